This is an optimization exercise on Yosys and OpenROAD, whose aim is small area, a short achievable clock period and few clock cycles, not a production implementation.
RTL that was checked went through simulation tests only; none was proved equivalent to the original.
Order is by start time. A run may have started before the one above it ended, and the first run may already hold edits.
Some runs may be left out. An edit can pass the tests and still lose a function that they never use.
No functional check of the RTL was part of runs 8, 11, 13, 16 to 19, 25, 29, 36, 37, 42, 44, 48, 49 and 51.

===== config.mk =====
export PLATFORM = sky130hd
export DESIGN_NAME = circle
export DESIGN_NICKNAME = circle
export VERILOG_FILES = /design/flow/design.v
export SDC_FILE = /design/flow/constraint.sdc
export NUM_CORES = 4
export LEC_CHECK = 0
export CAP_MARGIN = 20
export CORE_MARGIN = 2
export CORE_UTILIZATION = 40
export SLEW_MARGIN = 20

===== run.sh =====
#!/bin/bash
# synth_recipe.tcl (not shown) runs the flow's synth.tcl, then flattens the netlist and writes it again
# the make line also repeats each setting of config.mk as NAME=value (left out here)
make -C /OpenROAD-flow-scripts/flow DESIGN_CONFIG=/design/flow/config.mk WORK_HOME=/design/flow/orfs CLKGATE_MAP_FILE= SYNTH_SCRIPT=/design/flow/synth_recipe.tcl finish

===== design.v =====
module circle(
     input  logic       clk, 
     input  logic       rst_n, 
     input  logic [2:0] colour,
     input  logic [7:0] centre_x, 
     input  logic [6:0] centre_y, 
     input  logic [7:0] radius,
     input  logic       start, 
     output logic      done,
     output logic [7:0] vga_x, 
     output logic [6:0] vga_y,
     output logic [2:0] vga_colour, 
     output logic       vga_plot
     );
     logic signed [9:0]  offset_y;
     logic signed [9:0]  offset_x;
     logic signed [11:0] crit;
     logic signed [9:0]  signed_radius;
     logic signed [10:0] signed_vga_y;
     logic signed [10:0] signed_vga_x;
     logic signed [10:0] signed_centre_x;
     logic signed [10:0] signed_centre_y;
     enum { READY, PREP, OCT_1, OCT_2, OCT_3, OCT_4, OCT_5, OCT_6, OCT_7, OCT_8, CALC, DONE, ERROR } state;
     assign vga_colour    = colour;
     assign signed_radius = {2'b00, radius};
     assign signed_centre_x = {3'b000, centre_x};
     assign signed_centre_y = {4'b0000, centre_y};
     always_ff @(posedge clk) begin
          if(~rst_n) begin
               state    <= READY;
               done     <= 1'b0;
               vga_x     = 8'd0;
               vga_y     = 7'd0;
               vga_plot <= 1'b0;
          end
          else begin
               case (state)
                    READY: begin
                         if(start)
                              state = PREP;
                         else
                              state = READY;
                    end
                    PREP: begin
                         if(offset_y <= offset_x)
                              state = OCT_1;
                         else
                              state = DONE;
                    end
                    OCT_1: state = OCT_2;
                    OCT_2: state = OCT_3;
                    OCT_3: state = OCT_4;
                    OCT_4: state = OCT_5;
                    OCT_5: state = OCT_6;
                    OCT_6: state = OCT_7;
                    OCT_7: state = OCT_8;
                    OCT_8: state = CALC;
                    CALC: begin
                         if(offset_y <= offset_x)
                              state = OCT_1;
                         else
                              state = DONE;
                    end
                    DONE: begin     
                         if(~start)
                              state = READY;
                         else
                              state = DONE;
                    end
                    default: state = ERROR;
               endcase
               case (state)
                    READY: begin
                         done     <= 1'b0;
                         vga_x    <= 7'd0;
                         vga_y    <= 7'd0;
                         vga_plot <= 1'b0;
                    end 
                    PREP: begin
                         offset_y <= 6'd0;
                         offset_x <= signed_radius;
                         crit     <= 12'sd1 - signed_radius;
                         vga_plot  = 1'b0;
                    end
                    OCT_1: begin
                         signed_vga_x = signed_centre_x + offset_x;
                         signed_vga_y = signed_centre_y + offset_y;
                         if((signed_vga_x < 0) || (signed_vga_y < 0) || (signed_vga_x > 11'sd159) || (signed_vga_y > 11'sd119)) begin
                              vga_plot = 1'b0;
                              vga_x    = 8'd0;
                              vga_y    = 7'd0;
                         end
                         else begin
                              vga_plot = 1'b1;
                              vga_x    = signed_vga_x [7:0];
                              vga_y    = signed_vga_y [6:0];
                         end
                    end
                    OCT_2: begin
                         signed_vga_x = signed_centre_x + offset_y;
                         signed_vga_y = signed_centre_y + offset_x;
                         if((signed_vga_x < 0) || (signed_vga_y < 0) || (signed_vga_x > 11'sd159) || (signed_vga_y > 11'sd119)) begin
                              vga_plot = 1'b0;
                              vga_x    = 8'd0;
                              vga_y    = 7'd0;
                         end
                         else begin
                              vga_plot = 1'b1;
                              vga_x    = signed_vga_x [7:0];
                              vga_y    = signed_vga_y [6:0];
                         end
                    end
                    OCT_3: begin
                         signed_vga_x = signed_centre_x - offset_x;
                         signed_vga_y = signed_centre_y + offset_y;
                         if((signed_vga_x < 0) || (signed_vga_y < 0) || (signed_vga_x > 11'sd159) || (signed_vga_y > 11'sd119)) begin
                              vga_plot = 1'b0;
                              vga_x    = 8'd0;
                              vga_y    = 7'd0;
                         end
                         else begin
                              vga_plot = 1'b1;
                              vga_x    = signed_vga_x [7:0];
                              vga_y    = signed_vga_y [6:0];
                         end
                    end
                    OCT_4: begin
                         signed_vga_x = signed_centre_x - offset_y;
                         signed_vga_y = signed_centre_y + offset_x;
                         if((signed_vga_x < 0) || (signed_vga_y < 0) || (signed_vga_x > 11'sd159) || (signed_vga_y > 11'sd119)) begin
                              vga_plot = 1'b0;
                              vga_x    = 8'd0;
                              vga_y    = 7'd0;
                         end
                         else begin
                              vga_plot = 1'b1;
                              vga_x    = signed_vga_x [7:0];
                              vga_y    = signed_vga_y [6:0];
                         end
                    end
                    OCT_5: begin
                         signed_vga_x = signed_centre_x - offset_x;
                         signed_vga_y = signed_centre_y - offset_y;
                         if((signed_vga_x < 0) || (signed_vga_y < 0) || (signed_vga_x > 11'sd159) || (signed_vga_y > 11'sd119)) begin
                              vga_plot = 1'b0;
                              vga_x    = 8'd0;
                              vga_y    = 7'd0;
                         end
                         else begin
                              vga_plot = 1'b1;
                              vga_x    = signed_vga_x [7:0];
                              vga_y    = signed_vga_y [6:0];
                         end
                    end
                    OCT_6: begin
                         signed_vga_x = signed_centre_x - offset_y;
                         signed_vga_y = signed_centre_y - offset_x;
                         if((signed_vga_x < 0) || (signed_vga_y < 0) || (signed_vga_x > 11'sd159) || (signed_vga_y > 11'sd119)) begin
                              vga_plot = 1'b0;
                              vga_x    = 8'd0;
                              vga_y    = 7'd0;
                         end
                         else begin
                              vga_plot = 1'b1;
                              vga_x    = signed_vga_x [7:0];
                              vga_y    = signed_vga_y [6:0];
                         end
                    end
                    OCT_7: begin 
                         signed_vga_x = signed_centre_x + offset_x;
                         signed_vga_y = signed_centre_y - offset_y;
                         if((signed_vga_x < 0) || (signed_vga_y < 0) || (signed_vga_x > 11'sd159) || (signed_vga_y > 11'sd119)) begin
                              vga_plot = 1'b0;
                              vga_x    = 8'd0;
                              vga_y    = 7'd0;
                         end
                         else begin
                              vga_plot = 1'b1;
                              vga_x    = signed_vga_x [7:0];
                              vga_y    = signed_vga_y [6:0];
                         end
                    end
                    OCT_8: begin
                         signed_vga_x = signed_centre_x + offset_y;
                         signed_vga_y = signed_centre_y - offset_x;
                         if((signed_vga_x < 0) || (signed_vga_y < 0) || (signed_vga_x > 11'sd159) || (signed_vga_y > 11'sd119)) begin
                              vga_plot = 1'b0;
                              vga_x    = 8'd0;
                              vga_y    = 7'd0;
                         end
                         else begin
                              vga_plot = 1'b1;
                              vga_x    = signed_vga_x [7:0];
                              vga_y    = signed_vga_y [6:0];
                         end
                    end
                    CALC: begin
                         offset_y = offset_y + 1;
                         if(crit <= 0)
                              crit = crit + 12'sd2 * offset_y + 12'sd1;
                         else begin
                              offset_x = offset_x - 1;
                              crit = crit + 12'sd2 * (offset_y - offset_x) + 12'sd1;
                         end
                    end
                    DONE: begin
                         vga_plot <= 1'b0;
                         done     <= 1'b1;
                    end
                    default: begin
                         vga_x    <= 8'dx;
                         vga_y    <= 7'dx;
                         vga_plot <= 1'bx;
                         done     <= 1'bx;
                    end
               endcase
          end
     end
endmodule

===== constraint.sdc =====
create_clock -name core_clock -period 5.0 [get_ports {clk}]
set_input_delay 1.0000 -clock core_clock [delete_from_list [all_inputs] [get_ports {clk}]]
set_output_delay 1.0000 -clock core_clock [all_outputs]
set_load 0.01 [all_outputs]

==> results of run 1 <==
==> how the worst min path moves through the flow <==
stage	slack, ns	from	endpoint	cells after the start
CTS	0.52	vga_x[1]$_SDFFE_PN0N_	vga_x[1]$_SDFFE_PN0N_	2
global route	0.55	vga_x[1]$_SDFFE_PN0N_	vga_x[1]$_SDFFE_PN0N_	2
global placement	0.50	done$_SDFFE_PN0N_	done$_SDFFE_PN0N_	2
floorplan	0.50	vga_x[1]$_SDFFE_PN0N_	vga_x[1]$_SDFFE_PN0N_	2
finish	0.50	vga_x[1]$_SDFFE_PN0N_	vga_x[1]$_SDFFE_PN0N_	2
detailed placement	0.50	done$_SDFFE_PN0N_	done$_SDFFE_PN0N_	2
==> layout by cell type (no fill, tap or decap), drive strengths merged, types with 7 or more instances in the layout <==
cell,instances
a2111oi,8
nor3,31
a211oi,17
a21oi,60
o21ai,60
clkdlybuf4s50,42
ha,103
xor2,19
or3,13
a22oi,9
or2,9
fa,11
nand4,7
and2,12
o21bai,7
buf,12
nand3,26
o211ai,10
a221oi,7
o31a,11
nand2,62
nor3b,7
a21o,20
nor2,84
nand2b,28
edfxtp,32
a31oi,17
xnor2,54
inv,65
nand3b,7
dfxtp,21
nor2b,29
==> routing by layer <==
| layer | vias to the layer above | GRT usage | part of all wire |
|---|---|---|---|
| li1 | 3673 | - | - |
| met4 | 0 | 0.114 | 0.051 |
| met1 | 3472 | 0.296 | 0.43 |
| met5 | - | 0 | 0 |
| met2 | 208 | 0.379 | 0.45 |
| met3 | 47 | 0.0467 | 0.064 |
==> cell type report <==
type / count / area, um2
Multi-Input combinational cell: 828 / 6100
Fill cell: 1938 / 10700
Timing Repair Buffer: 54 / 510
Sequential cell: 53 / 1380
Clock buffer: 6 / 129
Inverter: 65 / 246
Clock inverter: 2 / 33.8
Tap cell: 265 / 332
==> Yosys cell counts (10+ instances only) <==
| cell | number |
|---|---|
| sky130_fd_sc_hd__a21oi_1 | 60 |
| sky130_fd_sc_hd__xor2_1 | 19 |
| sky130_fd_sc_hd__dfxtp_1 | 21 |
| sky130_fd_sc_hd__nand2_1 | 62 |
| sky130_fd_sc_hd__nor2b_1 | 29 |
| sky130_fd_sc_hd__a211oi_1 | 16 |
| sky130_fd_sc_hd__or3_1 | 13 |
| sky130_fd_sc_hd__nor2_1 | 84 |
| sky130_fd_sc_hd__o31a_1 | 11 |
| sky130_fd_sc_hd__o21ai_0 | 55 |
| sky130_fd_sc_hd__buf_4 | 10 |
| sky130_fd_sc_hd__inv_1 | 64 |
| sky130_fd_sc_hd__nor3_1 | 31 |
| sky130_fd_sc_hd__fa_1 | 11 |
| sky130_fd_sc_hd__clkbuf_1 | 19 |
| sky130_fd_sc_hd__ha_1 | 103 |
| sky130_fd_sc_hd__edfxtp_1 | 32 |
| sky130_fd_sc_hd__and2_1 | 12 |
| sky130_fd_sc_hd__nand3_1 | 26 |
| sky130_fd_sc_hd__a21o_1 | 20 |
| sky130_fd_sc_hd__a31oi_1 | 17 |
| sky130_fd_sc_hd__xnor2_1 | 54 |
| sky130_fd_sc_hd__nand2b_1 | 27 |
==> kinds of logic after synthesis <==
kind of cell	after synthesis
AOI/OAI and AO/OA	297
DFF	53
xor gates and xnor gates	73
buffers and inverters	106
adders and majority gates	114
and+or+nand+nor	337
muxes	7
==> through the flow <==
stage / utilization / instances / worst slack (ns) / hold WS, ns / instance area, um2
2_1_floorplan: - / 987 / 1.24 / 0.499 / 7930
3_3_place_gp: 0.440 / 1265 / 0.500 / 0.495 / 8570
3_5_place_dp: 0.440 / 1265 / 0.377 / 0.501 / 8570
4_1_cts: 0.449 / 1273 / 0.677 / 0.516 / 8730
5_1_grt: 0.449 / 1273 / 0.469 / 0.545 / 8730
6_report: 0.449 / 1273 / 0.678 / 0.500 / 8730
==> state kept, by name, indices dropped and copies added, names as in the netlist <==
name	flops
vga_x	8
vga_y	7
crit	12
offset_x	10
offset_y	10
vga_plot	1
done	1
state	4
==> worst min-delay path, delay by kind of cell (launching register included) <==
family           cells  cell delay (ns)
AO/OA/AOI/OAI        1             0.07
flip-flops           1             0.32
AND/OR/NAND/NOR      1             0.06
==> key figures, run 1 <==
CTS
  • CTS tree: done
  • H-tree lvl count: 2
  • Latest clock arrival within the worst-skew pair: between 0.3 and 0.4 ns
  • Count of hold-fix buffers inserted at cts: 0
  • Number of sinks driven by the clock tree: 53
  • CTS root buf: sky130_fd_sc_hd__clkbuf_16
  • CTS buffer count: 5
  • Max Root-Sink Buffers: 2
  • Resized cells post-CTS: 0
  • Post-CTS Setup Inserts: 0
  • Clock transition at the registers of the reported paths: roughly 0.07 ns

Worst setup path
  • Max stage delay cell, worst path: sky130_fd_sc_hd__ha_1
  • Family of cells with the greatest summed delay on the critical path: compound AO/OA/AOI/OAI gates
  • WP data arrival: roughly 4.5 ns
  • Worst setup path startpoint: centre_y[4]
  • Source of the worst register-to-register timing path: offset_y[0]$_SDFFCE_PP0P_
  • Crit path kind: in2reg
  • Required time of the worst setup path: a little over 5 ns
  • Setup slack on the worst flop-to-flop path: slightly above 0.9 ns
  • Critical-path cell list: clkdlybuf4s50_1 -> ha_1 -> nor2_1 -> a211o_1 -> o31a_1 -> a221oi_1 -> a221oi_1 -> o211ai_2 -> a21oi_1 -> a2111oi_0 -> a31oi_1
  • Worst Path Buf+Inv: 1
  • Worst Reg-to-Reg Cells: 16
  • Endpoint kind of the worst setup timing path: register
  • Crit path to: vga_x[3]$_SDFFE_PN0N_
  • Startpoint types: input pin
  • Number of stages on the worst setup path: 11
  • Most prevalent standard cell on the critical path: sky130_fd_sc_hd__a221oi_1
  • Reg-to-reg endpoint: crit[11]$_DFFE_PP_
  • Delay of the slowest critical-path stage: approximately 0.66 ns
  • Critical-path maximum fanout: 14

Yosys
  • Syn Nets: ~1100
  • Count of mapped cells out of synthesis: ~990
  • Share of the yosys chip area belonging to registers: 0.174
  • Post-synthesis xor/xnor area fraction: 0.0807
  • Netlist Area Pre-Place: 7930 um2
  • Number of enable flip-flop cells after synthesis: 32
  • Synth async-reset ratio: 0
  • Post-Synth Simple-Gate Area: 0.218
  • Average cell area after synthesis: between 8 and 9 um2
  • Largest family of logic cells by synthesized area: compound AO/OA/AOI/OAI gates
  • Main synth FF type: sky130_fd_sc_hd__edfxtp_1
  • Arithmetic-cell share of the synthesized area counting full adders, half adders and majority gates: 0.190
  • Library cell with the largest summed area after synthesis: sky130_fd_sc_hd__ha_1
  • Number of warnings reported in the yosys synthesis log: 1
  • Synth area leaders: sky130_fd_sc_hd__ha_1 16%, sky130_fd_sc_hd__edfxtp_1 12%, sky130_fd_sc_hd__xnor2_1 6.0%
  • Synth unique cells: slightly above 90
  • Share of Yosys cell area claimed by the top area cell type: 0.163
  • Compound-cell area share of the yosys netlist: 0.270
  • Mux contribution to synthesized area: 0.00900
  • Flip-flop and latch count after synthesis: 53

Finish
  • Area growth from synthesis to layout: 10.2%
  • NumNets Final: approximately 1200
  • Antenna cells: 0
  • Fraction of layout cells with a size suffix above 1: 0.0526

Min path
  • Kind of path behind the tightest hold check: reg2reg

Routing
  • Total vias in the final route: 7400
  • Final routed wirelength across all metal layers: ~24 mm
  • Number of iterations in the first detailed-routing pass: 5
  • Routed vias/inst: between 5 and 6
  • Final routed wire length divided by cell count: ~19 um
  • Starting DRC count in detailed routing: 436
  • Number of nets with antenna violations after routing: 0
  • Remaining design rule violation count: 0

Timing
  • Transition time at the pin with the least slew margin: around 0.84 ns
  • Final count of pins violating max slew: 0
  • Worst Clk Skew: around 0.014 ns
  • Total negative slack for setup checks: 0 ns
  • Maximum achievable frequency: approximately 230 MHz
  • RSZ-0062 raised after global routing: no
  • Final Setup Violations: 0
  • Final Cycle Share: 0.864
  • Number of hold-slack violations in the final timing report: 0
  • Final critical path time including I/O delays and setup: 4.32 ns
  • Worst slew slack as a fraction of its limit: 0.438

Floorplanning
  • Chip height: 145 um
  • Core ar.: just under 20000 um2
  • Starting Density: 0.407
  • Total Die Area: about 21000 um2
  • Width of the die: about 140 um
  • Number of I/O pins: 49
  • Site Rows: 51

GRT
  • Global-route wire length before repair: about 38 mm
  • Vias in the first global route: 7138
  • Initial antenna violation count: 0
  • Remaining Overflow, GRT: 0
  • GR Util All Layers: 0.234
  • Maximum number of pins on one net before global-route repair: 54

Outcome
  • Result of the run: finished clean

Place
  • Final GP Congestion: between 0.9 and 1
  • Quantity of I/O buffers inserted on ports: 42
  • Placed wire-length estimate: around 19 mm

Run
  • Max capacitance violation total: 0
Testbench counts, summed over its fixed seeds: cycles 380,700.
Power of run 1 is not shown: the default activity estimate is doubtful for this run.
==> inputs of run 2 (changes only) <==
==> design.v (replaced) <==
module circle(
     input  logic       clk,
     input  logic       rst_n,
     input  logic [2:0] colour,
     input  logic [7:0] centre_x,
     input  logic [6:0] centre_y,
     input  logic [7:0] radius,
     input  logic       start,
     output logic       done,
     output logic [7:0] vga_x,
     output logic [6:0] vga_y,
     output logic [2:0] vga_colour,
     output logic       vga_plot
     );
     logic              busy;
     logic [7:0]        ox, oy;
     logic signed [9:0] c;       
     logic signed [8:0] e;       
     logic [7:0]        em;      
     assign vga_colour = colour;
     wire signed [9:0] cx = {2'b00, centre_x};
     wire signed [9:0] cy = {3'b000, centre_y};
     wire signed [9:0] sx = {2'b00, ox};
     wire signed [9:0] sy = {2'b00, oy};
     wire signed [9:0] xa = cx + sx;    
     wire signed [9:0] xb = cx - sx;    
     wire signed [9:0] xc = cx + sy;    
     wire signed [9:0] xd = cx - sy;    
     wire signed [9:0] ya = cy + sy;    
     wire signed [9:0] yb = cy - sy;    
     wire signed [9:0] yc = cy + sx;    
     wire signed [9:0] yd = cy - sx;    
     wire vxa = xa <= 10'sd159;
     wire vxb = !xb[9] && xb <= 10'sd159;
     wire vxc = xc <= 10'sd159;
     wire vxd = !xd[9] && xd <= 10'sd159;
     wire vya = ya <= 10'sd119;
     wire vyb = !yb[9] && yb <= 10'sd119;
     wire vyc = yc <= 10'sd119;
     wire vyd = !yd[9] && yd <= 10'sd119;
     wire y0 = (oy == 8'd0);
     wire dg = (e == 9'sd0);    
     wire [7:0] vis = { vxc & vyd, vxa & vyb, vxd & vyd, vxb & vyb,
                        vxd & vyc, vxb & vya, vxc & vyc, vxa & vya };
     wire [7:0] dup = ({8{y0}} & 8'b1101_1000) | ({8{dg}} & 8'b1010_1010);
     wire [7:0] rem = vis & ~dup & ~em;
     wire [7:0] sel = rem & (~rem + 8'd1);
     wire       last = (rem & ~sel) == 8'd0;
     logic [7:0] px;
     logic [6:0] py;
     always_comb begin
          px = 8'd0;
          py = 7'd0;
          if (sel[0] | sel[6]) px = px | xa[7:0];
          if (sel[2] | sel[4]) px = px | xb[7:0];
          if (sel[1] | sel[7]) px = px | xc[7:0];
          if (sel[3] | sel[5]) px = px | xd[7:0];
          if (sel[0] | sel[2]) py = py | ya[6:0];
          if (sel[4] | sel[6]) py = py | yb[6:0];
          if (sel[1] | sel[3]) py = py | yc[6:0];
          if (sel[5] | sel[7]) py = py | yd[6:0];
     end
     wire       dec = !c[9];                   
     wire [9:0] cinc = dec ? ({e, 1'b0} + 10'sd5) : ({1'b0, oy, 1'b0} + 10'sd3);
     wire signed [8:0] e_n = e + (dec ? 9'sd2 : 9'sd1);
     wire       fin = !e_n[8] && (e_n != 9'sd0) ;    
     always_ff @(posedge clk) begin
          if (!rst_n) begin
               busy     <= 1'b0;
               done     <= 1'b0;
               vga_plot <= 1'b0;
          end else begin
               vga_plot <= 1'b0;
               if (busy) begin
                    vga_plot <= |rem;
                    vga_x    <= px;
                    vga_y    <= py;
                    if (last) begin
                         em <= 8'd0;
                         oy <= oy + 8'd1;
                         if (dec) ox <= ox - 8'd1;
                         c  <= c + cinc;
                         e  <= e_n;
                         if (fin) begin
                              busy <= 1'b0;
                              done <= 1'b1;
                         end
                    end else
                         em <= em | sel;
               end else if (done) begin
                    if (!start) done <= 1'b0;
               end else if (start) begin
                    busy <= 1'b1;
                    ox   <= radius;
                    oy   <= 8'd0;
                    c    <= 10'd0 - {2'b00, radius};
                    e    <= 9'd0 - {1'b0, radius};
                    em   <= 8'd0;
               end
          end
     end
endmodule
==> key figures, run 2 <==
Routing
  • Remaining design rule violation count: 0 (unchanged)
  • Final routed wire length divided by cell count: 18.0 um (was 18.7 um)
  • Number of nets with antenna violations after routing: 0 (unchanged)
  • Number of iterations in the first detailed-routing pass: 5 (unchanged)

Floorplanning
  • Total Die Area: 19100 um2 (was 21000 um2)
  • Number of I/O pins: 49 (unchanged)
  • Starting Density: 0.405 (was 0.407)
  • Chip height: 138 um (was 145 um)
  • Core ar.: 17800 um2 (was 19500 um2)

Worst setup path
  • Family of cells with the greatest summed delay on the critical path: compound AO/OA/AOI/OAI gates (unchanged)
  • Setup slack on the worst flop-to-flop path: 0.71 ns (was 0.92 ns)
  • Endpoint kind of the worst setup timing path: register (unchanged)
  • Required time of the worst setup path: 5.04 ns (was 5.17 ns)
  • Reg-to-reg endpoint: e[2]$_DFFE_PP_ (was crit[11]$_DFFE_PP_)
  • Max stage delay cell, worst path: sky130_fd_sc_hd__or4_4 (was sky130_fd_sc_hd__ha_1)
  • WP data arrival: 4.83 ns (was 4.49 ns)

Finish
  • Fraction of layout cells with a size suffix above 1: 0.168 (was 0.0526)
  • Most used cells in the layout excluding fill and tap cells: 88 x sky130_fd_sc_hd__nor2_1, 81 x sky130_fd_sc_hd__buf_4, 79 x sky130_fd_sc_hd__ha_1, 62 x sky130_fd_sc_hd__inv_1, 58 x sky130_fd_sc_hd__edfxtp_1 (was 103 x sky130_fd_sc_hd__ha_1, 84 x sky130_fd_sc_hd__nor2_1, 64 x sky130_fd_sc_hd__inv_1, 62 x sky130_fd_sc_hd__nand2_1, 59 x sky130_fd_sc_hd__a21oi_1)
  • Most flop-heavy register: c (was crit)
  • Largest register FFs: 10 (was 12)

Timing
  • Maximum achievable frequency: 209 MHz (was 231 MHz)
  • Transition time at the pin with the least slew margin: 0.767 ns (was 0.841 ns)
  • Total negative slack for setup checks: 0 ns (unchanged)
  • Worst slew slack as a fraction of its limit: 0.488 (was 0.438)
  • Worst Clk Skew: 0.00745 ns (was 0.0140 ns)
  • Setup slack of the critical path after layout: 0.207 ns (was 0.678 ns)
  • Final Setup Violations: 0 (unchanged)
  • Final Cycle Share: 0.959 (was 0.864)
  • RSZ-0062 raised after global routing: no (unchanged)
  • Final count of pins violating max slew: 0 (unchanged)

Place
  • Area of placed instances: 8370 um2 (was 8570 um2)
  • Inst Count DP: 1134 (was 1265)
  • Placed wire-length estimate: 16.8 mm (was 19.3 mm)
  • Final GP Congestion: 0.961 (was 0.971)
  • Quantity of I/O buffers inserted on ports: 42 (unchanged)

CTS
  • Latest clock arrival within the worst-skew pair: 0.34 ns (was 0.32 ns)
  • Clock transition at the registers of the reported paths: 0.06 ns (was 0.07 ns)
  • Max Root-Sink Buffers: 2 (unchanged)
  • CTS buffer count: 9 (was 5)
  • CTS tree: done (unchanged)
  • H-tree lvl count: 3 (was 2)

GRT
  • Vias in the first global route: 6232 (was 7138)

Yosys
  • Netlist Area Pre-Place: 7190 um2 (was 7930 um2)
  • Count of mapped cells out of synthesis: 815 (was 987)
  • Main synth FF type: sky130_fd_sc_hd__edfxtp_1 (unchanged)
  • Share of Yosys cell area claimed by the top area cell type: 0.242 (was 0.163)

Outcome
  • Result of the run: finished clean (unchanged)

Min path
  • Hold depth: 2 (unchanged)
  • Source of the worst hold timing path: done$_SDFFE_PN0P_ (was vga_x[1]$_SDFFE_PN0N_)
-- run 2: cell count changes after synthesis, moves of 11 or more --
cell and delta:
sky130_fd_sc_hd__dfxtp_1 -18, sky130_fd_sc_hd__ha_1 -24, sky130_fd_sc_hd__nor3_2 +11, sky130_fd_sc_hd__a31oi_1 -11, sky130_fd_sc_hd__nand2_1 -27, sky130_fd_sc_hd__nand2b_1 -11, sky130_fd_sc_hd__o21ai_0 -21, sky130_fd_sc_hd__a21oi_1 -16
sky130_fd_sc_hd__edfxtp_1 +26
-- run 2: area by class of cell --
| cell class | instances | area [um2] |
|---|---|---|
| Tap cell | 229 | 287 |
| Sequential cell | 61 | 1800 |
| Multi-Input combinational cell | 655 | 4960 |
| Clock buffer | 10 | 229 |
| Fill cell | 1741 | 9110 |
| Clock inverter | 6 | 63.8 |
| Timing Repair Buffer | 126 | 1090 |
| Inverter | 63 | 236 |
-- run 2: worst min-delay path, cell delays in order, from the launching register on --
cell and delay (ns):
sky130_fd_sc_hd__dfxtp_1 0.32, sky130_fd_sc_hd__o211ai_1 0.08, sky130_fd_sc_hd__o31ai_1 0.07
-- run 2: metal layers --
metal / up-vias / share of wire / GRT usage
met2: 145 / 0.48 / 0.367
li1: 3176 / - / -
met5: - / 0 / 0
met1: 3016 / 0.46 / 0.290
met4: 0 / 0.021 / 0.0607
met3: 28 / 0.040 / 0.0378
-- run 2: how the worst max path moves through the flow --
stage	start	endpoint	slack, ns	cells past startpoint
finish	centre_y[0]	e[2]$_DFFE_PP_	0.21	16
global route	centre_y[0]	e[5]$_DFFE_PP_	0.02	16
CTS	centre_y[0]	e[8]$_DFFE_PP_	0.24	16
detailed placement	centre_y[0]	c[1]$_DFFE_PP_	-0.09	16
global placement	centre_y[0]	c[2]$_DFFE_PP_	-0.06	16
floorplan	centre_y[0]	c[0]$_DFFE_PP_	0.02	14
-- run 2: kinds of logic (layout without fill, tap and decap cells) --
family,count (synthesis),after routing,share of synthesized area
AND/OR/NAND/NOR,267,267,0.199
AO/OA/AOI/OAI,224,224,0.231
buffers and inverters,99,205,0.0605
adder cells (fa/ha/maj),90,90,0.167
XOR/XNOR,68,68,0.0828
flip-flops,61,61,0.250
multiplexers,6,6,0.00956
Testbench counts for the RTL of run 2, summed over its fixed seeds: cycles 120,983.
Power of run 2 is not shown: the default activity estimate is doubtful for this run.
==> inputs of run 3 (changes only) <==
==> design.v (replaced) <==
module circle(
     input  logic       clk,
     input  logic       rst_n,
     input  logic [2:0] colour,
     input  logic [7:0] centre_x,
     input  logic [6:0] centre_y,
     input  logic [7:0] radius,
     input  logic       start,
     output logic       done,
     output logic [7:0] vga_x,
     output logic [6:0] vga_y,
     output logic [2:0] vga_colour,
     output logic       vga_plot
     );
     logic              busy;
     logic              prime;    
     logic [7:0]        ox, oy;
     logic signed [9:0] c;        
     logic signed [8:0] e;        
     logic [7:0]        rem;      
     logic [7:0]        cxr;      
     logic [6:0]        cyr;
     wire signed [9:0] cx = {2'b00, cxr};
     wire signed [9:0] cy = {3'b000, cyr};
     wire signed [9:0] sx = {2'b00, ox};
     wire signed [9:0] sy = {2'b00, oy};
     wire signed [9:0] xa = cx + sx;    
     wire signed [9:0] xb = cx - sx;    
     wire signed [9:0] xc = cx + sy;    
     wire signed [9:0] xd = cx - sy;    
     wire signed [9:0] ya = cy + sy;    
     wire signed [9:0] yb = cy - sy;    
     wire signed [9:0] yc = cy + sx;    
     wire signed [9:0] yd = cy - sx;    
     wire       dec = !c[9];             
     wire       dx  = dec & !prime;
     wire       dy  = !prime;
     wire vxa = dx ? (xa <= 10'sd160) : (xa <= 10'sd159);
     wire vxb = dx ? (xb >= -10'sd1 && xb <= 10'sd158) : (xb >= 10'sd0 && xb <= 10'sd159);
     wire vxc = dy ? (xc <= 10'sd158) : (xc <= 10'sd159);
     wire vxd = dy ? (xd >= 10'sd1 && xd <= 10'sd160) : (xd >= 10'sd0 && xd <= 10'sd159);
     wire vya = dy ? (ya <= 10'sd118) : (ya <= 10'sd119);
     wire vyb = dy ? (yb >= 10'sd1 && yb <= 10'sd120) : (yb >= 10'sd0 && yb <= 10'sd119);
     wire vyc = dx ? (yc <= 10'sd120) : (yc <= 10'sd119);
     wire vyd = dx ? (yd >= -10'sd1 && yd <= 10'sd118) : (yd >= 10'sd0 && yd <= 10'sd119);
     wire signed [8:0] e_n = prime ? e : e + (dec ? 9'sd2 : 9'sd1);
     wire       dg  = (e_n == 9'sd0);       
     wire       fin = !e_n[8] && !dg;       
     wire [7:0] vis = { vxc & vyd, vxa & vyb, vxd & vyd, vxb & vyb,
                        vxd & vyc, vxb & vya, vxc & vyc, vxa & vya };
     wire [7:0] dup = ({8{prime}} & 8'b1101_1000) | ({8{dg}} & 8'b1010_1010);
     wire [7:0] vis_n = vis & ~dup;
     wire [7:0] sel = rem & (~rem + 8'd1);
     wire       adv = (rem & (rem - 8'd1)) == 8'd0;
     logic [7:0] px;
     logic [6:0] py;
     always_comb begin
          px = 8'd0;
          py = 7'd0;
          if (sel[0] | sel[6]) px = px | xa[7:0];
          if (sel[2] | sel[4]) px = px | xb[7:0];
          if (sel[1] | sel[7]) px = px | xc[7:0];
          if (sel[3] | sel[5]) px = px | xd[7:0];
          if (sel[0] | sel[2]) py = py | ya[6:0];
          if (sel[4] | sel[6]) py = py | yb[6:0];
          if (sel[1] | sel[3]) py = py | yc[6:0];
          if (sel[5] | sel[7]) py = py | yd[6:0];
     end
     wire [9:0] cinc = dec ? ({e, 1'b0} + 10'sd5) : ({1'b0, oy, 1'b0} + 10'sd3);
     always_ff @(posedge clk) begin
          cxr        <= centre_x;
          cyr        <= centre_y;
          vga_colour <= colour;
          vga_x      <= px;
          vga_y      <= py;
          if (!rst_n) begin
               busy     <= 1'b0;
               done     <= 1'b0;
               vga_plot <= 1'b0;
          end else begin
               vga_plot <= busy & (|rem);
               if (busy) begin
                    if (adv) begin
                         rem   <= vis_n;
                         prime <= 1'b0;
                         if (!prime) begin
                              oy <= oy + 8'd1;
                              if (dec) ox <= ox - 8'd1;
                              c  <= c + cinc;
                              e  <= e_n;
                         end
                         if (fin) begin
                              busy <= 1'b0;
                              done <= 1'b1;
                         end
                    end else
                         rem <= rem & ~sel;
               end else if (done) begin
                    if (!start) done <= 1'b0;
               end else if (start) begin
                    busy  <= 1'b1;
                    prime <= 1'b1;
                    rem   <= 8'd0;
                    ox    <= radius;
                    oy    <= 8'd0;
                    c     <= 10'd0 - {2'b00, radius};
                    e     <= 9'd0 - {1'b0, radius};
               end
          end
     end
endmodule
==> key figures, run 3 <==
Finish
  • Antenna cells: 0 (unchanged)
  • Most used cells in the layout excluding fill and tap cells: 91 x sky130_fd_sc_hd__nor2_1, 76 x sky130_fd_sc_hd__ha_1, 59 x sky130_fd_sc_hd__inv_1, 53 x sky130_fd_sc_hd__a21oi_1, 48 x sky130_fd_sc_hd__clkdlybuf4s50_1 (was 88 x sky130_fd_sc_hd__nor2_1, 81 x sky130_fd_sc_hd__buf_4, 79 x sky130_fd_sc_hd__ha_1, 62 x sky130_fd_sc_hd__inv_1, 58 x sky130_fd_sc_hd__edfxtp_1)
  • Most common cell after layout, fill and taps aside: sky130_fd_sc_hd__nor2_1 (unchanged)
  • Most flop-heavy register: c (unchanged)
  • FILL cells: 1707 (was 1741)
  • Largest register FFs: 10 (unchanged)
  • Registers with the most flip-flops: c (10), e (9) (unchanged)
  • Layout Cell Area excl Fill: 8070 um2 (was 8670 um2)

Routing
  • Amount of wire on met2 after detailed routing: 9.49 mm (was 9.82 mm)
  • Uppermost routed layer: met4 (unchanged)
  • Wire length on met3: 1.12 mm (was 824 um)
  • Routed length on met1: 9.49 mm (was 9.59 mm)
  • Starting DRC count in detailed routing: 467 (was 374)
  • Number of nets with antenna violations after routing: 0 (unchanged)
  • Number of iterations in the first detailed-routing pass: 5 (unchanged)
  • Remaining design rule violation count: 0 (unchanged)

CTS
  • Max Root-Sink Buffers: 2 (unchanged)
  • CTS tree: done (unchanged)
  • Resized cells post-CTS: 0 (unchanged)
  • H-tree lvl count: 3 (unchanged)
  • Number of sinks driven by the clock tree: 80 (was 61)
  • Latest clock arrival within the worst-skew pair: 0.36 ns (was 0.34 ns)
  • Count of hold-fix buffers inserted at cts: 0 (unchanged)
  • Post-CTS Setup Inserts: 0 (unchanged)
  • Clock transition at the registers of the reported paths: 0.07 ns (was 0.06 ns)
  • CTS root buf: sky130_fd_sc_hd__clkbuf_16 (unchanged)

Yosys
  • Post-Synth Simple-Gate Area: 0.167 (was 0.199)
  • Library cell with the largest summed area after synthesis: sky130_fd_sc_hd__edfxtp_1 (unchanged)
  • Synth area leaders: sky130_fd_sc_hd__edfxtp_1 19%, sky130_fd_sc_hd__ha_1 13%, sky130_fd_sc_hd__dfxtp_1 10% (was sky130_fd_sc_hd__edfxtp_1 24%, sky130_fd_sc_hd__ha_1 14%, sky130_fd_sc_hd__xnor2_1 6.7%)
  • Synth async-reset ratio: 0 (unchanged)
  • Average cell area after synthesis: 8.73 um2 (was 8.83 um2)
  • Arithmetic-cell share of the synthesized area counting full adders, half adders and majority gates: 0.163 (was 0.167)
  • Share of the yosys chip area belonging to registers: 0.287 (was 0.250)
  • Largest family of logic cells by synthesized area: compound AO/OA/AOI/OAI gates (unchanged)
  • Synth unique cells: 73 (was 96)
  • Flip-flop and latch count after synthesis: 80 (was 61)
  • Mux contribution to synthesized area: 0.0162 (was 0.00957)
  • Syn Nets: 929 (was 933)
  • Library cell with the highest instance count after synthesis: sky130_fd_sc_hd__nor2_1 (unchanged)
  • Main synth FF type: sky130_fd_sc_hd__edfxtp_1 (unchanged)

GRT
  • GR Util All Layers: 0.230 (was 0.218)
  • Maximum number of pins on one net before global-route repair: 53 (was 45)
  • Initial antenna violation count: 0 (unchanged)
  • Vias in the first global route: 5730 (was 6232)

Timing
  • Final critical path time including I/O delays and setup: 3.59 ns (was 4.79 ns)
  • Transition time at the pin with the least slew margin: 0.948 ns (was 0.767 ns)
  • Final hold slack: 0.532 ns (was 0.519 ns)
  • Number of hold-slack violations in the final timing report: 0 (unchanged)
  • Final Cycle Share: 0.719 (was 0.959)
  • Maximum achievable frequency: 278 MHz (was 209 MHz)
  • RSZ-0062 raised after global routing: no (unchanged)
  • Worst slew slack as a fraction of its limit: 0.360 (was 0.488)
  • Final count of pins violating max slew: 0 (unchanged)

Worst setup path
  • Most prevalent standard cell on the critical path: sky130_fd_sc_hd__o21ai_0
  • WP data arrival: 3.67 ns (was 4.83 ns)
  • Max stage delay cell, worst path: sky130_fd_sc_hd__edfxtp_1 (was sky130_fd_sc_hd__or4_4)
  • Required time of the worst setup path: 5.08 ns (was 5.04 ns)
  • Delay of the slowest critical-path stage: 0.59 ns (was 0.55 ns)
  • Critical-path cell list: ha_1 -> inv_1 -> fa_1 -> a211oi_1 -> o21ai_0 -> a2111oi_0 -> a21oi_1 -> a31oi_1 -> o21ai_0 (was clkdlybuf4s50_1 -> inv_1 -> ha_1 -> inv_1 -> fa_1 -> a211oi_2 -> o21a_2 -> o211ai_2 -> or4_4 -> o211ai_2 -> nor4b_2 -> buf_4 -> or3_2 -> a31o_1 -> a21oi_2 -> buf_12)
  • Crit path kind: reg2reg (was in2reg)
  • Critical-path maximum fanout: 7 (was 27)

Floorplanning
  • Total Die Area: 18900 um2 (was 19100 um2)
  • Core ar.: 17400 um2 (was 17800 um2)
  • Width of the die: 137 um (was 138 um)
  • Starting Density: 0.410 (was 0.405)
  • Site Rows: 48 (was 49)
  • Chip height: 137 um (was 138 um)
  • Number of I/O pins: 49 (unchanged)

Place
  • Quantity of I/O buffers inserted on ports: 48 (was 42)

Outcome
  • Result of the run: finished clean (unchanged)

Run
  • Max capacitance violation total: 0 (unchanged)
==> run 3: routing by layer <==
metal | up-vias | GRT usage
met1 | 2910 | 0.304
met4 | 0 | 0.0928
li1 | 3049 | -
met3 | 33 | 0.0423
met5 | - | 0
met2 | 211 | 0.370
==> run 3: final timing paths <==
path	from	end	slack (ns)	depth (start not counted)
setup / recovery	ox[0]$_DFFE_PP_	rem[5]$_SDFFCE_PN0P_	1.41	9
hold / removal	done$_SDFFE_PN0P_	done$_SDFFE_PN0P_	0.53	2
setup reg to reg	ox[0]$_DFFE_PP_	rem[5]$_SDFFCE_PN0P_	1.41	9
hold reg to reg	done$_SDFFE_PN0P_	done$_SDFFE_PN0P_	0.53	2
==> run 3: kinds of logic after synthesis <==
group | after synthesis
and+or+nand+nor | 240
AOI/OAI and AO/OA | 239
buffers and inverters | 92
adders and majority gates | 87
DFF | 80
xor gates and xnor gates | 65
muxes | 11
==> run 3: final cells by class <==
type                            instances  area, um2  area share
Clock inverter                          7       77.6     0.00961
Clock buffer                            9        225      0.0279
Multi-Input combinational cell        642       4710       0.583
Inverter                               60        225      0.0279
Timing Repair Buffer                   52        510      0.0632
Tap cell                              225        282      0.0349
Sequential cell                        80       2040       0.253
==> run 3: stage by stage <==
stage / setup WS [ns] / utilization / cells
after CTS: 1.47 / 0.465 / 1075
after global routing: 1.13 / 0.465 / 1075
final: 1.41 / 0.465 / 1075
after global placement: 1.49 / 0.448 / 1059
after detailed placement: 1.49 / 0.448 / 1059
after floorplan: 0.882 / - / 814
==> run 3: worst max-delay path, delay by kind of cell, from the launching register on <==
family                     cells  cell delay (ns)
adders and majority gates      2             0.72
buffers and inverters          1             0.06
DFF                            1             0.59
AOI/OAI and AO/OA              6             1.95
Testbench counts for the RTL of run 3, summed over its fixed seeds: cycles 121,943.
Power of run 3 is not shown: the default activity estimate is doubtful for this run.
==> inputs of run 4 (changes only) <==
--- a/config.mk
+++ b/config.mk
@@ -10,2 +10,3 @@
 export CORE_UTILIZATION = 40
+export SETUP_SLACK_MARGIN = 2.0
 export SLEW_MARGIN = 20
==> key figures, run 4 <==
Routing
  • Number of nets with antenna violations after routing: 0 (unchanged)
  • Number of iterations in the first detailed-routing pass: 5 (unchanged)
  • Routed vias/inst: 5.76 (was 5.77)
  • Starting DRC count in detailed routing: 518 (was 467)
  • Final routed wire length divided by cell count: 19.7 um (was 19.3 um)
  • Total vias in the final route: 6428 (was 6203)
  • Remaining design rule violation count: 0 (unchanged)

Worst setup path
  • Required time of the worst setup path: 5.09 ns (was 5.08 ns)
  • Max stage delay cell, worst path: sky130_fd_sc_hd__edfxtp_1 (unchanged)
  • Critical-path maximum fanout: 4 (was 7)
  • Delay of the slowest critical-path stage: 0.53 ns (was 0.59 ns)
  • WP data arrival: 3.16 ns (was 3.67 ns)
  • Critical-path cell list: ha_2 -> fa_2 -> nor2b_1 -> o31a_1 -> or4b_1 -> o311a_1 -> or4_4 -> o2111ai_4 -> o32ai_1 (was ha_1 -> inv_1 -> fa_1 -> a211oi_1 -> o21ai_0 -> a2111oi_0 -> a21oi_1 -> a31oi_1 -> o21ai_0)
  • Startpoint types: register (unchanged)

Yosys
  • Syn Nets: 929 (unchanged)
  • Main synth FF type: sky130_fd_sc_hd__edfxtp_1 (unchanged)
  • Library cell with the highest instance count after synthesis: sky130_fd_sc_hd__nor2_1 (unchanged)
  • Count of mapped cells out of synthesis: 814 (unchanged)
  • Netlist Area Pre-Place: 7110 um2 (unchanged)
  • Flip-flop and latch count after synthesis: 80 (unchanged)
  • Share of Yosys cell area claimed by the top area cell type: 0.186 (unchanged)
  • Most common library cells after synthesis: 91 x sky130_fd_sc_hd__nor2_1, 76 x sky130_fd_sc_hd__ha_1, 59 x sky130_fd_sc_hd__inv_1, 53 x sky130_fd_sc_hd__a21oi_1, 47 x sky130_fd_sc_hd__xnor2_1 (unchanged)
  • Synth area leaders: sky130_fd_sc_hd__edfxtp_1 19%, sky130_fd_sc_hd__ha_1 13%, sky130_fd_sc_hd__dfxtp_1 10% (unchanged)
  • Number of warnings reported in the yosys synthesis log: 1 (unchanged)
  • Average cell area after synthesis: 8.73 um2 (unchanged)
  • Synth async-reset ratio: 0 (unchanged)
  • Number of enable flip-flop cells after synthesis: 44 (unchanged)
  • Synth unique cells: 73 (unchanged)
  • Library cell with the largest summed area after synthesis: sky130_fd_sc_hd__edfxtp_1 (unchanged)

Finish
  • Area growth from synthesis to layout: 22.1% (was 13.6%)
  • Most flop-heavy register: c (unchanged)
  • FILL cells: 1639 (was 1707)
  • Most used cells in the layout excluding fill and tap cells: 91 x sky130_fd_sc_hd__nor2_1, 67 x sky130_fd_sc_hd__ha_1, 52 x sky130_fd_sc_hd__inv_1, 48 x sky130_fd_sc_hd__clkdlybuf4s50_1, 47 x sky130_fd_sc_hd__a21oi_1 (was 91 x sky130_fd_sc_hd__nor2_1, 76 x sky130_fd_sc_hd__ha_1, 59 x sky130_fd_sc_hd__inv_1, 53 x sky130_fd_sc_hd__a21oi_1, 48 x sky130_fd_sc_hd__clkdlybuf4s50_1)
  • Registers with the most flip-flops: c (10), e (9) (unchanged)
  • NumNets Final: 1001 (was 960)
  • Most common cell after layout, fill and taps aside: sky130_fd_sc_hd__nor2_1 (unchanged)
  • Fraction of layout cells with a size suffix above 1: 0.160 (was 0.0482)

CTS
  • Latest clock arrival within the worst-skew pair: 0.36 ns (about the same)
  • CTS root buf: sky130_fd_sc_hd__clkbuf_16 (unchanged)
  • Number of sinks driven by the clock tree: 80 (unchanged)
  • CTS tree: done (unchanged)
  • Count of hold-fix buffers inserted at cts: 0 (unchanged)
  • CTS buffer count: 9 (unchanged)
  • H-tree lvl count: 3 (unchanged)
  • Max Root-Sink Buffers: 2 (unchanged)

Timing
  • Maximum achievable frequency: 327 MHz (was 278 MHz)
  • Final Setup Violations: 0 (unchanged)
  • Transition time at the pin with the least slew margin: 1.01 ns (was 0.948 ns)
  • Total negative slack for setup checks: 0 ns (unchanged)
  • Number of hold-slack violations in the final timing report: 0 (unchanged)
  • Final Cycle Share: 0.612 (was 0.719)
  • Final critical path time including I/O delays and setup: 3.06 ns (was 3.59 ns)
  • Worst slew slack as a fraction of its limit: 0.322 (was 0.360)
  • Worst Clk Skew: 0.0146 ns (was 0.00906 ns)
  • Final hold slack: 0.501 ns (was 0.532 ns)

GRT
  • Initial antenna violation count: 0 (unchanged)
  • GR Util All Layers: 0.239 (was 0.230)
  • Maximum number of pins on one net before global-route repair: 54 (was 53)
  • Remaining Overflow, GRT: 0 (unchanged)

Floorplanning
  • Number of I/O pins: 49 (unchanged)
  • Chip height: 137 um (unchanged)
  • Total Die Area: 18900 um2 (unchanged)
  • Core ar.: 17400 um2 (unchanged)
  • Starting Density: 0.410 (unchanged)
  • Site Rows: 48 (unchanged)
  • Width of the die: 137 um (unchanged)

Place
  • Placed wire-length estimate: 16.5 mm (was 16.3 mm)
  • Final GP Congestion: 0.948 (was 0.921)

Outcome
  • Result of the run: finished clean (unchanged)

Min path
  • Kind of path behind the tightest hold check: reg2reg (unchanged)

Run
  • Max capacitance violation total: 0 (unchanged)
## run 4: metal layers
metal,share of wire,GRT usage,vias up
met4,0.039,0.108,0
li1,-,-,3128
met2,0.46,0.383,217
met1,0.44,0.316,3046
met5,0,0,-
met3,0.058,0.0375,37
## run 4: logic make-up (layout without fill, tap and decap cells)
logic type               Yosys count  after routing  share of synthesized area
adder cells (fa/ha/maj)           87             87                      0.163
flip-flops                        80             80                      0.287
AO/OA/AOI/OAI                    239            239                      0.236
multiplexers                      11             11                     0.0162
buffers and inverters             92            169                     0.0509
XOR/XNOR                          65             65                     0.0801
AND/OR/NAND/NOR                  240            240                      0.167
## run 4: final cells by class
class                      instances  area, um2  share of cell area
multi-input combinational        642       5020               0.578
inverter                          60        230              0.0265
timing repair buffer              93        830              0.0955
clock buffer                      11        243              0.0280
clock inverter                     5       33.8             0.00389
tap                              225        282              0.0324
sequential                        80       2040               0.235
## run 4: worst paths after layout
check	start	slack, ns	end	cells past startpoint
setup / recovery	oy[0]$_SDFFCE_PN0P_	1.94	rem[6]$_SDFFCE_PN0P_	9
hold / removal	done$_SDFFE_PN0P_	0.50	done$_SDFFE_PN0P_	2
setup reg to reg	oy[0]$_SDFFCE_PN0P_	1.94	rem[6]$_SDFFCE_PN0P_	9
hold reg to reg	done$_SDFFE_PN0P_	0.50	done$_SDFFE_PN0P_	2
## run 4: metrics by stage
stage                     utilization  worst slack [ns]  cell area, um2  cells
after global placement          0.449              1.54            7780   1061
after CTS                       0.482              1.96            8370   1099
final                           0.500              1.94            8680   1116
after floorplan                     -              2.01            7110    814
after global routing            0.500              1.85            8680   1116
after detailed placement        0.449              1.51            7780   1061
## run 4: worst max-delay path: cells and delay by family, from the launching register on
kind	cells	cell delay, ns
AND/OR/NAND/NOR	3	1.05
adder cells (fa/ha/maj)	2	0.51
flip-flops	1	0.53
AO/OA/AOI/OAI	4	0.70
## run 4: timing repair
item	4_1_cts	5_1_grt
buffers inserted	22	17
hold endpoints to repair	0	0
setup endpoints to repair	11	11
pin swaps	3	17
resized for setup	40	42
Power of run 4 is not shown: the default activity estimate is doubtful for this run.
==> inputs of run 5 (changes only) <==
--- a/config.mk
+++ b/config.mk
@@ -7,2 +7,3 @@
 export LEC_CHECK = 0
+export ABC_CLOCK_PERIOD_IN_PS = 2500
 export CAP_MARGIN = 20
==> key figures, run 5 <==
Outcome
  • Result of the run: finished clean (unchanged)

Finish
  • Antenna cells: 0 (unchanged)
  • Area growth from synthesis to layout: 22.1% (unchanged)
  • Layout Cell Area excl Fill: 8680 um2 (unchanged)
  • Most flop-heavy register: c (unchanged)
  • Fin util: 0.500 (unchanged)
  • NumNets Final: 1001 (unchanged)
  • Most common cell after layout, fill and taps aside: sky130_fd_sc_hd__nor2_1 (unchanged)
  • Most used cells in the layout excluding fill and tap cells: 91 x sky130_fd_sc_hd__nor2_1, 67 x sky130_fd_sc_hd__ha_1, 52 x sky130_fd_sc_hd__inv_1, 48 x sky130_fd_sc_hd__clkdlybuf4s50_1, 47 x sky130_fd_sc_hd__a21oi_1 (unchanged)
  • Post-Layout Cell Count: 1116 (unchanged)

Routing
  • Total vias in the final route: 6428 (unchanged)
  • Wire length on met3: 1.27 mm (unchanged)
  • Starting DRC count in detailed routing: 518 (unchanged)
  • Number of iterations in the first detailed-routing pass: 5 (unchanged)
  • Final routed wirelength across all metal layers: 21.9 mm (unchanged)
  • Final routed wire length divided by cell count: 19.7 um (unchanged)
  • Routed vias/inst: 5.76 (unchanged)
  • Number of nets with antenna violations after routing: 0 (unchanged)
  • Routed length on met1: 9.64 mm (unchanged)

GRT
  • Initial antenna violation count: 0 (unchanged)
  • Vias in the first global route: 6058 (unchanged)
  • Remaining Overflow, GRT: 0 (unchanged)
  • GR Util All Layers: 0.239 (unchanged)
  • Global-route wire length before repair: 33.8 mm (unchanged)

Place
  • Placed wire-length estimate: 16.5 mm (unchanged)
  • Inst Count DP: 1061 (unchanged)
  • Area of placed instances: 7780 um2 (unchanged)
  • Post-place setup slack: 1.51 ns (unchanged)

CTS
  • Latest clock arrival within the worst-skew pair: 0.36 ns (about the same)
  • Max Root-Sink Buffers: 2 (unchanged)
  • Number of sinks driven by the clock tree: 80 (unchanged)
  • H-tree lvl count: 3 (unchanged)
  • Clock transition at the registers of the reported paths: 0.07 ns (about the same)

Yosys
  • Syn Nets: 929 (unchanged)
  • Share of the yosys chip area belonging to registers: 0.287 (unchanged)
  • Synth area leaders: sky130_fd_sc_hd__edfxtp_1 19%, sky130_fd_sc_hd__ha_1 13%, sky130_fd_sc_hd__dfxtp_1 10% (unchanged)
  • Flip-flop and latch count after synthesis: 80 (unchanged)
  • Synth async-reset ratio: 0 (unchanged)
  • Synth unique cells: 73 (unchanged)
  • Library cell with the largest summed area after synthesis: sky130_fd_sc_hd__edfxtp_1 (unchanged)
  • Average cell area after synthesis: 8.73 um2 (unchanged)
  • Number of enable flip-flop cells after synthesis: 44 (unchanged)
  • Most common library cells after synthesis: 91 x sky130_fd_sc_hd__nor2_1, 76 x sky130_fd_sc_hd__ha_1, 59 x sky130_fd_sc_hd__inv_1, 53 x sky130_fd_sc_hd__a21oi_1, 47 x sky130_fd_sc_hd__xnor2_1 (unchanged)
  • Netlist Area Pre-Place: 7110 um2 (unchanged)
  • Library cell with the highest instance count after synthesis: sky130_fd_sc_hd__nor2_1 (unchanged)
  • Number of warnings reported in the yosys synthesis log: 1 (unchanged)

Timing
  • Worst Clk Skew: 0.0146 ns (unchanged)
  • Worst slew slack as a fraction of its limit: 0.322 (unchanged)
  • Final count of pins violating max slew: 0 (unchanged)
  • Maximum achievable frequency: 327 MHz (unchanged)
  • Final critical path time including I/O delays and setup: 3.06 ns (unchanged)
  • Final Setup Violations: 0 (unchanged)
  • Final Cycle Share: 0.612 (unchanged)
  • Setup slack of the critical path after layout: 1.94 ns (unchanged)
  • Total negative slack for setup checks: 0 ns (unchanged)
  • Number of hold-slack violations in the final timing report: 0 (unchanged)
  • Final hold slack: 0.501 ns (unchanged)

Worst setup path
  • Required time of the worst setup path: 5.09 ns (about the same)
  • Startpoint types: register (unchanged)
  • Crit path kind: reg2reg (unchanged)
  • Endpoint kind of the worst setup timing path: register (unchanged)
  • Critical-path cell list: ha_2 -> fa_2 -> nor2b_1 -> o31a_1 -> or4b_1 -> o311a_1 -> or4_4 -> o2111ai_4 -> o32ai_1 (unchanged)
  • Worst Path Buf+Inv: 0 (unchanged)
  • Family of cells with the greatest summed delay on the critical path: simple AND/OR/NAND/NOR gates (unchanged)
  • Delay of the slowest critical-path stage: 0.53 ns (about the same)
  • WP data arrival: 3.16 ns (about the same)

Floorplanning
  • Chip height: 137 um (unchanged)
  • Core ar.: 17400 um2 (unchanged)
  • Starting Density: 0.410 (unchanged)
  • Total Die Area: 18900 um2 (unchanged)
  • Number of I/O pins: 49 (unchanged)
run 5: cell counts in the layout (fill, tap and decap cells not counted):
Identical to the previous run, type by type.
run 5: worst register-to-register path: stages (launching register included):
cell and delay (ns):
sky130_fd_sc_hd__edfxtp_1 0.53, sky130_fd_sc_hd__ha_2 0.28, sky130_fd_sc_hd__fa_2 0.24, sky130_fd_sc_hd__nor2b_1 0.07, sky130_fd_sc_hd__o31a_1 0.26, sky130_fd_sc_hd__or4b_1 0.47
sky130_fd_sc_hd__o311a_1 0.17, sky130_fd_sc_hd__or4_4 0.51, sky130_fd_sc_hd__o2111ai_4 0.15, sky130_fd_sc_hd__o32ai_1 0.12
run 5: layer usage:
| layer | global-route usage | up-vias |
|---|---|---|
| met1 | 0.316 | 3046 |
| met5 | 0 | - |
| li1 | - | 3128 |
| met2 | 0.383 | 217 |
| met3 | 0.0375 | 37 |
| met4 | 0.108 | 0 |
run 5: worst paths after layout:
| path | to | cells after the start | start |
|---|---|---|---|
| setup reg to reg | rem[6]$_SDFFCE_PN0P_ | 9 | oy[0]$_SDFFCE_PN0P_ |
| hold / removal | done$_SDFFE_PN0P_ | 2 | done$_SDFFE_PN0P_ |
| setup / recovery | rem[6]$_SDFFCE_PN0P_ | 9 | oy[0]$_SDFFCE_PN0P_ |
| hold reg to reg | done$_SDFFE_PN0P_ | 2 | done$_SDFFE_PN0P_ |
run 5: cell type report:
cell class | count | area [um2] | share of cell area
clock buffers | 11 | 243 | 0.0280
inverters | 60 | 230 | 0.0265
well taps | 225 | 282 | 0.0324
multi-input cells | 642 | 5020 | 0.578
repair buffers | 93 | 830 | 0.0955
clock inverters | 5 | 33.8 | 0.00389
flip-flops and latches | 80 | 2040 | 0.235
run 5: what timing repair did:
item,4_1_cts,5_1_grt
endpoints found under the setup margin,11,11
setup buffers,22,17
pin swaps,3,17
gates resized for setup,40,42
run 5: cells by family after synthesis:
| group | synth area share |
|---|---|
| and+or+nand+nor | 0.167 |
| muxes | 0.0162 |
| xor gates and xnor gates | 0.0801 |
| adders and majority gates | 0.163 |
| AOI/OAI and AO/OA | 0.236 |
| buffers and inverters | 0.0509 |
| DFF | 0.287 |
Power of run 5 is not shown: the default activity estimate is doubtful for this run.
==> inputs of run 6 (changes only) <==
--- a/design.v
+++ b/design.v
@@ -37,10 +37,18 @@
      wire       dy  = !prime;
-     wire vxa = dx ? (xa <= 10'sd160) : (xa <= 10'sd159);
-     wire vxb = dx ? (xb >= -10'sd1 && xb <= 10'sd158) : (xb >= 10'sd0 && xb <= 10'sd159);
-     wire vxc = dy ? (xc <= 10'sd158) : (xc <= 10'sd159);
-     wire vxd = dy ? (xd >= 10'sd1 && xd <= 10'sd160) : (xd >= 10'sd0 && xd <= 10'sd159);
-     wire vya = dy ? (ya <= 10'sd118) : (ya <= 10'sd119);
-     wire vyb = dy ? (yb >= 10'sd1 && yb <= 10'sd120) : (yb >= 10'sd0 && yb <= 10'sd119);
-     wire vyc = dx ? (yc <= 10'sd120) : (yc <= 10'sd119);
-     wire vyd = dx ? (yd >= -10'sd1 && yd <= 10'sd118) : (yd >= 10'sd0 && yd <= 10'sd119);
+     function automatic le(input logic [9:0] a, input logic [9:0] b);
+          logic r;
+          r = 1'b1;
+          for (int i = 0; i < 10; i++)
+               if (i == 9) r = (a[i] & !b[i]) | (r & !(!a[i] & b[i]));
+               else        r = (!a[i] & b[i]) | (r & !(a[i] & !b[i]));
+          le = r;
+     endfunction
+     wire vxa = dx ? le(xa, 10'd160) : le(xa, 10'd159);
+     wire vxb = dx ? (le(-10'd1, xb) && le(xb, 10'd158)) : (!xb[9] && le(xb, 10'd159));
+     wire vxc = dy ? le(xc, 10'd158) : le(xc, 10'd159);
+     wire vxd = dy ? (le(10'd1, xd) && le(xd, 10'd160)) : (!xd[9] && le(xd, 10'd159));
+     wire vya = dy ? le(ya, 10'd118) : le(ya, 10'd119);
+     wire vyb = dy ? (le(10'd1, yb) && le(yb, 10'd120)) : (!yb[9] && le(yb, 10'd119));
+     wire vyc = dx ? le(yc, 10'd120) : le(yc, 10'd119);
+     wire vyd = dx ? (le(-10'd1, yd) && le(yd, 10'd118)) : (!yd[9] && le(yd, 10'd119));
      wire signed [8:0] e_n = prime ? e : e + (dec ? 9'sd2 : 9'sd1);
@@ -75,2 +83,3 @@
           vga_y      <= py;
+          rem        <= !busy ? 8'd0 : adv ? vis_n : rem & ~sel;
           if (!rst_n) begin
@@ -83,3 +92,2 @@
                     if (adv) begin
-                         rem   <= vis_n;
                          prime <= 1'b0;
@@ -95,4 +103,3 @@
                          end
-                    end else
-                         rem <= rem & ~sel;
+                    end
                end else if (done) begin
@@ -102,3 +109,2 @@
                     prime <= 1'b1;
-                    rem   <= 8'd0;
                     ox    <= radius;
--- a/config.mk
+++ b/config.mk
@@ -7,3 +7,2 @@
 export LEC_CHECK = 0
-export ABC_CLOCK_PERIOD_IN_PS = 2500
 export CAP_MARGIN = 20
@@ -11,3 +10,3 @@
 export CORE_UTILIZATION = 40
-export SETUP_SLACK_MARGIN = 2.0
+export SETUP_SLACK_MARGIN = 2.5
 export SLEW_MARGIN = 20
==> key figures, run 6 <==
Worst setup path
  • Startpoint types: register (unchanged)
  • Critical-path maximum fanout: 6 (was 4)
  • Family of cells with the greatest summed delay on the critical path: compound AO/OA/AOI/OAI gates (was simple AND/OR/NAND/NOR gates)
  • Reg-to-reg endpoint: rem[7]$_SDFF_PN0_ (was rem[6]$_SDFFCE_PN0P_)
  • Required time of the worst setup path: 5.28 ns (was 5.09 ns)
  • Number of stages on the worst setup path: 11 (was 9)
  • Crit path kind: reg2reg (unchanged)
  • Crit path to: rem[7]$_SDFF_PN0_ (was rem[6]$_SDFFCE_PN0P_)
  • Critical-path cell list: buf_6 -> ha_4 -> fa_2 -> nor2b_4 -> or3_4 -> a21oi_2 -> o21bai_2 -> xnor2_2 -> o311ai_2 -> a211o_1 -> o31ai_2 (was ha_2 -> fa_2 -> nor2b_1 -> o31a_1 -> or4b_1 -> o311a_1 -> or4_4 -> o2111ai_4 -> o32ai_1)
  • Endpoint kind of the worst setup timing path: register (unchanged)
  • Worst setup path startpoint: oy[0]$_SDFFCE_PN0P_ (unchanged)
  • Delay of the slowest critical-path stage: 0.38 ns (was 0.53 ns)

Finish
  • Fin util: 0.553 (was 0.500)
  • Most flop-heavy register: c (unchanged)
  • Most common cell after layout, fill and taps aside: sky130_fd_sc_hd__nor2_1 (unchanged)
  • Largest register FFs: 10 (unchanged)
  • Fraction of layout cells with a size suffix above 1: 0.263 (was 0.160)
  • Area growth from synthesis to layout: 34.6% (was 22.1%)
  • Post-Layout Cell Count: 1117 (was 1116)
  • Registers with the most flip-flops: c (10), e (9) (unchanged)

CTS
  • CTS buffer count: 9 (unchanged)
  • Max Root-Sink Buffers: 2 (unchanged)
  • Number of sinks driven by the clock tree: 80 (unchanged)
  • CTS root buf: sky130_fd_sc_hd__clkbuf_16 (unchanged)
  • H-tree lvl count: 3 (unchanged)
  • CTS tree: done (unchanged)
  • Latest clock arrival within the worst-skew pair: 0.36 ns (about the same)
  • Clock transition at the registers of the reported paths: 0.06 ns (was 0.07 ns)

Routing
  • Number of iterations in the first detailed-routing pass: 5 (unchanged)
  • Remaining design rule violation count: 0 (unchanged)
  • Number of nets with antenna violations after routing: 0 (unchanged)
  • Total vias in the final route: 6375 (was 6428)
  • Starting DRC count in detailed routing: 370 (was 518)
  • Final routed wire length divided by cell count: 19.2 um (was 19.7 um)
  • Routed vias/inst: 5.71 (was 5.76)

GRT
  • Maximum number of pins on one net before global-route repair: 52 (was 54)
  • Global-route wire length before repair: 33.0 mm (was 33.8 mm)
  • Remaining Overflow, GRT: 0 (unchanged)
  • Initial antenna violation count: 0 (unchanged)
  • GR Util All Layers: 0.234 (was 0.239)
  • Vias in the first global route: 6219 (was 6058)

Timing
  • Worst slew slack as a fraction of its limit: 0.449 (was 0.322)
  • Final Cycle Share: 0.555 (was 0.612)
  • Final critical path time including I/O delays and setup: 2.77 ns (was 3.06 ns)
  • Number of hold-slack violations in the final timing report: 0 (unchanged)
  • Final count of pins violating max slew: 0 (unchanged)

Yosys
  • Share of the yosys chip area belonging to registers: 0.287 (about the same)
  • Number of enable flip-flop cells after synthesis: 36 (was 44)
  • Library cell with the highest instance count after synthesis: sky130_fd_sc_hd__nor2_1 (unchanged)
  • Average cell area after synthesis: 8.70 um2 (was 8.73 um2)
  • Share of Yosys cell area claimed by the top area cell type: 0.158 (was 0.186)
  • Synth unique cells: 75 (was 73)
  • Number of warnings reported in the yosys synthesis log: 1 (unchanged)
  • Library cell with the largest summed area after synthesis: sky130_fd_sc_hd__edfxtp_1 (unchanged)
  • Count of mapped cells out of synthesis: 785 (was 814)
  • Flip-flop and latch count after synthesis: 80 (unchanged)
  • Synth async-reset ratio: 0 (unchanged)
  • Synth area leaders: sky130_fd_sc_hd__edfxtp_1 16%, sky130_fd_sc_hd__ha_1 14%, sky130_fd_sc_hd__dfxtp_1 13% (was sky130_fd_sc_hd__edfxtp_1 19%, sky130_fd_sc_hd__ha_1 13%, sky130_fd_sc_hd__dfxtp_1 10%)
  • Netlist Area Pre-Place: 6830 um2 (was 7110 um2)

Place
  • Placed wire-length estimate: 15.1 mm (was 16.5 mm)
  • Quantity of I/O buffers inserted on ports: 48 (unchanged)
  • Inst Count DP: 1028 (was 1061)

Floorplanning
  • Site Rows: 47 (was 48)
  • Starting Density: 0.411 (was 0.410)
  • Width of the die: 135 um (was 137 um)
  • Chip height: 135 um (was 137 um)
  • Number of I/O pins: 49 (unchanged)
  • Core ar.: 16600 um2 (was 17400 um2)

Min path
  • Kind of path behind the tightest hold check: reg2reg (unchanged)
  • Source of the worst hold timing path: done$_SDFFE_PN0P_ (unchanged)

Outcome
  • Result of the run: finished clean (unchanged)
-- run 6: cell count changes in the layout (fill, tap and decap cells not counted), sizes merged, moves of 7 or more --
cell,delta
a21oi,+9
buf,+27
dfxtp,+8
edfxtp,-8
nor2,-10
o21ai,+7
xnor2,+7
-- run 6: cells by family after synthesis --
kind of cell	count (synthesis)	share of synthesized area
AO/OA/AOI/OAI	229	0.226
XOR/XNOR	77	0.0987
adder cells (fa/ha/maj)	85	0.167
buffers and inverters	90	0.0531
flip-flops	80	0.287
multiplexers	8	0.0119
AND/OR/NAND/NOR	216	0.157
-- run 6: final cells by class --
type                            instances  area (um2)  area share
Multi-Input combinational cell        616        5310       0.577
Tap cell                              220         275      0.0299
Inverter                               64         248      0.0269
Timing Repair inverter                  1        5.00    0.000544
Clock inverter                          5        81.3     0.00884
Timing Repair Buffer                  120        1080       0.117
Sequential cell                        80        1970       0.214
Clock buffer                           11         233      0.0253
-- run 6: worst min-delay path by stage --
stage	endpoint	cells past startpoint	slack, ns
2_1_floorplan	rem[5]$_SDFF_PN0_	2	0.51
3_3_place_gp	done$_SDFFE_PN0P_	2	0.51
3_5_place_dp	done$_SDFFE_PN0P_	2	0.50
4_1_cts	done$_SDFFE_PN0P_	2	0.52
5_1_grt	done$_SDFFE_PN0P_	2	0.55
6_report	done$_SDFFE_PN0P_	2	0.52
-- run 6: what timing repair did --
item,4_1_cts,5_1_grt
hold endpoints to repair,0,0
pin swaps,33,43
hold buffers,0,0
setup endpoints to repair,55,29
gates resized for setup,85,90
gates cloned,2,0
buffers inserted,55,16
-- run 6: stage by stage --
step           hold slack (ns)  instance area (um2)
5_1_grt                  0.549                 9200
3_5_place_dp             0.504                 7540
2_1_floorplan            0.512                 6900
6_report                 0.519                 9200
3_3_place_gp             0.507                 7540
4_1_cts                  0.516                 8640
-- run 6: per-layer routing --
metal  up-vias  wire length (um)  track usage
met3        62              1210       0.0394
met4         0               842       0.0959
li1       3024                 -            -
met5         -                 0            0
met2       240             10500        0.401
met1      3049              8910        0.291
-- run 6: tightest hold or removal path, delay by kind of cell (launching register included) --
| family | cells | cell delay, ns |
|---|---|---|
| DFF | 1 | 0.33 |
| AOI/OAI and AO/OA | 2 | 0.14 |
Testbench counts for the RTL of run 6, summed over its fixed seeds: cycles 121,943.
Power of run 6 is not shown: the default activity estimate is doubtful for this run.
==> inputs of run 7 (changes only) <==
--- a/config.mk
+++ b/config.mk
@@ -10,3 +10,3 @@
 export CORE_UTILIZATION = 40
-export SETUP_SLACK_MARGIN = 2.5
+export SETUP_SLACK_MARGIN = 3.0
 export SLEW_MARGIN = 20
==> key figures, run 7 <==
Routing
  • Uppermost routed layer: met4 (unchanged)
  • Starting DRC count in detailed routing: 373 (was 370)
  • Amount of wire on met2 after detailed routing: 11.6 mm (was 10.5 mm)
  • Final routed wire length divided by cell count: 20.3 um (was 19.2 um)
  • Number of nets with antenna violations after routing: 0 (unchanged)
  • Wire length on met3: 1.18 mm (was 1.21 mm)
  • Routed vias/inst: 5.62 (was 5.71)

Timing
  • Final count of pins violating max slew: 0 (unchanged)
  • Worst slew slack as a fraction of its limit: 0.389 (was 0.449)
  • RSZ-0062 raised after global routing: yes (unchanged)

Min path
  • Hold depth: 2 (unchanged)
  • Kind of path behind the tightest hold check: reg2reg (unchanged)
  • End point of the worst hold path: done$_SDFFE_PN0P_ (unchanged)
  • Source of the worst hold timing path: done$_SDFFE_PN0P_ (unchanged)

Worst setup path
  • Worst Reg-to-Reg Cells: 10 (was 11)
  • Delay of the slowest critical-path stage: 0.48 ns (was 0.38 ns)
  • Critical-path maximum fanout: 4 (was 6)
  • Critical-path cell list: ha_2 -> fa_2 -> nor2b_4 -> or3_4 -> a21oi_2 -> o21bai_1 -> xnor2_2 -> o311ai_2 -> a211o_1 -> o31ai_2 (was buf_6 -> ha_4 -> fa_2 -> nor2b_4 -> or3_4 -> a21oi_2 -> o21bai_2 -> xnor2_2 -> o311ai_2 -> a211o_1 -> o31ai_2)
  • Startpoint types: register (unchanged)
  • Family of cells with the greatest summed delay on the critical path: compound AO/OA/AOI/OAI gates (unchanged)
  • Setup slack on the worst flop-to-flop path: 2.12 ns (was 2.23 ns)

Finish
  • Registers with the most flip-flops: c (10), e (9) (unchanged)
  • Most flop-heavy register: c (unchanged)
  • Area growth from synthesis to layout: 38.0% (was 34.6%)

Yosys
  • Post-synthesis xor/xnor area fraction: 0.0987 (unchanged)
  • Share of Yosys cell area claimed by the top area cell type: 0.158 (unchanged)
  • Synth area leaders: sky130_fd_sc_hd__edfxtp_1 16%, sky130_fd_sc_hd__ha_1 14%, sky130_fd_sc_hd__dfxtp_1 13% (unchanged)
  • Number of enable flip-flop cells after synthesis: 36 (unchanged)
  • Arithmetic-cell share of the synthesized area counting full adders, half adders and majority gates: 0.167 (unchanged)
  • Number of warnings reported in the yosys synthesis log: 1 (unchanged)
  • Flip-flop and latch count after synthesis: 80 (unchanged)
  • Library cell with the highest instance count after synthesis: sky130_fd_sc_hd__nor2_1 (unchanged)
  • Largest family of logic cells by synthesized area: compound AO/OA/AOI/OAI gates (unchanged)
  • Average cell area after synthesis: 8.70 um2 (unchanged)

Floorplanning
  • Chip height: 135 um (unchanged)
  • Core ar.: 16600 um2 (unchanged)

Outcome
  • Result of the run: finished clean (unchanged)

GRT
  • Remaining Overflow, GRT: 0 (unchanged)
  • Grt met2 use: 0.455 (was 0.401)
  • Met1 usage in global routing: 0.305 (was 0.291)
  • GR Util All Layers: 0.257 (was 0.234)
  • Maximum number of pins on one net before global-route repair: 51 (was 52)

Place
  • Placed wire-length estimate: 16.7 mm (was 15.1 mm)
  • Final GP Congestion: 0.983 (was 0.941)

CTS
  • CTS tree: done (unchanged)
  • Clock transition at the registers of the reported paths: 0.07 ns (was 0.06 ns)
  • H-tree lvl count: 3 (unchanged)
  • CTS root buf: sky130_fd_sc_hd__clkbuf_16 (unchanged)
  • Max Root-Sink Buffers: 2 (unchanged)
==> run 7: cell counts after synthesis <==
Identical to the previous run, type by type.
==> run 7: what timing repair did <==
| action | CTS | global route |
|---|---|---|
| pin swaps | 40 | 50 |
| setup endpoints to repair | 98 | 74 |
| cloned | 2 | 0 |
| buffers inserted | 69 | 16 |
| resized for setup | 165 | 64 |
==> run 7: cells by family after synthesis <==
family                   count (synthesis)
adder cells (fa/ha/maj)                 85
multiplexers                             8
flip-flops                              80
AO/OA/AOI/OAI                          229
AND/OR/NAND/NOR                        216
buffers and inverters                   90
XOR/XNOR                                77
==> run 7: how the worst max path moves through the flow <==
stage | from | to | slack (ns) | cells past startpoint
3_5_place_dp | oy[0]$_SDFFCE_PN0P_ | rem[7]$_SDFF_PN0_ | 1.92 | 10
3_3_place_gp | oy[0]$_SDFFCE_PN0P_ | rem[7]$_SDFF_PN0_ | 1.88 | 10
4_1_cts | oy[0]$_SDFFCE_PN0P_ | rem[7]$_SDFF_PN0_ | 2.18 | 10
6_report | oy[0]$_SDFFCE_PN0P_ | rem[7]$_SDFF_PN0_ | 2.12 | 10
5_1_grt | oy[0]$_SDFFCE_PN0P_ | rem[7]$_SDFF_PN0_ | 1.99 | 10
2_1_floorplan | oy[0]$_SDFFCE_PN0P_ | rem[7]$_SDFF_PN0_ | 2.39 | 10
==> run 7: worst register-to-register path, delay by kind of cell, from the launching register on <==
family	cells	cell delay (ns)
AOI/OAI and AO/OA	5	0.98
xor gates and xnor gates	1	0.25
adders and majority gates	2	0.61
DFF	1	0.48
and+or+nand+nor	2	0.48
==> run 7: layout make-up <==
type,count,share of cell area
clock buffer,10,0.0265
clock inverter,6,0.0102
inverter,64,0.0279
multi-input combinational,616,0.567
sequential,80,0.209
tap,220,0.0292
timing repair buffer,136,0.130
==> run 7: stage by stage <==
step / instances / hold WS [ns] / cell area, um2 / setup WS, ns / util
2_1_floorplan: 785 / 0.509 / 7030 / 2.39 / -
3_3_place_gp: 1029 / 0.508 / 7660 / 1.88 / 0.461
3_5_place_dp: 1029 / 0.527 / 7660 / 1.92 / 0.461
4_1_cts: 1116 / 0.550 / 9060 / 2.18 / 0.544
5_1_grt: 1132 / 0.591 / 9430 / 1.99 / 0.567
6_report: 1132 / 0.549 / 9430 / 2.12 / 0.567
Power of run 7 is not shown: the default activity estimate is doubtful for this run.
==> inputs of run 8 (changes only) <==
==> design.v (replaced) <==
module circle(
     input  logic       clk,
     input  logic       rst_n,
     input  logic [2:0] colour,
     input  logic [7:0] centre_x,
     input  logic [6:0] centre_y,
     input  logic [7:0] radius,
     input  logic       start,
     output logic       done,
     output logic [7:0] vga_x,
     output logic [6:0] vga_y,
     output logic [2:0] vga_colour,
     output logic       vga_plot
     );
     logic              busy;
     logic              prime;    
     logic              pass;
     logic [7:0]        ox, oy;
     logic signed [9:0] c;        
     logic signed [8:0] e;        
     logic [3:0]        rem;      
     logic [7:0]        cxr;      
     logic [6:0]        cyr;
     function automatic le(input logic [9:0] a, input logic [9:0] b);
          logic r;
          r = 1'b1;
          for (int i = 0; i < 10; i++)
               if (i == 9) r = (a[i] & !b[i]) | (r & !(!a[i] & b[i]));
               else        r = (!a[i] & b[i]) | (r & !(a[i] & !b[i]));
          le = r;
     endfunction
     wire [7:0] a = pass ? oy : ox;
     wire [7:0] b = pass ? ox : oy;
     wire signed [9:0] cx = {2'b00, cxr};
     wire signed [9:0] cy = {3'b000, cyr};
     wire signed [9:0] xp = cx + {2'b00, a};
     wire signed [9:0] xm = cx - {2'b00, a};
     wire signed [9:0] yp = cy + {2'b00, b};
     wire signed [9:0] ym = cy - {2'b00, b};
     wire       dec = !c[9];             
     wire       dx  = dec & !prime;
     wire       dy  = !prime;
     wire       ainc = pass & dy;        
     wire       adec = !pass & dx;       
     wire       binc = !pass & dy;
     wire       bdec = pass & dx;
     wire vxp = ainc ? le(xp, 10'd158) : adec ? le(xp, 10'd160) : le(xp, 10'd159);
     wire vxm = ainc ? (le(10'd1, xm) && le(xm, 10'd160)) :
                adec ? (le(-10'd1, xm) && le(xm, 10'd158)) : (!xm[9] && le(xm, 10'd159));
     wire vyp = binc ? le(yp, 10'd118) : bdec ? le(yp, 10'd120) : le(yp, 10'd119);
     wire vym = binc ? (le(10'd1, ym) && le(ym, 10'd120)) :
                bdec ? (le(-10'd1, ym) && le(ym, 10'd118)) : (!ym[9] && le(ym, 10'd119));
     wire signed [8:0] e_n = prime ? e : e + (dec ? 9'sd2 : 9'sd1);
     wire       dg  = (e_n == 9'sd0);       
     wire       gone = pass ? (!vxp && (ainc ? le(xm, 10'd0) : xm[9]))
                            : (!vyp && (binc ? le(ym, 10'd0) : ym[9]));
     wire       last = (!e_n[8] && !dg) || gone;    
     wire [3:0] vis = { vxp & vym, vxm & vym, vxm & vyp, vxp & vyp };
     wire [3:0] dup = ({4{prime & !pass}} & 4'b1100) | ({4{prime & pass}} & 4'b0110) |
                      ({4{dg & pass}} & 4'b1111);
     wire [3:0] vis_n = vis & ~dup;
     wire [3:0] sel = rem & (~rem + 4'd1);
     wire       adv = (rem & (rem - 4'd1)) == 4'd0;
     wire [7:0] px = (sel[0] | sel[3]) ? xp[7:0] : xm[7:0];
     wire [6:0] py = (sel[0] | sel[1]) ? yp[6:0] : ym[6:0];
     wire [9:0] cinc = dec ? ({e, 1'b0} + 10'sd5) : ({1'b0, oy, 1'b0} + 10'sd3);
     always_ff @(posedge clk) begin
          cxr        <= centre_x;
          cyr        <= centre_y;
          vga_colour <= colour;
          vga_x      <= px;
          vga_y      <= py;
          rem        <= (!busy || (adv && last)) ? 4'd0 : adv ? vis_n : rem & ~sel;
          if (!rst_n) begin
               busy     <= 1'b0;
               done     <= 1'b0;
               vga_plot <= 1'b0;
          end else begin
               vga_plot <= busy & (|rem);
               if (busy) begin
                    if (adv) begin
                         prime <= 1'b0;
                         if (last) begin
                              if (pass) begin
                                   busy <= 1'b0;
                                   done <= 1'b1;
                              end else begin
                                   pass  <= 1'b1;
                                   prime <= 1'b1;
                                   ox    <= radius;
                                   oy    <= 8'd0;
                                   c     <= 10'd0 - {2'b00, radius};
                                   e     <= 9'd0 - {1'b0, radius};
                              end
                         end else if (!prime) begin
                              oy <= oy + 8'd1;
                              if (dec) ox <= ox - 8'd1;
                              c  <= c + cinc;
                              e  <= e_n;
                         end
                    end
               end else if (done) begin
                    if (!start) done <= 1'b0;
               end else if (start) begin
                    busy  <= 1'b1;
                    prime <= 1'b1;
                    pass  <= 1'b0;
                    ox    <= radius;
                    oy    <= 8'd0;
                    c     <= 10'd0 - {2'b00, radius};
                    e     <= 9'd0 - {1'b0, radius};
               end
          end
     end
endmodule
--- a/config.mk
+++ b/config.mk
@@ -10,3 +10,3 @@
 export CORE_UTILIZATION = 40
-export SETUP_SLACK_MARGIN = 3.0
+export SETUP_SLACK_MARGIN = 2.0
 export SLEW_MARGIN = 20
==> key figures, run 8 <==
Timing
  • Total negative slack for setup checks: 0 ns (unchanged)
  • Setup slack of the critical path after layout: 1.21 ns (was 2.12 ns)
  • Final hold slack: 0.492 ns (was 0.549 ns)
  • Number of hold-slack violations in the final timing report: 0 (unchanged)
  • Final count of pins violating max slew: 0 (unchanged)
  • Worst slew slack as a fraction of its limit: 0.315 (was 0.389)
  • Final Setup Violations: 0 (unchanged)
  • RSZ-0062 raised after global routing: yes (unchanged)
  • Maximum achievable frequency: 264 MHz (was 348 MHz)
  • Final critical path time including I/O delays and setup: 3.79 ns (was 2.88 ns)

Yosys
  • Share of the yosys chip area belonging to registers: 0.333 (was 0.287)
  • Library cell with the largest summed area after synthesis: sky130_fd_sc_hd__edfxtp_1 (unchanged)
  • Synth async-reset ratio: 0 (unchanged)
  • Number of warnings reported in the yosys synthesis log: 1 (unchanged)
  • Netlist Area Pre-Place: 5740 um2 (was 6830 um2)
  • Share of Yosys cell area claimed by the top area cell type: 0.194 (was 0.158)
  • Flip-flop and latch count after synthesis: 77 (was 80)
  • Syn Nets: 711 (was 899)
  • Count of mapped cells out of synthesis: 632 (was 785)
  • Average cell area after synthesis: 9.08 um2 (was 8.70 um2)

GRT
  • Maximum number of pins on one net before global-route repair: 16 (was 51)
  • Remaining Overflow, GRT: 0 (unchanged)
  • GR Util All Layers: 0.217 (was 0.257)

Routing
  • Number of iterations in the first detailed-routing pass: 5 (unchanged)
  • Routed vias/inst: 5.73 (was 5.62)
  • Final routed wirelength across all metal layers: 16.1 mm (was 23.0 mm)
  • Remaining design rule violation count: 0 (unchanged)
  • Starting DRC count in detailed routing: 433 (was 373)
  • Number of nets with antenna violations after routing: 0 (unchanged)

Floorplanning
  • Number of I/O pins: 49 (unchanged)
  • Site Rows: 43 (was 47)
  • Width of the die: 124 um (was 135 um)
  • Chip height: 124 um (was 135 um)
  • Starting Density: 0.412 (was 0.411)

Finish
  • FILL cells: 1156 (was 1451)
  • Storage element area: 1910 um2 (was 1970 um2)
  • Fraction of layout cells with a size suffix above 1: 0.249 (was 0.307)
  • Most common cell after layout, fill and taps aside: sky130_fd_sc_hd__clkdlybuf4s50_1 (was sky130_fd_sc_hd__nor2_1)
  • Post-Layout Cell Count: 895 (was 1132)
  • Area used by multi-input combinational logic: 4240 um2 (was 5350 um2)
  • Largest register FFs: 10 (unchanged)
  • Most used cells in the layout excluding fill and tap cells: 48 x sky130_fd_sc_hd__clkdlybuf4s50_1, 42 x sky130_fd_sc_hd__inv_1, 42 x sky130_fd_sc_hd__nor2_1, 40 x sky130_fd_sc_hd__dfxtp_1 (was 71 x sky130_fd_sc_hd__nor2_1, 67 x sky130_fd_sc_hd__buf_4, 56 x sky130_fd_sc_hd__ha_1, 52 x sky130_fd_sc_hd__inv_1, 44 x sky130_fd_sc_hd__xnor2_1)
  • Area growth from synthesis to layout: 35.7% (was 38.0%)
  • Most flop-heavy register: c (unchanged)
  • NumNets Final: 790 (was 1021)

CTS
  • CTS tree: done (unchanged)
  • CTS buffer count: 9 (unchanged)
  • Latest clock arrival within the worst-skew pair: 0.35 ns (was 0.36 ns)
  • Count of hold-fix buffers inserted at cts: 0 (unchanged)
  • Clock transition at the registers of the reported paths: 0.06 ns (was 0.07 ns)
  • Number of sinks driven by the clock tree: 77 (was 80)

Place
  • Final GP Congestion: 0.883 (was 0.983)
  • Post-place setup slack: 0.609 ns (was 1.92 ns)
  • Inst Count DP: 838 (was 1029)
  • Quantity of I/O buffers inserted on ports: 48 (unchanged)
  • Placed wire-length estimate: 10.8 mm (was 16.7 mm)

Worst setup path
  • WP data arrival: 3.88 ns (was 3.16 ns)
  • Startpoint types: register (unchanged)
  • Setup slack on the worst flop-to-flop path: 1.21 ns (was 2.12 ns)
  • Crit path kind: reg2reg (unchanged)
  • Worst Path Buf+Inv: 5 (was 0)
  • Max stage delay cell, worst path: sky130_fd_sc_hd__edfxtp_1 (unchanged)
  • Reg-to-reg endpoint: c[9]$_DFFE_PP_ (was rem[7]$_SDFF_PN0_)
  • Critical-path cell list: buf_6 -> mux2_4 -> ha_4 -> inv_2 -> fa_2 -> nor2_4 -> o311ai_4 -> buf_4 -> mux2_4 -> nor4_4 -> a311o_1 -> a211oi_2 -> a21bo_4 -> buf_12 -> buf_16 -> nor2_4 -> a21oi_2 (was ha_2 -> fa_2 -> nor2b_4 -> or3_4 -> a21oi_2 -> o21bai_1 -> xnor2_2 -> o311ai_2 -> a211o_1 -> o31ai_2)
  • Source of the worst register-to-register timing path: pass$_DFFE_PP_ (was oy[0]$_SDFFCE_PN0P_)

Min path
  • End point of the worst hold path: done$_SDFFE_PN0P_ (unchanged)
  • Hold depth: 2 (unchanged)
  • Kind of path behind the tightest hold check: reg2reg (unchanged)
  • Source of the worst hold timing path: done$_SDFFE_PN0P_ (unchanged)

Run
  • Max capacitance violation total: 0 (unchanged)

Outcome
  • Result of the run: finished clean (unchanged)
run 8: cell types whose count changed after synthesis, moves of 11 or more:
cell	delta
sky130_fd_sc_hd__inv_1	-18
sky130_fd_sc_hd__a21o_1	-16
sky130_fd_sc_hd__mux2i_1	+14
sky130_fd_sc_hd__nand2_1	+17
sky130_fd_sc_hd__nor2_1	-29
sky130_fd_sc_hd__a21oi_1	-27
sky130_fd_sc_hd__o21ai_1	+19
sky130_fd_sc_hd__ha_1	-31
sky130_fd_sc_hd__xnor2_1	-22
sky130_fd_sc_hd__o21ai_0	-11
run 8: cell type report:
cell class / count / area share
inverter: 44 / 0.0212
clock inverter: 5 / 0.00466
tap: 180 / 0.0289
multi-input combinational: 490 / 0.544
timing repair buffer: 89 / 0.125
sequential: 77 / 0.246
clock buffer: 10 / 0.0307
run 8: per-stage QoR:
stage,instance area (um2),utilization
after global placement,6400,0.460
final,7790,0.559
after floorplan,5870,-
after global routing,7790,0.559
after detailed placement,6400,0.460
after CTS,7440,0.534
run 8: cells by family (layout without fill, tap and decap cells):
family	Yosys count	after routing	synth area share
multiplexers	24	24	0.0425
XOR/XNOR	60	60	0.0916
buffers and inverters	68	148	0.0562
adder cells (fa/ha/maj)	51	51	0.119
flip-flops	77	77	0.333
AND/OR/NAND/NOR	199	199	0.174
AO/OA/AOI/OAI	153	156	0.184
run 8: metal layers:
layer	global-route usage	share of wire
met1	0.288	0.46
met2	0.347	0.47
met3	0.0540	0.053
met4	0.0717	0.022
met5	0	0
run 8: what timing repair did:
| item | 4_1_cts | 5_1_grt |
|---|---|---|
| cloned | 9 | 0 |
| resized for setup | 92 | 62 |
| setup buffers | 27 | 6 |
| endpoints found under the setup margin | 80 | 78 |
| pin swaps | 33 | 21 |
run 8: how the worst max path moves through the flow:
stage,slack (ns),from,endpoint
final,1.21,pass$_DFFE_PP_,c[9]$_DFFE_PP_
after global routing,1.12,pass$_DFFE_PP_,c[9]$_DFFE_PP_
after CTS,1.27,pass$_DFFE_PP_,e[1]$_DFFE_PP_
after detailed placement,0.61,pass$_DFFE_PP_,e[2]$_DFFE_PP_
after global placement,0.67,pass$_DFFE_PP_,e[3]$_DFFE_PP_
after floorplan,1.41,pass$_DFFE_PP_,c[0]$_DFFE_PP_
Power of run 8 is not shown: the default activity estimate is doubtful for this run.
==> inputs of run 9 (changes only) <==
==> design.v: back to that of run 6 <==
--- a/config.mk
+++ b/config.mk
@@ -10,3 +10,3 @@
 export CORE_UTILIZATION = 40
-export SETUP_SLACK_MARGIN = 2.0
+export SETUP_SLACK_MARGIN = 1.5
 export SLEW_MARGIN = 20
==> key figures, run 9 <==
Outcome
  • Result of the run: finished clean (unchanged)

CTS
  • CTS buffer count: 9 (unchanged)
  • Clock transition at the registers of the reported paths: 0.08 ns (was 0.06 ns)
  • CTS root buf: sky130_fd_sc_hd__clkbuf_16 (unchanged)
  • Number of sinks driven by the clock tree: 80 (was 77)
  • H-tree lvl count: 3 (unchanged)
  • Latest clock arrival within the worst-skew pair: 0.37 ns (was 0.35 ns)
  • CTS tree: done (unchanged)

Yosys
  • Library cell with the largest summed area after synthesis: sky130_fd_sc_hd__edfxtp_1 (unchanged)
  • Most common library cells after synthesis: 80 x sky130_fd_sc_hd__nor2_1, 75 x sky130_fd_sc_hd__ha_1, 62 x sky130_fd_sc_hd__inv_1, 60 x sky130_fd_sc_hd__a21oi_1, 54 x sky130_fd_sc_hd__xnor2_1 (was 51 x sky130_fd_sc_hd__nand2_1, 51 x sky130_fd_sc_hd__nor2_1, 44 x sky130_fd_sc_hd__ha_1, 44 x sky130_fd_sc_hd__inv_1, 40 x sky130_fd_sc_hd__dfxtp_1)
  • Flip-flop and latch count after synthesis: 80 (was 77)
  • Number of warnings reported in the yosys synthesis log: 1 (unchanged)
  • Share of the yosys chip area belonging to registers: 0.287 (was 0.333)
  • Count of mapped cells out of synthesis: 785 (was 632)
  • Synth unique cells: 75 (was 72)
  • Library cell with the highest instance count after synthesis: sky130_fd_sc_hd__nor2_1
  • Number of enable flip-flop cells after synthesis: 36 (was 37)
  • Synth async-reset ratio: 0 (unchanged)
  • Syn Nets: 899 (was 711)
  • Main synth FF type: sky130_fd_sc_hd__dfxtp_1 (unchanged)
  • Average cell area after synthesis: 8.70 um2 (was 9.08 um2)

Finish
  • Post-Layout Cell Count: 1046 (was 895)
  • Registers with the most flip-flops: c (10), e (9) (unchanged)
  • Storage element area: 1960 um2 (was 1910 um2)
  • FILL cells: 1644 (was 1156)
  • Largest register FFs: 10 (unchanged)
  • Fin util: 0.469 (was 0.559)
  • Antenna cells: 0 (unchanged)
  • Most common cell after layout, fill and taps aside: sky130_fd_sc_hd__nor2_1 (was sky130_fd_sc_hd__clkdlybuf4s50_1)
  • NumNets Final: 935 (was 790)
  • Fraction of layout cells with a size suffix above 1: 0.0472 (was 0.249)
  • Most flop-heavy register: c (unchanged)

GRT
  • Met3 capacity usage during global routing: 0.0443 (was 0.0540)
  • Global-route wire length before repair: 29.6 mm (was 25.2 mm)
  • Initial antenna violation count: 0 (unchanged)
  • Most utilized layer in the global route result: met2 (unchanged)
  • GR Util All Layers: 0.213 (was 0.217)
  • Maximum number of pins on one net before global-route repair: 50 (was 16)
  • Grt met2 use: 0.370 (was 0.347)

Place
  • Final GP Congestion: 0.940 (was 0.883)
  • Area of placed instances: 7490 um2 (was 6400 um2)
  • Placed wire-length estimate: 15.1 mm (was 10.8 mm)
  • Quantity of I/O buffers inserted on ports: 48 (unchanged)
  • Post-place setup slack: 1.81 ns (was 0.609 ns)

Floorplanning
  • Core ar.: 16600 um2 (was 13900 um2)
  • Width of the die: 135 um (was 124 um)
  • Starting Density: 0.411 (was 0.412)
  • Site Rows: 47 (was 43)

Min path
  • Kind of path behind the tightest hold check: reg2reg (unchanged)

Routing
  • Total vias in the final route: 5842 (was 5132)
  • Number of nets with antenna violations after routing: 0 (unchanged)
  • Final routed wirelength across all metal layers: 18.8 mm (was 16.1 mm)
  • Final routed wire length divided by cell count: 18.0 um (about the same)
  • Starting DRC count in detailed routing: 348 (was 433)
  • Remaining design rule violation count: 0 (unchanged)
  • Routed vias/inst: 5.59 (was 5.73)

Worst setup path
  • WP data arrival: 3.36 ns (was 3.88 ns)
  • Startpoint types: register (unchanged)
  • Endpoint kind of the worst setup timing path: register (unchanged)
  • Crit path kind: reg2reg (unchanged)
  • Critical-path maximum fanout: 11 (was 7)

Timing
  • Maximum achievable frequency: 318 MHz (was 264 MHz)
  • Final Cycle Share: 0.630 (was 0.759)
  • Final count of pins violating max slew: 0 (unchanged)
  • Final critical path time including I/O delays and setup: 3.15 ns (was 3.79 ns)
  • Worst Clk Skew: 0.0120 ns (was 0.0110 ns)
  • Total negative slack for setup checks: 0 ns (unchanged)
  • Final hold slack: 0.512 ns (was 0.492 ns)
  • Final Setup Violations: 0 (unchanged)
  • Worst slew slack as a fraction of its limit: 0.408 (was 0.315)

Run
  • Max capacitance violation total: 0 (unchanged)
[run 9: cell types whose count changed after synthesis, sizes merged, moves of 10 or more]
cell / change
ha: +31
mux2i: -14
clkbuf: +10
a21oi: +28
a21o: +16
nand2: -17
xnor2: +22
nor2: +29
inv: +18
[run 9: worst paths after layout]
| path | from | to | depth (start not counted) | slack (ns) |
|---|---|---|---|---|
| worst max-delay path | c[9]$_DFFE_PP_ | rem[3]$_SDFF_PN0_ | 9 | 1.85 |
| worst min-delay path | done$_SDFFE_PN0P_ | done$_SDFFE_PN0P_ | 2 | 0.51 |
| worst max register to register | c[9]$_DFFE_PP_ | rem[3]$_SDFF_PN0_ | 9 | 1.85 |
| worst min register to register | done$_SDFFE_PN0P_ | done$_SDFFE_PN0P_ | 2 | 0.51 |
[run 9: cell families after synthesis]
logic type	count (synthesis)	synth area share
AOI/OAI and AO/OA	229	0.226
DFF	80	0.287
muxes	8	0.0119
and+or+nand+nor	216	0.157
buffers and inverters	90	0.0531
adders and majority gates	85	0.167
xor gates and xnor gates	77	0.0987
[run 9: routing by layer]
metal | part of all wire | wire length, um
met1 | 0.43 | 8150
met2 | 0.49 | 9230
met3 | 0.052 | 973
met4 | 0.026 | 488
met5 | 0 | 0
[run 9: worst max-delay path: stages, from the launching register on]
cell and delay, ns:
sky130_fd_sc_hd__edfxtp_1 0.59, sky130_fd_sc_hd__clkinvlp_4 0.33, sky130_fd_sc_hd__fa_1 0.60, sky130_fd_sc_hd__nor4_1 0.34
sky130_fd_sc_hd__a21oi_1 0.07, sky130_fd_sc_hd__o21ai_0 0.32, sky130_fd_sc_hd__o211ai_1 0.21, sky130_fd_sc_hd__o21ai_2 0.24
sky130_fd_sc_hd__a2111o_1 0.23, sky130_fd_sc_hd__o31ai_2 0.07
[run 9: layout make-up]
class                   instances  share of cell area
clock inverters                 7              0.0111
clock buffers                   9              0.0288
multi-input cells             615               0.578
inverters                      64              0.0312
flip-flops and latches         80               0.251
repair buffers                 51              0.0644
well taps                     220              0.0353
[run 9: what timing repair did]
| action | CTS | global route |
|---|---|---|
| setup endpoints to repair | 0 | 1 |
| hold buffers | 0 | 0 |
| buffers inserted | 0 | 0 |
| endpoints found under the hold margin | 0 | 0 |
| resized for setup | 0 | 1 |
Testbench counts for the RTL of run 9, summed over its fixed seeds: cycles 121,943.
Power of run 9 is not shown: the default activity estimate is doubtful for this run.
==> inputs of run 10 (changes only) <==
--- a/config.mk
+++ b/config.mk
@@ -10,3 +10,3 @@
 export CORE_UTILIZATION = 40
-export SETUP_SLACK_MARGIN = 1.5
+export SETUP_SLACK_MARGIN = 1.0
 export SLEW_MARGIN = 20
==> key figures, run 10 <==
Outcome
  • Result of the run: finished clean (unchanged)

Finish
  • Most common cell after layout, fill and taps aside: sky130_fd_sc_hd__nor2_1 (unchanged)
  • Most used cells in the layout excluding fill and tap cells: 80 x sky130_fd_sc_hd__nor2_1, 75 x sky130_fd_sc_hd__ha_1, 62 x sky130_fd_sc_hd__inv_1, 59 x sky130_fd_sc_hd__a21oi_1, 54 x sky130_fd_sc_hd__xnor2_1 (unchanged)
  • Area used by multi-input combinational logic: 4510 um2 (unchanged)
  • Most flop-heavy register: c (unchanged)
  • Post-Layout Cell Count: 1046 (unchanged)
  • Registers with the most flip-flops: c (10), e (9) (unchanged)
  • Antenna cells: 0 (unchanged)
  • Storage element area: 1960 um2 (unchanged)
  • NumNets Final: 935 (unchanged)
  • Area growth from synthesis to layout: 14.2% (was 14.3%)

Yosys
  • Synth area leaders: sky130_fd_sc_hd__edfxtp_1 16%, sky130_fd_sc_hd__ha_1 14%, sky130_fd_sc_hd__dfxtp_1 13% (unchanged)
  • Syn Nets: 899 (unchanged)
  • Share of the yosys chip area belonging to registers: 0.287 (unchanged)
  • Count of mapped cells out of synthesis: 785 (unchanged)
  • Number of warnings reported in the yosys synthesis log: 1 (unchanged)
  • Post-Synth Simple-Gate Area: 0.157 (unchanged)
  • Main synth FF type: sky130_fd_sc_hd__dfxtp_1 (unchanged)
  • Number of enable flip-flop cells after synthesis: 36 (unchanged)
  • Most common library cells after synthesis: 80 x sky130_fd_sc_hd__nor2_1, 75 x sky130_fd_sc_hd__ha_1, 62 x sky130_fd_sc_hd__inv_1, 60 x sky130_fd_sc_hd__a21oi_1, 54 x sky130_fd_sc_hd__xnor2_1 (unchanged)
  • Compound-cell area share of the yosys netlist: 0.226 (unchanged)
  • Synth async-reset ratio: 0 (unchanged)
  • Library cell with the highest instance count after synthesis: sky130_fd_sc_hd__nor2_1 (unchanged)

CTS
  • CTS tree: done (unchanged)
  • Max Root-Sink Buffers: 2 (unchanged)
  • Post-CTS Setup Inserts: 0 (unchanged)
  • CTS buffer count: 9 (unchanged)
  • Latest clock arrival within the worst-skew pair: 0.36 ns (was 0.37 ns)
  • Clock transition at the registers of the reported paths: 0.07 ns (was 0.08 ns)
  • Count of hold-fix buffers inserted at cts: 0 (unchanged)
  • H-tree lvl count: 3 (unchanged)
  • CTS root buf: sky130_fd_sc_hd__clkbuf_16 (unchanged)

Worst setup path
  • Startpoint types: register (unchanged)
  • Required time of the worst setup path: 5.27 ns (was 5.22 ns)
  • Critical-path cell list: clkinv_1 -> ha_1 -> a21oi_1 -> nand2b_1 -> nor2_1 -> a22o_1 -> o211ai_1 -> o21ai_2 -> a2111o_1 -> o31ai_2 (was clkinvlp_4 -> fa_1 -> nor4_1 -> a21oi_1 -> o21ai_0 -> o211ai_1 -> o21ai_2 -> a2111o_1 -> o31ai_2)
  • Max stage delay cell, worst path: sky130_fd_sc_hd__edfxtp_1 (was sky130_fd_sc_hd__fa_1)
  • Delay of the slowest critical-path stage: 0.55 ns (was 0.60 ns)
  • Endpoint kind of the worst setup timing path: register (unchanged)
  • Crit path kind: reg2reg (unchanged)
  • Critical-path maximum fanout: 11 (unchanged)

Routing
  • Final routed wirelength across all metal layers: 18.8 mm (about the same)
  • Number of nets with antenna violations after routing: 0 (unchanged)
  • Total vias in the final route: 5839 (was 5842)
  • Final routed wire length divided by cell count: 18.0 um (about the same)
  • Routed vias/inst: 5.58 (was 5.59)
  • Remaining design rule violation count: 0 (unchanged)
  • Number of iterations in the first detailed-routing pass: 5 (unchanged)
  • Starting DRC count in detailed routing: 329 (was 348)

Timing
  • Final Setup Violations: 0 (unchanged)
  • Final Cycle Share: 0.643 (was 0.630)
  • Total negative slack for setup checks: 0 ns (unchanged)
  • Final count of pins violating max slew: 0 (unchanged)
  • Worst Clk Skew: 0.0122 ns (was 0.0120 ns)
  • RSZ-0062 raised after global routing: no (unchanged)
  • Final critical path time including I/O delays and setup: 3.21 ns (was 3.15 ns)
  • Worst slew slack as a fraction of its limit: 0.408 (about the same)

Run
  • Max capacitance violation total: 0 (unchanged)

Place
  • Inst Count DP: 1030 (unchanged)
  • Quantity of I/O buffers inserted on ports: 48 (unchanged)
  • Final GP Congestion: 0.940 (unchanged)
  • Placed wire-length estimate: 15.1 mm (unchanged)

GRT
  • Remaining Overflow, GRT: 0 (unchanged)
  • Global-route wire length before repair: 29.6 mm (unchanged)
  • Vias in the first global route: 5681 (unchanged)
  • Initial antenna violation count: 0 (unchanged)

Floorplanning
  • Chip height: 135 um (unchanged)
  • Total Die Area: 18100 um2 (unchanged)
  • Starting Density: 0.411 (unchanged)
  • Number of I/O pins: 49 (unchanged)
  • Core ar.: 16600 um2 (unchanged)

Min path
  • Kind of path behind the tightest hold check: reg2reg (unchanged)
-- run 10: cell counts after synthesis --
No cell type changed its count.
-- run 10: final cells by class --
type / count / share of cell area
repair buffers: 51 / 0.0644
flip-flops and latches: 80 / 0.252
clock inverters: 7 / 0.0111
multi-input cells: 615 / 0.578
inverters: 64 / 0.0308
clock buffers: 9 / 0.0289
well taps: 220 / 0.0353
-- run 10: worst max-delay path: cells and delay by family, from the launching register on --
family	cells	cell delay, ns
AO/OA/AOI/OAI	6	1.43
flip-flops	1	0.55
adder cells (fa/ha/maj)	1	0.39
AND/OR/NAND/NOR	2	0.38
buffers and inverters	1	0.37
-- run 10: worst paths after layout --
path	from	slack [ns]	end	cells after the start
hold / removal	done$_SDFFE_PN0P_	0.51	done$_SDFFE_PN0P_	2
hold reg to reg	done$_SDFFE_PN0P_	0.51	done$_SDFFE_PN0P_	2
setup / recovery	c[9]$_DFFE_PP_	1.79	rem[3]$_SDFF_PN0_	10
setup reg to reg	c[9]$_DFFE_PP_	1.79	rem[3]$_SDFF_PN0_	10
-- run 10: layer usage --
metal / GRT usage / share of wire / wire length, um
met2: 0.370 / 0.49 / 9240
met3: 0.0443 / 0.050 / 945
met1: 0.261 / 0.43 / 8120
met4: 0.0749 / 0.026 / 480
met5: 0 / 0 / 0
-- run 10: cell families after synthesis --
family	Yosys count
AOI/OAI and AO/OA	229
xor gates and xnor gates	77
adders and majority gates	85
buffers and inverters	90
DFF	80
muxes	8
and+or+nand+nor	216
-- run 10: through the flow --
| stage | utilization | setup slack, ns | hold slack (ns) | instance area, um2 |
|---|---|---|---|---|
| final | 0.469 | 1.79 | 0.512 | 7800 |
| after global routing | 0.469 | 1.49 | 0.534 | 7800 |
| after CTS | 0.469 | 1.78 | 0.518 | 7800 |
| after detailed placement | 0.450 | 1.81 | 0.507 | 7490 |
| after global placement | 0.450 | 1.84 | 0.498 | 7490 |
| after floorplan | - | 1.86 | 0.513 | 6830 |
Power of run 10 is not shown: the default activity estimate is doubtful for this run.
==> inputs of run 11 (changes only) <==
--- a/design.v
+++ b/design.v
@@ -53,5 +53,7 @@
      wire vyd = dx ? (le(-10'd1, yd) && le(yd, 10'd118)) : (!yd[9] && le(yd, 10'd119));
-     wire signed [8:0] e_n = prime ? e : e + (dec ? 9'sd2 : 9'sd1);
-     wire       dg  = (e_n == 9'sd0);       
-     wire       fin = !e_n[8] && !dg;       
+     wire signed [8:0] e_n = e + {7'd0, dec, !dec};
+     wire       em1 = (e == 9'h1ff);        
+     wire       em2 = (e == 9'h1fe);        
+     wire       dg  = prime ? (e == 9'd0) : dec ? em2 : em1;
+     wire       fin = !prime && (dec ? (!e[8] || em1) : !e[8]);
      wire [7:0] vis = { vxc & vyd, vxa & vyb, vxd & vyd, vxb & vyb,
@@ -60,4 +62,7 @@
      wire [7:0] vis_n = vis & ~dup;
-     wire [7:0] sel = rem & (~rem + 8'd1);
-     wire       adv = (rem & (rem - 8'd1)) == 8'd0;
+     logic [7:0] sel;
+     always_comb
+          for (int i = 0; i < 8; i++)
+               sel[i] = rem[i] && (i == 0 || (rem & ((8'd1 << i) - 8'd1)) == 8'd0);
+     wire       adv = (rem & ~sel) == 8'd0;
      logic [7:0] px;
@@ -76,3 +81,9 @@
      end
+     wire       stp  = busy & adv & !prime;         
+     wire       load = !busy & !done & start;
      wire [9:0] cinc = dec ? ({e, 1'b0} + 10'sd5) : ({1'b0, oy, 1'b0} + 10'sd3);
+     wire [7:0] ox_n = ox - {7'd0, stp & dec};
+     wire [7:0] oy_n = oy + {7'd0, stp};
+     wire [9:0] c_n  = c + (stp ? cinc : 10'd0);
+     wire [8:0] e_s  = e + {7'd0, stp & dec, stp & !dec};
      always_ff @(posedge clk) begin
@@ -84,2 +95,6 @@
           rem        <= !busy ? 8'd0 : adv ? vis_n : rem & ~sel;
+          ox         <= load ? radius : ox_n;
+          oy         <= load ? 8'd0 : oy_n;
+          c          <= load ? 10'd0 - {2'b00, radius} : c_n;
+          e          <= load ? 9'd0 - {1'b0, radius} : e_s;
           if (!rst_n) begin
@@ -93,8 +108,2 @@
                          prime <= 1'b0;
-                         if (!prime) begin
-                              oy <= oy + 8'd1;
-                              if (dec) ox <= ox - 8'd1;
-                              c  <= c + cinc;
-                              e  <= e_n;
-                         end
                          if (fin) begin
@@ -109,6 +118,2 @@
                     prime <= 1'b1;
-                    ox    <= radius;
-                    oy    <= 8'd0;
-                    c     <= 10'd0 - {2'b00, radius};
-                    e     <= 9'd0 - {1'b0, radius};
                end
--- a/config.mk
+++ b/config.mk
@@ -10,3 +10,3 @@
 export CORE_UTILIZATION = 40
-export SETUP_SLACK_MARGIN = 1.0
+export SETUP_SLACK_MARGIN = 2.0
 export SLEW_MARGIN = 20
==> key figures, run 11 <==
Routing
  • Remaining design rule violation count: 0 (unchanged)
  • Wire length on met3: 1.23 mm (was 945 um)
  • Total vias in the final route: 6211 (was 5839)
  • Number of nets with antenna violations after routing: 0 (unchanged)
  • Final routed wire length divided by cell count: 18.7 um (was 18.0 um)
  • Routed length on met1: 9.08 mm (was 8.12 mm)
  • Number of iterations in the first detailed-routing pass: 4 (was 5)
  • Starting DRC count in detailed routing: 474 (was 329)

CTS
  • H-tree lvl count: 3 (unchanged)
  • CTS root buf: sky130_fd_sc_hd__clkbuf_16 (unchanged)
  • Clock transition at the registers of the reported paths: 0.07 ns (about the same)
  • Count of hold-fix buffers inserted at cts: 0 (unchanged)
  • Number of sinks driven by the clock tree: 80 (unchanged)
  • Latest clock arrival within the worst-skew pair: 0.36 ns (about the same)
  • CTS tree: done (unchanged)

Yosys
  • Flip-flop and latch count after synthesis: 80 (unchanged)
  • Share of Yosys cell area claimed by the top area cell type: 0.242 (was 0.158)
  • Syn Nets: 926 (was 899)
  • Synth area leaders: sky130_fd_sc_hd__dfxtp_1 24%, sky130_fd_sc_hd__ha_1 15%, sky130_fd_sc_hd__xnor2_1 6.8% (was sky130_fd_sc_hd__edfxtp_1 16%, sky130_fd_sc_hd__ha_1 14%, sky130_fd_sc_hd__dfxtp_1 13%)
  • Share of the yosys chip area belonging to registers: 0.246 (was 0.287)
  • Number of enable flip-flop cells after synthesis: 1 (was 36)
  • Most common library cells after synthesis: 79 x sky130_fd_sc_hd__dfxtp_1, 78 x sky130_fd_sc_hd__ha_1, 76 x sky130_fd_sc_hd__nor2_1, 66 x sky130_fd_sc_hd__o21ai_0, 56 x sky130_fd_sc_hd__nand2_1 (was 80 x sky130_fd_sc_hd__nor2_1, 75 x sky130_fd_sc_hd__ha_1, 62 x sky130_fd_sc_hd__inv_1, 60 x sky130_fd_sc_hd__a21oi_1, 54 x sky130_fd_sc_hd__xnor2_1)
  • Library cell with the largest summed area after synthesis: sky130_fd_sc_hd__dfxtp_1 (was sky130_fd_sc_hd__edfxtp_1)
  • Number of warnings reported in the yosys synthesis log: 1 (unchanged)

Min path
  • End point of the worst hold path: done$_SDFFE_PN0P_ (unchanged)
  • Source of the worst hold timing path: done$_SDFFE_PN0P_ (unchanged)
  • Hold depth: 2 (unchanged)

GRT
  • Remaining Overflow, GRT: 0 (unchanged)
  • Initial antenna violation count: 0 (unchanged)
  • Global-route wire length before repair: 31.7 mm (was 29.6 mm)
  • GR Util All Layers: 0.233 (was 0.213)
  • Maximum number of pins on one net before global-route repair: 25 (was 50)

Timing
  • Total negative slack for setup checks: 0 ns (unchanged)
  • Number of hold-slack violations in the final timing report: 0 (unchanged)
  • RSZ-0062 raised after global routing: yes (was no)
  • Final Setup Violations: 0 (unchanged)
  • Worst Clk Skew: 0.00995 ns (was 0.0122 ns)
  • Setup slack of the critical path after layout: 2.01 ns (was 1.79 ns)
  • Worst slew slack as a fraction of its limit: 0.362 (was 0.408)
  • Maximum achievable frequency: 334 MHz (was 311 MHz)
  • Final count of pins violating max slew: 0 (unchanged)

Floorplanning
  • Number of I/O pins: 49 (unchanged)
  • Total Die Area: 17400 um2 (was 18100 um2)
  • Site Rows: 46 (was 47)
  • Starting Density: 0.410 (was 0.411)

Worst setup path
  • WP data arrival: 3.27 ns (was 3.48 ns)
  • Endpoint kind of the worst setup timing path: register (unchanged)
  • Source of the worst register-to-register timing path: oy[0]$_SDFF_PP0_ (was c[9]$_DFFE_PP_)
  • Max stage delay cell, worst path: sky130_fd_sc_hd__dfxtp_4 (was sky130_fd_sc_hd__edfxtp_1)
  • Critical-path maximum fanout: 5 (was 11)
  • Setup slack on the worst flop-to-flop path: 2.01 ns (was 1.79 ns)
  • Most prevalent standard cell on the critical path: sky130_fd_sc_hd__or3_4
  • Startpoint types: register (unchanged)
  • Reg-to-reg endpoint: rem[2]$_SDFF_PN0_ (was rem[3]$_SDFF_PN0_)
  • Crit path kind: reg2reg (unchanged)
  • Required time of the worst setup path: 5.28 ns (was 5.27 ns)
  • Delay of the slowest critical-path stage: 0.39 ns (was 0.55 ns)

Finish
  • Largest register FFs: 10 (unchanged)
  • Layout Cell Area excl Fill: 7990 um2 (was 7800 um2)
  • Area growth from synthesis to layout: 22.2% (was 14.2%)
  • Most common cell after layout, fill and taps aside: sky130_fd_sc_hd__nor2_1 (unchanged)
  • Fin util: 0.501 (was 0.469)
  • NumNets Final: 988 (was 935)
  • Antenna cells: 0 (unchanged)

Place
  • Post-place setup slack: 1.37 ns (was 1.81 ns)
  • Placed wire-length estimate: 15.5 mm (was 15.1 mm)
  • Area of placed instances: 7220 um2 (was 7490 um2)
  • Quantity of I/O buffers inserted on ports: 48 (unchanged)
  • Final GP Congestion: 0.922 (was 0.940)

Run
  • Max capacitance violation total: 0 (unchanged)

Outcome
  • Result of the run: finished clean (unchanged)
-- run 11: cell types whose count changed after synthesis, moves of 9 or more --
cell	delta
sky130_fd_sc_hd__dfxtp_1	+35
sky130_fd_sc_hd__edfxtp_1	-35
sky130_fd_sc_hd__o21ai_0	+24
sky130_fd_sc_hd__nand2_1	+22
sky130_fd_sc_hd__a21o_1	-20
sky130_fd_sc_hd__inv_1	-10
sky130_fd_sc_hd__clkbuf_1	+9
-- run 11: worst max path at each step --
stage / cells after the start / end / start / slack (ns)
finish: 9 / rem[2]$_SDFF_PN0_ / oy[0]$_SDFF_PP0_ / 2.01
global route: 15 / c[8]$_DFF_P_ / rem[7]$_SDFF_PN0_ / 1.85
CTS: 15 / c[8]$_DFF_P_ / rem[6]$_SDFF_PN0_ / 1.99
detailed placement: 15 / c[8]$_DFF_P_ / rem[0]$_SDFF_PP0_ / 1.37
global placement: 15 / c[8]$_DFF_P_ / rem[0]$_SDFF_PP0_ / 1.43
floorplan: 17 / c[8]$_DFF_P_ / rem[1]$_SDFF_PN0_ / 1.95
-- run 11: final cells by class --
cell class	instances	area [um2]
repair buffers	81	728
multi-input cells	647	4840
flip-flops and latches	80	1660
clock inverters	6	52.6
fillers	1580	7950
clock buffers	10	239
inverters	52	205
well taps	216	270
-- run 11: what timing repair did --
action                                  CTS  global route
endpoints found under the setup margin   15            12
cloned                                    0             0
gates resized for setup                  47            35
setup buffers                            15            15
pin swaps                                 7            19
-- run 11: routing by layer --
layer / GRT usage / vias up
met5: 0 / -
met4: 0.132 / 0
met3: 0.0450 / 62
met2: 0.361 / 254
met1: 0.303 / 2880
li1: - / 3015
-- run 11: worst max-delay path: cells and delay by family, from the launching register on --
kind / cells / cell delay [ns]
AO/OA/AOI/OAI: 3 / 0.87
adder cells (fa/ha/maj): 2 / 0.50
flip-flops: 1 / 0.39
multiplexers: 1 / 0.26
AND/OR/NAND/NOR: 3 / 0.86
-- run 11: cells by family (layout without fill, tap and decap cells) --
family,Yosys count,count (layout),synth area share
XOR/XNOR,76,76,0.102
adder cells (fa/ha/maj),88,88,0.180
buffers and inverters,82,149,0.0488
flip-flops,80,80,0.246
multiplexers,1,1,0.00172
AO/OA/AOI/OAI,239,239,0.239
AND/OR/NAND/NOR,243,243,0.183
Power of run 11 is not shown: the default activity estimate is doubtful for this run.
==> inputs of run 12 (changes only) <==
--- a/design.v
+++ b/design.v
@@ -53,7 +53,5 @@
      wire vyd = dx ? (le(-10'd1, yd) && le(yd, 10'd118)) : (!yd[9] && le(yd, 10'd119));
-     wire signed [8:0] e_n = e + {7'd0, dec, !dec};
-     wire       em1 = (e == 9'h1ff);        
-     wire       em2 = (e == 9'h1fe);        
-     wire       dg  = prime ? (e == 9'd0) : dec ? em2 : em1;
-     wire       fin = !prime && (dec ? (!e[8] || em1) : !e[8]);
+     wire signed [8:0] e_n = prime ? e : e + (dec ? 9'sd2 : 9'sd1);
+     wire       dg  = (e_n == 9'sd0);       
+     wire       fin = !e_n[8] && !dg;       
      wire [7:0] vis = { vxc & vyd, vxa & vyb, vxd & vyd, vxb & vyb,
@@ -62,7 +60,4 @@
      wire [7:0] vis_n = vis & ~dup;
-     logic [7:0] sel;
-     always_comb
-          for (int i = 0; i < 8; i++)
-               sel[i] = rem[i] && (i == 0 || (rem & ((8'd1 << i) - 8'd1)) == 8'd0);
-     wire       adv = (rem & ~sel) == 8'd0;
+     wire [7:0] sel = rem & (~rem + 8'd1);
+     wire       adv = (rem & (rem - 8'd1)) == 8'd0;
      logic [7:0] px;
@@ -81,9 +76,3 @@
      end
-     wire       stp  = busy & adv & !prime;         
-     wire       load = !busy & !done & start;
      wire [9:0] cinc = dec ? ({e, 1'b0} + 10'sd5) : ({1'b0, oy, 1'b0} + 10'sd3);
-     wire [7:0] ox_n = ox - {7'd0, stp & dec};
-     wire [7:0] oy_n = oy + {7'd0, stp};
-     wire [9:0] c_n  = c + (stp ? cinc : 10'd0);
-     wire [8:0] e_s  = e + {7'd0, stp & dec, stp & !dec};
      always_ff @(posedge clk) begin
@@ -95,6 +84,2 @@
           rem        <= !busy ? 8'd0 : adv ? vis_n : rem & ~sel;
-          ox         <= load ? radius : ox_n;
-          oy         <= load ? 8'd0 : oy_n;
-          c          <= load ? 10'd0 - {2'b00, radius} : c_n;
-          e          <= load ? 9'd0 - {1'b0, radius} : e_s;
           if (!rst_n) begin
@@ -108,2 +93,8 @@
                          prime <= 1'b0;
+                         if (!prime) begin
+                              oy <= oy + 8'd1;
+                              if (dec) ox <= ox - 8'd1;
+                              c  <= c + cinc;
+                              e  <= e_n;
+                         end
                          if (fin) begin
@@ -118,2 +109,6 @@
                     prime <= 1'b1;
+                    ox    <= radius;
+                    oy    <= 8'd0;
+                    c     <= 10'd0 - {2'b00, radius};
+                    e     <= 9'd0 - {1'b0, radius};
                end
==> key figures, run 12 <==
GRT
  • Global-route wire length before repair: 29.8 mm (was 31.7 mm)
  • Maximum number of pins on one net before global-route repair: 50 (was 25)
  • Vias in the first global route: 5764 (was 5890)
  • Met3 capacity usage during global routing: 0.0424 (was 0.0450)
  • Remaining Overflow, GRT: 0 (unchanged)
  • GR Util All Layers: 0.214 (was 0.233)

Outcome
  • Result of the run: finished clean (unchanged)

CTS
  • Clock transition at the registers of the reported paths: 0.07 ns (about the same)
  • Latest clock arrival within the worst-skew pair: 0.36 ns (about the same)
  • Max Root-Sink Buffers: 2 (unchanged)
  • H-tree lvl count: 3 (unchanged)

Timing
  • Final critical path time including I/O delays and setup: 2.89 ns (was 2.99 ns)
  • Final Cycle Share: 0.578 (was 0.598)
  • Final count of pins violating max slew: 0 (unchanged)
  • Maximum achievable frequency: 346 MHz (was 334 MHz)
  • RSZ-0062 raised after global routing: yes (unchanged)
  • Final Setup Violations: 0 (unchanged)
  • Transition time at the pin with the least slew margin: 0.934 ns (was 0.958 ns)

Worst setup path
  • Crit path to: rem[4]$_SDFF_PN0_ (was rem[2]$_SDFF_PN0_)
  • Crit path kind: reg2reg (unchanged)
  • Worst Reg-to-Reg Cells: 11 (was 9)
  • Reg-to-reg endpoint: rem[4]$_SDFF_PN0_ (was rem[2]$_SDFF_PN0_)
  • Most prevalent standard cell on the critical path: sky130_fd_sc_hd__buf_4 (was sky130_fd_sc_hd__or3_4)
  • Critical-path maximum fanout: 4 (was 5)
  • Endpoint kind of the worst setup timing path: register (unchanged)
  • Critical-path cell list: buf_4 -> buf_4 -> ha_1 -> fa_1 -> nor2b_2 -> o31a_1 -> a21oi_1 -> or3_1 -> o311ai_1 -> nor3_2 -> a32o_1 (was ha_4 -> fa_2 -> nor2b_4 -> or3_4 -> a2111o_1 -> mux2_2 -> o32a_1 -> or3_4 -> o32ai_2)

Finish
  • Fraction of layout cells with a size suffix above 1: 0.0909 (was 0.144)
  • Largest register FFs: 10 (unchanged)
  • Most used cells in the layout excluding fill and tap cells: 79 x sky130_fd_sc_hd__nor2_1, 74 x sky130_fd_sc_hd__ha_1, 60 x sky130_fd_sc_hd__inv_1, 56 x sky130_fd_sc_hd__a21oi_1, 53 x sky130_fd_sc_hd__xnor2_1 (was 76 x sky130_fd_sc_hd__nor2_1, 68 x sky130_fd_sc_hd__ha_1, 60 x sky130_fd_sc_hd__dfxtp_1, 58 x sky130_fd_sc_hd__o21ai_0, 55 x sky130_fd_sc_hd__nand2_1)
  • Antenna cells: 0 (unchanged)

Run
  • Max capacitance violation total: 0 (unchanged)

Yosys
  • Post-synthesis xor/xnor area fraction: 0.0987 (was 0.102)
  • Synth area leaders: sky130_fd_sc_hd__edfxtp_1 16%, sky130_fd_sc_hd__ha_1 14%, sky130_fd_sc_hd__dfxtp_1 13% (was sky130_fd_sc_hd__dfxtp_1 24%, sky130_fd_sc_hd__ha_1 15%, sky130_fd_sc_hd__xnor2_1 6.8%)
  • Library cell with the highest instance count after synthesis: sky130_fd_sc_hd__nor2_1 (was sky130_fd_sc_hd__dfxtp_1)
  • Post-Synth Simple-Gate Area: 0.157 (was 0.183)
  • Synth unique cells: 75 (was 69)
  • Mux contribution to synthesized area: 0.0119 (was 0.00172)
  • Share of the yosys chip area belonging to registers: 0.287 (was 0.246)
  • Average cell area after synthesis: 8.70 um2 (was 8.09 um2)
  • Library cell with the largest summed area after synthesis: sky130_fd_sc_hd__edfxtp_1 (was sky130_fd_sc_hd__dfxtp_1)
  • Number of enable flip-flop cells after synthesis: 36 (was 1)
  • Share of Yosys cell area claimed by the top area cell type: 0.158 (was 0.242)

Routing
  • Remaining design rule violation count: 0 (unchanged)
  • Routed length on met1: 8.07 mm (was 9.08 mm)
  • Starting DRC count in detailed routing: 301 (was 474)

Floorplanning
  • Number of I/O pins: 49 (unchanged)
  • Width of the die: 135 um (was 132 um)
  • Chip height: 135 um (was 132 um)

Place
  • Final GP Congestion: 0.958 (was 0.922)
==> run 12: cell count changes in the layout (fill, tap and decap cells not counted), sizes merged, moves of 9 or more <==
cell    change
buf         -9
inv        +12
a21o       +20
nand2      -22
edfxtp     +35
dfxtp      -35
o21ai      -18
==> run 12: worst min path at each step <==
stage | from | endpoint | slack [ns] | cells after the start
finish | done$_SDFFE_PN0P_ | done$_SDFFE_PN0P_ | 0.51 | 2
global route | done$_SDFFE_PN0P_ | done$_SDFFE_PN0P_ | 0.58 | 2
CTS | done$_SDFFE_PN0P_ | done$_SDFFE_PN0P_ | 0.52 | 2
detailed placement | done$_SDFFE_PN0P_ | done$_SDFFE_PN0P_ | 0.50 | 2
global placement | done$_SDFFE_PN0P_ | done$_SDFFE_PN0P_ | 0.52 | 2
floorplan | rem[5]$_SDFF_PN0_ | rem[5]$_SDFF_PN0_ | 0.51 | 2
==> run 12: worst max-delay path, delay by kind of cell (launching register included) <==
kind | cells | cell delay (ns)
AOI/OAI and AO/OA | 4 | 0.73
and+or+nand+nor | 3 | 0.71
adders and majority gates | 2 | 0.66
DFF | 1 | 0.38
buffers and inverters | 2 | 0.30
==> run 12: cell families (layout without fill, tap and decap cells) <==
group / after synthesis / count (layout)
AO/OA/AOI/OAI: 229 / 229
AND/OR/NAND/NOR: 216 / 216
buffers and inverters: 90 / 152
adder cells (fa/ha/maj): 85 / 85
flip-flops: 80 / 80
XOR/XNOR: 77 / 77
multiplexers: 8 / 8
==> run 12: stage by stage <==
stage / instances / hold WS, ns / area (um2) / setup slack (ns)
after detailed placement: 1029 / 0.502 / 7490 / 1.73
after floorplan: 785 / 0.513 / 6840 / 2.11
after CTS: 1052 / 0.517 / 7850 / 2.02
after global routing: 1067 / 0.581 / 8030 / 1.97
final: 1067 / 0.509 / 8030 / 2.11
after global placement: 1029 / 0.522 / 7490 / 1.74
==> run 12: area by class of cell <==
type / instances / area (um2)
Timing Repair Buffer: 72 / 661
Fill cell: 1609 / 8610
Sequential cell: 80 / 1960
Multi-Input combinational cell: 615 / 4590
Inverter: 64 / 244
Tap cell: 220 / 275
Clock buffer: 10 / 229
Clock inverter: 6 / 67.6
==> run 12: what timing repair did <==
item / in CTS / in global routing
endpoints found under the setup margin: 21 / 23
hold buffers: 0 / 0
pin swaps: 0 / 6
gates resized for setup: 5 / 20
endpoints found under the hold margin: 0 / 0
buffers inserted: 7 / 15
Testbench counts for the RTL of run 12, summed over its fixed seeds: cycles 121,943.
Power of run 12 is not shown: the default activity estimate is doubtful for this run.
==> inputs of run 13 (changes only) <==
==> design.v (replaced) <==
module circle(
     input  logic       clk,
     input  logic       rst_n,
     input  logic [2:0] colour,
     input  logic [7:0] centre_x,
     input  logic [6:0] centre_y,
     input  logic [7:0] radius,
     input  logic       start,
     output logic       done,
     output logic [7:0] vga_x,
     output logic [6:0] vga_y,
     output logic [2:0] vga_colour,
     output logic       vga_plot
     );
     logic              busy;
     logic              prime;    
     logic              pass;
     logic              sw;       
     logic [7:0]        ox, oy;
     logic signed [9:0] c;        
     logic signed [8:0] e;        
     logic [3:0]        rem;      
     logic [7:0]        cxr;      
     logic [6:0]        cyr;
     function automatic le(input logic [9:0] a, input logic [9:0] b);
          logic r;
          r = 1'b1;
          for (int i = 0; i < 10; i++)
               if (i == 9) r = (a[i] & !b[i]) | (r & !(!a[i] & b[i]));
               else        r = (!a[i] & b[i]) | (r & !(a[i] & !b[i]));
          le = r;
     endfunction
     wire [7:0] a = pass ? oy : ox;
     wire [7:0] b = pass ? ox : oy;
     wire signed [9:0] cx = {2'b00, cxr};
     wire signed [9:0] cy = {3'b000, cyr};
     wire signed [9:0] xp = cx + {2'b00, a};
     wire signed [9:0] xm = cx - {2'b00, a};
     wire signed [9:0] yp = cy + {2'b00, b};
     wire signed [9:0] ym = cy - {2'b00, b};
     wire       dec = !c[9];             
     wire       dx  = dec & !prime;
     wire       dy  = !prime;
     wire       ainc = pass & dy;        
     wire       adec = !pass & dx;       
     wire       binc = !pass & dy;
     wire       bdec = pass & dx;
     wire vxp = ainc ? le(xp, 10'd158) : adec ? le(xp, 10'd160) : le(xp, 10'd159);
     wire vxm = ainc ? (le(10'd1, xm) && le(xm, 10'd160)) :
                adec ? (le(-10'd1, xm) && le(xm, 10'd158)) : (!xm[9] && le(xm, 10'd159));
     wire vyp = binc ? le(yp, 10'd118) : bdec ? le(yp, 10'd120) : le(yp, 10'd119);
     wire vym = binc ? (le(10'd1, ym) && le(ym, 10'd120)) :
                bdec ? (le(-10'd1, ym) && le(ym, 10'd118)) : (!ym[9] && le(ym, 10'd119));
     wire signed [8:0] e_n = prime ? e : e + (dec ? 9'sd2 : 9'sd1);
     wire       dg  = (e_n == 9'sd0);       
     wire       gone = pass ? (!vxp && (ainc ? le(xm, 10'd0) : xm[9]))
                            : (!vyp && (binc ? le(ym, 10'd0) : ym[9]));
     wire       last = (!e_n[8] && !dg) || gone;    
     wire [3:0] vis = { vxp & vym, vxm & vym, vxm & vyp, vxp & vyp };
     wire [3:0] dup = ({4{prime & !pass}} & 4'b1100) | ({4{prime & pass}} & 4'b0110) |
                      ({4{dg & pass}} & 4'b1111);
     wire [3:0] vis_n = vis & ~dup;
     wire [3:0] sel = {rem[3] & ~|rem[2:0], rem[2] & ~|rem[1:0], rem[1] & ~rem[0], rem[0]};
     wire       adv = (rem & ~sel) == 4'd0;
     wire [7:0] px = (sel[0] | sel[3]) ? xp[7:0] : xm[7:0];
     wire [6:0] py = (sel[0] | sel[1]) ? yp[6:0] : ym[6:0];
     wire       stp  = busy & adv & !prime;         
     wire       load = (!busy & !done & start) | sw;
     wire [9:0] cinc = dec ? ({e, 1'b0} + 10'sd5) : ({1'b0, oy, 1'b0} + 10'sd3);
     wire [7:0] ox_n = ox - {7'd0, stp & dec};
     wire [7:0] oy_n = oy + {7'd0, stp};
     wire [9:0] c_n  = c + (stp ? cinc : 10'd0);
     wire [8:0] e_s  = e + {7'd0, stp & dec, stp & !dec};
     always_ff @(posedge clk) begin
          cxr        <= centre_x;
          cyr        <= centre_y;
          vga_colour <= colour;
          vga_x      <= px;
          vga_y      <= py;
          rem        <= (!busy || sw || (adv && last)) ? 4'd0 : adv ? vis_n : rem & ~sel;
          ox         <= load ? radius : ox_n;
          oy         <= load ? 8'd0 : oy_n;
          c          <= load ? 10'd0 - {2'b00, radius} : c_n;
          e          <= load ? 9'd0 - {1'b0, radius} : e_s;
          if (!rst_n) begin
               busy     <= 1'b0;
               done     <= 1'b0;
               vga_plot <= 1'b0;
               sw       <= 1'b0;
          end else begin
               vga_plot <= busy & (|rem);
               if (busy) begin
                    if (sw) begin
                         sw    <= 1'b0;
                         pass  <= 1'b1;
                         prime <= 1'b1;
                    end else if (adv) begin
                         prime <= 1'b0;
                         if (last) begin
                              if (pass) begin
                                   busy <= 1'b0;
                                   done <= 1'b1;
                              end else
                                   sw <= 1'b1;
                         end
                    end
               end else if (done) begin
                    if (!start) done <= 1'b0;
               end else if (start) begin
                    busy  <= 1'b1;
                    prime <= 1'b1;
                    pass  <= 1'b0;
               end
          end
     end
endmodule
==> key figures, run 13 <==
Outcome
  • Result of the run: finished clean (unchanged)

Worst setup path
  • Critical-path cell list: buf_4 -> mux2i_4 -> inv_1 -> fa_2 -> buf_4 -> xnor2_1 -> nor3b_2 -> o2111ai_2 -> nor4_1 -> nor3_1 -> o31ai_2 -> buf_4 -> o2111a_1 -> o21a_1 (was buf_4 -> buf_4 -> ha_1 -> fa_1 -> nor2b_2 -> o31a_1 -> a21oi_1 -> or3_1 -> o311ai_1 -> nor3_2 -> a32o_1)
  • Critical-path maximum fanout: 8 (was 4)
  • Required time of the worst setup path: 5.30 ns (was 5.25 ns)
  • Endpoint kind of the worst setup timing path: register (unchanged)
  • Crit path kind: reg2reg (unchanged)

Timing
  • Worst slew slack as a fraction of its limit: 0.285 (was 0.378)
  • Worst Clk Skew: 0.00896 ns (was 0.0111 ns)
  • Total negative slack for setup checks: 0 ns (unchanged)
  • Final Setup Violations: 0 (unchanged)
  • Final count of pins violating max slew: 0 (unchanged)
  • Final critical path time including I/O delays and setup: 3.35 ns (was 2.89 ns)

Yosys
  • Library cell with the highest instance count after synthesis: sky130_fd_sc_hd__dfxtp_1 (was sky130_fd_sc_hd__nor2_1)
  • Most common library cells after synthesis: 76 x sky130_fd_sc_hd__dfxtp_1, 65 x sky130_fd_sc_hd__nor2_1, 50 x sky130_fd_sc_hd__ha_1, 48 x sky130_fd_sc_hd__nand2_1, 42 x sky130_fd_sc_hd__o21ai_0 (was 80 x sky130_fd_sc_hd__nor2_1, 75 x sky130_fd_sc_hd__ha_1, 62 x sky130_fd_sc_hd__inv_1, 60 x sky130_fd_sc_hd__a21oi_1, 54 x sky130_fd_sc_hd__xnor2_1)
  • Number of enable flip-flop cells after synthesis: 2 (was 36)
  • Synth async-reset ratio: 0 (unchanged)
  • Number of warnings reported in the yosys synthesis log: 1 (unchanged)
  • Share of the yosys chip area belonging to registers: 0.290 (was 0.287)
  • Synth unique cells: 64 (was 75)
  • Count of mapped cells out of synthesis: 652 (was 785)
  • Average cell area after synthesis: 8.38 um2 (was 8.70 um2)
  • Share of Yosys cell area claimed by the top area cell type: 0.279 (was 0.158)
  • Library cell with the largest summed area after synthesis: sky130_fd_sc_hd__dfxtp_1 (was sky130_fd_sc_hd__edfxtp_1)
  • Flip-flop and latch count after synthesis: 78 (was 80)

GRT
  • Remaining Overflow, GRT: 0 (unchanged)
  • Initial antenna violation count: 0 (unchanged)
  • GR Util All Layers: 0.202 (was 0.214)
  • Most utilized layer in the global route result: met2 (unchanged)
  • Maximum number of pins on one net before global-route repair: 48 (was 50)

Routing
  • Wire length on met3: 557 um (was 814 um)
  • Total vias in the final route: 4776 (was 5902)
  • Routed vias/inst: 5.36 (was 5.53)
  • Number of iterations in the first detailed-routing pass: 4 (was 5)
  • Number of nets with antenna violations after routing: 0 (unchanged)
  • Final routed wire length divided by cell count: 16.1 um (was 17.6 um)

Place
  • Placed wire-length estimate: 10.7 mm (was 14.9 mm)

Finish
  • NumNets Final: 796 (was 956)
  • Most common cell after layout, fill and taps aside: sky130_fd_sc_hd__dfxtp_1 (was sky130_fd_sc_hd__nor2_1)
  • Most used cells in the layout excluding fill and tap cells: 72 x sky130_fd_sc_hd__dfxtp_1, 63 x sky130_fd_sc_hd__nor2_1, 48 x sky130_fd_sc_hd__clkdlybuf4s50_1, 47 x sky130_fd_sc_hd__nand2_1, 40 x sky130_fd_sc_hd__xnor2_1 (was 79 x sky130_fd_sc_hd__nor2_1, 74 x sky130_fd_sc_hd__ha_1, 60 x sky130_fd_sc_hd__inv_1, 56 x sky130_fd_sc_hd__a21oi_1, 53 x sky130_fd_sc_hd__xnor2_1)
  • Largest register FFs: 10 (unchanged)
  • Fraction of layout cells with a size suffix above 1: 0.180 (was 0.0909)
  • Registers with the most flip-flops: c (10), e (9) (unchanged)

CTS
  • Clock transition at the registers of the reported paths: 0.06 ns (was 0.07 ns)
  • Latest clock arrival within the worst-skew pair: 0.35 ns (was 0.36 ns)
  • CTS root buf: sky130_fd_sc_hd__clkbuf_16 (unchanged)

Min path
  • Kind of path behind the tightest hold check: reg2reg (unchanged)

Floorplanning
  • Chip height: 121 um (was 135 um)
  • Total Die Area: 14600 um2 (was 18100 um2)
  • Core ar.: 13300 um2 (was 16600 um2)
-- run 13: changes by cell type after synthesis, sizes merged, moves of 11 or more --
| cell | delta |
|---|---|
| edfxtp | -34 |
| dfxtp | +32 |
| ha | -25 |
| a21oi | -24 |
| inv | -20 |
| a21o | -17 |
| nor2 | -16 |
| nand2 | +14 |
| nor3 | -13 |
| xnor2 | -13 |
| mux2i | +11 |
-- run 13: cell type report --
class / instances / area [um2]
Clock buffer: 9 / 225
Clock inverter: 7 / 97.6
Fill cell: 1261 / 6280
Inverter: 42 / 160
Multi-Input combinational cell: 502 / 4010
Sequential cell: 78 / 1590
Tap cell: 176 / 220
Timing Repair Buffer: 77 / 718
-- run 13: kinds of logic (layout without fill, tap and decap cells) --
logic type | after synthesis | count (layout) | share of synthesized area
AND/OR/NAND/NOR | 208 | 208 | 0.189
flip-flops | 78 | 78 | 0.290
XOR/XNOR | 67 | 67 | 0.107
AO/OA/AOI/OAI | 149 | 149 | 0.183
adder cells (fa/ha/maj) | 57 | 57 | 0.140
buffers and inverters | 72 | 135 | 0.0518
multiplexers | 21 | 21 | 0.0392
-- run 13: path summary, 6_finish.rpt --
path / start / depth (start not counted) / end / slack [ns]
hold / removal: cxr[0]$_DFF_P_ / 3 / vga_x[0]$_DFF_P_ / 0.57
hold reg to reg: cxr[0]$_DFF_P_ / 3 / vga_x[0]$_DFF_P_ / 0.57
setup reg to reg: pass$_DFFE_PP_ / 14 / done$_SDFFE_PN0P_ / 1.65
setup / recovery: pass$_DFFE_PP_ / 14 / done$_SDFFE_PN0P_ / 1.65
-- run 13: worst max-delay path: cells and delay by family, from the launching register on --
kind	cells	cell delay, ns
AOI/OAI and AO/OA	4	0.69
xor gates and xnor gates	1	0.14
adders and majority gates	1	0.41
buffers and inverters	4	0.66
DFF	1	0.46
muxes	1	0.31
and+or+nand+nor	3	0.60
-- run 13: per-stage QoR --
| stage | area, um2 | worst slack, ns |
|---|---|---|
| 6_report | 7020 | 1.65 |
| 2_1_floorplan | 5540 | 1.78 |
| 3_5_place_dp | 6080 | 1.16 |
| 4_1_cts | 6800 | 1.70 |
| 5_1_grt | 7020 | 1.51 |
| 3_3_place_gp | 6080 | 1.27 |
-- run 13: timing repair --
item / 4_1_cts / 5_1_grt
setup endpoints to repair: 16 / 10
pin swaps: 27 / 21
endpoints found under the hold margin: 0 / 0
resized for setup: 53 / 36
setup buffers: 21 / 7
hold buffers: 0 / 0
Power of run 13 is not shown: the default activity estimate is doubtful for this run.
==> inputs of run 14 (changes only) <==
==> design.v: back to that of run 6 <==
--- a/config.mk
+++ b/config.mk
@@ -9,3 +9,3 @@
 export CORE_MARGIN = 2
-export CORE_UTILIZATION = 40
+export CORE_UTILIZATION = 60
 export SETUP_SLACK_MARGIN = 2.0
==> key figures, run 14 <==
Routing
  • Remaining design rule violation count: 0 (unchanged)
  • Number of iterations in the first detailed-routing pass: 5 (was 4)
  • Total vias in the final route: 6144 (was 4776)

Finish
  • Most common cell after layout, fill and taps aside: sky130_fd_sc_hd__nor2_1 (was sky130_fd_sc_hd__dfxtp_1)
  • Fin util: 0.719 (was 0.528)
  • Antenna cells: 0 (unchanged)
  • Layout Cell Area excl Fill: 7900 um2 (was 7020 um2)
  • Fraction of layout cells with a size suffix above 1: 0.0842 (was 0.180)
  • Largest register FFs: 10 (unchanged)
  • Area growth from synthesis to layout: 15.5% (was 28.5%)
  • NumNets Final: 952 (was 796)
  • Registers with the most flip-flops: c (10), e (9) (unchanged)

Place
  • Final GP Congestion: 1.05 (was 0.881)
  • Placed wire-length estimate: 14.9 mm (was 10.7 mm)
  • Area of placed instances: 7380 um2 (was 6080 um2)

GRT
  • Maximum number of pins on one net before global-route repair: 50 (was 48)
  • Most utilized layer in the global route result: met2 (unchanged)
  • Remaining Overflow, GRT: 0 (unchanged)
  • Vias in the first global route: 5971 (was 4652)
  • Initial antenna violation count: 0 (unchanged)
  • Met1 usage in global routing: 0.382 (was 0.257)
  • GR Util All Layers: 0.312 (was 0.202)

Yosys
  • Synth async-reset ratio: 0 (unchanged)
  • Netlist Area Pre-Place: 6830 um2 (was 5460 um2)
  • Library cell with the largest summed area after synthesis: sky130_fd_sc_hd__edfxtp_1 (was sky130_fd_sc_hd__dfxtp_1)
  • Number of warnings reported in the yosys synthesis log: 1 (unchanged)
  • Compound-cell area share of the yosys netlist: 0.226 (was 0.183)
  • Number of enable flip-flop cells after synthesis: 36 (was 2)
  • Average cell area after synthesis: 8.70 um2 (was 8.38 um2)
  • Largest family of logic cells by synthesized area: compound AO/OA/AOI/OAI gates (was simple AND/OR/NAND/NOR gates)
  • Share of Yosys cell area claimed by the top area cell type: 0.158 (was 0.279)
  • Mux contribution to synthesized area: 0.0119 (was 0.0392)
  • Main synth FF type: sky130_fd_sc_hd__dfxtp_1 (unchanged)
  • Synth area leaders: sky130_fd_sc_hd__edfxtp_1 16%, sky130_fd_sc_hd__ha_1 14%, sky130_fd_sc_hd__dfxtp_1 13% (was sky130_fd_sc_hd__dfxtp_1 28%, sky130_fd_sc_hd__ha_1 11%, sky130_fd_sc_hd__xnor2_1 6.6%)

Min path
  • End point of the worst hold path: done$_SDFFE_PN0P_ (was vga_x[0]$_DFF_P_)
  • Source of the worst hold timing path: done$_SDFFE_PN0P_ (was cxr[0]$_DFF_P_)

Worst setup path
  • WP data arrival: 3.27 ns (was 3.65 ns)
  • Reg-to-reg endpoint: rem[2]$_SDFF_PN0_ (was done$_SDFFE_PN0P_)
  • Required time of the worst setup path: 5.30 ns (about the same)
  • Crit path kind: reg2reg (unchanged)
  • Worst Reg-to-Reg Cells: 10 (was 14)

Timing
  • Worst slew slack as a fraction of its limit: 0.422 (was 0.285)
  • Transition time at the pin with the least slew margin: 0.858 ns (was 1.07 ns)
  • Final hold slack: 0.508 ns (was 0.567 ns)
  • RSZ-0062 raised after global routing: yes (unchanged)

CTS
  • Latest clock arrival within the worst-skew pair: 0.35 ns (about the same)
  • Max Root-Sink Buffers: 2 (unchanged)
  • Count of hold-fix buffers inserted at cts: 0 (unchanged)

Outcome
  • Result of the run: finished clean (unchanged)
run 14: changes by cell type after synthesis, moves of 13 or more:
cell                       delta
sky130_fd_sc_hd__edfxtp_1    +34
sky130_fd_sc_hd__dfxtp_1     -32
sky130_fd_sc_hd__ha_1        +25
sky130_fd_sc_hd__a21oi_1     +24
sky130_fd_sc_hd__inv_1       +21
sky130_fd_sc_hd__a21o_1      +17
sky130_fd_sc_hd__nor2_1      +15
sky130_fd_sc_hd__nand2_1     -14
sky130_fd_sc_hd__xnor2_1     +13
run 14: repair_timing:
item / in CTS / in global routing
gates resized for setup: 1 / 21
setup endpoints to repair: 7 / 11
setup buffers: 5 / 13
pin swaps: 0 / 1
run 14: critical path, stage by stage, from the launching register on:
cell	delay, ns
sky130_fd_sc_hd__edfxtp_1	0.59
sky130_fd_sc_hd__ha_2	0.30
sky130_fd_sc_hd__fa_1	0.42
sky130_fd_sc_hd__nand2b_1	0.22
sky130_fd_sc_hd__a21oi_2	0.22
sky130_fd_sc_hd__o21ai_0	0.11
sky130_fd_sc_hd__nand2b_1	0.15
sky130_fd_sc_hd__xnor2_1	0.16
sky130_fd_sc_hd__o31a_1	0.34
sky130_fd_sc_hd__mux2i_2	0.23
sky130_fd_sc_hd__a2bb2o_1	0.18
run 14: area by class of cell:
cell class	instances	area [um2]	area share
tap	140	175	0.0222
timing repair buffer	68	631	0.0799
clock buffer	10	229	0.0290
multi-input combinational	615	4590	0.581
sequential	80	1960	0.248
clock inverter	6	68.8	0.00872
inverter	64	241	0.0306
run 14: worst max-delay path by stage:
| stage | start | endpoint |
|---|---|---|
| after global placement | oy[0]$_SDFFCE_PN0P_ | rem[7]$_SDFF_PN0_ |
| after CTS | oy[0]$_SDFFCE_PN0P_ | rem[7]$_SDFF_PN0_ |
| after detailed placement | oy[0]$_SDFFCE_PN0P_ | rem[7]$_SDFF_PN0_ |
| final | ox[0]$_DFFE_PP_ | rem[2]$_SDFF_PN0_ |
| after global routing | oy[0]$_SDFFCE_PN0P_ | c[8]$_DFFE_PP_ |
| after floorplan | c[9]$_DFFE_PP_ | c[9]$_DFFE_PP_ |
run 14: layer usage:
metal,up-vias,routed length (um)
li1,2912,-
met3,69,1430
met2,304,9080
met5,-,0
met1,2859,7850
met4,0,1080
Testbench counts for the RTL of run 14, summed over its fixed seeds: cycles 121,943.
Power of run 14 is not shown: the default activity estimate is doubtful for this run.
==> inputs of run 15 (changes only) <==
--- a/design.v
+++ b/design.v
@@ -18,3 +18,3 @@
      logic signed [9:0] c;        
-     logic signed [8:0] e;        
+     logic [9:0]        e5;       
      logic [7:0]        rem;      
@@ -53,5 +53,7 @@
      wire vyd = dx ? (le(-10'd1, yd) && le(yd, 10'd118)) : (!yd[9] && le(yd, 10'd119));
-     wire signed [8:0] e_n = prime ? e : e + (dec ? 9'sd2 : 9'sd1);
-     wire       dg  = (e_n == 9'sd0);       
-     wire       fin = !e_n[8] && !dg;       
+     wire       em1 = (e5 == 10'd3);        
+     wire       em2 = (e5 == 10'd1);        
+     wire       eneg = e5[9] || e5 < 10'd5;   
+     wire       dg  = prime ? (e5 == 10'd5) : dec ? em2 : em1;
+     wire       fin = !prime && (dec ? (!eneg || em1) : !eneg);
      wire [7:0] vis = { vxc & vyd, vxa & vyb, vxd & vyd, vxb & vyb,
@@ -60,4 +62,7 @@
      wire [7:0] vis_n = vis & ~dup;
-     wire [7:0] sel = rem & (~rem + 8'd1);
-     wire       adv = (rem & (rem - 8'd1)) == 8'd0;
+     logic [7:0] sel;
+     always_comb
+          for (int i = 0; i < 8; i++)
+               sel[i] = rem[i] && (i == 0 || (rem & ((8'd1 << i) - 8'd1)) == 8'd0);
+     wire       adv = (rem & ~sel) == 8'd0;
      logic [7:0] px;
@@ -76,3 +81,11 @@
      end
-     wire [9:0] cinc = dec ? ({e, 1'b0} + 10'sd5) : ({1'b0, oy, 1'b0} + 10'sd3);
+     wire       stp  = busy & adv & !prime;         
+     wire       load = !busy & !done & start;
+     wire [7:0] oy1 = oy + 8'd1;
+     wire [9:0] c_d = c + e5;                   
+     wire [9:0] c_s = c + {1'b0, oy1, 1'b1};    
+     wire [7:0] ox_n = ox - {7'd0, stp & dec};
+     wire [7:0] oy_n = oy + {7'd0, stp};
+     wire [9:0] c_n  = !stp ? c : dec ? c_d : c_s;
+     wire [9:0] e_s  = e5 + {7'd0, stp & dec, stp & !dec, 1'b0};
      always_ff @(posedge clk) begin
@@ -84,2 +97,6 @@
           rem        <= !busy ? 8'd0 : adv ? vis_n : rem & ~sel;
+          ox         <= load ? radius : ox_n;
+          oy         <= load ? 8'd0 : oy_n;
+          c          <= load ? 10'd0 - {2'b00, radius} : c_n;
+          e5         <= load ? 10'd5 - {2'b00, radius, 1'b0} : e_s;
           if (!rst_n) begin
@@ -93,8 +110,2 @@
                          prime <= 1'b0;
-                         if (!prime) begin
-                              oy <= oy + 8'd1;
-                              if (dec) ox <= ox - 8'd1;
-                              c  <= c + cinc;
-                              e  <= e_n;
-                         end
                          if (fin) begin
@@ -109,6 +120,2 @@
                     prime <= 1'b1;
-                    ox    <= radius;
-                    oy    <= 8'd0;
-                    c     <= 10'd0 - {2'b00, radius};
-                    e     <= 9'd0 - {1'b0, radius};
                end
--- a/config.mk
+++ b/config.mk
@@ -9,3 +9,3 @@
 export CORE_MARGIN = 2
-export CORE_UTILIZATION = 60
+export CORE_UTILIZATION = 40
 export SETUP_SLACK_MARGIN = 2.0
==> key figures, run 15 <==
Yosys
  • Number of warnings reported in the yosys synthesis log: 1 (unchanged)
  • Netlist Area Pre-Place: 6890 um2 (was 6830 um2)
  • Syn Nets: 966 (was 899)
  • Average cell area after synthesis: 8.10 um2 (was 8.70 um2)
  • Share of Yosys cell area claimed by the top area cell type: 0.200 (was 0.158)
  • Number of enable flip-flop cells after synthesis: 11 (was 36)
  • Synth async-reset ratio: 0 (unchanged)
  • Synth unique cells: 72 (was 75)

Worst setup path
  • Source of the worst register-to-register timing path: oy[3]$_SDFF_PP0_ (was ox[0]$_DFFE_PP_)
  • Number of stages on the worst setup path: 9 (was 10)
  • Worst Path Buf+Inv: 1 (was 0)
  • Endpoint kind of the worst setup timing path: register (unchanged)
  • Startpoint types: register (unchanged)
  • Reg-to-reg endpoint: rem[5]$_SDFF_PN0_ (was rem[2]$_SDFF_PN0_)
  • WP data arrival: 3.15 ns (was 3.27 ns)
  • Setup slack on the worst flop-to-flop path: 2.13 ns (was 2.03 ns)
  • Delay of the slowest critical-path stage: 0.51 ns (was 0.59 ns)
  • Family of cells with the greatest summed delay on the critical path: compound AO/OA/AOI/OAI gates (unchanged)
  • Max stage delay cell, worst path: sky130_fd_sc_hd__dfxtp_1 (was sky130_fd_sc_hd__edfxtp_1)

Min path
  • Kind of path behind the tightest hold check: reg2reg (unchanged)
  • Hold depth: 2 (unchanged)

Floorplanning
  • Total Die Area: 18300 um2 (was 12300 um2)
  • Chip height: 135 um (was 111 um)

Timing
  • Final Cycle Share: 0.574 (was 0.594)
  • Number of hold-slack violations in the final timing report: 0 (unchanged)
  • Transition time at the pin with the least slew margin: 0.671 ns (was 0.858 ns)
  • Final critical path time including I/O delays and setup: 2.87 ns (was 2.97 ns)
  • RSZ-0062 raised after global routing: yes (unchanged)

Finish
  • Most flop-heavy register: c (unchanged)
  • Most used cells in the layout excluding fill and tap cells: 82 x sky130_fd_sc_hd__nor2_1, 76 x sky130_fd_sc_hd__ha_1, 62 x sky130_fd_sc_hd__dfxtp_1, 57 x sky130_fd_sc_hd__nand2_1, 57 x sky130_fd_sc_hd__a21oi_1 (was 80 x sky130_fd_sc_hd__nor2_1, 72 x sky130_fd_sc_hd__ha_1, 61 x sky130_fd_sc_hd__inv_1, 55 x sky130_fd_sc_hd__a21oi_1, 53 x sky130_fd_sc_hd__xnor2_1)
  • NumNets Final: 994 (was 952)
  • Area growth from synthesis to layout: 14.1% (was 15.5%)
  • Largest register FFs: 10 (unchanged)

GRT
  • Maximum number of pins on one net before global-route repair: 48 (was 50)
  • Global-route wire length before repair: 31.7 mm (was 30.2 mm)
  • GR Util All Layers: 0.225 (was 0.312)
  • Initial antenna violation count: 0 (unchanged)

Place
  • Quantity of I/O buffers inserted on ports: 48 (unchanged)

CTS
  • CTS buffer count: 9 (unchanged)
  • H-tree lvl count: 3 (unchanged)
  • Number of sinks driven by the clock tree: 80 (unchanged)
  • CTS root buf: sky130_fd_sc_hd__clkbuf_16 (unchanged)
  • Max Root-Sink Buffers: 2 (unchanged)

Routing
  • Number of iterations in the first detailed-routing pass: 5 (unchanged)
  • Final routed wire length divided by cell count: 18.2 um (was 19.8 um)
  • Remaining design rule violation count: 0 (unchanged)
  • Final routed wirelength across all metal layers: 20.2 mm (was 19.5 mm)

Run
  • Max capacitance violation total: 0 (unchanged)

Outcome
  • Result of the run: finished clean (unchanged)
run 15: routing by layer:
metal  global-route usage  part of all wire
met4               0.0700             0.024
met1                0.303              0.46
met3               0.0441             0.050
met5                    0                 0
met2                0.365              0.46
run 15: area by class of cell:
class,count,share of cell area
clock inverters,7,0.00906
repair buffers,51,0.0639
clock buffers,9,0.0286
inverters,50,0.0243
well taps,225,0.0358
multi-input cells,687,0.619
flip-flops and latches,80,0.219
run 15: cell families (layout without fill, tap and decap cells):
| logic type | Yosys count | count (layout) | synth area share |
|---|---|---|---|
| flip-flops | 80 | 80 | 0.248 |
| AND/OR/NAND/NOR | 291 | 291 | 0.213 |
| adder cells (fa/ha/maj) | 87 | 87 | 0.167 |
| buffers and inverters | 84 | 117 | 0.0483 |
| multiplexers | 4 | 4 | 0.00581 |
| XOR/XNOR | 80 | 80 | 0.102 |
| AO/OA/AOI/OAI | 225 | 225 | 0.216 |
run 15: what timing repair did:
item / in CTS / in global routing
pin swaps: 0 / 0
endpoints found under the setup margin: 2 / 9
setup buffers: 1 / 1
hold endpoints to repair: 0 / 0
resized for setup: 1 / 15
run 15: tightest hold or removal path: cells and delay by family, from the launching register on:
kind | cells | cell delay (ns)
flops | 1 | 0.34
compound gates | 2 | 0.14
run 15: worst max-delay path by stage:
| stage | end | slack (ns) |
|---|---|---|
| 6_report | rem[5]$_SDFF_PN0_ | 2.13 |
| 5_1_grt | rem[7]$_SDFF_PN0_ | 1.92 |
| 4_1_cts | rem[5]$_SDFF_PN0_ | 2.04 |
| 3_5_place_dp | c[8]$_DFFE_PP_ | 1.91 |
| 3_3_place_gp | c[8]$_DFFE_PP_ | 1.95 |
| 2_1_floorplan | c[8]$_DFFE_PP_ | 2.23 |
run 15: stage by stage:
stage / setup slack [ns] / utilization / instances / area (um2)
final: 2.13 / 0.461 / 1109 / 7870
after global routing: 1.92 / 0.461 / 1109 / 7870
after CTS: 2.04 / 0.459 / 1108 / 7830
after detailed placement: 1.91 / 0.441 / 1091 / 7520
after global placement: 1.95 / 0.441 / 1091 / 7520
after floorplan: 2.23 / - / 851 / 6890
Testbench counts for the RTL of run 15, summed over its fixed seeds: cycles 121,943.
Power of run 15 is not shown: the default activity estimate is doubtful for this run.
==> inputs of run 16 (changes only) <==
--- a/design.v
+++ b/design.v
@@ -18,3 +18,3 @@
      logic signed [9:0] c;        
-     logic [9:0]        e5;       
+     logic signed [8:0] e;        
      logic [7:0]        rem;      
@@ -53,7 +53,7 @@
      wire vyd = dx ? (le(-10'd1, yd) && le(yd, 10'd118)) : (!yd[9] && le(yd, 10'd119));
-     wire       em1 = (e5 == 10'd3);        
-     wire       em2 = (e5 == 10'd1);        
-     wire       eneg = e5[9] || e5 < 10'd5;   
-     wire       dg  = prime ? (e5 == 10'd5) : dec ? em2 : em1;
-     wire       fin = !prime && (dec ? (!eneg || em1) : !eneg);
+     wire signed [8:0] e_n = e + {7'd0, dec, !dec};
+     wire       em1 = (e == 9'h1ff);        
+     wire       em2 = (e == 9'h1fe);        
+     wire       dg  = prime ? (e == 9'd0) : dec ? em2 : em1;
+     wire       fin = !prime && (dec ? (!e[8] || em1) : !e[8]);
      wire [7:0] vis = { vxc & vyd, vxa & vyb, vxd & vyd, vxb & vyb,
@@ -83,5 +83,4 @@
      wire       load = !busy & !done & start;
-     wire [7:0] oy1 = oy + 8'd1;
-     wire [9:0] c_d = c + e5;                   
-     wire [9:0] c_s = c + {1'b0, oy1, 1'b1};    
+     wire [9:0] c_d = c + {e, 1'b1} + 10'd4;           
+     wire [9:0] c_s = c + {1'b0, oy, 1'b1} + 10'd2;    
      wire [7:0] ox_n = ox - {7'd0, stp & dec};
@@ -89,3 +88,3 @@
      wire [9:0] c_n  = !stp ? c : dec ? c_d : c_s;
-     wire [9:0] e_s  = e5 + {7'd0, stp & dec, stp & !dec, 1'b0};
+     wire [8:0] e_s  = e + {7'd0, stp & dec, stp & !dec};
      always_ff @(posedge clk) begin
@@ -100,3 +99,3 @@
           c          <= load ? 10'd0 - {2'b00, radius} : c_n;
-          e5         <= load ? 10'd5 - {2'b00, radius, 1'b0} : e_s;
+          e          <= load ? 9'd0 - {1'b0, radius} : e_s;
           if (!rst_n) begin
==> key figures, run 16 <==
Yosys
  • Share of the yosys chip area belonging to registers: 0.237 (was 0.248)
  • Number of warnings reported in the yosys synthesis log: 1 (unchanged)
  • Most common library cells after synthesis: 99 x sky130_fd_sc_hd__ha_1, 82 x sky130_fd_sc_hd__nor2_1, 69 x sky130_fd_sc_hd__dfxtp_1, 66 x sky130_fd_sc_hd__inv_1, 58 x sky130_fd_sc_hd__a21oi_1 (was 82 x sky130_fd_sc_hd__nor2_1, 77 x sky130_fd_sc_hd__ha_1, 69 x sky130_fd_sc_hd__dfxtp_1, 57 x sky130_fd_sc_hd__a21oi_1, 57 x sky130_fd_sc_hd__nand2_1)
  • Syn Nets: 1021 (was 966)
  • Synth area leaders: sky130_fd_sc_hd__dfxtp_1 19%, sky130_fd_sc_hd__ha_1 17%, sky130_fd_sc_hd__xnor2_1 4.9% (was sky130_fd_sc_hd__dfxtp_1 20%, sky130_fd_sc_hd__ha_1 14%, sky130_fd_sc_hd__xnor2_1 6.1%)
  • Number of enable flip-flop cells after synthesis: 11 (unchanged)
  • Flip-flop and latch count after synthesis: 80 (unchanged)
  • Library cell with the largest summed area after synthesis: sky130_fd_sc_hd__dfxtp_1 (unchanged)
  • Count of mapped cells out of synthesis: 883 (was 851)

Timing
  • Total negative slack for setup checks: 0 ns (unchanged)
  • Final Cycle Share: 0.597 (was 0.574)
  • RSZ-0062 raised after global routing: yes (unchanged)
  • Final count of pins violating max slew: 0 (unchanged)
  • Number of hold-slack violations in the final timing report: 0 (unchanged)
  • Final Setup Violations: 0 (unchanged)
  • Final hold slack: 0.557 ns (was 0.523 ns)

Place
  • Inst Count DP: 1134 (was 1091)
  • Quantity of I/O buffers inserted on ports: 48 (unchanged)
  • Placed wire-length estimate: 17.0 mm (was 15.9 mm)
  • Final GP Congestion: 0.964 (was 0.907)

Routing
  • Total vias in the final route: 6587 (was 6341)
  • Starting DRC count in detailed routing: 602 (was 491)
  • Remaining design rule violation count: 0 (unchanged)

GRT
  • GR Util All Layers: 0.221 (was 0.225)
  • Initial antenna violation count: 0 (unchanged)

Worst setup path
  • Most prevalent standard cell on the critical path: sky130_fd_sc_hd__o31a_1
  • Worst Path Buf+Inv: 1 (unchanged)
  • WP data arrival: 3.20 ns (was 3.15 ns)
  • Crit path kind: reg2reg (unchanged)
  • Family of cells with the greatest summed delay on the critical path: compound AO/OA/AOI/OAI gates (unchanged)
  • Critical-path cell list: inv_1 -> ha_1 -> o21a_1 -> o31a_1 -> o31a_1 -> or4_1 -> and2_1 -> a222oi_1 -> nand2_1 (was inv_1 -> ha_1 -> o21ai_1 -> a21oi_1 -> o311a_1 -> nor3_1 -> or3_1 -> mux2i_2 -> o31ai_1)
  • Delay of the slowest critical-path stage: 0.46 ns (was 0.51 ns)

Floorplanning
  • Chip height: 138 um (was 135 um)
  • Core ar.: 17800 um2 (was 17100 um2)
  • Width of the die: 138 um (was 135 um)
  • Site Rows: 49 (was 48)

CTS
  • Latest clock arrival within the worst-skew pair: 0.36 ns (about the same)
  • H-tree lvl count: 3 (unchanged)
  • Max Root-Sink Buffers: 2 (unchanged)
  • Count of hold-fix buffers inserted at cts: 0 (unchanged)

Finish
  • Largest register FFs: 10 (unchanged)
  • Fraction of layout cells with a size suffix above 1: 0.0703 (was 0.0486)
  • FILL cells: 1750 (was 1709)
  • Fin util: 0.467 (was 0.461)
  • Most used cells in the layout excluding fill and tap cells: 92 x sky130_fd_sc_hd__ha_1, 82 x sky130_fd_sc_hd__nor2_1, 65 x sky130_fd_sc_hd__inv_1, 57 x sky130_fd_sc_hd__dfxtp_1, 56 x sky130_fd_sc_hd__a21oi_1 (was 82 x sky130_fd_sc_hd__nor2_1, 76 x sky130_fd_sc_hd__ha_1, 62 x sky130_fd_sc_hd__dfxtp_1, 57 x sky130_fd_sc_hd__nand2_1, 57 x sky130_fd_sc_hd__a21oi_1)
  • Area growth from synthesis to layout: 15.5% (was 14.1%)
  • Most common cell after layout, fill and taps aside: sky130_fd_sc_hd__ha_1 (was sky130_fd_sc_hd__nor2_1)

Run
  • Max capacitance violation total: 0 (unchanged)

Outcome
  • Result of the run: finished clean (unchanged)
## run 16: cell count changes after synthesis, sizes merged, moves of 7 or more
| cell | before | now |
|---|---|---|
| nand2 | 58 | 49 |
| inv | 50 | 66 |
| a221oi | 11 | 1 |
| xor2 | 32 | 25 |
| ha | 77 | 99 |
| or2 | 11 | 1 |
| o21ai | 54 | 62 |
| xnor2 | 48 | 40 |
| o31a | 1 | 8 |
## run 16: cell families (layout without fill, tap and decap cells)
| logic type | after synthesis | after routing | synth area share |
|---|---|---|---|
| buf+inv | 94 | 136 | 0.0510 |
| flops | 80 | 80 | 0.237 |
| simple gates | 285 | 285 | 0.199 |
| xor+xnor | 65 | 65 | 0.0789 |
| mux | 3 | 3 | 0.00433 |
| compound gates | 246 | 246 | 0.229 |
| fa+ha+maj | 110 | 110 | 0.201 |
## run 16: timing repair
item | 4_1_cts | 5_1_grt
endpoints found under the setup margin | 11 | 15
buffers inserted | 2 | 2
pin swaps | 0 | 3
resized for setup | 13 | 28
## run 16: layout make-up
| class | instances | area [um2] | share of cell area |
|---|---|---|---|
| Clock buffer | 10 | 250 | 0.0300 |
| Clock inverter | 6 | 42.5 | 0.00510 |
| Inverter | 66 | 251 | 0.0302 |
| Multi-Input combinational cell | 709 | 5250 | 0.630 |
| Sequential cell | 80 | 1730 | 0.208 |
| Tap cell | 229 | 287 | 0.0344 |
| Timing Repair Buffer | 54 | 526 | 0.0630 |
## run 16: worst paths after layout
path	startpoint	depth (start not counted)	slack, ns	end
worst min register to register	done$_SDFFE_PN0P_	2	0.56	done$_SDFFE_PN0P_
worst max register to register	ox[2]$_DFF_P_	9	2.01	vga_x[7]$_DFF_P_
worst min-delay path	done$_SDFFE_PN0P_	2	0.56	done$_SDFFE_PN0P_
worst max-delay path	ox[2]$_DFF_P_	9	2.01	vga_x[7]$_DFF_P_
## run 16: stage by stage
step           setup slack [ns]  cell area (um2)
2_1_floorplan              2.19             7220
3_3_place_gp               1.85             7890
3_5_place_dp               1.85             7890
4_1_cts                    2.00             8230
5_1_grt                    1.95             8340
6_report                   2.01             8340
## run 16: metal layers
metal / vias up / GRT usage
met2: 191 / 0.343
met4: 0 / 0.0859
met5: - / 0
li1: 3286 / -
met3: 34 / 0.0326
met1: 3076 / 0.310
Power of run 16 is not shown: the default activity estimate is doubtful for this run.
==> inputs of run 17 (changes only) <==
==> design.v (replaced) <==
module circle(
     input  logic       clk,
     input  logic       rst_n,
     input  logic [2:0] colour,
     input  logic [7:0] centre_x,
     input  logic [6:0] centre_y,
     input  logic [7:0] radius,
     input  logic       start,
     output logic       done,
     output logic [7:0] vga_x,
     output logic [6:0] vga_y,
     output logic [2:0] vga_colour,
     output logic       vga_plot
     );
     logic              busy;
     logic [1:0]        ph;       
     logic [7:0]        oy;
     logic signed [9:0] c;        
     logic signed [8:0] e;        
     logic [7:0]        rem;      
     logic [8:0]        xa, xb, xc, xd;    
     logic [8:0]        ya, yb, yc, yd;    
     wire prime = (ph == 2'd3);
     function automatic le(input logic [8:0] a, input logic [8:0] b);
          logic r;
          r = 1'b1;
          for (int i = 0; i < 9; i++)
               r = (!a[i] & b[i]) | (r & !(a[i] & !b[i]));
          le = r;
     endfunction
     wire       dec = !c[9];             
     wire       dx  = dec & !prime;
     wire       dy  = !prime;
     wire vxa = dx ? le(xa, 9'd160) : le(xa, 9'd159);
     wire vxb = dx ? (le(xb, 9'd158) || xb == 9'h1ff) : le(xb, 9'd159);
     wire vxc = dy ? le(xc, 9'd158) : le(xc, 9'd159);
     wire vxd = dy ? (le(xd, 9'd160) && xd != 9'd0) : le(xd, 9'd159);
     wire vya = dy ? le(ya, 9'd118) : le(ya, 9'd119);
     wire vyb = dy ? (le(yb, 9'd120) && yb != 9'd0) : le(yb, 9'd119);
     wire vyc = dx ? le(yc, 9'd120) : le(yc, 9'd119);
     wire vyd = dx ? (le(yd, 9'd118) || yd == 9'h1ff) : le(yd, 9'd119);
     wire       em1 = (e == 9'h1ff);        
     wire       em2 = (e == 9'h1fe);        
     wire       dg  = prime ? (e == 9'd0) : dec ? em2 : em1;
     wire       fin = !prime && (dec ? (!e[8] || em1) : !e[8]);
     wire [7:0] vis = { vxc & vyd, vxa & vyb, vxd & vyd, vxb & vyb,
                        vxd & vyc, vxb & vya, vxc & vyc, vxa & vya };
     wire [7:0] dup = ({8{prime}} & 8'b1101_1000) | ({8{dg}} & 8'b1010_1010);
     wire [7:0] vis_n = vis & ~dup;
     logic [7:0] sel;
     always_comb
          for (int i = 0; i < 8; i++)
               sel[i] = rem[i] && (i == 0 || (rem & ((8'd1 << i) - 8'd1)) == 8'd0);
     wire       adv = (rem & ~sel) == 8'd0;
     logic [7:0] px;
     logic [6:0] py;
     always_comb begin
          px = 8'd0;
          py = 7'd0;
          if (sel[0] | sel[6]) px = px | xa[7:0];
          if (sel[2] | sel[4]) px = px | xb[7:0];
          if (sel[1] | sel[7]) px = px | xc[7:0];
          if (sel[3] | sel[5]) px = px | xd[7:0];
          if (sel[0] | sel[2]) py = py | ya[6:0];
          if (sel[4] | sel[6]) py = py | yb[6:0];
          if (sel[1] | sel[3]) py = py | yc[6:0];
          if (sel[5] | sel[7]) py = py | yd[6:0];
     end
     wire [8:0] xi = ph[1] ? xc + e : xc - e;
     wire [8:0] yi = ph[1] ? ya + e : ya - e;
     wire       walk = busy & (ph == 2'd0);
     wire       stp  = walk & adv;                  
     wire       sx   = stp & dec;                   
     wire       load = !busy & !done & start;
     wire [9:0] cinc = dec ? ({e, 1'b0} + 10'sd5) : ({1'b0, oy, 1'b0} + 10'sd3);
     always_ff @(posedge clk) begin
          vga_colour <= colour;
          vga_x      <= px;
          vga_y      <= py;
          rem        <= !busy ? 8'd0 : (prime || (walk && adv)) ? vis_n : rem & ~sel;
          if (load) begin
               xc <= {1'b0, centre_x};
               xd <= {1'b0, centre_x};
               ya <= {2'b00, centre_y};
               yb <= {2'b00, centre_y};
               oy <= 8'd0;
               c  <= 10'd0 - {2'b00, radius};
               e  <= 9'd0 - {1'b0, radius};
          end else if (stp) begin
               xc <= xc + 9'd1;
               xd <= xd - 9'd1;
               ya <= ya + 9'd1;
               yb <= yb - 9'd1;
               oy <= oy + 8'd1;
               c  <= c + cinc;
               e  <= e + (dec ? 9'sd2 : 9'sd1);
          end
          if (busy && ph == 2'd1) begin
               xa <= xi;
               yc <= yi;
          end else if (busy && ph == 2'd2) begin
               xb <= xi;
               yd <= yi;
          end else if (sx) begin
               xa <= xa - 9'd1;
               xb <= xb + 9'd1;
               yc <= yc - 9'd1;
               yd <= yd + 9'd1;
          end
          if (!rst_n) begin
               busy     <= 1'b0;
               done     <= 1'b0;
               vga_plot <= 1'b0;
               ph       <= 2'd0;
          end else begin
               vga_plot <= walk & (|rem);
               if (busy) begin
                    if (ph != 2'd0)
                         ph <= ph + 2'd1;
                    else if (adv && fin) begin
                         busy <= 1'b0;
                         done <= 1'b1;
                    end
               end else if (done) begin
                    if (!start) done <= 1'b0;
               end else if (start) begin
                    busy <= 1'b1;
                    ph   <= 2'd1;
               end
          end
     end
endmodule
==> key figures, run 17 <==
Outcome
  • Result of the run: finished clean (unchanged)

Yosys
  • Main synth FF type: sky130_fd_sc_hd__edfxtp_1 (was sky130_fd_sc_hd__dfxtp_1)
  • Average cell area after synthesis: 9.28 um2 (was 8.17 um2)
  • Flip-flop and latch count after synthesis: 130 (was 80)
  • Number of enable flip-flop cells after synthesis: 85 (was 11)
  • Share of Yosys cell area claimed by the top area cell type: 0.309 (was 0.191)
  • Post-Synth Simple-Gate Area: 0.181 (was 0.199)
  • Post-synthesis xor/xnor area fraction: 0.112 (was 0.0789)
  • Netlist Area Pre-Place: 8250 um2 (was 7220 um2)
  • Count of mapped cells out of synthesis: 889 (was 883)
  • Synth area leaders: sky130_fd_sc_hd__edfxtp_1 31%, sky130_fd_sc_hd__dfxtp_1 11%, sky130_fd_sc_hd__ha_1 8.2% (was sky130_fd_sc_hd__dfxtp_1 19%, sky130_fd_sc_hd__ha_1 17%, sky130_fd_sc_hd__xnor2_1 4.9%)
  • Share of the yosys chip area belonging to registers: 0.418 (was 0.237)
  • Arithmetic-cell share of the synthesized area counting full adders, half adders and majority gates: 0.0916 (was 0.201)

Floorplanning
  • Core ar.: 20200 um2 (was 17800 um2)
  • Total Die Area: 21800 um2 (was 19100 um2)
  • Chip height: 148 um (was 138 um)
  • Width of the die: 148 um (was 138 um)
  • Starting Density: 0.408 (was 0.405)

CTS
  • Count of hold-fix buffers inserted at cts: 0 (unchanged)
  • Number of sinks driven by the clock tree: 130 (was 80)
  • Resized cells post-CTS: 3 (was 13)
  • CTS tree: done (unchanged)
  • Max Root-Sink Buffers: 2 (unchanged)
  • Latest clock arrival within the worst-skew pair: 0.43 ns (was 0.36 ns)
  • H-tree lvl count: 4 (was 3)
  • CTS buffer count: 17 (was 9)

Worst setup path
  • Worst Reg-to-Reg Cells: 7 (was 9)
  • Critical-path maximum fanout: 11 (was 9)

Timing
  • Final Cycle Share: 0.577 (was 0.597)
  • Final count of pins violating max slew: 0 (unchanged)
  • Worst slew slack as a fraction of its limit: 0.487 (was 0.492)
  • Final critical path time including I/O delays and setup: 2.89 ns (was 2.99 ns)
  • Worst Clk Skew: 0.00880 ns (was 0.0102 ns)

GRT
  • Vias in the first global route: 6359 (was 6134)
  • Global-route wire length before repair: 33.8 mm (was 33.6 mm)
  • Maximum number of pins on one net before global-route repair: 52 (was 32)
  • Initial antenna violation count: 0 (unchanged)
  • GR Util All Layers: 0.200 (was 0.221)

Finish
  • Most common cell after layout, fill and taps aside: sky130_fd_sc_hd__nand2_1 (was sky130_fd_sc_hd__ha_1)
  • FILL cells: 1923 (was 1750)
  • Fraction of layout cells with a size suffix above 1: 0.0751 (was 0.0703)
  • NumNets Final: 1020 (was 1058)

Place
  • Final GP Congestion: 0.888 (was 0.964)
  • Placed wire-length estimate: 15.5 mm (was 17.0 mm)

Routing
  • Starting DRC count in detailed routing: 548 (was 602)
  • Remaining design rule violation count: 0 (unchanged)
  • Number of iterations in the first detailed-routing pass: 5 (unchanged)

Min path
  • Kind of path behind the tightest hold check: reg2reg (unchanged)
  • Hold depth: 2 (unchanged)
## run 17: cell count changes in the layout (fill, tap and decap cells not counted), sizes merged, moves of 15 or more
cell and change:
dfxtp -24, edfxtp +74, ha -45, inv -29, nand2 +60, nand2b -15, nor2b -15, xnor2 +17
xor2 +24
## run 17: area by class of cell
cell class                      instances  area, um2  area share
Clock buffer                           19        464      0.0479
Timing Repair Buffer                   61        591      0.0610
Tap cell                              270        338      0.0349
Clock inverter                         13        125      0.0129
Inverter                               34        128      0.0132
Multi-Input combinational cell        689       4590       0.474
Sequential cell                       130       3450       0.356
## run 17: final timing paths
check	startpoint	endpoint	slack, ns
worst max-delay path	ph[1]$_SDFFE_PN0P_	rem[7]$_SDFF_PN0_	2.11
worst min-delay path	yd[1]$_DFFE_PP_	vga_y[1]$_DFF_P_	0.51
worst max register to register	ph[1]$_SDFFE_PN0P_	rem[7]$_SDFF_PN0_	2.11
worst min register to register	yd[1]$_DFFE_PP_	vga_y[1]$_DFF_P_	0.51
## run 17: critical path, cell delays in order, from the launching register on
cell and delay, ns:
sky130_fd_sc_hd__dfxtp_1 0.62, sky130_fd_sc_hd__ha_1 0.64, sky130_fd_sc_hd__nor2_1 0.34, sky130_fd_sc_hd__a21o_1 0.26
sky130_fd_sc_hd__a211oi_1 0.22, sky130_fd_sc_hd__a31o_2 0.18, sky130_fd_sc_hd__nor4bb_1 0.40, sky130_fd_sc_hd__o21a_1 0.16
## run 17: cell families (layout without fill, tap and decap cells)
logic type                 Yosys count  after routing
and+or+nand+nor                    316            316
buffers and inverters               70            127
DFF                                130            130
adders and majority gates           58             58
AOI/OAI and AO/OA                  201            201
xor gates and xnor gates           106            106
muxes                                8              8
## run 17: metrics by stage
step | setup WS [ns] | instance area (um2) | std cells | util | hold WS [ns]
2_1_floorplan | 2.23 | 8260 | 889 | - | 0.462
3_3_place_gp | 1.68 | 8980 | 1176 | 0.444 | 0.490
6_report | 2.11 | 9690 | 1216 | 0.479 | 0.509
5_1_grt | 2.00 | 9690 | 1216 | 0.479 | 0.526
4_1_cts | 2.07 | 9610 | 1211 | 0.475 | 0.511
3_5_place_dp | 1.66 | 8980 | 1176 | 0.444 | 0.497
## run 17: layer usage
metal,wire (um),vias to the layer above,global-route usage
met4,312,0,0.0524
met5,0,-,0
met2,9830,181,0.314
met3,1220,22,0.0423
met1,9760,3125,0.282
li1,-,3303,-
Power of run 17 is not shown: the default activity estimate is doubtful for this run.
==> inputs of run 18 (changes only) <==
--- a/config.mk
+++ b/config.mk
@@ -10,3 +10,3 @@
 export CORE_UTILIZATION = 40
-export SETUP_SLACK_MARGIN = 2.0
+export SETUP_SLACK_MARGIN = 2.6
 export SLEW_MARGIN = 20
==> key figures, run 18 <==
Outcome
  • Result of the run: finished clean (unchanged)

Place
  • Inst Count DP: 1176 (unchanged)
  • Quantity of I/O buffers inserted on ports: 48 (unchanged)
  • Placed wire-length estimate: 15.6 mm (was 15.5 mm)
  • Final GP Congestion: 0.897 (was 0.888)
  • Post-place setup slack: 1.76 ns (was 1.66 ns)

CTS
  • Latest clock arrival within the worst-skew pair: 0.43 ns (about the same)
  • Clock transition at the registers of the reported paths: 0.06 ns (about the same)
  • Max Root-Sink Buffers: 2 (unchanged)
  • CTS tree: done (unchanged)
  • H-tree lvl count: 4 (unchanged)

Worst setup path
  • WP data arrival: 2.84 ns (was 3.26 ns)
  • Crit path kind: reg2reg (unchanged)
  • Critical-path maximum fanout: 4 (was 11)
  • Critical-path cell list: inv_2 -> ha_4 -> mux2_4 -> fa_2 -> a21o_1 -> a21oi_2 -> buf_4 -> o21ai_1 -> a31oi_1 -> xnor2_1 -> o21ai_0 (was ha_1 -> nor2_1 -> a21o_1 -> a211oi_1 -> a31o_2 -> nor4bb_1 -> o21a_1)
  • Endpoint kind of the worst setup timing path: register (unchanged)
  • Worst Reg-to-Reg Cells: 11 (was 7)
  • Required time of the worst setup path: 5.17 ns (was 5.37 ns)
  • Startpoint types: register (unchanged)

Routing
  • Wire length on met3: 1.39 mm (was 1.22 mm)
  • Starting DRC count in detailed routing: 641 (was 548)
  • Routed length on met1: 10.1 mm (was 9.76 mm)
  • Total vias in the final route: 6924 (was 6631)
  • Final routed wirelength across all metal layers: 22.8 mm (was 21.1 mm)
  • Routed vias/inst: 5.52 (was 5.45)
  • Amount of wire on met2 after detailed routing: 10.8 mm (was 9.83 mm)
  • Number of nets with antenna violations after routing: 0 (unchanged)
  • Final routed wire length divided by cell count: 18.2 um (was 17.4 um)

Run
  • Max capacitance violation total: 0 (unchanged)

Yosys
  • Count of mapped cells out of synthesis: 889 (unchanged)
  • Syn Nets: 976 (unchanged)
  • Average cell area after synthesis: 9.28 um2 (unchanged)
  • Flip-flop and latch count after synthesis: 130 (unchanged)
  • Synth unique cells: 63 (unchanged)
  • Mux contribution to synthesized area: 0.0103 (unchanged)
  • Post-Synth Simple-Gate Area: 0.181 (unchanged)
  • Library cell with the largest summed area after synthesis: sky130_fd_sc_hd__edfxtp_1 (unchanged)
  • Netlist Area Pre-Place: 8250 um2 (unchanged)
  • Synth area leaders: sky130_fd_sc_hd__edfxtp_1 31%, sky130_fd_sc_hd__dfxtp_1 11%, sky130_fd_sc_hd__ha_1 8.2% (unchanged)
  • Post-synthesis xor/xnor area fraction: 0.112 (unchanged)
  • Synth async-reset ratio: 0 (unchanged)
  • Largest family of logic cells by synthesized area: simple AND/OR/NAND/NOR gates (unchanged)
  • Number of enable flip-flop cells after synthesis: 85 (unchanged)
  • Share of Yosys cell area claimed by the top area cell type: 0.309 (unchanged)

Floorplanning
  • Starting Density: 0.408 (unchanged)
  • Number of I/O pins: 49 (unchanged)
  • Total Die Area: 21800 um2 (unchanged)
  • Width of the die: 148 um (unchanged)
  • Site Rows: 52 (unchanged)

Finish
  • Fraction of layout cells with a size suffix above 1: 0.187 (was 0.0751)
  • Most flop-heavy register: c (unchanged)
  • Antenna cells: 0 (unchanged)
  • NumNets Final: 1058 (was 1020)
  • Most used cells in the layout excluding fill and tap cells: 107 x sky130_fd_sc_hd__nand2_1, 85 x sky130_fd_sc_hd__edfxtp_1, 75 x sky130_fd_sc_hd__nor2_1, 57 x sky130_fd_sc_hd__a21oi_1, 54 x sky130_fd_sc_hd__xnor2_1 (was 108 x sky130_fd_sc_hd__nand2_1, 85 x sky130_fd_sc_hd__edfxtp_1, 82 x sky130_fd_sc_hd__nor2_1, 66 x sky130_fd_sc_hd__a21oi_1, 59 x sky130_fd_sc_hd__o21ai_0)
  • Area growth from synthesis to layout: 27.3% (was 17.4%)
  • Post-Layout Cell Count: 1254 (was 1216)

GRT
  • GR Util All Layers: 0.206 (was 0.200)
  • Global-route wire length before repair: 34.7 mm (was 33.8 mm)
  • Maximum number of pins on one net before global-route repair: 52 (unchanged)
  • Vias in the first global route: 6603 (was 6359)
  • Initial antenna violation count: 0 (unchanged)
  • Remaining Overflow, GRT: 0 (unchanged)

Timing
  • Total negative slack for setup checks: 0 ns (unchanged)
  • Final hold slack: 0.505 ns (was 0.509 ns)
  • Worst slew slack as a fraction of its limit: 0.484 (was 0.487)
  • Maximum achievable frequency: 374 MHz (was 346 MHz)
  • Final Cycle Share: 0.535 (was 0.577)
  • Transition time at the pin with the least slew margin: 0.771 ns (was 0.766 ns)
  • Final Setup Violations: 0 (unchanged)
  • Worst Clk Skew: 0.00906 ns (was 0.00880 ns)

Min path
  • Kind of path behind the tightest hold check: reg2reg (unchanged)
-- run 18: area by class of cell --
| type | instances | area, um2 | share of cell area |
|---|---|---|---|
| Multi-Input combinational cell | 690 | 5110 | 0.486 |
| Timing Repair Buffer | 98 | 910 | 0.0865 |
| Tap cell | 270 | 338 | 0.0321 |
| Clock buffer | 17 | 425 | 0.0405 |
| Clock inverter | 15 | 131 | 0.0125 |
| Inverter | 34 | 133 | 0.0126 |
| Sequential cell | 130 | 3460 | 0.329 |
-- run 18: final timing paths --
| path | start | end | slack, ns |
|---|---|---|---|
| worst max-delay path | e[0]$_DFFE_PP_ | yd[8]$_DFFE_PP_ | 2.32 |
| worst min-delay path | yd[1]$_DFFE_PP_ | vga_y[1]$_DFF_P_ | 0.51 |
| worst max register to register | e[0]$_DFFE_PP_ | yd[8]$_DFFE_PP_ | 2.32 |
| worst min register to register | yd[1]$_DFFE_PP_ | vga_y[1]$_DFF_P_ | 0.51 |
-- run 18: repair_timing --
item | CTS | global route
cloned | 1 | 0
gates resized for setup | 42 | 73
pin swaps | 25 | 44
endpoints found under the setup margin | 155 | 75
setup buffers | 23 | 22
hold buffers | 0 | 0
-- run 18: layer usage --
| metal | track usage | vias up |
|---|---|---|
| li1 | - | 3375 |
| met1 | 0.276 | 3321 |
| met2 | 0.329 | 200 |
| met3 | 0.0444 | 28 |
| met4 | 0.0760 | 0 |
| met5 | 0 | - |
-- run 18: worst max-delay path, delay by kind of cell, from the launching register on --
family	cells	cell delay, ns
muxes	1	0.32
buffers and inverters	2	0.25
adders and majority gates	2	0.57
AOI/OAI and AO/OA	5	0.67
xor gates and xnor gates	1	0.16
DFF	1	0.44
-- run 18: through the flow --
step | area (um2) | util
finish | 10500 | 0.519
global route | 10500 | 0.519
CTS | 9960 | 0.492
detailed placement | 9010 | 0.446
global placement | 9010 | 0.446
floorplan | 8310 | -
-- run 18: logic make-up after synthesis --
family / count (synthesis)
AND/OR/NAND/NOR: 316
AO/OA/AOI/OAI: 201
flip-flops: 130
XOR/XNOR: 106
buffers and inverters: 70
adder cells (fa/ha/maj): 58
multiplexers: 8
Power of run 18 is not shown: the default activity estimate is doubtful for this run.
==> inputs of run 19 (changes only) <==
--- a/config.mk
+++ b/config.mk
@@ -10,3 +10,3 @@
 export CORE_UTILIZATION = 40
-export SETUP_SLACK_MARGIN = 2.6
+export SETUP_SLACK_MARGIN = 3.0
 export SLEW_MARGIN = 20
==> key figures, run 19 <==
Outcome
  • Result of the run: finished clean (unchanged)

Floorplanning
  • Chip height: 148 um (unchanged)
  • Core ar.: 20200 um2 (unchanged)
  • Site Rows: 52 (unchanged)
  • Number of I/O pins: 49 (unchanged)

Timing
  • Total negative slack for setup checks: 0 ns (unchanged)
  • Worst slew slack as a fraction of its limit: 0.519 (was 0.484)
  • Final count of pins violating max slew: 0 (unchanged)
  • Setup slack of the critical path after layout: 2.31 ns (was 2.32 ns)
  • Maximum achievable frequency: 371 MHz (was 374 MHz)
  • Final Setup Violations: 0 (unchanged)
  • Transition time at the pin with the least slew margin: 0.717 ns (was 0.771 ns)
  • Final hold slack: 0.499 ns (was 0.505 ns)

Yosys
  • Post-synthesis xor/xnor area fraction: 0.112 (unchanged)
  • Most common library cells after synthesis: 109 x sky130_fd_sc_hd__nand2_1, 85 x sky130_fd_sc_hd__edfxtp_1, 82 x sky130_fd_sc_hd__nor2_1, 68 x sky130_fd_sc_hd__a21oi_1, 60 x sky130_fd_sc_hd__o21ai_0 (unchanged)
  • Synth area leaders: sky130_fd_sc_hd__edfxtp_1 31%, sky130_fd_sc_hd__dfxtp_1 11%, sky130_fd_sc_hd__ha_1 8.2% (unchanged)
  • Count of mapped cells out of synthesis: 889 (unchanged)
  • Share of Yosys cell area claimed by the top area cell type: 0.309 (unchanged)
  • Number of enable flip-flop cells after synthesis: 85 (unchanged)
  • Netlist Area Pre-Place: 8250 um2 (unchanged)
  • Post-Synth Simple-Gate Area: 0.181 (unchanged)
  • Main synth FF type: sky130_fd_sc_hd__edfxtp_1 (unchanged)
  • Share of the yosys chip area belonging to registers: 0.418 (unchanged)
  • Synth unique cells: 63 (unchanged)

Worst setup path
  • Startpoint types: register (unchanged)
  • Delay of the slowest critical-path stage: 0.51 ns (was 0.44 ns)
  • Family of cells with the greatest summed delay on the critical path: compound AO/OA/AOI/OAI gates (unchanged)
  • Crit path kind: reg2reg (unchanged)
  • Required time of the worst setup path: 5.18 ns (was 5.17 ns)
  • Max stage delay cell, worst path: sky130_fd_sc_hd__edfxtp_1 (unchanged)
  • Source of the worst register-to-register timing path: e[2]$_DFFE_PP_ (was e[0]$_DFFE_PP_)
  • Worst Reg-to-Reg Cells: 12 (was 11)
  • Worst Path Buf+Inv: 1 (was 2)

Run
  • Max capacitance violation total: 0 (unchanged)

Finish
  • Post-Layout Cell Count: 1330 (was 1254)
  • Largest register FFs: 10 (unchanged)
  • Area growth from synthesis to layout: 44.6% (was 27.3%)
  • Most common cell after layout, fill and taps aside: sky130_fd_sc_hd__nand2_1 (unchanged)

Place
  • Placed wire-length estimate: 15.7 mm (was 15.6 mm)
  • Area of placed instances: 9230 um2 (was 9010 um2)
  • Inst Count DP: 1174 (was 1176)
  • Quantity of I/O buffers inserted on ports: 48 (unchanged)

Routing
  • Starting DRC count in detailed routing: 740 (was 641)
  • Number of nets with antenna violations after routing: 0 (unchanged)

Min path
  • Hold depth: 2 (unchanged)
  • Source of the worst hold timing path: yd[1]$_DFFE_PP_ (unchanged)
  • Kind of path behind the tightest hold check: reg2reg (unchanged)

CTS
  • CTS tree: done (unchanged)
  • H-tree lvl count: 4 (unchanged)
[run 19: cell types whose count changed in the layout (fill, tap and decap cells not counted), moves of 6 or more]
cell,change
sky130_fd_sc_hd__clkdlybuf4s50_1,-20
sky130_fd_sc_hd__o21ai_0,-12
sky130_fd_sc_hd__nor2_1,-14
sky130_fd_sc_hd__nand2_8,+6
sky130_fd_sc_hd__buf_4,+33
sky130_fd_sc_hd__dfxtp_1,-6
sky130_fd_sc_hd__a21oi_2,+8
sky130_fd_sc_hd__clkdlybuf4s15_1,+15
sky130_fd_sc_hd__dfxtp_4,+7
sky130_fd_sc_hd__nor2_4,+14
sky130_fd_sc_hd__o21ai_1,+10
sky130_fd_sc_hd__buf_6,+21
sky130_fd_sc_hd__buf_12,+8
[run 19: final timing paths]
kind	to	slack (ns)
worst max register to register	c[9]$_DFFE_PP_	2.31
worst min register to register	vga_y[1]$_DFF_P_	0.50
worst max-delay path	c[9]$_DFFE_PP_	2.31
worst min-delay path	vga_y[1]$_DFF_P_	0.50
[run 19: worst reg2reg max path, delay by kind of cell, from the launching register on]
kind | cells | cell delay [ns]
adders and majority gates | 2 | 0.45
buffers and inverters | 1 | 0.18
DFF | 1 | 0.51
AOI/OAI and AO/OA | 4 | 0.54
xor gates and xnor gates | 2 | 0.27
and+or+nand+nor | 3 | 0.50
[run 19: timing repair]
item	in CTS	in global routing
gates resized for setup	153	112
cloned	8	7
setup endpoints to repair	227	194
buffers inserted	61	48
hold buffers	0	0
pin swaps	40	59
[run 19: cells by family (layout without fill, tap and decap cells)]
family | after synthesis | in the layout
xor gates and xnor gates | 106 | 106
AOI/OAI and AO/OA | 201 | 201
adders and majority gates | 58 | 58
and+or+nand+nor | 316 | 328
DFF | 130 | 130
buffers and inverters | 70 | 229
muxes | 8 | 8
[run 19: area by class of cell]
cell class	instances	area, um2
clock buffers	21	503
inverters	34	150
flip-flops and latches	130	3490
repair buffers	163	1610
clock inverters	11	169
well taps	270	338
multi-input cells	701	5680
fillers	1658	8300
[run 19: layer usage]
layer	global-route usage	share of wire	up-vias	routed length, um
met5	0	0	-	0
met4	0.0986	0.040	0	1060
met3	0.0410	0.061	78	1610
met2	0.370	0.48	344	12800
met1	0.300	0.42	3704	11100
li1	-	-	3559	-
Power of run 19 is not shown: the default activity estimate is doubtful for this run.
==> inputs of run 20 (changes only) <==
==> design.v: back to that of run 15 <==
--- a/config.mk
+++ b/config.mk
@@ -7,6 +7,6 @@
 export LEC_CHECK = 0
-export CAP_MARGIN = 20
+export CAP_MARGIN = 0
 export CORE_MARGIN = 2
 export CORE_UTILIZATION = 40
-export SETUP_SLACK_MARGIN = 3.0
-export SLEW_MARGIN = 20
+export SETUP_SLACK_MARGIN = 2.0
+export SLEW_MARGIN = 0
==> key figures, run 20 <==
Outcome
  • Result of the run: finished clean (unchanged)

Routing
  • Remaining design rule violation count: 0 (unchanged)
  • Final routed wirelength across all metal layers: 20.2 mm (was 26.6 mm)
  • Routed vias/inst: 5.72 (was 5.78)
  • Number of nets with antenna violations after routing: 0 (unchanged)
  • Final routed wire length divided by cell count: 18.2 um (was 20.0 um)
  • Total vias in the final route: 6341 (was 7685)
  • Number of iterations in the first detailed-routing pass: 5 (was 7)
  • Starting DRC count in detailed routing: 491 (was 740)

Yosys
  • Share of Yosys cell area claimed by the top area cell type: 0.200 (was 0.309)
  • Synth unique cells: 72 (was 63)
  • Most common library cells after synthesis: 82 x sky130_fd_sc_hd__nor2_1, 77 x sky130_fd_sc_hd__ha_1, 69 x sky130_fd_sc_hd__dfxtp_1, 57 x sky130_fd_sc_hd__a21oi_1, 57 x sky130_fd_sc_hd__nand2_1 (was 109 x sky130_fd_sc_hd__nand2_1, 85 x sky130_fd_sc_hd__edfxtp_1, 82 x sky130_fd_sc_hd__nor2_1, 68 x sky130_fd_sc_hd__a21oi_1, 60 x sky130_fd_sc_hd__o21ai_0)
  • Netlist Area Pre-Place: 6890 um2 (was 8250 um2)
  • Number of enable flip-flop cells after synthesis: 11 (was 85)
  • Syn Nets: 966 (was 976)
  • Library cell with the largest summed area after synthesis: sky130_fd_sc_hd__dfxtp_1 (was sky130_fd_sc_hd__edfxtp_1)
  • Synth async-reset ratio: 0 (unchanged)
  • Main synth FF type: sky130_fd_sc_hd__dfxtp_1 (was sky130_fd_sc_hd__edfxtp_1)

Place
  • Quantity of I/O buffers inserted on ports: 48 (unchanged)
  • Placed wire-length estimate: 15.9 mm (was 15.7 mm)

Finish
  • FILL cells: 1709 (was 1658)
  • Most used cells in the layout excluding fill and tap cells: 82 x sky130_fd_sc_hd__nor2_1, 76 x sky130_fd_sc_hd__ha_1, 62 x sky130_fd_sc_hd__dfxtp_1, 57 x sky130_fd_sc_hd__nand2_1, 57 x sky130_fd_sc_hd__a21oi_1 (was 105 x sky130_fd_sc_hd__nand2_1, 85 x sky130_fd_sc_hd__edfxtp_1, 77 x sky130_fd_sc_hd__buf_4, 61 x sky130_fd_sc_hd__nor2_1, 52 x sky130_fd_sc_hd__a21oi_1)
  • Fraction of layout cells with a size suffix above 1: 0.0486 (was 0.302)
  • Storage element area: 1720 um2 (was 3490 um2)
  • Largest register FFs: 10 (unchanged)
  • NumNets Final: 994 (was 1134)

Worst setup path
  • Worst Reg-to-Reg Cells: 9 (was 12)
  • Critical-path cell list: inv_1 -> ha_1 -> o21ai_1 -> a21oi_1 -> o311a_1 -> nor3_1 -> or3_1 -> mux2i_2 -> o31ai_1 (was buf_6 -> ha_4 -> nand3_2 -> xnor2_1 -> nand2_1 -> o21ai_1 -> ha_1 -> a21o_1 -> or3_1 -> a31oi_1 -> xnor2_1 -> o21ai_1)
  • Source of the worst register-to-register timing path: oy[3]$_SDFF_PP0_ (was e[2]$_DFFE_PP_)
  • Endpoint kind of the worst setup timing path: register (unchanged)
  • WP data arrival: 3.15 ns (was 2.87 ns)
  • Reg-to-reg endpoint: rem[5]$_SDFF_PN0_ (was c[9]$_DFFE_PP_)
  • Delay of the slowest critical-path stage: 0.51 ns (about the same)
  • Required time of the worst setup path: 5.27 ns (was 5.18 ns)

Floorplanning
  • Width of the die: 135 um (was 148 um)
  • Chip height: 135 um (was 148 um)
  • Total Die Area: 18300 um2 (was 21800 um2)

Timing
  • Worst slew slack as a fraction of its limit: 0.551 (was 0.519)
  • Worst Clk Skew: 0.00810 ns (was 0.0106 ns)
  • RSZ-0062 raised after global routing: yes (unchanged)
  • Number of hold-slack violations in the final timing report: 0 (unchanged)
  • Final hold slack: 0.523 ns (was 0.499 ns)
  • Final count of pins violating max slew: 0 (unchanged)

GRT
  • Remaining Overflow, GRT: 0 (unchanged)
  • Vias in the first global route: 5824 (was 7159)
  • Initial antenna violation count: 0 (unchanged)

CTS
  • Count of hold-fix buffers inserted at cts: 0 (unchanged)
  • CTS buffer count: 9 (was 17)
  • H-tree lvl count: 3 (was 4)
## run 20: kinds of logic after synthesis
kind of cell,Yosys count,share of synthesized area
simple gates,291,0.213
compound gates,225,0.216
fa+ha+maj,87,0.167
buf+inv,84,0.0483
xor+xnor,80,0.102
flops,80,0.248
mux,4,0.00581
## run 20: what timing repair did
item                                    in CTS  in global routing
resized for setup                            1                 15
pin swaps                                    0                  0
buffers inserted                             1                  1
endpoints found under the setup margin       2                  9
## run 20: metal layers
metal | GRT usage | routed length (um) | share of wire | vias to the layer above
met5 | 0 | 0 | 0 | -
li1 | - | - | - | 3122
met4 | 0.0700 | 490 | 0.024 | 0
met1 | 0.303 | 9310 | 0.46 | 3000
met3 | 0.0441 | 1000 | 0.050 | 33
met2 | 0.365 | 9370 | 0.46 | 186
## run 20: layout make-up
| class | instances | area share |
|---|---|---|
| multi-input combinational | 687 | 0.619 |
| sequential | 80 | 0.219 |
| timing repair buffer | 51 | 0.0639 |
| tap | 225 | 0.0358 |
| clock buffer | 9 | 0.0286 |
| inverter | 50 | 0.0243 |
| clock inverter | 7 | 0.00906 |
## run 20: worst max-delay path by stage
stage          slack [ns]  cells past startpoint             start           endpoint
2_1_floorplan        2.23                     10  oy[1]$_SDFF_PP0_     c[8]$_DFFE_PP_
3_3_place_gp         1.95                     10  oy[1]$_SDFF_PP0_     c[8]$_DFFE_PP_
3_5_place_dp         1.91                     10  oy[1]$_SDFF_PP0_     c[8]$_DFFE_PP_
4_1_cts              2.04                      9  oy[2]$_SDFF_PP0_  rem[5]$_SDFF_PN0_
5_1_grt              1.92                      9     ox[1]$_DFF_P_  rem[7]$_SDFF_PN0_
6_report             2.13                      9  oy[3]$_SDFF_PP0_  rem[5]$_SDFF_PN0_
## run 20: stage by stage
step / cells / setup slack (ns)
global placement: 1091 / 1.95
floorplan: 851 / 2.23
finish: 1109 / 2.13
detailed placement: 1091 / 1.91
CTS: 1108 / 2.04
global route: 1109 / 1.92
Testbench counts for the RTL of run 20, summed over its fixed seeds: cycles 121,943.
Power of run 20 is not shown: the default activity estimate is doubtful for this run.
==> inputs of run 21 (changes only) <==
--- a/config.mk
+++ b/config.mk
@@ -7,6 +7,6 @@
 export LEC_CHECK = 0
-export CAP_MARGIN = 0
+export CAP_MARGIN = 20
 export CORE_MARGIN = 2
 export CORE_UTILIZATION = 40
-export SETUP_SLACK_MARGIN = 2.0
-export SLEW_MARGIN = 0
+export SETUP_SLACK_MARGIN = 2.2
+export SLEW_MARGIN = 20
==> key figures, run 21 <==
Outcome
  • Result of the run: finished clean (unchanged)

Worst setup path
  • Family of cells with the greatest summed delay on the critical path: simple AND/OR/NAND/NOR gates (was compound AO/OA/AOI/OAI gates)
  • Worst Reg-to-Reg Cells: 8 (was 9)
  • Critical-path cell list: inv_1 -> ha_1 -> and3_1 -> nor4_1 -> xnor2_1 -> or3_1 -> nand3_1 -> o22ai_1 (was inv_1 -> ha_1 -> o21ai_1 -> a21oi_1 -> o311a_1 -> nor3_1 -> or3_1 -> mux2i_2 -> o31ai_1)
  • Startpoint types: register (unchanged)
  • Endpoint kind of the worst setup timing path: register (unchanged)
  • Delay of the slowest critical-path stage: 0.47 ns (was 0.51 ns)
  • Worst Path Buf+Inv: 1 (unchanged)
  • Setup slack on the worst flop-to-flop path: 2.30 ns (was 2.13 ns)
  • Required time of the worst setup path: 5.22 ns (was 5.27 ns)

Floorplanning
  • Starting Density: 0.404 (unchanged)
  • Chip height: 135 um (unchanged)
  • Total Die Area: 18300 um2 (unchanged)
  • Site Rows: 48 (unchanged)

GRT
  • Maximum number of pins on one net before global-route repair: 48 (unchanged)
  • Global-route wire length before repair: 31.8 mm (was 31.7 mm)

Yosys
  • Count of mapped cells out of synthesis: 851 (unchanged)
  • Syn Nets: 966 (unchanged)
  • Synth async-reset ratio: 0 (unchanged)
  • Netlist Area Pre-Place: 6890 um2 (unchanged)

Routing
  • Remaining design rule violation count: 0 (unchanged)
  • Starting DRC count in detailed routing: 505 (was 491)
  • Total vias in the final route: 6309 (was 6341)
  • Final routed wire length divided by cell count: 18.3 um (was 18.2 um)
  • Routed vias/inst: 5.66 (was 5.72)
  • Number of nets with antenna violations after routing: 0 (unchanged)
  • Final routed wirelength across all metal layers: 20.4 mm (was 20.2 mm)

Timing
  • Final critical path time including I/O delays and setup: 2.70 ns (was 2.87 ns)
  • Maximum achievable frequency: 370 MHz (was 348 MHz)
  • Final count of pins violating max slew: 0 (unchanged)
  • Setup slack of the critical path after layout: 2.30 ns (was 2.13 ns)
  • Worst slew slack as a fraction of its limit: 0.553 (was 0.551)
  • RSZ-0062 raised after global routing: yes (unchanged)
  • Transition time at the pin with the least slew margin: 0.669 ns (was 0.671 ns)
  • Number of hold-slack violations in the final timing report: 0 (unchanged)

Finish
  • Fin util: 0.470 (was 0.461)
  • Registers with the most flip-flops: c (10), e5 (9) (unchanged)
  • Area growth from synthesis to layout: 16.2% (was 14.1%)
  • FILL cells: 1700 (was 1709)
  • Most used cells in the layout excluding fill and tap cells: 82 x sky130_fd_sc_hd__nor2_1, 71 x sky130_fd_sc_hd__ha_1, 57 x sky130_fd_sc_hd__nand2_1, 56 x sky130_fd_sc_hd__dfxtp_1, 53 x sky130_fd_sc_hd__a21oi_1 (was 82 x sky130_fd_sc_hd__nor2_1, 76 x sky130_fd_sc_hd__ha_1, 62 x sky130_fd_sc_hd__dfxtp_1, 57 x sky130_fd_sc_hd__nand2_1, 57 x sky130_fd_sc_hd__a21oi_1)
  • Storage element area: 1740 um2 (was 1720 um2)
  • Antenna cells: 0 (unchanged)

CTS
  • Latest clock arrival within the worst-skew pair: 0.36 ns (about the same)
  • CTS buffer count: 9 (unchanged)
  • Clock transition at the registers of the reported paths: 0.07 ns (about the same)
  • Count of hold-fix buffers inserted at cts: 0 (unchanged)
  • Max Root-Sink Buffers: 2 (unchanged)

Place
  • Quantity of I/O buffers inserted on ports: 48 (unchanged)
  • Post-place setup slack: 1.91 ns (unchanged)
[run 21: changes by cell type in the layout (fill, tap and decap cells not counted), sizes merged]
cell,delta
inv,+1
clkinvlp,-1
buf,+5
[run 21: metal layers]
| metal | vias up | part of all wire | GRT usage |
|---|---|---|---|
| met2 | 182 | 0.46 | 0.367 |
| met3 | 35 | 0.054 | 0.0453 |
| met5 | - | 0 | 0 |
| met4 | 0 | 0.026 | 0.0741 |
| li1 | 3127 | - | - |
| met1 | 2965 | 0.46 | 0.302 |
[run 21: area by class of cell]
| type | instances | share of cell area |
|---|---|---|
| Tap cell | 225 | 0.0352 |
| Timing Repair Buffer | 56 | 0.0675 |
| Inverter | 50 | 0.0234 |
| Multi-Input combinational cell | 687 | 0.620 |
| Sequential cell | 80 | 0.217 |
| Clock inverter | 7 | 0.00890 |
| Clock buffer | 9 | 0.0281 |
[run 21: logic make-up (layout without fill, tap and decap cells)]
family	after synthesis	in the layout	share of synthesized area
mux	4	4	0.00581
compound gates	225	225	0.216
buf+inv	84	122	0.0483
fa+ha+maj	87	87	0.167
xor+xnor	80	80	0.102
simple gates	291	291	0.213
flops	80	80	0.248
[run 21: stage by stage]
step	std cells	area, um2	hold WS [ns]
floorplan	851	6890	0.491
global placement	1091	7520	0.507
detailed placement	1091	7520	0.524
CTS	1111	7880	0.533
global route	1114	8010	0.559
finish	1114	8010	0.525
[run 21: tightest hold or removal path: cells and delay by family, from the launching register on]
kind / cells / cell delay (ns)
flip-flops: 1 / 0.34
AO/OA/AOI/OAI: 2 / 0.14
[run 21: what timing repair did]
action / CTS / global route
pin swaps: 0 / 1
gates resized for setup: 13 / 33
setup buffers: 4 / 3
endpoints found under the setup margin: 11 / 16
[run 21: worst max-delay path by stage]
stage                           from                end  slack, ns  cells past startpoint
floorplan           oy[1]$_SDFF_PP0_     c[8]$_DFFE_PP_       2.23                     10
global placement    oy[1]$_SDFF_PP0_     c[8]$_DFFE_PP_       1.95                     10
detailed placement  oy[1]$_SDFF_PP0_     c[8]$_DFFE_PP_       1.91                     10
CTS                 oy[1]$_SDFF_PP0_     c[8]$_DFFE_PP_       2.16                     10
global route          c[9]$_DFFE_PP_     c[8]$_DFFE_PP_       2.15                     11
finish              oy[4]$_SDFF_PP0_  rem[6]$_SDFF_PN0_       2.30                      8
Power of run 21 is not shown: the default activity estimate is doubtful for this run.
==> inputs of run 22 (changes only) <==
--- a/config.mk
+++ b/config.mk
@@ -10,3 +10,5 @@
 export CORE_UTILIZATION = 40
-export SETUP_SLACK_MARGIN = 2.2
+export CTS_CLUSTER_DIAMETER = 100
+export CTS_CLUSTER_SIZE = 50
+export SETUP_SLACK_MARGIN = 2.0
 export SLEW_MARGIN = 20
==> key figures, run 22 <==
Finish
  • Antenna cells: 0 (unchanged)
  • FILL cells: 1709 (was 1700)
  • Registers with the most flip-flops: c (10), e5 (9) (unchanged)
  • Area growth from synthesis to layout: 14.1% (was 16.2%)
  • Most flop-heavy register: c (unchanged)
  • Most used cells in the layout excluding fill and tap cells: 82 x sky130_fd_sc_hd__nor2_1, 76 x sky130_fd_sc_hd__ha_1, 62 x sky130_fd_sc_hd__dfxtp_1, 57 x sky130_fd_sc_hd__nand2_1, 57 x sky130_fd_sc_hd__a21oi_1 (was 82 x sky130_fd_sc_hd__nor2_1, 71 x sky130_fd_sc_hd__ha_1, 57 x sky130_fd_sc_hd__nand2_1, 56 x sky130_fd_sc_hd__dfxtp_1, 53 x sky130_fd_sc_hd__a21oi_1)
  • Fraction of layout cells with a size suffix above 1: 0.0486 (was 0.0821)
  • NumNets Final: 994 (was 999)
  • Largest register FFs: 10 (unchanged)

Routing
  • Number of nets with antenna violations after routing: 0 (unchanged)
  • Total vias in the final route: 6341 (was 6309)
  • Number of iterations in the first detailed-routing pass: 5 (was 7)
  • Uppermost routed layer: met4 (unchanged)
  • Routed vias/inst: 5.72 (was 5.66)
  • Routed length on met1: 9.31 mm (was 9.29 mm)
  • Amount of wire on met2 after detailed routing: 9.37 mm (was 9.48 mm)

Timing
  • Number of hold-slack violations in the final timing report: 0 (unchanged)
  • Final Setup Violations: 0 (unchanged)
  • Worst Clk Skew: 0.00810 ns (was 0.00848 ns)
  • Final Cycle Share: 0.574 (was 0.541)
  • Worst slew slack as a fraction of its limit: 0.551 (was 0.553)
  • Transition time at the pin with the least slew margin: 0.671 ns (was 0.669 ns)
  • Total negative slack for setup checks: 0 ns (unchanged)
  • Final count of pins violating max slew: 0 (unchanged)

CTS
  • CTS buffer count: 9 (unchanged)
  • Clock transition at the registers of the reported paths: 0.07 ns (about the same)
  • CTS root buf: sky130_fd_sc_hd__clkbuf_16 (unchanged)
  • Latest clock arrival within the worst-skew pair: 0.36 ns (about the same)
  • Max Root-Sink Buffers: 2 (unchanged)
  • H-tree lvl count: 3 (unchanged)
  • Count of hold-fix buffers inserted at cts: 0 (unchanged)
  • Number of sinks driven by the clock tree: 80 (unchanged)

Min path
  • Source of the worst hold timing path: done$_SDFFE_PN0P_ (unchanged)

Yosys
  • Most common library cells after synthesis: 82 x sky130_fd_sc_hd__nor2_1, 77 x sky130_fd_sc_hd__ha_1, 69 x sky130_fd_sc_hd__dfxtp_1, 57 x sky130_fd_sc_hd__a21oi_1, 57 x sky130_fd_sc_hd__nand2_1 (unchanged)
  • Syn Nets: 966 (unchanged)
  • Library cell with the highest instance count after synthesis: sky130_fd_sc_hd__nor2_1 (unchanged)
  • Share of Yosys cell area claimed by the top area cell type: 0.200 (unchanged)
  • Share of the yosys chip area belonging to registers: 0.248 (unchanged)
  • Number of warnings reported in the yosys synthesis log: 1 (unchanged)
  • Number of enable flip-flop cells after synthesis: 11 (unchanged)
  • Main synth FF type: sky130_fd_sc_hd__dfxtp_1 (unchanged)
  • Flip-flop and latch count after synthesis: 80 (unchanged)
  • Synth area leaders: sky130_fd_sc_hd__dfxtp_1 20%, sky130_fd_sc_hd__ha_1 14%, sky130_fd_sc_hd__xnor2_1 6.1% (unchanged)
  • Count of mapped cells out of synthesis: 851 (unchanged)
  • Netlist Area Pre-Place: 6890 um2 (unchanged)

Worst setup path
  • Worst Path Buf+Inv: 1 (unchanged)
  • Crit path kind: reg2reg (unchanged)
  • Startpoint types: register (unchanged)
  • Max stage delay cell, worst path: sky130_fd_sc_hd__dfxtp_1 (unchanged)
  • Required time of the worst setup path: 5.27 ns (was 5.22 ns)
  • Critical-path maximum fanout: 10 (was 8)
  • Endpoint kind of the worst setup timing path: register (unchanged)
  • WP data arrival: 3.15 ns (was 2.93 ns)
  • Delay of the slowest critical-path stage: 0.51 ns (was 0.47 ns)
  • Family of cells with the greatest summed delay on the critical path: compound AO/OA/AOI/OAI gates (was simple AND/OR/NAND/NOR gates)

GRT
  • Grt met2 use: 0.365 (was 0.367)
  • Vias in the first global route: 5824 (was 5875)
  • Remaining Overflow, GRT: 0 (unchanged)
  • Met1 usage in global routing: 0.303 (was 0.302)
  • Maximum number of pins on one net before global-route repair: 48 (unchanged)
  • GR Util All Layers: 0.225 (was 0.226)
  • Met3 capacity usage during global routing: 0.0441 (was 0.0453)
  • Initial antenna violation count: 0 (unchanged)
  • Global-route wire length before repair: 31.7 mm (was 31.8 mm)

Outcome
  • Result of the run: finished clean (unchanged)

Place
  • Quantity of I/O buffers inserted on ports: 48 (unchanged)
  • Final GP Congestion: 0.907 (unchanged)

Floorplanning
  • Site Rows: 48 (unchanged)
  • Width of the die: 135 um (unchanged)
  • Core ar.: 17100 um2 (unchanged)
  • Chip height: 135 um (unchanged)
[run 22: logic make-up (layout without fill, tap and decap cells)]
logic type	Yosys count	count (layout)	synth area share
mux	4	4	0.00581
buf+inv	84	117	0.0483
fa+ha+maj	87	87	0.167
xor+xnor	80	80	0.102
flops	80	80	0.248
simple gates	291	291	0.213
compound gates	225	225	0.216
[run 22: layout make-up]
cell class / instances / area [um2] / area share
Sequential cell: 80 / 1720 / 0.219
Clock inverter: 7 / 71.3 / 0.00906
Inverter: 50 / 191 / 0.0243
Multi-Input combinational cell: 687 / 4870 / 0.619
Clock buffer: 9 / 225 / 0.0286
Tap cell: 225 / 282 / 0.0358
Timing Repair Buffer: 51 / 503 / 0.0639
[run 22: what timing repair did]
item,4_1_cts,5_1_grt
setup buffers,1,1
resized for setup,1,15
cloned,0,0
setup endpoints to repair,2,9
pin swaps,0,0
[run 22: final timing paths]
check | end | slack, ns | cells after the start
setup / recovery | rem[5]$_SDFF_PN0_ | 2.13 | 9
hold reg to reg | done$_SDFFE_PN0P_ | 0.52 | 2
setup reg to reg | rem[5]$_SDFF_PN0_ | 2.13 | 9
hold / removal | done$_SDFFE_PN0P_ | 0.52 | 2
[run 22: worst register-to-register path, cell delays in order (launching register included)]
cell and delay [ns]:
sky130_fd_sc_hd__dfxtp_1 0.51, sky130_fd_sc_hd__inv_1 0.24, sky130_fd_sc_hd__ha_1 0.49, sky130_fd_sc_hd__o21ai_1 0.18, sky130_fd_sc_hd__a21oi_1 0.07, sky130_fd_sc_hd__o311a_1 0.32
sky130_fd_sc_hd__nor3_1 0.44, sky130_fd_sc_hd__or3_1 0.21, sky130_fd_sc_hd__mux2i_2 0.10, sky130_fd_sc_hd__o31ai_1 0.24
[run 22: through the flow]
| stage | hold slack, ns | utilization | worst slack (ns) | area, um2 | std cells |
|---|---|---|---|---|---|
| CTS | 0.533 | 0.459 | 2.04 | 7830 | 1108 |
| global route | 0.559 | 0.461 | 1.92 | 7870 | 1109 |
| finish | 0.523 | 0.461 | 2.13 | 7870 | 1109 |
| global placement | 0.507 | 0.441 | 1.95 | 7520 | 1091 |
| floorplan | 0.491 | - | 2.23 | 6890 | 851 |
| detailed placement | 0.524 | 0.441 | 1.91 | 7520 | 1091 |
Power of run 22 is not shown: the default activity estimate is doubtful for this run.
==> inputs of run 23 (changes only) <==
--- a/config.mk
+++ b/config.mk
@@ -10,5 +10,3 @@
 export CORE_UTILIZATION = 40
-export CTS_CLUSTER_DIAMETER = 100
-export CTS_CLUSTER_SIZE = 50
-export SETUP_SLACK_MARGIN = 2.0
+export SETUP_SLACK_MARGIN = 1.8
 export SLEW_MARGIN = 20
==> key figures, run 23 <==
Routing
  • Routed vias/inst: 5.66 (was 5.72)
  • Wire length on met3: 1.20 mm (was 1.00 mm)
  • Amount of wire on met2 after detailed routing: 9.26 mm (was 9.37 mm)
  • Number of nets with antenna violations after routing: 0 (unchanged)
  • Routed length on met1: 9.07 mm (was 9.31 mm)
  • Total vias in the final route: 6268 (was 6341)
  • Final routed wirelength across all metal layers: 20.0 mm (was 20.2 mm)
  • Remaining design rule violation count: 0 (unchanged)
  • Starting DRC count in detailed routing: 489 (was 491)

Place
  • Quantity of I/O buffers inserted on ports: 48 (unchanged)
  • Final GP Congestion: 0.907 (unchanged)
  • Post-place setup slack: 1.91 ns (unchanged)
  • Placed wire-length estimate: 15.9 mm (unchanged)

Yosys
  • Netlist Area Pre-Place: 6890 um2 (unchanged)
  • Library cell with the largest summed area after synthesis: sky130_fd_sc_hd__dfxtp_1 (unchanged)
  • Count of mapped cells out of synthesis: 851 (unchanged)
  • Syn Nets: 966 (unchanged)
  • Library cell with the highest instance count after synthesis: sky130_fd_sc_hd__nor2_1 (unchanged)
  • Main synth FF type: sky130_fd_sc_hd__dfxtp_1 (unchanged)
  • Flip-flop and latch count after synthesis: 80 (unchanged)
  • Average cell area after synthesis: 8.10 um2 (unchanged)
  • Most common library cells after synthesis: 82 x sky130_fd_sc_hd__nor2_1, 77 x sky130_fd_sc_hd__ha_1, 69 x sky130_fd_sc_hd__dfxtp_1, 57 x sky130_fd_sc_hd__a21oi_1, 57 x sky130_fd_sc_hd__nand2_1 (unchanged)
  • Synth async-reset ratio: 0 (unchanged)

GRT
  • Met3 capacity usage during global routing: 0.0441 (unchanged)
  • Met1 usage in global routing: 0.303 (about the same)
  • Remaining Overflow, GRT: 0 (unchanged)
  • Initial antenna violation count: 0 (unchanged)
  • Most utilized layer in the global route result: met2 (unchanged)
  • Maximum number of pins on one net before global-route repair: 48 (unchanged)

CTS
  • Clock transition at the registers of the reported paths: 0.06 ns (was 0.07 ns)
  • CTS root buf: sky130_fd_sc_hd__clkbuf_16 (unchanged)
  • CTS tree: done (unchanged)
  • Number of sinks driven by the clock tree: 80 (unchanged)

Floorplanning
  • Width of the die: 135 um (unchanged)
  • Site Rows: 48 (unchanged)
  • Starting Density: 0.404 (unchanged)
  • Number of I/O pins: 49 (unchanged)
  • Core ar.: 17100 um2 (unchanged)
  • Total Die Area: 18300 um2 (unchanged)
  • Chip height: 135 um (unchanged)

Worst setup path
  • Most prevalent standard cell on the critical path: sky130_fd_sc_hd__o311a_1
  • Required time of the worst setup path: 5.23 ns (was 5.27 ns)
  • Max stage delay cell, worst path: sky130_fd_sc_hd__ha_1 (was sky130_fd_sc_hd__dfxtp_1)
  • Crit path kind: reg2reg (unchanged)
  • Delay of the slowest critical-path stage: 0.53 ns (was 0.51 ns)
  • Worst Path Buf+Inv: 1 (unchanged)
  • Critical-path cell list: inv_1 -> ha_1 -> or2_1 -> o311a_1 -> o21ai_1 -> o2bb2ai_1 -> o311a_1 -> a21oi_1 -> o32ai_1 (was inv_1 -> ha_1 -> o21ai_1 -> a21oi_1 -> o311a_1 -> nor3_1 -> or3_1 -> mux2i_2 -> o31ai_1)

Timing
  • Worst slew slack as a fraction of its limit: 0.552 (was 0.551)
  • Final count of pins violating max slew: 0 (unchanged)
  • RSZ-0062 raised after global routing: no (was yes)
  • Maximum achievable frequency: 338 MHz (was 348 MHz)
  • Final Cycle Share: 0.591 (was 0.574)
  • Transition time at the pin with the least slew margin: 0.670 ns (was 0.671 ns)
  • Total negative slack for setup checks: 0 ns (unchanged)
  • Number of hold-slack violations in the final timing report: 0 (unchanged)
  • Final Setup Violations: 0 (unchanged)
  • Worst Clk Skew: 0.00798 ns (was 0.00810 ns)
  • Final critical path time including I/O delays and setup: 2.96 ns (was 2.87 ns)

Finish
  • Fin util: 0.459 (was 0.461)
  • Most used cells in the layout excluding fill and tap cells: 82 x sky130_fd_sc_hd__nor2_1, 77 x sky130_fd_sc_hd__ha_1, 67 x sky130_fd_sc_hd__dfxtp_1, 57 x sky130_fd_sc_hd__nand2_1, 57 x sky130_fd_sc_hd__a21oi_1 (was 82 x sky130_fd_sc_hd__nor2_1, 76 x sky130_fd_sc_hd__ha_1, 62 x sky130_fd_sc_hd__dfxtp_1, 57 x sky130_fd_sc_hd__nand2_1, 57 x sky130_fd_sc_hd__a21oi_1)
  • FILL cells: 1705 (was 1709)
  • Largest register FFs: 10 (unchanged)
  • Storage element area: 1710 um2 (was 1720 um2)
  • Most common cell after layout, fill and taps aside: sky130_fd_sc_hd__nor2_1 (unchanged)
  • Most flop-heavy register: c (unchanged)
  • Antenna cells: 0 (unchanged)
  • Registers with the most flip-flops: c (10), e5 (9) (unchanged)
  • Fraction of layout cells with a size suffix above 1: 0.0362 (was 0.0486)

Outcome
  • Result of the run: finished clean (unchanged)

Run
  • Max capacitance violation total: 0 (unchanged)

Min path
  • Kind of path behind the tightest hold check: reg2reg (unchanged)
==> run 23: cell counts after synthesis <==
Identical to the previous run, type by type.
==> run 23: timing repair <==
| action | CTS | global route |
|---|---|---|
| setup endpoints to repair | 0 | 4 |
| resized for setup | 0 | 2 |
| buffers inserted | 0 | 1 |
==> run 23: path summary, 6_finish.rpt <==
| path | startpoint | end | slack (ns) | cells past startpoint |
|---|---|---|---|---|
| hold / removal | done$_SDFFE_PN0P_ | done$_SDFFE_PN0P_ | 0.52 | 2 |
| hold reg to reg | done$_SDFFE_PN0P_ | done$_SDFFE_PN0P_ | 0.52 | 2 |
| setup / recovery | ox[2]$_DFF_P_ | rem[7]$_SDFF_PN0_ | 2.04 | 9 |
| setup reg to reg | ox[2]$_DFF_P_ | rem[7]$_SDFF_PN0_ | 2.04 | 9 |
==> run 23: logic make-up (layout without fill, tap and decap cells) <==
logic type / count (synthesis) / after routing / share of synthesized area
compound gates: 225 / 225 / 0.216
xor+xnor: 80 / 80 / 0.102
fa+ha+maj: 87 / 87 / 0.167
buf+inv: 84 / 116 / 0.0483
flops: 80 / 80 / 0.248
mux: 4 / 4 / 0.00581
simple gates: 291 / 291 / 0.213
==> run 23: cell type report <==
| class | instances | share of cell area |
|---|---|---|
| multi-input combinational | 687 | 0.620 |
| clock inverter | 7 | 0.00911 |
| timing repair buffer | 50 | 0.0633 |
| sequential | 80 | 0.219 |
| tap | 225 | 0.0360 |
| clock buffer | 9 | 0.0288 |
| inverter | 50 | 0.0240 |
==> run 23: metrics by stage <==
stage	hold slack, ns	cells	area (um2)
6_report	0.523	1108	7830
5_1_grt	0.559	1108	7830
3_3_place_gp	0.507	1091	7520
3_5_place_dp	0.524	1091	7520
2_1_floorplan	0.491	851	6890
4_1_cts	0.533	1107	7820
==> run 23: worst reg2reg max path, cell delays in order, from the launching register on <==
cell and delay, ns:
sky130_fd_sc_hd__dfxtp_1 0.51, sky130_fd_sc_hd__inv_1 0.18, sky130_fd_sc_hd__ha_1 0.53, sky130_fd_sc_hd__or2_1 0.18, sky130_fd_sc_hd__o311a_1 0.19, sky130_fd_sc_hd__o21ai_1 0.11
sky130_fd_sc_hd__o2bb2ai_1 0.22, sky130_fd_sc_hd__o311a_1 0.38, sky130_fd_sc_hd__a21oi_1 0.37, sky130_fd_sc_hd__o32ai_1 0.16
Power of run 23 is not shown: the default activity estimate is doubtful for this run.
==> inputs of run 24 (changes only) <==
--- a/config.mk
+++ b/config.mk
@@ -10,3 +10,3 @@
 export CORE_UTILIZATION = 40
-export SETUP_SLACK_MARGIN = 1.8
+export SETUP_SLACK_MARGIN = 2.6
 export SLEW_MARGIN = 20
==> key figures, run 24 <==
Outcome
  • Result of the run: finished clean (unchanged)

Floorplanning
  • Chip height: 135 um (unchanged)
  • Total Die Area: 18300 um2 (unchanged)
  • Site Rows: 48 (unchanged)
  • Width of the die: 135 um (unchanged)

Yosys
  • Netlist Area Pre-Place: 6890 um2 (unchanged)
  • Number of warnings reported in the yosys synthesis log: 1 (unchanged)
  • Syn Nets: 966 (unchanged)
  • Share of the yosys chip area belonging to registers: 0.248 (unchanged)
  • Library cell with the largest summed area after synthesis: sky130_fd_sc_hd__dfxtp_1 (unchanged)
  • Count of mapped cells out of synthesis: 851 (unchanged)
  • Share of Yosys cell area claimed by the top area cell type: 0.200 (unchanged)
  • Synth async-reset ratio: 0 (unchanged)
  • Synth unique cells: 72 (unchanged)
  • Main synth FF type: sky130_fd_sc_hd__dfxtp_1 (unchanged)
  • Synth area leaders: sky130_fd_sc_hd__dfxtp_1 20%, sky130_fd_sc_hd__ha_1 14%, sky130_fd_sc_hd__xnor2_1 6.1% (unchanged)
  • Library cell with the highest instance count after synthesis: sky130_fd_sc_hd__nor2_1 (unchanged)
  • Most common library cells after synthesis: 82 x sky130_fd_sc_hd__nor2_1, 77 x sky130_fd_sc_hd__ha_1, 69 x sky130_fd_sc_hd__dfxtp_1, 57 x sky130_fd_sc_hd__a21oi_1, 57 x sky130_fd_sc_hd__nand2_1 (unchanged)

Routing
  • Remaining design rule violation count: 0 (unchanged)
  • Number of nets with antenna violations after routing: 0 (unchanged)
  • Amount of wire on met2 after detailed routing: 9.93 mm (was 9.26 mm)
  • Routed vias/inst: 5.68 (was 5.66)
  • Wire length on met3: 1.17 mm (was 1.20 mm)
  • Total vias in the final route: 6610 (was 6268)
  • Routed length on met1: 9.80 mm (was 9.07 mm)
  • Number of iterations in the first detailed-routing pass: 6 (was 5)
  • Starting DRC count in detailed routing: 510 (was 489)

Worst setup path
  • Delay of the slowest critical-path stage: 0.40 ns (was 0.53 ns)
  • Max stage delay cell, worst path: sky130_fd_sc_hd__fa_2 (was sky130_fd_sc_hd__ha_1)
  • Required time of the worst setup path: 5.24 ns (was 5.23 ns)
  • Worst Path Buf+Inv: 1 (unchanged)
  • WP data arrival: 2.80 ns (was 3.19 ns)
  • Worst setup path startpoint: cxr[0]$_DFF_P_ (was ox[2]$_DFF_P_)
  • Family of cells with the greatest summed delay on the critical path: simple AND/OR/NAND/NOR gates (was compound AO/OA/AOI/OAI gates)
  • Critical-path maximum fanout: 3 (was 9)
  • Endpoint kind of the worst setup timing path: register (unchanged)
  • Crit path kind: reg2reg (unchanged)

Finish
  • Largest register FFs: 10 (unchanged)
  • Area growth from synthesis to layout: 31.2% (was 13.6%)
  • FILL cells: 1579 (was 1705)
  • NumNets Final: 1048 (was 993)
  • Most used cells in the layout excluding fill and tap cells: 81 x sky130_fd_sc_hd__nor2_1, 56 x sky130_fd_sc_hd__nand2_1, 53 x sky130_fd_sc_hd__ha_1, 52 x sky130_fd_sc_hd__buf_4, 46 x sky130_fd_sc_hd__clkdlybuf4s50_1 (was 82 x sky130_fd_sc_hd__nor2_1, 77 x sky130_fd_sc_hd__ha_1, 67 x sky130_fd_sc_hd__dfxtp_1, 57 x sky130_fd_sc_hd__nand2_1, 57 x sky130_fd_sc_hd__a21oi_1)
  • Most common cell after layout, fill and taps aside: sky130_fd_sc_hd__nor2_1 (unchanged)

Timing
  • Maximum achievable frequency: 389 MHz (was 338 MHz)
  • Final critical path time including I/O delays and setup: 2.57 ns (was 2.96 ns)
  • RSZ-0062 raised after global routing: yes (was no)
  • Number of hold-slack violations in the final timing report: 0 (unchanged)
  • Total negative slack for setup checks: 0 ns (unchanged)
  • Worst slew slack as a fraction of its limit: 0.535 (was 0.552)
  • Final Setup Violations: 0 (unchanged)
  • Transition time at the pin with the least slew margin: 0.690 ns (was 0.670 ns)
  • Worst Clk Skew: 0.0113 ns (was 0.00798 ns)
  • Final count of pins violating max slew: 0 (unchanged)

Min path
  • Source of the worst hold timing path: done$_SDFFE_PN0P_ (unchanged)
  • Kind of path behind the tightest hold check: reg2reg (unchanged)

GRT
  • Vias in the first global route: 6005 (was 5812)
  • Maximum number of pins on one net before global-route repair: 48 (unchanged)
  • Initial antenna violation count: 0 (unchanged)
  • GR Util All Layers: 0.229 (was 0.225)

CTS
  • Clock transition at the registers of the reported paths: 0.07 ns (was 0.06 ns)
  • Max Root-Sink Buffers: 2 (unchanged)
  • H-tree lvl count: 3 (unchanged)
  • CTS tree: done (unchanged)
  • Latest clock arrival within the worst-skew pair: 0.35 ns (was 0.36 ns)
  • CTS buffer count: 9 (unchanged)
  • CTS root buf: sky130_fd_sc_hd__clkbuf_16 (unchanged)

Run
  • Max capacitance violation total: 0 (unchanged)

Place
  • Quantity of I/O buffers inserted on ports: 48 (unchanged)
  • Final GP Congestion: 0.917 (was 0.907)
  • Post-place setup slack: 2.06 ns (was 1.91 ns)
  • Placed wire-length estimate: 15.8 mm (was 15.9 mm)
## run 24: cell counts after synthesis
No cell type changed its count.
## run 24: logic make-up (layout without fill, tap and decap cells)
group / after synthesis / after routing / synth area share
mux: 4 / 4 / 0.00581
xor+xnor: 80 / 80 / 0.102
simple gates: 291 / 291 / 0.213
fa+ha+maj: 87 / 87 / 0.167
compound gates: 225 / 225 / 0.216
buf+inv: 84 / 171 / 0.0483
flops: 80 / 80 / 0.248
## run 24: per-stage QoR
stage	instance area (um2)	instances	hold WS, ns	util
6_report	9040	1163	0.513	0.530
5_1_grt	9040	1163	0.539	0.530
4_1_cts	8370	1128	0.518	0.491
3_5_place_dp	7560	1091	0.512	0.443
3_3_place_gp	7560	1091	0.508	0.443
2_1_floorplan	6960	851	0.491	-
## run 24: path summary, 6_finish.rpt
| path | slack [ns] | endpoint | cells past startpoint |
|---|---|---|---|
| worst max-delay path | 2.43 | rem[5]$_SDFF_PN0_ | 10 |
| worst min-delay path | 0.51 | done$_SDFFE_PN0P_ | 2 |
| worst max register to register | 2.43 | rem[5]$_SDFF_PN0_ | 10 |
| worst min register to register | 0.51 | done$_SDFFE_PN0P_ | 2 |
## run 24: timing repair
item,4_1_cts,5_1_grt
endpoints found under the setup margin,43,44
buffers inserted,21,35
pin swaps,42,44
gates resized for setup,85,78
hold buffers,0,0
endpoints found under the hold margin,0,0
## run 24: area by class of cell
| cell class | count | area [um2] | share of cell area |
|---|---|---|---|
| inverters | 50 | 204 | 0.0226 |
| clock buffers | 13 | 287 | 0.0317 |
| repair buffers | 105 | 958 | 0.106 |
| multi-input cells | 687 | 5500 | 0.608 |
| flip-flops and latches | 80 | 1770 | 0.195 |
| well taps | 225 | 282 | 0.0311 |
| clock inverters | 3 | 45.0 | 0.00498 |
## run 24: metal layers
layer  vias up  GRT usage
li1       3231          -
met1      3126      0.321
met5         -          0
met2       224      0.367
met4         0     0.0584
met3        29     0.0374
Power of run 24 is not shown: the default activity estimate is doubtful for this run.
==> inputs of run 25 (changes only) <==
--- a/design.v
+++ b/design.v
@@ -57,3 +57,4 @@
      wire       dg  = prime ? (e5 == 10'd5) : dec ? em2 : em1;
-     wire       fin = !prime && (dec ? (!eneg || em1) : !eneg);
+     wire       gone = !vya && yb[9] && !vxc && xd[9];
+     wire       fin = !prime && ((dec ? (!eneg || em1) : !eneg) || gone);
      wire [7:0] vis = { vxc & vyd, vxa & vyb, vxd & vyd, vxb & vyb,
--- a/config.mk
+++ b/config.mk
@@ -10,3 +10,3 @@
 export CORE_UTILIZATION = 40
-export SETUP_SLACK_MARGIN = 2.6
+export SETUP_SLACK_MARGIN = 2.2
 export SLEW_MARGIN = 20
==> key figures, run 25 <==
Min path
  • End point of the worst hold path: done$_SDFFE_PN0P_ (unchanged)

Yosys
  • Post-Synth Simple-Gate Area: 0.200 (was 0.213)
  • Synth async-reset ratio: 0 (unchanged)
  • Number of warnings reported in the yosys synthesis log: 1 (unchanged)
  • Post-synthesis xor/xnor area fraction: 0.0754 (was 0.102)
  • Synth area leaders: sky130_fd_sc_hd__dfxtp_1 19%, sky130_fd_sc_hd__ha_1 14%, sky130_fd_sc_hd__xnor2_1 6.1% (was sky130_fd_sc_hd__dfxtp_1 20%, sky130_fd_sc_hd__ha_1 14%, sky130_fd_sc_hd__xnor2_1 6.1%)
  • Synth unique cells: 84 (was 72)
  • Count of mapped cells out of synthesis: 889 (was 851)
  • Mux contribution to synthesized area: 0.00695 (was 0.00581)
  • Average cell area after synthesis: 8.10 um2 (about the same)
  • Main synth FF type: sky130_fd_sc_hd__dfxtp_1 (unchanged)
  • Most common library cells after synthesis: 97 x sky130_fd_sc_hd__nor2_1, 78 x sky130_fd_sc_hd__ha_1, 69 x sky130_fd_sc_hd__dfxtp_1, 64 x sky130_fd_sc_hd__inv_1, 59 x sky130_fd_sc_hd__a21oi_1 (was 82 x sky130_fd_sc_hd__nor2_1, 77 x sky130_fd_sc_hd__ha_1, 69 x sky130_fd_sc_hd__dfxtp_1, 57 x sky130_fd_sc_hd__a21oi_1, 57 x sky130_fd_sc_hd__nand2_1)
  • Compound-cell area share of the yosys netlist: 0.256 (was 0.216)
  • Netlist Area Pre-Place: 7200 um2 (was 6890 um2)
  • Library cell with the largest summed area after synthesis: sky130_fd_sc_hd__dfxtp_1 (unchanged)

Floorplanning
  • Total Die Area: 19100 um2 (was 18300 um2)
  • Core ar.: 17800 um2 (was 17100 um2)
  • Starting Density: 0.404 (about the same)

Worst setup path
  • Source of the worst register-to-register timing path: oy[0]$_SDFF_PP0_ (was cxr[0]$_DFF_P_)
  • Critical-path maximum fanout: 8 (was 3)
  • Endpoint kind of the worst setup timing path: register (unchanged)
  • Startpoint types: register (unchanged)
  • Delay of the slowest critical-path stage: 0.41 ns (was 0.40 ns)

Timing
  • Setup slack of the critical path after layout: 2.24 ns (was 2.43 ns)
  • Final Cycle Share: 0.553 (was 0.514)
  • Worst Clk Skew: 0.0130 ns (was 0.0113 ns)
  • Maximum achievable frequency: 362 MHz (was 389 MHz)
  • Final critical path time including I/O delays and setup: 2.76 ns (was 2.57 ns)

CTS
  • Clock transition at the registers of the reported paths: 0.07 ns (about the same)
  • Max Root-Sink Buffers: 2 (unchanged)
  • Post-CTS Setup Inserts: 9 (was 21)
  • CTS tree: done (unchanged)
  • CTS root buf: sky130_fd_sc_hd__clkbuf_16 (unchanged)
  • H-tree lvl count: 3 (unchanged)

Place
  • Placed wire-length estimate: 16.8 mm (was 15.8 mm)
  • Area of placed instances: 7790 um2 (was 7560 um2)
  • Quantity of I/O buffers inserted on ports: 48 (unchanged)

Finish
  • Largest register FFs: 10 (unchanged)
  • NumNets Final: 1056 (was 1048)
  • Antenna cells: 0 (unchanged)
  • Fraction of layout cells with a size suffix above 1: 0.158 (was 0.231)
  • Area growth from synthesis to layout: 21.7% (was 31.2%)
  • Most used cells in the layout excluding fill and tap cells: 95 x sky130_fd_sc_hd__nor2_1, 61 x sky130_fd_sc_hd__inv_1, 59 x sky130_fd_sc_hd__ha_1, 55 x sky130_fd_sc_hd__a21oi_1, 55 x sky130_fd_sc_hd__o21ai_0 (was 81 x sky130_fd_sc_hd__nor2_1, 56 x sky130_fd_sc_hd__nand2_1, 53 x sky130_fd_sc_hd__ha_1, 52 x sky130_fd_sc_hd__buf_4, 46 x sky130_fd_sc_hd__clkdlybuf4s50_1)
  • Most common cell after layout, fill and taps aside: sky130_fd_sc_hd__nor2_1 (unchanged)

GRT
  • Remaining Overflow, GRT: 0 (unchanged)
  • GR Util All Layers: 0.225 (was 0.229)
  • Initial antenna violation count: 0 (unchanged)

Outcome
  • Result of the run: finished clean (unchanged)

Routing
  • Routed vias/inst: 5.82 (was 5.68)
[run 25: changes by cell type after synthesis, moves of 9 or more]
cell and delta:
sky130_fd_sc_hd__xor2_1 -20, sky130_fd_sc_hd__o21ai_0 +33, sky130_fd_sc_hd__nor2_1 +15, sky130_fd_sc_hd__o31a_1 +9, sky130_fd_sc_hd__inv_1 +19, sky130_fd_sc_hd__o21ai_1 -28
[run 25: cell families after synthesis]
group	after synthesis
muxes	5
xor gates and xnor gates	62
and+or+nand+nor	286
DFF	80
AOI/OAI and AO/OA	267
buffers and inverters	101
adders and majority gates	88
[run 25: cell type report]
cell class / count / area [um2]
Timing Repair Buffer: 76 / 691
Clock inverter: 5 / 43.8
Multi-Input combinational cell: 708 / 5470
Inverter: 64 / 244
Clock buffer: 11 / 264
Sequential cell: 80 / 1760
Fill cell: 1711 / 9080
Tap cell: 229 / 287
[run 25: how the worst max path moves through the flow]
stage | start | endpoint | slack (ns) | cells past startpoint
2_1_floorplan | rem[0]$_SDFF_PP0_ | e5[9]$_DFF_P_ | 2.25 | 14
3_3_place_gp | rem[0]$_SDFF_PP0_ | e5[9]$_DFF_P_ | 1.53 | 13
3_5_place_dp | rem[0]$_SDFF_PP0_ | e5[7]$_DFF_P_ | 1.59 | 13
4_1_cts | rem[3]$_SDFF_PN0_ | e5[9]$_DFF_P_ | 2.14 | 13
5_1_grt | rem[6]$_SDFF_PN0_ | e5[8]$_DFF_P_ | 2.16 | 12
6_report | oy[0]$_SDFF_PP0_ | rem[7]$_SDFF_PN0_ | 2.24 | 9
[run 25: critical path, delay by kind of cell (launching register included)]
family / cells / cell delay (ns)
fa+ha+maj: 2 / 0.63
compound gates: 5 / 1.29
buf+inv: 1 / 0.17
simple gates: 1 / 0.18
flops: 1 / 0.40
[run 25: metrics by stage]
step           cells  hold WS [ns]
2_1_floorplan    889         0.516
3_3_place_gp    1131         0.540
3_5_place_dp    1131         0.522
4_1_cts         1156         0.542
5_1_grt         1173         0.581
6_report        1173         0.556
[run 25: layer usage]
| metal | routed length, um | GRT usage | part of all wire |
|---|---|---|---|
| met1 | 9970 | 0.308 | 0.45 |
| met2 | 10300 | 0.362 | 0.46 |
| met3 | 1340 | 0.0360 | 0.060 |
| met4 | 602 | 0.0795 | 0.027 |
| met5 | 0 | 0 | 0 |
Power of run 25 is not shown: the default activity estimate is doubtful for this run.
==> inputs of run 26 (changes only) <==
--- a/design.v
+++ b/design.v
@@ -57,4 +57,3 @@
      wire       dg  = prime ? (e5 == 10'd5) : dec ? em2 : em1;
-     wire       gone = !vya && yb[9] && !vxc && xd[9];
-     wire       fin = !prime && ((dec ? (!eneg || em1) : !eneg) || gone);
+     wire       fin = !prime && (dec ? (!eneg || em1) : !eneg);
      wire [7:0] vis = { vxc & vyd, vxa & vyb, vxd & vyd, vxb & vyb,
--- a/config.mk
+++ b/config.mk
@@ -10,3 +10,3 @@
 export CORE_UTILIZATION = 40
-export SETUP_SLACK_MARGIN = 2.2
+export SETUP_SLACK_MARGIN = 2.3
 export SLEW_MARGIN = 20
==> key figures, run 26 <==
Worst setup path
  • Reg-to-reg endpoint: rem[7]$_SDFF_PN0_ (unchanged)
  • Source of the worst register-to-register timing path: cyr[0]$_DFF_P_ (was oy[0]$_SDFF_PP0_)
  • Crit path kind: reg2reg (unchanged)
  • Required time of the worst setup path: 5.25 ns (was 5.26 ns)
  • Delay of the slowest critical-path stage: 0.37 ns (was 0.41 ns)
  • Worst Reg-to-Reg Cells: 11 (was 9)
  • Startpoint types: register (unchanged)
  • Critical-path cell list: inv_1 -> ha_1 -> inv_1 -> fa_2 -> a21o_1 -> a21oi_1 -> xnor2_1 -> nand2_1 -> a2111oi_4 -> a21oi_2 -> o32ai_1 (was ha_2 -> fa_2 -> nor2b_2 -> o211a_1 -> o311ai_4 -> o311ai_2 -> a211o_1 -> buf_4 -> o32ai_1)
  • Setup slack on the worst flop-to-flop path: 2.33 ns (was 2.24 ns)
  • Endpoint kind of the worst setup timing path: register (unchanged)
  • Most prevalent standard cell on the critical path: sky130_fd_sc_hd__inv_1

Finish
  • NumNets Final: 1004 (was 1056)
  • Fraction of layout cells with a size suffix above 1: 0.113 (was 0.158)
  • FILL cells: 1740 (was 1711)
  • Registers with the most flip-flops: c (10), e5 (9) (unchanged)
  • Most common cell after layout, fill and taps aside: sky130_fd_sc_hd__nor2_1 (unchanged)
  • Antenna cells: 0 (unchanged)
  • Layout Cell Area excl Fill: 8140 um2 (was 8760 um2)

CTS
  • CTS tree: done (unchanged)
  • Latest clock arrival within the worst-skew pair: 0.35 ns (was 0.36 ns)
  • H-tree lvl count: 3 (unchanged)
  • CTS buffer count: 9 (unchanged)
  • Number of sinks driven by the clock tree: 80 (unchanged)
  • Max Root-Sink Buffers: 2 (unchanged)
  • Clock transition at the registers of the reported paths: 0.06 ns (was 0.07 ns)
  • CTS root buf: sky130_fd_sc_hd__clkbuf_16 (unchanged)

Yosys
  • Share of Yosys cell area claimed by the top area cell type: 0.200 (was 0.192)
  • Netlist Area Pre-Place: 6890 um2 (was 7200 um2)
  • Count of mapped cells out of synthesis: 851 (was 889)
  • Number of enable flip-flop cells after synthesis: 11 (unchanged)
  • Syn Nets: 966 (was 1006)
  • Flip-flop and latch count after synthesis: 80 (unchanged)
  • Number of warnings reported in the yosys synthesis log: 1 (unchanged)
  • Main synth FF type: sky130_fd_sc_hd__dfxtp_1 (unchanged)
  • Library cell with the largest summed area after synthesis: sky130_fd_sc_hd__dfxtp_1 (unchanged)
  • Share of the yosys chip area belonging to registers: 0.248 (was 0.238)

Outcome
  • Result of the run: finished clean (unchanged)

Timing
  • RSZ-0062 raised after global routing: yes (unchanged)
  • Worst slew slack as a fraction of its limit: 0.524 (was 0.356)
  • Maximum achievable frequency: 375 MHz (was 362 MHz)
  • Final Cycle Share: 0.534 (was 0.553)
  • Total negative slack for setup checks: 0 ns (unchanged)
  • Final critical path time including I/O delays and setup: 2.67 ns (was 2.76 ns)

Floorplanning
  • Site Rows: 48 (was 49)
  • Starting Density: 0.404 (about the same)
  • Core ar.: 17100 um2 (was 17800 um2)
  • Chip height: 135 um (was 138 um)
  • Total Die Area: 18300 um2 (was 19100 um2)
  • Number of I/O pins: 49 (unchanged)

Place
  • Placed wire-length estimate: 16.1 mm (was 16.8 mm)
  • Area of placed instances: 7520 um2 (was 7790 um2)
  • Quantity of I/O buffers inserted on ports: 48 (unchanged)

Routing
  • Final routed wirelength across all metal layers: 20.8 mm (was 22.2 mm)
  • Number of iterations in the first detailed-routing pass: 5 (unchanged)
  • Starting DRC count in detailed routing: 519 (was 567)
  • Routed vias/inst: 5.74 (was 5.82)
  • Remaining design rule violation count: 0 (unchanged)
  • Final routed wire length divided by cell count: 18.6 um (was 18.9 um)
  • Number of nets with antenna violations after routing: 0 (unchanged)

Min path
  • End point of the worst hold path: done$_SDFFE_PN0P_ (unchanged)
  • Hold depth: 2 (unchanged)
  • Source of the worst hold timing path: done$_SDFFE_PN0P_ (unchanged)
  • Kind of path behind the tightest hold check: reg2reg (unchanged)

GRT
  • Met3 capacity usage during global routing: 0.0340 (was 0.0360)
  • Global-route wire length before repair: 32.2 mm (was 34.2 mm)
  • Met1 usage in global routing: 0.304 (was 0.308)
  • Remaining Overflow, GRT: 0 (unchanged)
  • Vias in the first global route: 5980 (was 6284)
  • Maximum number of pins on one net before global-route repair: 48 (was 30)
  • Grt met2 use: 0.376 (was 0.362)

Run
  • Max capacitance violation total: 0 (unchanged)
run 26: cell types whose count changed in the layout (fill, tap and decap cells not counted), moves of 13 or more:
cell	change
sky130_fd_sc_hd__o21ai_0	-31
sky130_fd_sc_hd__buf_4	-15
sky130_fd_sc_hd__xor2_1	+20
sky130_fd_sc_hd__nor2_1	-13
sky130_fd_sc_hd__o21ai_1	+25
sky130_fd_sc_hd__inv_1	-18
run 26: cell type report:
cell class	instances	area (um2)	area share
Clock buffer	11	233	0.0286
Clock inverter	5	33.8	0.00415
Inverter	50	188	0.0231
Multi-Input combinational cell	687	5080	0.624
Sequential cell	80	1740	0.214
Tap cell	225	282	0.0346
Timing Repair Buffer	61	578	0.0710
run 26: logic make-up after synthesis:
group / share of synthesized area
DFF: 0.248
AOI/OAI and AO/OA: 0.216
and+or+nand+nor: 0.213
adders and majority gates: 0.167
muxes: 0.00581
xor gates and xnor gates: 0.102
buffers and inverters: 0.0483
run 26: worst max path at each step:
stage                              to  slack (ns)  cells after the start
floorplan              c[8]$_DFFE_PP_        2.31                     11
global placement       c[8]$_DFFE_PP_        2.06                     10
detailed placement     c[8]$_DFFE_PP_        1.96                     10
CTS                    c[8]$_DFFE_PP_        2.22                     10
global route        rem[3]$_SDFF_PN0_        2.24                      9
finish              rem[7]$_SDFF_PN0_        2.33                     11
run 26: per-layer routing:
metal / part of all wire / vias up
met2: 0.47 / 225
met3: 0.058 / 39
li1: - / 3140
met4: 0.030 / 0
met1: 0.45 / 3014
met5: 0 / -
run 26: metrics by stage:
stage	instances	setup WS (ns)	hold slack (ns)	utilization
3_3_place_gp	1091	2.06	0.507	0.441
4_1_cts	1111	2.22	0.522	0.461
2_1_floorplan	851	2.31	0.491	-
3_5_place_dp	1091	1.96	0.514	0.441
5_1_grt	1119	2.24	0.547	0.477
6_report	1119	2.33	0.513	0.477
run 26: critical path: cells and delay by family, from the launching register on:
family	cells	cell delay (ns)
buf+inv	2	0.15
compound gates	5	1.19
simple gates	1	0.16
flops	1	0.34
fa+ha+maj	2	0.54
xor+xnor	1	0.18
run 26: timing repair:
action	CTS	global route
hold endpoints to repair	0	0
resized for setup	20	52
endpoints found under the setup margin	14	22
buffers inserted	4	8
pin swaps	1	8
hold buffers	0	0
Testbench counts for the RTL of run 26, summed over its fixed seeds: cycles 121,943.
Power of run 26 is not shown: the default activity estimate is doubtful for this run.
==> inputs of run 27 (changes only) <==
--- a/config.mk
+++ b/config.mk
@@ -10,3 +10,3 @@
 export CORE_UTILIZATION = 40
-export SETUP_SLACK_MARGIN = 2.3
+export SETUP_SLACK_MARGIN = 2.4
 export SLEW_MARGIN = 20
==> key figures, run 27 <==
Worst setup path
  • Worst Reg-to-Reg Cells: 9 (was 11)
  • Startpoint types: register (unchanged)
  • Critical-path maximum fanout: 6 (was 4)
  • Delay of the slowest critical-path stage: 0.41 ns (was 0.37 ns)
  • Max stage delay cell, worst path: sky130_fd_sc_hd__fa_2 (unchanged)
  • Crit path kind: reg2reg (unchanged)
  • WP data arrival: 2.81 ns (was 2.91 ns)
  • Setup slack on the worst flop-to-flop path: 2.43 ns (was 2.33 ns)

Floorplanning
  • Total Die Area: 18300 um2 (unchanged)
  • Number of I/O pins: 49 (unchanged)
  • Site Rows: 48 (unchanged)
  • Chip height: 135 um (unchanged)
  • Starting Density: 0.404 (unchanged)

Finish
  • Fraction of layout cells with a size suffix above 1: 0.152 (was 0.113)
  • Largest register FFs: 10 (unchanged)
  • Most flop-heavy register: c (unchanged)
  • NumNets Final: 1012 (was 1004)
  • Area growth from synthesis to layout: 21.6% (was 18.0%)
  • Most used cells in the layout excluding fill and tap cells: 81 x sky130_fd_sc_hd__nor2_1, 62 x sky130_fd_sc_hd__ha_1, 56 x sky130_fd_sc_hd__nand2_1, 47 x sky130_fd_sc_hd__dfxtp_1, 47 x sky130_fd_sc_hd__clkdlybuf4s50_1 (was 82 x sky130_fd_sc_hd__nor2_1, 66 x sky130_fd_sc_hd__ha_1, 57 x sky130_fd_sc_hd__nand2_1, 53 x sky130_fd_sc_hd__a21oi_1, 51 x sky130_fd_sc_hd__dfxtp_1)

Routing
  • Remaining design rule violation count: 0 (unchanged)
  • Routed vias/inst: 5.75 (was 5.74)
  • Final routed wirelength across all metal layers: 21.1 mm (was 20.8 mm)
  • Number of iterations in the first detailed-routing pass: 6 (was 5)
  • Final routed wire length divided by cell count: 18.7 um (was 18.6 um)
  • Starting DRC count in detailed routing: 567 (was 519)

GRT
  • Global-route wire length before repair: 32.6 mm (was 32.2 mm)
  • Remaining Overflow, GRT: 0 (unchanged)
  • Vias in the first global route: 6041 (was 5980)
  • Initial antenna violation count: 0 (unchanged)
  • GR Util All Layers: 0.232 (was 0.229)

Yosys
  • Count of mapped cells out of synthesis: 851 (unchanged)
  • Most common library cells after synthesis: 82 x sky130_fd_sc_hd__nor2_1, 77 x sky130_fd_sc_hd__ha_1, 69 x sky130_fd_sc_hd__dfxtp_1, 57 x sky130_fd_sc_hd__a21oi_1, 57 x sky130_fd_sc_hd__nand2_1 (unchanged)
  • Synth async-reset ratio: 0 (unchanged)
  • Largest family of logic cells by synthesized area: compound AO/OA/AOI/OAI gates (unchanged)
  • Mux contribution to synthesized area: 0.00581 (unchanged)
  • Arithmetic-cell share of the synthesized area counting full adders, half adders and majority gates: 0.167 (unchanged)
  • Share of Yosys cell area claimed by the top area cell type: 0.200 (unchanged)
  • Post-Synth Simple-Gate Area: 0.213 (unchanged)
  • Syn Nets: 966 (unchanged)
  • Compound-cell area share of the yosys netlist: 0.216 (unchanged)
  • Main synth FF type: sky130_fd_sc_hd__dfxtp_1 (unchanged)
  • Number of enable flip-flop cells after synthesis: 11 (unchanged)
  • Flip-flop and latch count after synthesis: 80 (unchanged)
  • Number of warnings reported in the yosys synthesis log: 1 (unchanged)
  • Netlist Area Pre-Place: 6890 um2 (unchanged)

CTS
  • Latest clock arrival within the worst-skew pair: 0.36 ns (was 0.35 ns)
  • H-tree lvl count: 3 (unchanged)
  • Count of hold-fix buffers inserted at cts: 0 (unchanged)
  • Clock transition at the registers of the reported paths: 0.07 ns (was 0.06 ns)
  • Number of sinks driven by the clock tree: 80 (unchanged)
  • CTS buffer count: 9 (unchanged)
  • Max Root-Sink Buffers: 2 (unchanged)
  • CTS tree: done (unchanged)

Place
  • Post-place setup slack: 1.98 ns (was 1.96 ns)
  • Placed wire-length estimate: 16.2 mm (was 16.1 mm)
  • Final GP Congestion: 0.913 (was 0.924)

Timing
  • Final critical path time including I/O delays and setup: 2.57 ns (was 2.67 ns)
  • Final Setup Violations: 0 (unchanged)
  • Transition time at the pin with the least slew margin: 0.776 ns (was 0.706 ns)
  • Final hold slack: 0.528 ns (was 0.513 ns)
  • Worst Clk Skew: 0.00827 ns (was 0.00847 ns)
  • Maximum achievable frequency: 390 MHz (was 375 MHz)
  • Total negative slack for setup checks: 0 ns (unchanged)
  • RSZ-0062 raised after global routing: yes (unchanged)
  • Setup slack of the critical path after layout: 2.43 ns (was 2.33 ns)
  • Final Cycle Share: 0.513 (was 0.534)
  • Final count of pins violating max slew: 0 (unchanged)
  • Number of hold-slack violations in the final timing report: 0 (unchanged)

Outcome
  • Result of the run: finished clean (unchanged)

Min path
  • Kind of path behind the tightest hold check: reg2reg (unchanged)

Run
  • Max capacitance violation total: 0 (unchanged)
## run 27: cell counts after synthesis
No cell type changed its count.
## run 27: area by class of cell
type                            count  area (um2)
Clock buffer                       10         229
Sequential cell                    80        1750
Clock inverter                      6        58.8
Fill cell                        1681        8670
Tap cell                          225         282
Inverter                           50         188
Multi-Input combinational cell    687        5240
Timing Repair Buffer               69         641
## run 27: critical path, delay by kind of cell (launching register included)
kind,cells,cell delay (ns)
DFF,1,0.38
adders and majority gates,2,0.68
and+or+nand+nor,3,0.51
AOI/OAI and AO/OA,4,0.87
## run 27: per-stage QoR
stage | std cells | utilization | cell area (um2)
6_report | 1127 | 0.492 | 8390
5_1_grt | 1127 | 0.492 | 8390
4_1_cts | 1116 | 0.470 | 8020
3_5_place_dp | 1092 | 0.442 | 7530
3_3_place_gp | 1092 | 0.442 | 7530
2_1_floorplan | 851 | - | 6900
## run 27: what timing repair did
| action | in CTS | in global routing |
|---|---|---|
| setup buffers | 8 | 11 |
| endpoints found under the setup margin | 22 | 22 |
| gates resized for setup | 46 | 63 |
| pin swaps | 3 | 34 |
## run 27: metal layers
metal / track usage / vias up / share of wire
li1: - / 3165 / -
met1: 0.307 / 3050 / 0.44
met2: 0.380 / 228 / 0.46
met3: 0.0397 / 36 / 0.065
met4: 0.0851 / 0 / 0.033
met5: 0 / - / 0
## run 27: cells by family (layout without fill, tap and decap cells)
group,Yosys count,after routing
flip-flops,80,80
multiplexers,4,4
XOR/XNOR,80,80
AO/OA/AOI/OAI,225,225
adder cells (fa/ha/maj),87,87
buffers and inverters,84,135
AND/OR/NAND/NOR,291,291
## run 27: final timing paths
kind,start,endpoint
max,ox[0]$_DFF_P_,rem[3]$_SDFF_PN0_
min,done$_SDFFE_PN0P_,done$_SDFFE_PN0P_
max reg2reg,ox[0]$_DFF_P_,rem[3]$_SDFF_PN0_
min reg2reg,done$_SDFFE_PN0P_,done$_SDFFE_PN0P_
Power of run 27 is not shown: the default activity estimate is doubtful for this run.
==> inputs of run 28 (changes only) <==
==> flow/run.sh (new file) <==
#!/bin/bash
# The standard layout, with the ports buffered by a small plain buffer
# instead of the delay buffer that buffer_ports picks by default.
set -e
cp standard.sh standard_sh.txt
export BUFFER_PORTS_ARGS="-buffer_cell sky130_fd_sc_hd__buf_2"
bash standard.sh > standard.log 2>&1
==> standard.sh (new file) <==
#!/bin/bash
# synth_recipe.tcl (not shown) runs the flow's synth.tcl, then flattens the netlist and writes it again
# the make line also repeats each setting of config.mk as NAME=value (left out here)
make -C /OpenROAD-flow-scripts/flow DESIGN_CONFIG=/design/flow/config.mk WORK_HOME=/design/flow/orfs CLKGATE_MAP_FILE= SYNTH_SCRIPT=/design/flow/synth_recipe.tcl "${@:-finish}"
removed: run.sh
==> key figures, run 28 <==
Yosys
  • Syn Nets: 966 (unchanged)
  • Share of Yosys cell area claimed by the top area cell type: 0.200 (unchanged)
  • Most common library cells after synthesis: 82 x sky130_fd_sc_hd__nor2_1, 77 x sky130_fd_sc_hd__ha_1, 69 x sky130_fd_sc_hd__dfxtp_1, 57 x sky130_fd_sc_hd__a21oi_1, 57 x sky130_fd_sc_hd__nand2_1 (unchanged)
  • Number of warnings reported in the yosys synthesis log: 1 (unchanged)
  • Flip-flop and latch count after synthesis: 80 (unchanged)
  • Synth async-reset ratio: 0 (unchanged)
  • Synth area leaders: sky130_fd_sc_hd__dfxtp_1 20%, sky130_fd_sc_hd__ha_1 14%, sky130_fd_sc_hd__xnor2_1 6.1% (unchanged)
  • Library cell with the highest instance count after synthesis: sky130_fd_sc_hd__nor2_1 (unchanged)
  • Number of enable flip-flop cells after synthesis: 11 (unchanged)
  • Share of the yosys chip area belonging to registers: 0.248 (unchanged)
  • Count of mapped cells out of synthesis: 851 (unchanged)
  • Main synth FF type: sky130_fd_sc_hd__dfxtp_1 (unchanged)
  • Netlist Area Pre-Place: 6890 um2 (unchanged)

Timing
  • Transition time at the pin with the least slew margin: 0.793 ns (was 0.776 ns)
  • Maximum achievable frequency: 392 MHz (was 390 MHz)
  • Total negative slack for setup checks: 0 ns (unchanged)
  • Final Cycle Share: 0.511 (was 0.513)
  • Worst slew slack as a fraction of its limit: 0.466 (was 0.477)
  • RSZ-0062 raised after global routing: no (was yes)
  • Number of hold-slack violations in the final timing report: 0 (unchanged)
  • Worst Clk Skew: 0.0122 ns (was 0.00827 ns)
  • Final Setup Violations: 0 (unchanged)
  • Final count of pins violating max slew: 0 (unchanged)

GRT
  • Maximum number of pins on one net before global-route repair: 48 (unchanged)
  • Vias in the first global route: 5984 (was 6041)
  • Global-route wire length before repair: 32.7 mm (was 32.6 mm)
  • Remaining Overflow, GRT: 0 (unchanged)

Routing
  • Total vias in the final route: 6496 (was 6479)
  • Final routed wire length divided by cell count: 18.9 um (was 18.7 um)
  • Routed vias/inst: 5.76 (was 5.75)
  • Remaining design rule violation count: 0 (unchanged)
  • Final routed wirelength across all metal layers: 21.3 mm (was 21.1 mm)
  • Number of nets with antenna violations after routing: 0 (unchanged)
  • Number of iterations in the first detailed-routing pass: 6 (unchanged)
  • Starting DRC count in detailed routing: 589 (was 567)

Finish
  • Fin util: 0.478 (was 0.492)
  • Most flop-heavy register: c (unchanged)
  • Registers with the most flip-flops: c (10), e5 (9) (unchanged)
  • Most used cells in the layout excluding fill and tap cells: 80 x sky130_fd_sc_hd__nor2_1, 60 x sky130_fd_sc_hd__ha_1, 57 x sky130_fd_sc_hd__nand2_1, 48 x sky130_fd_sc_hd__buf_2, 46 x sky130_fd_sc_hd__dfxtp_1 (was 81 x sky130_fd_sc_hd__nor2_1, 62 x sky130_fd_sc_hd__ha_1, 56 x sky130_fd_sc_hd__nand2_1, 47 x sky130_fd_sc_hd__dfxtp_1, 47 x sky130_fd_sc_hd__clkdlybuf4s50_1)
  • NumNets Final: 1012 (unchanged)
  • Antenna cells: 0 (unchanged)
  • Largest register FFs: 10 (unchanged)
  • Fraction of layout cells with a size suffix above 1: 0.211 (was 0.152)
  • FILL cells: 1691 (was 1681)
  • Area growth from synthesis to layout: 18.3% (was 21.6%)

Place
  • Post-place setup slack: 2.00 ns (was 1.98 ns)
  • Final GP Congestion: 0.961 (was 0.913)
  • Quantity of I/O buffers inserted on ports: 48 (unchanged)

Floorplanning
  • Number of I/O pins: 49 (unchanged)
  • Total Die Area: 18300 um2 (unchanged)
  • Chip height: 135 um (unchanged)
  • Site Rows: 48 (unchanged)
  • Starting Density: 0.404 (unchanged)
  • Width of the die: 135 um (unchanged)
  • Core ar.: 17100 um2 (unchanged)

CTS
  • Count of hold-fix buffers inserted at cts: 0 (unchanged)
  • Clock transition at the registers of the reported paths: 0.06 ns (was 0.07 ns)
  • Latest clock arrival within the worst-skew pair: 0.36 ns (about the same)
  • Max Root-Sink Buffers: 2 (unchanged)
  • CTS buffer count: 9 (unchanged)
  • CTS root buf: sky130_fd_sc_hd__clkbuf_16 (unchanged)
  • H-tree lvl count: 3 (unchanged)
  • Number of sinks driven by the clock tree: 80 (unchanged)
  • CTS tree: done (unchanged)

Worst setup path
  • Endpoint kind of the worst setup timing path: register (unchanged)
  • Critical-path maximum fanout: 8 (was 6)
  • Source of the worst register-to-register timing path: oy[0]$_SDFF_PP0_ (was ox[0]$_DFF_P_)

Min path
  • Kind of path behind the tightest hold check: reg2reg (unchanged)
  • Source of the worst hold timing path: rem[6]$_SDFF_PN0_ (was done$_SDFFE_PN0P_)

Run
  • Max capacitance violation total: 0 (unchanged)

Outcome
  • Result of the run: finished clean (unchanged)
run 28: worst paths after layout:
path / to / slack (ns) / cells after the start
worst min-delay path: rem[6]$_SDFF_PN0_ / 0.53 / 2
worst min register to register: rem[6]$_SDFF_PN0_ / 0.53 / 2
worst max register to register: rem[5]$_SDFF_PN0_ / 2.45 / 9
worst max-delay path: rem[5]$_SDFF_PN0_ / 2.45 / 9
run 28: cells by family after synthesis:
group,Yosys count,synth area share
xor gates and xnor gates,80,0.102
AOI/OAI and AO/OA,225,0.216
muxes,4,0.00581
and+or+nand+nor,291,0.213
buffers and inverters,84,0.0483
adders and majority gates,87,0.167
DFF,80,0.248
run 28: cell type report:
| class | count | area [um2] | share of cell area |
|---|---|---|---|
| Timing Repair Buffer | 69 | 398 | 0.0488 |
| Clock inverter | 7 | 70.1 | 0.00859 |
| Multi-Input combinational cell | 687 | 5240 | 0.642 |
| Inverter | 50 | 188 | 0.0230 |
| Clock buffer | 9 | 225 | 0.0276 |
| Tap cell | 225 | 282 | 0.0345 |
| Sequential cell | 80 | 1760 | 0.215 |
run 28: per-layer routing:
| layer | global-route usage | vias to the layer above | part of all wire |
|---|---|---|---|
| met1 | 0.306 | 3059 | 0.44 |
| met2 | 0.382 | 246 | 0.47 |
| met3 | 0.0430 | 35 | 0.066 |
| met4 | 0.0816 | 0 | 0.029 |
| met5 | 0 | - | 0 |
| li1 | - | 3156 | - |
run 28: critical path: stages (launching register included):
cell and delay, ns:
sky130_fd_sc_hd__dfxtp_4 0.39, sky130_fd_sc_hd__ha_2 0.21, sky130_fd_sc_hd__fa_2 0.35, sky130_fd_sc_hd__buf_4 0.16, sky130_fd_sc_hd__xor2_1 0.12, sky130_fd_sc_hd__nand4b_1 0.13
sky130_fd_sc_hd__or3_4 0.39, sky130_fd_sc_hd__or3_1 0.32, sky130_fd_sc_hd__mux2i_2 0.25, sky130_fd_sc_hd__o31ai_1 0.12
run 28: what timing repair did:
action | in CTS | in global routing
gates resized for setup | 38 | 73
pin swaps | 2 | 25
buffers inserted | 9 | 11
endpoints found under the setup margin | 23 | 22
run 28: stage by stage:
step           cell area (um2)  cells
2_1_floorplan             6900    851
3_3_place_gp              7290   1091
3_5_place_dp              7290   1091
4_1_cts                   7760   1116
5_1_grt                   8160   1127
6_report                  8160   1127
Power of run 28 is not shown: the default activity estimate is doubtful for this run.
==> inputs of run 29 (changes only) <==
--- a/design.v
+++ b/design.v
@@ -57,3 +57,4 @@
      wire       dg  = prime ? (e5 == 10'd5) : dec ? em2 : em1;
-     wire       fin = !prime && (dec ? (!eneg || em1) : !eneg);
+     wire       gone = !vya && yb[9] && !vxc && xd[9];
+     wire       fin = !prime && ((dec ? (!eneg || em1) : !eneg) || gone);
      wire [7:0] vis = { vxc & vyd, vxa & vyb, vxd & vyd, vxb & vyb,
==> run.sh (new file) <==
#!/bin/bash
# synth_recipe.tcl (not shown) runs the flow's synth.tcl, then flattens the netlist and writes it again
# the make line also repeats each setting of config.mk as NAME=value (left out here)
make -C /OpenROAD-flow-scripts/flow DESIGN_CONFIG=/design/flow/config.mk WORK_HOME=/design/flow/orfs CLKGATE_MAP_FILE= SYNTH_SCRIPT=/design/flow/synth_recipe.tcl finish
removed: flow/run.sh
removed: standard.sh
==> key figures, run 29 <==
Worst setup path
  • Delay of the slowest critical-path stage: 0.43 ns (was 0.39 ns)
  • Source of the worst register-to-register timing path: oy[0]$_SDFF_PP0_ (unchanged)
  • Critical-path cell list: buf_4 -> ha_1 -> fa_2 -> nand2b_4 -> a21oi_1 -> xor2_1 -> a21o_1 -> o311ai_4 -> a31oi_4 -> a221o_1 (was ha_2 -> fa_2 -> buf_4 -> xor2_1 -> nand4b_1 -> or3_4 -> or3_1 -> mux2i_2 -> o31ai_1)
  • WP data arrival: 2.96 ns (was 2.79 ns)
  • Worst Path Buf+Inv: 1 (unchanged)
  • Worst Reg-to-Reg Cells: 10 (was 9)
  • Family of cells with the greatest summed delay on the critical path: compound AO/OA/AOI/OAI gates (was simple AND/OR/NAND/NOR gates)
  • Critical-path maximum fanout: 6 (was 8)
  • Crit path kind: reg2reg (unchanged)

Routing
  • Final routed wirelength across all metal layers: 23.1 mm (was 21.3 mm)
  • Remaining design rule violation count: 0 (unchanged)
  • Starting DRC count in detailed routing: 467 (was 589)
  • Number of nets with antenna violations after routing: 0 (unchanged)

Timing
  • Worst slew slack as a fraction of its limit: 0.435 (was 0.466)
  • Final critical path time including I/O delays and setup: 2.72 ns (was 2.55 ns)
  • Final Setup Violations: 0 (unchanged)
  • Transition time at the pin with the least slew margin: 0.841 ns (was 0.793 ns)
  • Setup slack of the critical path after layout: 2.28 ns (was 2.45 ns)

Place
  • Area of placed instances: 7810 um2 (was 7290 um2)
  • Final GP Congestion: 0.956 (was 0.961)
  • Placed wire-length estimate: 16.6 mm (was 16.3 mm)

Yosys
  • Library cell with the largest summed area after synthesis: sky130_fd_sc_hd__dfxtp_1 (unchanged)
  • Main synth FF type: sky130_fd_sc_hd__dfxtp_1 (unchanged)
  • Share of Yosys cell area claimed by the top area cell type: 0.192 (was 0.200)
  • Netlist Area Pre-Place: 7200 um2 (was 6890 um2)
  • Share of the yosys chip area belonging to registers: 0.238 (was 0.248)
  • Most common library cells after synthesis: 97 x sky130_fd_sc_hd__nor2_1, 78 x sky130_fd_sc_hd__ha_1, 69 x sky130_fd_sc_hd__dfxtp_1, 64 x sky130_fd_sc_hd__inv_1, 59 x sky130_fd_sc_hd__a21oi_1 (was 82 x sky130_fd_sc_hd__nor2_1, 77 x sky130_fd_sc_hd__ha_1, 69 x sky130_fd_sc_hd__dfxtp_1, 57 x sky130_fd_sc_hd__a21oi_1, 57 x sky130_fd_sc_hd__nand2_1)
  • Number of enable flip-flop cells after synthesis: 11 (unchanged)

Finish
  • Fraction of layout cells with a size suffix above 1: 0.259 (was 0.211)
  • Area growth from synthesis to layout: 32.5% (was 18.3%)
  • Largest register FFs: 10 (unchanged)
  • Most flop-heavy register: c (unchanged)
  • Registers with the most flip-flops: c (10), e5 (9) (unchanged)
  • Antenna cells: 0 (unchanged)

GRT
  • Grt met2 use: 0.367 (was 0.382)
  • Most utilized layer in the global route result: met2 (unchanged)
  • Met1 usage in global routing: 0.307 (was 0.306)

CTS
  • Number of sinks driven by the clock tree: 80 (unchanged)
  • Latest clock arrival within the worst-skew pair: 0.36 ns (about the same)
  • Count of hold-fix buffers inserted at cts: 0 (unchanged)
  • CTS tree: done (unchanged)
  • CTS buffer count: 9 (unchanged)
  • Max Root-Sink Buffers: 2 (unchanged)
  • H-tree lvl count: 3 (unchanged)
  • Clock transition at the registers of the reported paths: 0.06 ns (about the same)

Outcome
  • Result of the run: finished clean (unchanged)

Floorplanning
  • Core ar.: 17800 um2 (was 17100 um2)
  • Width of the die: 138 um (was 135 um)

Min path
  • Kind of path behind the tightest hold check: reg2reg (unchanged)
run 29: cell types whose count changed after synthesis, moves of 9 or more:
cell	previous run	this run
sky130_fd_sc_hd__nor2_1	82	97
sky130_fd_sc_hd__inv_1	45	64
sky130_fd_sc_hd__o21ai_1	30	2
sky130_fd_sc_hd__o31a_1	1	10
sky130_fd_sc_hd__o21ai_0	24	57
sky130_fd_sc_hd__xor2_1	32	12
run 29: kinds of logic after synthesis:
group	after synthesis	share of synthesized area
adders and majority gates	88	0.163
and+or+nand+nor	286	0.200
AOI/OAI and AO/OA	267	0.256
muxes	5	0.00695
buffers and inverters	101	0.0598
xor gates and xnor gates	62	0.0754
DFF	80	0.238
run 29: repair_timing:
action                     4_1_cts  5_1_grt
resized for setup              107      108
setup endpoints to repair       47       28
hold endpoints to repair         0        0
pin swaps                       33       60
buffers inserted                43       26
gates cloned                     0        0
run 29: worst max-delay path by stage:
| stage | start | endpoint | slack (ns) | depth (start not counted) |
|---|---|---|---|---|
| 6_report | oy[0]$_SDFF_PP0_ | busy$_SDFF_PN0_ | 2.28 | 10 |
| 3_3_place_gp | oy[2]$_SDFF_PP0_ | busy$_SDFF_PN0_ | 1.68 | 9 |
| 3_5_place_dp | oy[2]$_SDFF_PP0_ | busy$_SDFF_PN0_ | 1.69 | 9 |
| 5_1_grt | oy[0]$_SDFF_PP0_ | busy$_SDFF_PN0_ | 2.21 | 10 |
| 4_1_cts | oy[0]$_SDFF_PP0_ | busy$_SDFF_PN0_ | 2.28 | 10 |
| 2_1_floorplan | rem[1]$_SDFF_PN0_ | e5[9]$_DFF_P_ | 2.37 | 14 |
run 29: layout make-up:
| class | instances | area [um2] |
|---|---|---|
| multi-input cells | 708 | 5910 |
| fillers | 1653 | 8300 |
| clock inverters | 7 | 55.1 |
| well taps | 229 | 287 |
| flip-flops and latches | 80 | 1780 |
| inverters | 64 | 258 |
| clock buffers | 9 | 225 |
| repair buffers | 119 | 1030 |
run 29: stage by stage:
stage	hold WS, ns	cells
global route	0.581	1216
global placement	0.575	1131
CTS	0.538	1190
finish	0.562	1216
floorplan	0.516	889
detailed placement	0.553	1131
run 29: per-layer routing:
metal,wire (um),up-vias
met1,10500,3352
met4,1020,0
met5,0,-
met3,1090,62
li1,-,3409
met2,10500,232
Power of run 29 is not shown: the default activity estimate is doubtful for this run.
==> inputs of run 30 (changes only) <==
--- a/design.v
+++ b/design.v
@@ -57,4 +57,3 @@
      wire       dg  = prime ? (e5 == 10'd5) : dec ? em2 : em1;
-     wire       gone = !vya && yb[9] && !vxc && xd[9];
-     wire       fin = !prime && ((dec ? (!eneg || em1) : !eneg) || gone);
+     wire       fin = !prime && (dec ? (!eneg || em1) : !eneg);
      wire [7:0] vis = { vxc & vyd, vxa & vyb, vxd & vyd, vxb & vyb,
--- a/config.mk
+++ b/config.mk
@@ -10,3 +10,3 @@
 export CORE_UTILIZATION = 40
-export SETUP_SLACK_MARGIN = 2.4
+export SETUP_SLACK_MARGIN = 2.5
 export SLEW_MARGIN = 20
==> key figures, run 30 <==
GRT
  • Global-route wire length before repair: 33.7 mm (was 35.4 mm)
  • Initial antenna violation count: 0 (unchanged)
  • Remaining Overflow, GRT: 0 (unchanged)

Routing
  • Starting DRC count in detailed routing: 685 (was 467)
  • Number of nets with antenna violations after routing: 0 (unchanged)
  • Remaining design rule violation count: 0 (unchanged)
  • Routed vias/inst: 5.80 (about the same)

Worst setup path
  • Critical-path cell list: ha_4 -> fa_2 -> buf_4 -> xor2_1 -> nand4b_1 -> or3_1 -> or3_4 -> mux2i_4 -> o31ai_1 (was buf_4 -> ha_1 -> fa_2 -> nand2b_4 -> a21oi_1 -> xor2_1 -> a21o_1 -> o311ai_4 -> a31oi_4 -> a221o_1)
  • Setup slack on the worst flop-to-flop path: 2.50 ns (was 2.28 ns)
  • Max stage delay cell, worst path: sky130_fd_sc_hd__dfxtp_4 (was sky130_fd_sc_hd__fa_2)
  • Startpoint types: register (unchanged)
  • Required time of the worst setup path: 5.23 ns (was 5.24 ns)
  • Delay of the slowest critical-path stage: 0.40 ns (was 0.43 ns)
  • Family of cells with the greatest summed delay on the critical path: simple AND/OR/NAND/NOR gates (was compound AO/OA/AOI/OAI gates)
  • Source of the worst register-to-register timing path: oy[0]$_SDFF_PP0_ (unchanged)
  • Worst Reg-to-Reg Cells: 9 (was 10)
  • Endpoint kind of the worst setup timing path: register (unchanged)

Place
  • Quantity of I/O buffers inserted on ports: 48 (unchanged)
  • Placed wire-length estimate: 16.6 mm (about the same)
  • Final GP Congestion: 0.955 (was 0.956)

Floorplanning
  • Chip height: 135 um (was 138 um)
  • Site Rows: 48 (was 49)
  • Number of I/O pins: 49 (unchanged)

Yosys
  • Most common library cells after synthesis: 82 x sky130_fd_sc_hd__nor2_1, 77 x sky130_fd_sc_hd__ha_1, 69 x sky130_fd_sc_hd__dfxtp_1, 57 x sky130_fd_sc_hd__a21oi_1, 57 x sky130_fd_sc_hd__nand2_1 (was 97 x sky130_fd_sc_hd__nor2_1, 78 x sky130_fd_sc_hd__ha_1, 69 x sky130_fd_sc_hd__dfxtp_1, 64 x sky130_fd_sc_hd__inv_1, 59 x sky130_fd_sc_hd__a21oi_1)
  • Synth unique cells: 72 (was 84)
  • Share of the yosys chip area belonging to registers: 0.248 (was 0.238)
  • Average cell area after synthesis: 8.10 um2 (about the same)
  • Library cell with the highest instance count after synthesis: sky130_fd_sc_hd__nor2_1 (unchanged)
  • Main synth FF type: sky130_fd_sc_hd__dfxtp_1 (unchanged)
  • Library cell with the largest summed area after synthesis: sky130_fd_sc_hd__dfxtp_1 (unchanged)
  • Share of Yosys cell area claimed by the top area cell type: 0.200 (was 0.192)
  • Number of enable flip-flop cells after synthesis: 11 (unchanged)

CTS
  • CTS buffer count: 9 (unchanged)
  • Number of sinks driven by the clock tree: 80 (unchanged)
  • Count of hold-fix buffers inserted at cts: 0 (unchanged)
  • CTS root buf: sky130_fd_sc_hd__clkbuf_16 (unchanged)
  • Max Root-Sink Buffers: 2 (unchanged)

Timing
  • Worst slew slack as a fraction of its limit: 0.490 (was 0.435)
  • Total negative slack for setup checks: 0 ns (unchanged)
  • Worst Clk Skew: 0.0128 ns (was 0.00853 ns)
  • Number of hold-slack violations in the final timing report: 0 (unchanged)
  • Final Setup Violations: 0 (unchanged)

Run
  • Max capacitance violation total: 0 (unchanged)

Finish
  • NumNets Final: 1034 (was 1099)
  • Antenna cells: 0 (unchanged)
  • Registers with the most flip-flops: c (10), e5 (9) (unchanged)

Min path
  • Kind of path behind the tightest hold check: reg2reg (unchanged)
  • Hold depth: 2 (unchanged)

Outcome
  • Result of the run: finished clean (unchanged)
[run 30: cells by family after synthesis]
logic type | Yosys count | synth area share
XOR/XNOR | 80 | 0.102
AO/OA/AOI/OAI | 225 | 0.216
flip-flops | 80 | 0.248
multiplexers | 4 | 0.00581
AND/OR/NAND/NOR | 291 | 0.213
buffers and inverters | 84 | 0.0483
adder cells (fa/ha/maj) | 87 | 0.167
[run 30: layout make-up]
cell class | count | area, um2
clock buffers | 11 | 233
inverters | 50 | 198
multi-input cells | 687 | 5480
well taps | 225 | 282
fillers | 1625 | 8220
flip-flops and latches | 80 | 1780
repair buffers | 91 | 816
clock inverters | 5 | 55.1
[run 30: worst max path at each step]
stage / startpoint / endpoint / depth (start not counted)
after floorplan: c[9]$_DFFE_PP_ / c[9]$_DFFE_PP_ / 11
after CTS: oy[0]$_SDFF_PP0_ / c[8]$_DFFE_PP_ / 10
final: oy[0]$_SDFF_PP0_ / rem[5]$_SDFF_PN0_ / 9
after detailed placement: c[9]$_DFFE_PP_ / c[8]$_DFFE_PP_ / 10
after global routing: cxr[0]$_DFF_P_ / rem[7]$_SDFF_PN0_ / 11
after global placement: c[9]$_DFFE_PP_ / c[8]$_DFFE_PP_ / 10
[run 30: per-layer routing]
metal | global-route usage | wire length [um] | vias up
met5 | 0 | 0 | -
met4 | 0.0868 | 647 | 0
met3 | 0.0486 | 1450 | 51
met2 | 0.377 | 10100 | 274
met1 | 0.329 | 9990 | 3138
li1 | - | - | 3197
[run 30: what timing repair did]
item | CTS | global route
gates resized for setup | 64 | 105
pin swaps | 18 | 54
buffers inserted | 18 | 24
endpoints found under the setup margin | 39 | 37
[run 30: worst min-delay path, delay by kind of cell (launching register included)]
kind / cells / cell delay, ns
DFF: 1 / 0.33
AOI/OAI and AO/OA: 2 / 0.14
[run 30: per-stage QoR]
step | hold slack, ns | worst slack [ns] | util | instances | cell area (um2)
final | 0.518 | 2.50 | 0.518 | 1149 | 8830
after global routing | 0.578 | 2.40 | 0.518 | 1149 | 8830
after floorplan | 0.491 | 2.52 | - | 851 | 6940
after CTS | 0.522 | 2.44 | 0.479 | 1125 | 8170
after detailed placement | 0.512 | 2.04 | 0.443 | 1091 | 7550
after global placement | 0.506 | 2.07 | 0.443 | 1091 | 7550
Testbench counts for the RTL of run 30, summed over its fixed seeds: cycles 121,943.
Power of run 30 is not shown: the default activity estimate is doubtful for this run.
==> inputs of run 31 (changes only) <==
==> flow/run.sh (new file) <==
#!/bin/bash
# The standard layout, with the ports buffered by a small plain buffer
# instead of the delay buffer that buffer_ports picks by default.
set -e
cp standard.sh standard_sh.txt
export BUFFER_PORTS_ARGS="-buffer_cell sky130_fd_sc_hd__buf_1"
bash standard.sh > standard.log 2>&1
==> standard.sh (new file) <==
#!/bin/bash
# synth_recipe.tcl (not shown) runs the flow's synth.tcl, then flattens the netlist and writes it again
# the make line also repeats each setting of config.mk as NAME=value (left out here)
make -C /OpenROAD-flow-scripts/flow DESIGN_CONFIG=/design/flow/config.mk WORK_HOME=/design/flow/orfs CLKGATE_MAP_FILE= SYNTH_SCRIPT=/design/flow/synth_recipe.tcl "${@:-finish}"
--- a/config.mk
+++ b/config.mk
@@ -10,3 +10,3 @@
 export CORE_UTILIZATION = 40
-export SETUP_SLACK_MARGIN = 2.5
+export SETUP_SLACK_MARGIN = 2.4
 export SLEW_MARGIN = 20
removed: run.sh
==> key figures, run 31 <==
Timing
  • Final Cycle Share: 0.514 (was 0.500)
  • Final critical path time including I/O delays and setup: 2.57 ns (was 2.50 ns)
  • Final count of pins violating max slew: 0 (unchanged)
  • RSZ-0062 raised after global routing: yes (unchanged)
  • Setup slack of the critical path after layout: 2.43 ns (was 2.50 ns)
  • Worst slew slack as a fraction of its limit: 0.443 (was 0.490)
  • Final Setup Violations: 0 (unchanged)
  • Worst Clk Skew: 0.0123 ns (was 0.0128 ns)
  • Transition time at the pin with the least slew margin: 0.827 ns (was 0.757 ns)
  • Final hold slack: 0.513 ns (was 0.518 ns)
  • Total negative slack for setup checks: 0 ns (unchanged)
  • Number of hold-slack violations in the final timing report: 0 (unchanged)
  • Maximum achievable frequency: 389 MHz (was 400 MHz)

Yosys
  • Syn Nets: 966 (unchanged)
  • Count of mapped cells out of synthesis: 851 (unchanged)
  • Share of Yosys cell area claimed by the top area cell type: 0.200 (unchanged)
  • Flip-flop and latch count after synthesis: 80 (unchanged)
  • Most common library cells after synthesis: 82 x sky130_fd_sc_hd__nor2_1, 77 x sky130_fd_sc_hd__ha_1, 69 x sky130_fd_sc_hd__dfxtp_1, 57 x sky130_fd_sc_hd__a21oi_1, 57 x sky130_fd_sc_hd__nand2_1 (unchanged)
  • Main synth FF type: sky130_fd_sc_hd__dfxtp_1 (unchanged)
  • Library cell with the highest instance count after synthesis: sky130_fd_sc_hd__nor2_1 (unchanged)
  • Number of enable flip-flop cells after synthesis: 11 (unchanged)
  • Number of warnings reported in the yosys synthesis log: 1 (unchanged)

Run
  • Max capacitance violation total: 0 (unchanged)

Floorplanning
  • Number of I/O pins: 49 (unchanged)
  • Starting Density: 0.404 (unchanged)
  • Chip height: 135 um (unchanged)
  • Width of the die: 135 um (unchanged)
  • Site Rows: 48 (unchanged)
  • Core ar.: 17100 um2 (unchanged)

Worst setup path
  • WP data arrival: 2.84 ns (was 2.73 ns)
  • Endpoint kind of the worst setup timing path: register (unchanged)
  • Crit path kind: reg2reg (unchanged)
  • Startpoint types: register (unchanged)
  • Required time of the worst setup path: 5.27 ns (was 5.23 ns)
  • Critical-path maximum fanout: 6 (was 7)

Place
  • Final GP Congestion: 0.940 (was 0.955)
  • Placed wire-length estimate: 16.2 mm (was 16.6 mm)
  • Inst Count DP: 1091 (unchanged)
  • Area of placed instances: 7230 um2 (was 7550 um2)
  • Quantity of I/O buffers inserted on ports: 48 (unchanged)

GRT
  • Vias in the first global route: 5969 (was 6088)
  • Global-route wire length before repair: 32.6 mm (was 33.7 mm)
  • Initial antenna violation count: 0 (unchanged)
  • Remaining Overflow, GRT: 0 (unchanged)
  • Maximum number of pins on one net before global-route repair: 48 (unchanged)

CTS
  • Latest clock arrival within the worst-skew pair: 0.36 ns (about the same)
  • CTS root buf: sky130_fd_sc_hd__clkbuf_16 (unchanged)
  • H-tree lvl count: 3 (unchanged)
  • Clock transition at the registers of the reported paths: 0.06 ns (was 0.07 ns)
  • CTS buffer count: 9 (unchanged)

Finish
  • Fin util: 0.485 (was 0.518)
  • FILL cells: 1675 (was 1625)
  • Most used cells in the layout excluding fill and tap cells: 79 x sky130_fd_sc_hd__nor2_1, 58 x sky130_fd_sc_hd__ha_1, 56 x sky130_fd_sc_hd__nand2_1, 48 x sky130_fd_sc_hd__a21oi_1, 48 x sky130_fd_sc_hd__buf_1 (was 77 x sky130_fd_sc_hd__nor2_1, 57 x sky130_fd_sc_hd__ha_1, 54 x sky130_fd_sc_hd__nand2_1, 46 x sky130_fd_sc_hd__a21oi_1, 45 x sky130_fd_sc_hd__clkdlybuf4s50_1)
  • Layout Cell Area excl Fill: 8270 um2 (was 8830 um2)
  • Largest register FFs: 10 (unchanged)
  • Antenna cells: 0 (unchanged)
  • Fraction of layout cells with a size suffix above 1: 0.174 (was 0.215)
  • Area growth from synthesis to layout: 19.9% (was 28.1%)
  • NumNets Final: 1017 (was 1034)
  • Most common cell after layout, fill and taps aside: sky130_fd_sc_hd__nor2_1 (unchanged)
  • Post-Layout Cell Count: 1131 (was 1149)
  • Most flop-heavy register: c (unchanged)

Routing
  • Routed vias/inst: 5.74 (was 5.80)
  • Number of nets with antenna violations after routing: 0 (unchanged)
  • Remaining design rule violation count: 0 (unchanged)
  • Number of iterations in the first detailed-routing pass: 7 (was 5)
  • Starting DRC count in detailed routing: 546 (was 685)
  • Final routed wirelength across all metal layers: 21.3 mm (was 22.2 mm)
  • Final routed wire length divided by cell count: 18.9 um (was 19.3 um)

Outcome
  • Result of the run: finished clean (unchanged)

Min path
  • Kind of path behind the tightest hold check: reg2reg (unchanged)
## run 31: kinds of logic (layout without fill, tap and decap cells)
kind of cell | count (synthesis) | count (layout) | synth area share
AOI/OAI and AO/OA | 225 | 225 | 0.216
xor gates and xnor gates | 80 | 80 | 0.102
adders and majority gates | 87 | 87 | 0.167
buffers and inverters | 84 | 139 | 0.0483
DFF | 80 | 80 | 0.248
muxes | 4 | 4 | 0.00581
and+or+nand+nor | 291 | 291 | 0.213
## run 31: worst paths after layout
| path | depth (start not counted) | from | to | slack, ns |
|---|---|---|---|---|
| max | 9 | ox[0]$_DFF_P_ | rem[5]$_SDFF_PN0_ | 2.43 |
| min reg2reg | 2 | done$_SDFFE_PN0P_ | done$_SDFFE_PN0P_ | 0.51 |
| max reg2reg | 9 | ox[0]$_DFF_P_ | rem[5]$_SDFF_PN0_ | 2.43 |
| min | 2 | done$_SDFFE_PN0P_ | done$_SDFFE_PN0P_ | 0.51 |
## run 31: area by class of cell
type | count | area, um2 | area share
Tap cell | 225 | 282 | 0.0340
Clock inverter | 2 | 60.1 | 0.00726
Timing Repair Buffer | 74 | 388 | 0.0469
Inverter | 50 | 188 | 0.0227
Clock buffer | 13 | 282 | 0.0340
Multi-Input combinational cell | 687 | 5320 | 0.643
Sequential cell | 80 | 1760 | 0.212
## run 31: routing by layer
metal,wire [um],track usage,part of all wire,vias up
met5,0,0,0,-
met4,775,0.0972,0.036,0
met3,1300,0.0408,0.061,43
met1,9400,0.311,0.44,3023
li1,-,-,-,3162
met2,9870,0.370,0.46,265
## run 31: worst max-delay path: stages, from the launching register on
cell,delay [ns]
sky130_fd_sc_hd__dfxtp_4,0.39
sky130_fd_sc_hd__ha_2,0.19
sky130_fd_sc_hd__inv_1,0.06
sky130_fd_sc_hd__fa_2,0.44
sky130_fd_sc_hd__xnor2_2,0.17
sky130_fd_sc_hd__nor4b_4,0.34
sky130_fd_sc_hd__nand2_1,0.15
sky130_fd_sc_hd__a2111oi_4,0.38
sky130_fd_sc_hd__a21oi_4,0.14
sky130_fd_sc_hd__o31ai_1,0.22
## run 31: timing repair
| action | in CTS | in global routing |
|---|---|---|
| endpoints found under the hold margin | 0 | 0 |
| resized for setup | 40 | 85 |
| setup endpoints to repair | 22 | 22 |
| pin swaps | 5 | 43 |
| buffers inserted | 9 | 16 |
Power of run 31 is not shown: the default activity estimate is doubtful for this run.
==> inputs of run 32 (changes only) <==
--- a/flow/run.sh
+++ b/flow/run.sh
@@ -5,3 +5,3 @@
 cp standard.sh standard_sh.txt
-export BUFFER_PORTS_ARGS="-buffer_cell sky130_fd_sc_hd__buf_1"
+export BUFFER_PORTS_ARGS="-buffer_cell sky130_fd_sc_hd__buf_2"
 bash standard.sh > standard.log 2>&1
--- a/config.mk
+++ b/config.mk
@@ -10,2 +10,3 @@
 export CORE_UTILIZATION = 40
+export CTS_BUF_LIST = sky130_fd_sc_hd__clkbuf_4 sky130_fd_sc_hd__clkbuf_8
 export SETUP_SLACK_MARGIN = 2.4
==> key figures, run 32 <==
Yosys
  • Share of the yosys chip area belonging to registers: 0.248 (unchanged)
  • Library cell with the largest summed area after synthesis: sky130_fd_sc_hd__dfxtp_1 (unchanged)
  • Share of Yosys cell area claimed by the top area cell type: 0.200 (unchanged)
  • Synth area leaders: sky130_fd_sc_hd__dfxtp_1 20%, sky130_fd_sc_hd__ha_1 14%, sky130_fd_sc_hd__xnor2_1 6.1% (unchanged)
  • Number of enable flip-flop cells after synthesis: 11 (unchanged)
  • Main synth FF type: sky130_fd_sc_hd__dfxtp_1 (unchanged)
  • Number of warnings reported in the yosys synthesis log: 1 (unchanged)
  • Netlist Area Pre-Place: 6890 um2 (unchanged)
  • Syn Nets: 966 (unchanged)
  • Count of mapped cells out of synthesis: 851 (unchanged)
  • Flip-flop and latch count after synthesis: 80 (unchanged)
  • Most common library cells after synthesis: 82 x sky130_fd_sc_hd__nor2_1, 77 x sky130_fd_sc_hd__ha_1, 69 x sky130_fd_sc_hd__dfxtp_1, 57 x sky130_fd_sc_hd__a21oi_1, 57 x sky130_fd_sc_hd__nand2_1 (unchanged)
  • Average cell area after synthesis: 8.10 um2 (unchanged)
  • Synth async-reset ratio: 0 (unchanged)
  • Library cell with the highest instance count after synthesis: sky130_fd_sc_hd__nor2_1 (unchanged)

CTS
  • CTS root buf: sky130_fd_sc_hd__clkbuf_8 (was sky130_fd_sc_hd__clkbuf_16)
  • Clock transition at the registers of the reported paths: 0.08 ns (was 0.06 ns)
  • Latest clock arrival within the worst-skew pair: 0.40 ns (was 0.36 ns)
  • Number of sinks driven by the clock tree: 80 (unchanged)
  • CTS tree: done (unchanged)
  • Max Root-Sink Buffers: 2 (unchanged)

GRT
  • Maximum number of pins on one net before global-route repair: 48 (unchanged)
  • Global-route wire length before repair: 33.0 mm (was 32.6 mm)
  • Initial antenna violation count: 0 (unchanged)
  • GR Util All Layers: 0.233 (was 0.232)
  • Remaining Overflow, GRT: 0 (unchanged)
  • Vias in the first global route: 5987 (was 5969)

Worst setup path
  • WP data arrival: 2.81 ns (was 2.84 ns)
  • Startpoint types: register (unchanged)
  • Critical-path maximum fanout: 3 (was 6)
  • Crit path kind: reg2reg (unchanged)
  • Required time of the worst setup path: 5.27 ns (about the same)
  • Endpoint kind of the worst setup timing path: register (unchanged)
  • Worst Reg-to-Reg Cells: 10 (was 9)

Floorplanning
  • Chip height: 135 um (unchanged)
  • Site Rows: 48 (unchanged)
  • Total Die Area: 18300 um2 (unchanged)
  • Width of the die: 135 um (unchanged)
  • Core ar.: 17100 um2 (unchanged)
  • Number of I/O pins: 49 (unchanged)

Timing
  • Total negative slack for setup checks: 0 ns (unchanged)
  • Number of hold-slack violations in the final timing report: 0 (unchanged)
  • Final Cycle Share: 0.508 (was 0.514)
  • RSZ-0062 raised after global routing: yes (unchanged)
  • Worst Clk Skew: 0.0206 ns (was 0.0123 ns)
  • Final critical path time including I/O delays and setup: 2.54 ns (was 2.57 ns)
  • Worst slew slack as a fraction of its limit: 0.434 (was 0.443)
  • Final Setup Violations: 0 (unchanged)
  • Maximum achievable frequency: 394 MHz (was 389 MHz)

Place
  • Area of placed instances: 7290 um2 (was 7230 um2)
  • Quantity of I/O buffers inserted on ports: 48 (unchanged)
  • Final GP Congestion: 0.961 (was 0.940)

Finish
  • Area growth from synthesis to layout: 17.0% (was 19.9%)
  • Largest register FFs: 10 (unchanged)
  • FILL cells: 1714 (was 1675)
  • Most common cell after layout, fill and taps aside: sky130_fd_sc_hd__nor2_1 (unchanged)
  • Registers with the most flip-flops: c (10), e5 (9) (unchanged)
  • Layout Cell Area excl Fill: 8070 um2 (was 8270 um2)
  • Storage element area: 1760 um2 (about the same)
  • Antenna cells: 0 (unchanged)
  • NumNets Final: 1013 (was 1017)

Min path
  • Kind of path behind the tightest hold check: reg2reg (unchanged)
  • Hold depth: 2 (unchanged)

Routing
  • Routed vias/inst: 5.73 (was 5.74)
  • Number of iterations in the first detailed-routing pass: 5 (was 7)
  • Final routed wirelength across all metal layers: 21.3 mm (about the same)
  • Final routed wire length divided by cell count: 18.9 um (about the same)
  • Total vias in the final route: 6461 (was 6493)
  • Starting DRC count in detailed routing: 521 (was 546)

Outcome
  • Result of the run: finished clean (unchanged)

Run
  • Max capacitance violation total: 0 (unchanged)
[run 32: what timing repair did]
item	in CTS	in global routing
resized for setup	42	70
setup endpoints to repair	23	22
hold buffers	0	0
setup buffers	11	10
hold endpoints to repair	0	0
pin swaps	4	28
[run 32: path summary, 6_finish.rpt]
path,start,to,slack (ns)
setup reg to reg,cxr[0]$_DFF_P_,rem[5]$_SDFF_PN0_,2.46
hold / removal,rem[6]$_SDFF_PN0_,rem[6]$_SDFF_PN0_,0.53
setup / recovery,cxr[0]$_DFF_P_,rem[5]$_SDFF_PN0_,2.46
hold reg to reg,rem[6]$_SDFF_PN0_,rem[6]$_SDFF_PN0_,0.53
[run 32: metrics by stage]
step / worst slack [ns] / hold WS, ns / utilization / std cells
6_report: 2.46 / 0.531 / 0.473 / 1128
5_1_grt: 2.36 / 0.561 / 0.473 / 1128
4_1_cts: 2.37 / 0.537 / 0.451 / 1118
3_5_place_dp: 2.00 / 0.522 / 0.427 / 1091
3_3_place_gp: 2.05 / 0.507 / 0.427 / 1091
2_1_floorplan: 2.41 / 0.491 / - / 851
[run 32: area by class of cell]
class	instances	area share
multi-input cells	687	0.647
flip-flops and latches	80	0.218
repair buffers	70	0.0523
well taps	225	0.0349
inverters	50	0.0237
clock buffers	9	0.0154
clock inverters	7	0.00868
[run 32: cell families after synthesis]
group           synth area share
buf+inv                   0.0483
compound gates             0.216
mux                      0.00581
xor+xnor                   0.102
fa+ha+maj                  0.167
simple gates               0.213
flops                      0.248
[run 32: per-layer routing]
metal	vias to the layer above	GRT usage	share of wire
met2	226	0.388	0.48
met5	-	0	0
li1	3156	-	-
met3	31	0.0453	0.059
met1	3048	0.306	0.44
met4	0	0.0723	0.023
[run 32: worst max-delay path, cell delays in order, from the launching register on]
cell	delay, ns
sky130_fd_sc_hd__dfxtp_2	0.38
sky130_fd_sc_hd__inv_2	0.05
sky130_fd_sc_hd__ha_2	0.18
sky130_fd_sc_hd__fa_2	0.35
sky130_fd_sc_hd__buf_4	0.15
sky130_fd_sc_hd__xor2_1	0.12
sky130_fd_sc_hd__nand4b_1	0.13
sky130_fd_sc_hd__or3_4	0.41
sky130_fd_sc_hd__or3_1	0.32
sky130_fd_sc_hd__mux2i_2	0.25
sky130_fd_sc_hd__o31ai_1	0.09
Power of run 32 is not shown: the default activity estimate is doubtful for this run.
==> inputs of run 33 (changes only) <==
--- a/config.mk
+++ b/config.mk
@@ -10,3 +10,3 @@
 export CORE_UTILIZATION = 40
-export CTS_BUF_LIST = sky130_fd_sc_hd__clkbuf_4 sky130_fd_sc_hd__clkbuf_8
+export CTS_BUF_LIST = sky130_fd_sc_hd__clkbuf_2 sky130_fd_sc_hd__clkbuf_4 sky130_fd_sc_hd__clkbuf_8
 export SETUP_SLACK_MARGIN = 2.4
==> key figures, run 33 <==
Finish
  • Antenna cells: 0 (unchanged)
  • Largest cell class by area: multi-input gates (unchanged)
  • ClkCell Share: 0.0240 (unchanged)
  • Storage element area: 1760 um2 (unchanged)
  • NumNets Final: 1013 (unchanged)
  • Largest register FFs: 10 (unchanged)
  • Area used by multi-input combinational logic: 5220 um2 (unchanged)
  • Share of cell area taken by flip-flops and latches: 0.218 (unchanged)
  • Count of plain and timing-repair buffers in the layout: 70 (unchanged)
  • Most flop-heavy register: c (unchanged)
  • Inverters excl. clock: 50 (unchanged)
  • Fraction of layout cells with a size suffix above 1: 0.212 (unchanged)
  • FILL cells: 1714 (unchanged)
  • Clk_buf instances: 9 (unchanged)
  • Most used cells in the layout excluding fill and tap cells: 80 x sky130_fd_sc_hd__nor2_1, 62 x sky130_fd_sc_hd__ha_1, 57 x sky130_fd_sc_hd__nand2_1, 48 x sky130_fd_sc_hd__buf_2 (unchanged)
  • Proportion of cell area occupied by multi-input gates: 0.647 (unchanged)
  • Fin util: 0.473 (unchanged)

Routing
  • Routed vias/inst: 5.73 (unchanged)
  • Final routed wire length divided by cell count: 18.9 um (unchanged)
  • Final routed wirelength across all metal layers: 21.3 mm (unchanged)
  • Starting DRC count in detailed routing: 521 (unchanged)
  • Total vias in the final route: 6461 (unchanged)
  • Remaining design rule violation count: 0 (unchanged)
  • Number of iterations in the first detailed-routing pass: 5 (unchanged)

Timing
  • Final critical path time including I/O delays and setup: 2.54 ns (unchanged)
  • Total negative slack for setup checks: 0 ns (unchanged)
  • Number of hold-slack violations in the final timing report: 0 (unchanged)
  • Final Setup Violations: 0 (unchanged)
  • Final Cycle Share: 0.508 (unchanged)
  • Transition time at the pin with the least slew margin: 0.840 ns (unchanged)
  • RSZ-0062 raised after global routing: yes (unchanged)
  • Maximum achievable frequency: 394 MHz (unchanged)
  • Final count of pins violating max slew: 0 (unchanged)
  • Worst Clk Skew: 0.0206 ns (unchanged)
  • Worst slew slack as a fraction of its limit: 0.434 (unchanged)

Run
  • Max capacitance violation total: 0 (unchanged)

Worst setup path
  • Reg-to-reg endpoint: rem[5]$_SDFF_PN0_ (unchanged)
  • Critical-path maximum fanout: 3 (unchanged)
  • Required time of the worst setup path: 5.27 ns (about the same)
  • Source of the worst register-to-register timing path: cxr[0]$_DFF_P_ (unchanged)
  • Worst Reg-to-Reg Cells: 10 (unchanged)

Floorplanning
  • Number of I/O pins: 49 (unchanged)
  • Core ar.: 17100 um2 (unchanged)
  • Width of the die: 135 um (unchanged)
  • Well-tap cell count: 225 (unchanged)

GRT
  • Global-route wire length before repair: 33.0 mm (unchanged)
  • Initial antenna violation count: 0 (unchanged)
  • Maximum number of pins on one net before global-route repair: 48 (unchanged)
  • Vias in the first global route: 5987 (unchanged)
  • Remaining Overflow, GRT: 0 (unchanged)

CTS
  • Clock transition at the registers of the reported paths: 0.08 ns (about the same)
  • CTS buffer count: 9 (unchanged)
  • Latest clock arrival within the worst-skew pair: 0.40 ns (about the same)
  • CTS root buf: sky130_fd_sc_hd__clkbuf_8 (unchanged)

Yosys
  • Share of the yosys chip area belonging to registers: 0.248 (unchanged)
  • Count of mapped cells out of synthesis: 851 (unchanged)
  • Average cell area after synthesis: 8.10 um2 (unchanged)
  • Synth unique cells: 72 (unchanged)
  • Netlist Area Pre-Place: 6890 um2 (unchanged)
  • Synth area leaders: sky130_fd_sc_hd__dfxtp_1 20%, sky130_fd_sc_hd__ha_1 14%, sky130_fd_sc_hd__xnor2_1 6.1% (unchanged)
  • Share of Yosys cell area claimed by the top area cell type: 0.200 (unchanged)
  • Number of warnings reported in the yosys synthesis log: 1 (unchanged)
  • Synth async-reset ratio: 0 (unchanged)
  • Library cell with the highest instance count after synthesis: sky130_fd_sc_hd__nor2_1 (unchanged)
  • Number of enable flip-flop cells after synthesis: 11 (unchanged)

Min path
  • Source of the worst hold timing path: rem[6]$_SDFF_PN0_ (unchanged)
  • Hold depth: 2 (unchanged)
  • End point of the worst hold path: rem[6]$_SDFF_PN0_ (unchanged)

Place
  • Final GP Congestion: 0.961 (unchanged)
  • Quantity of I/O buffers inserted on ports: 48 (unchanged)

Outcome
  • Result of the run: finished clean (unchanged)
==> run 33: cell counts in the layout (fill, tap and decap cells not counted) <==
No cell type changed its count.
==> run 33: kinds of logic (layout without fill, tap and decap cells) <==
| logic type | after synthesis | after routing | share of synthesized area |
|---|---|---|---|
| fa+ha+maj | 87 | 87 | 0.167 |
| buf+inv | 84 | 136 | 0.0483 |
| simple gates | 291 | 291 | 0.213 |
| xor+xnor | 80 | 80 | 0.102 |
| mux | 4 | 4 | 0.00581 |
| flops | 80 | 80 | 0.248 |
| compound gates | 225 | 225 | 0.216 |
==> run 33: worst max-delay path, stage by stage (launching register included) <==
cell and delay (ns):
sky130_fd_sc_hd__dfxtp_2 0.38, sky130_fd_sc_hd__inv_2 0.05, sky130_fd_sc_hd__ha_2 0.18, sky130_fd_sc_hd__fa_2 0.35
sky130_fd_sc_hd__buf_4 0.15, sky130_fd_sc_hd__xor2_1 0.12, sky130_fd_sc_hd__nand4b_1 0.13, sky130_fd_sc_hd__or3_4 0.41
sky130_fd_sc_hd__or3_1 0.32, sky130_fd_sc_hd__mux2i_2 0.25, sky130_fd_sc_hd__o31ai_1 0.09
==> run 33: worst max path at each step <==
stage / startpoint / endpoint / cells past startpoint
6_report: cxr[0]$_DFF_P_ / rem[5]$_SDFF_PN0_ / 10
5_1_grt: ox[2]$_DFF_P_ / vga_x[7]$_DFF_P_ / 9
4_1_cts: oy[0]$_SDFF_PP0_ / c[8]$_DFFE_PP_ / 10
3_5_place_dp: c[9]$_DFFE_PP_ / c[8]$_DFFE_PP_ / 10
3_3_place_gp: c[9]$_DFFE_PP_ / c[8]$_DFFE_PP_ / 10
2_1_floorplan: c[9]$_DFFE_PP_ / c[8]$_DFFE_PP_ / 11
==> run 33: through the flow <==
stage	hold slack, ns	setup WS [ns]	area (um2)	cells
final	0.531	2.46	8070	1128
after global routing	0.561	2.36	8070	1128
after CTS	0.537	2.37	7690	1118
after detailed placement	0.522	2.00	7290	1091
after global placement	0.507	2.05	7290	1091
after floorplan	0.491	2.41	6900	851
==> run 33: routing by layer <==
layer	part of all wire	vias to the layer above	global-route usage
met5	0	-	0
met4	0.023	0	0.0723
met3	0.059	31	0.0453
met2	0.48	226	0.388
met1	0.44	3048	0.306
li1	-	3156	-
==> run 33: timing repair <==
item	4_1_cts	5_1_grt
endpoints found under the setup margin	23	22
pin swaps	4	28
resized for setup	42	70
buffers inserted	11	10
hold endpoints to repair	0	0
Power of run 33 is not shown: the default activity estimate is doubtful for this run.
==> inputs of run 34 (changes only) <==
--- a/config.mk
+++ b/config.mk
@@ -10,4 +10,4 @@
 export CORE_UTILIZATION = 40
-export CTS_BUF_LIST = sky130_fd_sc_hd__clkbuf_2 sky130_fd_sc_hd__clkbuf_4 sky130_fd_sc_hd__clkbuf_8
-export SETUP_SLACK_MARGIN = 2.4
+export CTS_BUF_LIST = sky130_fd_sc_hd__clkbuf_4 sky130_fd_sc_hd__clkbuf_8
+export SETUP_SLACK_MARGIN = 2.5
 export SLEW_MARGIN = 20
==> key figures, run 34 <==
Yosys
  • Syn Nets: 966 (unchanged)
  • Main synth FF type: sky130_fd_sc_hd__dfxtp_1 (unchanged)
  • Library cell with the largest summed area after synthesis: sky130_fd_sc_hd__dfxtp_1 (unchanged)
  • Netlist Area Pre-Place: 6890 um2 (unchanged)
  • Count of mapped cells out of synthesis: 851 (unchanged)
  • Synth async-reset ratio: 0 (unchanged)
  • Synth area leaders: sky130_fd_sc_hd__dfxtp_1 20%, sky130_fd_sc_hd__ha_1 14%, sky130_fd_sc_hd__xnor2_1 6.1% (unchanged)
  • Library cell with the highest instance count after synthesis: sky130_fd_sc_hd__nor2_1 (unchanged)
  • Share of the yosys chip area belonging to registers: 0.248 (unchanged)
  • Number of warnings reported in the yosys synthesis log: 1 (unchanged)
  • Synth unique cells: 72 (unchanged)
  • Average cell area after synthesis: 8.10 um2 (unchanged)
  • Most common library cells after synthesis: 82 x sky130_fd_sc_hd__nor2_1, 77 x sky130_fd_sc_hd__ha_1, 69 x sky130_fd_sc_hd__dfxtp_1, 57 x sky130_fd_sc_hd__a21oi_1, 57 x sky130_fd_sc_hd__nand2_1 (unchanged)

Timing
  • Final Setup Violations: 0 (unchanged)
  • RSZ-0062 raised after global routing: yes (unchanged)
  • Transition time at the pin with the least slew margin: 0.730 ns (was 0.840 ns)
  • Final hold slack: 0.546 ns (was 0.531 ns)
  • Worst Clk Skew: 0.0110 ns (was 0.0206 ns)
  • Final count of pins violating max slew: 0 (unchanged)
  • Total negative slack for setup checks: 0 ns (unchanged)
  • Final critical path time including I/O delays and setup: 2.58 ns (was 2.54 ns)
  • Worst slew slack as a fraction of its limit: 0.512 (was 0.434)
  • Final Cycle Share: 0.516 (was 0.508)

CTS
  • Count of hold-fix buffers inserted at cts: 0 (unchanged)
  • CTS buffer count: 9 (unchanged)
  • Latest clock arrival within the worst-skew pair: 0.38 ns (was 0.40 ns)
  • H-tree lvl count: 3 (unchanged)
  • Number of sinks driven by the clock tree: 80 (unchanged)

Worst setup path
  • Required time of the worst setup path: 5.25 ns (was 5.27 ns)
  • Critical-path maximum fanout: 6 (was 3)
  • Crit path kind: reg2reg (unchanged)
  • Endpoint kind of the worst setup timing path: register (unchanged)
  • Critical-path cell list: ha_2 -> inv_1 -> fa_2 -> a21o_1 -> a21oi_2 -> xnor2_2 -> nand2_2 -> o311a_1 -> a21oi_2 -> o32ai_1 (was inv_2 -> ha_2 -> fa_2 -> buf_4 -> xor2_1 -> nand4b_1 -> or3_4 -> or3_1 -> mux2i_2 -> o31ai_1)
  • Number of stages on the worst setup path: 10 (unchanged)
  • Startpoint types: register (unchanged)
  • Worst Reg-to-Reg Cells: 10 (unchanged)
  • Delay of the slowest critical-path stage: 0.44 ns (was 0.41 ns)
  • Most prevalent standard cell on the critical path: sky130_fd_sc_hd__a21oi_2
  • WP data arrival: 2.83 ns (was 2.81 ns)
  • Max stage delay cell, worst path: sky130_fd_sc_hd__fa_2 (was sky130_fd_sc_hd__or3_4)
  • Family of cells with the greatest summed delay on the critical path: compound AO/OA/AOI/OAI gates (was simple AND/OR/NAND/NOR gates)

Place
  • Final GP Congestion: 0.905 (was 0.961)
  • Area of placed instances: 7320 um2 (was 7290 um2)
  • Quantity of I/O buffers inserted on ports: 48 (unchanged)
  • Inst Count DP: 1092 (was 1091)

Finish
  • NumNets Final: 1025 (was 1013)
  • Post-Layout Cell Count: 1140 (was 1128)
  • Most flop-heavy register: c (unchanged)
  • Area growth from synthesis to layout: 21.8% (was 17.0%)
  • Layout Cell Area excl Fill: 8390 um2 (was 8070 um2)
  • Antenna cells: 0 (unchanged)
  • Fraction of layout cells with a size suffix above 1: 0.247 (was 0.212)

Routing
  • Final routed wire length divided by cell count: 18.7 um (was 18.9 um)
  • Final routed wirelength across all metal layers: 21.3 mm (about the same)
  • Starting DRC count in detailed routing: 574 (was 521)
  • Routed vias/inst: 5.71 (was 5.73)
  • Number of nets with antenna violations after routing: 0 (unchanged)
  • Total vias in the final route: 6506 (was 6461)
  • Remaining design rule violation count: 0 (unchanged)

Floorplanning
  • Total Die Area: 18300 um2 (unchanged)
  • Starting Density: 0.404 (unchanged)
  • Chip height: 135 um (unchanged)
  • Core ar.: 17100 um2 (unchanged)

GRT
  • Remaining Overflow, GRT: 0 (unchanged)
  • Initial antenna violation count: 0 (unchanged)
  • Vias in the first global route: 6093 (was 5987)
  • Maximum number of pins on one net before global-route repair: 33 (was 48)
  • GR Util All Layers: 0.231 (was 0.233)
  • Global-route wire length before repair: 32.6 mm (was 33.0 mm)

Outcome
  • Result of the run: finished clean (unchanged)

Min path
  • Hold depth: 2 (unchanged)
## run 34: cell count changes in the layout (fill, tap and decap cells not counted), sizes merged
| cell | before | now |
|---|---|---|
| clkinvlp | 2 | 4 |
| bufinv | 1 | 2 |
| clkbuf | 9 | 11 |
| inv | 50 | 48 |
| clkinv | 4 | 1 |
| buf | 70 | 82 |
## run 34: path summary, 6_finish.rpt
path | from | end | slack, ns
max | ox[0]$_DFF_P_ | rem[7]$_SDFF_PN0_ | 2.42
min | rem[6]$_SDFF_PN0_ | rem[6]$_SDFF_PN0_ | 0.55
max reg2reg | ox[0]$_DFF_P_ | rem[7]$_SDFF_PN0_ | 2.42
min reg2reg | rem[6]$_SDFF_PN0_ | rem[6]$_SDFF_PN0_ | 0.55
## run 34: layout make-up
type,instances,area (um2)
Clock buffer,11,145
Clock inverter,5,80.1
Fill cell,1680,8660
Inverter,50,195
Multi-Input combinational cell,687,5430
Sequential cell,80,1770
Tap cell,225,282
Timing Repair Buffer,82,493
## run 34: cell families (layout without fill, tap and decap cells)
family,Yosys count,count (layout),share of synthesized area
buffers and inverters,84,148,0.0483
adders and majority gates,87,87,0.167
muxes,4,4,0.00581
and+or+nand+nor,291,291,0.213
xor gates and xnor gates,80,80,0.102
DFF,80,80,0.248
AOI/OAI and AO/OA,225,225,0.216
## run 34: what timing repair did
action,4_1_cts,5_1_grt
pin swaps,26,38
resized for setup,76,74
endpoints found under the setup margin,27,30
setup buffers,16,16
## run 34: metrics by stage
| step | util | worst slack (ns) |
|---|---|---|
| 5_1_grt | 0.492 | 2.33 |
| 3_5_place_dp | 0.429 | 2.03 |
| 2_1_floorplan | - | 2.52 |
| 4_1_cts | 0.464 | 2.49 |
| 3_3_place_gp | 0.429 | 2.04 |
| 6_report | 0.492 | 2.42 |
## run 34: layer usage
metal,up-vias,track usage,part of all wire
met1,3068,0.301,0.44
met2,206,0.375,0.47
met5,-,0,0
li1,3185,-,-
met4,0,0.0943,0.039
met3,47,0.0475,0.053
Power of run 34 is not shown: the default activity estimate is doubtful for this run.
==> inputs of run 35 (changes only) <==
--- a/config.mk
+++ b/config.mk
@@ -11,3 +11,3 @@
 export CTS_BUF_LIST = sky130_fd_sc_hd__clkbuf_4 sky130_fd_sc_hd__clkbuf_8
-export SETUP_SLACK_MARGIN = 2.5
+export SETUP_SLACK_MARGIN = 2.3
 export SLEW_MARGIN = 20
==> key figures, run 35 <==
Yosys
  • Most common library cells after synthesis: 82 x sky130_fd_sc_hd__nor2_1, 77 x sky130_fd_sc_hd__ha_1, 69 x sky130_fd_sc_hd__dfxtp_1, 57 x sky130_fd_sc_hd__a21oi_1, 57 x sky130_fd_sc_hd__nand2_1 (unchanged)
  • Netlist Area Pre-Place: 6890 um2 (unchanged)
  • Count of mapped cells out of synthesis: 851 (unchanged)
  • Library cell with the highest instance count after synthesis: sky130_fd_sc_hd__nor2_1 (unchanged)
  • Library cell with the largest summed area after synthesis: sky130_fd_sc_hd__dfxtp_1 (unchanged)
  • Share of the yosys chip area belonging to registers: 0.248 (unchanged)
  • Number of enable flip-flop cells after synthesis: 11 (unchanged)
  • Syn Nets: 966 (unchanged)
  • Average cell area after synthesis: 8.10 um2 (unchanged)
  • Main synth FF type: sky130_fd_sc_hd__dfxtp_1 (unchanged)

Timing
  • Transition time at the pin with the least slew margin: 0.773 ns (was 0.730 ns)
  • Worst Clk Skew: 0.0107 ns (was 0.0110 ns)
  • Total negative slack for setup checks: 0 ns (unchanged)
  • Final count of pins violating max slew: 0 (unchanged)
  • Maximum achievable frequency: 379 MHz (was 388 MHz)
  • Worst slew slack as a fraction of its limit: 0.479 (was 0.512)
  • Final critical path time including I/O delays and setup: 2.64 ns (was 2.58 ns)
  • RSZ-0062 raised after global routing: yes (unchanged)
  • Final Cycle Share: 0.528 (was 0.516)
  • Number of hold-slack violations in the final timing report: 0 (unchanged)

GRT
  • Vias in the first global route: 5954 (was 6093)
  • GR Util All Layers: 0.230 (was 0.231)
  • Initial antenna violation count: 0 (unchanged)
  • Remaining Overflow, GRT: 0 (unchanged)
  • Maximum number of pins on one net before global-route repair: 32 (was 33)
  • Global-route wire length before repair: 32.4 mm (was 32.6 mm)

Place
  • Final GP Congestion: 0.916 (was 0.905)
  • Quantity of I/O buffers inserted on ports: 48 (unchanged)
  • Placed wire-length estimate: 16.4 mm (was 16.0 mm)

Run
  • Max capacitance violation total: 0 (unchanged)

Finish
  • Area growth from synthesis to layout: 13.6% (was 21.8%)
  • Storage element area: 1740 um2 (was 1770 um2)
  • Fin util: 0.459 (was 0.492)
  • Most common cell after layout, fill and taps aside: sky130_fd_sc_hd__nor2_1 (unchanged)
  • Area used by multi-input combinational logic: 5030 um2 (was 5430 um2)
  • Fraction of layout cells with a size suffix above 1: 0.166 (was 0.247)
  • Antenna cells: 0 (unchanged)
  • FILL cells: 1722 (was 1680)
  • Most used cells in the layout excluding fill and tap cells: 81 x sky130_fd_sc_hd__nor2_1, 67 x sky130_fd_sc_hd__ha_1, 57 x sky130_fd_sc_hd__nand2_1, 50 x sky130_fd_sc_hd__a21oi_1, 50 x sky130_fd_sc_hd__dfxtp_1 (was 81 x sky130_fd_sc_hd__nor2_1, 60 x sky130_fd_sc_hd__ha_1, 56 x sky130_fd_sc_hd__nand2_1, 49 x sky130_fd_sc_hd__buf_2, 47 x sky130_fd_sc_hd__a21oi_1)
  • NumNets Final: 1003 (was 1025)

Outcome
  • Result of the run: finished clean (unchanged)

Worst setup path
  • Startpoint types: register (unchanged)
  • Family of cells with the greatest summed delay on the critical path: compound AO/OA/AOI/OAI gates (unchanged)
  • WP data arrival: 2.89 ns (was 2.83 ns)
  • Setup slack on the worst flop-to-flop path: 2.36 ns (was 2.42 ns)
  • Critical-path maximum fanout: 11 (was 6)
  • Endpoint kind of the worst setup timing path: register (unchanged)
  • Worst Path Buf+Inv: 1 (unchanged)
  • Crit path kind: reg2reg (unchanged)
  • Delay of the slowest critical-path stage: 0.49 ns (was 0.44 ns)
  • Critical-path cell list: inv_1 -> ha_2 -> o21bai_1 -> a21oi_1 -> xor2_1 -> nor3_1 -> o21ba_1 -> o221ai_1 -> o22ai_1 (was ha_2 -> inv_1 -> fa_2 -> a21o_1 -> a21oi_2 -> xnor2_2 -> nand2_2 -> o311a_1 -> a21oi_2 -> o32ai_1)

CTS
  • Latest clock arrival within the worst-skew pair: 0.38 ns (about the same)
  • Clock transition at the registers of the reported paths: 0.08 ns (was 0.09 ns)
  • H-tree lvl count: 3 (unchanged)
  • Max Root-Sink Buffers: 2 (unchanged)
  • CTS root buf: sky130_fd_sc_hd__clkbuf_8 (unchanged)
  • Number of sinks driven by the clock tree: 80 (unchanged)

Floorplanning
  • Total Die Area: 18300 um2 (unchanged)
  • Chip height: 135 um (unchanged)
  • Core ar.: 17100 um2 (unchanged)
  • Number of I/O pins: 49 (unchanged)
  • Width of the die: 135 um (unchanged)
  • Starting Density: 0.404 (unchanged)
  • Site Rows: 48 (unchanged)

Routing
  • Total vias in the final route: 6378 (was 6506)
  • Number of iterations in the first detailed-routing pass: 7 (was 6)
  • Routed vias/inst: 5.70 (was 5.71)
  • Final routed wire length divided by cell count: 18.8 um (was 18.7 um)
  • Number of nets with antenna violations after routing: 0 (unchanged)
  • Final routed wirelength across all metal layers: 21.0 mm (was 21.3 mm)

Min path
  • Kind of path behind the tightest hold check: reg2reg (unchanged)
-- run 35: cell families (layout without fill, tap and decap cells) --
group,after synthesis,after routing,synth area share
AND/OR/NAND/NOR,291,291,0.213
AO/OA/AOI/OAI,225,225,0.216
adder cells (fa/ha/maj),87,87,0.167
buffers and inverters,84,126,0.0483
XOR/XNOR,80,80,0.102
flip-flops,80,80,0.248
multiplexers,4,4,0.00581
-- run 35: path summary, 6_finish.rpt --
path                                   startpoint           endpoint  cells after the start
worst max-delay path                ox[2]$_DFF_P_  rem[6]$_SDFF_PN0_                      9
worst max register to register      ox[2]$_DFF_P_  rem[6]$_SDFF_PN0_                      9
worst min-delay path            done$_SDFFE_PN0P_  done$_SDFFE_PN0P_                      2
worst min register to register  done$_SDFFE_PN0P_  done$_SDFFE_PN0P_                      2
-- run 35: timing repair --
| action | 4_1_cts | 5_1_grt |
|---|---|---|
| buffers inserted | 3 | 7 |
| hold buffers | 0 | 0 |
| pin swaps | 1 | 7 |
| resized for setup | 22 | 45 |
| endpoints found under the setup margin | 16 | 22 |
-- run 35: through the flow --
step	hold WS, ns	std cells	cell area, um2	setup WS (ns)
6_report	0.516	1118	7830	2.36
5_1_grt	0.573	1118	7830	2.18
3_5_place_dp	0.511	1092	7290	2.00
3_3_place_gp	0.505	1092	7290	2.07
4_1_cts	0.521	1111	7620	2.27
2_1_floorplan	0.491	851	6900	2.31
-- run 35: worst reg2reg max path: cells and delay by family (launching register included) --
kind            cells  cell delay (ns)
compound gates      5             1.01
xor+xnor            1             0.33
fa+ha+maj           1             0.49
buf+inv             1             0.13
flops               1             0.44
simple gates        1             0.11
-- run 35: cell type report --
cell class | count | share of cell area
flip-flops and latches | 80 | 0.222
inverters | 50 | 0.0240
repair buffers | 60 | 0.0422
clock buffers | 11 | 0.0193
well taps | 225 | 0.0360
clock inverters | 5 | 0.0131
multi-input cells | 687 | 0.643
-- run 35: layer usage --
layer  part of all wire  GRT usage  vias to the layer above
met5                  0          0                        -
met4              0.034      0.104                        0
met3              0.044     0.0333                       41
met2               0.47      0.377                      167
met1               0.45      0.301                     3033
li1                   -          -                     3137
Power of run 35 is not shown: the default activity estimate is doubtful for this run.
==> inputs of run 36 (changes only) <==
==> design.v (replaced) <==
module circle(
     input  logic       clk,
     input  logic       rst_n,
     input  logic [2:0] colour,
     input  logic [7:0] centre_x,
     input  logic [6:0] centre_y,
     input  logic [7:0] radius,
     input  logic       start,
     output logic       done,
     output logic [7:0] vga_x,
     output logic [6:0] vga_y,
     output logic [2:0] vga_colour,
     output logic       vga_plot
     );
     logic              busy;
     logic              prime;    
     logic              pass;
     logic              sw;       
     logic              gone;     
     logic [7:0]        a, b;     
     logic signed [9:0] c;        
     logic [9:0]        e5;       
     logic [3:0]        rem;      
     logic [7:0]        cxr;      
     logic [6:0]        cyr;
     function automatic le(input logic [9:0] a, input logic [9:0] b);
          logic r;
          r = 1'b1;
          for (int i = 0; i < 10; i++)
               if (i == 9) r = (a[i] & !b[i]) | (r & !(!a[i] & b[i]));
               else        r = (!a[i] & b[i]) | (r & !(a[i] & !b[i]));
          le = r;
     endfunction
     wire signed [9:0] cx = {2'b00, cxr};
     wire signed [9:0] cy = {3'b000, cyr};
     wire signed [9:0] xp = cx + {2'b00, a};
     wire signed [9:0] xm = cx - {2'b00, a};
     wire signed [9:0] yp = cy + {2'b00, b};
     wire signed [9:0] ym = cy - {2'b00, b};
     wire       dec  = !c[9];             
     wire       dx   = dec & !prime;
     wire       dy   = !prime;
     wire       ainc = pass & dy;         
     wire       adec = !pass & dx;        
     wire       binc = !pass & dy;
     wire       bdec = pass & dx;
     wire vxp = ainc ? le(xp, 10'd158) : adec ? le(xp, 10'd160) : le(xp, 10'd159);
     wire vxm = ainc ? (le(10'd1, xm) && le(xm, 10'd160)) :
                adec ? (le(-10'd1, xm) && le(xm, 10'd158)) : (!xm[9] && le(xm, 10'd159));
     wire vyp = binc ? le(yp, 10'd118) : bdec ? le(yp, 10'd120) : le(yp, 10'd119);
     wire vym = binc ? (le(10'd1, ym) && le(ym, 10'd120)) :
                bdec ? (le(-10'd1, ym) && le(ym, 10'd118)) : (!ym[9] && le(ym, 10'd119));
     wire       em1 = (e5 == 10'd3);        
     wire       em2 = (e5 == 10'd1);        
     wire       eneg = e5[9] || e5 < 10'd5;   
     wire       dg  = prime ? (e5 == 10'd5) : dec ? em2 : em1;
     wire       last = (!prime && (dec ? (!eneg || em1) : !eneg)) || gone;
     wire [3:0] vis = { vxp & vym, vxm & vym, vxm & vyp, vxp & vyp };
     wire [3:0] dup = ({4{prime & !pass}} & 4'b1100) | ({4{prime & pass}} & 4'b0110) |
                      ({4{dg & pass}} & 4'b1111);
     wire [3:0] vis_n = vis & ~dup;
     wire [3:0] sel = {rem[3] & ~|rem[2:0], rem[2] & ~|rem[1:0], rem[1] & ~rem[0], rem[0]};
     wire       adv = (rem & ~sel) == 4'd0;
     wire [7:0] px = (sel[0] | sel[3]) ? xp[7:0] : xm[7:0];
     wire [6:0] py = (sel[0] | sel[1]) ? yp[6:0] : ym[6:0];
     wire       gone_n = pass ? (!le(xp, 10'd159) && xm[9]) : (!le(yp, 10'd119) && ym[9]);
     wire       stp  = busy & adv & !prime & !sw;   
     wire       sa   = stp & (pass | dec);          
     wire       sb   = stp & (!pass | dec);         
     wire       load = (!busy & !done & start) | sw;
     wire [7:0] oy   = pass ? a : b;
     wire [7:0] oy1  = oy + 8'd1;
     wire [9:0] c_d  = c + e5;                      
     wire [9:0] c_s  = c + {1'b0, oy1, 1'b1};       
     wire [9:0] c_n  = !stp ? c : dec ? c_d : c_s;
     wire [9:0] e_s  = e5 + {7'd0, stp & dec, stp & !dec, 1'b0};
     wire [7:0] a_n  = pass ? a + {7'd0, sa} : a - {7'd0, sa};
     wire [7:0] b_n  = pass ? b - {7'd0, sb} : b + {7'd0, sb};
     always_ff @(posedge clk) begin
          cxr        <= centre_x;
          cyr        <= centre_y;
          vga_colour <= colour;
          vga_x      <= px;
          vga_y      <= py;
          rem        <= (!busy || sw || (adv && last)) ? 4'd0 : adv ? vis_n : rem & ~sel;
          gone       <= busy && !sw && !prime && gone_n;
          a          <= load ? (sw ? 8'd0 : radius) : a_n;
          b          <= load ? (sw ? radius : 8'd0) : b_n;
          c          <= load ? 10'd0 - {2'b00, radius} : c_n;
          e5         <= load ? 10'd5 - {1'b0, radius, 1'b0} : e_s;
          if (!rst_n) begin
               busy     <= 1'b0;
               done     <= 1'b0;
               vga_plot <= 1'b0;
               sw       <= 1'b0;
          end else begin
               vga_plot <= busy & (|rem);
               if (busy) begin
                    if (sw) begin
                         sw    <= 1'b0;
                         pass  <= 1'b1;
                         prime <= 1'b1;
                    end else if (adv) begin
                         prime <= 1'b0;
                         if (last) begin
                              if (pass) begin
                                   busy <= 1'b0;
                                   done <= 1'b1;
                              end else
                                   sw <= 1'b1;
                         end
                    end
               end else if (done) begin
                    if (!start) done <= 1'b0;
               end else if (start) begin
                    busy  <= 1'b1;
                    prime <= 1'b1;
                    pass  <= 1'b0;
               end
          end
     end
endmodule
--- a/config.mk
+++ b/config.mk
@@ -7,2 +7,3 @@
 export LEC_CHECK = 0
+export ABC_AREA = 1
 export CAP_MARGIN = 20
@@ -11,3 +12,3 @@
 export CTS_BUF_LIST = sky130_fd_sc_hd__clkbuf_4 sky130_fd_sc_hd__clkbuf_8
-export SETUP_SLACK_MARGIN = 2.3
+export SETUP_SLACK_MARGIN = 2.4
 export SLEW_MARGIN = 20
==> key figures, run 36 <==
Outcome
  • Result of the run: finished clean (unchanged)

Worst setup path
  • Worst Reg-to-Reg Cells: 18 (was 9)
  • Startpoint types: register (unchanged)
  • Worst setup path startpoint: pass$_DFFE_PP_ (was ox[2]$_DFF_P_)
  • Required time of the worst setup path: 5.14 ns (was 5.25 ns)

Finish
  • Area used by multi-input combinational logic: 4310 um2 (was 5030 um2)
  • Most flop-heavy register: c (unchanged)
  • Area growth from synthesis to layout: 20.6% (was 13.6%)
  • NumNets Final: 1134 (was 1003)
  • Fin util: 0.496 (was 0.459)
  • Most used cells in the layout excluding fill and tap cells: 257 x sky130_fd_sc_hd__nand2_1, 130 x sky130_fd_sc_hd__inv_1, 85 x sky130_fd_sc_hd__nor2_1, 84 x sky130_fd_sc_hd__nand3_1, 59 x sky130_fd_sc_hd__dfxtp_1 (was 81 x sky130_fd_sc_hd__nor2_1, 67 x sky130_fd_sc_hd__ha_1, 57 x sky130_fd_sc_hd__nand2_1, 50 x sky130_fd_sc_hd__a21oi_1, 50 x sky130_fd_sc_hd__dfxtp_1)
  • Post-Layout Cell Count: 1261 (was 1118)
  • Antenna cells: 0 (unchanged)
  • Storage element area: 1710 um2 (was 1740 um2)

Yosys
  • Average cell area after synthesis: 6.50 um2 (was 8.10 um2)
  • Synth unique cells: 45 (was 72)
  • Synth async-reset ratio: 0 (unchanged)
  • Netlist Area Pre-Place: 6300 um2 (was 6890 um2)
  • Library cell with the largest summed area after synthesis: sky130_fd_sc_hd__dfxtp_1 (unchanged)
  • Flip-flop and latch count after synthesis: 79 (was 80)

Floorplanning
  • Core ar.: 15300 um2 (was 17100 um2)
  • Site Rows: 45 (was 48)
  • Chip height: 130 um (was 135 um)
  • Width of the die: 130 um (was 135 um)
  • Number of I/O pins: 49 (unchanged)
  • Starting Density: 0.411 (was 0.404)

CTS
  • Resized cells post-CTS: 44 (was 22)
  • CTS root buf: sky130_fd_sc_hd__clkbuf_8 (unchanged)
  • Post-CTS Setup Inserts: 25 (was 3)
  • H-tree lvl count: 3 (unchanged)
  • CTS buffer count: 9 (unchanged)
  • Clock transition at the registers of the reported paths: 0.09 ns (was 0.08 ns)

Timing
  • Final hold slack: 0.535 ns (was 0.516 ns)
  • Final Setup Violations: 0 (unchanged)
  • Transition time at the pin with the least slew margin: 0.571 ns (was 0.773 ns)
  • Number of hold-slack violations in the final timing report: 0 (unchanged)
  • Final critical path time including I/O delays and setup: 2.70 ns (was 2.64 ns)

GRT
  • Remaining Overflow, GRT: 0 (unchanged)
  • GR Util All Layers: 0.217 (was 0.230)
  • Initial antenna violation count: 0 (unchanged)
  • Global-route wire length before repair: 28.4 mm (was 32.4 mm)

Routing
  • Remaining design rule violation count: 0 (unchanged)
  • Final routed wire length divided by cell count: 14.3 um (was 18.8 um)
  • Routed vias/inst: 5.02 (was 5.70)
  • Final routed wirelength across all metal layers: 18.0 mm (was 21.0 mm)

Place
  • Quantity of I/O buffers inserted on ports: 48 (unchanged)
  • Final GP Congestion: 0.883 (was 0.916)
  • Post-place setup slack: 1.76 ns (was 2.00 ns)

Run
  • Max capacitance violation total: 0 (unchanged)
## run 36: cell type report
class	instances	area share
multi-input combinational	723	0.568
sequential	79	0.225
inverter	148	0.0744
timing repair buffer	84	0.0692
tap	211	0.0347
clock buffer	9	0.0163
clock inverter	7	0.0125
## run 36: cell families (layout without fill, tap and decap cells)
kind of cell / after synthesis / in the layout / share of synthesized area
buffers and inverters: 168 / 248 / 0.104
DFF: 79 / 79 / 0.270
xor gates and xnor gates: 18 / 18 / 0.0250
AOI/OAI and AO/OA: 140 / 140 / 0.123
adders and majority gates: 60 / 60 / 0.127
and+or+nand+nor: 504 / 504 / 0.349
muxes: 1 / 1 / 0.00159
## run 36: worst max-delay path: stages (launching register included)
cell and delay [ns]:
sky130_fd_sc_hd__edfxtp_1 0.41, sky130_fd_sc_hd__buf_6 0.16, sky130_fd_sc_hd__nand2_2 0.07, sky130_fd_sc_hd__o21ai_2 0.05
sky130_fd_sc_hd__inv_2 0.11, sky130_fd_sc_hd__ha_4 0.16, sky130_fd_sc_hd__nand3_2 0.10, sky130_fd_sc_hd__nor2_2 0.15
sky130_fd_sc_hd__nand2_1 0.08, sky130_fd_sc_hd__xor2_1 0.14, sky130_fd_sc_hd__o21ai_1 0.08, sky130_fd_sc_hd__ha_1 0.32
sky130_fd_sc_hd__nand2_2 0.08, sky130_fd_sc_hd__nor3_4 0.14, sky130_fd_sc_hd__nand3_1 0.11, sky130_fd_sc_hd__o2111ai_2 0.10
sky130_fd_sc_hd__xor2_1 0.09, sky130_fd_sc_hd__nand2_1 0.06, sky130_fd_sc_hd__nand2_1 0.04
## run 36: worst min path at each step
stage | from | to | slack, ns | cells after the start
2_1_floorplan | sw$_SDFFE_PN0P_ | sw$_SDFFE_PN0P_ | 0.48 | 2
3_3_place_gp | done$_SDFFE_PN0P_ | done$_SDFFE_PN0P_ | 0.52 | 2
3_5_place_dp | busy$_SDFF_PN0_ | pass$_DFFE_PP_ | 0.52 | 0
4_1_cts | busy$_SDFF_PN0_ | pass$_DFFE_PP_ | 0.53 | 0
5_1_grt | rem[3]$_SDFF_PP0_ | rem[3]$_SDFF_PP0_ | 0.55 | 2
6_report | busy$_SDFF_PN0_ | pass$_DFFE_PP_ | 0.54 | 0
## run 36: per-layer routing
layer	track usage	up-vias	part of all wire
li1	-	3292	-
met1	0.295	2850	0.47
met2	0.351	164	0.47
met3	0.0450	22	0.050
met4	0.0620	0	0.016
met5	0	-	0
Power of run 36 is not shown: the default activity estimate is doubtful for this run.
==> inputs of run 37 (changes only) <==
--- a/config.mk
+++ b/config.mk
@@ -7,3 +7,2 @@
 export LEC_CHECK = 0
-export ABC_AREA = 1
 export CAP_MARGIN = 20
==> key figures, run 37 <==
Outcome
  • Result of the run: finished clean (unchanged)

Finish
  • Area used by multi-input combinational logic: 4280 um2 (was 4310 um2)
  • Most flop-heavy register: c (unchanged)
  • Registers with the most flip-flops: c (10), e5 (9) (unchanged)
  • FILL cells: 1261 (was 1609)
  • Antenna cells: 0 (unchanged)
  • Post-Layout Cell Count: 949 (was 1261)
  • Most used cells in the layout excluding fill and tap cells: 57 x sky130_fd_sc_hd__nor2_1, 54 x sky130_fd_sc_hd__dfxtp_1, 49 x sky130_fd_sc_hd__nand2_1, 48 x sky130_fd_sc_hd__buf_2, 48 x sky130_fd_sc_hd__buf_4 (was 257 x sky130_fd_sc_hd__nand2_1, 130 x sky130_fd_sc_hd__inv_1, 85 x sky130_fd_sc_hd__nor2_1, 84 x sky130_fd_sc_hd__nand3_1, 59 x sky130_fd_sc_hd__dfxtp_1)
  • Storage element area: 1730 um2 (was 1710 um2)
  • Area growth from synthesis to layout: 27.8% (was 20.6%)
  • NumNets Final: 853 (was 1134)

Worst setup path
  • Worst Reg-to-Reg Cells: 14 (was 18)
  • Most prevalent standard cell on the critical path: sky130_fd_sc_hd__a21o_1 (was sky130_fd_sc_hd__nand2_1)
  • Source of the worst register-to-register timing path: rem[0]$_SDFF_PP0_ (was pass$_DFFE_PP_)
  • Max stage delay cell, worst path: sky130_fd_sc_hd__or3_4 (was sky130_fd_sc_hd__edfxtp_1)
  • Worst setup path startpoint: rem[0]$_SDFF_PP0_ (was pass$_DFFE_PP_)
  • Family of cells with the greatest summed delay on the critical path: compound AO/OA/AOI/OAI gates (was simple AND/OR/NAND/NOR gates)
  • Critical-path maximum fanout: 3 (was 5)
  • Delay of the slowest critical-path stage: 0.39 ns (was 0.41 ns)

Yosys
  • Post-Synth Simple-Gate Area: 0.181 (was 0.349)
  • Most common library cells after synthesis: 67 x sky130_fd_sc_hd__dfxtp_1, 63 x sky130_fd_sc_hd__nor2_1, 54 x sky130_fd_sc_hd__a21oi_1, 53 x sky130_fd_sc_hd__ha_1, 52 x sky130_fd_sc_hd__nand2_1 (was 267 x sky130_fd_sc_hd__nand2_1, 138 x sky130_fd_sc_hd__inv_1, 92 x sky130_fd_sc_hd__nor2_1, 88 x sky130_fd_sc_hd__nand3_1, 67 x sky130_fd_sc_hd__dfxtp_1)
  • Synth unique cells: 67 (was 45)
  • Mux contribution to synthesized area: 0.0294 (was 0.00159)
  • Number of warnings reported in the yosys synthesis log: 1 (unchanged)
  • Arithmetic-cell share of the synthesized area counting full adders, half adders and majority gates: 0.141 (was 0.127)
  • Netlist Area Pre-Place: 5700 um2 (was 6300 um2)
  • Compound-cell area share of the yosys netlist: 0.186 (was 0.123)

CTS
  • Max Root-Sink Buffers: 2 (unchanged)
  • Clock transition at the registers of the reported paths: 0.10 ns (was 0.09 ns)
  • CTS root buf: sky130_fd_sc_hd__clkbuf_8 (unchanged)
  • Number of sinks driven by the clock tree: 79 (unchanged)

Timing
  • Transition time at the pin with the least slew margin: 0.894 ns (was 0.571 ns)
  • Worst slew slack as a fraction of its limit: 0.404 (was 0.617)
  • Final Cycle Share: 0.577 (was 0.541)
  • Number of hold-slack violations in the final timing report: 0 (unchanged)
  • Worst Clk Skew: 0.0187 ns (was 0.0169 ns)

Floorplanning
  • Site Rows: 43 (was 45)
  • Width of the die: 123 um (was 130 um)

GRT
  • Met3 capacity usage during global routing: 0.0457 (was 0.0450)
  • Met1 usage in global routing: 0.278 (was 0.295)
  • Initial antenna violation count: 0 (unchanged)
  • Vias in the first global route: 4961 (was 5701)
  • GR Util All Layers: 0.212 (was 0.217)
  • Remaining Overflow, GRT: 0 (unchanged)
  • Grt met2 use: 0.351 (about the same)

Place
  • Final GP Congestion: 0.896 (was 0.883)
  • Placed wire-length estimate: 11.0 mm (was 13.4 mm)

Routing
  • Number of iterations in the first detailed-routing pass: 8 (unchanged)

Min path
  • Kind of path behind the tightest hold check: reg2reg (unchanged)
run 37: changes by cell type after synthesis, sizes merged, moves of 12 or more:
cell,previous run,this run
nor2,100,64
o21ai,66,36
nor2b,0,12
a21oi,43,56
clkbuf,6,18
xnor2,3,49
nand3,90,15
inv,146,43
nand2,275,52
run 37: routing by layer:
| metal | share of wire | wire length, um |
|---|---|---|
| met1 | 0.45 | 7170 |
| met2 | 0.48 | 7620 |
| met3 | 0.051 | 809 |
| met4 | 0.020 | 321 |
| met5 | 0 | 0 |
run 37: how the worst min path moves through the flow:
| stage | cells past startpoint | startpoint | end | slack (ns) |
|---|---|---|---|---|
| after floorplan | 0 | busy$_SDFF_PN0_ | pass$_DFFE_PP_ | 0.46 |
| after global placement | 2 | done$_SDFFE_PN0P_ | done$_SDFFE_PN0P_ | 0.48 |
| after detailed placement | 2 | done$_SDFFE_PN0P_ | done$_SDFFE_PN0P_ | 0.49 |
| final | 2 | done$_SDFFE_PN0P_ | done$_SDFFE_PN0P_ | 0.51 |
| after CTS | 0 | busy$_SDFF_PN0_ | pass$_DFFE_PP_ | 0.50 |
| after global routing | 0 | busy$_SDFF_PN0_ | pass$_DFFE_PP_ | 0.52 |
run 37: area by class of cell:
type                    instances  share of cell area
clock buffers                  10              0.0189
clock inverters                 6             0.00927
inverters                      44              0.0242
multi-input cells             528               0.586
flip-flops and latches         79               0.238
well taps                     180              0.0309
repair buffers                102              0.0928
run 37: timing repair:
item,in CTS,in global routing
pin swaps,26,24
resized for setup,65,47
cloned,0,1
endpoints found under the setup margin,28,33
buffers inserted,33,19
run 37: per-stage QoR:
| stage | hold slack [ns] | worst slack (ns) |
|---|---|---|
| 2_1_floorplan | 0.458 | 2.27 |
| 3_3_place_gp | 0.478 | 1.77 |
| 3_5_place_dp | 0.494 | 1.63 |
| 4_1_cts | 0.502 | 2.14 |
| 5_1_grt | 0.518 | 1.94 |
| 6_report | 0.507 | 2.11 |
run 37: cell families after synthesis:
family	Yosys count
flip-flops	79
adder cells (fa/ha/maj)	60
buffers and inverters	73
XOR/XNOR	74
multiplexers	16
AND/OR/NAND/NOR	212
AO/OA/AOI/OAI	165
run 37: tightest hold or removal path: stages, from the launching register on:
cell	delay, ns
sky130_fd_sc_hd__dfxtp_1	0.32
sky130_fd_sc_hd__o21ai_0	0.07
sky130_fd_sc_hd__a21boi_0	0.07
Power of run 37 is not shown: the default activity estimate is doubtful for this run.
==> inputs of run 38 (changes only) <==
==> design.v: back to that of run 15 <==
--- a/config.mk
+++ b/config.mk
@@ -7,2 +7,3 @@
 export LEC_CHECK = 0
+export ABC_AREA = 1
 export CAP_MARGIN = 20
==> key figures, run 38 <==
Finish
  • Area used by multi-input combinational logic: 4710 um2 (was 4280 um2)
  • Most used cells in the layout excluding fill and tap cells: 204 x sky130_fd_sc_hd__nand2_1, 149 x sky130_fd_sc_hd__inv_1, 85 x sky130_fd_sc_hd__nor2_1, 76 x sky130_fd_sc_hd__nand3_1, 65 x sky130_fd_sc_hd__a21oi_1 (was 57 x sky130_fd_sc_hd__nor2_1, 54 x sky130_fd_sc_hd__dfxtp_1, 49 x sky130_fd_sc_hd__nand2_1, 48 x sky130_fd_sc_hd__buf_2, 48 x sky130_fd_sc_hd__buf_4)
  • Largest register FFs: 10 (unchanged)
  • Post-Layout Cell Count: 1301 (was 949)
  • Fraction of layout cells with a size suffix above 1: 0.157 (was 0.298)
  • Layout Cell Area excl Fill: 7970 um2 (was 7290 um2)
  • Fin util: 0.465 (was 0.525)
  • Most common cell after layout, fill and taps aside: sky130_fd_sc_hd__nand2_1 (was sky130_fd_sc_hd__nor2_1)
  • Registers with the most flip-flops: c (10), e5 (9) (unchanged)

Yosys
  • Count of mapped cells out of synthesis: 1001 (was 679)
  • Synth area leaders: sky130_fd_sc_hd__dfxtp_1 20%, sky130_fd_sc_hd__ha_1 14%, sky130_fd_sc_hd__nand2_1 11% (was sky130_fd_sc_hd__dfxtp_1 24%, sky130_fd_sc_hd__ha_1 12%, sky130_fd_sc_hd__xnor2_1 7.5%)
  • Number of enable flip-flop cells after synthesis: 11 (was 12)
  • Most common library cells after synthesis: 206 x sky130_fd_sc_hd__nand2_1, 156 x sky130_fd_sc_hd__inv_1, 87 x sky130_fd_sc_hd__nor2_1, 77 x sky130_fd_sc_hd__ha_1, 76 x sky130_fd_sc_hd__nand3_1 (was 67 x sky130_fd_sc_hd__dfxtp_1, 63 x sky130_fd_sc_hd__nor2_1, 54 x sky130_fd_sc_hd__a21oi_1, 53 x sky130_fd_sc_hd__ha_1, 52 x sky130_fd_sc_hd__nand2_1)
  • Flip-flop and latch count after synthesis: 80 (was 79)
  • Library cell with the highest instance count after synthesis: sky130_fd_sc_hd__nand2_1 (was sky130_fd_sc_hd__dfxtp_1)
  • Syn Nets: 1116 (was 768)
  • Synth unique cells: 52 (was 67)

Worst setup path
  • Endpoint kind of the worst setup timing path: register (unchanged)
  • Required time of the worst setup path: 5.15 ns (was 5.26 ns)
  • Worst setup path startpoint: c[9]$_DFFE_PP_ (was rem[0]$_SDFF_PP0_)
  • WP data arrival: 2.68 ns (was 3.14 ns)
  • Reg-to-reg endpoint: c[9]$_DFFE_PP_ (was b[6]$_DFF_P_)
  • Worst Reg-to-Reg Cells: 16 (was 14)
  • Crit path kind: reg2reg (unchanged)

CTS
  • CTS tree: done (unchanged)
  • Clock transition at the registers of the reported paths: 0.09 ns (was 0.10 ns)
  • Max Root-Sink Buffers: 2 (unchanged)
  • CTS buffer count: 9 (unchanged)
  • Latest clock arrival within the worst-skew pair: 0.39 ns (was 0.38 ns)

Floorplanning
  • Width of the die: 135 um (was 123 um)
  • Site Rows: 48 (was 43)
  • Total Die Area: 18300 um2 (was 15200 um2)

Routing
  • Uppermost routed layer: met4 (unchanged)
  • Starting DRC count in detailed routing: 569 (was 327)
  • Wire length on met3: 1.09 mm (was 809 um)
  • Amount of wire on met2 after detailed routing: 9.94 mm (was 7.62 mm)
  • Total vias in the final route: 6835 (was 5187)

Place
  • Quantity of I/O buffers inserted on ports: 48 (unchanged)
  • Placed wire-length estimate: 16.9 mm (was 11.0 mm)
  • Final GP Congestion: 0.963 (was 0.896)

GRT
  • Global-route wire length before repair: 33.3 mm (was 24.9 mm)

Min path
  • Hold depth: 2 (unchanged)
  • Kind of path behind the tightest hold check: reg2reg (unchanged)

Timing
  • Worst Clk Skew: 0.0138 ns (was 0.0187 ns)
  • Transition time at the pin with the least slew margin: 0.970 ns (was 0.894 ns)
  • Final count of pins violating max slew: 0 (unchanged)
  • Number of hold-slack violations in the final timing report: 0 (unchanged)
  • Total negative slack for setup checks: 0 ns (unchanged)

Outcome
  • Result of the run: finished clean (unchanged)
-- run 38: cell types whose count changed in the layout (fill, tap and decap cells not counted), moves of 24 or more --
cell and delta:
sky130_fd_sc_hd__nand3_1 +61, sky130_fd_sc_hd__o21ai_0 +31, sky130_fd_sc_hd__buf_4 -24, sky130_fd_sc_hd__xnor2_1 -37, sky130_fd_sc_hd__a21oi_1 +24, sky130_fd_sc_hd__nand2_1 +155
sky130_fd_sc_hd__nor2_1 +28, sky130_fd_sc_hd__inv_1 +111, sky130_fd_sc_hd__ha_1 +26
-- run 38: logic make-up after synthesis --
kind of cell             synth area share
buffers and inverters              0.0947
XOR/XNOR                           0.0532
AO/OA/AOI/OAI                       0.149
AND/OR/NAND/NOR                     0.290
adder cells (fa/ha/maj)             0.166
flip-flops                          0.248
-- run 38: critical path, stage by stage, from the launching register on --
cell	delay, ns
sky130_fd_sc_hd__edfxtp_1	0.44
sky130_fd_sc_hd__buf_4	0.16
sky130_fd_sc_hd__buf_4	0.15
sky130_fd_sc_hd__o21ai_0	0.18
sky130_fd_sc_hd__ha_1	0.30
sky130_fd_sc_hd__a21oi_1	0.16
sky130_fd_sc_hd__nand2_1	0.08
sky130_fd_sc_hd__inv_1	0.07
sky130_fd_sc_hd__nor2_1	0.04
sky130_fd_sc_hd__nor2_1	0.15
sky130_fd_sc_hd__o21ai_1	0.11
sky130_fd_sc_hd__nand2_1	0.11
sky130_fd_sc_hd__a21boi_1	0.08
sky130_fd_sc_hd__nor2_1	0.09
sky130_fd_sc_hd__nand2_1	0.05
sky130_fd_sc_hd__nand3_1	0.08
sky130_fd_sc_hd__nand2_1	0.05
-- run 38: cell type report --
cell class / instances / share of cell area
clock buffer: 9 / 0.0155
clock inverter: 7 / 0.00879
inverter: 157 / 0.0758
multi-input combinational: 750 / 0.591
sequential: 80 / 0.219
tap: 225 / 0.0353
timing repair buffer: 72 / 0.0528
timing repair inverter: 1 / 0.000942
-- run 38: repair_timing --
item / 4_1_cts / 5_1_grt
setup buffers: 6 / 17
hold endpoints to repair: 0 / 0
pin swaps: 1 / 20
endpoints found under the setup margin: 17 / 28
resized for setup: 15 / 62
gates cloned: 0 / 1
-- run 38: routing by layer --
metal  track usage  vias up
met5             0        -
met4        0.0851        0
met3        0.0337       40
met2         0.393      220
met1         0.314     3132
li1              -     3443
Testbench counts for the RTL of run 38, summed over its fixed seeds: cycles 121,943.
Power of run 38 is not shown: the default activity estimate is doubtful for this run.
==> inputs of run 39 (changes only) <==
--- a/config.mk
+++ b/config.mk
@@ -14 +14,2 @@
 export SLEW_MARGIN = 20
+export TNS_END_PERCENT = 0
==> key figures, run 39 <==
CTS
  • Max Root-Sink Buffers: 2 (unchanged)
  • CTS tree: done (unchanged)
  • Latest clock arrival within the worst-skew pair: 0.40 ns (was 0.39 ns)
  • Number of sinks driven by the clock tree: 80 (unchanged)
  • CTS buffer count: 9 (unchanged)
  • H-tree lvl count: 3 (unchanged)
  • Count of hold-fix buffers inserted at cts: 0 (unchanged)
  • CTS root buf: sky130_fd_sc_hd__clkbuf_8 (unchanged)
  • Clock transition at the registers of the reported paths: 0.09 ns (about the same)

Yosys
  • Library cell with the highest instance count after synthesis: sky130_fd_sc_hd__nand2_1 (unchanged)
  • Synth async-reset ratio: 0 (unchanged)
  • Share of Yosys cell area claimed by the top area cell type: 0.200 (unchanged)
  • Largest family of logic cells by synthesized area: simple AND/OR/NAND/NOR gates (unchanged)
  • Mux contribution to synthesized area: 0 (unchanged)
  • Most common library cells after synthesis: 206 x sky130_fd_sc_hd__nand2_1, 156 x sky130_fd_sc_hd__inv_1, 87 x sky130_fd_sc_hd__nor2_1, 77 x sky130_fd_sc_hd__ha_1, 76 x sky130_fd_sc_hd__nand3_1 (unchanged)
  • Share of the yosys chip area belonging to registers: 0.248 (unchanged)
  • Average cell area after synthesis: 6.90 um2 (unchanged)
  • Flip-flop and latch count after synthesis: 80 (unchanged)
  • Synth unique cells: 52 (unchanged)
  • Count of mapped cells out of synthesis: 1001 (unchanged)
  • Netlist Area Pre-Place: 6910 um2 (unchanged)
  • Syn Nets: 1116 (unchanged)
  • Number of warnings reported in the yosys synthesis log: 1 (unchanged)
  • Post-synthesis xor/xnor area fraction: 0.0532 (unchanged)
  • Compound-cell area share of the yosys netlist: 0.149 (unchanged)

Finish
  • Registers with the most flip-flops: c (10), e5 (9) (unchanged)
  • Layout Cell Area excl Fill: 7740 um2 (was 7970 um2)
  • Most common cell after layout, fill and taps aside: sky130_fd_sc_hd__nand2_1 (unchanged)
  • Fin util: 0.452 (was 0.465)
  • Most used cells in the layout excluding fill and tap cells: 205 x sky130_fd_sc_hd__nand2_1, 152 x sky130_fd_sc_hd__inv_1, 87 x sky130_fd_sc_hd__nor2_1, 76 x sky130_fd_sc_hd__nand3_1, 75 x sky130_fd_sc_hd__ha_1 (was 204 x sky130_fd_sc_hd__nand2_1, 149 x sky130_fd_sc_hd__inv_1, 85 x sky130_fd_sc_hd__nor2_1, 76 x sky130_fd_sc_hd__nand3_1, 65 x sky130_fd_sc_hd__a21oi_1)
  • NumNets Final: 1176 (was 1186)
  • Most flop-heavy register: c (unchanged)
  • Post-Layout Cell Count: 1291 (was 1301)

Routing
  • Routed vias/inst: 5.22 (was 5.25)
  • Number of iterations in the first detailed-routing pass: 6 (was 5)
  • Starting DRC count in detailed routing: 577 (was 569)
  • Remaining design rule violation count: 0 (unchanged)
  • Total vias in the final route: 6734 (was 6835)

Timing
  • Final Cycle Share: 0.523 (was 0.507)
  • Final hold slack: 0.503 ns (was 0.504 ns)
  • Worst slew slack as a fraction of its limit: 0.365 (was 0.346)
  • Transition time at the pin with the least slew margin: 0.942 ns (was 0.970 ns)
  • RSZ-0062 raised after global routing: yes (unchanged)
  • Final count of pins violating max slew: 0 (unchanged)
  • Worst Clk Skew: 0.0154 ns (was 0.0138 ns)
  • Total negative slack for setup checks: 0 ns (unchanged)
  • Final critical path time including I/O delays and setup: 2.62 ns (was 2.53 ns)
  • Setup slack of the critical path after layout: 2.38 ns (was 2.47 ns)
  • Number of hold-slack violations in the final timing report: 0 (unchanged)

Worst setup path
  • Critical-path maximum fanout: 4 (was 6)
  • Endpoint kind of the worst setup timing path: register (unchanged)
  • Crit path kind: reg2reg (unchanged)
  • Required time of the worst setup path: 5.14 ns (was 5.15 ns)

Place
  • Post-place setup slack: 2.04 ns (unchanged)
  • Inst Count DP: 1261 (unchanged)
  • Final GP Congestion: 0.963 (unchanged)
  • Placed wire-length estimate: 16.9 mm (unchanged)

Floorplanning
  • Total Die Area: 18300 um2 (unchanged)
  • Core ar.: 17100 um2 (unchanged)
  • Starting Density: 0.404 (unchanged)
  • Site Rows: 48 (unchanged)
  • Number of I/O pins: 49 (unchanged)
  • Chip height: 135 um (unchanged)

GRT
  • Maximum number of pins on one net before global-route repair: 33 (unchanged)
  • Initial antenna violation count: 0 (unchanged)
  • Remaining Overflow, GRT: 0 (unchanged)
  • GR Util All Layers: 0.236 (about the same)
  • Global-route wire length before repair: 33.2 mm (was 33.3 mm)
  • Vias in the first global route: 6329 (was 6341)

Run
  • Max capacitance violation total: 0 (unchanged)

Outcome
  • Result of the run: finished clean (unchanged)
[run 39: cell counts after synthesis]
Identical to the previous run, type by type.
[run 39: final timing paths]
check                    start           endpoint  slack (ns)  cells past startpoint
max             c[9]$_DFFE_PP_     c[9]$_DFFE_PP_        2.38                     16
min          done$_SDFFE_PN0P_  done$_SDFFE_PN0P_        0.50                      2
max reg2reg     c[9]$_DFFE_PP_     c[9]$_DFFE_PP_        2.38                     16
min reg2reg  done$_SDFFE_PN0P_  done$_SDFFE_PN0P_        0.50                      2
[run 39: final cells by class]
type	count	area, um2
Clock buffer	9	124
Clock inverter	7	70.1
Fill cell	1812	9380
Inverter	157	601
Multi-Input combinational cell	750	4580
Sequential cell	80	1730
Tap cell	225	282
Timing Repair Buffer	62	345
Timing Repair inverter	1	7.51
[run 39: layer usage]
layer  up-vias  share of wire  global-route usage
met5         -              0                   0
met4         0          0.026              0.0845
met3        36          0.048              0.0344
li1       3423              -                   -
met2       178           0.47               0.392
met1      3097           0.46               0.312
[run 39: logic make-up after synthesis]
logic type	Yosys count
and+or+nand+nor	443
buffers and inverters	171
xor gates and xnor gates	42
AOI/OAI and AO/OA	179
adders and majority gates	86
DFF	80
[run 39: critical path, cell delays in order (launching register included)]
cell and delay, ns:
sky130_fd_sc_hd__edfxtp_1 0.45, sky130_fd_sc_hd__clkinvlp_4 0.14, sky130_fd_sc_hd__buf_4 0.15, sky130_fd_sc_hd__o21ai_0 0.33, sky130_fd_sc_hd__ha_1 0.32, sky130_fd_sc_hd__nand3_1 0.08
sky130_fd_sc_hd__nand2_1 0.07, sky130_fd_sc_hd__inv_1 0.07, sky130_fd_sc_hd__nor2_1 0.04, sky130_fd_sc_hd__nor2_1 0.15, sky130_fd_sc_hd__o21ai_1 0.11, sky130_fd_sc_hd__nand2_1 0.10
sky130_fd_sc_hd__a21boi_1 0.08, sky130_fd_sc_hd__nor2_1 0.09, sky130_fd_sc_hd__nand2_1 0.05, sky130_fd_sc_hd__nand3_1 0.08, sky130_fd_sc_hd__nand2_1 0.05
[run 39: timing repair]
item	4_1_cts	5_1_grt
setup endpoints to repair	17	30
resized for setup	6	23
cloned	0	1
buffers inserted	3	10
pin swaps	1	2
Power of run 39 is not shown: the default activity estimate is doubtful for this run.
==> inputs of run 40 (changes only) <==
--- a/config.mk
+++ b/config.mk
@@ -14,2 +14,2 @@
 export SLEW_MARGIN = 20
-export TNS_END_PERCENT = 0
+export TNS_END_PERCENT = 30
==> key figures, run 40 <==
Outcome
  • Result of the run: finished clean (unchanged)

Routing
  • Total vias in the final route: 6722 (was 6734)
  • Starting DRC count in detailed routing: 619 (was 577)
  • Final routed wirelength across all metal layers: 21.1 mm (was 21.0 mm)
  • Routed vias/inst: 5.19 (was 5.22)
  • Number of iterations in the first detailed-routing pass: 5 (was 6)
  • Final routed wire length divided by cell count: 16.3 um (about the same)
  • Remaining design rule violation count: 0 (unchanged)

Place
  • Final GP Congestion: 0.963 (unchanged)
  • Placed wire-length estimate: 16.9 mm (unchanged)
  • Post-place setup slack: 2.04 ns (unchanged)
  • Quantity of I/O buffers inserted on ports: 48 (unchanged)

GRT
  • Initial antenna violation count: 0 (unchanged)
  • Global-route wire length before repair: 33.2 mm (about the same)
  • Maximum number of pins on one net before global-route repair: 33 (unchanged)
  • GR Util All Layers: 0.236 (about the same)
  • Vias in the first global route: 6335 (was 6329)
  • Remaining Overflow, GRT: 0 (unchanged)

Yosys
  • Average cell area after synthesis: 6.90 um2 (unchanged)
  • Library cell with the highest instance count after synthesis: sky130_fd_sc_hd__nand2_1 (unchanged)
  • Syn Nets: 1116 (unchanged)
  • Share of the yosys chip area belonging to registers: 0.248 (unchanged)
  • Share of Yosys cell area claimed by the top area cell type: 0.200 (unchanged)
  • Count of mapped cells out of synthesis: 1001 (unchanged)
  • Most common library cells after synthesis: 206 x sky130_fd_sc_hd__nand2_1, 156 x sky130_fd_sc_hd__inv_1, 87 x sky130_fd_sc_hd__nor2_1, 77 x sky130_fd_sc_hd__ha_1, 76 x sky130_fd_sc_hd__nand3_1 (unchanged)
  • Number of warnings reported in the yosys synthesis log: 1 (unchanged)
  • Synth unique cells: 52 (unchanged)
  • Netlist Area Pre-Place: 6910 um2 (unchanged)
  • Synth async-reset ratio: 0 (unchanged)
  • Library cell with the largest summed area after synthesis: sky130_fd_sc_hd__dfxtp_1 (unchanged)

Finish
  • Registers with the most flip-flops: c (10), e5 (9) (unchanged)
  • Storage element area: 1740 um2 (was 1730 um2)
  • Most flop-heavy register: c (unchanged)
  • NumNets Final: 1180 (was 1176)
  • Antenna cells: 0 (unchanged)
  • Most common cell after layout, fill and taps aside: sky130_fd_sc_hd__nand2_1 (unchanged)
  • Area used by multi-input combinational logic: 4670 um2 (was 4580 um2)
  • Fraction of layout cells with a size suffix above 1: 0.148 (was 0.121)
  • Largest register FFs: 10 (unchanged)

Min path
  • Kind of path behind the tightest hold check: reg2reg (unchanged)

Timing
  • Worst Clk Skew: 0.0176 ns (was 0.0154 ns)
  • Setup slack of the critical path after layout: 2.50 ns (was 2.38 ns)
  • Maximum achievable frequency: 399 MHz (was 382 MHz)
  • Final Setup Violations: 0 (unchanged)
  • Transition time at the pin with the least slew margin: 0.986 ns (was 0.942 ns)
  • Number of hold-slack violations in the final timing report: 0 (unchanged)
  • Final Cycle Share: 0.501 (was 0.523)
  • RSZ-0062 raised after global routing: yes (unchanged)
  • Total negative slack for setup checks: 0 ns (unchanged)
  • Final count of pins violating max slew: 0 (unchanged)

Worst setup path
  • Endpoint kind of the worst setup timing path: register (unchanged)
  • Worst Reg-to-Reg Cells: 12 (was 16)
  • WP data arrival: 2.83 ns (was 2.76 ns)
  • Required time of the worst setup path: 5.32 ns (was 5.14 ns)
  • Startpoint types: register (unchanged)
  • Critical-path maximum fanout: 6 (was 4)

Floorplanning
  • Chip height: 135 um (unchanged)
  • Starting Density: 0.404 (unchanged)
  • Core ar.: 17100 um2 (unchanged)
  • Total Die Area: 18300 um2 (unchanged)
  • Width of the die: 135 um (unchanged)
  • Site Rows: 48 (unchanged)
  • Number of I/O pins: 49 (unchanged)

CTS
  • H-tree lvl count: 3 (unchanged)
  • Latest clock arrival within the worst-skew pair: 0.40 ns (about the same)
  • Number of sinks driven by the clock tree: 80 (unchanged)
  • Clock transition at the registers of the reported paths: 0.09 ns (about the same)
  • Max Root-Sink Buffers: 2 (unchanged)
  • CTS tree: done (unchanged)
  • CTS root buf: sky130_fd_sc_hd__clkbuf_8 (unchanged)

Run
  • Max capacitance violation total: 0 (unchanged)
-- run 40: final cells by class --
class	instances	area share
clock buffer	9	0.0157
clock inverter	7	0.00890
inverter	157	0.0767
multi-input combinational	750	0.593
sequential	80	0.221
tap	225	0.0357
timing repair buffer	66	0.0477
timing repair inverter	1	0.000953
-- run 40: metrics by stage --
stage	cell area, um2	std cells	hold slack, ns	utilization
after floorplan	6910	1001	0.503	-
after global placement	7370	1261	0.493	0.431
after detailed placement	7370	1261	0.491	0.431
after CTS	7610	1281	0.509	0.445
after global routing	7880	1295	0.553	0.460
final	7880	1295	0.503	0.460
-- run 40: final timing paths --
check	start	endpoint	slack, ns
max reg2reg	ox[5]$_DFF_P_	rem[1]$_SDFF_PN0_	2.50
min	done$_SDFFE_PN0P_	done$_SDFFE_PN0P_	0.50
min reg2reg	done$_SDFFE_PN0P_	done$_SDFFE_PN0P_	0.50
max	ox[5]$_DFF_P_	rem[1]$_SDFF_PN0_	2.50
-- run 40: worst max-delay path, cell delays in order (launching register included) --
cell                      delay [ns]
sky130_fd_sc_hd__dfxtp_2        0.43
sky130_fd_sc_hd__inv_1          0.20
sky130_fd_sc_hd__ha_1           0.48
sky130_fd_sc_hd__inv_1          0.12
sky130_fd_sc_hd__a21oi_1        0.15
sky130_fd_sc_hd__nand3_1        0.15
sky130_fd_sc_hd__a21oi_1        0.18
sky130_fd_sc_hd__nand2_1        0.08
sky130_fd_sc_hd__a21oi_2        0.26
sky130_fd_sc_hd__nand3_1        0.12
sky130_fd_sc_hd__nor2_1         0.14
sky130_fd_sc_hd__nor2_1         0.05
sky130_fd_sc_hd__nor2_1         0.07
-- run 40: layer usage --
layer  vias to the layer above  global-route usage  routed length (um)
li1                       3429                   -                   -
met1                      3080               0.312                9850
met2                       178               0.393                9850
met3                        35              0.0344                 890
met4                         0              0.0845                 556
met5                         -                   0                   0
-- run 40: kinds of logic (layout without fill, tap and decap cells) --
kind of cell | after synthesis | in the layout | share of synthesized area
and+or+nand+nor | 443 | 443 | 0.290
AOI/OAI and AO/OA | 179 | 179 | 0.149
buffers and inverters | 171 | 240 | 0.0947
adders and majority gates | 86 | 86 | 0.166
DFF | 80 | 80 | 0.248
xor gates and xnor gates | 42 | 42 | 0.0532
-- run 40: timing repair --
action	in CTS	in global routing
pin swaps	1	14
setup endpoints to repair	17	29
setup buffers	4	13
cloned	0	1
gates resized for setup	7	58
hold buffers	0	0
Power of run 40 is not shown: the default activity estimate is doubtful for this run.
==> inputs of run 41 (changes only) <==
--- a/config.mk
+++ b/config.mk
@@ -12,4 +12,4 @@
 export CTS_BUF_LIST = sky130_fd_sc_hd__clkbuf_4 sky130_fd_sc_hd__clkbuf_8
+export PLACE_DENSITY = 0.75
 export SETUP_SLACK_MARGIN = 2.4
 export SLEW_MARGIN = 20
-export TNS_END_PERCENT = 30
==> key figures, run 41 <==
Outcome
  • Result of the run: finished clean (unchanged)

GRT
  • GR Util All Layers: 0.230 (was 0.236)
  • Global-route wire length before repair: 32.8 mm (was 33.2 mm)
  • Remaining Overflow, GRT: 0 (unchanged)
  • Vias in the first global route: 6622 (was 6335)

CTS
  • Max Root-Sink Buffers: 2 (unchanged)
  • Resized cells post-CTS: 17 (was 7)
  • CTS buffer count: 9 (unchanged)
  • Post-CTS Setup Inserts: 6 (was 4)
  • Latest clock arrival within the worst-skew pair: 0.41 ns (was 0.40 ns)
  • H-tree lvl count: 3 (unchanged)
  • CTS root buf: sky130_fd_sc_hd__clkbuf_8 (unchanged)

Finish
  • Registers with the most flip-flops: c (10), e5 (9) (unchanged)
  • Antenna cells: 0 (unchanged)
  • Post-Layout Cell Count: 1306 (was 1295)
  • Area growth from synthesis to layout: 16.2% (was 14.0%)
  • Fraction of layout cells with a size suffix above 1: 0.161 (was 0.148)
  • Most used cells in the layout excluding fill and tap cells: 200 x sky130_fd_sc_hd__nand2_1, 151 x sky130_fd_sc_hd__inv_1, 82 x sky130_fd_sc_hd__nor2_1, 76 x sky130_fd_sc_hd__nand3_1, 68 x sky130_fd_sc_hd__ha_1 (was 203 x sky130_fd_sc_hd__nand2_1, 150 x sky130_fd_sc_hd__inv_1, 84 x sky130_fd_sc_hd__nor2_1, 75 x sky130_fd_sc_hd__nand3_1, 70 x sky130_fd_sc_hd__ha_1)
  • Most flop-heavy register: c (unchanged)
  • NumNets Final: 1191 (was 1180)
  • Largest register FFs: 10 (unchanged)

Routing
  • Final routed wire length divided by cell count: 16.3 um (about the same)
  • Wire length on met3: 1.61 mm (was 890 um)
  • Number of nets with antenna violations after routing: 0 (unchanged)
  • Number of iterations in the first detailed-routing pass: 6 (was 5)
  • Amount of wire on met2 after detailed routing: 9.70 mm (was 9.85 mm)
  • Remaining design rule violation count: 0 (unchanged)
  • Routed length on met1: 9.09 mm (was 9.85 mm)
  • Uppermost routed layer: met4 (unchanged)
  • Total vias in the final route: 7084 (was 6722)
  • Routed vias/inst: 5.42 (was 5.19)

Floorplanning
  • Number of I/O pins: 49 (unchanged)
  • Chip height: 135 um (unchanged)
  • Starting Density: 0.404 (unchanged)

Yosys
  • Number of warnings reported in the yosys synthesis log: 1 (unchanged)
  • Library cell with the highest instance count after synthesis: sky130_fd_sc_hd__nand2_1 (unchanged)
  • Synth async-reset ratio: 0 (unchanged)
  • Netlist Area Pre-Place: 6910 um2 (unchanged)
  • Mux contribution to synthesized area: 0 (unchanged)
  • Main synth FF type: sky130_fd_sc_hd__dfxtp_1 (unchanged)
  • Arithmetic-cell share of the synthesized area counting full adders, half adders and majority gates: 0.166 (unchanged)
  • Post-synthesis xor/xnor area fraction: 0.0532 (unchanged)
  • Number of enable flip-flop cells after synthesis: 11 (unchanged)
  • Synth unique cells: 52 (unchanged)
  • Flip-flop and latch count after synthesis: 80 (unchanged)
  • Synth area leaders: sky130_fd_sc_hd__dfxtp_1 20%, sky130_fd_sc_hd__ha_1 14%, sky130_fd_sc_hd__nand2_1 11% (unchanged)
  • Share of Yosys cell area claimed by the top area cell type: 0.200 (unchanged)
  • Average cell area after synthesis: 6.90 um2 (unchanged)
  • Largest family of logic cells by synthesized area: simple AND/OR/NAND/NOR gates (unchanged)
  • Count of mapped cells out of synthesis: 1001 (unchanged)
  • Post-Synth Simple-Gate Area: 0.290 (unchanged)
  • Most common library cells after synthesis: 206 x sky130_fd_sc_hd__nand2_1, 156 x sky130_fd_sc_hd__inv_1, 87 x sky130_fd_sc_hd__nor2_1, 77 x sky130_fd_sc_hd__ha_1, 76 x sky130_fd_sc_hd__nand3_1 (unchanged)
  • Syn Nets: 1116 (unchanged)
  • Compound-cell area share of the yosys netlist: 0.149 (unchanged)

Place
  • Inst Count DP: 1261 (unchanged)
  • Final GP Congestion: 0.972 (was 0.963)
  • Placed wire-length estimate: 16.1 mm (was 16.9 mm)
  • Quantity of I/O buffers inserted on ports: 48 (unchanged)

Worst setup path
  • Crit path kind: reg2reg (unchanged)
  • Startpoint types: register (unchanged)
  • Worst Reg-to-Reg Cells: 15 (was 12)
  • WP data arrival: 2.82 ns (was 2.83 ns)

Timing
  • RSZ-0062 raised after global routing: yes (unchanged)
  • Maximum achievable frequency: 396 MHz (was 399 MHz)
  • Total negative slack for setup checks: 0 ns (unchanged)
  • Final critical path time including I/O delays and setup: 2.53 ns (was 2.50 ns)
  • Worst slew slack as a fraction of its limit: 0.365 (was 0.336)
  • Worst Clk Skew: 0.0198 ns (was 0.0176 ns)
  • Final Setup Violations: 0 (unchanged)
  • Final Cycle Share: 0.505 (was 0.501)
  • Transition time at the pin with the least slew margin: 0.942 ns (was 0.986 ns)
-- run 41: cell count changes in the layout (fill, tap and decap cells not counted), sizes merged --
cell / change
bufinv: +1
clkbuf: +1
clkinv: -2
buf: +11
-- run 41: worst max-delay path, stage by stage, from the launching register on --
cell                      delay, ns
sky130_fd_sc_hd__dfxtp_2       0.44
sky130_fd_sc_hd__inv_1         0.26
sky130_fd_sc_hd__ha_4          0.40
sky130_fd_sc_hd__nand2_1       0.06
sky130_fd_sc_hd__inv_1         0.07
sky130_fd_sc_hd__o21ai_0       0.07
sky130_fd_sc_hd__nand3_1       0.18
sky130_fd_sc_hd__nand3_1       0.13
sky130_fd_sc_hd__nand2_1       0.11
sky130_fd_sc_hd__nand2_1       0.05
sky130_fd_sc_hd__nand2_1       0.08
sky130_fd_sc_hd__nor2_1        0.05
sky130_fd_sc_hd__nor2_1        0.13
sky130_fd_sc_hd__nand2_1       0.08
sky130_fd_sc_hd__nand2_1       0.19
sky130_fd_sc_hd__o21ai_0       0.10
-- run 41: metrics by stage --
step	hold slack, ns	worst slack [ns]	cell area [um2]
finish	0.503	2.47	8030
global route	0.553	2.32	8030
CTS	0.502	2.41	7670
detailed placement	0.485	2.03	7370
global placement	0.483	2.16	7370
floorplan	0.503	2.41	6910
-- run 41: layout make-up --
cell class / instances / area, um2 / share of cell area
Multi-Input combinational cell: 750 / 4700 / 0.585
Sequential cell: 80 / 1740 / 0.217
Inverter: 157 / 604 / 0.0752
Timing Repair Buffer: 77 / 478 / 0.0595
Tap cell: 225 / 282 / 0.0351
Clock buffer: 10 / 131 / 0.0164
Clock inverter: 6 / 90.1 / 0.0112
Timing Repair inverter: 1 / 7.51 / 0.000935
-- run 41: routing by layer --
layer / global-route usage / vias up
li1: - / 3470
met1: 0.285 / 3272
met2: 0.384 / 279
met3: 0.0554 / 63
met4: 0.0955 / 0
met5: 0 / -
-- run 41: worst paths after layout --
path                            slack, ns         startpoint                 to
worst max-delay path                 2.47      ox[3]$_DFF_P_  rem[7]$_SDFF_PN0_
worst min-delay path                 0.50  done$_SDFFE_PN0P_  done$_SDFFE_PN0P_
worst max register to register       2.47      ox[3]$_DFF_P_  rem[7]$_SDFF_PN0_
worst min register to register       0.50  done$_SDFFE_PN0P_  done$_SDFFE_PN0P_
Power of run 41 is not shown: the default activity estimate is doubtful for this run.
==> inputs of run 42 (changes only) <==
--- a/design.v
+++ b/design.v
@@ -16,3 +16,4 @@
      logic              prime;    
-     logic [7:0]        ox, oy;
+     logic [7:0]        ox;
+     logic signed [8:0] oy;
      logic signed [9:0] c;        
@@ -25,3 +26,3 @@
      wire signed [9:0] sx = {2'b00, ox};
-     wire signed [9:0] sy = {2'b00, oy};
+     wire signed [9:0] sy = {oy[8], oy};
      wire signed [9:0] xa = cx + sx;    
@@ -35,4 +36,3 @@
      wire       dec = !c[9];             
-     wire       dx  = dec & !prime;
-     wire       dy  = !prime;
+     wire       dx  = dec;
      function automatic le(input logic [9:0] a, input logic [9:0] b);
@@ -41,4 +41,3 @@
           for (int i = 0; i < 10; i++)
-               if (i == 9) r = (a[i] & !b[i]) | (r & !(!a[i] & b[i]));
-               else        r = (!a[i] & b[i]) | (r & !(a[i] & !b[i]));
+               r = (!a[i] & b[i]) | (r & !(a[i] & !b[i]));
           le = r;
@@ -46,9 +45,9 @@
      wire vxa = dx ? le(xa, 10'd160) : le(xa, 10'd159);
-     wire vxb = dx ? (le(-10'd1, xb) && le(xb, 10'd158)) : (!xb[9] && le(xb, 10'd159));
-     wire vxc = dy ? le(xc, 10'd158) : le(xc, 10'd159);
-     wire vxd = dy ? (le(10'd1, xd) && le(xd, 10'd160)) : (!xd[9] && le(xd, 10'd159));
-     wire vya = dy ? le(ya, 10'd118) : le(ya, 10'd119);
-     wire vyb = dy ? (le(10'd1, yb) && le(yb, 10'd120)) : (!yb[9] && le(yb, 10'd119));
+     wire vxb = dx ? (le(xb, 10'd158) || xb == 10'h3ff) : le(xb, 10'd159);
+     wire vxc = le(xc, 10'd158) || xc == 10'h3ff;
+     wire vxd = le(xd, 10'd160) && xd != 10'd0;
+     wire vya = le(ya, 10'd118) || ya == 10'h3ff;
+     wire vyb = le(yb, 10'd120) && yb != 10'd0;
      wire vyc = dx ? le(yc, 10'd120) : le(yc, 10'd119);
-     wire vyd = dx ? (le(-10'd1, yd) && le(yd, 10'd118)) : (!yd[9] && le(yd, 10'd119));
+     wire vyd = dx ? (le(yd, 10'd118) || yd == 10'h3ff) : le(yd, 10'd119);
      wire       em1 = (e5 == 10'd3);        
@@ -56,4 +55,4 @@
      wire       eneg = e5[9] || e5 < 10'd5;   
-     wire       dg  = prime ? (e5 == 10'd5) : dec ? em2 : em1;
-     wire       fin = !prime && (dec ? (!eneg || em1) : !eneg);
+     wire       dg  = dec ? em2 : em1;
+     wire       fin = dec ? (!eneg || em1) : !eneg;
      wire [7:0] vis = { vxc & vyd, vxa & vyb, vxd & vyd, vxb & vyb,
@@ -81,9 +80,11 @@
      end
-     wire       stp  = busy & adv & !prime;         
+     wire       stp  = busy & adv;                  
      wire       load = !busy & !done & start;
-     wire [7:0] oy1 = oy + 8'd1;
      wire [9:0] c_d = c + e5;                   
-     wire [9:0] c_s = c + {1'b0, oy1, 1'b1};    
+     wire [9:0] o2  = {oy, 1'b1};
+     wire [9:0] c_t = c ^ o2 ^ 10'd2;
+     wire [9:0] c_u = {(c[8:0] & o2[8:0]) | ((c[8:0] | o2[8:0]) & 9'd2), 1'b0};
+     wire [9:0] c_s = c_t + c_u;
      wire [7:0] ox_n = ox - {7'd0, stp & dec};
-     wire [7:0] oy_n = oy + {7'd0, stp};
+     wire [8:0] oy_n = oy + {8'd0, stp};
      wire [9:0] c_n  = !stp ? c : dec ? c_d : c_s;
@@ -98,5 +99,5 @@
           ox         <= load ? radius : ox_n;
-          oy         <= load ? 8'd0 : oy_n;
-          c          <= load ? 10'd0 - {2'b00, radius} : c_n;
-          e5         <= load ? 10'd5 - {2'b00, radius, 1'b0} : e_s;
+          oy         <= load ? 9'h1ff : oy_n;
+          c          <= load ? ~{2'b00, radius} : c_n;
+          e5         <= load ? 10'd3 - {1'b0, radius, 1'b0} : e_s;
           if (!rst_n) begin
--- a/config.mk
+++ b/config.mk
@@ -12,4 +12,4 @@
 export CTS_BUF_LIST = sky130_fd_sc_hd__clkbuf_4 sky130_fd_sc_hd__clkbuf_8
-export PLACE_DENSITY = 0.75
 export SETUP_SLACK_MARGIN = 2.4
 export SLEW_MARGIN = 20
+export TNS_END_PERCENT = 30
==> key figures, run 42 <==
Outcome
  • Result of the run: finished clean (unchanged)

GRT
  • Vias in the first global route: 6553 (was 6622)
  • Initial antenna violation count: 0 (unchanged)
  • Global-route wire length before repair: 35.4 mm (was 32.8 mm)

Timing
  • Total negative slack for setup checks: 0 ns (unchanged)
  • Final critical path time including I/O delays and setup: 2.53 ns (about the same)
  • Number of hold-slack violations in the final timing report: 0 (unchanged)
  • Maximum achievable frequency: 395 MHz (was 396 MHz)
  • Final count of pins violating max slew: 0 (unchanged)
  • Worst Clk Skew: 0.0182 ns (was 0.0198 ns)
  • Final Setup Violations: 0 (unchanged)

Worst setup path
  • Endpoint kind of the worst setup timing path: register (unchanged)
  • Crit path kind: reg2reg (unchanged)
  • Critical-path cell list: nor2_4 -> nand2_2 -> o21ai_2 -> nand2_2 -> nor3_4 -> nand2_2 -> inv_1 -> ha_1 -> ha_1 -> nand2_2 -> nor3_4 -> nand3_2 -> a21oi_2 -> o21ai_0 (was inv_1 -> ha_4 -> nand2_1 -> inv_1 -> o21ai_0 -> nand3_1 -> nand3_1 -> nand2_1 -> nand2_1 -> nand2_1 -> nor2_1 -> nor2_1 -> nand2_1 -> nand2_1 -> o21ai_0)
  • Startpoint types: register (unchanged)

Finish
  • Most flop-heavy register: c (unchanged)
  • FILL cells: 1933 (was 1732)
  • Most used cells in the layout excluding fill and tap cells: 253 x sky130_fd_sc_hd__nand2_1, 163 x sky130_fd_sc_hd__inv_1, 104 x sky130_fd_sc_hd__nand3_1, 85 x sky130_fd_sc_hd__nor2_1, 84 x sky130_fd_sc_hd__ha_1 (was 200 x sky130_fd_sc_hd__nand2_1, 151 x sky130_fd_sc_hd__inv_1, 82 x sky130_fd_sc_hd__nor2_1, 76 x sky130_fd_sc_hd__nand3_1, 68 x sky130_fd_sc_hd__ha_1)
  • Antenna cells: 0 (unchanged)
  • Most common cell after layout, fill and taps aside: sky130_fd_sc_hd__nand2_1 (unchanged)
  • Storage element area: 1750 um2 (was 1740 um2)
  • Area used by multi-input combinational logic: 5050 um2 (was 4700 um2)
  • Area growth from synthesis to layout: 11.7% (was 16.2%)
  • NumNets Final: 1283 (was 1191)

Floorplanning
  • Total Die Area: 19500 um2 (was 18300 um2)
  • Chip height: 140 um (was 135 um)
  • Number of I/O pins: 49 (unchanged)
  • Starting Density: 0.409 (was 0.404)
  • Core ar.: 18000 um2 (was 17100 um2)

Yosys
  • Synth unique cells: 45 (was 52)
  • Number of warnings reported in the yosys synthesis log: 1 (unchanged)
  • Netlist Area Pre-Place: 7370 um2 (was 6910 um2)
  • Count of mapped cells out of synthesis: 1105 (was 1001)
  • Flip-flop and latch count after synthesis: 81 (was 80)
  • Number of enable flip-flop cells after synthesis: 11 (unchanged)
  • Syn Nets: 1236 (was 1116)
  • Share of the yosys chip area belonging to registers: 0.235 (was 0.248)
  • Synth area leaders: sky130_fd_sc_hd__dfxtp_1 19%, sky130_fd_sc_hd__ha_1 16%, sky130_fd_sc_hd__nand2_1 13% (was sky130_fd_sc_hd__dfxtp_1 20%, sky130_fd_sc_hd__ha_1 14%, sky130_fd_sc_hd__nand2_1 11%)

CTS
  • Count of hold-fix buffers inserted at cts: 0 (unchanged)
  • CTS tree: done (unchanged)
  • Number of sinks driven by the clock tree: 81 (was 80)
  • Resized cells post-CTS: 2 (was 17)
  • CTS root buf: sky130_fd_sc_hd__clkbuf_8 (unchanged)

Routing
  • Final routed wirelength across all metal layers: 22.7 mm (was 21.2 mm)
  • Number of iterations in the first detailed-routing pass: 5 (was 6)
  • Remaining design rule violation count: 0 (unchanged)

Place
  • Placed wire-length estimate: 18.5 mm (was 16.1 mm)
  • Final GP Congestion: 0.953 (was 0.972)

Run
  • Max capacitance violation total: 0 (unchanged)
==> run 42: cell count changes after synthesis, sizes merged, moves of 5 or more <==
cell	delta
a21boi	-5
ha	+15
nand2	+56
a21oi	+9
xor2	-5
inv	+7
nand3	+25
clkbuf	+8
==> run 42: cells by family (layout without fill, tap and decap cells) <==
logic type,Yosys count,count (layout),synth area share
XOR/XNOR,38,38,0.0452
AND/OR/NAND/NOR,522,522,0.310
flip-flops,81,81,0.235
buffers and inverters,186,238,0.0955
adder cells (fa/ha/maj),102,102,0.183
AO/OA/AOI/OAI,176,176,0.131
==> run 42: stage by stage <==
| stage | setup slack, ns | std cells | cell area, um2 | hold WS [ns] | util |
|---|---|---|---|---|---|
| finish | 2.47 | 1386 | 8230 | 0.534 | 0.457 |
| global route | 2.33 | 1386 | 8230 | 0.572 | 0.457 |
| CTS | 2.31 | 1379 | 8030 | 0.529 | 0.445 |
| detailed placement | 2.25 | 1363 | 7820 | 0.514 | 0.434 |
| global placement | 2.26 | 1363 | 7820 | 0.501 | 0.434 |
| floorplan | 2.70 | 1105 | 7370 | 0.469 | - |
==> run 42: final cells by class <==
type / count / share of cell area
multi-input combinational: 838 / 0.614
sequential: 81 / 0.213
inverter: 166 / 0.0759
timing repair buffer: 56 / 0.0380
tap: 229 / 0.0348
clock buffer: 10 / 0.0160
clock inverter: 6 / 0.00821
==> run 42: worst paths after layout <==
path | start | end | slack [ns] | cells after the start
setup / recovery | rem[1]$_SDFF_PN0_ | oy[8]$_SDFF_PP1_ | 2.47 | 14
hold / removal | rem[7]$_SDFF_PN0_ | vga_plot$_SDFF_PN0_ | 0.53 | 2
setup reg to reg | rem[1]$_SDFF_PN0_ | oy[8]$_SDFF_PP1_ | 2.47 | 14
hold reg to reg | rem[7]$_SDFF_PN0_ | vga_plot$_SDFF_PN0_ | 0.53 | 2
==> run 42: per-layer routing <==
| metal | GRT usage | share of wire | vias to the layer above | routed length [um] |
|---|---|---|---|---|
| li1 | - | - | 3713 | - |
| met1 | 0.344 | 0.50 | 3347 | 11300 |
| met2 | 0.335 | 0.41 | 267 | 9350 |
| met3 | 0.0420 | 0.070 | 34 | 1590 |
| met4 | 0.0711 | 0.019 | 0 | 441 |
| met5 | 0 | 0 | - | 0 |
==> run 42: worst min-delay path, delay by kind of cell, from the launching register on <==
kind	cells	cell delay (ns)
DFF	1	0.33
AOI/OAI and AO/OA	1	0.07
buffers and inverters	1	0.08
Power of run 42 is not shown: the default activity estimate is doubtful for this run.
==> inputs of run 43 (changes only) <==
==> design.v: back to that of run 15 <==
--- a/config.mk
+++ b/config.mk
@@ -12,4 +12,4 @@
 export CTS_BUF_LIST = sky130_fd_sc_hd__clkbuf_4 sky130_fd_sc_hd__clkbuf_8
+export GPL_ROUTABILITY_DRIVEN = 0
 export SETUP_SLACK_MARGIN = 2.4
 export SLEW_MARGIN = 20
-export TNS_END_PERCENT = 30
==> key figures, run 43 <==
Timing
  • Total negative slack for setup checks: 0 ns (unchanged)
  • Final Setup Violations: 0 (unchanged)
  • Final Cycle Share: 0.500 (was 0.506)
  • Transition time at the pin with the least slew margin: 0.959 ns (was 0.764 ns)
  • Maximum achievable frequency: 400 MHz (was 395 MHz)
  • Final count of pins violating max slew: 0 (unchanged)
  • Final critical path time including I/O delays and setup: 2.50 ns (was 2.53 ns)
  • Worst Clk Skew: 0.0139 ns (was 0.0182 ns)
  • Setup slack of the critical path after layout: 2.50 ns (was 2.47 ns)
  • Worst slew slack as a fraction of its limit: 0.354 (was 0.485)
  • RSZ-0062 raised after global routing: yes (unchanged)

Routing
  • Total vias in the final route: 6798 (was 7361)
  • Final routed wirelength across all metal layers: 20.8 mm (was 22.7 mm)
  • Starting DRC count in detailed routing: 407 (was 763)
  • Number of nets with antenna violations after routing: 0 (unchanged)
  • Final routed wire length divided by cell count: 16.0 um (was 16.4 um)
  • Remaining design rule violation count: 0 (unchanged)

Finish
  • Fin util: 0.464 (was 0.457)
  • Most flop-heavy register: c (unchanged)
  • Most common cell after layout, fill and taps aside: sky130_fd_sc_hd__nand2_1 (unchanged)
  • Largest register FFs: 10 (unchanged)
  • Post-Layout Cell Count: 1301 (was 1386)
  • Antenna cells: 0 (unchanged)
  • NumNets Final: 1186 (was 1283)
  • FILL cells: 1772 (was 1933)
  • Registers with the most flip-flops: c (10), e5 (9) (was c (10), e5 (9), oy (9))

Worst setup path
  • Startpoint types: register (unchanged)
  • Most prevalent standard cell on the critical path: sky130_fd_sc_hd__nand2_1 (was sky130_fd_sc_hd__nand2_2)
  • Crit path kind: reg2reg (unchanged)
  • Setup slack on the worst flop-to-flop path: 2.50 ns (was 2.47 ns)
  • Max stage delay cell, worst path: sky130_fd_sc_hd__fa_1 (was sky130_fd_sc_hd__dfxtp_2)
  • Required time of the worst setup path: 5.33 ns (was 5.26 ns)
  • Critical-path cell list: inv_1 -> ha_1 -> fa_1 -> nand3b_1 -> nand2_1 -> a21boi_2 -> xor2_1 -> inv_1 -> nand3_1 -> o21ai_1 -> nor2_1 -> nand2_1 -> nand2_1 (was nor2_4 -> nand2_2 -> o21ai_2 -> nand2_2 -> nor3_4 -> nand2_2 -> inv_1 -> ha_1 -> ha_1 -> nand2_2 -> nor3_4 -> nand3_2 -> a21oi_2 -> o21ai_0)
  • WP data arrival: 2.82 ns (was 2.79 ns)

Place
  • Placed wire-length estimate: 16.6 mm (was 18.5 mm)
  • Post-place setup slack: 2.07 ns (was 2.25 ns)
  • Quantity of I/O buffers inserted on ports: 48 (unchanged)
  • Inst Count DP: 1262 (was 1363)

Floorplanning
  • Width of the die: 135 um (was 140 um)
  • Core ar.: 17100 um2 (was 18000 um2)
  • Site Rows: 48 (was 49)
  • Starting Density: 0.404 (was 0.409)
  • Total Die Area: 18300 um2 (was 19500 um2)
  • Chip height: 135 um (was 140 um)

Outcome
  • Result of the run: finished clean (unchanged)

Yosys
  • Count of mapped cells out of synthesis: 1001 (was 1105)
  • Synth area leaders: sky130_fd_sc_hd__dfxtp_1 20%, sky130_fd_sc_hd__ha_1 14%, sky130_fd_sc_hd__nand2_1 11% (was sky130_fd_sc_hd__dfxtp_1 19%, sky130_fd_sc_hd__ha_1 16%, sky130_fd_sc_hd__nand2_1 13%)
  • Library cell with the largest summed area after synthesis: sky130_fd_sc_hd__dfxtp_1 (unchanged)
  • Syn Nets: 1116 (was 1236)
  • Netlist Area Pre-Place: 6910 um2 (was 7370 um2)
  • Synth async-reset ratio: 0 (unchanged)
  • Number of enable flip-flop cells after synthesis: 11 (unchanged)
  • Most common library cells after synthesis: 206 x sky130_fd_sc_hd__nand2_1, 156 x sky130_fd_sc_hd__inv_1, 87 x sky130_fd_sc_hd__nor2_1, 77 x sky130_fd_sc_hd__ha_1, 76 x sky130_fd_sc_hd__nand3_1 (was 260 x sky130_fd_sc_hd__nand2_1, 164 x sky130_fd_sc_hd__inv_1, 105 x sky130_fd_sc_hd__nand3_1, 92 x sky130_fd_sc_hd__ha_1, 91 x sky130_fd_sc_hd__nor2_1)
  • Share of the yosys chip area belonging to registers: 0.248 (was 0.235)
  • Average cell area after synthesis: 6.90 um2 (was 6.67 um2)
  • Flip-flop and latch count after synthesis: 80 (was 81)

GRT
  • Global-route wire length before repair: 32.6 mm (was 35.4 mm)
  • GR Util All Layers: 0.232 (was 0.231)
  • Remaining Overflow, GRT: 0 (unchanged)
  • Maximum number of pins on one net before global-route repair: 33 (was 43)
  • Vias in the first global route: 6307 (was 6553)

CTS
  • CTS buffer count: 9 (unchanged)
  • Count of hold-fix buffers inserted at cts: 0 (unchanged)
  • Number of sinks driven by the clock tree: 80 (was 81)
  • Latest clock arrival within the worst-skew pair: 0.39 ns (about the same)
  • Max Root-Sink Buffers: 2 (unchanged)
  • CTS root buf: sky130_fd_sc_hd__clkbuf_8 (unchanged)
  • H-tree lvl count: 3 (unchanged)
  • CTS tree: done (unchanged)

Run
  • Max capacitance violation total: 0 (unchanged)

Min path
  • Kind of path behind the tightest hold check: reg2reg (unchanged)
run 43: cell type report:
type | instances | area [um2] | area share
tap | 225 | 282 | 0.0354
clock inverter | 5 | 37.5 | 0.00472
multi-input combinational | 750 | 4700 | 0.591
inverter | 157 | 608 | 0.0765
clock buffer | 11 | 145 | 0.0183
sequential | 80 | 1750 | 0.220
timing repair buffer | 73 | 432 | 0.0543
run 43: layer usage:
layer / part of all wire / global-route usage
met1: 0.44 / 0.294
met2: 0.45 / 0.379
met3: 0.062 / 0.0486
met4: 0.043 / 0.104
met5: 0 / 0
run 43: worst paths after layout:
| check | start | endpoint | depth (start not counted) |
|---|---|---|---|
| worst min-delay path | done$_SDFFE_PN0P_ | done$_SDFFE_PN0P_ | 2 |
| worst max register to register | cyr[0]$_DFF_P_ | rem[4]$_SDFF_PN0_ | 13 |
| worst min register to register | done$_SDFFE_PN0P_ | done$_SDFFE_PN0P_ | 2 |
| worst max-delay path | cyr[0]$_DFF_P_ | rem[4]$_SDFF_PN0_ | 13 |
run 43: repair_timing:
| item | CTS | global route |
|---|---|---|
| endpoints found under the setup margin | 19 | 19 |
| setup buffers | 8 | 15 |
| pin swaps | 0 | 19 |
| cloned | 0 | 0 |
| gates resized for setup | 14 | 63 |
run 43: logic make-up (layout without fill, tap and decap cells):
group,count (synthesis),in the layout,share of synthesized area
simple gates,443,443,0.290
compound gates,179,179,0.149
buf+inv,171,246,0.0947
fa+ha+maj,86,86,0.166
flops,80,80,0.248
xor+xnor,42,42,0.0532
run 43: through the flow:
step | instance area [um2] | hold slack, ns
floorplan | 6910 | 0.503
CTS | 7660 | 0.515
global placement | 7380 | 0.490
finish | 7950 | 0.516
global route | 7950 | 0.547
detailed placement | 7380 | 0.496
run 43: critical path, delay by kind of cell (launching register included):
| kind | cells | cell delay, ns |
|---|---|---|
| xor+xnor | 1 | 0.25 |
| simple gates | 6 | 0.85 |
| fa+ha+maj | 2 | 0.63 |
| buf+inv | 2 | 0.18 |
| compound gates | 2 | 0.17 |
| flops | 1 | 0.37 |
Testbench counts for the RTL of run 43, summed over its fixed seeds: cycles 121,943.
Power of run 43 is not shown: the default activity estimate is doubtful for this run.
==> inputs of run 44 (changes only) <==
==> design.v: back to that of run 42 <==
--- a/config.mk
+++ b/config.mk
@@ -12,3 +12,2 @@
 export CTS_BUF_LIST = sky130_fd_sc_hd__clkbuf_4 sky130_fd_sc_hd__clkbuf_8
-export GPL_ROUTABILITY_DRIVEN = 0
 export SETUP_SLACK_MARGIN = 2.4
==> key figures, run 44 <==
Routing
  • Total vias in the final route: 7363 (was 6798)
  • Routed vias/inst: 5.31 (was 5.23)
  • Routed length on met1: 11.2 mm (was 9.22 mm)
  • Uppermost routed layer: met4 (unchanged)
  • Final routed wirelength across all metal layers: 22.6 mm (was 20.8 mm)
  • Amount of wire on met2 after detailed routing: 9.33 mm (was 9.39 mm)
  • Number of iterations in the first detailed-routing pass: 7 (was 5)
  • Starting DRC count in detailed routing: 672 (was 407)
  • Remaining design rule violation count: 0 (unchanged)
  • Final routed wire length divided by cell count: 16.3 um (was 16.0 um)

Yosys
  • Compound-cell area share of the yosys netlist: 0.131 (was 0.149)
  • Post-synthesis xor/xnor area fraction: 0.0452 (was 0.0532)
  • Arithmetic-cell share of the synthesized area counting full adders, half adders and majority gates: 0.183 (was 0.166)
  • Flip-flop and latch count after synthesis: 81 (was 80)
  • Synth unique cells: 45 (was 52)
  • Mux contribution to synthesized area: 0 (unchanged)
  • Synth area leaders: sky130_fd_sc_hd__dfxtp_1 19%, sky130_fd_sc_hd__ha_1 16%, sky130_fd_sc_hd__nand2_1 13% (was sky130_fd_sc_hd__dfxtp_1 20%, sky130_fd_sc_hd__ha_1 14%, sky130_fd_sc_hd__nand2_1 11%)
  • Largest family of logic cells by synthesized area: simple AND/OR/NAND/NOR gates (unchanged)
  • Library cell with the highest instance count after synthesis: sky130_fd_sc_hd__nand2_1 (unchanged)
  • Most common library cells after synthesis: 260 x sky130_fd_sc_hd__nand2_1, 164 x sky130_fd_sc_hd__inv_1, 105 x sky130_fd_sc_hd__nand3_1, 92 x sky130_fd_sc_hd__ha_1, 91 x sky130_fd_sc_hd__nor2_1 (was 206 x sky130_fd_sc_hd__nand2_1, 156 x sky130_fd_sc_hd__inv_1, 87 x sky130_fd_sc_hd__nor2_1, 77 x sky130_fd_sc_hd__ha_1, 76 x sky130_fd_sc_hd__nand3_1)
  • Number of enable flip-flop cells after synthesis: 11 (unchanged)
  • Post-Synth Simple-Gate Area: 0.310 (was 0.290)

GRT
  • Initial antenna violation count: 0 (unchanged)
  • Global-route wire length before repair: 35.4 mm (was 32.6 mm)
  • Met1 usage in global routing: 0.344 (was 0.294)
  • Grt met2 use: 0.335 (was 0.379)
  • GR Util All Layers: 0.231 (was 0.232)
  • Most utilized layer in the global route result: met1 (was met2)
  • Met3 capacity usage during global routing: 0.0420 (was 0.0486)

Floorplanning
  • Core ar.: 18000 um2 (was 17100 um2)
  • Number of I/O pins: 49 (unchanged)
  • Chip height: 140 um (was 135 um)
  • Width of the die: 140 um (was 135 um)
  • Total Die Area: 19500 um2 (was 18300 um2)
  • Site Rows: 49 (was 48)

Worst setup path
  • Worst Path Buf+Inv: 1 (was 2)
  • Crit path to: oy[8]$_SDFF_PP1_ (was rem[4]$_SDFF_PN0_)
  • Required time of the worst setup path: 5.26 ns (was 5.33 ns)
  • Family of cells with the greatest summed delay on the critical path: simple AND/OR/NAND/NOR gates (unchanged)
  • Number of stages on the worst setup path: 14 (was 13)
  • Max stage delay cell, worst path: sky130_fd_sc_hd__dfxtp_2 (was sky130_fd_sc_hd__fa_1)
  • Setup slack on the worst flop-to-flop path: 2.48 ns (was 2.50 ns)
  • Startpoint types: register (unchanged)
  • Most prevalent standard cell on the critical path: sky130_fd_sc_hd__nand2_2 (was sky130_fd_sc_hd__nand2_1)
  • Endpoint kind of the worst setup timing path: register (unchanged)

CTS
  • Resized cells post-CTS: 4 (was 14)
  • Count of hold-fix buffers inserted at cts: 0 (unchanged)
  • Post-CTS Setup Inserts: 0 (was 8)
  • CTS root buf: sky130_fd_sc_hd__clkbuf_8 (unchanged)
  • H-tree lvl count: 3 (unchanged)
  • Clock transition at the registers of the reported paths: 0.09 ns (about the same)
  • Latest clock arrival within the worst-skew pair: 0.39 ns (about the same)
  • Number of sinks driven by the clock tree: 81 (was 80)

Finish
  • Registers with the most flip-flops: c (10), e5 (9), oy (9) (was c (10), e5 (9))
  • Area growth from synthesis to layout: 12.0% (was 15.0%)
  • Most flop-heavy register: c (unchanged)
  • Most common cell after layout, fill and taps aside: sky130_fd_sc_hd__nand2_1 (unchanged)
  • Fraction of layout cells with a size suffix above 1: 0.122 (was 0.158)
  • Antenna cells: 0 (unchanged)
  • NumNets Final: 1283 (was 1186)

Timing
  • Final count of pins violating max slew: 0 (unchanged)
  • Transition time at the pin with the least slew margin: 0.760 ns (was 0.959 ns)
  • Worst slew slack as a fraction of its limit: 0.488 (was 0.354)
  • Number of hold-slack violations in the final timing report: 0 (unchanged)
  • Final Cycle Share: 0.504 (was 0.500)

Min path
  • Kind of path behind the tightest hold check: reg2reg (unchanged)
  • Source of the worst hold timing path: ox[3]$_DFF_P_ (was done$_SDFFE_PN0P_)
  • Hold depth: 2 (unchanged)

Outcome
  • Result of the run: finished clean (unchanged)

Place
  • Final GP Congestion: 0.953

Run
  • Max capacitance violation total: 0 (unchanged)
run 44: cell count changes in the layout (fill, tap and decap cells not counted), moves of 5 or more:
cell                      previous run  this run
sky130_fd_sc_hd__dfxtp_2             9        15
sky130_fd_sc_hd__dfxtp_4             6         1
sky130_fd_sc_hd__a21oi_1            67        79
sky130_fd_sc_hd__o21ai_0            49        57
sky130_fd_sc_hd__inv_1             149       163
sky130_fd_sc_hd__nor3_1             14         9
sky130_fd_sc_hd__buf_4              24         7
sky130_fd_sc_hd__nand3_1            76       104
sky130_fd_sc_hd__o21ai_1            14         6
sky130_fd_sc_hd__nand2_2             4        12
sky130_fd_sc_hd__nand2_1           203       253
sky130_fd_sc_hd__ha_1               68        83
run 44: final cells by class:
class / instances / area (um2)
clock buffer: 10 / 131
fill: 1929 / 9770
multi-input combinational: 838 / 5070
tap: 229 / 287
sequential: 81 / 1750
clock inverter: 6 / 67.6
inverter: 166 / 624
timing repair buffer: 56 / 313
run 44: metrics by stage:
step / cells / instance area, um2 / setup slack [ns] / hold slack [ns]
after floorplan: 1105 / 7370 / 2.70 / 0.469
after global placement: 1363 / 7820 / 2.26 / 0.501
after detailed placement: 1363 / 7820 / 2.25 / 0.514
after CTS: 1379 / 8030 / 2.31 / 0.529
after global routing: 1386 / 8250 / 2.33 / 0.572
final: 1386 / 8250 / 2.48 / 0.531
run 44: worst reg2reg max path, cell delays in order, from the launching register on:
cell                      delay (ns)
sky130_fd_sc_hd__dfxtp_2        0.35
sky130_fd_sc_hd__nor2_4         0.19
sky130_fd_sc_hd__nand2_2        0.11
sky130_fd_sc_hd__o21ai_2        0.20
sky130_fd_sc_hd__nand2_2        0.12
sky130_fd_sc_hd__nor3_4         0.28
sky130_fd_sc_hd__nand2_2        0.12
sky130_fd_sc_hd__inv_1          0.10
sky130_fd_sc_hd__ha_1           0.17
sky130_fd_sc_hd__ha_1           0.18
sky130_fd_sc_hd__nand2_2        0.11
sky130_fd_sc_hd__nor3_4         0.16
sky130_fd_sc_hd__nand3_2        0.10
sky130_fd_sc_hd__a21oi_2        0.11
sky130_fd_sc_hd__o21ai_0        0.09
run 44: cell families (layout without fill, tap and decap cells):
group / after synthesis / after routing
fa+ha+maj: 102 / 102
compound gates: 176 / 176
flops: 81 / 81
buf+inv: 186 / 238
xor+xnor: 38 / 38
simple gates: 522 / 522
Power of run 44 is not shown: the default activity estimate is doubtful for this run.
==> inputs of run 45 (changes only) <==
==> design.v: back to that of run 15 <==
--- a/config.mk
+++ b/config.mk
@@ -12,3 +12,4 @@
 export CTS_BUF_LIST = sky130_fd_sc_hd__clkbuf_4 sky130_fd_sc_hd__clkbuf_8
-export SETUP_SLACK_MARGIN = 2.4
+export GPL_ROUTABILITY_DRIVEN = 0
+export SETUP_SLACK_MARGIN = 2.5
 export SLEW_MARGIN = 20
==> key figures, run 45 <==
Outcome
  • Result of the run: finished clean (unchanged)

Yosys
  • Library cell with the largest summed area after synthesis: sky130_fd_sc_hd__dfxtp_1 (unchanged)
  • Number of enable flip-flop cells after synthesis: 11 (unchanged)
  • Share of Yosys cell area claimed by the top area cell type: 0.200 (was 0.190)
  • Number of warnings reported in the yosys synthesis log: 1 (unchanged)
  • Post-Synth Simple-Gate Area: 0.290 (was 0.310)
  • Compound-cell area share of the yosys netlist: 0.149 (was 0.131)
  • Synth async-reset ratio: 0 (unchanged)
  • Flip-flop and latch count after synthesis: 80 (was 81)
  • Synth unique cells: 52 (was 45)
  • Post-synthesis xor/xnor area fraction: 0.0532 (was 0.0452)
  • Count of mapped cells out of synthesis: 1001 (was 1105)
  • Netlist Area Pre-Place: 6910 um2 (was 7370 um2)
  • Syn Nets: 1116 (was 1236)
  • Average cell area after synthesis: 6.90 um2 (was 6.67 um2)

Place
  • Quantity of I/O buffers inserted on ports: 48 (unchanged)

Floorplanning
  • Number of I/O pins: 49 (unchanged)
  • Site Rows: 48 (was 49)
  • Starting Density: 0.404 (was 0.409)
  • Core ar.: 17100 um2 (was 18000 um2)
  • Total Die Area: 18300 um2 (was 19500 um2)

Worst setup path
  • Required time of the worst setup path: 5.14 ns (was 5.26 ns)
  • Crit path kind: reg2reg (unchanged)
  • Crit path to: c[9]$_DFFE_PP_ (was oy[8]$_SDFF_PP1_)
  • Endpoint kind of the worst setup timing path: register (unchanged)
  • WP data arrival: 2.58 ns (was 2.78 ns)
  • Critical-path maximum fanout: 6 (unchanged)
  • Source of the worst register-to-register timing path: c[9]$_DFFE_PP_ (was rem[1]$_SDFF_PN0_)

CTS
  • Number of sinks driven by the clock tree: 80 (was 81)
  • H-tree lvl count: 3 (unchanged)
  • CTS root buf: sky130_fd_sc_hd__clkbuf_8 (unchanged)
  • CTS tree: done (unchanged)
  • Max Root-Sink Buffers: 2 (unchanged)
  • Clock transition at the registers of the reported paths: 0.09 ns (about the same)
  • CTS buffer count: 9 (unchanged)

Timing
  • Number of hold-slack violations in the final timing report: 0 (unchanged)
  • Final Setup Violations: 0 (unchanged)
  • RSZ-0062 raised after global routing: yes (unchanged)
  • Transition time at the pin with the least slew margin: 0.958 ns (was 0.760 ns)
  • Total negative slack for setup checks: 0 ns (unchanged)
  • Final critical path time including I/O delays and setup: 2.44 ns (was 2.52 ns)
  • Maximum achievable frequency: 411 MHz (was 397 MHz)
  • Final count of pins violating max slew: 0 (unchanged)
  • Setup slack of the critical path after layout: 2.56 ns (was 2.48 ns)
  • Worst slew slack as a fraction of its limit: 0.361 (was 0.488)
  • Final Cycle Share: 0.487 (was 0.504)

Min path
  • Kind of path behind the tightest hold check: reg2reg (unchanged)
  • End point of the worst hold path: done$_SDFFE_PN0P_ (was ox[3]$_DFF_P_)
  • Hold depth: 2 (unchanged)
  • Source of the worst hold timing path: done$_SDFFE_PN0P_ (was ox[3]$_DFF_P_)

Finish
  • Storage element area: 1760 um2 (was 1750 um2)
  • Most flop-heavy register: c (unchanged)
  • Most used cells in the layout excluding fill and tap cells: 198 x sky130_fd_sc_hd__nand2_1, 143 x sky130_fd_sc_hd__inv_1, 78 x sky130_fd_sc_hd__nor2_1, 74 x sky130_fd_sc_hd__nand3_1, 65 x sky130_fd_sc_hd__a21oi_1 (was 253 x sky130_fd_sc_hd__nand2_1, 163 x sky130_fd_sc_hd__inv_1, 104 x sky130_fd_sc_hd__nand3_1, 85 x sky130_fd_sc_hd__nor2_1, 83 x sky130_fd_sc_hd__ha_1)
  • Fin util: 0.486 (was 0.458)
  • Largest register FFs: 10 (unchanged)
  • Fraction of layout cells with a size suffix above 1: 0.213 (was 0.122)
  • FILL cells: 1744 (was 1929)
  • Area used by multi-input combinational logic: 4940 um2 (was 5070 um2)
  • Most common cell after layout, fill and taps aside: sky130_fd_sc_hd__nand2_1 (unchanged)
  • Layout Cell Area excl Fill: 8330 um2 (was 8250 um2)
  • Registers with the most flip-flops: c (10), e5 (9) (was c (10), e5 (9), oy (9))
  • Antenna cells: 0 (unchanged)

Routing
  • Final routed wirelength across all metal layers: 22.2 mm (was 22.6 mm)
  • Total vias in the final route: 6996 (was 7363)
  • Number of iterations in the first detailed-routing pass: 5 (was 7)
  • Number of nets with antenna violations after routing: 0 (unchanged)
  • Remaining design rule violation count: 0 (unchanged)
  • Starting DRC count in detailed routing: 547 (was 672)

GRT
  • GR Util All Layers: 0.239 (was 0.231)
  • Vias in the first global route: 6505 (was 6553)

Run
  • Max capacitance violation total: 0 (unchanged)
## run 45: through the flow
step                hold WS, ns  instances
finish                    0.508       1315
floorplan                 0.503       1001
global placement          0.491       1261
CTS                       0.509       1291
detailed placement        0.494       1261
global route              0.555       1315
## run 45: critical path, cell delays in order, from the launching register on
cell	delay, ns
sky130_fd_sc_hd__edfxtp_1	0.41
sky130_fd_sc_hd__clkinvlp_4	0.20
sky130_fd_sc_hd__buf_6	0.18
sky130_fd_sc_hd__o21ai_4	0.20
sky130_fd_sc_hd__ha_4	0.16
sky130_fd_sc_hd__a21oi_1	0.07
sky130_fd_sc_hd__nand2_2	0.09
sky130_fd_sc_hd__inv_2	0.05
sky130_fd_sc_hd__nor2_4	0.09
sky130_fd_sc_hd__nor2_2	0.06
sky130_fd_sc_hd__o21ai_2	0.17
sky130_fd_sc_hd__nand2_2	0.08
sky130_fd_sc_hd__a21boi_2	0.18
sky130_fd_sc_hd__o21bai_1	0.11
sky130_fd_sc_hd__nand3_1	0.08
sky130_fd_sc_hd__nand2_1	0.05
## run 45: timing repair
item / 4_1_cts / 5_1_grt
hold endpoints to repair: 0 / 0
endpoints found under the setup margin: 25 / 26
pin swaps: 4 / 43
buffers inserted: 14 / 24
hold buffers: 0 / 0
gates resized for setup: 37 / 113
## run 45: layout make-up
type / count / area share
inverter: 157 / 0.0739
clock buffer: 11 / 0.0167
multi-input combinational: 750 / 0.593
sequential: 80 / 0.211
tap: 225 / 0.0338
timing repair buffer: 87 / 0.0678
clock inverter: 5 / 0.00406
## run 45: kinds of logic after synthesis
family / Yosys count
xor gates and xnor gates: 42
buffers and inverters: 171
AOI/OAI and AO/OA: 179
DFF: 80
adders and majority gates: 86
and+or+nand+nor: 443
## run 45: routing by layer
| metal | track usage | part of all wire | wire length [um] | vias to the layer above |
|---|---|---|---|---|
| met2 | 0.410 | 0.49 | 10900 | 252 |
| met4 | 0.0723 | 0.021 | 473 | 0 |
| met5 | 0 | 0 | 0 | - |
| met3 | 0.0445 | 0.063 | 1410 | 36 |
| met1 | 0.304 | 0.43 | 9420 | 3227 |
| li1 | - | - | - | 3481 |
Testbench counts for the RTL of run 45, summed over its fixed seeds: cycles 121,943.
Power of run 45 is not shown: the default activity estimate is doubtful for this run.
==> inputs of run 46 (changes only) <==
--- a/config.mk
+++ b/config.mk
@@ -13,3 +13,3 @@
 export GPL_ROUTABILITY_DRIVEN = 0
-export SETUP_SLACK_MARGIN = 2.5
+export SETUP_SLACK_MARGIN = 2.3
 export SLEW_MARGIN = 20
==> key figures, run 46 <==
Finish
  • NumNets Final: 1176 (was 1200)
  • Post-Layout Cell Count: 1291 (was 1315)
  • Most common cell after layout, fill and taps aside: sky130_fd_sc_hd__nand2_1 (unchanged)
  • Most used cells in the layout excluding fill and tap cells: 205 x sky130_fd_sc_hd__nand2_1, 153 x sky130_fd_sc_hd__inv_1, 86 x sky130_fd_sc_hd__nor2_1, 76 x sky130_fd_sc_hd__nand3_1, 73 x sky130_fd_sc_hd__ha_1 (was 198 x sky130_fd_sc_hd__nand2_1, 143 x sky130_fd_sc_hd__inv_1, 78 x sky130_fd_sc_hd__nor2_1, 74 x sky130_fd_sc_hd__nand3_1, 65 x sky130_fd_sc_hd__a21oi_1)
  • Largest register FFs: 10 (unchanged)
  • Area growth from synthesis to layout: 12.2% (was 20.5%)
  • Fraction of layout cells with a size suffix above 1: 0.127 (was 0.213)

Timing
  • Final hold slack: 0.516 ns (was 0.508 ns)
  • Transition time at the pin with the least slew margin: 0.942 ns (was 0.958 ns)
  • Worst Clk Skew: 0.0151 ns (was 0.0142 ns)
  • Final critical path time including I/O delays and setup: 2.55 ns (was 2.44 ns)

Worst setup path
  • Worst Reg-to-Reg Cells: 12 (was 15)
  • Max stage delay cell, worst path: sky130_fd_sc_hd__dfxtp_1 (was sky130_fd_sc_hd__edfxtp_1)
  • Crit path kind: reg2reg (unchanged)
  • Number of stages on the worst setup path: 12 (was 15)
  • Most prevalent standard cell on the critical path: sky130_fd_sc_hd__nand2_1 (was sky130_fd_sc_hd__nand2_2)
  • Critical-path cell list: inv_1 -> ha_2 -> a21oi_1 -> nand2_1 -> a21boi_1 -> xor2_1 -> nand3_1 -> nor2_1 -> nor2_1 -> nand2_1 -> nand2_1 -> o21ai_0 (was clkinvlp_4 -> buf_6 -> o21ai_4 -> ha_4 -> a21oi_1 -> nand2_2 -> inv_2 -> nor2_4 -> nor2_2 -> o21ai_2 -> nand2_2 -> a21boi_2 -> o21bai_1 -> nand3_1 -> nand2_1)
  • Worst Path Buf+Inv: 1 (was 3)

Routing
  • Final routed wire length divided by cell count: 15.9 um (was 16.9 um)
  • Starting DRC count in detailed routing: 418 (was 547)
  • Number of nets with antenna violations after routing: 0 (unchanged)
  • Number of iterations in the first detailed-routing pass: 5 (unchanged)
  • Routed vias/inst: 5.19 (was 5.32)

Floorplanning
  • Starting Density: 0.404 (unchanged)
  • Total Die Area: 18300 um2 (unchanged)
  • Chip height: 135 um (unchanged)
  • Core ar.: 17100 um2 (unchanged)
  • Width of the die: 135 um (unchanged)

Yosys
  • Average cell area after synthesis: 6.90 um2 (unchanged)
  • Largest family of logic cells by synthesized area: simple AND/OR/NAND/NOR gates (unchanged)
  • Compound-cell area share of the yosys netlist: 0.149 (unchanged)
  • Most common library cells after synthesis: 206 x sky130_fd_sc_hd__nand2_1, 156 x sky130_fd_sc_hd__inv_1, 87 x sky130_fd_sc_hd__nor2_1, 77 x sky130_fd_sc_hd__ha_1, 76 x sky130_fd_sc_hd__nand3_1 (unchanged)
  • Flip-flop and latch count after synthesis: 80 (unchanged)
  • Syn Nets: 1116 (unchanged)
  • Share of Yosys cell area claimed by the top area cell type: 0.200 (unchanged)
  • Main synth FF type: sky130_fd_sc_hd__dfxtp_1 (unchanged)
  • Number of enable flip-flop cells after synthesis: 11 (unchanged)
  • Netlist Area Pre-Place: 6910 um2 (unchanged)
  • Synth area leaders: sky130_fd_sc_hd__dfxtp_1 20%, sky130_fd_sc_hd__ha_1 14%, sky130_fd_sc_hd__nand2_1 11% (unchanged)
  • Library cell with the largest summed area after synthesis: sky130_fd_sc_hd__dfxtp_1 (unchanged)

CTS
  • Latest clock arrival within the worst-skew pair: 0.39 ns (about the same)
  • CTS tree: done (unchanged)
  • Max Root-Sink Buffers: 2 (unchanged)

Place
  • Placed wire-length estimate: 16.6 mm (was 16.8 mm)
  • Inst Count DP: 1262 (was 1261)

GRT
  • Maximum number of pins on one net before global-route repair: 33 (was 32)
  • Remaining Overflow, GRT: 0 (unchanged)

Outcome
  • Result of the run: finished clean (unchanged)

Min path
  • Kind of path behind the tightest hold check: reg2reg (unchanged)
## run 46: cell types whose count changed in the layout (fill, tap and decap cells not counted), sizes merged
| cell | change |
|---|---|
| inv | +5 |
| buf | -24 |
| clkinvlp | -5 |
## run 46: timing repair
action / in CTS / in global routing
pin swaps: 0 / 5
resized for setup: 7 / 32
setup buffers: 4 / 9
endpoints found under the setup margin: 8 / 17
## run 46: final timing paths
kind / start / endpoint / slack [ns]
setup / recovery: ox[3]$_DFF_P_ / rem[7]$_SDFF_PN0_ / 2.45
hold / removal: done$_SDFFE_PN0P_ / done$_SDFFE_PN0P_ / 0.52
setup reg to reg: ox[3]$_DFF_P_ / rem[7]$_SDFF_PN0_ / 2.45
hold reg to reg: done$_SDFFE_PN0P_ / done$_SDFFE_PN0P_ / 0.52
## run 46: layout make-up
cell class                 count  area, um2
multi-input combinational    750       4600
timing repair buffer          63        353
tap                          225        282
inverter                     157        597
clock inverter                 5       37.5
sequential                    80       1740
clock buffer                  11        145
fill                        1790       9370
## run 46: logic make-up after synthesis
kind of cell / count (synthesis)
xor+xnor: 42
flops: 80
compound gates: 179
simple gates: 443
buf+inv: 171
fa+ha+maj: 86
## run 46: per-stage QoR
stage	worst slack [ns]	instance area, um2
after floorplan	2.41	6910
after global placement	2.18	7380
after detailed placement	2.07	7380
after CTS	2.29	7610
after global routing	2.22	7750
final	2.45	7750
## run 46: per-layer routing
| metal | vias up | global-route usage | share of wire |
|---|---|---|---|
| met1 | 3042 | 0.291 | 0.45 |
| li1 | 3425 | - | - |
| met2 | 190 | 0.377 | 0.45 |
| met4 | 0 | 0.105 | 0.046 |
| met3 | 48 | 0.0501 | 0.058 |
| met5 | - | 0 | 0 |
## run 46: worst register-to-register path: stages (launching register included)
cell                       delay (ns)
sky130_fd_sc_hd__dfxtp_1         0.46
sky130_fd_sc_hd__inv_1           0.21
sky130_fd_sc_hd__ha_2            0.41
sky130_fd_sc_hd__a21oi_1         0.16
sky130_fd_sc_hd__nand2_1         0.09
sky130_fd_sc_hd__a21boi_1        0.20
sky130_fd_sc_hd__xor2_1          0.31
sky130_fd_sc_hd__nand3_1         0.12
sky130_fd_sc_hd__nor2_1          0.11
sky130_fd_sc_hd__nor2_1          0.05
sky130_fd_sc_hd__nand2_1         0.06
sky130_fd_sc_hd__nand2_1         0.14
sky130_fd_sc_hd__o21ai_0         0.18
Power of run 46 is not shown: the default activity estimate is doubtful for this run.
==> inputs of run 47 (changes only) <==
--- a/config.mk
+++ b/config.mk
@@ -13,3 +13,4 @@
 export GPL_ROUTABILITY_DRIVEN = 0
-export SETUP_SLACK_MARGIN = 2.3
+export SETUP_SLACK_MARGIN = 2.5
 export SLEW_MARGIN = 20
+export TNS_END_PERCENT = 30
==> key figures, run 47 <==
Floorplanning
  • Site Rows: 48 (unchanged)
  • Core ar.: 17100 um2 (unchanged)
  • Width of the die: 135 um (unchanged)
  • Starting Density: 0.404 (unchanged)
  • Number of I/O pins: 49 (unchanged)
  • Total Die Area: 18300 um2 (unchanged)

Timing
  • Maximum achievable frequency: 411 MHz (was 392 MHz)
  • Final critical path time including I/O delays and setup: 2.43 ns (was 2.55 ns)
  • Worst Clk Skew: 0.0147 ns (was 0.0151 ns)
  • Final Setup Violations: 0 (unchanged)
  • Worst slew slack as a fraction of its limit: 0.346 (was 0.365)
  • Final count of pins violating max slew: 0 (unchanged)
  • Final hold slack: 0.508 ns (was 0.516 ns)
  • Number of hold-slack violations in the final timing report: 0 (unchanged)
  • Transition time at the pin with the least slew margin: 0.980 ns (was 0.942 ns)

Place
  • Inst Count DP: 1261 (was 1262)
  • Placed wire-length estimate: 16.8 mm (was 16.6 mm)
  • Post-place setup slack: 1.90 ns (was 2.07 ns)
  • Area of placed instances: 7370 um2 (was 7380 um2)

CTS
  • Resized cells post-CTS: 31 (was 7)
  • CTS buffer count: 9 (unchanged)
  • Count of hold-fix buffers inserted at cts: 0 (unchanged)
  • H-tree lvl count: 3 (unchanged)
  • Post-CTS Setup Inserts: 14 (was 4)
  • CTS tree: done (unchanged)
  • CTS root buf: sky130_fd_sc_hd__clkbuf_8 (unchanged)

Yosys
  • Average cell area after synthesis: 6.90 um2 (unchanged)
  • Number of enable flip-flop cells after synthesis: 11 (unchanged)
  • Library cell with the largest summed area after synthesis: sky130_fd_sc_hd__dfxtp_1 (unchanged)
  • Synth async-reset ratio: 0 (unchanged)
  • Most common library cells after synthesis: 206 x sky130_fd_sc_hd__nand2_1, 156 x sky130_fd_sc_hd__inv_1, 87 x sky130_fd_sc_hd__nor2_1, 77 x sky130_fd_sc_hd__ha_1, 76 x sky130_fd_sc_hd__nand3_1 (unchanged)
  • Share of the yosys chip area belonging to registers: 0.248 (unchanged)
  • Flip-flop and latch count after synthesis: 80 (unchanged)
  • Main synth FF type: sky130_fd_sc_hd__dfxtp_1 (unchanged)
  • Netlist Area Pre-Place: 6910 um2 (unchanged)
  • Library cell with the highest instance count after synthesis: sky130_fd_sc_hd__nand2_1 (unchanged)
  • Synth unique cells: 52 (unchanged)
  • Syn Nets: 1116 (unchanged)
  • Count of mapped cells out of synthesis: 1001 (unchanged)
  • Share of Yosys cell area claimed by the top area cell type: 0.200 (unchanged)

Finish
  • Fraction of layout cells with a size suffix above 1: 0.208 (was 0.127)
  • Area growth from synthesis to layout: 20.2% (was 12.2%)
  • Post-Layout Cell Count: 1314 (was 1291)
  • FILL cells: 1738 (was 1790)
  • Fin util: 0.485 (was 0.453)
  • NumNets Final: 1199 (was 1176)
  • Largest register FFs: 10 (unchanged)
  • Layout Cell Area excl Fill: 8310 um2 (was 7750 um2)
  • Registers with the most flip-flops: c (10), e5 (9) (unchanged)
  • Most used cells in the layout excluding fill and tap cells: 199 x sky130_fd_sc_hd__nand2_1, 145 x sky130_fd_sc_hd__inv_1, 78 x sky130_fd_sc_hd__nor2_1, 74 x sky130_fd_sc_hd__nand3_1, 66 x sky130_fd_sc_hd__a21oi_1 (was 205 x sky130_fd_sc_hd__nand2_1, 153 x sky130_fd_sc_hd__inv_1, 86 x sky130_fd_sc_hd__nor2_1, 76 x sky130_fd_sc_hd__nand3_1, 73 x sky130_fd_sc_hd__ha_1)
  • Antenna cells: 0 (unchanged)

Run
  • Max capacitance violation total: 0 (unchanged)

Worst setup path
  • Startpoint types: register (unchanged)
  • Worst setup path startpoint: c[9]$_DFFE_PP_ (was ox[3]$_DFF_P_)
  • Endpoint kind of the worst setup timing path: register (unchanged)
  • WP data arrival: 2.57 ns (was 2.87 ns)
  • Source of the worst register-to-register timing path: c[9]$_DFFE_PP_ (was ox[3]$_DFF_P_)
  • Required time of the worst setup path: 5.14 ns (was 5.32 ns)
  • Crit path kind: reg2reg (unchanged)
  • Critical-path maximum fanout: 6 (was 9)

Min path
  • Source of the worst hold timing path: done$_SDFFE_PN0P_ (unchanged)
  • Kind of path behind the tightest hold check: reg2reg (unchanged)

Routing
  • Total vias in the final route: 6971 (was 6705)
  • Routed vias/inst: 5.31 (was 5.19)
  • Remaining design rule violation count: 0 (unchanged)
  • Number of iterations in the first detailed-routing pass: 7 (was 5)

GRT
  • GR Util All Layers: 0.238 (was 0.231)
  • Maximum number of pins on one net before global-route repair: 32 (was 33)
  • Remaining Overflow, GRT: 0 (unchanged)
  • Global-route wire length before repair: 33.5 mm (was 32.5 mm)

Outcome
  • Result of the run: finished clean (unchanged)
[run 47: cell count changes in the layout (fill, tap and decap cells not counted), sizes merged]
cell / previous run / this run
inv: 158 / 153
clkinvlp: 2 / 7
buf: 63 / 86
[run 47: area by class of cell]
| type | instances | area, um2 | share of cell area |
|---|---|---|---|
| multi-input combinational | 750 | 4920 | 0.592 |
| sequential | 80 | 1760 | 0.211 |
| inverter | 157 | 616 | 0.0741 |
| timing repair buffer | 86 | 566 | 0.0681 |
| tap | 225 | 282 | 0.0339 |
| clock buffer | 11 | 139 | 0.0167 |
| clock inverter | 5 | 33.8 | 0.00407 |
[run 47: per-layer routing]
layer	vias up	part of all wire	track usage
met5	-	0	0
met4	0	0.025	0.0752
met3	38	0.067	0.0468
met2	252	0.48	0.408
met1	3202	0.42	0.302
li1	3479	-	-
[run 47: worst max-delay path, cell delays in order (launching register included)]
cell and delay, ns:
sky130_fd_sc_hd__edfxtp_1 0.41, sky130_fd_sc_hd__clkinvlp_4 0.20, sky130_fd_sc_hd__nand2_2 0.16, sky130_fd_sc_hd__o21ai_4 0.09
sky130_fd_sc_hd__fa_2 0.37, sky130_fd_sc_hd__nand3_1 0.09, sky130_fd_sc_hd__nand2_1 0.07, sky130_fd_sc_hd__nand2_1 0.08
sky130_fd_sc_hd__nand2_1 0.07, sky130_fd_sc_hd__a21oi_2 0.17, sky130_fd_sc_hd__nor2_2 0.06, sky130_fd_sc_hd__o21ai_1 0.15
sky130_fd_sc_hd__nand2_1 0.08, sky130_fd_sc_hd__o21ai_1 0.11, sky130_fd_sc_hd__nand2_1 0.06
[run 47: kinds of logic (layout without fill, tap and decap cells)]
| group | Yosys count | count (layout) | share of synthesized area |
|---|---|---|---|
| AND/OR/NAND/NOR | 443 | 443 | 0.290 |
| AO/OA/AOI/OAI | 179 | 179 | 0.149 |
| buffers and inverters | 171 | 259 | 0.0947 |
| adder cells (fa/ha/maj) | 86 | 86 | 0.166 |
| flip-flops | 80 | 80 | 0.248 |
| XOR/XNOR | 42 | 42 | 0.0532 |
[run 47: final timing paths]
check	to	slack (ns)	cells past startpoint
worst max-delay path	c[8]$_DFFE_PP_	2.57	14
worst min-delay path	done$_SDFFE_PN0P_	0.51	2
worst max register to register	c[8]$_DFFE_PP_	2.57	14
worst min register to register	done$_SDFFE_PN0P_	0.51	2
Power of run 47 is not shown: the default activity estimate is doubtful for this run.
==> inputs of run 48 (changes only) <==
--- a/design.v
+++ b/design.v
@@ -16,2 +16,3 @@
      logic              prime;    
+     logic              gone;     
      logic [7:0]        ox, oy;
@@ -57,3 +58,4 @@
      wire       dg  = prime ? (e5 == 10'd5) : dec ? em2 : em1;
-     wire       fin = !prime && (dec ? (!eneg || em1) : !eneg);
+     wire       fin = (!prime && (dec ? (!eneg || em1) : !eneg)) || gone;
+     wire       gone_n = !vya && !vxc && (dy ? le(yb, 10'd0) : yb[9]) && (dy ? le(xd, 10'd0) : xd[9]);
      wire [7:0] vis = { vxc & vyd, vxa & vyb, vxd & vyd, vxb & vyb,
@@ -101,2 +103,3 @@
           e5         <= load ? 10'd5 - {2'b00, radius, 1'b0} : e_s;
+          gone       <= load ? 1'b0 : stp ? gone_n : gone;
           if (!rst_n) begin
--- a/config.mk
+++ b/config.mk
@@ -13,4 +13,3 @@
 export GPL_ROUTABILITY_DRIVEN = 0
-export SETUP_SLACK_MARGIN = 2.5
+export SETUP_SLACK_MARGIN = 2.4
 export SLEW_MARGIN = 20
-export TNS_END_PERCENT = 30
==> key figures, run 48 <==
Outcome
  • Result of the run: finished clean (unchanged)

Routing
  • Starting DRC count in detailed routing: 594 (was 473)
  • Routed vias/inst: 5.25 (was 5.31)
  • Final routed wire length divided by cell count: 16.0 um (was 16.7 um)
  • Final routed wirelength across all metal layers: 21.5 mm (was 22.0 mm)
  • Total vias in the final route: 7077 (was 6971)
  • Remaining design rule violation count: 0 (unchanged)

Finish
  • Area growth from synthesis to layout: 12.8% (was 20.2%)
  • Registers with the most flip-flops: c (10), e5 (9) (unchanged)
  • Most flop-heavy register: c (unchanged)
  • Fin util: 0.456 (was 0.485)
  • Most common cell after layout, fill and taps aside: sky130_fd_sc_hd__nand2_1 (unchanged)
  • Largest register FFs: 10 (unchanged)
  • FILL cells: 1905 (was 1738)
  • Post-Layout Cell Count: 1347 (was 1314)
  • Antenna cells: 0 (unchanged)

Timing
  • Final Cycle Share: 0.508 (was 0.487)
  • Final count of pins violating max slew: 0 (unchanged)
  • Total negative slack for setup checks: 0 ns (unchanged)
  • Worst slew slack as a fraction of its limit: 0.308 (was 0.346)
  • Transition time at the pin with the least slew margin: 1.03 ns (was 0.980 ns)
  • Final critical path time including I/O delays and setup: 2.54 ns (was 2.43 ns)
  • Final Setup Violations: 0 (unchanged)
  • Maximum achievable frequency: 393 MHz (was 411 MHz)
  • Number of hold-slack violations in the final timing report: 0 (unchanged)
  • Final hold slack: 0.483 ns (was 0.508 ns)
  • Worst Clk Skew: 0.0161 ns (was 0.0147 ns)

Yosys
  • Library cell with the largest summed area after synthesis: sky130_fd_sc_hd__dfxtp_1 (unchanged)
  • Synth async-reset ratio: 0 (unchanged)
  • Number of warnings reported in the yosys synthesis log: 1 (unchanged)
  • Flip-flop and latch count after synthesis: 81 (was 80)
  • Average cell area after synthesis: 6.78 um2 (was 6.90 um2)
  • Netlist Area Pre-Place: 7200 um2 (was 6910 um2)
  • Share of Yosys cell area claimed by the top area cell type: 0.195 (was 0.200)
  • Count of mapped cells out of synthesis: 1061 (was 1001)
  • Library cell with the highest instance count after synthesis: sky130_fd_sc_hd__nand2_1 (unchanged)
  • Main synth FF type: sky130_fd_sc_hd__dfxtp_1 (unchanged)
  • Synth unique cells: 53 (was 52)
  • Most common library cells after synthesis: 234 x sky130_fd_sc_hd__nand2_1, 162 x sky130_fd_sc_hd__inv_1, 90 x sky130_fd_sc_hd__nand3_1, 89 x sky130_fd_sc_hd__nor2_1, 77 x sky130_fd_sc_hd__ha_1 (was 206 x sky130_fd_sc_hd__nand2_1, 156 x sky130_fd_sc_hd__inv_1, 87 x sky130_fd_sc_hd__nor2_1, 77 x sky130_fd_sc_hd__ha_1, 76 x sky130_fd_sc_hd__nand3_1)

Floorplanning
  • Site Rows: 49 (was 48)
  • Total Die Area: 19100 um2 (was 18300 um2)
  • Chip height: 138 um (was 135 um)
  • Core ar.: 17800 um2 (was 17100 um2)
  • Width of the die: 138 um (was 135 um)
  • Starting Density: 0.405 (was 0.404)

CTS
  • Clock transition at the registers of the reported paths: 0.10 ns (was 0.09 ns)
  • Number of sinks driven by the clock tree: 81 (was 80)
  • Latest clock arrival within the worst-skew pair: 0.38 ns (was 0.39 ns)
  • CTS buffer count: 9 (unchanged)
  • Max Root-Sink Buffers: 2 (unchanged)

GRT
  • Remaining Overflow, GRT: 0 (unchanged)
  • Vias in the first global route: 6593 (was 6500)
  • Global-route wire length before repair: 33.9 mm (was 33.5 mm)
  • GR Util All Layers: 0.223 (was 0.238)
  • Maximum number of pins on one net before global-route repair: 35 (was 32)
  • Initial antenna violation count: 0 (unchanged)

Worst setup path
  • Endpoint kind of the worst setup timing path: register (unchanged)
  • Max stage delay cell, worst path: sky130_fd_sc_hd__ha_1 (was sky130_fd_sc_hd__edfxtp_1)
  • Source of the worst register-to-register timing path: ox[5]$_DFF_P_ (was c[9]$_DFFE_PP_)
  • Most prevalent standard cell on the critical path: sky130_fd_sc_hd__nor2_1 (was sky130_fd_sc_hd__nand2_1)
  • Worst Reg-to-Reg Cells: 11 (was 14)
  • Critical-path maximum fanout: 6 (unchanged)
  • Startpoint types: register (unchanged)
  • Delay of the slowest critical-path stage: 0.43 ns (was 0.41 ns)
  • Required time of the worst setup path: 5.27 ns (was 5.14 ns)
  • Crit path to: rem[1]$_SDFF_PN0_ (was c[8]$_DFFE_PP_)

Place
  • Inst Count DP: 1318 (was 1261)
  • Quantity of I/O buffers inserted on ports: 48 (unchanged)

Run
  • Max capacitance violation total: 0 (unchanged)

Min path
  • Kind of path behind the tightest hold check: reg2reg (unchanged)
  • Source of the worst hold timing path: gone$_SDFFE_PP0N_ (was done$_SDFFE_PN0P_)
## run 48: cell types whose count changed after synthesis, sizes merged, moves of 5 or more
cell    delta
a21boi     -6
inv        +8
nand2     +29
nor3       -5
nand4     +10
buf        +6
o21ai      +5
a21oi      -9
nand3     +16
## run 48: worst min-delay path by stage
stage / end / slack [ns] / cells after the start
floorplan: gone$_SDFFE_PP0N_ / 0.45 / 2
global placement: gone$_SDFFE_PP0N_ / 0.47 / 2
detailed placement: gone$_SDFFE_PP0N_ / 0.47 / 2
CTS: gone$_SDFFE_PP0N_ / 0.49 / 2
global route: gone$_SDFFE_PP0N_ / 0.52 / 2
finish: gone$_SDFFE_PP0N_ / 0.48 / 2
## run 48: area by class of cell
class | count | area [um2] | area share
timing repair buffer | 61 | 338 | 0.0416
tap | 229 | 287 | 0.0353
timing repair inverter | 1 | 5.00 | 0.000617
clock buffer | 9 | 124 | 0.0153
sequential | 81 | 1770 | 0.218
multi-input combinational | 793 | 4860 | 0.598
clock inverter | 7 | 101 | 0.0125
inverter | 166 | 638 | 0.0786
## run 48: layer usage
layer  share of wire  track usage  vias up
li1                -            -     3614
met1            0.45        0.301     3219
met2            0.47        0.365      211
met3           0.057       0.0343       33
met4           0.022       0.0741        0
met5               0            0        -
## run 48: cells by family (layout without fill, tap and decap cells)
group | count (synthesis) | count (layout) | synth area share
AND/OR/NAND/NOR | 493 | 493 | 0.312
buffers and inverters | 187 | 244 | 0.101
AO/OA/AOI/OAI | 173 | 173 | 0.138
adder cells (fa/ha/maj) | 86 | 86 | 0.159
flip-flops | 81 | 81 | 0.241
XOR/XNOR | 41 | 41 | 0.0499
## run 48: what timing repair did
| action | in CTS | in global routing |
|---|---|---|
| resized for setup | 10 | 52 |
| gates cloned | 0 | 1 |
| hold buffers | 0 | 0 |
| pin swaps | 0 | 6 |
| buffers inserted | 3 | 9 |
| endpoints found under the setup margin | 24 | 30 |
## run 48: critical path: cells and delay by family (launching register included)
family / cells / cell delay (ns)
adder cells (fa/ha/maj): 1 / 0.43
XOR/XNOR: 1 / 0.35
buffers and inverters: 2 / 0.34
flip-flops: 1 / 0.42
AO/OA/AOI/OAI: 2 / 0.32
AND/OR/NAND/NOR: 5 / 0.57
## run 48: through the flow
step                      worst slack [ns]  area (um2)
final                                 2.46        8110
after global routing                  2.31        8110
after CTS                             2.26        7910
after detailed placement              1.84        7640
after global placement                1.84        7640
after floorplan                       2.47        7200
Power of run 48 is not shown: the default activity estimate is doubtful for this run.
==> inputs of run 49 (changes only) <==
--- a/design.v
+++ b/design.v
@@ -16,3 +16,2 @@
      logic              prime;    
-     logic              gone;     
      logic [7:0]        ox, oy;
@@ -23,2 +22,3 @@
      logic [6:0]        cyr;
+     assign vga_colour = colour;
      wire signed [9:0] cx = {2'b00, cxr};
@@ -58,4 +58,3 @@
      wire       dg  = prime ? (e5 == 10'd5) : dec ? em2 : em1;
-     wire       fin = (!prime && (dec ? (!eneg || em1) : !eneg)) || gone;
-     wire       gone_n = !vya && !vxc && (dy ? le(yb, 10'd0) : yb[9]) && (dy ? le(xd, 10'd0) : xd[9]);
+     wire       fin = !prime && (dec ? (!eneg || em1) : !eneg);
      wire [7:0] vis = { vxc & vyd, vxa & vyb, vxd & vyd, vxb & vyb,
@@ -95,3 +94,2 @@
           cyr        <= centre_y;
-          vga_colour <= colour;
           vga_x      <= px;
@@ -103,3 +101,2 @@
           e5         <= load ? 10'd5 - {2'b00, radius, 1'b0} : e_s;
-          gone       <= load ? 1'b0 : stp ? gone_n : gone;
           if (!rst_n) begin
--- a/config.mk
+++ b/config.mk
@@ -15 +15,2 @@
 export SLEW_MARGIN = 20
+export TNS_END_PERCENT = 30
==> key figures, run 49 <==
Worst setup path
  • Max stage delay cell, worst path: sky130_fd_sc_hd__ha_1 (unchanged)
  • Critical-path cell list: inv_1 -> ha_1 -> a21oi_1 -> a21boi_1 -> xor2_1 -> nand3_1 -> nor2_1 -> nor2_1 -> nand2_1 -> nand2_1 -> o21ai_1 (was inv_1 -> ha_1 -> inv_1 -> a21oi_1 -> o211ai_1 -> xor2_1 -> nand3_1 -> nand3_1 -> nor2_1 -> nor2_1 -> nor2_1)
  • Startpoint types: register (unchanged)
  • WP data arrival: 2.85 ns (was 2.81 ns)
  • Crit path kind: reg2reg (unchanged)
  • Required time of the worst setup path: 5.33 ns (was 5.27 ns)
  • Delay of the slowest critical-path stage: 0.45 ns (was 0.43 ns)
  • Critical-path maximum fanout: 6 (unchanged)

Run
  • Max capacitance violation total: 0 (unchanged)

CTS
  • Clock transition at the registers of the reported paths: 0.09 ns (was 0.10 ns)
  • Max Root-Sink Buffers: 2 (unchanged)
  • CTS buffer count: 9 (unchanged)
  • CTS root buf: sky130_fd_sc_hd__clkbuf_8 (unchanged)
  • CTS tree: done (unchanged)
  • Latest clock arrival within the worst-skew pair: 0.40 ns (was 0.38 ns)
  • H-tree lvl count: 3 (unchanged)

Finish
  • Antenna cells: 0 (unchanged)
  • FILL cells: 1699 (was 1905)
  • NumNets Final: 1170 (was 1228)
  • Fin util: 0.467 (was 0.456)
  • Fraction of layout cells with a size suffix above 1: 0.142 (was 0.143)
  • Most common cell after layout, fill and taps aside: sky130_fd_sc_hd__nand2_1 (unchanged)
  • Area growth from synthesis to layout: 13.8% (was 12.8%)
  • Area used by multi-input combinational logic: 4680 um2 (was 4860 um2)
  • Post-Layout Cell Count: 1280 (was 1347)
  • Largest register FFs: 10 (unchanged)
  • Most flop-heavy register: c (unchanged)
  • Storage element area: 1680 um2 (was 1770 um2)

Yosys
  • Main synth FF type: sky130_fd_sc_hd__dfxtp_1 (unchanged)
  • Number of warnings reported in the yosys synthesis log: 1 (unchanged)
  • Number of enable flip-flop cells after synthesis: 11 (unchanged)
  • Netlist Area Pre-Place: 6830 um2 (was 7200 um2)
  • Syn Nets: 1120 (was 1176)
  • Library cell with the highest instance count after synthesis: sky130_fd_sc_hd__nand2_1 (unchanged)
  • Synth area leaders: sky130_fd_sc_hd__dfxtp_1 19%, sky130_fd_sc_hd__ha_1 14%, sky130_fd_sc_hd__nand2_1 11% (was sky130_fd_sc_hd__dfxtp_1 19%, sky130_fd_sc_hd__ha_1 13%, sky130_fd_sc_hd__nand2_1 12%)
  • Most common library cells after synthesis: 205 x sky130_fd_sc_hd__nand2_1, 158 x sky130_fd_sc_hd__inv_1, 101 x sky130_fd_sc_hd__nor2_1, 81 x sky130_fd_sc_hd__nand3_1, 77 x sky130_fd_sc_hd__ha_1 (was 234 x sky130_fd_sc_hd__nand2_1, 162 x sky130_fd_sc_hd__inv_1, 90 x sky130_fd_sc_hd__nand3_1, 89 x sky130_fd_sc_hd__nor2_1, 77 x sky130_fd_sc_hd__ha_1)
  • Synth async-reset ratio: 0 (unchanged)
  • Average cell area after synthesis: 6.80 um2 (was 6.78 um2)
  • Share of Yosys cell area claimed by the top area cell type: 0.193 (was 0.195)
  • Synth unique cells: 49 (was 53)

Place
  • Placed wire-length estimate: 16.4 mm (was 17.3 mm)
  • Quantity of I/O buffers inserted on ports: 42 (was 48)

Routing
  • Final routed wirelength across all metal layers: 20.7 mm (was 21.5 mm)
  • Final routed wire length divided by cell count: 16.1 um (was 16.0 um)
  • Number of iterations in the first detailed-routing pass: 5 (was 7)
  • Number of nets with antenna violations after routing: 0 (unchanged)
  • Routed vias/inst: 5.20 (was 5.25)
  • Starting DRC count in detailed routing: 405 (was 594)
  • Total vias in the final route: 6651 (was 7077)

Timing
  • Worst Clk Skew: 0.0176 ns (was 0.0161 ns)
  • Final critical path time including I/O delays and setup: 2.52 ns (was 2.54 ns)
  • Total negative slack for setup checks: 0 ns (unchanged)
  • Worst slew slack as a fraction of its limit: 0.327 (was 0.308)
  • Final hold slack: 0.510 ns (was 0.483 ns)
  • Final count of pins violating max slew: 0 (unchanged)
  • Final Setup Violations: 0 (unchanged)
  • Maximum achievable frequency: 396 MHz (was 393 MHz)
  • Transition time at the pin with the least slew margin: 0.999 ns (was 1.03 ns)

Min path
  • Kind of path behind the tightest hold check: reg2reg (unchanged)

Floorplanning
  • Total Die Area: 18100 um2 (was 19100 um2)
  • Chip height: 135 um (was 138 um)
  • Core ar.: 16600 um2 (was 17800 um2)
  • Number of I/O pins: 49 (unchanged)
  • Width of the die: 135 um (was 138 um)
  • Site Rows: 47 (was 49)
  • Starting Density: 0.411 (was 0.405)

Outcome
  • Result of the run: finished clean (unchanged)

GRT
  • Initial antenna violation count: 0 (unchanged)
  • Maximum number of pins on one net before global-route repair: 32 (was 35)
  • GR Util All Layers: 0.230 (was 0.223)
  • Remaining Overflow, GRT: 0 (unchanged)
[run 49: changes by cell type after synthesis, sizes merged, moves of 4 or more]
cell / change
nand2: -32
nand3: -15
nand4: -14
nor2: +9
o22ai: +8
o21ai: -6
inv: -5
buf: -4
dfxtp: -4
[run 49: repair_timing]
action	CTS	global route
setup buffers	1	15
gates cloned	0	0
endpoints found under the setup margin	11	24
hold buffers	0	0
pin swaps	0	14
gates resized for setup	8	69
[run 49: critical path: cells and delay by family, from the launching register on]
kind | cells | cell delay [ns]
AND/OR/NAND/NOR | 5 | 0.49
adder cells (fa/ha/maj) | 1 | 0.45
XOR/XNOR | 1 | 0.31
AO/OA/AOI/OAI | 3 | 0.57
buffers and inverters | 1 | 0.20
flip-flops | 1 | 0.44
[run 49: routing by layer]
| metal | track usage | vias to the layer above | share of wire |
|---|---|---|---|
| li1 | - | 3398 | - |
| met1 | 0.296 | 3046 | 0.46 |
| met2 | 0.383 | 181 | 0.47 |
| met3 | 0.0480 | 26 | 0.054 |
| met4 | 0.0789 | 0 | 0.021 |
| met5 | 0 | - | 0 |
[run 49: worst paths after layout]
check / start / to / slack (ns) / cells after the start
max: ox[5]$_DFF_P_ / rem[5]$_SDFF_PN0_ / 2.48 / 11
max reg2reg: ox[5]$_DFF_P_ / rem[5]$_SDFF_PN0_ / 2.48 / 11
min reg2reg: done$_SDFFE_PN0P_ / done$_SDFFE_PN0P_ / 0.51 / 2
min: done$_SDFFE_PN0P_ / done$_SDFFE_PN0P_ / 0.51 / 2
[run 49: area by class of cell]
class	count	share of cell area
clock buffer	9	0.0159
clock inverter	7	0.00869
inverter	160	0.0780
multi-input combinational	748	0.602
sequential	77	0.217
tap	220	0.0354
timing repair buffer	59	0.0435
[run 49: per-stage QoR]
step	worst slack (ns)	area, um2
finish	2.48	7770
global route	2.32	7770
CTS	2.36	7450
detailed placement	2.07	7230
global placement	2.12	7230
floorplan	2.41	6830
[run 49: cell families (layout without fill, tap and decap cells)]
group	Yosys count	after routing	synth area share
compound gates	173	173	0.146
xor+xnor	43	43	0.0551
fa+ha+maj	86	86	0.167
buf+inv	180	235	0.102
flops	77	77	0.242
simple gates	446	446	0.288
Power of run 49 is not shown: the default activity estimate is doubtful for this run.
==> inputs of run 50 (changes only) <==
--- a/design.v
+++ b/design.v
@@ -22,3 +22,2 @@
      logic [6:0]        cyr;
-     assign vga_colour = colour;
      wire signed [9:0] cx = {2'b00, cxr};
@@ -94,2 +93,3 @@
           cyr        <= centre_y;
+          vga_colour <= colour;
           vga_x      <= px;
==> key figures, run 50 <==
Outcome
  • Result of the run: finished clean (unchanged)

GRT
  • GR Util All Layers: 0.232 (was 0.230)
  • Maximum number of pins on one net before global-route repair: 33 (was 32)
  • Remaining Overflow, GRT: 0 (unchanged)

Yosys
  • Post-Synth Simple-Gate Area: 0.290 (was 0.288)
  • Syn Nets: 1116 (was 1120)
  • Share of Yosys cell area claimed by the top area cell type: 0.200 (was 0.193)
  • Mux contribution to synthesized area: 0 (unchanged)
  • Library cell with the highest instance count after synthesis: sky130_fd_sc_hd__nand2_1 (unchanged)
  • Share of the yosys chip area belonging to registers: 0.248 (was 0.242)
  • Most common library cells after synthesis: 206 x sky130_fd_sc_hd__nand2_1, 156 x sky130_fd_sc_hd__inv_1, 87 x sky130_fd_sc_hd__nor2_1, 77 x sky130_fd_sc_hd__ha_1, 76 x sky130_fd_sc_hd__nand3_1 (was 205 x sky130_fd_sc_hd__nand2_1, 158 x sky130_fd_sc_hd__inv_1, 101 x sky130_fd_sc_hd__nor2_1, 81 x sky130_fd_sc_hd__nand3_1, 77 x sky130_fd_sc_hd__ha_1)
  • Largest family of logic cells by synthesized area: simple AND/OR/NAND/NOR gates (unchanged)
  • Compound-cell area share of the yosys netlist: 0.149 (was 0.146)
  • Flip-flop and latch count after synthesis: 80 (was 77)
  • Synth unique cells: 52 (was 49)

Timing
  • Final Setup Violations: 0 (unchanged)
  • Setup slack of the critical path after layout: 2.50 ns (was 2.48 ns)
  • Total negative slack for setup checks: 0 ns (unchanged)
  • Worst slew slack as a fraction of its limit: 0.359 (was 0.327)
  • Final hold slack: 0.516 ns (was 0.510 ns)
  • Worst Clk Skew: 0.0153 ns (was 0.0176 ns)
  • Final count of pins violating max slew: 0 (unchanged)
  • Transition time at the pin with the least slew margin: 0.951 ns (was 0.999 ns)

Worst setup path
  • Crit path kind: reg2reg (unchanged)
  • Worst Path Buf+Inv: 2 (was 1)
  • Required time of the worst setup path: 5.33 ns (about the same)
  • Setup slack on the worst flop-to-flop path: 2.50 ns (was 2.48 ns)
  • Most prevalent standard cell on the critical path: sky130_fd_sc_hd__nand2_1
  • Worst Reg-to-Reg Cells: 13 (was 11)
  • Reg-to-reg endpoint: rem[4]$_SDFF_PN0_ (was rem[5]$_SDFF_PN0_)

Finish
  • Largest register FFs: 10 (unchanged)
  • Registers with the most flip-flops: c (10), e5 (9) (unchanged)
  • Antenna cells: 0 (unchanged)
  • Fraction of layout cells with a size suffix above 1: 0.150 (was 0.142)
  • Most used cells in the layout excluding fill and tap cells: 203 x sky130_fd_sc_hd__nand2_1, 151 x sky130_fd_sc_hd__inv_1, 83 x sky130_fd_sc_hd__nor2_1, 76 x sky130_fd_sc_hd__nand3_1, 68 x sky130_fd_sc_hd__ha_1 (was 202 x sky130_fd_sc_hd__nand2_1, 153 x sky130_fd_sc_hd__inv_1, 96 x sky130_fd_sc_hd__nor2_1, 77 x sky130_fd_sc_hd__nand3_1, 67 x sky130_fd_sc_hd__ha_1)
  • Most common cell after layout, fill and taps aside: sky130_fd_sc_hd__nand2_1 (unchanged)
  • NumNets Final: 1182 (was 1170)

Floorplanning
  • Core ar.: 17100 um2 (was 16600 um2)
  • Number of I/O pins: 49 (unchanged)
  • Chip height: 135 um (about the same)
  • Width of the die: 135 um (about the same)

Min path
  • Hold depth: 2 (unchanged)
  • Kind of path behind the tightest hold check: reg2reg (unchanged)

Routing
  • Total vias in the final route: 6772 (was 6651)
  • Final routed wire length divided by cell count: 16.0 um (was 16.1 um)

CTS
  • Clock transition at the registers of the reported paths: 0.09 ns (about the same)

Run
  • Max capacitance violation total: 0 (unchanged)

Place
  • Quantity of I/O buffers inserted on ports: 48 (was 42)
  • Placed wire-length estimate: 16.6 mm (was 16.4 mm)
==> run 50: kinds of logic (layout without fill, tap and decap cells) <==
kind of cell | count (synthesis) | count (layout)
flip-flops | 80 | 80
XOR/XNOR | 42 | 42
AND/OR/NAND/NOR | 443 | 443
adder cells (fa/ha/maj) | 86 | 86
AO/OA/AOI/OAI | 179 | 179
buffers and inverters | 171 | 242
==> run 50: cell type report <==
cell class	count	area (um2)
Fill cell	1782	9220
Multi-Input combinational cell	750	4680
Sequential cell	80	1740
Inverter	157	601
Timing Repair Buffer	69	402
Tap cell	225	282
Clock buffer	11	145
Clock inverter	5	37.5
==> run 50: layer usage <==
layer | track usage | up-vias | part of all wire
met2 | 0.379 | 206 | 0.45
met4 | 0.104 | 0 | 0.045
li1 | - | 3434 | -
met1 | 0.294 | 3084 | 0.45
met3 | 0.0486 | 48 | 0.060
met5 | 0 | - | 0
==> run 50: worst max path at each step <==
stage | to | cells after the start
finish | rem[4]$_SDFF_PN0_ | 13
CTS | c[9]$_DFFE_PP_ | 15
global route | ox[6]$_DFF_P_ | 14
floorplan | c[9]$_DFFE_PP_ | 15
global placement | c[9]$_DFFE_PP_ | 15
detailed placement | c[9]$_DFFE_PP_ | 15
==> run 50: repair_timing <==
item / CTS / global route
endpoints found under the setup margin: 19 / 19
pin swaps: 0 / 16
buffers inserted: 8 / 11
gates resized for setup: 13 / 57
==> run 50: worst register-to-register path, stage by stage (launching register included) <==
cell and delay [ns]:
sky130_fd_sc_hd__dfxtp_2 0.37, sky130_fd_sc_hd__inv_1 0.08, sky130_fd_sc_hd__ha_1 0.21, sky130_fd_sc_hd__fa_1 0.42, sky130_fd_sc_hd__nand3b_1 0.18, sky130_fd_sc_hd__nand2_1 0.13
sky130_fd_sc_hd__a21boi_2 0.09, sky130_fd_sc_hd__xor2_1 0.25, sky130_fd_sc_hd__inv_1 0.10, sky130_fd_sc_hd__nand3_1 0.08, sky130_fd_sc_hd__o21ai_1 0.08, sky130_fd_sc_hd__nor2_1 0.28
sky130_fd_sc_hd__nand2_1 0.12, sky130_fd_sc_hd__nand2_1 0.06
==> run 50: through the flow <==
step / cell area, um2 / std cells / utilization
6_report: 7890 / 1297 / 0.461
5_1_grt: 7890 / 1297 / 0.461
4_1_cts: 7650 / 1286 / 0.447
3_5_place_dp: 7380 / 1262 / 0.431
3_3_place_gp: 7380 / 1262 / 0.431
2_1_floorplan: 6910 / 1001 / -
Testbench counts for the RTL of run 50, summed over its fixed seeds: cycles 121,943.
Power of run 50 is not shown: the default activity estimate is doubtful for this run.
==> inputs of run 51 (changes only) <==
==> design.v: back to that of run 42 <==
==> key figures, run 51 <==
Yosys
  • Most common library cells after synthesis: 260 x sky130_fd_sc_hd__nand2_1, 164 x sky130_fd_sc_hd__inv_1, 105 x sky130_fd_sc_hd__nand3_1, 92 x sky130_fd_sc_hd__ha_1, 91 x sky130_fd_sc_hd__nor2_1 (was 206 x sky130_fd_sc_hd__nand2_1, 156 x sky130_fd_sc_hd__inv_1, 87 x sky130_fd_sc_hd__nor2_1, 77 x sky130_fd_sc_hd__ha_1, 76 x sky130_fd_sc_hd__nand3_1)
  • Netlist Area Pre-Place: 7370 um2 (was 6910 um2)
  • Synth async-reset ratio: 0 (unchanged)
  • Synth unique cells: 45 (was 52)
  • Syn Nets: 1236 (was 1116)
  • Mux contribution to synthesized area: 0 (unchanged)
  • Arithmetic-cell share of the synthesized area counting full adders, half adders and majority gates: 0.183 (was 0.166)
  • Share of Yosys cell area claimed by the top area cell type: 0.190 (was 0.200)
  • Largest family of logic cells by synthesized area: simple AND/OR/NAND/NOR gates (unchanged)
  • Library cell with the largest summed area after synthesis: sky130_fd_sc_hd__dfxtp_1 (unchanged)
  • Post-synthesis xor/xnor area fraction: 0.0452 (was 0.0532)
  • Count of mapped cells out of synthesis: 1105 (was 1001)
  • Post-Synth Simple-Gate Area: 0.310 (was 0.290)

Routing
  • Routed vias/inst: 5.31 (was 5.22)
  • Uppermost routed layer: met4 (unchanged)
  • Final routed wirelength across all metal layers: 22.2 mm (was 20.7 mm)
  • Routed length on met1: 11.0 mm (was 9.24 mm)
  • Final routed wire length divided by cell count: 16.0 um (about the same)
  • Total vias in the final route: 7362 (was 6772)
  • Amount of wire on met2 after detailed routing: 8.93 mm (was 9.33 mm)
  • Starting DRC count in detailed routing: 738 (was 421)
  • Wire length on met3: 1.62 mm (was 1.24 mm)

GRT
  • Remaining Overflow, GRT: 0 (unchanged)
  • Met3 capacity usage during global routing: 0.0348 (was 0.0486)
  • Grt met2 use: 0.326 (was 0.379)
  • Initial antenna violation count: 0 (unchanged)
  • Maximum number of pins on one net before global-route repair: 43 (was 33)
  • GR Util All Layers: 0.228 (was 0.232)

Place
  • Inst Count DP: 1363 (was 1262)
  • Area of placed instances: 7820 um2 (was 7380 um2)
  • Placed wire-length estimate: 18.0 mm (was 16.6 mm)

Worst setup path
  • Endpoint kind of the worst setup timing path: register (unchanged)
  • Worst Reg-to-Reg Cells: 14 (was 13)
  • Required time of the worst setup path: 5.31 ns (was 5.33 ns)
  • Startpoint types: register (unchanged)
  • Crit path kind: reg2reg (unchanged)

Timing
  • Maximum achievable frequency: 401 MHz (about the same)
  • Final critical path time including I/O delays and setup: 2.49 ns (was 2.50 ns)
  • Final hold slack: 0.523 ns (was 0.516 ns)
  • Final Setup Violations: 0 (unchanged)
  • Number of hold-slack violations in the final timing report: 0 (unchanged)
  • Transition time at the pin with the least slew margin: 0.693 ns (was 0.951 ns)
  • Total negative slack for setup checks: 0 ns (unchanged)
  • Worst Clk Skew: 0.0142 ns (was 0.0153 ns)
  • Worst slew slack as a fraction of its limit: 0.533 (was 0.359)
  • Final count of pins violating max slew: 0 (unchanged)
  • RSZ-0062 raised after global routing: yes (unchanged)

Finish
  • Fraction of layout cells with a size suffix above 1: 0.117 (was 0.150)
  • Most flop-heavy register: c (unchanged)
  • Most common cell after layout, fill and taps aside: sky130_fd_sc_hd__nand2_1 (unchanged)
  • FILL cells: 1911 (was 1782)
  • Largest register FFs: 10 (unchanged)
  • Registers with the most flip-flops: c (10), e5 (9), oy (9) (was c (10), e5 (9))
  • Area growth from synthesis to layout: 12.0% (was 14.3%)
  • Most used cells in the layout excluding fill and tap cells: 254 x sky130_fd_sc_hd__nand2_1, 162 x sky130_fd_sc_hd__inv_1, 104 x sky130_fd_sc_hd__nand3_1, 88 x sky130_fd_sc_hd__nor2_1, 82 x sky130_fd_sc_hd__ha_1 (was 203 x sky130_fd_sc_hd__nand2_1, 151 x sky130_fd_sc_hd__inv_1, 83 x sky130_fd_sc_hd__nor2_1, 76 x sky130_fd_sc_hd__nand3_1, 68 x sky130_fd_sc_hd__ha_1)
  • Post-Layout Cell Count: 1386 (was 1297)
  • Layout Cell Area excl Fill: 8250 um2 (was 7890 um2)

CTS
  • CTS root buf: sky130_fd_sc_hd__clkbuf_8 (unchanged)
  • CTS buffer count: 9 (unchanged)
  • Clock transition at the registers of the reported paths: 0.10 ns (was 0.09 ns)
  • Number of sinks driven by the clock tree: 81 (was 80)
  • Max Root-Sink Buffers: 2 (unchanged)
  • Latest clock arrival within the worst-skew pair: 0.39 ns (about the same)
  • CTS tree: done (unchanged)

Floorplanning
  • Core ar.: 18000 um2 (was 17100 um2)
  • Site Rows: 49 (was 48)
  • Width of the die: 140 um (was 135 um)
  • Number of I/O pins: 49 (unchanged)
  • Starting Density: 0.409 (was 0.404)

Min path
  • Hold depth: 2 (unchanged)

Outcome
  • Result of the run: finished clean (unchanged)
==> run 51: cell types whose count changed after synthesis, sizes merged, moves of 3 or more <==
cell and change:
a21boi -5, a21oi +9, a221oi -4, a31oi +3, clkbuf +8, ha +15, inv +7, nand2 +56
nand3 +25, nand3b +4, nor3 -4, xor2 -5
==> run 51: cell families (layout without fill, tap and decap cells) <==
family                   count (synthesis)  count (layout)
AO/OA/AOI/OAI                          176             176
AND/OR/NAND/NOR                        522             522
buffers and inverters                  186             238
flip-flops                              81              81
adder cells (fa/ha/maj)                102             102
XOR/XNOR                                38              38
==> run 51: worst paths after layout <==
check | start | end | slack, ns
max | oy[3]$_SDFF_PP1_ | rem[2]$_SDFF_PN0_ | 2.51
min | rem[7]$_SDFF_PN0_ | vga_plot$_SDFF_PN0_ | 0.52
max reg2reg | oy[3]$_SDFF_PP1_ | rem[2]$_SDFF_PN0_ | 2.51
min reg2reg | rem[7]$_SDFF_PN0_ | vga_plot$_SDFF_PN0_ | 0.52
==> run 51: critical path, stage by stage, from the launching register on <==
cell	delay, ns
sky130_fd_sc_hd__dfxtp_2	0.44
sky130_fd_sc_hd__inv_1	0.12
sky130_fd_sc_hd__ha_1	0.43
sky130_fd_sc_hd__inv_1	0.14
sky130_fd_sc_hd__nand2_1	0.11
sky130_fd_sc_hd__nand2_1	0.06
sky130_fd_sc_hd__a21oi_1	0.15
sky130_fd_sc_hd__nand2_1	0.11
sky130_fd_sc_hd__xor2_2	0.26
sky130_fd_sc_hd__inv_1	0.07
sky130_fd_sc_hd__nor2_1	0.11
sky130_fd_sc_hd__nand3_1	0.07
sky130_fd_sc_hd__nand2_1	0.14
sky130_fd_sc_hd__nand2_1	0.10
sky130_fd_sc_hd__a21oi_1	0.12
==> run 51: repair_timing <==
item                       4_1_cts  5_1_grt
setup endpoints to repair       15       27
gates resized for setup          3       53
pin swaps                        2        9
setup buffers                    1        6
==> run 51: cell type report <==
class,count,area (um2),area share
inverters,166,624,0.0757
clock inverters,6,91.3,0.0111
repair buffers,56,300,0.0364
multi-input cells,838,5060,0.613
flip-flops and latches,81,1760,0.213
clock buffers,10,131,0.0159
well taps,229,287,0.0347
==> run 51: through the flow <==
step                setup slack (ns)  utilization
global placement                2.12        0.434
floorplan                       2.70            -
finish                          2.51        0.458
global route                    2.29        0.458
detailed placement              2.16        0.434
CTS                             2.34        0.447
Power of run 51 is not shown: the default activity estimate is doubtful for this run.
==> inputs of run 52 (changes only) <==
==> design.v: back to that of run 15 <==
--- a/config.mk
+++ b/config.mk
@@ -13,3 +13,3 @@
 export GPL_ROUTABILITY_DRIVEN = 0
-export SETUP_SLACK_MARGIN = 2.4
+export SETUP_SLACK_MARGIN = 2.35
 export SLEW_MARGIN = 20
==> key figures, run 52 <==
Floorplanning
  • Number of I/O pins: 49 (unchanged)
  • Total Die Area: 18300 um2 (was 19500 um2)
  • Width of the die: 135 um (was 140 um)
  • Chip height: 135 um (was 140 um)

Finish
  • Largest register FFs: 10 (unchanged)
  • Storage element area: 1740 um2 (was 1760 um2)
  • Most flop-heavy register: c (unchanged)
  • Area growth from synthesis to layout: 12.4% (was 12.0%)
  • Area used by multi-input combinational logic: 4610 um2 (was 5060 um2)
  • Post-Layout Cell Count: 1292 (was 1386)
  • Fraction of layout cells with a size suffix above 1: 0.128 (was 0.117)
  • FILL cells: 1787 (was 1911)
  • Antenna cells: 0 (unchanged)
  • Most common cell after layout, fill and taps aside: sky130_fd_sc_hd__nand2_1 (unchanged)

GRT
  • GR Util All Layers: 0.231 (was 0.228)
  • Vias in the first global route: 6287 (was 6632)
  • Initial antenna violation count: 0 (unchanged)

Worst setup path
  • Setup slack on the worst flop-to-flop path: 2.46 ns (was 2.51 ns)
  • Source of the worst register-to-register timing path: oy[3]$_SDFF_PP0_ (was oy[3]$_SDFF_PP1_)
  • Endpoint kind of the worst setup timing path: register (unchanged)
  • Worst Reg-to-Reg Cells: 12 (was 14)
  • WP data arrival: 2.87 ns (was 2.81 ns)

CTS
  • Number of sinks driven by the clock tree: 80 (was 81)
  • Clock transition at the registers of the reported paths: 0.09 ns (was 0.10 ns)
  • Max Root-Sink Buffers: 2 (unchanged)
  • CTS buffer count: 9 (unchanged)
  • Count of hold-fix buffers inserted at cts: 0 (unchanged)

Place
  • Inst Count DP: 1262 (was 1363)
  • Placed wire-length estimate: 16.6 mm (was 18.0 mm)

Routing
  • Starting DRC count in detailed routing: 428 (was 738)
  • Remaining design rule violation count: 0 (unchanged)

Yosys
  • Main synth FF type: sky130_fd_sc_hd__dfxtp_1 (unchanged)
  • Average cell area after synthesis: 6.90 um2 (was 6.67 um2)
  • Library cell with the largest summed area after synthesis: sky130_fd_sc_hd__dfxtp_1 (unchanged)
  • Number of warnings reported in the yosys synthesis log: 1 (unchanged)
  • Syn Nets: 1116 (was 1236)
  • Synth unique cells: 52 (was 45)
  • Share of Yosys cell area claimed by the top area cell type: 0.200 (was 0.190)
  • Number of enable flip-flop cells after synthesis: 11 (unchanged)
  • Synth async-reset ratio: 0 (unchanged)
  • Synth area leaders: sky130_fd_sc_hd__dfxtp_1 20%, sky130_fd_sc_hd__ha_1 14%, sky130_fd_sc_hd__nand2_1 11% (was sky130_fd_sc_hd__dfxtp_1 19%, sky130_fd_sc_hd__ha_1 16%, sky130_fd_sc_hd__nand2_1 13%)

Timing
  • Final Setup Violations: 0 (unchanged)
  • Final critical path time including I/O delays and setup: 2.54 ns (was 2.49 ns)
  • Final count of pins violating max slew: 0 (unchanged)
  • Maximum achievable frequency: 393 MHz (was 401 MHz)
  • Final Cycle Share: 0.509 (was 0.498)
  • Number of hold-slack violations in the final timing report: 0 (unchanged)

Min path
  • Kind of path behind the tightest hold check: reg2reg (unchanged)

Outcome
  • Result of the run: finished clean (unchanged)
==> run 52: layout make-up <==
cell class	instances	area share
clock buffers	11	0.0187
clock inverters	5	0.00483
inverters	157	0.0768
multi-input cells	750	0.593
flip-flops and latches	80	0.224
well taps	225	0.0362
repair buffers	64	0.0464
==> run 52: worst min path at each step <==
stage | slack (ns) | cells past startpoint | endpoint
finish | 0.52 | 2 | done$_SDFFE_PN0P_
detailed placement | 0.50 | 2 | done$_SDFFE_PN0P_
floorplan | 0.50 | 2 | ox[5]$_DFF_P_
global route | 0.55 | 2 | done$_SDFFE_PN0P_
CTS | 0.51 | 2 | done$_SDFFE_PN0P_
global placement | 0.49 | 2 | done$_SDFFE_PN0P_
==> run 52: metal layers <==
metal  track usage  vias to the layer above  part of all wire
li1              -                     3422                 -
met1         0.293                     3067              0.45
met2         0.377                      205              0.45
met3        0.0501                       44             0.057
met4         0.105                        0             0.043
met5             0                        -                 0
==> run 52: kinds of logic after synthesis <==
family                     count (synthesis)  synth area share
AOI/OAI and AO/OA                        179             0.149
and+or+nand+nor                          443             0.290
adders and majority gates                 86             0.166
DFF                                       80             0.248
xor gates and xnor gates                  42            0.0532
buffers and inverters                    171            0.0947
==> run 52: repair_timing <==
item	CTS	global route
pin swaps	0	5
resized for setup	8	34
buffers inserted	5	9
setup endpoints to repair	15	18
==> run 52: through the flow <==
step	worst slack [ns]	hold WS, ns	utilization	cell area, um2
global placement	2.18	0.490	0.431	7380
floorplan	2.41	0.503	-	6910
global route	2.28	0.547	0.454	7770
CTS	2.33	0.515	0.445	7620
detailed placement	2.07	0.496	0.431	7380
finish	2.46	0.516	0.454	7770
==> run 52: critical path, cell delays in order, from the launching register on <==
cell	delay [ns]
sky130_fd_sc_hd__dfxtp_2	0.42
sky130_fd_sc_hd__inv_1	0.17
sky130_fd_sc_hd__ha_1	0.43
sky130_fd_sc_hd__a21oi_1	0.17
sky130_fd_sc_hd__nand2_1	0.12
sky130_fd_sc_hd__a21boi_2	0.19
sky130_fd_sc_hd__xor2_1	0.28
sky130_fd_sc_hd__inv_1	0.11
sky130_fd_sc_hd__nand3_1	0.08
sky130_fd_sc_hd__o21ai_1	0.08
sky130_fd_sc_hd__nor2_1	0.27
sky130_fd_sc_hd__nand2_1	0.11
sky130_fd_sc_hd__nand2_1	0.06
Testbench counts for the RTL of run 52, summed over its fixed seeds: cycles 121,943.
Power of run 52 is not shown: the default activity estimate is doubtful for this run.
==> inputs of run 53 (changes only) <==
--- a/config.mk
+++ b/config.mk
@@ -13,3 +13,3 @@
 export GPL_ROUTABILITY_DRIVEN = 0
-export SETUP_SLACK_MARGIN = 2.35
+export SETUP_SLACK_MARGIN = 2.45
 export SLEW_MARGIN = 20
==> key figures, run 53 <==
Routing
  • Final routed wire length divided by cell count: 16.6 um (was 16.0 um)
  • Number of iterations in the first detailed-routing pass: 5 (unchanged)
  • Number of nets with antenna violations after routing: 0 (unchanged)
  • Final routed wirelength across all metal layers: 21.6 mm (was 20.7 mm)
  • Total vias in the final route: 6934 (was 6738)

Finish
  • Fraction of layout cells with a size suffix above 1: 0.185 (was 0.128)
  • Most common cell after layout, fill and taps aside: sky130_fd_sc_hd__nand2_1 (unchanged)
  • Fin util: 0.472 (was 0.454)
  • Registers with the most flip-flops: c (10), e5 (9) (unchanged)
  • Most used cells in the layout excluding fill and tap cells: 201 x sky130_fd_sc_hd__nand2_1, 149 x sky130_fd_sc_hd__inv_1, 79 x sky130_fd_sc_hd__nor2_1, 74 x sky130_fd_sc_hd__nand3_1, 66 x sky130_fd_sc_hd__a21oi_1 (was 205 x sky130_fd_sc_hd__nand2_1, 153 x sky130_fd_sc_hd__inv_1, 86 x sky130_fd_sc_hd__nor2_1, 76 x sky130_fd_sc_hd__nand3_1, 73 x sky130_fd_sc_hd__ha_1)
  • FILL cells: 1758 (was 1787)

Timing
  • Final Cycle Share: 0.497 (was 0.509)
  • Setup slack of the critical path after layout: 2.51 ns (was 2.46 ns)
  • Worst slew slack as a fraction of its limit: 0.341 (was 0.355)
  • Final hold slack: 0.508 ns (was 0.516 ns)
  • Worst Clk Skew: 0.0174 ns (was 0.0125 ns)
  • Total negative slack for setup checks: 0 ns (unchanged)
  • RSZ-0062 raised after global routing: yes (unchanged)
  • Number of hold-slack violations in the final timing report: 0 (unchanged)

GRT
  • Initial antenna violation count: 0 (unchanged)
  • GR Util All Layers: 0.237 (was 0.231)

Worst setup path
  • Required time of the worst setup path: 5.26 ns (was 5.33 ns)
  • Endpoint kind of the worst setup timing path: register (unchanged)
  • Max stage delay cell, worst path: sky130_fd_sc_hd__ha_2 (was sky130_fd_sc_hd__ha_1)
  • Setup slack on the worst flop-to-flop path: 2.51 ns (was 2.46 ns)
  • Worst Reg-to-Reg Cells: 13 (was 12)
  • Critical-path cell list: inv_1 -> ha_2 -> inv_1 -> a21oi_1 -> nand2_1 -> nand4_1 -> nand3_1 -> xor2_1 -> nand2_1 -> nand2_1 -> nor2_1 -> nor2_1 -> nor2_1 (was inv_1 -> ha_1 -> a21oi_1 -> nand2_1 -> a21boi_2 -> xor2_1 -> inv_1 -> nand3_1 -> o21ai_1 -> nor2_1 -> nand2_1 -> nand2_1)
  • Source of the worst register-to-register timing path: oy[2]$_SDFF_PP0_ (was oy[3]$_SDFF_PP0_)
  • Crit path kind: reg2reg (unchanged)
  • Reg-to-reg endpoint: rem[1]$_SDFF_PN0_ (was rem[4]$_SDFF_PN0_)

CTS
  • Number of sinks driven by the clock tree: 80 (unchanged)
  • Latest clock arrival within the worst-skew pair: 0.39 ns (about the same)
  • Count of hold-fix buffers inserted at cts: 0 (unchanged)
  • CTS tree: done (unchanged)

Place
  • Post-place setup slack: 1.90 ns (was 2.07 ns)
  • Placed wire-length estimate: 16.8 mm (was 16.6 mm)

Yosys
  • Netlist Area Pre-Place: 6910 um2 (unchanged)
  • Count of mapped cells out of synthesis: 1001 (unchanged)
  • Synth unique cells: 52 (unchanged)
  • Synth async-reset ratio: 0 (unchanged)
  • Library cell with the largest summed area after synthesis: sky130_fd_sc_hd__dfxtp_1 (unchanged)
  • Main synth FF type: sky130_fd_sc_hd__dfxtp_1 (unchanged)
  • Synth area leaders: sky130_fd_sc_hd__dfxtp_1 20%, sky130_fd_sc_hd__ha_1 14%, sky130_fd_sc_hd__nand2_1 11% (unchanged)
  • Flip-flop and latch count after synthesis: 80 (unchanged)
  • Most common library cells after synthesis: 206 x sky130_fd_sc_hd__nand2_1, 156 x sky130_fd_sc_hd__inv_1, 87 x sky130_fd_sc_hd__nor2_1, 77 x sky130_fd_sc_hd__ha_1, 76 x sky130_fd_sc_hd__nand3_1 (unchanged)

Outcome
  • Result of the run: finished clean (unchanged)

Floorplanning
  • Site Rows: 48 (unchanged)
  • Chip height: 135 um (unchanged)
  • Total Die Area: 18300 um2 (unchanged)
==> run 53: cell counts after synthesis <==
Identical to the previous run, type by type.
==> run 53: worst max-delay path by stage <==
| stage | cells past startpoint | slack [ns] | start | end |
|---|---|---|---|---|
| final | 13 | 2.51 | oy[2]$_SDFF_PP0_ | rem[1]$_SDFF_PN0_ |
| after global routing | 14 | 2.35 | cyr[0]$_DFF_P_ | rem[5]$_SDFF_PN0_ |
| after CTS | 12 | 2.36 | ox[1]$_DFF_P_ | rem[7]$_SDFF_PN0_ |
| after detailed placement | 12 | 1.90 | c[9]$_DFFE_PP_ | ox[6]$_DFF_P_ |
| after global placement | 12 | 1.89 | c[9]$_DFFE_PP_ | ox[6]$_DFF_P_ |
| after floorplan | 14 | 2.51 | c[9]$_DFFE_PP_ | c[8]$_DFFE_PP_ |
==> run 53: area by class of cell <==
cell class                      count  area [um2]  share of cell area
Clock buffer                       11         139              0.0172
Clock inverter                      5        33.8             0.00418
Inverter                          157         606              0.0750
Multi-Input combinational cell    750        4810               0.595
Sequential cell                    80        1750               0.217
Tap cell                          225         282              0.0348
Timing Repair Buffer               77         462              0.0571
==> run 53: repair_timing <==
action | CTS | global route
resized for setup | 22 | 86
buffers inserted | 8 | 20
endpoints found under the setup margin | 23 | 25
pin swaps | 1 | 28
==> run 53: cells by family (layout without fill, tap and decap cells) <==
group / after synthesis / in the layout / share of synthesized area
adder cells (fa/ha/maj): 86 / 86 / 0.166
buffers and inverters: 171 / 250 / 0.0947
AO/OA/AOI/OAI: 179 / 179 / 0.149
AND/OR/NAND/NOR: 443 / 443 / 0.290
flip-flops: 80 / 80 / 0.248
XOR/XNOR: 42 / 42 / 0.0532
==> run 53: metal layers <==
metal | up-vias | part of all wire | track usage
met5 | - | 0 | 0
met1 | 3210 | 0.43 | 0.303
met2 | 225 | 0.48 | 0.406
li1 | 3456 | - | -
met4 | 0 | 0.028 | 0.0741
met3 | 43 | 0.064 | 0.0441
==> run 53: metrics by stage <==
step	cell area, um2	std cells
6_report	8080	1305
5_1_grt	8080	1305
4_1_cts	7650	1285
3_5_place_dp	7370	1261
3_3_place_gp	7370	1261
2_1_floorplan	6910	1001
==> run 53: tightest hold or removal path, stage by stage, from the launching register on <==
cell                       delay (ns)
sky130_fd_sc_hd__dfxtp_1         0.33
sky130_fd_sc_hd__inv_1           0.07
sky130_fd_sc_hd__a211oi_1        0.06
Power of run 53 is not shown: the default activity estimate is doubtful for this run.

## what the ideal ports hide
In the flow no input, the clock included, has a driving cell. The finished layouts below were timed again as built, in two steps.
Step 1: set_driving_cell puts a clkbuf_16 on clk and a buf_2 on each other input, an assumption about the parent block.
Step 2 times the ports against the registers' clock, not the clock port: input delays grow and output delays shrink by t, the midpoint of the rising clock arrivals with the driver on.
Three values: ideal ports, drivers, drivers and shift; two values: the first two.
run | t, ns | setup slack, ns | worst hold slack (ns) | slew at the worst register clock pin (ns) | worst data-port slew with drivers (ns)
run 1 | 0.349 | 0.678 / 0.692 / 0.343 | 0.500 / 0.500 / 0.500 | 0.08 / 0.08 | 0.06
run 2 | 0.384 | 0.207 / 0.229 / -0.155 | 0.519 / 0.519 / 0.519 | 0.06 / 0.06 | 0.06
run 3 | 0.398 | 1.407 / 1.407 / 1.407 | 0.532 / 0.532 / 0.532 | 0.07 / 0.07 | 0.04
run 4 | 0.396 | 1.939 / 1.939 / 1.878 | 0.501 / 0.501 / 0.501 | 0.07 / 0.07 | 0.03
run 5 | 0.396 | 1.939 / 1.939 / 1.878 | 0.501 / 0.501 / 0.501 | 0.07 / 0.07 | 0.03
run 6 | 0.399 | 2.227 / 2.227 / 2.205 | 0.519 / 0.519 / 0.519 | 0.07 / 0.07 | 0.04
run 7 | 0.396 | 2.125 / 2.125 / 2.125 | 0.549 / 0.549 / 0.549 | 0.07 / 0.07 | 0.05
run 8 | 0.385 | 1.206 / 1.206 / 1.206 | 0.492 / 0.492 / 0.492 | 0.07 / 0.07 | 0.03
run 9 | 0.399 | 1.852 / 1.852 / 1.852 | 0.512 / 0.512 / 0.512 | 0.08 / 0.08 | 0.04
run 10 | 0.395 | 1.786 / 1.786 / 1.786 | 0.512 / 0.512 / 0.512 | 0.07 / 0.07 | 0.04
run 11 | 0.400 | 2.010 / 2.010 / 2.010 | 0.519 / 0.519 / 0.519 | 0.07 / 0.07 | 0.04
run 12 | 0.396 | 2.109 / 2.109 / 2.102 | 0.509 / 0.509 / 0.509 | 0.07 / 0.07 | 0.03
run 13 | 0.385 | 1.646 / 1.646 / 1.646 | 0.567 / 0.567 / 0.567 | 0.07 / 0.07 | 0.04
run 14 | 0.386 | 2.028 / 2.028 / 2.028 | 0.508 / 0.508 / 0.508 | 0.06 / 0.06 | 0.04
run 15 | 0.399 | 2.128 / 2.128 / 2.035 | 0.523 / 0.523 / 0.523 | 0.07 / 0.07 | 0.04
run 16 | 0.401 | 2.014 / 2.014 / 1.873 | 0.557 / 0.557 / 0.557 | 0.07 / 0.07 | 0.03
run 17 | 0.473 | 2.114 / 2.114 / 1.872 | 0.509 / 0.509 / 0.509 | 0.06 / 0.06 | 0.04
run 18 | 0.477 | 2.325 / 2.325 / 2.217 | 0.505 / 0.505 / 0.505 | 0.06 / 0.06 | 0.03
run 19 | 0.473 | 2.307 / 2.307 / 2.307 | 0.499 / 0.499 / 0.499 | 0.07 / 0.07 | 0.05
run 20 | 0.399 | 2.128 / 2.128 / 2.035 | 0.523 / 0.523 / 0.523 | 0.07 / 0.07 | 0.04
run 21 | 0.398 | 2.297 / 2.297 / 2.037 | 0.525 / 0.525 / 0.525 | 0.07 / 0.07 | 0.04
run 22 | 0.399 | 2.128 / 2.128 / 2.035 | 0.523 / 0.523 / 0.523 | 0.07 / 0.07 | 0.04
run 23 | 0.399 | 2.043 / 2.043 / 2.037 | 0.523 / 0.523 / 0.523 | 0.07 / 0.07 | 0.04
run 24 | 0.393 | 2.432 / 2.432 / 2.195 | 0.513 / 0.513 / 0.513 | 0.07 / 0.07 | 0.03
run 25 | 0.396 | 2.237 / 2.237 / 1.995 | 0.556 / 0.555 / 0.555 | 0.07 / 0.07 | 0.03
run 26 | 0.389 | 2.330 / 2.330 / 2.101 | 0.513 / 0.513 / 0.513 | 0.06 / 0.06 | 0.03
run 27 | 0.396 | 2.434 / 2.434 / 2.203 | 0.528 / 0.528 / 0.528 | 0.07 / 0.07 | 0.03
run 28 | 0.399 | 2.446 / 2.446 / 2.410 | 0.527 / 0.527 / 0.527 | 0.07 / 0.07 | 0.03
run 29 | 0.402 | 2.279 / 2.279 / 2.133 | 0.562 / 0.562 / 0.562 | 0.07 / 0.07 | 0.03
run 30 | 0.398 | 2.500 / 2.500 / 2.223 | 0.518 / 0.518 / 0.518 | 0.07 / 0.07 | 0.05
run 31 | 0.393 | 2.429 / 2.429 / 2.403 | 0.513 / 0.512 / 0.512 | 0.07 / 0.07 | 0.04
run 32 | 0.430 | 2.459 / 2.459 / 2.432 | 0.531 / 0.531 / 0.531 | 0.10 / 0.10 | 0.03
run 33 | 0.430 | 2.459 / 2.459 / 2.432 | 0.531 / 0.531 / 0.531 | 0.10 / 0.10 | 0.03
run 34 | 0.422 | 2.420 / 2.420 / 2.367 | 0.546 / 0.546 / 0.546 | 0.09 / 0.09 | 0.04
run 35 | 0.417 | 2.359 / 2.359 / 2.359 | 0.516 / 0.516 / 0.516 | 0.09 / 0.09 | 0.03
run 36 | 0.422 | 2.295 / 2.295 / 2.295 | 0.535 / 0.535 / 0.535 | 0.09 / 0.09 | 0.03
run 37 | 0.412 | 2.114 / 2.114 / 2.114 | 0.507 / 0.507 / 0.507 | 0.10 / 0.10 | 0.03
run 38 | 0.423 | 2.466 / 2.466 / 2.456 | 0.504 / 0.504 / 0.504 | 0.10 / 0.10 | 0.03
run 39 | 0.425 | 2.383 / 2.383 / 2.383 | 0.503 / 0.503 / 0.503 | 0.10 / 0.10 | 0.03
run 40 | 0.423 | 2.497 / 2.497 / 2.459 | 0.503 / 0.503 / 0.503 | 0.10 / 0.10 | 0.03
run 41 | 0.436 | 2.473 / 2.473 / 2.463 | 0.503 / 0.503 / 0.503 | 0.10 / 0.10 | 0.04
run 42 | 0.426 | 2.471 / 2.471 / 2.471 | 0.534 / 0.534 / 0.534 | 0.10 / 0.10 | 0.03
run 43 | 0.418 | 2.502 / 2.502 / 2.502 | 0.516 / 0.516 / 0.516 | 0.09 / 0.09 | 0.03
run 44 | 0.428 | 2.479 / 2.479 / 2.479 | 0.531 / 0.531 / 0.531 | 0.10 / 0.10 | 0.03
run 45 | 0.420 | 2.564 / 2.564 / 2.395 | 0.508 / 0.508 / 0.508 | 0.10 / 0.10 | 0.03
run 46 | 0.420 | 2.452 / 2.452 / 2.452 | 0.516 / 0.516 / 0.516 | 0.09 / 0.09 | 0.03
run 47 | 0.419 | 2.566 / 2.566 / 2.388 | 0.508 / 0.508 / 0.508 | 0.10 / 0.10 | 0.03
run 48 | 0.415 | 2.459 / 2.459 / 2.273 | 0.483 / 0.483 / 0.483 | 0.10 / 0.10 | 0.04
run 49 | 0.430 | 2.478 / 2.478 / 2.456 | 0.510 / 0.510 / 0.510 | 0.10 / 0.10 | 0.06
run 50 | 0.421 | 2.504 / 2.504 / 2.504 | 0.516 / 0.516 / 0.516 | 0.10 / 0.10 | 0.03
run 51 | 0.419 | 2.508 / 2.508 / 2.508 | 0.523 / 0.523 / 0.523 | 0.10 / 0.10 | 0.03
run 52 | 0.421 | 2.457 / 2.457 / 2.457 | 0.516 / 0.516 / 0.516 | 0.09 / 0.09 | 0.03
run 53 | 0.421 | 2.515 / 2.515 / 2.375 | 0.508 / 0.508 / 0.508 | 0.10 / 0.10 | 0.03
With both steps, setup timing fails in run 2, where it was met with ideal ports. The setup slack of run 2, which loses most, moves by +0.022 ns with the drivers and by -0.362 ns with both steps.
